From an optimization exercise on the open Yosys and OpenROAD flow, aimed at small area, a short achievable clock period and few clock cycles; shortcuts taken in it are not production practice. Where RTL was checked, it was by simulation tests only, not by an equivalence proof against the original. The runs stand in the order in which they began. Some may have run side by side, so a run need not build on the results above it, and the first need not be the original design. The series may have gaps, and a smaller design here may also do less where the tests do not look. The RTL of runs 2 to 4, 6, 9, 10, 12, 14, 20, 21, 23, 24, 30, 33 to 37, 39, 42, 54 and 55 was laid out without a check of its function. Power figures rest on the tool's default switching activity, not on a simulated workload.

==> design/flow/design.v <==
module SQRT(
	RST,
	CLK,
	IN_VALID,
	IN,
	OUT_VALID,
	OUT
);
input CLK;
input RST;
input [15:0] IN;
input IN_VALID;
output [11:0] OUT;
output OUT_VALID;
reg ovalid ;
reg [11:0] ans ;
reg [25:0] result ;
reg [25:0] indata ;  
reg [25:0] lhd ;
reg [25:0] mid ; 
reg [25:0] rhd ;  
reg [2:0] state ; 
reg [3:0] cnt ; 
assign OUT_VALID = ovalid  ;  
assign OUT = ans ;  
always@( posedge CLK or posedge RST )
begin
    if( RST == 1 )
    begin
        ovalid <= 0 ;
    end
    else 
    begin
    case(state)
    3'd0:
    begin
        ovalid <= 0 ;
    end
    3'd2:
    begin
        ovalid <= 1 ; 
    end
    endcase
    end
end
always@( posedge CLK or posedge RST )
begin
    if( RST == 1 )
    begin
        ans <= 0 ;
    end
    else 
    begin
    case(state)
    3'd2:
    begin
        ans <= result[12:1] + result[0] ; 
    end
    endcase
    end
end
always@( posedge CLK or posedge RST )
begin
    if( RST == 1 )
    begin
        state <= 0 ;  
    end
    else 
    begin
    case(state)
    3'd0:
    begin
        if( IN_VALID == 1 )
	    begin
		    state <= 1 ;  
	    end
        else
        begin
            state <= 0 ; 
        end
    end
    3'd1:
    begin
        if( cnt == 0 )
        begin
            state <= 2 ;
        end
        else
        begin
            state <= 1 ;
        end
    end
    3'd2:
    begin
        state <= 0 ;
    end
    endcase
    end
end
always@( posedge CLK )
begin
    if( state == 0 )
    begin
        if( IN_VALID == 1 )
        begin
            indata <= IN << 10 ; 
        end
    end
end
always@( posedge CLK )
begin
    if( state == 1 )
    begin
        if( cnt == 0 )
        begin
            if( lhd >= mid )
            begin 
                result <= rhd | 1 ;
            end
            else
            begin
                result <= rhd ; 
            end
        end
    end
end
always@( posedge CLK or posedge RST )
begin
    if( RST == 1 )
    begin
        cnt <= 12 ;
    end
    else 
    begin
    case(state)
    3'd0:
    begin
        cnt <= 12 ; 
    end
    3'd1:
    begin
        cnt <= cnt - 1 ; 
    end
    endcase
    end
end
always@( posedge CLK or posedge RST )
begin
    if( RST == 1 )
    begin
        lhd <= 0 ;
    end
    else 
    begin
    case(state)
    3'd0:
    begin
        if( IN_VALID == 1 )
	    begin
		    lhd <= IN << 10 ; 
	    end
    end
    3'd1:
    begin
	if( lhd >= mid )
        begin 
            lhd <= lhd - mid ;
        end
    end
    endcase
    end
end
always@( posedge CLK or posedge RST )
begin
	if( RST == 1 )
	begin	 
        mid <= 16777216 ;  
	end
	else
	begin
	case(state)
	3'd0:		
	begin
	    if( IN_VALID == 1 )
	    begin
            mid <= 16777216 ; 
	    end
	end
    3'd1:
    begin
        if( cnt != 0 )
        begin
            if( lhd >= mid )
            begin 
                mid <= ( ( rhd | ( 1 << cnt ) ) << cnt ) | ( 1 << ( cnt + cnt - 2 ) ); 
            end
            else
            begin
                mid <= ( rhd  << cnt ) | ( 1 << ( cnt + cnt - 2 ) ) ; 
            end
        end
    end
	endcase
	end
end
always@( posedge CLK or posedge RST )
begin
	if( RST == 1 )
	begin	
        rhd <= 0 ; 
	end
	else
	begin
	case(state)
	3'd0:		
	begin
	    if( IN_VALID == 1 )
	    begin
            rhd <= 0 ; 
	    end
	end
    3'd1:
    begin
        if( cnt != 0 )
        begin
           if( lhd >= mid )
            begin 
                rhd <= rhd | ( 1 << cnt ) ;
            end
        end
    end
	endcase
	end
end
endmodule
==> design/flow/run.sh <==
#!/bin/bash
# synth_recipe.tcl (not shown) runs the flow's synth.tcl, then flattens the netlist and writes it again
# the make line also repeats each setting of config.mk as NAME=value (left out here)
make -C /OpenROAD-flow-scripts/flow DESIGN_CONFIG=/design/flow/config.mk WORK_HOME=/design/flow/orfs CLKGATE_MAP_FILE= SYNTH_SCRIPT=/design/flow/synth_recipe.tcl finish
==> design/flow/config.mk <==
export PLATFORM = sky130hd
export DESIGN_NAME = SQRT
export DESIGN_NICKNAME = SQRT
export VERILOG_FILES = /design/flow/design.v
export SDC_FILE = /design/flow/constraint.sdc
export NUM_CORES = 4
export LEC_CHECK = 0
export CAP_MARGIN = 20
export CORE_MARGIN = 2
export CORE_UTILIZATION = 40
export SLEW_MARGIN = 20
==> design/flow/constraint.sdc <==
create_clock -name core_clock -period 5.0 [get_ports {CLK}]
set_input_delay 1.0000 -clock core_clock [delete_from_list [all_inputs] [get_ports {CLK}]]
set_output_delay 1.0000 -clock core_clock [all_outputs]
set_load 0.01 [all_outputs]
==> results.json, run 1 <==
{
  "first_pass_iters": 7,
  "skew_ns": 0.0110,
  "grt_pass1_vias": 5769,
  "core_mm2": 0.0167,
  "whs_ns": 0.481,
  "clockBufferDepth": 2,
  "startpoint": "lhd[0]$_DFFE_PP0P_",
  "numCtsBuffers": 9,
  "outcome": "finished clean",
  "final_core_util_pct": 45.8,
  "timing.rr.start": "lhd[0]$_DFFE_PP0P_",
  "vias": 6050,
  "filler_cell_count": 1685,
  "viasPerCell": 5.98,
  "synth-seq-cells": 100,
  "syn-cell-area_mm2": 0.00686,
  "syn-num-nets": 846,
  "grt_max_degree": 40,
  "cts_tree": "done",
  "drt_iter0_drc": 498,
  "syn-instance-count": 789,
  "drive_above_1_share_pct": 7.83,
  "path_max_fanout": 12,
  "cp.required_ns": 5.22,
  "ys.flop_type": "dfrtp_1",
  "synth_edf_count": 13,
  "drt_wl_total_mm": 19.9,
  "num_antenna_cells": 0,
  "setup_violations": 0,
  "timing_worst_setup_path_type": "register to register",
  "avgSynthCellArea_um2": 8.70,
  "antenna_found_initial": 0,
  "min_from": "ovalid$_DFFE_PP0P_",
  "insertion_delay_ns": 0.37,
  "min_period_ns": 3.89,
  "die_x_um": 135,
  "ant_nets": 0,
  "yosysSeqAreaShare_pct": 37.5,
  "drv_slew": 0,
  "cap_viol_max_count": 0,
  "post_cts_resize_count": 0,
  "post_cts_buffers": 0,
  "holdBufCountCts": 0,
  "clockRootBuffer": "clkbuf_16",
  "ioPinCount": 32,
  "gp_congestion": 1.02,
  "wl_per_cell_um": 19.7,
  "port-buffer-count": 31,
  "post-route-period-util_pct": 77.8,
  "relSlewSlack_pct": 39.8,
  "tns_ns": 0,
  "synth_async_sr_flop_share_pct": 87.0,
  "track_usage_pct": 22.5,
  "end_kind": "register",
  "rows": 47,
  "area_delta_synth_final_pct": 11.4,
  "drc_errors": 0,
  "rrSetupSlack_ns": 1.11,
  "layout_common_cells": "dfrtp_1 (84), nand2_1 (68), nor2_1 (66)",
  "yosysUniqueCellTypes": 66,
  "cts_sinks": 100,
  "hold_path.class": "register to register",
  "clk_pin_slew_ns": 0.08,
  "startpoint_type": "register",
  "worst_ep_arrival_time_ns": 4.11,
  "nNetsFinal": 844,
  "rsz0062_at_grt": "no",
  "dp_cells": 996,
  "dp_hpwl_mm": 14.4,
  "overflow": 0,
  "stdcell_count": 1012,
  "timing.final.hold_violations": 0,
  "die_area_mm2": 0.0182,
  "die_h_um": 135,
  "yosys_warnings": 1,
  "fmax_ghz": 0.257,
  "h-tree-depth": 3,
  "final_common_cell": "dfrtp_1",
  "worst_pin_slew_ns": 0.904,
  "initial_utilization_pct": 41.1,
  "grt_pass1_wl_mm": 31.9
}
==> worst paths after layout <==
kind | end | cells after the start
max | mid[12]$_DFFE_PP0P_ | 13
min | ovalid$_DFFE_PP0P_ | 1
max reg2reg | mid[12]$_DFFE_PP0P_ | 13
min reg2reg | ovalid$_DFFE_PP0P_ | 1
max in group asynchronous | rhd[2]$_DFFE_PP0P_ | 3
min in group asynchronous | state[0]$_DFFE_PP0P_ | 2
==> metrics by stage <==
stage / setup slack [ns] / area [um^2]
2_1_floorplan: 1.75 / 6860
3_3_place_gp: 1.26 / 7320
3_5_place_dp: 1.18 / 7340
4_1_cts: 1.17 / 7650
5_1_grt: 0.889 / 7650
6_report: 1.11 / 7650
==> per-layer routing <==
metal  GRT usage [%]  part of all wire (%)
met3            4.17                   5.7
met2            34.5                    46
met5               0                     0
met1            32.5                    47
met4            6.37                   1.6
==> cells in the mapped netlist (5+ instances only) <==
library cell	n	area (um^2)
o221ai_1	5	43.8
o31ai_1	7	52.6
ha_1	37	463
mux2_2	13	146
nor2_1	67	251
a21o_1	10	75.1
nand3_1	32	160
and3_1	7	43.8
dfrtp_1	84	2100
inv_1	45	169
nand2_1	68	255
mux2i_1	20	200
a211oi_1	6	45.0
nor3_1	10	50.1
a32oi_1	5	43.8
o31a_1	5	43.8
edfxtp_1	13	390
xor2_1	16	140
o21ai_0	58	290
and2_1	7	43.8
a31oi_1	24	150
a21oi_1	59	295
o211ai_1	16	120
clkbuf_1	47	176
xnor2_1	14	123
nand2b_1	5	31.3
nand4_1	10	62.6
buf_1	7	26.3
nor4_1	5	31.3
a22o_1	5	43.8
a22oi_1	18	135
==> state kept, by name, indices dropped and copies added, names as in the netlist <==
register,flops
ans,12
ovalid,1
mid,26
lhd,26
rhd,16
cnt,4
result,13
state,2
==> cell type report <==
cell class	count	area, um^2	share of cell area (%)
Timing Repair Buffer	45	428	5.60
Clock buffer	9	225	2.95
Sequential cell	100	2570	33.6
Tap cell	220	275	3.60
Multi-Input combinational cell	584	3890	50.9
Clock inverter	7	80.1	1.05
Inverter	47	178	2.32
==> critical path: stages, from the launching register on <==
cell,delay [ns]
dfrtp_1,0.37
inv_1,0.07
ha_1,0.17
inv_1,0.06
fa_1,0.40
a21o_1,0.20
a221oi_2,0.40
nor4_1,0.10
o31a_1,0.47
or2_2,0.45
o21ai_0,0.41
mux2i_1,0.17
o21ai_0,0.31
o221ai_1,0.17
==> logic make-up (layout without fill, tap and decap cells) <==
kind of cell,Yosys count,after routing,share of synthesized area (%)
AND/OR/NAND/NOR,222,222,14.6
AO/OA/AOI/OAI,257,257,24.8
flip-flops,100,100,37.5
multiplexers,37,37,6.36
adder cells (fa/ha/maj),38,38,7.04
XOR/XNOR,30,30,3.83
buffers and inverters,105,108,5.91
Testbench counts, summed over its fixed seeds: cycles 60,008.
Power of run 1 is not shown: the default activity estimate is doubtful for this run.
==> run 2, diff against run 1 <==
==> design/flow/design.v (replaced) <==
module SQRT(
	RST,
	CLK,
	IN_VALID,
	IN,
	OUT_VALID,
	OUT
);
input CLK;
input RST;
input [15:0] IN;
input IN_VALID;
output [11:0] OUT;
output OUT_VALID;
reg [3:0] cnt;       
reg ovalid;
reg [13:0] r;        
reg [11:0] q;        
reg [7:0] x;         
assign OUT_VALID = ovalid;
assign OUT = q;
wire busy  = |cnt;
wire start = IN_VALID & ~busy;
wire last  = (cnt == 4'd9);
function [8:0] sqrt8;
	input [7:0] v;
	reg [3:0] qq;
	reg [4:0] rr;
	reg [6:0] w;
	integer i;
	begin
		qq = 4'd0;
		rr = 5'd0;
		for (i = 3; i >= 0; i = i - 1) begin
			w = {rr, v[2*i+1], v[2*i]};
			if (w >= {1'b0, qq, 2'b01}) begin
				rr = w - {1'b0, qq, 2'b01};
				qq = {qq[2:0], 1'b1};
			end else begin
				rr = w[4:0];
				qq = {qq[2:0], 1'b0};
			end
		end
		sqrt8 = {qq, rr};
	end
endfunction
wire [8:0] first = sqrt8(IN[15:8]);
wire        pos = ~r[13];
wire [15:0] a   = {r, x[7:6]};
wire [15:0] op  = {{2{pos}}, q ^ {12{pos}}, 2'b11};
wire [15:0] sum = a + op;
wire        bit_ = ~sum[15];
always @(posedge CLK or posedge RST) begin
	if (RST) begin
		cnt <= 4'd0;
		ovalid <= 1'b0;
	end else begin
		cnt <= start ? 4'd1 : (last ? 4'd0 : cnt + {3'd0, busy});
		ovalid <= last;
	end
end
always @(posedge CLK) begin
	if (start) begin
		r <= {9'd0, first[4:0]};
		q <= {8'd0, first[8:5]};
		x <= IN[7:0];
	end else begin
		r <= sum[13:0];
		q <= last ? q + {11'd0, bit_} : {q[10:0], bit_};
		x <= {x[5:0], 2'b00};
	end
end
endmodule
==> results.json, run 2 <==
{
  "syn-instance-count": 343,
  "dr_wl_met2_mm": 2.74,
  "port-buffer-count": 31,
  "nWellTaps": 96,
  "yosysUniqueCellTypes": 63,
  "skew_ns": 0.00314,
  "setup_violations": 0,
  "antenna_found_initial": 0,
  "clock_area_share_pct": 2.95,
  "nNetsFinal": 431,
  "fmax_ghz": 0.217,
  "irDropWorstVdd_mv": 0.294,
  "grtUsageMet1_pct": 22.1,
  "die_h_um": 87.7,
  "numCtsBuffers": 5,
  "min_period_ns": 4.61,
  "multi_input_area_share_pct": 55.0,
  "hold_path.class": "register to register",
  "inv_count": 22,
  "timing_worst_setup_path_type": "primary input to register",
  "synth.area.top_cells": "dfxtp_1 (24%), ha_1 (13%), xnor2_1 (8.8%), nand2_1 (6.0%), a21oi_1 (5.4%)",
  "post_cts_resize_count": 0,
  "largest_register_ffs": 14,
  "area_delta_synth_final_pct": 20.9,
  "wl_per_cell_um": 12.2,
  "synth-seq-cells": 39,
  "multi_input_area_mm2": 0.00187,
  "clkbuf_count": 8,
  "drive_above_1_share_pct": 11.2,
  "path_max_fanout": 6,
  "first_pass_iters": 4,
  "ant_nets": 0,
  "gp_congestion": 0.868,
  "clockRootBuffer": "clkbuf_8",
  "overflow": 0,
  "top_layer_used": "met4",
  "reg_top3": "r x14, q x12, x x8",
  "drt_wl_total_mm": 5.86,
  "rsz0062_at_grt": "no",
  "whs_ns": 0.426,
  "track_usage_pct": 16.3,
  "worst_ep_arrival_time_ns": 4.85,
  "largestClassByArea": "multi-input gates",
  "grt_pass1_vias": 2208,
  "seq_area_share_pct": 23.8,
  "regMostFlops": "r",
  "die_x_um": 87.7,
  "filler_cell_count": 674,
  "drv_slew": 0,
  "ioPinCount": 32,
  "gr-max-usage-layer": "met2",
  "wl_met3_um": 168,
  "met1_length_mm": 2.90,
  "synth_edf_count": 0,
  "final_common_cell": "nand2_1",
  "die_area_mm2": 0.00769,
  "synth_top_area_share_pct": 24.3,
  "grt_pass1_wl_mm": 10.0,
  "cts_sinks": 39,
  "synthTopCellsByCount": "nand2_1 (45), dfxtp_1 (34), a21oi_1 (30), nor2_1 (30)",
  "clockBufferDepth": 2,
  "dp_hpwl_mm": 4.60,
  "startpoint_type": "primary input",
  "drt_iter0_drc": 75,
  "syn-cell-area_mm2": 0.00280,
  "outcome": "finished clean",
  "post-route-period-util_pct": 92.2,
  "holdBufCountCts": 0,
  "timing.final.hold_violations": 0,
  "relSlewSlack_pct": 50.7,
  "powerDensity_mw_per_mm2": 729,
  "dp_cells": 473,
  "yosysSeqAreaShare_pct": 28.7,
  "cp.required_ns": 5.24,
  "h-tree-depth": 2,
  "syn-num-nets": 390,
  "core_mm2": 0.00679,
  "synth_async_sr_flop_share_pct": 12.8,
  "leakagePower_nw": 1.42,
  "bufAreaShareNonClock_pct": 12.3,
  "synth_top_cell_by_area": "dfxtp_1",
  "grtUsageMet2_pct": 26.5,
  "seq_area_um2": 806,
  "drc_errors": 0,
  "yosysMostFrequentCell": "nand2_1",
  "nMultiInputCombCells": 271,
  "clk_pin_slew_ns": 0.07,
  "stdcell_count": 481,
  "ys.flop_type": "dfxtp_1",
  "initial_utilization_pct": 41.3,
  "tns_ns": 0,
  "avgSynthCellArea_um2": 8.17,
  "met3_usage_pct": 3.39,
  "viasPerCell": 4.99,
  "vias": 2399,
  "seq_cell_count": 39,
  "signal_buffers": 45,
  "rows": 30,
  "cts_tree": "done",
  "end_kind": "register",
  "cap_viol_max_count": 0,
  "num_antenna_cells": 0,
  "post_cts_buffers": 0,
  "worst_pin_slew_ns": 0.740,
  "yosys_warnings": 1,
  "layout_common_cells": "nand2_1 (45), dfxtp_1 (34), clkdlybuf4s50_1 (31)",
  "insertion_delay_ns": 0.29,
  "grt_max_degree": 21
}
-- run 2: cell count changes after synthesis, moves of 25 or more --
cell / change
clkbuf_1: -38
dfxtp_1: +34
nor2_1: -37
inv_1: -25
a21oi_1: -29
dfrtp_1: -79
o21ai_0: -44
-- run 2: where the power goes --
part | leakage, nW | internal [mW] | switching [mW]
combinational | 1.02 | 0.807 | 0.823
clock | 0.0515 | 0.126 | 0.111
sequential | 0.346 | 0.479 | 0.126
total | 1.42 | 1.41 | 1.06
-- run 2: final timing paths --
check / depth (start not counted) / endpoint / slack [ns] / startpoint
hold reg to reg: 2 / x[4]$_DFF_P_ / 0.43 / x[2]$_DFF_P_
min in group asynchronous: 2 / cnt[2]$_DFF_PP0_ / 0.91 / RST
setup reg to reg: 18 / q[10]$_SDFF_PP0_ / 1.15 / r[13]$_SDFF_PP0_
max in group asynchronous: 2 / ovalid$_DFF_PP0_ / 3.92 / RST
hold / removal: 2 / x[4]$_DFF_P_ / 0.43 / x[2]$_DFF_P_
setup / recovery: 20 / r[1]$_DFF_P_ / 0.39 / IN[12]
-- run 2: critical path, cell delays in order --
cell and delay, ns:
clkdlybuf4s50_1 0.50, ha_1 0.30, nor4_4 0.19, nor2_2 0.07, inv_2 0.07, o21ai_0 0.11, ha_1 0.32, nand2_1 0.05
or4_4 0.41, o211a_4 0.16, nand3_2 0.10, nor2_1 0.05, a21oi_1 0.16, ha_1 0.32, a31oi_1 0.19, a22oi_2 0.12
nor3_4 0.27, buf_4 0.17, mux2i_1 0.17, o21a_1 0.11
-- run 2: metrics by stage --
| stage | power, mW | util [%] | setup slack, ns | instance area [um^2] |
|---|---|---|---|---|
| detailed placement | 2.25 | 48.4 | 0.0557 | 3290 |
| floorplan | 1.87 | - | 0.703 | 2800 |
| global placement | 2.23 | 48.4 | 0.158 | 3290 |
| global route | 2.77 | 49.9 | 0.0501 | 3390 |
| CTS | 2.50 | 49.9 | 0.360 | 3390 |
| finish | 2.47 | 49.9 | 0.388 | 3390 |
-- run 2: logic make-up after synthesis --
logic type      count (synthesis)  share of synthesized area [%]
buf+inv                        33                           4.69
compound gates                 77                           18.4
fa+ha+maj                      28                           12.5
flops                          39                           28.7
mux                             4                           1.43
simple gates                  128                           23.3
xor+xnor                       34                           10.9
==> run 3, diff against run 2 <==
--- a/design/flow/config.mk
+++ b/design/flow/config.mk
@@ -8,4 +8,5 @@
 export CAP_MARGIN = 20
 export CORE_MARGIN = 2
 export CORE_UTILIZATION = 40
+export SETUP_SLACK_MARGIN = 2.5
 export SLEW_MARGIN = 20
==> results.json, run 3 <==
{
  "whs_ns": 0.427,
  "grtUsageMet1_pct": 23.1,
  "hold_path.class": "register to register",
  "drc_errors": 0,
  "dp_hpwl_mm": 4.75,
  "rsz0062_at_grt": "yes",
  "nNetsFinal": 457,
  "synthTopCellsByCount": "nand2_1 (45), dfxtp_1 (34), a21oi_1 (30), nor2_1 (30)",
  "clockBufferDepth": 2,
  "clk_pin_slew_ns": 0.07,
  "synth.area.top_cells": "dfxtp_1 (24%), ha_1 (13%), xnor2_1 (8.8%), nand2_1 (6.0%), a21oi_1 (5.4%)",
  "cts_sinks": 39,
  "timing.rr.start": "r[13]$_SDFF_PP0_",
  "syn-instance-count": 343,
  "synth_top_cell_by_area": "dfxtp_1",
  "timing_worst_setup_path_type": "primary input to register",
  "ioPinCount": 32,
  "core_mm2": 0.00679,
  "grt_pass1_vias": 2466,
  "setup_violations": 0,
  "outcome": "finished clean",
  "skew_ns": 0.00645,
  "viasPerCell": 5.06,
  "syn-num-nets": 390,
  "ys.flop_type": "dfxtp_1",
  "whs_path_depth": 2,
  "layout_common_cells": "nand2_1 (43), buf_4 (36), dfxtp_1 (30)",
  "rows": 30,
  "die_h_um": 87.7,
  "fin_ws_ns": 0.984,
  "vias": 2563,
  "regMostFlops": "r",
  "die_area_mm2": 0.00769,
  "drv_slew": 0,
  "yosysMostFrequentCell": "nand2_1",
  "post-route-period-util_pct": 80.3,
  "final_area_mm2": 0.00389,
  "cp.required_ns": 5.16,
  "ant_nets": 0,
  "startpoint_type": "primary input",
  "drt_wl_total_mm": 6.66,
  "relSlewSlack_pct": 53.9,
  "path_max_fanout": 6,
  "synth_async_sr_flop_share_pct": 12.8,
  "avgSynthCellArea_um2": 8.17,
  "place_area_mm2": 0.00340,
  "timing.final.hold_violations": 0,
  "drive_above_1_share_pct": 27.5,
  "final_common_cell": "nand2_1",
  "synth-seq-cells": 39,
  "numCtsBuffers": 5,
  "synth_top_area_share_pct": 24.3,
  "antenna_found_initial": 0,
  "num_antenna_cells": 0,
  "met3_usage_pct": 3.39,
  "grtUsageMet2_pct": 29.9,
  "startpoint": "IN[13]",
  "min_from": "x[0]$_SDFF_PN0_",
  "fmax_ghz": 0.249,
  "worst_pin_slew_ns": 0.685,
  "gp_congestion": 0.838,
  "insertion_delay_ns": 0.30,
  "clockRootBuffer": "clkbuf_8",
  "filler_cell_count": 612,
  "min_period_ns": 4.02,
  "worst_ep_arrival_time_ns": 4.17,
  "reg2reg_depth": 16,
  "yosys_warnings": 1,
  "end_kind": "register",
  "port-buffer-count": 31,
  "gr-max-usage-layer": "met2",
  "largest_register_ffs": 14,
  "yosysUniqueCellTypes": 63,
  "grt_pass1_wl_mm": 10.9,
  "drt_iter0_drc": 80,
  "cap_viol_max_count": 0,
  "area_delta_synth_final_pct": 38.8,
  "first_pass_iters": 4,
  "reg_top3": "r x14, q x12, x x8",
  "track_usage_pct": 17.8,
  "die_x_um": 87.7,
  "wl_per_cell_um": 13.1,
  "cts_tree": "done",
  "tns_ns": 0,
  "syn-cell-area_mm2": 0.00280,
  "h-tree-depth": 2,
  "synth_edf_count": 0,
  "initial_utilization_pct": 41.3,
  "place_ws_ns": 0.0552,
  "grt_max_degree": 18,
  "overflow": 0,
  "yosysSeqAreaShare_pct": 28.7
}
## run 3: stage by stage
step	std cells	util, %
3_3_place_gp	472	50.1
6_report	507	57.2
3_5_place_dp	472	50.1
2_1_floorplan	343	-
5_1_grt	507	57.2
4_1_cts	497	54.5
## run 3: repair_timing
item	in CTS	in global routing
pin swaps	14	16
buffers inserted	17	10
gates cloned	0	0
setup endpoints to repair	19	20
hold buffers	0	0
gates resized for setup	37	23
## run 3: logic make-up after synthesis
logic type	after synthesis	synth area share, %
compound gates	77	18.4
xor+xnor	34	10.9
fa+ha+maj	28	12.5
buf+inv	33	4.69
flops	39	28.7
mux	4	1.43
simple gates	128	23.3
## run 3: critical path, stage by stage
cell	delay [ns]
buf_12	0.11
buf_6	0.12
nor4_4	0.29
nor2_2	0.07
inv_2	0.10
o21ai_4	0.07
ha_4	0.27
nand2_1	0.05
or4_4	0.41
o211a_4	0.16
nand3_4	0.12
inv_6	0.04
ha_4	0.28
buf_4	0.12
nand2_1	0.05
nor2_1	0.08
nand4_1	0.09
o311a_1	0.18
nor2_1	0.17
o21ai_1	0.09
a21oi_1	0.20
o41ai_2	0.08
## run 3: layout make-up
| type | instances | area [um^2] | share of cell area, % |
|---|---|---|---|
| tap | 96 | 120 | 3.09 |
| clock buffer | 5 | 68.8 | 1.77 |
| clock inverter | 3 | 15.0 | 0.386 |
| multi-input combinational | 271 | 2130 | 54.9 |
| inverter | 22 | 100 | 2.57 |
| timing repair buffer | 71 | 638 | 16.4 |
| sequential | 39 | 813 | 20.9 |
## run 3: worst paths after layout
path                                    endpoint  slack [ns]
worst min register to register      x[2]$_DFF_P_        0.43
worst max-delay path                r[4]$_DFF_P_        0.98
worst max register to register  q[10]$_SDFF_PP0_        2.00
worst min-delay path                x[2]$_DFF_P_        0.43
max in group asynchronous       ovalid$_DFF_PP0_        3.92
min in group asynchronous       cnt[0]$_DFF_PP0_        0.90
## run 3: layer usage
metal  vias to the layer above  share of wire, %
met2                        35                50
met3                        11               2.5
met5                         -                 0
met1                      1186                46
met4                         0               1.5
li1                       1331                 -
Power of run 3 is not shown: the default activity estimate is doubtful for this run.
==> run 4, diff against run 3 <==
--- a/design/flow/config.mk
+++ b/design/flow/config.mk
@@ -8,5 +8,5 @@
 export CAP_MARGIN = 20
 export CORE_MARGIN = 2
 export CORE_UTILIZATION = 40
-export SETUP_SLACK_MARGIN = 2.5
+export SETUP_SLACK_MARGIN = 3.2
 export SLEW_MARGIN = 20
==> results.json, run 4 <==
{
  "initial_utilization_pct": 41.3,
  "hold_path.class": "register to register",
  "final_core_util_pct": 69.3,
  "cts_sinks": 39,
  "synthTopCellsByCount": "nand2_1 (45), dfxtp_1 (34), a21oi_1 (30), nor2_1 (30)",
  "synth_async_sr_flop_share_pct": 12.8,
  "viasPerCell": 5.19,
  "insertion_delay_ns": 0.29,
  "drt_iter0_drc": 84,
  "wl_per_cell_um": 14.3,
  "grt_max_degree": 18,
  "final_common_cell": "buf_4",
  "timing.rr.start": "r[13]$_SDFF_PP0_",
  "path_max_fanout": 6,
  "grt_pass1_wl_mm": 12.5,
  "area_delta_synth_final_pct": 68.0,
  "end_kind": "register",
  "grt_pass1_vias": 2679,
  "first_pass_iters": 4,
  "reg2reg_depth": 16,
  "regMostFlops": "r",
  "dp_cells": 472,
  "h-tree-depth": 2,
  "ant_nets": 0,
  "relSlewSlack_pct": 62.4,
  "timing.final.hold_violations": 0,
  "syn-cell-area_mm2": 0.00280,
  "dp_hpwl_mm": 4.67,
  "drive_above_1_share_pct": 46.3,
  "ys.flop_type": "dfxtp_1",
  "numCtsBuffers": 5,
  "die_area_mm2": 0.00769,
  "synth_top_cell_by_area": "dfxtp_1",
  "gp_congestion": 0.827,
  "syn-instance-count": 343,
  "startpoint_type": "primary input",
  "min_period_ns": 4.04,
  "drc_errors": 0,
  "clockBufferDepth": 2,
  "tns_ns": 0,
  "track_usage_pct": 20.5,
  "ioPinCount": 32,
  "die_x_um": 87.7,
  "reg2reg_to": "q[10]$_SDFF_PP0_",
  "yosysSeqAreaShare_pct": 28.7,
  "clockRootBuffer": "clkbuf_8",
  "layout_common_cells": "buf_4 (58), nand2_1 (43), buf_6 (43)",
  "cp.required_ns": 5.17,
  "worst_ep_arrival_time_ns": 4.21,
  "synth_edf_count": 0,
  "post-route-period-util_pct": 80.8,
  "drv_slew": 0,
  "rsz0062_at_grt": "yes",
  "rrSetupSlack_ns": 1.95,
  "antenna_found_initial": 0,
  "synth.area.top_cells": "dfxtp_1 (24%), ha_1 (13%), xnor2_1 (8.8%), nand2_1 (6.0%), a21oi_1 (5.4%)",
  "worst_pin_slew_ns": 0.557,
  "rows": 30,
  "drt_wl_total_mm": 7.97,
  "yosys_warnings": 1,
  "syn-num-nets": 390,
  "clk_pin_slew_ns": 0.08,
  "endpoint": "r[4]$_DFF_P_",
  "cap_viol_max_count": 0,
  "avgSynthCellArea_um2": 8.17,
  "synth-seq-cells": 39,
  "cts_tree": "done",
  "reg_top3": "r x14, q x12, x x8",
  "yosysMostFrequentCell": "nand2_1",
  "overflow": 0,
  "setup_violations": 0,
  "largest_register_ffs": 14,
  "stdcell_count": 558,
  "num_antenna_cells": 0,
  "core_mm2": 0.00679,
  "startpoint": "IN[13]",
  "yosysUniqueCellTypes": 63,
  "nNetsFinal": 508,
  "die_h_um": 87.7,
  "skew_ns": 0.00628,
  "synth_top_area_share_pct": 24.3,
  "fmax_ghz": 0.247,
  "vias": 2896,
  "outcome": "finished clean",
  "timing_worst_setup_path_type": "primary input to register",
  "port-buffer-count": 31
}
==> run 4: timing repair <==
action	in CTS	in global routing
gates cloned	0	0
hold buffers	0	0
pin swaps	44	41
resized for setup	172	41
setup buffers	59	19
endpoints found under the setup margin	49	49
hold endpoints to repair	0	0
==> run 4: layout make-up <==
cell class	instances	area, um^2
multi-input cells	271	2360
fillers	492	2090
repair buffers	122	1160
flip-flops and latches	39	852
well taps	96	120
inverters	22	104
clock buffers	6	82.6
clock inverters	2	35.0
==> run 4: worst min path at each step <==
stage / end / slack [ns] / cells past startpoint / from
global route: x[6]$_DFF_P_ / 0.45 / 2 / x[4]$_DFF_P_
CTS: x[2]$_DFF_P_ / 0.43 / 2 / x[0]$_SDFF_PN0_
global placement: x[2]$_DFF_P_ / 0.40 / 2 / x[0]$_SDFF_PN0_
floorplan: x[2]$_DFF_P_ / 0.40 / 2 / x[0]$_SDFF_PN0_
finish: x[2]$_DFF_P_ / 0.43 / 2 / x[0]$_SDFF_PN0_
detailed placement: x[6]$_DFF_P_ / 0.41 / 2 / x[4]$_DFF_P_
==> run 4: per-stage QoR <==
| step | hold slack, ns | setup WS, ns | cell area, um^2 |
|---|---|---|---|
| detailed placement | 0.413 | 0.0110 | 3410 |
| finish | 0.427 | 0.959 | 4710 |
| global placement | 0.404 | 0.120 | 3410 |
| floorplan | 0.399 | 0.818 | 2960 |
| CTS | 0.434 | 1.02 | 4330 |
| global route | 0.448 | 0.849 | 4710 |
==> run 4: routing by layer <==
metal	routed length, um	GRT usage, %
met1	3370	26.6
met2	4060	35.8
met3	304	3.58
met4	236	4.20
met5	0	0
==> run 4: kinds of logic (layout without fill, tap and decap cells) <==
group	after synthesis	after routing	synth area share, %
fa+ha+maj	28	28	12.5
simple gates	128	128	23.3
compound gates	77	77	18.4
buf+inv	33	152	4.69
flops	39	39	28.7
xor+xnor	34	34	10.9
mux	4	4	1.43
==> run 4: critical path, cell delays in order <==
cell      delay, ns
buf_12         0.09
inv_12         0.03
ha_4           0.16
nor4_4         0.27
nor2_2         0.07
inv_2          0.09
o21ai_4        0.08
ha_4           0.27
nand2_1        0.04
or4_4          0.41
o211a_4        0.17
nand3_4        0.14
a21oi_4        0.08
ha_4           0.31
buf_6          0.11
nand2b_4       0.04
o311a_1        0.35
nor2_1         0.14
o21ai_1        0.08
a21oi_1        0.17
o41ai_2        0.09
Power of run 4 is not shown: the default activity estimate is doubtful for this run.
==> run 5, diff against run 4 <==
==> design/flow/design.v (replaced) <==
module SQRT(
	RST,
	CLK,
	IN_VALID,
	IN,
	OUT_VALID,
	OUT
);
input CLK;
input RST;
input [15:0] IN;
input IN_VALID;
output [11:0] OUT;
output OUT_VALID;
reg [3:0] cnt;       
reg ovalid;
reg [13:0] r;        
reg [11:0] q;        
reg [11:0] x;         
assign OUT_VALID = ovalid;
assign OUT = q;
wire busy  = |cnt;
wire start = IN_VALID & ~busy;
wire last  = (cnt == 4'd11);
function [4:0] sqrt_first;
	input [3:0] v;
	reg [1:0] qq;
	reg [2:0] rr;
	reg [4:0] w;
	integer i;
	begin
		qq = 2'd0;
		rr = 3'd0;
		for (i = 1; i >= 0; i = i - 1) begin
			w = {rr, v[2*i+1], v[2*i]};
			if (w >= {1'b0, qq, 2'b01}) begin
				rr = w - {1'b0, qq, 2'b01};
				qq = {qq, 1'b1};
			end else begin
				rr = w[2:0];
				qq = {qq, 1'b0};
			end
		end
		sqrt_first = {qq, rr};
	end
endfunction
wire [4:0] first = sqrt_first(IN[15:12]);
wire        pos = ~r[13];
wire [15:0] a   = {r, x[11:10]};
wire [15:0] op  = {{2{pos}}, q ^ {12{pos}}, 2'b11};
wire [15:0] sum = a + op;
wire        nb  = ~sum[15];
wire [11:0] qinc = q + 12'd1;
always @(posedge CLK or posedge RST) begin
	if (RST) begin
		cnt <= 4'd0;
		ovalid <= 1'b0;
	end else begin
		cnt <= start ? 4'd1 : (last ? 4'd0 : cnt + {3'd0, busy});
		ovalid <= last;
	end
end
always @(posedge CLK) begin
	if (start) begin
		r <= {11'd0, first[2:0]};
		q <= {10'd0, first[4:3]};
		x <= IN[11:0];
	end else begin
		r <= sum[13:0];
		q <= last ? (nb ? qinc : q) : {q[10:0], nb};
		x <= {x[9:0], 2'b00};
	end
end
endmodule
--- a/design/flow/config.mk
+++ b/design/flow/config.mk
@@ -8,5 +8,4 @@
 export CAP_MARGIN = 20
 export CORE_MARGIN = 2
 export CORE_UTILIZATION = 40
-export SETUP_SLACK_MARGIN = 3.2
 export SLEW_MARGIN = 20
==> results.json, run 5 <==
{
  "outcome": "finished clean",
  "ant_nets": 0,
  "startpoint_type": "register",
  "post_cts_resize_count": 0,
  "regMostFlops": "r",
  "dp_hpwl_mm": 4.04,
  "timing.rr.start": "r[13]$_SDFF_PP0_",
  "avgSynthCellArea_um2": 8.35,
  "post-route-period-util_pct": 58.7,
  "dr_wl_met2_mm": 2.46,
  "top_layer_used": "met4",
  "skew_ns": 0.00677,
  "antenna_found_initial": 0,
  "hold_path.class": "register to register",
  "reg_top3": "r x14, q x12, x x12",
  "synth_async_sr_flop_share_pct": 11.6,
  "track_usage_pct": 16.6,
  "yosysUniqueCellTypes": 46,
  "clk_pin_slew_ns": 0.09,
  "drive_above_1_share_pct": 5.47,
  "met1_length_mm": 2.71,
  "final_common_cell": "nand2_1",
  "final_core_util_pct": 50.1,
  "setup_violations": 0,
  "cp.required_ns": 5.18,
  "first_pass_iters": 4,
  "nNetsFinal": 368,
  "timing_worst_setup_path_type": "register to register",
  "area_delta_synth_final_pct": 19.9,
  "syn-cell-area_mm2": 0.00249,
  "cap_viol_max_count": 0,
  "yosysSeqAreaShare_pct": 36.4,
  "largest_register_ffs": 14,
  "grt_pass1_vias": 2017,
  "holdBufCountCts": 0,
  "h-tree-depth": 2,
  "fmax_ghz": 0.341,
  "synth_top_cell_by_area": "dfxtp_1",
  "path_max_fanout": 13,
  "die_x_um": 82.9,
  "clockBufferDepth": 2,
  "syn-num-nets": 338,
  "post_cts_buffers": 0,
  "die_area_mm2": 0.00686,
  "ys.flop_type": "dfxtp_1",
  "drc_errors": 0,
  "port-buffer-count": 31,
  "startpoint": "r[13]$_SDFF_PP0_",
  "ioPinCount": 32,
  "relSlewSlack_pct": 35.8,
  "grt_pass1_wl_mm": 9.44,
  "drv_slew": 0,
  "clockRootBuffer": "clkbuf_8",
  "rows": 28,
  "tns_ns": 0,
  "gp_congestion": 0.876,
  "min_period_ns": 2.94,
  "cts_sinks": 43,
  "timing.final.hold_violations": 0,
  "wl_per_cell_um": 13.5,
  "drt_wl_total_mm": 5.46,
  "insertion_delay_ns": 0.30,
  "synth.area.top_cells": "dfxtp_1 (29%), ha_1 (11%), xnor2_1 (9.5%), nand2_1 (8.3%), dfrtp_1 (5.0%)",
  "synthTopCellsByCount": "nand2_1 (55), dfxtp_1 (36), xnor2_1 (27)",
  "grt_max_degree": 32,
  "yosysMostFrequentCell": "nand2_1",
  "overflow": 0,
  "core_mm2": 0.00596,
  "vias": 2105,
  "yosys_warnings": 1,
  "viasPerCell": 5.21,
  "layout_common_cells": "nand2_1 (55), dfxtp_1 (36), clkdlybuf4s50_1 (31)",
  "min_from": "x[6]$_DFF_P_",
  "synth-seq-cells": 43,
  "synth_edf_count": 2,
  "numCtsBuffers": 5,
  "rsz0062_at_grt": "no",
  "worst_ep_arrival_time_ns": 3.12,
  "drt_iter0_drc": 86,
  "num_antenna_cells": 0,
  "cts_tree": "done",
  "die_h_um": 82.9,
  "wl_met3_um": 199,
  "syn-instance-count": 298,
  "worst_pin_slew_ns": 0.959,
  "initial_utilization_pct": 41.8,
  "end_kind": "register",
  "synth_top_area_share_pct": 29.0
}
[run 5: layer usage]
metal  vias up  global-route usage (%)
met5         -                       0
li1       1079                       -
met4         0                    6.11
met1       971                    22.2
met3         8                    3.38
met2        47                    26.5
[run 5: final timing paths]
kind                                endpoint  slack [ns]  depth (start not counted)
setup / recovery           q[5]$_SDFFE_PP0P_        2.06                          8
min in group asynchronous   cnt[0]$_DFF_PP0_        0.89                          2
setup reg to reg           q[5]$_SDFFE_PP0P_        2.06                          8
hold reg to reg                 x[8]$_DFF_P_        0.43                          2
hold / removal                  x[8]$_DFF_P_        0.43                          2
max in group asynchronous   cnt[1]$_DFF_PP0_        3.94                          2
[run 5: final cells by class]
cell class	count	area (um^2)
Inverter	17	63.8
Tap cell	75	93.8
Clock inverter	3	43.8
Timing Repair Buffer	32	318
Clock buffer	5	68.8
Multi-Input combinational cell	229	1490
Sequential cell	43	906
Fill cell	611	2970
[run 5: cell families after synthesis]
logic type	count (synthesis)	share of synthesized area, %
buffers and inverters	26	3.97
AO/OA/AOI/OAI	66	17.9
adder cells (fa/ha/maj)	21	10.6
XOR/XNOR	32	11.3
flip-flops	43	36.4
multiplexers	1	0.453
AND/OR/NAND/NOR	109	19.5
[run 5: critical path, stage by stage, from the launching register on]
cell and delay [ns]:
dfxtp_1 0.73, xnor2_1 0.19, ha_1 0.28, a21oi_1 0.20, o21a_1 0.17, a2bb2oi_1 0.77, a211oi_1 0.20, xnor2_1 0.20
o21ai_1 0.07
[run 5: per-stage QoR]
stage / cell area (um^2) / setup WS [ns] / std cells / hold slack [ns]
floorplan: 2490 / 2.21 / 298 / 0.399
global placement: 2870 / 2.11 / 396 / 0.403
detailed placement: 2870 / 2.10 / 396 / 0.406
CTS: 2980 / 2.07 / 404 / 0.428
global route: 2980 / 1.81 / 404 / 0.446
finish: 2980 / 2.06 / 404 / 0.427
Testbench counts for the RTL of run 5, summed over its fixed seeds: cycles 48,008.
Power of run 5 is not shown: the default activity estimate is doubtful for this run.
==> run 6, diff against run 5 <==
==> design/flow/design.v (replaced) <==
module SQRT(
	RST,
	CLK,
	IN_VALID,
	IN,
	OUT_VALID,
	OUT
);
input CLK;
input RST;
input [15:0] IN;
input IN_VALID;
output [11:0] OUT;
output OUT_VALID;
reg [3:0] cnt;       
reg ovalid;
reg [13:0] r;        
reg [11:0] q;        
reg [9:0] x;         
assign OUT_VALID = ovalid;
assign OUT = q;
wire busy  = |cnt;
wire start = IN_VALID & ~busy;
wire last  = (cnt == 4'd10);
function [6:0] sqrt_first;
	input [5:0] v;
	reg [2:0] qq;
	reg [3:0] rr;
	reg [5:0] w;
	integer i;
	begin
		qq = 3'd0;
		rr = 4'd0;
		for (i = 2; i >= 0; i = i - 1) begin
			w = {rr, v[2*i+1], v[2*i]};
			if (w >= {1'b0, qq, 2'b01}) begin
				rr = w - {1'b0, qq, 2'b01};
				qq = {qq, 1'b1};
			end else begin
				rr = w[3:0];
				qq = {qq, 1'b0};
			end
		end
		sqrt_first = {qq, rr};
	end
endfunction
wire [6:0] first = sqrt_first(IN[15:10]);
wire        pos = ~r[13];
wire [15:0] a   = {r, x[9:8]};
wire [15:0] op  = {{2{pos}}, q ^ {12{pos}}, 2'b11};
wire [15:0] sum = a + op;
wire        nb  = ~sum[15];
wire [11:0] qinc = q + 12'd1;
always @(posedge CLK or posedge RST) begin
	if (RST) begin
		cnt <= 4'd0;
		ovalid <= 1'b0;
	end else begin
		cnt <= start ? 4'd1 : (last ? 4'd0 : cnt + {3'd0, busy});
		ovalid <= last;
	end
end
always @(posedge CLK) begin
	if (start) begin
		r <= {10'd0, first[3:0]};
		q <= {9'd0, first[6:4]};
		x <= IN[9:0];
	end else begin
		r <= sum[13:0];
		q <= last ? (nb ? qinc : q) : {q[10:0], nb};
		x <= {x[7:0], 2'b00};
	end
end
endmodule
==> results.json, run 6 <==
{
  "final_common_cell": "nand2_1",
  "grt_pass1_vias": 2092,
  "layout_common_cells": "nand2_1 (41), nor2_1 (33), dfxtp_1 (33)",
  "num_antenna_cells": 0,
  "synthTopCellsByCount": "nand2_1 (41), dfxtp_1 (33), nor2_1 (33)",
  "holdBufCountCts": 0,
  "grt_pass1_wl_mm": 9.68,
  "h-tree-depth": 2,
  "clockBufferDepth": 2,
  "end_kind": "register",
  "rrSetupSlack_ns": 1.91,
  "ioPinCount": 32,
  "drc_errors": 0,
  "syn-instance-count": 297,
  "track_usage_pct": 16.7,
  "syn-cell-area_mm2": 0.00253,
  "outcome": "finished clean",
  "met3_usage_pct": 3.07,
  "ys.flop_type": "dfxtp_1",
  "yosysMostFrequentCell": "nand2_1",
  "cap_viol_max_count": 0,
  "antenna_found_initial": 0,
  "relSlewSlack_pct": 48.4,
  "first_pass_iters": 4,
  "wl_per_cell_um": 13.6,
  "rows": 28,
  "viasPerCell": 5.47,
  "synth_edf_count": 3,
  "initial_utilization_pct": 42.0,
  "cts_sinks": 41,
  "skew_ns": 0.00754,
  "min_period_ns": 3.51,
  "place_area_mm2": 0.00289,
  "stdcell_count": 399,
  "whs_ns": 0.429,
  "hold_path.class": "register to register",
  "path_max_fanout": 6,
  "worst_ep_arrival_time_ns": 3.69,
  "cp.required_ns": 5.18,
  "clk_pin_slew_ns": 0.10,
  "clockRootBuffer": "clkbuf_8",
  "drt_iter0_drc": 81,
  "regMostFlops": "r",
  "port-buffer-count": 31,
  "final_area_mm2": 0.00298,
  "drv_slew": 0,
  "ant_nets": 0,
  "startpoint_type": "primary input",
  "synth-seq-cells": 41,
  "post-route-period-util_pct": 70.2,
  "yosysSeqAreaShare_pct": 34.6,
  "synth.area.top_cells": "dfxtp_1 (26%), ha_1 (11%), xnor2_1 (8.7%), nand2_1 (6.1%), dfrtp_1 (4.9%)",
  "dp_hpwl_mm": 4.00,
  "numCtsBuffers": 5,
  "timing_worst_setup_path_type": "primary input to register",
  "reg_top3": "r x14, q x12, x x10",
  "gp_congestion": 0.803,
  "synth_async_sr_flop_share_pct": 12.2,
  "grtUsageMet2_pct": 26.4,
  "synth_top_cell_by_area": "dfxtp_1",
  "vias": 2181,
  "core_mm2": 0.00603,
  "die_area_mm2": 0.00698,
  "area_delta_synth_final_pct": 17.8,
  "grtUsageMet1_pct": 22.8,
  "dp_cells": 391,
  "gr-max-usage-layer": "met2",
  "yosysUniqueCellTypes": 57,
  "largest_register_ffs": 14,
  "drive_above_1_share_pct": 5.25,
  "rsz0062_at_grt": "no",
  "post_cts_buffers": 0,
  "nNetsFinal": 364,
  "fmax_ghz": 0.285,
  "drt_wl_total_mm": 5.44,
  "avgSynthCellArea_um2": 8.52,
  "cts_tree": "done",
  "tns_ns": 0,
  "timing.final.hold_violations": 0,
  "syn-num-nets": 338,
  "worst_pin_slew_ns": 0.765,
  "overflow": 0,
  "grt_max_degree": 29,
  "post_cts_resize_count": 0,
  "synth_top_area_share_pct": 26.1,
  "die_h_um": 83.5,
  "die_x_um": 83.5,
  "setup_violations": 0,
  "insertion_delay_ns": 0.30,
  "yosys_warnings": 1
}
run 6: changes by cell type after synthesis, moves of 3 or more:
cell      before  now
a32o_1         0    3
o21ai_0       14   11
mux2i_1        0    3
a211oi_1       5    1
o21ai_1        5    1
nor2_1        22   33
o211ai_1       6    0
nand2_1       55   41
nor3_1         5    2
and3_1         2    7
dfxtp_1       36   33
nand3_1       10    4
run 6: area by class of cell:
class | instances | area, um^2
fill | 600 | 3050
inverter | 14 | 52.6
tap | 75 | 93.8
clock buffer | 5 | 68.8
sequential | 41 | 876
multi-input combinational | 229 | 1550
clock inverter | 3 | 26.3
timing repair buffer | 32 | 318
run 6: per-layer routing:
layer	vias up	part of all wire (%)
met5	-	0
met4	0	1.8
met3	10	3.3
met2	37	46
met1	1034	48
li1	1100	-
run 6: worst max-delay path: stages:
cell,delay [ns]
clkdlybuf4s50_1,0.49
inv_1,0.12
ha_1,0.18
inv_1,0.05
o31a_1,0.33
a21oi_1,0.21
ha_1,0.29
a311oi_2,0.51
mux2i_1,0.28
xnor2_1,0.14
a21oi_1,0.08
run 6: cells by family (layout without fill, tap and decap cells):
group	after synthesis	in the layout	synth area share, %
fa+ha+maj	22	22	10.9
xor+xnor	30	30	10.4
buf+inv	27	54	4.30
simple gates	109	109	20.5
compound gates	65	65	18.1
flops	41	41	34.6
mux	3	3	1.19
run 6: final timing paths:
| check | depth (start not counted) | from | endpoint |
|---|---|---|---|
| worst min-delay path | 2 | x[2]$_DFF_P_ | x[4]$_DFF_P_ |
| min in group asynchronous | 2 | RST | cnt[0]$_DFF_PP0_ |
| worst max-delay path | 11 | IN[12] | r[2]$_DFF_P_ |
| max in group asynchronous | 2 | RST | ovalid$_DFF_PP0_ |
| worst min register to register | 2 | x[2]$_DFF_P_ | x[4]$_DFF_P_ |
| worst max register to register | 9 | r[13]$_SDFF_PP0_ | q[1]$_DFFE_PP_ |
run 6: per-stage QoR:
step	worst slack (ns)	util, %
final	1.49	49.5
after global routing	1.21	49.5
after CTS	1.47	49.5
after detailed placement	1.16	47.9
after global placement	1.22	47.9
after floorplan	1.94	-
Power of run 6 is not shown: the default activity estimate is doubtful for this run.
==> run 7, diff against run 6 <==
==> design/flow/design.v (replaced) <==
module SQRT(
	RST,
	CLK,
	IN_VALID,
	IN,
	OUT_VALID,
	OUT
);
input CLK;
input RST;
input [15:0] IN;
input IN_VALID;
output [11:0] OUT;
output OUT_VALID;
reg [3:0] cnt;       
reg ovalid;
reg [13:0] r;        
reg [11:0] q;        
reg [11:0] x;         
assign OUT_VALID = ovalid;
assign OUT = q;
wire busy  = |cnt;
wire start = IN_VALID & ~busy;
wire last  = (cnt == 4'd11);
function [4:0] sqrt_first;
	input [3:0] v;
	reg [1:0] qq;
	reg [2:0] rr;
	reg [4:0] w;
	integer i;
	begin
		qq = 2'd0;
		rr = 3'd0;
		for (i = 1; i >= 0; i = i - 1) begin
			w = {rr, v[2*i+1], v[2*i]};
			if (w >= {1'b0, qq, 2'b01}) begin
				rr = w - {1'b0, qq, 2'b01};
				qq = {qq, 1'b1};
			end else begin
				rr = w[2:0];
				qq = {qq, 1'b0};
			end
		end
		sqrt_first = {qq, rr};
	end
endfunction
wire [4:0] first = sqrt_first(IN[15:12]);
wire        pos = ~r[13];
wire [15:0] a   = {r, x[11:10]};
wire [15:0] op  = {{2{pos}}, q ^ {12{pos}}, 2'b11};
wire [15:0] sum = a + op;
wire        nb  = ~sum[15];
wire [11:0] qinc = q + 12'd1;
always @(posedge CLK or posedge RST) begin
	if (RST) begin
		cnt <= 4'd0;
		ovalid <= 1'b0;
	end else begin
		cnt <= start ? 4'd1 : (last ? 4'd0 : cnt + {3'd0, busy});
		ovalid <= last;
	end
end
always @(posedge CLK) begin
	if (start) begin
		r <= {11'd0, first[2:0]};
		q <= {10'd0, first[4:3]};
		x <= IN[11:0];
	end else begin
		r <= sum[13:0];
		q <= last ? (nb ? qinc : q) : {q[10:0], nb};
		x <= {x[9:0], 2'b00};
	end
end
endmodule
--- a/design/flow/config.mk
+++ b/design/flow/config.mk
@@ -8,4 +8,5 @@
 export CAP_MARGIN = 20
 export CORE_MARGIN = 2
 export CORE_UTILIZATION = 40
+export SETUP_SLACK_MARGIN = 2.3
 export SLEW_MARGIN = 20
==> results.json, run 7 <==
{
  "outcome": "finished clean",
  "vias": 2075,
  "initial_utilization_pct": 41.8,
  "timing_worst_setup_path_type": "register to register",
  "viasPerCell": 5.09,
  "clockRootBuffer": "clkbuf_8",
  "ant_nets": 0,
  "overflow": 0,
  "wl_per_cell_um": 12.4,
  "skew_ns": 0.00808,
  "grt_pass1_wl_mm": 8.66,
  "synth_top_area_share_pct": 29.0,
  "yosysMostFrequentCell": "nand2_1",
  "die_area_mm2": 0.00686,
  "path_max_fanout": 9,
  "nNetsFinal": 372,
  "numCtsBuffers": 5,
  "synth_async_sr_flop_share_pct": 11.6,
  "yosysSeqAreaShare_pct": 36.4,
  "clockBufferDepth": 2,
  "drc_errors": 0,
  "startpoint_type": "register",
  "clk_pin_slew_ns": 0.09,
  "cp.required_ns": 5.04,
  "drv_slew": 0,
  "syn-num-nets": 338,
  "gp_congestion": 0.811,
  "layout_common_cells": "nand2_1 (55), dfxtp_1 (35), clkdlybuf4s50_1 (31)",
  "rsz0062_at_grt": "yes",
  "die_x_um": 82.9,
  "holdBufCountCts": 0,
  "dp_hpwl_mm": 3.79,
  "ys.flop_type": "dfxtp_1",
  "relSlewSlack_pct": 48.4,
  "drt_iter0_drc": 117,
  "grt_pass1_vias": 1851,
  "drt_wl_total_mm": 5.08,
  "syn-cell-area_mm2": 0.00249,
  "hold_path.class": "register to register",
  "syn-instance-count": 298,
  "synth-seq-cells": 43,
  "avgSynthCellArea_um2": 8.35,
  "final_common_cell": "nand2_1",
  "grt_max_degree": 19,
  "rows": 28,
  "worst_ep_arrival_time_ns": 2.59,
  "end_kind": "register",
  "die_h_um": 82.9,
  "synth_edf_count": 2,
  "antenna_found_initial": 0,
  "cts_sinks": 43,
  "synth.area.top_cells": "dfxtp_1 (29%), ha_1 (11%), xnor2_1 (9.5%), nand2_1 (8.3%), dfrtp_1 (5.0%)",
  "timing.final.hold_violations": 0,
  "port-buffer-count": 31,
  "post-route-period-util_pct": 50.9,
  "ioPinCount": 32,
  "area_delta_synth_final_pct": 22.5,
  "worst_pin_slew_ns": 0.773,
  "cts_tree": "done",
  "core_mm2": 0.00596,
  "min_period_ns": 2.55,
  "yosysUniqueCellTypes": 46,
  "synth_top_cell_by_area": "dfxtp_1",
  "track_usage_pct": 15.3,
  "regMostFlops": "r",
  "cap_viol_max_count": 0,
  "h-tree-depth": 2,
  "insertion_delay_ns": 0.30,
  "yosys_warnings": 1,
  "setup_violations": 0,
  "drive_above_1_share_pct": 7.21,
  "fmax_ghz": 0.393,
  "tns_ns": 0,
  "largest_register_ffs": 14,
  "num_antenna_cells": 0,
  "first_pass_iters": 4,
  "reg_top3": "r x14, q x12, x x12",
  "synthTopCellsByCount": "nand2_1 (55), dfxtp_1 (36), xnor2_1 (27)"
}
## run 7: final timing paths
path,from,endpoint,slack (ns),cells after the start
hold / removal,x[6]$_DFF_P_,x[8]$_DFF_P_,0.43,2
max in group asynchronous,RST,cnt[2]$_DFF_PP0_,3.94,2
setup reg to reg,q[3]$_SDFFE_PP0P_,q[0]$_DFFE_PP_,2.45,7
hold reg to reg,x[6]$_DFF_P_,x[8]$_DFF_P_,0.43,2
setup / recovery,q[3]$_SDFFE_PP0P_,q[0]$_DFFE_PP_,2.45,7
min in group asynchronous,RST,cnt[0]$_DFF_PP0_,0.89,2
## run 7: logic make-up after synthesis
group                    synth area share (%)
buffers and inverters                    3.97
flip-flops                               36.4
multiplexers                            0.453
adder cells (fa/ha/maj)                  10.6
XOR/XNOR                                 11.3
AO/OA/AOI/OAI                            17.9
AND/OR/NAND/NOR                          19.5
## run 7: routing by layer
layer / global-route usage, % / part of all wire (%) / up-vias
met2: 25.2 / 47 / 53
met5: 0 / 0 / -
met3: 4.77 / 4.6 / 5
met4: 2.68 / 0.73 / 0
met1: 20.0 / 47 / 921
li1: - / - / 1096
## run 7: worst max-delay path: stages, from the launching register on
cell      delay (ns)
dfxtp_1         0.50
xnor2_1         0.13
ha_1            0.37
a211o_1         0.33
nor3b_2         0.17
nor3_1          0.34
o31a_1          0.29
o221ai_1        0.15
## run 7: through the flow
step | cells | setup slack, ns | hold slack [ns] | util, % | cell area, um^2
2_1_floorplan | 298 | 2.43 | 0.399 | - | 2490
3_3_place_gp | 396 | 2.00 | 0.403 | 48.3 | 2880
3_5_place_dp | 396 | 1.91 | 0.406 | 48.3 | 2880
4_1_cts | 404 | 2.39 | 0.430 | 50.6 | 3010
5_1_grt | 408 | 2.30 | 0.445 | 51.2 | 3050
6_report | 408 | 2.45 | 0.427 | 51.2 | 3050
## run 7: timing repair
action	4_1_cts	5_1_grt
setup endpoints to repair	14	7
buffers inserted	0	4
gates resized for setup	2	1
## run 7: layout make-up
type,count,area (um^2)
Multi-Input combinational cell,229,1500
Sequential cell,43,910
Clock buffer,6,93.8
Tap cell,75,93.8
Clock inverter,2,37.5
Inverter,17,63.8
Fill cell,586,2910
Timing Repair Buffer,36,348
Testbench counts for the RTL of run 7, summed over its fixed seeds: cycles 48,008.
Power of run 7 is not shown: the default activity estimate is doubtful for this run.
==> run 8, diff against run 7 <==
--- a/design/flow/config.mk
+++ b/design/flow/config.mk
@@ -8,5 +8,5 @@
 export CAP_MARGIN = 20
 export CORE_MARGIN = 2
 export CORE_UTILIZATION = 40
-export SETUP_SLACK_MARGIN = 2.3
+export SETUP_SLACK_MARGIN = 2.7
 export SLEW_MARGIN = 20
==> results.json, run 8 <==
{
  "port-buffer-count": 31,
  "post-route-period-util_pct": 48.5,
  "drt_iter0_drc": 93,
  "timing.final.hold_violations": 0,
  "num_antenna_cells": 0,
  "layout_common_cells": "nand2_1 (54), xnor2_1 (27), clkdlybuf4s50_1 (27)",
  "grt_pass1_wl_mm": 9.18,
  "synth_edf_count": 2,
  "crit_path_cell_trace": "xnor2_1, ha_1, nand3_2, a211oi_4, nor3_2, o31a_1, or4_1, nand3_1",
  "cts_sinks": 43,
  "timing.rr.start": "r[13]$_SDFF_PP0_",
  "nNetsFinal": 387,
  "viasPerCell": 5.01,
  "die_area_mm2": 0.00686,
  "reg_top3": "r x14, q x12, x x12",
  "initial_utilization_pct": 41.8,
  "yosysMostFrequentCell": "nand2_1",
  "drc_errors": 0,
  "hold_path.class": "register to register",
  "reg2reg_depth": 8,
  "syn-num-nets": 338,
  "drv_slew": 0,
  "synth-seq-cells": 43,
  "min_period_ns": 2.43,
  "ant_nets": 0,
  "area_delta_synth_final_pct": 29.6,
  "numCtsBuffers": 5,
  "skew_ns": 0.00724,
  "dp_hpwl_mm": 3.79,
  "clockBufferDepth": 2,
  "fmax_ghz": 0.412,
  "hold_path_end": "x[6]$_DFF_P_",
  "track_usage_pct": 16.1,
  "timing_worst_setup_path_type": "register to register",
  "h-tree-depth": 2,
  "vias": 2121,
  "clockRootBuffer": "clkbuf_8",
  "largest_register_ffs": 14,
  "worst_ep_arrival_time_ns": 2.67,
  "insertion_delay_ns": 0.30,
  "drt_wl_total_mm": 5.55,
  "critical_path.max_stage_delay_ns": 0.42,
  "cap_viol_max_count": 0,
  "startpoint_type": "register",
  "rsz0062_at_grt": "yes",
  "end_kind": "register",
  "ioPinCount": 32,
  "worst_pin_slew_ns": 0.492,
  "rrSetupSlack_ns": 2.57,
  "rows": 28,
  "path_max_fanout": 11,
  "synthTopCellsByCount": "nand2_1 (55), dfxtp_1 (36), xnor2_1 (27)",
  "synth_async_sr_flop_share_pct": 11.6,
  "endpoint": "q[2]$_SDFFE_PP0P_",
  "syn-cell-area_mm2": 0.00249,
  "drive_above_1_share_pct": 16.1,
  "min_from": "x[4]$_DFF_P_",
  "tns_ns": 0,
  "final_common_cell": "nand2_1",
  "gp_congestion": 0.784,
  "grt_max_degree": 32,
  "regMostFlops": "r",
  "core_mm2": 0.00596,
  "cts_tree": "done",
  "whs_path_depth": 2,
  "overflow": 0,
  "avgSynthCellArea_um2": 8.35,
  "startpoint": "r[13]$_SDFF_PP0_",
  "yosysSeqAreaShare_pct": 36.4,
  "syn-instance-count": 298,
  "synth_top_cell_by_area": "dfxtp_1",
  "die_x_um": 82.9,
  "wl_per_cell_um": 13.1,
  "setup_violations": 0,
  "synth.area.top_cells": "dfxtp_1 (29%), ha_1 (11%), xnor2_1 (9.5%), nand2_1 (8.3%), dfrtp_1 (5.0%)",
  "yosys_warnings": 1,
  "first_pass_iters": 4,
  "reg2reg_to": "q[2]$_SDFFE_PP0P_",
  "relSlewSlack_pct": 67.1,
  "ys.flop_type": "dfxtp_1",
  "clk_pin_slew_ns": 0.09,
  "cp.required_ns": 5.24,
  "grt_pass1_vias": 2063,
  "outcome": "finished clean",
  "synth_top_area_share_pct": 29.0,
  "antenna_found_initial": 0,
  "die_h_um": 82.9,
  "cp_slowest_cell": "or4_1",
  "yosysUniqueCellTypes": 46
}
==> run 8: area by class of cell <==
| class | count | area (um^2) |
|---|---|---|
| clock buffers | 6 | 93.8 |
| multi-input cells | 229 | 1570 |
| clock inverters | 2 | 17.5 |
| fillers | 581 | 2730 |
| flip-flops and latches | 43 | 923 |
| well taps | 75 | 93.8 |
| inverters | 17 | 63.8 |
| repair buffers | 51 | 464 |
==> run 8: metal layers <==
layer / GRT usage (%) / vias up / share of wire (%)
li1: - / 1116 / -
met1: 20.0 / 954 / 46
met2: 28.7 / 43 / 50
met3: 2.98 / 8 / 3.8
met4: 4.02 / 0 / 1.0
met5: 0 / - / 0
==> run 8: per-stage QoR <==
stage | util, % | hold slack, ns | cells | instance area, um^2 | worst slack (ns)
global route | 54.1 | 0.443 | 423 | 3220 | 2.47
floorplan | - | 0.399 | 298 | 2520 | 2.64
detailed placement | 48.4 | 0.410 | 396 | 2890 | 2.21
CTS | 53.1 | 0.431 | 420 | 3160 | 2.61
finish | 54.1 | 0.428 | 423 | 3220 | 2.57
global placement | 48.4 | 0.405 | 396 | 2890 | 2.25
==> run 8: logic make-up (layout without fill, tap and decap cells) <==
kind of cell / after synthesis / in the layout / share of synthesized area (%)
buffers and inverters: 26 / 76 / 3.97
adders and majority gates: 21 / 21 / 10.6
muxes: 1 / 1 / 0.453
and+or+nand+nor: 109 / 109 / 19.5
DFF: 43 / 43 / 36.4
AOI/OAI and AO/OA: 66 / 66 / 17.9
xor gates and xnor gates: 32 / 32 / 11.3
==> run 8: worst max-delay path, delay by kind of cell, from the launching register on <==
family | cells | cell delay (ns)
AND/OR/NAND/NOR | 4 | 0.76
AO/OA/AOI/OAI | 2 | 0.68
flip-flops | 1 | 0.41
XOR/XNOR | 1 | 0.16
adder cells (fa/ha/maj) | 1 | 0.35
==> run 8: repair_timing <==
action,4_1_cts,5_1_grt
hold buffers,0,0
endpoints found under the hold margin,0,0
gates cloned,0,1
resized for setup,19,9
setup endpoints to repair,34,23
pin swaps,10,3
setup buffers,16,2
Power of run 8 is not shown: the default activity estimate is doubtful for this run.
==> run 9, diff against run 8 <==
==> design/flow/design.v (replaced) <==
module SQRT(
	RST,
	CLK,
	IN_VALID,
	IN,
	OUT_VALID,
	OUT
);
input CLK;
input RST;
input [15:0] IN;
input IN_VALID;
output [11:0] OUT;
output OUT_VALID;
reg [3:0] cnt;       
reg ovalid;
reg [13:0] r;        
reg [11:0] q;        
reg [9:0] x;         
assign OUT_VALID = ovalid;
assign OUT = q;
wire busy  = |cnt;
wire start = IN_VALID & ~busy;
wire last  = (cnt == 4'd10);
function [6:0] sqrt_first;
	input [5:0] v;
	reg [2:0] qq;
	reg [3:0] rr;
	reg [5:0] w;
	integer i;
	begin
		qq = 3'd0;
		rr = 4'd0;
		for (i = 2; i >= 0; i = i - 1) begin
			w = {rr, v[2*i+1], v[2*i]};
			if (w >= {1'b0, qq, 2'b01}) begin
				rr = w - {1'b0, qq, 2'b01};
				qq = {qq, 1'b1};
			end else begin
				rr = w[3:0];
				qq = {qq, 1'b0};
			end
		end
		sqrt_first = {qq, rr};
	end
endfunction
wire [6:0] first = sqrt_first(IN[15:10]);
wire        pos = ~r[13];
wire [15:0] a   = {r, x[9:8]};
wire [15:0] op  = {{2{pos}}, q ^ {12{pos}}, 2'b11};
wire [15:0] sum = a + op;
wire        nb  = ~sum[15];
wire [11:0] qinc = q + 12'd1;
always @(posedge CLK or posedge RST) begin
	if (RST) begin
		cnt <= 4'd0;
		ovalid <= 1'b0;
	end else begin
		cnt <= start ? 4'd1 : (last ? 4'd0 : cnt + {3'd0, busy});
		ovalid <= last;
	end
end
always @(posedge CLK) begin
	if (start) begin
		r <= {10'd0, first[3:0]};
		q <= {9'd0, first[6:4]};
		x <= IN[9:0];
	end else begin
		r <= sum[13:0];
		q <= last ? (nb ? qinc : q) : {q[10:0], nb};
		x <= {x[7:0], 2'b00};
	end
end
endmodule
--- a/design/flow/config.mk
+++ b/design/flow/config.mk
@@ -8,5 +8,5 @@
 export CAP_MARGIN = 20
 export CORE_MARGIN = 2
 export CORE_UTILIZATION = 40
-export SETUP_SLACK_MARGIN = 2.7
+export SETUP_SLACK_MARGIN = 2.4
 export SLEW_MARGIN = 20
==> results.json, run 9 <==
{
  "die_h_um": 83.5,
  "grt_max_degree": 22,
  "antenna_found_initial": 0,
  "avgSynthCellArea_um2": 8.52,
  "syn-instance-count": 297,
  "critical_path.max_stage_delay_ns": 0.31,
  "yosys_warnings": 1,
  "vias": 2257,
  "die_x_um": 83.5,
  "numCtsBuffers": 5,
  "synth_edf_count": 3,
  "timing.rr.start": "r[13]$_SDFF_PP0_",
  "core_mm2": 0.00603,
  "clockBufferDepth": 2,
  "first_pass_iters": 5,
  "nNetsFinal": 391,
  "yosysMostFrequentCell": "nand2_1",
  "drt_iter0_drc": 106,
  "timing.final.hold_violations": 0,
  "setup_violations": 0,
  "cts_sinks": 41,
  "die_area_mm2": 0.00698,
  "filler_cell_count": 546,
  "tns_ns": 0,
  "timing_worst_setup_path_type": "primary input to register",
  "clockRootBuffer": "clkbuf_8",
  "min_from": "x[1]$_SDFF_PN0_",
  "layout_common_cells": "nand2_1 (41), nor2_1 (31), dfxtp_1 (29)",
  "gp_congestion": 0.793,
  "whs_path_depth": 2,
  "overflow": 0,
  "startpoint_type": "primary input",
  "synth_top_cell_by_area": "dfxtp_1",
  "whs_ns": 0.426,
  "rsz0062_at_grt": "yes",
  "drc_errors": 0,
  "grt_pass1_wl_mm": 9.88,
  "synth_top_area_share_pct": 26.1,
  "synth-seq-cells": 41,
  "synth.area.top_cells": "dfxtp_1 (26%), ha_1 (11%), xnor2_1 (8.7%), nand2_1 (6.1%), dfrtp_1 (4.9%)",
  "path_max_fanout": 3,
  "cp.required_ns": 5.06,
  "port-buffer-count": 31,
  "drive_above_1_share_pct": 24.2,
  "relSlewSlack_pct": 59.5,
  "area_delta_synth_final_pct": 36.9,
  "synthTopCellsByCount": "nand2_1 (41), dfxtp_1 (33), nor2_1 (33)",
  "grt_pass1_vias": 2112,
  "drt_wl_total_mm": 5.94,
  "cts_tree": "done",
  "crit_path_cell_trace": "buf_8, inv_8, ha_4, inv_2, o31a_1, a21oi_2, ha_4, a311oi_4, buf_6, a22oi_2, o31a_1",
  "ioPinCount": 32,
  "yosysSeqAreaShare_pct": 34.6,
  "min_period_ns": 2.65,
  "startpoint": "IN[13]",
  "largest_register_ffs": 14,
  "holdBufCountCts": 0,
  "cap_viol_max_count": 0,
  "drv_slew": 0,
  "insertion_delay_ns": 0.29,
  "yosysUniqueCellTypes": 57,
  "final_core_util_pct": 57.5,
  "post-route-period-util_pct": 53.1,
  "syn-cell-area_mm2": 0.00253,
  "regMostFlops": "r",
  "dp_hpwl_mm": 4.04,
  "track_usage_pct": 17.0,
  "wl_per_cell_um": 14.0,
  "cp_slowest_cell": "o31a_1",
  "final_common_cell": "nand2_1",
  "h-tree-depth": 2,
  "end_kind": "register",
  "outcome": "finished clean",
  "seq_area_um2": 886,
  "worst_pin_slew_ns": 0.602,
  "ant_nets": 0,
  "reg2reg_depth": 10,
  "hold_path.class": "register to register",
  "ys.flop_type": "dfxtp_1",
  "skew_ns": 0.00543,
  "initial_utilization_pct": 42.0,
  "syn-num-nets": 338,
  "num_antenna_cells": 0,
  "fmax_ghz": 0.377,
  "viasPerCell": 5.30,
  "synth_async_sr_flop_share_pct": 12.2,
  "clk_pin_slew_ns": 0.09,
  "multi_input_area_mm2": 0.00177,
  "reg_top3": "r x14, q x12, x x10",
  "worst_ep_arrival_time_ns": 2.71,
  "rows": 28
}
run 9: cell count changes after synthesis, sizes merged, moves of 5 or more:
cell and delta:
nand2 -14, nor2 +11, o21ai -8, and3 +6
nand3 -6, o211ai -6, a211oi -5
run 9: cell type report:
class	instances	area share [%]
Clock inverter	3	0.723
Multi-Input combinational cell	229	51.1
Sequential cell	41	25.6
Timing Repair Buffer	59	15.8
Tap cell	75	2.71
Clock buffer	5	1.99
Inverter	14	2.10
run 9: worst max-delay path: cells and delay by family:
family,cells,cell delay [ns]
buffers and inverters,4,0.36
adder cells (fa/ha/maj),2,0.36
AO/OA/AOI/OAI,5,0.99
run 9: metal layers:
layer  vias to the layer above  share of wire [%]  global-route usage [%]
met3                         4                2.5                    2.77
met2                        21                 48                    26.6
li1                       1150                  -                       -
met4                         0               0.72                    4.40
met1                      1082                 49                    24.5
met5                         -                  0                       0
run 9: stage by stage:
step | setup WS, ns | instances | instance area (um^2)
finish | 2.35 | 426 | 3460
global route | 2.24 | 426 | 3460
CTS | 2.24 | 418 | 3260
detailed placement | 1.21 | 391 | 2970
global placement | 1.27 | 391 | 2970
floorplan | 2.17 | 297 | 2630
run 9: logic make-up (layout without fill, tap and decap cells):
logic type      Yosys count  in the layout  share of synthesized area (%)
simple gates            109            109                           20.5
buf+inv                  27             81                           4.30
xor+xnor                 30             30                           10.4
fa+ha+maj                22             22                           10.9
flops                    41             41                           34.6
mux                       3              3                           1.19
compound gates           65             65                           18.1
run 9: final timing paths:
path | slack [ns] | endpoint
min | 0.43 | x[3]$_DFF_P_
max | 2.35 | q[0]$_DFFE_PP_
min in group asynchronous | 0.89 | ovalid$_DFF_PP0_
max reg2reg | 2.45 | q[1]$_DFFE_PP_
min reg2reg | 0.43 | x[3]$_DFF_P_
max in group asynchronous | 3.93 | cnt[3]$_DFF_PP0_
run 9: what timing repair did:
item                       4_1_cts  5_1_grt
pin swaps                        9       14
setup buffers                   19        8
setup endpoints to repair       20       16
cloned                           0        0
resized for setup               30       32
Power of run 9 is not shown: the default activity estimate is doubtful for this run.
==> run 10, diff against run 9 <==
==> design/flow/design.v (replaced) <==
module SQRT(
	RST,
	CLK,
	IN_VALID,
	IN,
	OUT_VALID,
	OUT
);
input CLK;
input RST;
input [15:0] IN;
input IN_VALID;
output [11:0] OUT;
output OUT_VALID;
reg [3:0] cnt;       
reg ovalid;
reg [13:0] r;        
reg [11:0] q;        
reg [7:0] x;         
assign OUT_VALID = ovalid;
assign OUT = q;
wire busy  = |cnt;
wire start = IN_VALID & ~busy;
wire last  = (cnt == 4'd9);
function [8:0] sqrt_first;
	input [7:0] v;
	reg [3:0] qq;
	reg [4:0] rr;
	reg [6:0] w;
	integer i;
	begin
		qq = 4'd0;
		rr = 5'd0;
		for (i = 3; i >= 0; i = i - 1) begin
			w = {rr, v[2*i+1], v[2*i]};
			if (w >= {1'b0, qq, 2'b01}) begin
				rr = w - {1'b0, qq, 2'b01};
				qq = {qq, 1'b1};
			end else begin
				rr = w[4:0];
				qq = {qq, 1'b0};
			end
		end
		sqrt_first = {qq, rr};
	end
endfunction
wire [8:0] first = sqrt_first(IN[15:8]);
wire        pos = ~r[13];
wire [15:0] a   = {r, x[7:6]};
wire [15:0] op  = {{2{pos}}, q ^ {12{pos}}, 2'b11};
wire [15:0] sum = a + op;
wire        nb  = ~sum[15];
wire [11:0] qinc = q + 12'd1;
always @(posedge CLK or posedge RST) begin
	if (RST) begin
		cnt <= 4'd0;
		ovalid <= 1'b0;
	end else begin
		cnt <= start ? 4'd1 : (last ? 4'd0 : cnt + {3'd0, busy});
		ovalid <= last;
	end
end
always @(posedge CLK) begin
	if (start) begin
		r <= {9'd0, first[4:0]};
		q <= {8'd0, first[8:5]};
		x <= IN[7:0];
	end else begin
		r <= sum[13:0];
		q <= last ? (nb ? qinc : q) : {q[10:0], nb};
		x <= {x[5:0], 2'b00};
	end
end
endmodule
==> results.json, run 10 <==
{
  "outcome": "finished clean",
  "worst_ep_arrival_time_ns": 4.01,
  "synth-seq-cells": 39,
  "cts_sinks": 39,
  "place_ws_ns": 0.0467,
  "area_delta_synth_final_pct": 40.3,
  "syn-num-nets": 387,
  "overflow": 0,
  "largest_register_ffs": 14,
  "ys.flop_type": "dfxtp_1",
  "final_common_cell": "nand2_1",
  "crit_path_cell_trace": "buf_12, inv_12, ha_4, or3_4, nand2_4, ha_4, or3_4, a21oi_4, nor3_4, a21oi_2, xnor2_2, ha_1, a21oi_2, o21a_1, o211a_4, mux2_4, mux2i_4",
  "filler_cell_count": 613,
  "rows": 30,
  "cp.required_ns": 5.22,
  "tns_ns": 0,
  "yosysMostFrequentCell": "nand2_1",
  "reg_top3": "r x14, q x12, x x8",
  "met3_usage_pct": 3.20,
  "drc_errors": 0,
  "timing_worst_setup_path_type": "primary input to register",
  "drv_slew": 0,
  "ioPinCount": 32,
  "port-buffer-count": 31,
  "core_mm2": 0.00679,
  "clk_pin_slew_ns": 0.07,
  "gr-max-usage-layer": "met2",
  "yosys_warnings": 1,
  "grtUsageMet1_pct": 26.2,
  "synth_top_area_share_pct": 21.3,
  "reg2reg_depth": 12,
  "skew_ns": 0.0121,
  "initial_utilization_pct": 41.5,
  "die_area_mm2": 0.00774,
  "synth_async_sr_flop_share_pct": 12.8,
  "first_pass_iters": 4,
  "die_x_um": 88.0,
  "critical_path.max_stage_delay_ns": 0.34,
  "worst_pin_slew_ns": 0.615,
  "cp_slowest_cell": "or3_4",
  "regMostFlops": "r",
  "holdBufCountCts": 0,
  "fin_ws_ns": 1.21,
  "timing.final.hold_violations": 0,
  "synth.area.top_cells": "dfxtp_1 (21%), ha_1 (13%), xnor2_1 (8.4%), nand2_1 (5.6%), dfrtp_1 (4.4%)",
  "yosysSeqAreaShare_pct": 30.0,
  "h-tree-depth": 2,
  "grt_max_degree": 20,
  "nNetsFinal": 451,
  "antenna_found_initial": 0,
  "dr_wl_met2_mm": 3.51,
  "top_layer_used": "met4",
  "grt_pass1_wl_mm": 11.4,
  "numCtsBuffers": 5,
  "syn-instance-count": 339,
  "num_antenna_cells": 0,
  "dp_hpwl_mm": 4.88,
  "drt_wl_total_mm": 7.34,
  "whs_path_depth": 2,
  "clockBufferDepth": 2,
  "viasPerCell": 5.24,
  "synth_edf_count": 4,
  "yosysUniqueCellTypes": 59,
  "cap_viol_max_count": 0,
  "gp_congestion": 0.838,
  "grt_pass1_vias": 2480,
  "synthTopCellsByCount": "nand2_1 (42), dfxtp_1 (30), ha_1 (29)",
  "synth_top_cell_by_area": "dfxtp_1",
  "vias": 2622,
  "cts_tree": "done",
  "path_max_fanout": 4,
  "end_kind": "register",
  "relSlewSlack_pct": 59.0,
  "hold_path.class": "register to register",
  "track_usage_pct": 18.8,
  "ant_nets": 0,
  "drt_iter0_drc": 138,
  "startpoint_type": "primary input",
  "avgSynthCellArea_um2": 8.33,
  "drive_above_1_share_pct": 23.8,
  "fmax_ghz": 0.264,
  "post-route-period-util_pct": 75.9,
  "clockRootBuffer": "clkbuf_8",
  "grtUsageMet2_pct": 30.0,
  "wl_met3_um": 314,
  "wl_per_cell_um": 14.7,
  "die_h_um": 88.0,
  "met1_length_mm": 3.46,
  "layout_common_cells": "nand2_1 (40), buf_4 (29), clkdlybuf4s50_1 (27), dfxtp_1 (27), inv_1 (25)",
  "setup_violations": 0,
  "syn-cell-area_mm2": 0.00282,
  "min_period_ns": 3.79,
  "rsz0062_at_grt": "yes",
  "insertion_delay_ns": 0.30
}
## run 10: changes by cell type after synthesis, moves of 4 or more
cell / before / now
nand3_1: 4 / 10
inv_1: 14 / 26
a31oi_1: 2 / 6
a21oi_1: 17 / 24
nor3_1: 2 / 12
nor2_1: 33 / 19
o21a_1: 2 / 7
ha_1: 22 / 29
## run 10: metrics by stage
| stage | area (um^2) | hold WS [ns] | cells | utilization, % |
|---|---|---|---|---|
| global placement | 3330 | 0.405 | 462 | 49.1 |
| CTS | 3720 | 0.427 | 487 | 54.7 |
| global route | 3960 | 0.442 | 500 | 58.3 |
| floorplan | 2910 | 0.399 | 339 | - |
| detailed placement | 3330 | 0.408 | 462 | 49.1 |
| finish | 3960 | 0.425 | 500 | 58.3 |
## run 10: cells by family (layout without fill, tap and decap cells)
| family | count (synthesis) | in the layout | synth area share [%] |
|---|---|---|---|
| buffers and inverters | 37 | 101 | 5.19 |
| AOI/OAI and AO/OA | 83 | 84 | 20.3 |
| xor gates and xnor gates | 29 | 29 | 9.00 |
| and+or+nand+nor | 117 | 117 | 20.3 |
| DFF | 39 | 39 | 30.0 |
| muxes | 5 | 5 | 2.39 |
| adders and majority gates | 29 | 29 | 12.9 |
## run 10: what timing repair did
action	4_1_cts	5_1_grt
pin swaps	18	27
setup endpoints to repair	23	21
resized for setup	43	26
gates cloned	1	0
buffers inserted	16	13
## run 10: path summary, 6_finish.rpt
kind,from,slack [ns],endpoint
hold / removal,x[0]$_SDFF_PN0_,0.43,x[2]$_DFF_P_
hold reg to reg,x[0]$_SDFF_PN0_,0.43,x[2]$_DFF_P_
min in group asynchronous,RST,0.89,ovalid$_DFF_PP0_
max in group asynchronous,RST,3.92,cnt[1]$_DFF_PP0_
setup / recovery,IN[13],1.21,r[1]$_DFF_P_
setup reg to reg,r[13]$_SDFF_PP0_,2.38,q[4]$_SDFFE_PP0P_
## run 10: critical path: cells and delay by family
family	cells	cell delay [ns]
and+or+nand+nor	4	0.87
AOI/OAI and AO/OA	5	0.83
adders and majority gates	3	0.67
muxes	2	0.43
buffers and inverters	2	0.12
xor gates and xnor gates	1	0.09
## run 10: final cells by class
cell class	instances	area, um^2	area share, %
tap	96	120	3.03
clock buffer	7	97.6	2.46
sequential	39	852	21.5
clock inverter	1	30.0	0.758
inverter	26	110	2.78
timing repair buffer	67	616	15.5
multi-input combinational	264	2130	53.9
Power of run 10 is not shown: the default activity estimate is doubtful for this run.
==> run 11, diff against run 10 <==
==> design/flow/design.v (replaced) <==
module SQRT(
	RST,
	CLK,
	IN_VALID,
	IN,
	OUT_VALID,
	OUT
);
input CLK;
input RST;
input [15:0] IN;
input IN_VALID;
output [11:0] OUT;
output OUT_VALID;
reg [3:0] cnt;       
reg ovalid;
reg [13:0] r;        
reg [11:0] q;        
reg [11:0] x;         
assign OUT_VALID = ovalid;
assign OUT = q;
wire busy  = |cnt;
wire start = IN_VALID & ~busy;
wire last  = (cnt == 4'd11);
function [4:0] sqrt_first;
	input [3:0] v;
	reg [1:0] qq;
	reg [2:0] rr;
	reg [4:0] w;
	integer i;
	begin
		qq = 2'd0;
		rr = 3'd0;
		for (i = 1; i >= 0; i = i - 1) begin
			w = {rr, v[2*i+1], v[2*i]};
			if (w >= {1'b0, qq, 2'b01}) begin
				rr = w - {1'b0, qq, 2'b01};
				qq = {qq, 1'b1};
			end else begin
				rr = w[2:0];
				qq = {qq, 1'b0};
			end
		end
		sqrt_first = {qq, rr};
	end
endfunction
wire [4:0] first = sqrt_first(IN[15:12]);
wire        pos = ~r[13];
wire [15:0] a   = {r, x[11:10]};
wire [15:0] op  = {{2{pos}}, q ^ {12{pos}}, 2'b11};
wire [15:0] sum = a + op;
wire        nb  = ~sum[15];
wire [11:0] qinc = q + 12'd1;
always @(posedge CLK or posedge RST) begin
	if (RST) begin
		cnt <= 4'd0;
		ovalid <= 1'b0;
	end else begin
		cnt <= start ? 4'd1 : (last ? 4'd0 : cnt + {3'd0, busy});
		ovalid <= last;
	end
end
always @(posedge CLK) begin
	if (start) begin
		r <= {11'd0, first[2:0]};
		q <= {10'd0, first[4:3]};
		x <= IN[11:0];
	end else begin
		r <= sum[13:0];
		q <= last ? (nb ? qinc : q) : {q[10:0], nb};
		x <= {x[9:0], 2'b00};
	end
end
endmodule
==> design/flow/flow/run.sh (new file) <==
#!/bin/bash
set -o pipefail
export BUFFER_PORTS_ARGS="-buffer_cell sky130_fd_sc_hd__buf_1"
bash standard.sh > standard.log 2>&1
==> design/flow/standard.sh (new file) <==
#!/bin/bash
# synth_recipe.tcl (not shown) runs the flow's synth.tcl, then flattens the netlist and writes it again
# the make line also repeats each setting of config.mk as NAME=value (left out here)
make -C /OpenROAD-flow-scripts/flow DESIGN_CONFIG=/design/flow/config.mk WORK_HOME=/design/flow/orfs CLKGATE_MAP_FILE= SYNTH_SCRIPT=/design/flow/synth_recipe.tcl "${@:-finish}"
--- a/design/flow/config.mk
+++ b/design/flow/config.mk
@@ -8,5 +8,5 @@
 export CAP_MARGIN = 20
 export CORE_MARGIN = 2
 export CORE_UTILIZATION = 40
-export SETUP_SLACK_MARGIN = 2.4
+export SETUP_SLACK_MARGIN = 2.3
 export SLEW_MARGIN = 20
removed: design/flow/run.sh
==> results.json, run 11 <==
{
  "syn-instance-count": 298,
  "synth_top_area_share_pct": 29.0,
  "critical_path.max_stage_delay_ns": 0.48,
  "rrSetupSlack_ns": 2.52,
  "crit_buf_inv": 0,
  "h-tree-depth": 2,
  "viasPerCell": 5.02,
  "final_common_cell": "nand2_1",
  "insertion_delay_ns": 0.30,
  "min_period_ns": 2.48,
  "cts_tree": "done",
  "wl_met3_um": 200,
  "path_max_fanout": 7,
  "gr-max-usage-layer": "met2",
  "cp.required_ns": 5.24,
  "drive_above_1_share_pct": 6.95,
  "met3_usage_pct": 2.98,
  "clk_pin_slew_ns": 0.09,
  "ioPinCount": 32,
  "cts_sinks": 43,
  "met1_length_mm": 2.56,
  "core_mm2": 0.00596,
  "overflow": 0,
  "numCtsBuffers": 5,
  "relSlewSlack_pct": 47.2,
  "setup_violations": 0,
  "timing_worst_setup_path_type": "register to register",
  "drt_wl_total_mm": 5.13,
  "clockRootBuffer": "clkbuf_8",
  "wl_per_cell_um": 12.6,
  "die_h_um": 82.9,
  "tns_ns": 0,
  "vias": 2037,
  "antenna_found_initial": 0,
  "drc_errors": 0,
  "synth_edf_count": 2,
  "die_x_um": 82.9,
  "synthTopCellsByCount": "nand2_1 (55), dfxtp_1 (36), xnor2_1 (27)",
  "synth-seq-cells": 43,
  "yosysSeqAreaShare_pct": 36.4,
  "ant_nets": 0,
  "rows": 28,
  "syn-num-nets": 338,
  "die_area_mm2": 0.00686,
  "startpoint_type": "register",
  "reg_top3": "r x14, q x12, x x12",
  "gp_congestion": 0.836,
  "outcome": "finished clean",
  "regMostFlops": "r",
  "layout_common_cells": "nand2_1 (55), dfxtp_1 (34), buf_1 (31)",
  "post-route-period-util_pct": 49.6,
  "filler_cell_count": 616,
  "worst_ep_arrival_time_ns": 2.72,
  "top_layer_used": "met4",
  "grtUsageMet2_pct": 25.2,
  "avgSynthCellArea_um2": 8.35,
  "dp_hpwl_mm": 3.73,
  "skew_ns": 0.00683,
  "fmax_ghz": 0.403,
  "hold_path.class": "register to register",
  "syn-cell-area_mm2": 0.00249,
  "area_delta_synth_final_pct": 12.3,
  "dr_wl_met2_mm": 2.33,
  "drt_iter0_drc": 132,
  "cap_viol_max_count": 0,
  "synth.area.top_cells": "dfxtp_1 (29%), ha_1 (11%), xnor2_1 (9.5%), nand2_1 (8.3%), dfrtp_1 (5.0%)",
  "first_pass_iters": 4,
  "synth_top_cell_by_area": "dfxtp_1",
  "rsz0062_at_grt": "no",
  "grt_max_degree": 32,
  "yosys_warnings": 1,
  "end_kind": "register",
  "clockBufferDepth": 2,
  "port-buffer-count": 31,
  "timing.final.hold_violations": 0,
  "grt_pass1_wl_mm": 8.96,
  "drv_slew": 0,
  "track_usage_pct": 15.6,
  "nNetsFinal": 370,
  "largest_register_ffs": 14,
  "crit_family": "simple AND/OR/NAND/NOR gates",
  "ys.flop_type": "dfxtp_1",
  "cp_slowest_cell": "dfxtp_1",
  "grtUsageMet1_pct": 21.7,
  "crit_path_cell_trace": "xnor2_1, ha_1, nand4_2, a211oi_2, nor3_1, o31a_1, or4_1, nand3_1",
  "grt_pass1_vias": 1973,
  "synth_async_sr_flop_share_pct": 11.6,
  "yosysUniqueCellTypes": 46,
  "worst_pin_slew_ns": 0.789,
  "num_antenna_cells": 0,
  "yosysMostFrequentCell": "nand2_1",
  "initial_utilization_pct": 41.8
}
==> run 11: repair_timing <==
action,CTS,global route
resized for setup,1,2
hold buffers,0,0
endpoints found under the setup margin,12,9
setup buffers,0,2
==> run 11: through the flow <==
step | hold WS (ns) | cell area, um^2 | instances | setup slack [ns] | utilization, %
floorplan | 0.399 | 2490 | 298 | 2.43 | -
global placement | 0.404 | 2680 | 396 | 2.27 | 45.0
detailed placement | 0.405 | 2680 | 396 | 2.19 | 45.0
CTS | 0.425 | 2770 | 404 | 2.41 | 46.6
global route | 0.446 | 2790 | 406 | 2.32 | 46.9
finish | 0.423 | 2790 | 406 | 2.52 | 46.9
==> run 11: final timing paths <==
path,to,from,cells past startpoint
max in group asynchronous,cnt[3]$_DFF_PP0_,RST,2
max reg2reg,q[2]$_SDFFE_PP0P_,q[4]$_SDFFE_PP0P_,8
max,q[2]$_SDFFE_PP0P_,q[4]$_SDFFE_PP0P_,8
min reg2reg,x[2]$_DFF_P_,x[0]$_SDFF_PN0_,2
min,x[2]$_DFF_P_,x[0]$_SDFF_PN0_,2
min in group asynchronous,ovalid$_DFF_PP0_,RST,2
==> run 11: area by class of cell <==
class | instances | area, um^2 | share of cell area, %
Sequential cell | 43 | 911 | 32.6
Multi-Input combinational cell | 229 | 1490 | 53.5
Clock buffer | 5 | 68.8 | 2.46
Clock inverter | 3 | 22.5 | 0.806
Tap cell | 75 | 93.8 | 3.36
Inverter | 17 | 63.8 | 2.28
Timing Repair Buffer | 34 | 139 | 4.97
==> run 11: cells by family (layout without fill, tap and decap cells) <==
| logic type | after synthesis | after routing | share of synthesized area (%) |
|---|---|---|---|
| AO/OA/AOI/OAI | 66 | 66 | 17.9 |
| XOR/XNOR | 32 | 32 | 11.3 |
| adder cells (fa/ha/maj) | 21 | 21 | 10.6 |
| buffers and inverters | 26 | 59 | 3.97 |
| flip-flops | 43 | 43 | 36.4 |
| multiplexers | 1 | 1 | 0.453 |
| AND/OR/NAND/NOR | 109 | 109 | 19.5 |
==> run 11: worst reg2reg max path, delay by kind of cell (launching register included) <==
family	cells	cell delay, ns
and+or+nand+nor	4	0.79
AOI/OAI and AO/OA	2	0.61
adders and majority gates	1	0.39
DFF	1	0.48
xor gates and xnor gates	1	0.15
Testbench counts for the RTL of run 11, summed over its fixed seeds: cycles 48,008.
Power of run 11 is not shown: the default activity estimate is doubtful for this run.
==> run 12, diff against run 11 <==
==> design/flow/design.v (replaced) <==
module SQRT(
	RST,
	CLK,
	IN_VALID,
	IN,
	OUT_VALID,
	OUT
);
input CLK;
input RST;
input [15:0] IN;
input IN_VALID;
output [11:0] OUT;
output OUT_VALID;
reg [3:0] cnt;       
reg ovalid;
reg [13:0] r;        
reg [11:0] q;        
reg [9:0] x;         
assign OUT_VALID = ovalid;
assign OUT = q;
wire busy  = |cnt;
wire start = IN_VALID & ~busy;
wire last  = (cnt == 4'd10);
function [6:0] sqrt_first;
	input [5:0] v;
	reg [2:0] qq;
	reg [3:0] rr;
	reg [5:0] w;
	integer i;
	begin
		qq = 3'd0;
		rr = 4'd0;
		for (i = 2; i >= 0; i = i - 1) begin
			w = {rr, v[2*i+1], v[2*i]};
			if (w >= {1'b0, qq, 2'b01}) begin
				rr = w - {1'b0, qq, 2'b01};
				qq = {qq, 1'b1};
			end else begin
				rr = w[3:0];
				qq = {qq, 1'b0};
			end
		end
		sqrt_first = {qq, rr};
	end
endfunction
wire [6:0] first = sqrt_first(IN[15:10]);
wire        pos = ~r[13];
wire [15:0] a   = {r, x[9:8]};
wire [15:0] op  = {{2{pos}}, q ^ {12{pos}}, 2'b11};
wire [15:0] sum = a + op;
wire        nb  = ~sum[15];
wire [11:0] qinc = q + 12'd1;
always @(posedge CLK or posedge RST) begin
	if (RST) begin
		cnt <= 4'd0;
		ovalid <= 1'b0;
	end else begin
		cnt <= start ? 4'd1 : (last ? 4'd0 : cnt + {3'd0, busy});
		ovalid <= last;
	end
end
always @(posedge CLK) begin
	if (start) begin
		r <= {10'd0, first[3:0]};
		q <= {9'd0, first[6:4]};
		x <= IN[9:0];
	end else begin
		r <= sum[13:0];
		q <= last ? (nb ? qinc : q) : {q[10:0], nb};
		x <= {x[7:0], 2'b00};
	end
end
endmodule
==> results.json, run 12 <==
{
  "track_usage_pct": 16.8,
  "clockBufferDepth": 2,
  "die_x_um": 83.5,
  "synth_top_family_by_area": "simple AND/OR/NAND/NOR gates",
  "clk_pin_slew_ns": 0.09,
  "port-buffer-count": 31,
  "ioPinCount": 32,
  "dp_cells": 391,
  "rows": 28,
  "stdcell_count": 422,
  "synth.area.top_cells": "dfxtp_1 (26%), ha_1 (11%), xnor2_1 (8.7%), nand2_1 (6.1%), dfrtp_1 (4.9%)",
  "ant_nets": 0,
  "synth-adder-area-share_pct": 10.9,
  "worst_pin_slew_ns": 0.552,
  "num_antenna_cells": 0,
  "final_common_cell": "nand2_1",
  "drt_iter0_drc": 100,
  "largest_register_ffs": 14,
  "cp.required_ns": 5.18,
  "viasPerCell": 5.31,
  "synthTopCellsByCount": "nand2_1 (41), dfxtp_1 (33), nor2_1 (33)",
  "timing_worst_setup_path_type": "primary input to register",
  "reg_top3": "r x14, q x12, x x10",
  "layout_common_cells": "nand2_1 (41), nor2_1 (32), dfxtp_1 (30)",
  "reg2reg_depth": 9,
  "vias": 2240,
  "cts_sinks": 41,
  "syn-num-nets": 338,
  "startpoint": "IN[13]",
  "post-route-period-util_pct": 55.2,
  "synth_compound_area_share_pct": 18.1,
  "timing.rr.start": "q[0]$_DFFE_PP_",
  "avgSynthCellArea_um2": 8.52,
  "synth_async_sr_flop_share_pct": 12.2,
  "synth_top_area_share_pct": 26.1,
  "cap_viol_max_count": 0,
  "synthMuxAreaShare_pct": 1.19,
  "drv_slew": 0,
  "rrSetupSlack_ns": 2.38,
  "min_period_ns": 2.76,
  "rsz0062_at_grt": "yes",
  "drc_errors": 0,
  "drt_wl_total_mm": 5.62,
  "overflow": 0,
  "syn-instance-count": 297,
  "die_h_um": 83.5,
  "grt_max_degree": 29,
  "grt_pass1_wl_mm": 9.65,
  "path_max_fanout": 4,
  "numCtsBuffers": 5,
  "cts_tree": "done",
  "synth_simple_gate_area_share_pct": 20.5,
  "tns_ns": 0,
  "relSlewSlack_pct": 62.9,
  "first_pass_iters": 4,
  "ys.flop_type": "dfxtp_1",
  "whs_ns": 0.428,
  "fmax_ghz": 0.363,
  "yosysUniqueCellTypes": 57,
  "reg2reg_to": "q[2]$_DFFE_PP_",
  "initial_utilization_pct": 42.0,
  "place_area_mm2": 0.00276,
  "end_kind": "register",
  "syn-cell-area_mm2": 0.00253,
  "yosysMostFrequentCell": "nand2_1",
  "area_delta_synth_final_pct": 23.8,
  "grt_pass1_vias": 2124,
  "insertion_delay_ns": 0.30,
  "synth_top_cell_by_area": "dfxtp_1",
  "startpoint_type": "primary input",
  "min_from": "x[3]$_DFF_P_",
  "timing.final.hold_violations": 0,
  "yosys_warnings": 1,
  "h-tree-depth": 2,
  "worst_ep_arrival_time_ns": 2.94,
  "endpoint": "r[2]$_DFF_P_",
  "nNetsFinal": 387,
  "skew_ns": 0.00324,
  "synth-seq-cells": 41,
  "core_mm2": 0.00603,
  "antenna_found_initial": 0,
  "synth_edf_count": 3,
  "drive_above_1_share_pct": 17.3,
  "wl_per_cell_um": 13.3,
  "outcome": "finished clean",
  "clockRootBuffer": "clkbuf_8",
  "regMostFlops": "r",
  "dp_hpwl_mm": 3.92,
  "filler_cell_count": 578,
  "yosysSeqAreaShare_pct": 34.6,
  "setup_violations": 0,
  "die_area_mm2": 0.00698,
  "gp_congestion": 0.825,
  "hold_path.class": "register to register",
  "synth_xor_xnor_area_share_pct": 10.4,
  "final_area_mm2": 0.00313
}
## run 12: changes by cell type in the layout (fill, tap and decap cells not counted), moves of 5 or more
cell / delta
buf_4: +20
inv_1: -5
nand2_1: -14
nand3_1: -6
nor2_1: +10
o211ai_1: -6
o21ai_1: -5
## run 12: metrics by stage
stage               setup WS [ns]  utilization (%)
floorplan                    2.17                -
global placement             1.62             45.9
detailed placement           1.55             45.9
CTS                          2.19             50.0
global route                 2.18             52.0
finish                       2.24             52.0
## run 12: logic make-up (layout without fill, tap and decap cells)
kind of cell / count (synthesis) / in the layout
multiplexers: 3 / 3
adder cells (fa/ha/maj): 22 / 22
flip-flops: 41 / 41
AO/OA/AOI/OAI: 65 / 65
AND/OR/NAND/NOR: 109 / 109
buffers and inverters: 27 / 77
XOR/XNOR: 30 / 30
## run 12: per-layer routing
layer | up-vias | global-route usage [%] | wire (um)
li1 | 1144 | - | -
met1 | 1045 | 21.8 | 2740
met2 | 44 | 28.1 | 2590
met3 | 7 | 3.46 | 225
met4 | 0 | 4.99 | 63
met5 | - | 0 | 0
## run 12: repair_timing
item | CTS | global route
gates resized for setup | 14 | 9
setup endpoints to repair | 19 | 14
cloned | 0 | 0
hold buffers | 0 | 0
pin swaps | 9 | 8
buffers inserted | 12 | 11
## run 12: critical path, stage by stage
cell and delay, ns:
buf_8 0.11, inv_8 0.05, ha_4 0.13, inv_2 0.03, o31a_1 0.33, a21oi_2 0.21
ha_4 0.23, a311oi_4 0.26, buf_4 0.18, mux2i_1 0.21, xnor2_1 0.14, a21oi_1 0.07
## run 12: worst min-delay path by stage
stage,to,slack (ns),cells past startpoint
2_1_floorplan,x[2]$_DFF_P_,0.40,2
3_3_place_gp,x[4]$_DFF_P_,0.40,2
3_5_place_dp,x[5]$_DFF_P_,0.41,2
4_1_cts,x[3]$_DFF_P_,0.43,2
5_1_grt,x[4]$_DFF_P_,0.45,2
6_report,x[5]$_DFF_P_,0.43,2
## run 12: final cells by class
class	count	area, um^2	area share (%)
repair buffers	55	328	10.5
well taps	75	93.8	3.00
inverters	14	72.6	2.32
multi-input cells	229	1640	52.4
clock buffers	5	68.8	2.20
flip-flops and latches	41	882	28.2
clock inverters	3	46.3	1.48
Power of run 12 is not shown: the default activity estimate is doubtful for this run.
==> run 13, diff against run 12 <==
==> design/flow/design.v (replaced) <==
module SQRT(
	RST,
	CLK,
	IN_VALID,
	IN,
	OUT_VALID,
	OUT
);
input CLK;
input RST;
input [15:0] IN;
input IN_VALID;
output [11:0] OUT;
output OUT_VALID;
reg [3:0] cnt;       
reg ovalid;
reg [13:0] r;        
reg [11:0] q;        
reg [11:0] x;         
assign OUT_VALID = ovalid;
assign OUT = q;
wire busy  = |cnt;
wire start = IN_VALID & ~busy;
wire last  = (cnt == 4'd11);
function [4:0] sqrt_first;
	input [3:0] v;
	reg [1:0] qq;
	reg [2:0] rr;
	reg [4:0] w;
	integer i;
	begin
		qq = 2'd0;
		rr = 3'd0;
		for (i = 1; i >= 0; i = i - 1) begin
			w = {rr, v[2*i+1], v[2*i]};
			if (w >= {1'b0, qq, 2'b01}) begin
				rr = w - {1'b0, qq, 2'b01};
				qq = {qq, 1'b1};
			end else begin
				rr = w[2:0];
				qq = {qq, 1'b0};
			end
		end
		sqrt_first = {qq, rr};
	end
endfunction
wire [4:0] first = sqrt_first(IN[15:12]);
wire        pos = ~r[13];
wire [15:0] a   = {r, x[11:10]};
wire [15:0] op  = {{2{pos}}, q ^ {12{pos}}, 2'b11};
wire [15:0] sum = a + op;
wire        nb  = ~sum[15];
wire [11:0] qinc = q + 12'd1;
always @(posedge CLK or posedge RST) begin
	if (RST) begin
		cnt <= 4'd0;
		ovalid <= 1'b0;
	end else begin
		cnt <= start ? 4'd1 : (last ? 4'd0 : cnt + {3'd0, busy});
		ovalid <= last;
	end
end
always @(posedge CLK) begin
	if (start) begin
		r <= {11'd0, first[2:0]};
		q <= {10'd0, first[4:3]};
		x <= IN[11:0];
	end else begin
		r <= sum[13:0];
		q <= last ? (nb ? qinc : q) : {q[10:0], nb};
		x <= {x[9:0], 2'b00};
	end
end
endmodule
--- a/design/flow/config.mk
+++ b/design/flow/config.mk
@@ -7,6 +7,6 @@
 export LEC_CHECK = 0
 export CAP_MARGIN = 20
 export CORE_MARGIN = 2
-export CORE_UTILIZATION = 40
-export SETUP_SLACK_MARGIN = 2.3
+export CORE_UTILIZATION = 60
+export SETUP_SLACK_MARGIN = 2.5
 export SLEW_MARGIN = 20
==> results.json, run 13 <==
{
  "outcome": "finished clean",
  "rsz0062_at_grt": "yes",
  "path_max_fanout": 8,
  "port-buffer-count": 31,
  "antenna_found_initial": 0,
  "cts_sinks": 43,
  "grt_max_degree": 19,
  "timing.final.hold_violations": 0,
  "worst_ep_arrival_time_ns": 2.77,
  "rrSetupSlack_ns": 2.48,
  "relSlewSlack_pct": 48.1,
  "drive_above_1_share_pct": 12.8,
  "synthTopCellsByCount": "nand2_1 (55), dfxtp_1 (36), xnor2_1 (27)",
  "viasPerCell": 5.56,
  "nNetsFinal": 383,
  "num_antenna_cells": 0,
  "final_area_mm2": 0.00297,
  "die_x_um": 68.4,
  "initial_utilization_pct": 62.2,
  "regMostFlops": "r",
  "core_mm2": 0.00400,
  "clockBufferDepth": 2,
  "overflow": 0,
  "die_area_mm2": 0.00468,
  "holdBufCountCts": 0,
  "synth_top_cell_by_area": "dfxtp_1",
  "yosys_warnings": 1,
  "grt_pass1_vias": 1861,
  "vias": 2189,
  "drt_wl_total_mm": 5.48,
  "largest_register_ffs": 14,
  "cap_viol_max_count": 0,
  "final_core_util_pct": 74.1,
  "hold_path_end": "x[3]$_DFF_P_",
  "layout_common_cells": "nand2_1 (55), dfxtp_1 (33), buf_1 (31)",
  "post_cts_resize_count": 3,
  "fmax_ghz": 0.396,
  "syn-num-nets": 338,
  "numCtsBuffers": 5,
  "reg2reg_depth": 9,
  "track_usage_pct": 23.7,
  "timing.rr.start": "r[13]$_SDFF_PP0_",
  "yosysSeqAreaShare_pct": 36.4,
  "place_area_mm2": 0.00266,
  "area_delta_synth_final_pct": 19.2,
  "syn-instance-count": 298,
  "synth.area.top_cells": "dfxtp_1 (29%), ha_1 (11%), xnor2_1 (9.5%), nand2_1 (8.3%), dfrtp_1 (5.0%)",
  "timing_worst_setup_path_type": "register to register",
  "ant_nets": 0,
  "die_h_um": 68.4,
  "drt_iter0_drc": 73,
  "min_period_ns": 2.52,
  "tns_ns": 0,
  "clk_pin_slew_ns": 0.09,
  "ioPinCount": 32,
  "setup_violations": 0,
  "synth_async_sr_flop_share_pct": 11.6,
  "filler_cell_count": 312,
  "insertion_delay_ns": 0.30,
  "reg2reg_to": "q[2]$_SDFFE_PP0P_",
  "dp_cells": 371,
  "first_pass_iters": 4,
  "skew_ns": 0.00407,
  "synth_edf_count": 2,
  "stdcell_count": 394,
  "min_from": "x[1]$_SDFF_PN0_",
  "startpoint_type": "register",
  "syn-cell-area_mm2": 0.00249,
  "dp_hpwl_mm": 3.73,
  "final_common_cell": "nand2_1",
  "ys.flop_type": "dfxtp_1",
  "drc_errors": 0,
  "whs_path_depth": 2,
  "drv_slew": 0,
  "h-tree-depth": 2,
  "yosysUniqueCellTypes": 46,
  "synth_top_area_share_pct": 29.0,
  "post-route-period-util_pct": 50.4,
  "wl_per_cell_um": 13.9,
  "synth-seq-cells": 43,
  "worst_pin_slew_ns": 0.776,
  "hold_path.class": "register to register",
  "end_kind": "register",
  "rows": 23,
  "clockRootBuffer": "clkbuf_8",
  "reg_top3": "r x14, q x12, x x12",
  "avgSynthCellArea_um2": 8.35,
  "gp_congestion": 0.835,
  "cts_tree": "done",
  "yosysMostFrequentCell": "nand2_1",
  "cp.required_ns": 5.25,
  "post_cts_buffers": 2,
  "grt_pass1_wl_mm": 8.19
}
-- run 13: cell count changes after synthesis, moves of 4 or more --
cell / before / now
a211oi_1: 1 / 5
and3_1: 7 / 2
nand2_1: 41 / 55
nand3_1: 4 / 10
nor2_1: 33 / 22
o211ai_1: 0 / 6
o21ai_1: 1 / 5
-- run 13: how the worst max path moves through the flow --
stage                              to  slack [ns]  depth (start not counted)              from
CTS                    q[1]$_DFFE_PP_        2.53                          7          IN_VALID
global placement       q[1]$_DFFE_PP_        2.19                          7          IN_VALID
detailed placement     q[1]$_DFFE_PP_        2.21                          7          IN_VALID
global route        q[2]$_SDFFE_PP0P_        2.40                          9  r[13]$_SDFF_PP0_
finish              q[2]$_SDFFE_PP0P_        2.48                          9  r[13]$_SDFF_PP0_
floorplan           q[2]$_SDFFE_PP0P_        2.53                         10  r[13]$_SDFF_PP0_
-- run 13: per-layer routing --
metal / wire (um) / vias to the layer above / GRT usage [%]
li1: - / 1111 / -
met1: 2430 / 1021 / 29.1
met2: 2750 / 44 / 41.5
met3: 191 / 13 / 4.93
met4: 111 / 0 / 6.75
met5: 0 / - / 0
-- run 13: cells by family after synthesis --
group | after synthesis | share of synthesized area (%)
and+or+nand+nor | 109 | 19.5
adders and majority gates | 21 | 10.6
xor gates and xnor gates | 32 | 11.3
muxes | 1 | 0.453
buffers and inverters | 26 | 3.97
DFF | 43 | 36.4
AOI/OAI and AO/OA | 66 | 17.9
-- run 13: final cells by class --
cell class,count,area (um^2),area share [%]
Tap cell,50,62.6,2.11
Clock buffer,5,68.8,2.32
Inverter,17,63.8,2.15
Multi-Input combinational cell,230,1600,54.1
Timing Repair Buffer,46,229,7.72
Sequential cell,43,915,30.8
Clock inverter,3,23.8,0.802
-- run 13: critical path, stage by stage, from the launching register on --
cell and delay [ns]:
dfxtp_4 0.39, buf_4 0.18, xnor2_1 0.14, ha_2 0.41, nand2_1 0.11, o21ai_2 0.28, nor3_2 0.09, o31a_1 0.36
or4_1 0.41, nand3_1 0.09
-- run 13: per-stage QoR --
stage                     worst slack (ns)  hold WS (ns)
after floorplan                       2.53         0.399
after global placement                2.19         0.401
after detailed placement              2.21         0.410
after CTS                             2.53         0.430
after global routing                  2.40         0.446
final                                 2.48         0.428
Testbench counts for the RTL of run 13, summed over its fixed seeds: cycles 48,008.
Power of run 13 is not shown: default switching activity piles up to over one toggle a cycle in this logic, so the estimate is an artifact.
==> run 14, diff against run 13 <==
--- a/design/flow/design.v
+++ b/design/flow/design.v
@@ -46,10 +46,10 @@
 endfunction
 wire [4:0] first = sqrt_first(IN[15:12]);
 wire        pos = ~r[13];
-wire [15:0] a   = {r, x[11:10]};
-wire [15:0] op  = {{2{pos}}, q ^ {12{pos}}, 2'b11};
-wire [15:0] sum = a + op;
-wire        nb  = ~sum[15];
+wire [14:0] a   = {r[12:0], x[11:10]};
+wire [14:0] op  = {pos, q ^ {12{pos}}, 2'b11};
+wire [14:0] sum = a + op;
+wire        nb  = ~sum[14];
 wire [11:0] qinc = q + 12'd1;
 always @(posedge CLK or posedge RST) begin
 	if (RST) begin
--- a/design/flow/config.mk
+++ b/design/flow/config.mk
@@ -7,6 +7,6 @@
 export LEC_CHECK = 0
 export CAP_MARGIN = 20
 export CORE_MARGIN = 2
-export CORE_UTILIZATION = 60
-export SETUP_SLACK_MARGIN = 2.5
+export CORE_UTILIZATION = 40
+export SETUP_SLACK_MARGIN = 2.3
 export SLEW_MARGIN = 20
==> results.json, run 14 <==
{
  "outcome": "finished clean",
  "timing.final.hold_violations": 0,
  "clockRootBuffer": "clkbuf_8",
  "clockBufferDepth": 2,
  "dr_wl_met2_mm": 3.09,
  "place_ws_ns": 1.73,
  "critical_path.max_stage_delay_ns": 0.47,
  "die_x_um": 83.6,
  "grt_pass1_wl_mm": 10.0,
  "tns_ns": 0,
  "end_kind": "register",
  "whs_ns": 0.427,
  "viasPerCell": 5.38,
  "rows": 29,
  "cap_viol_max_count": 0,
  "regMostFlops": "r",
  "drv_slew": 0,
  "ys.flop_type": "dfxtp_1",
  "min_period_ns": 2.77,
  "fin_ws_ns": 2.23,
  "syn-num-nets": 344,
  "skew_ns": 0.00525,
  "syn-cell-area_mm2": 0.00253,
  "port-buffer-count": 31,
  "startpoint_type": "register",
  "overflow": 0,
  "initial_utilization_pct": 40.6,
  "crit_path_cell_trace": "buf_8, xnor2_2, ha_1, nand3_2, nor2_1, a221o_1, or3_4, a21o_4, or4_1, nand3_1",
  "final_area_mm2": 0.00310,
  "nNetsFinal": 385,
  "cp.required_ns": 5.24,
  "insertion_delay_ns": 0.30,
  "core_mm2": 0.00624,
  "grt_max_degree": 30,
  "yosysSeqAreaShare_pct": 35.7,
  "worst_ep_arrival_time_ns": 3.01,
  "place_area_mm2": 0.00270,
  "synth_edf_count": 2,
  "synth_top_cell_by_area": "dfxtp_1",
  "drive_above_1_share_pct": 16.2,
  "top_layer_used": "met4",
  "setup_violations": 0,
  "synthTopCellsByCount": "nand2_1 (49), dfxtp_1 (36), nor2_1 (35)",
  "avgSynthCellArea_um2": 8.37,
  "met1_length_mm": 2.74,
  "first_pass_iters": 6,
  "cts_sinks": 43,
  "synth-seq-cells": 43,
  "track_usage_pct": 17.3,
  "largest_register_ffs": 14,
  "gp_congestion": 0.873,
  "dp_hpwl_mm": 3.93,
  "cts_tree": "done",
  "grt_pass1_vias": 2182,
  "yosysUniqueCellTypes": 53,
  "yosysMostFrequentCell": "nand2_1",
  "hold_path.class": "register to register",
  "relSlewSlack_pct": 40.0,
  "drt_iter0_drc": 66,
  "synth_top_area_share_pct": 28.4,
  "synth.area.top_cells": "dfxtp_1 (28%), ha_1 (11%), nand2_1 (7.3%), xnor2_1 (6.9%), nor2_1 (5.2%)",
  "ant_nets": 0,
  "post-route-period-util_pct": 55.4,
  "die_h_um": 83.6,
  "path_max_fanout": 8,
  "filler_cell_count": 626,
  "die_area_mm2": 0.00699,
  "reg_top3": "r x14, q x12, x x12",
  "ioPinCount": 32,
  "final_common_cell": "nand2_1",
  "drc_errors": 0,
  "yosys_warnings": 1,
  "numCtsBuffers": 5,
  "drt_wl_total_mm": 6.16,
  "synth_async_sr_flop_share_pct": 11.6,
  "cp_slowest_cell": "or4_1",
  "crit_family": "simple AND/OR/NAND/NOR gates",
  "fmax_ghz": 0.361,
  "clk_pin_slew_ns": 0.09,
  "h-tree-depth": 2,
  "wl_met3_um": 243,
  "num_antenna_cells": 0,
  "antenna_found_initial": 0,
  "rsz0062_at_grt": "yes",
  "vias": 2270,
  "timing_worst_setup_path_type": "register to register",
  "area_delta_synth_final_pct": 22.3,
  "wl_per_cell_um": 14.6,
  "layout_common_cells": "nand2_1 (49), nor2_1 (35), buf_1 (31)",
  "crit_buf_inv": 1,
  "syn-instance-count": 303,
  "worst_pin_slew_ns": 0.897
}
==> run 14: cell count changes after synthesis, moves of 4 or more <==
cell,change
o21ai_0,-8
xnor2_1,-7
nand3_1,+6
nand2_1,-6
nor2_1,+13
o21ai_1,-5
a211oi_1,-4
a21oi_1,-7
inv_1,-6
==> run 14: cells by family (layout without fill, tap and decap cells) <==
group                      Yosys count  in the layout  synth area share [%]
DFF                                 43             43                  35.7
and+or+nand+nor                    130            130                  23.5
adders and majority gates           22             22                  10.9
muxes                                1              1                 0.395
buffers and inverters               25             67                  4.29
xor gates and xnor gates            26             26                  8.98
AOI/OAI and AO/OA                   56             56                  16.2
==> run 14: repair_timing <==
| action | CTS | global route |
|---|---|---|
| hold buffers | 0 | 0 |
| endpoints found under the hold margin | 0 | 0 |
| pin swaps | 4 | 10 |
| setup endpoints to repair | 16 | 15 |
| gates resized for setup | 11 | 24 |
| setup buffers | 8 | 8 |
==> run 14: final timing paths <==
check                            startpoint                 end  slack [ns]  cells past startpoint
max                        r[13]$_SDFF_PP0_  q[11]$_SDFFE_PP0P_        2.23                     10
min                            x[5]$_DFF_P_        x[7]$_DFF_P_        0.43                      2
max reg2reg                r[13]$_SDFF_PP0_  q[11]$_SDFFE_PP0P_        2.23                     10
min reg2reg                    x[5]$_DFF_P_        x[7]$_DFF_P_        0.43                      2
max in group asynchronous               RST    cnt[2]$_DFF_PP0_        4.28                      2
min in group asynchronous               RST    cnt[1]$_DFF_PP0_        0.55                      2
==> run 14: layer usage <==
metal  vias to the layer above  global-route usage (%)
li1                       1142                       -
met1                      1073                    22.0
met2                        46                    30.0
met3                         9                    2.97
met4                         0                    5.13
met5                         -                       0
==> run 14: per-stage QoR <==
| stage | util (%) | cells |
|---|---|---|
| after global routing | 49.7 | 422 |
| after floorplan | - | 303 |
| final | 49.7 | 422 |
| after global placement | 43.2 | 398 |
| after CTS | 46.9 | 414 |
| after detailed placement | 43.2 | 398 |
==> run 14: final cells by class <==
cell class | count | area (um^2) | share of cell area [%]
inverters | 11 | 45.0 | 1.45
multi-input cells | 235 | 1650 | 53.3
flip-flops and latches | 43 | 918 | 29.6
well taps | 77 | 96.3 | 3.11
clock buffers | 5 | 68.8 | 2.22
repair buffers | 48 | 251 | 8.11
clock inverters | 3 | 67.6 | 2.18
Power of run 14 is left out for the same reason.
==> run 15, diff against run 14 <==
--- a/design/flow/design.v
+++ b/design/flow/design.v
@@ -46,10 +46,10 @@
 endfunction
 wire [4:0] first = sqrt_first(IN[15:12]);
 wire        pos = ~r[13];
-wire [14:0] a   = {r[12:0], x[11:10]};
-wire [14:0] op  = {pos, q ^ {12{pos}}, 2'b11};
-wire [14:0] sum = a + op;
-wire        nb  = ~sum[14];
+wire [15:0] a   = {r, x[11:10]};
+wire [15:0] op  = {{2{pos}}, q ^ {12{pos}}, 2'b11};
+wire [15:0] sum = a + op;
+wire        nb  = ~sum[15];
 wire [11:0] qinc = q + 12'd1;
 always @(posedge CLK or posedge RST) begin
 	if (RST) begin
--- a/design/flow/config.mk
+++ b/design/flow/config.mk
@@ -8,5 +8,5 @@
 export CAP_MARGIN = 20
 export CORE_MARGIN = 2
 export CORE_UTILIZATION = 40
-export SETUP_SLACK_MARGIN = 2.3
+export SETUP_SLACK_MARGIN = 2.0
 export SLEW_MARGIN = 20
==> results.json, run 15 <==
{
  "outcome": "finished clean",
  "synth_edf_count": 2,
  "wl_per_cell_um": 13.3,
  "synth_compound_area_share_pct": 17.9,
  "drv_slew": 0,
  "place_ws_ns": 2.09,
  "cp.required_ns": 5.23,
  "numCtsBuffers": 5,
  "skew_ns": 0.00539,
  "overflow": 0,
  "worst_ep_arrival_time_ns": 2.86,
  "grt_pass1_wl_mm": 9.43,
  "drc_errors": 0,
  "synth.area.top_cells": "dfxtp_1 (29%), ha_1 (11%), xnor2_1 (9.5%), nand2_1 (8.3%), dfrtp_1 (5.0%)",
  "cap_viol_max_count": 0,
  "ys.flop_type": "dfxtp_1",
  "fmax_ghz": 0.380,
  "gp_congestion": 0.816,
  "setup_violations": 0,
  "synth_simple_gate_area_share_pct": 19.5,
  "yosysUniqueCellTypes": 46,
  "drt_iter0_drc": 100,
  "avgSynthCellArea_um2": 8.35,
  "timing.final.hold_violations": 0,
  "layout_common_cells": "nand2_1 (55), dfxtp_1 (35), buf_1 (31)",
  "yosysSeqAreaShare_pct": 36.4,
  "rsz0062_at_grt": "no",
  "synth-adder-area-share_pct": 10.6,
  "post_cts_resize_count": 0,
  "reg_top3": "r x14, q x12, x x12",
  "holdBufCountCts": 0,
  "yosys_warnings": 1,
  "ioPinCount": 32,
  "dp_hpwl_mm": 3.91,
  "synth_async_sr_flop_share_pct": 11.6,
  "grt_max_degree": 32,
  "insertion_delay_ns": 0.30,
  "min_period_ns": 2.63,
  "cts_sinks": 43,
  "reg2reg_depth": 8,
  "place_area_mm2": 0.00268,
  "min_from": "x[5]$_DFF_P_",
  "fin_ws_ns": 2.37,
  "relSlewSlack_pct": 49.3,
  "rrSetupSlack_ns": 2.37,
  "core_mm2": 0.00596,
  "whs_ns": 0.430,
  "critical_path.max_stage_delay_ns": 0.52,
  "yosysMostFrequentCell": "nand2_1",
  "viasPerCell": 5.17,
  "drive_above_1_share_pct": 6.08,
  "rows": 28,
  "initial_utilization_pct": 41.8,
  "clockBufferDepth": 2,
  "final_common_cell": "nand2_1",
  "post-route-period-util_pct": 52.6,
  "area_delta_synth_final_pct": 12.5,
  "die_area_mm2": 0.00686,
  "end_kind": "register",
  "synthTopCellsByCount": "nand2_1 (55), dfxtp_1 (36), xnor2_1 (27)",
  "timing_worst_setup_path_type": "register to register",
  "whs_path_depth": 2,
  "num_antenna_cells": 0,
  "die_h_um": 82.9,
  "final_core_util_pct": 47.0,
  "synth_xor_xnor_area_share_pct": 11.3,
  "clk_pin_slew_ns": 0.09,
  "hold_path_end": "x[7]$_DFF_P_",
  "syn-cell-area_mm2": 0.00249,
  "synthMuxAreaShare_pct": 0.453,
  "track_usage_pct": 16.4,
  "worst_pin_slew_ns": 0.758,
  "synth_top_cell_by_area": "dfxtp_1",
  "synth-seq-cells": 43,
  "cts_tree": "done",
  "first_pass_iters": 4,
  "regMostFlops": "r",
  "crit_path_cell_trace": "xnor2_1, ha_1, o211ai_1, a211oi_2, nor3_1, o31a_1, o41ai_1, o2bb2ai_1",
  "hold_path.class": "register to register",
  "final_area_mm2": 0.00280,
  "startpoint_type": "register",
  "stdcell_count": 404,
  "path_max_fanout": 6,
  "tns_ns": 0,
  "reg2reg_to": "q[3]$_SDFFE_PP0P_",
  "largest_register_ffs": 14,
  "nNetsFinal": 368,
  "port-buffer-count": 31,
  "syn-num-nets": 338,
  "cp_slowest_cell": "edfxtp_1",
  "syn-instance-count": 298,
  "synth_top_family_by_area": "simple AND/OR/NAND/NOR gates",
  "clockRootBuffer": "clkbuf_8",
  "synth_top_area_share_pct": 29.0,
  "dp_cells": 396,
  "timing.rr.start": "q[1]$_DFFE_PP_",
  "grt_pass1_vias": 2061,
  "ant_nets": 0,
  "vias": 2089,
  "post_cts_buffers": 0,
  "h-tree-depth": 2,
  "die_x_um": 82.9,
  "drt_wl_total_mm": 5.38,
  "antenna_found_initial": 0
}
==> run 15: cell types whose count changed in the layout (fill, tap and decap cells not counted), sizes merged, moves of 4 or more <==
| cell | before | now |
|---|---|---|
| buf | 48 | 32 |
| o21ai | 6 | 20 |
| nor2 | 35 | 22 |
| inv | 10 | 17 |
| nand3 | 17 | 10 |
| xnor2 | 20 | 27 |
| a21oi | 9 | 15 |
| nand2 | 49 | 55 |
| a211oi | 1 | 6 |
| a21o | 6 | 2 |
==> run 15: worst max-delay path by stage <==
| stage | startpoint | endpoint | slack (ns) | cells past startpoint |
|---|---|---|---|---|
| floorplan | r[13]$_SDFF_PP0_ | q[11]$_SDFFE_PP0P_ | 2.21 | 10 |
| global placement | r[13]$_SDFF_PP0_ | q[9]$_SDFFE_PP0P_ | 2.16 | 8 |
| detailed placement | r[13]$_SDFF_PP0_ | q[10]$_SDFFE_PP0P_ | 2.09 | 8 |
| CTS | r[13]$_SDFF_PP0_ | q[10]$_SDFFE_PP0P_ | 2.08 | 8 |
| global route | q[0]$_DFFE_PP_ | q[3]$_SDFFE_PP0P_ | 2.17 | 8 |
| finish | q[1]$_DFFE_PP_ | q[3]$_SDFFE_PP0P_ | 2.37 | 8 |
==> run 15: logic make-up after synthesis <==
kind of cell | Yosys count
buffers and inverters | 26
adder cells (fa/ha/maj) | 21
flip-flops | 43
multiplexers | 1
AO/OA/AOI/OAI | 66
XOR/XNOR | 32
AND/OR/NAND/NOR | 109
==> run 15: per-layer routing <==
metal	part of all wire, %	wire, um	GRT usage (%)	up-vias
met5	0	0	0	-
met4	0.95	51	3.87	0
met3	3.3	178	3.08	5
met2	48	2570	28.7	31
met1	48	2580	21.0	971
li1	-	-	-	1082
==> run 15: critical path, delay by kind of cell, from the launching register on <==
kind,cells,cell delay (ns)
adder cells (fa/ha/maj),1,0.38
flip-flops,1,0.52
AO/OA/AOI/OAI,5,1.31
AND/OR/NAND/NOR,1,0.15
XOR/XNOR,1,0.19
==> run 15: final cells by class <==
cell class | count | area [um^2]
repair buffers | 32 | 124
inverters | 17 | 63.8
multi-input cells | 229 | 1490
clock inverters | 3 | 47.5
clock buffers | 5 | 68.8
flip-flops and latches | 43 | 907
well taps | 75 | 93.8
fillers | 612 | 3160
Testbench counts for the RTL of run 15, summed over its fixed seeds: cycles 48,008.
Power of run 15 is not shown: the default activity estimate is doubtful for this run.
==> run 16, diff against run 15 <==
--- a/design/flow/config.mk
+++ b/design/flow/config.mk
@@ -8,5 +8,5 @@
 export CAP_MARGIN = 20
 export CORE_MARGIN = 2
 export CORE_UTILIZATION = 40
-export SETUP_SLACK_MARGIN = 2.0
+export SETUP_SLACK_MARGIN = 2.45
 export SLEW_MARGIN = 20
==> results.json, run 16 <==
{
  "end_kind": "register",
  "clockBufferDepth": 2,
  "setup_violations": 0,
  "ant_nets": 0,
  "port-buffer-count": 31,
  "ioPinCount": 32,
  "synth.area.top_cells": "dfxtp_1 (29%), ha_1 (11%), xnor2_1 (9.5%), nand2_1 (8.3%), dfrtp_1 (5.0%)",
  "grt_max_degree": 31,
  "crit_buf_inv": 1,
  "syn-instance-count": 298,
  "wl_per_cell_um": 12.3,
  "whs_ns": 0.427,
  "rsz0062_at_grt": "yes",
  "core_mm2": 0.00596,
  "area_delta_synth_final_pct": 16.4,
  "drt_wl_total_mm": 5.08,
  "crit_family": "compound AO/OA/AOI/OAI gates",
  "synth_edf_count": 2,
  "insertion_delay_ns": 0.30,
  "outcome": "finished clean",
  "ys.flop_type": "dfxtp_1",
  "synth-seq-cells": 43,
  "hold_path.class": "register to register",
  "crit_path_cell_trace": "xnor2_1, ha_1, o211ai_1, a211oi_2, buf_4, nor3_4, o31a_1, or4_1, nand3_1",
  "yosysSeqAreaShare_pct": 36.4,
  "synthTopCellsByCount": "nand2_1 (55), dfxtp_1 (36), xnor2_1 (27)",
  "syn-num-nets": 338,
  "synth_top_area_share_pct": 29.0,
  "startpoint_type": "register",
  "final_common_cell": "nand2_1",
  "syn-cell-area_mm2": 0.00249,
  "largest_register_ffs": 14,
  "dp_cells": 396,
  "relSlewSlack_pct": 46.6,
  "clockRootBuffer": "clkbuf_8",
  "cap_viol_max_count": 0,
  "critical_path.max_stage_delay_ns": 0.50,
  "drc_errors": 0,
  "rows": 28,
  "cts_tree": "done",
  "die_x_um": 82.9,
  "drive_above_1_share_pct": 10.7,
  "final_area_mm2": 0.00290,
  "nNetsFinal": 376,
  "synth_top_cell_by_area": "dfxtp_1",
  "synth_async_sr_flop_share_pct": 11.6,
  "worst_pin_slew_ns": 0.798,
  "cp.required_ns": 5.24,
  "cp_slowest_cell": "edfxtp_1",
  "worst_ep_arrival_time_ns": 2.81,
  "overflow": 0,
  "cts_sinks": 43,
  "drv_slew": 0,
  "die_h_um": 82.9,
  "post-route-period-util_pct": 51.3,
  "min_period_ns": 2.57,
  "numCtsBuffers": 5,
  "yosysMostFrequentCell": "nand2_1",
  "avgSynthCellArea_um2": 8.35,
  "vias": 2112,
  "clk_pin_slew_ns": 0.09,
  "h-tree-depth": 2,
  "place_area_mm2": 0.00268,
  "num_antenna_cells": 0,
  "grt_pass1_wl_mm": 8.75,
  "track_usage_pct": 15.0,
  "fin_ws_ns": 2.43,
  "first_pass_iters": 4,
  "yosys_warnings": 1,
  "dp_hpwl_mm": 3.72,
  "viasPerCell": 5.13,
  "drt_iter0_drc": 120,
  "timing_worst_setup_path_type": "register to register",
  "gp_congestion": 0.796,
  "die_area_mm2": 0.00686,
  "yosysUniqueCellTypes": 46,
  "grt_pass1_vias": 1969,
  "regMostFlops": "r",
  "tns_ns": 0,
  "place_ws_ns": 2.19,
  "layout_common_cells": "nand2_1 (54), buf_1 (31), dfxtp_1 (30)",
  "initial_utilization_pct": 41.8,
  "stdcell_count": 412,
  "fmax_ghz": 0.390,
  "path_max_fanout": 5,
  "reg_top3": "r x14, q x12, x x12",
  "timing.final.hold_violations": 0,
  "final_core_util_pct": 48.6,
  "skew_ns": 0.0130,
  "antenna_found_initial": 0
}
## run 16: changes by cell type in the layout (fill, tap and decap cells not counted), sizes merged
cell      delta
clkbuf       +1
clkinv       -1
buf          +8
clkinvlp     +1
bufinv       -1
## run 16: worst register-to-register path: stages (launching register included)
cell and delay, ns:
edfxtp_1 0.50, xnor2_1 0.17, ha_1 0.32, o211ai_1 0.17, a211oi_2 0.26, buf_4 0.17
nor3_4 0.04, o31a_1 0.36, or4_1 0.42, nand3_1 0.09
## run 16: cell type report
class	instances	area, um^2
fill	601	3060
multi-input combinational	229	1530
sequential	43	916
timing repair buffer	40	184
clock buffer	6	93.8
tap	75	93.8
inverter	17	63.8
clock inverter	2	16.3
## run 16: path summary, 6_finish.rpt
kind,startpoint,depth (start not counted),to,slack (ns)
worst max-delay path,q[1]$_DFFE_PP_,9,q[2]$_SDFFE_PP0P_,2.43
worst min-delay path,x[6]$_DFF_P_,2,x[8]$_DFF_P_,0.43
worst max register to register,q[1]$_DFFE_PP_,9,q[2]$_SDFFE_PP0P_,2.43
worst min register to register,x[6]$_DFF_P_,2,x[8]$_DFF_P_,0.43
max in group asynchronous,RST,2,ovalid$_DFF_PP0_,4.26
min in group asynchronous,RST,2,cnt[3]$_DFF_PP0_,0.56
## run 16: what timing repair did
| item | 4_1_cts | 5_1_grt |
|---|---|---|
| hold buffers | 0 | 0 |
| endpoints found under the setup margin | 15 | 13 |
| resized for setup | 2 | 11 |
| pin swaps | 0 | 6 |
| setup buffers | 0 | 8 |
## run 16: cells by family (layout without fill, tap and decap cells)
kind of cell	count (synthesis)	after routing	share of synthesized area [%]
AO/OA/AOI/OAI	66	66	17.9
XOR/XNOR	32	32	11.3
adder cells (fa/ha/maj)	21	21	10.6
buffers and inverters	26	65	3.97
flip-flops	43	43	36.4
multiplexers	1	1	0.453
AND/OR/NAND/NOR	109	109	19.5
## run 16: metal layers
metal | global-route usage (%) | wire length (um) | vias to the layer above | share of wire, %
li1 | - | - | 1103 | -
met3 | 2.78 | 267 | 5 | 5.3
met5 | 0 | 0 | - | 0
met4 | 3.58 | 40 | 0 | 0.79
met2 | 25.0 | 2320 | 57 | 46
met1 | 20.2 | 2460 | 947 | 48
Power of run 16 is not shown: the default activity estimate is doubtful for this run.
==> run 17, diff against run 16 <==
--- a/design/flow/config.mk
+++ b/design/flow/config.mk
@@ -8,5 +8,5 @@
 export CAP_MARGIN = 20
 export CORE_MARGIN = 2
 export CORE_UTILIZATION = 40
-export SETUP_SLACK_MARGIN = 2.45
+export SETUP_SLACK_MARGIN = 2.6
 export SLEW_MARGIN = 20
==> results.json, run 17 <==
{
  "outcome": "finished clean",
  "regMostFlops": "r",
  "crit_buf_inv": 1,
  "drv_slew": 0,
  "syn-num-nets": 338,
  "holdBufCountCts": 0,
  "tns_ns": 0,
  "clockRootBuffer": "clkbuf_8",
  "drt_wl_total_mm": 5.23,
  "skew_ns": 0.0130,
  "met3_usage_pct": 3.08,
  "crit_path_cell_trace": "xnor2_1, ha_1, nand3_2, a211oi_4, buf_4, o21ai_4, a2111oi_4, xnor2_1, o22ai_1",
  "vias": 2089,
  "track_usage_pct": 15.1,
  "ant_nets": 0,
  "startpoint_type": "register",
  "initial_utilization_pct": 41.8,
  "synth_async_sr_flop_share_pct": 11.6,
  "relSlewSlack_pct": 45.7,
  "first_pass_iters": 4,
  "clockBufferDepth": 2,
  "synthTopCellsByCount": "nand2_1 (55), dfxtp_1 (36), xnor2_1 (27)",
  "drive_above_1_share_pct": 12.4,
  "reg_top3": "r x14, q x12, x x12",
  "timing_worst_setup_path_type": "register to register",
  "final_area_mm2": 0.00292,
  "antenna_found_initial": 0,
  "synth.area.top_cells": "dfxtp_1 (29%), ha_1 (11%), xnor2_1 (9.5%), nand2_1 (8.3%), dfrtp_1 (5.0%)",
  "worst_ep_arrival_time_ns": 2.61,
  "numCtsBuffers": 5,
  "viasPerCell": 5.06,
  "die_h_um": 82.9,
  "cap_viol_max_count": 0,
  "hold_path.class": "register to register",
  "ys.flop_type": "dfxtp_1",
  "yosysUniqueCellTypes": 46,
  "syn-instance-count": 298,
  "place_area_mm2": 0.00269,
  "critical_path.max_stage_delay_ns": 0.41,
  "dp_cells": 396,
  "timing.rr.start": "r[13]$_SDFF_PP0_",
  "layout_common_cells": "nand2_1 (55), buf_1 (31), dfxtp_1 (29)",
  "cp.required_ns": 5.18,
  "whs_ns": 0.429,
  "gr-max-usage-layer": "met2",
  "gp_congestion": 0.866,
  "die_area_mm2": 0.00686,
  "multi_input_area_mm2": 0.00155,
  "grtUsageMet2_pct": 24.0,
  "yosysMostFrequentCell": "nand2_1",
  "seq_area_um2": 917,
  "insertion_delay_ns": 0.30,
  "stdcell_count": 413,
  "crit_family": "compound AO/OA/AOI/OAI gates",
  "cts_sinks": 43,
  "cts_tree": "done",
  "grt_pass1_wl_mm": 8.71,
  "synth-seq-cells": 43,
  "clk_pin_slew_ns": 0.09,
  "synth_top_cell_by_area": "dfxtp_1",
  "rsz0062_at_grt": "yes",
  "path_max_fanout": 11,
  "rows": 28,
  "port-buffer-count": 31,
  "min_from": "x[4]$_DFF_P_",
  "yosys_warnings": 1,
  "core_mm2": 0.00596,
  "syn-cell-area_mm2": 0.00249,
  "drc_errors": 0,
  "avgSynthCellArea_um2": 8.35,
  "grt_pass1_vias": 1954,
  "num_antenna_cells": 0,
  "min_period_ns": 2.43,
  "end_kind": "register",
  "grt_max_degree": 32,
  "post-route-period-util_pct": 48.6,
  "worst_pin_slew_ns": 0.812,
  "final_common_cell": "nand2_1",
  "drt_iter0_drc": 108,
  "overflow": 0,
  "dp_hpwl_mm": 3.75,
  "grtUsageMet1_pct": 20.4,
  "wl_per_cell_um": 12.7,
  "fmax_ghz": 0.411,
  "ioPinCount": 32,
  "h-tree-depth": 2,
  "synth_edf_count": 2,
  "startpoint": "r[13]$_SDFF_PP0_",
  "nNetsFinal": 377,
  "timing.final.hold_violations": 0,
  "cp_slowest_cell": "dfxtp_4",
  "yosysSeqAreaShare_pct": 36.4,
  "synth_top_area_share_pct": 29.0,
  "die_x_um": 82.9,
  "setup_violations": 0,
  "filler_cell_count": 609,
  "area_delta_synth_final_pct": 17.6,
  "critPathMostFrequentCell": "xnor2_1",
  "largest_register_ffs": 14
}
## run 17: cell counts after synthesis
No cell type changed its count.
## run 17: metal layers
metal / vias up / part of all wire (%)
met2: 41 / 45
met3: 9 / 3.5
met5: - / 0
met1: 943 / 49
li1: 1096 / -
met4: 0 / 1.7
## run 17: kinds of logic (layout without fill, tap and decap cells)
group / after synthesis / after routing / synth area share [%]
and+or+nand+nor: 109 / 109 / 19.5
AOI/OAI and AO/OA: 66 / 66 / 17.9
DFF: 43 / 43 / 36.4
xor gates and xnor gates: 32 / 32 / 11.3
buffers and inverters: 26 / 66 / 3.97
adders and majority gates: 21 / 21 / 10.6
muxes: 1 / 1 / 0.453
## run 17: through the flow
stage	setup WS [ns]	utilization, %
5_1_grt	2.46	49.1
3_5_place_dp	2.21	45.1
2_1_floorplan	2.62	-
3_3_place_gp	2.28	45.1
6_report	2.57	49.1
4_1_cts	2.60	47.8
## run 17: timing repair
action | in CTS | in global routing
resized for setup | 9 | 8
cloned | 0 | 0
endpoints found under the setup margin | 16 | 14
pin swaps | 3 | 4
setup buffers | 4 | 5
## run 17: worst min-delay path, cell delays in order, from the launching register on
cell and delay [ns]:
dfxtp_1 0.31, nand2_1 0.04, nand2_1 0.04
## run 17: final timing paths
path                                      end  slack [ns]  depth (start not counted)
min reg2reg                      x[6]$_DFF_P_        0.43                          2
max in group asynchronous    cnt[3]$_DFF_PP0_        4.27                          2
min                              x[6]$_DFF_P_        0.43                          2
max                        q[11]$_SDFFE_PP0P_        2.57                          9
max reg2reg                q[11]$_SDFFE_PP0P_        2.57                          9
min in group asynchronous    cnt[0]$_DFF_PP0_        0.56                          2
## run 17: layout make-up
cell class	instances	share of cell area [%]
well taps	75	3.21
inverters	17	2.18
multi-input cells	229	52.9
clock buffers	6	3.21
flip-flops and latches	43	31.4
repair buffers	41	6.55
clock inverters	2	0.556
Power of run 17 is not shown: the default activity estimate is doubtful for this run.
==> run 18, diff against run 17 <==
--- a/design/flow/config.mk
+++ b/design/flow/config.mk
@@ -8,5 +8,8 @@
 export CAP_MARGIN = 20
 export CORE_MARGIN = 2
 export CORE_UTILIZATION = 40
-export SETUP_SLACK_MARGIN = 2.6
+export CTS_BUF_LIST = sky130_fd_sc_hd__clkbuf_16
+export CTS_CLUSTER_DIAMETER = 300
+export CTS_CLUSTER_SIZE = 60
+export SETUP_SLACK_MARGIN = 2.3
 export SLEW_MARGIN = 20
==> results.json, run 18 <==
{
  "ys.flop_type": "dfxtp_1",
  "rows": 28,
  "insertion_delay_ns": 0.29,
  "die_h_um": 82.9,
  "rsz0062_at_grt": "no",
  "die_area_mm2": 0.00686,
  "clk_pin_slew_ns": 0.07,
  "setup_violations": 0,
  "largest_register_ffs": 14,
  "filler_cell_count": 606,
  "grt_pass1_vias": 1976,
  "timing.final.hold_violations": 0,
  "worst_pin_slew_ns": 0.787,
  "startpoint_type": "register",
  "antenna_found_initial": 0,
  "post-route-period-util_pct": 49.5,
  "skew_ns": 0.00473,
  "numCtsBuffers": 5,
  "dp_hpwl_mm": 3.73,
  "tns_ns": 0,
  "holdBufCountCts": 0,
  "synth_top_cell_by_area": "dfxtp_1",
  "yosysMostFrequentCell": "nand2_1",
  "hold_path.class": "register to register",
  "ant_nets": 0,
  "clockRootBuffer": "clkbuf_16",
  "drt_iter0_drc": 117,
  "ioPinCount": 32,
  "port-buffer-count": 31,
  "initial_utilization_pct": 41.8,
  "syn-num-nets": 338,
  "fmax_ghz": 0.404,
  "viasPerCell": 4.99,
  "synth_edf_count": 2,
  "final_common_cell": "nand2_1",
  "outcome": "finished clean",
  "avgSynthCellArea_um2": 8.35,
  "area_delta_synth_final_pct": 14.5,
  "nNetsFinal": 370,
  "grt_max_degree": 32,
  "regMostFlops": "r",
  "synth.area.top_cells": "dfxtp_1 (29%), ha_1 (11%), xnor2_1 (9.5%), nand2_1 (8.3%), dfrtp_1 (5.0%)",
  "drive_above_1_share_pct": 6.95,
  "clockBufferDepth": 2,
  "relSlewSlack_pct": 47.4,
  "min_period_ns": 2.48,
  "layout_common_cells": "nand2_1 (55), dfxtp_1 (34), buf_1 (31)",
  "synth_top_area_share_pct": 29.0,
  "cts_tree": "done",
  "synth-seq-cells": 43,
  "yosys_warnings": 1,
  "core_mm2": 0.00596,
  "overflow": 0,
  "drv_slew": 0,
  "syn-instance-count": 298,
  "h-tree-depth": 2,
  "worst_ep_arrival_time_ns": 2.70,
  "vias": 2026,
  "fin_ws_ns": 2.52,
  "cp.required_ns": 5.23,
  "cap_viol_max_count": 0,
  "num_antenna_cells": 0,
  "first_pass_iters": 4,
  "yosysUniqueCellTypes": 46,
  "syn-cell-area_mm2": 0.00249,
  "end_kind": "register",
  "path_max_fanout": 7,
  "yosysSeqAreaShare_pct": 36.4,
  "synthTopCellsByCount": "nand2_1 (55), dfxtp_1 (36), xnor2_1 (27)",
  "cts_sinks": 43,
  "reg_top3": "r x14, q x12, x x12",
  "synth_async_sr_flop_share_pct": 11.6,
  "timing_worst_setup_path_type": "register to register",
  "drt_wl_total_mm": 5.18,
  "final_core_util_pct": 47.8,
  "wl_per_cell_um": 12.7,
  "track_usage_pct": 16.0,
  "die_x_um": 82.9,
  "drc_errors": 0,
  "grt_pass1_wl_mm": 9.05,
  "gp_congestion": 0.836,
  "place_ws_ns": 2.19
}
==> run 18: cell counts after synthesis <==
Identical to the previous run, type by type.
==> run 18: per-stage QoR <==
stage               area (um^2)  hold slack, ns  cells
finish                     2850           0.416    406
global route               2850           0.441    406
CTS                        2830           0.422    404
detailed placement         2680           0.405    396
global placement           2680           0.404    396
floorplan                  2490           0.399    298
==> run 18: cells by family after synthesis <==
kind of cell | count (synthesis) | share of synthesized area (%)
fa+ha+maj | 21 | 10.6
simple gates | 109 | 19.5
mux | 1 | 0.453
flops | 43 | 36.4
xor+xnor | 32 | 11.3
compound gates | 66 | 17.9
buf+inv | 26 | 3.97
==> run 18: critical path: stages (launching register included) <==
cell and delay (ns):
dfxtp_1 0.48, xnor2_1 0.15, ha_1 0.38, nand4_2 0.15, a211oi_2 0.29, nor3_1 0.13
o31a_1 0.32, or4_1 0.42, nand3_1 0.09
==> run 18: worst paths after layout <==
check	start	endpoint	slack, ns	cells after the start
setup reg to reg	q[4]$_SDFFE_PP0P_	q[2]$_SDFFE_PP0P_	2.52	8
hold reg to reg	x[0]$_SDFF_PN0_	x[2]$_DFF_P_	0.42	2
min in group asynchronous	RST	cnt[2]$_DFF_PP0_	0.57	2
max in group asynchronous	RST	cnt[3]$_DFF_PP0_	4.25	2
hold / removal	x[0]$_SDFF_PN0_	x[2]$_DFF_P_	0.42	2
setup / recovery	q[4]$_SDFFE_PP0P_	q[2]$_SDFFE_PP0P_	2.52	8
==> run 18: routing by layer <==
metal	vias up	part of all wire, %	GRT usage, %
met5	-	0	0
met4	0	1.5	5.37
met3	7	3.9	3.28
met2	37	45	25.3
met1	891	50	21.8
li1	1091	-	-
==> run 18: layout make-up <==
cell class	count	area [um^2]	share of cell area, %
multi-input cells	229	1490	52.4
flip-flops and latches	43	911	32.0
repair buffers	34	139	4.87
clock buffers	5	125	4.39
well taps	75	93.8	3.29
inverters	17	63.8	2.24
clock inverters	3	22.5	0.791
==> run 18: what timing repair did <==
item                       CTS  global route
hold endpoints to repair     0             0
setup buffers                0             2
gates resized for setup      1             2
setup endpoints to repair   12             9
Power of run 18 is not shown: the default activity estimate is doubtful for this run.
==> run 19, diff against run 18 <==
--- a/design/flow/config.mk
+++ b/design/flow/config.mk
@@ -8,8 +8,8 @@
 export CAP_MARGIN = 20
 export CORE_MARGIN = 2
 export CORE_UTILIZATION = 40
-export CTS_BUF_LIST = sky130_fd_sc_hd__clkbuf_16
-export CTS_CLUSTER_DIAMETER = 300
-export CTS_CLUSTER_SIZE = 60
+export CTS_BUF_LIST = sky130_fd_sc_hd__clkbuf_8
+export CTS_CLUSTER_DIAMETER = 200
+export CTS_CLUSTER_SIZE = 30
 export SETUP_SLACK_MARGIN = 2.3
 export SLEW_MARGIN = 20
==> results.json, run 19 <==
{
  "synthTopCellsByCount": "nand2_1 (55), dfxtp_1 (36), xnor2_1 (27)",
  "synth.area.top_cells": "dfxtp_1 (29%), ha_1 (11%), xnor2_1 (9.5%), nand2_1 (8.3%), dfrtp_1 (5.0%)",
  "outcome": "finished clean",
  "synth_edf_count": 2,
  "yosys_warnings": 1,
  "avgSynthCellArea_um2": 8.35,
  "rows": 28,
  "overflow": 0,
  "startpoint_type": "register",
  "viasPerCell": 5.02,
  "synth_top_cell_by_area": "dfxtp_1",
  "fmax_ghz": 0.403,
  "skew_ns": 0.00683,
  "area_delta_synth_final_pct": 12.3,
  "first_pass_iters": 4,
  "synth_top_area_share_pct": 29.0,
  "yosysUniqueCellTypes": 46,
  "hold_path.class": "register to register",
  "die_area_mm2": 0.00686,
  "core_mm2": 0.00596,
  "filler_cell_count": 616,
  "vias": 2037,
  "post-route-period-util_pct": 49.6,
  "grt_max_degree": 32,
  "clk_pin_slew_ns": 0.09,
  "synth_async_sr_flop_share_pct": 11.6,
  "ant_nets": 0,
  "dp_hpwl_mm": 3.73,
  "cap_viol_max_count": 0,
  "drc_errors": 0,
  "timing.rr.start": "q[4]$_SDFFE_PP0P_",
  "yosysMostFrequentCell": "nand2_1",
  "seq_area_um2": 911,
  "die_h_um": 82.9,
  "largest_register_ffs": 14,
  "grt_pass1_vias": 1973,
  "worst_ep_arrival_time_ns": 2.72,
  "crit_family": "simple AND/OR/NAND/NOR gates",
  "track_usage_pct": 15.6,
  "h-tree-depth": 2,
  "reg_top3": "r x14, q x12, x x12",
  "tns_ns": 0,
  "path_max_fanout": 7,
  "multi_input_area_mm2": 0.00149,
  "antenna_found_initial": 0,
  "rsz0062_at_grt": "no",
  "startpoint": "q[4]$_SDFFE_PP0P_",
  "num_antenna_cells": 0,
  "drt_wl_total_mm": 5.13,
  "crit_path_cell_trace": "xnor2_1, ha_1, nand4_2, a211oi_2, nor3_1, o31a_1, or4_1, nand3_1",
  "synth-seq-cells": 43,
  "ys.flop_type": "dfxtp_1",
  "ioPinCount": 32,
  "relSlewSlack_pct": 47.2,
  "initial_utilization_pct": 41.8,
  "drv_slew": 0,
  "min_period_ns": 2.48,
  "cp.required_ns": 5.24,
  "yosysSeqAreaShare_pct": 36.4,
  "numCtsBuffers": 5,
  "drive_above_1_share_pct": 6.95,
  "drt_iter0_drc": 132,
  "gp_congestion": 0.836,
  "clockRootBuffer": "clkbuf_8",
  "port-buffer-count": 31,
  "cts_sinks": 43,
  "crit_buf_inv": 0,
  "setup_violations": 0,
  "min_from": "x[0]$_SDFF_PN0_",
  "syn-cell-area_mm2": 0.00249,
  "grt_pass1_wl_mm": 8.96,
  "final_common_cell": "nand2_1",
  "worst_pin_slew_ns": 0.789,
  "die_x_um": 82.9,
  "cts_tree": "done",
  "clockBufferDepth": 2,
  "timing.final.hold_violations": 0,
  "regMostFlops": "r",
  "layout_common_cells": "nand2_1 (55), dfxtp_1 (34), buf_1 (31)",
  "cp_slowest_cell": "dfxtp_1",
  "syn-num-nets": 338,
  "wl_per_cell_um": 12.6,
  "nNetsFinal": 370,
  "timing_worst_setup_path_type": "register to register",
  "insertion_delay_ns": 0.30,
  "end_kind": "register",
  "syn-instance-count": 298,
  "holdBufCountCts": 0,
  "critical_path.max_stage_delay_ns": 0.48
}
run 19: cell type report:
cell class              instances  area share [%]
clock buffers                   5            2.46
clock inverters                 3           0.806
inverters                      17            2.28
multi-input cells             229            53.5
well taps                      75            3.36
flip-flops and latches         43            32.6
repair buffers                 34            4.97
run 19: logic make-up after synthesis:
logic type | share of synthesized area (%)
simple gates | 19.5
compound gates | 17.9
flops | 36.4
xor+xnor | 11.3
buf+inv | 3.97
fa+ha+maj | 10.6
mux | 0.453
run 19: through the flow:
| step | utilization (%) | std cells | setup slack (ns) | hold slack [ns] | instance area, um^2 |
|---|---|---|---|---|---|
| floorplan | - | 298 | 2.43 | 0.399 | 2490 |
| global placement | 45.0 | 396 | 2.27 | 0.404 | 2680 |
| detailed placement | 45.0 | 396 | 2.19 | 0.405 | 2680 |
| CTS | 46.6 | 404 | 2.41 | 0.425 | 2770 |
| global route | 46.9 | 406 | 2.32 | 0.446 | 2790 |
| finish | 46.9 | 406 | 2.52 | 0.423 | 2790 |
run 19: what timing repair did:
action / 4_1_cts / 5_1_grt
endpoints found under the setup margin: 12 / 9
resized for setup: 1 / 2
buffers inserted: 0 / 2
run 19: final timing paths:
check | to | slack [ns] | cells past startpoint
min in group asynchronous | ovalid$_DFF_PP0_ | 0.56 | 2
worst max-delay path | q[2]$_SDFFE_PP0P_ | 2.52 | 8
worst min-delay path | x[2]$_DFF_P_ | 0.42 | 2
max in group asynchronous | cnt[3]$_DFF_PP0_ | 4.27 | 2
worst min register to register | x[2]$_DFF_P_ | 0.42 | 2
worst max register to register | q[2]$_SDFFE_PP0P_ | 2.52 | 8
run 19: per-layer routing:
metal	part of all wire [%]	track usage, %	routed length [um]
met4	0.74	3.13	38
met1	50	21.7	2560
met5	0	0	0
met3	3.9	2.98	200
met2	45	25.2	2330
run 19: tightest hold or removal path: stages, from the launching register on:
cell     delay, ns
dfxtp_1       0.30
nand2_1       0.04
nand2_1       0.04
Power of run 19 is not shown: the default activity estimate is doubtful for this run.
==> run 20, diff against run 19 <==
--- a/design/flow/design.v
+++ b/design/flow/design.v
@@ -16,12 +16,14 @@
 reg ovalid;
 reg [13:0] r;        
 reg [11:0] q;        
-reg [11:0] x;         
+reg [11:0] x;        
+reg rb;              
 assign OUT_VALID = ovalid;
 assign OUT = q;
 wire busy  = |cnt;
 wire start = IN_VALID & ~busy;
-wire last  = (cnt == 4'd11);
+wire lastb = (cnt == 4'd11);    
+wire rnd   = (cnt == 4'd12);    
 function [4:0] sqrt_first;
 	input [3:0] v;
 	reg [1:0] qq;
@@ -45,30 +47,32 @@
 	end
 endfunction
 wire [4:0] first = sqrt_first(IN[15:12]);
+wire [1:0] q2 = first[4:3];
+wire [2:0] r2 = first[2:0];
 wire        pos = ~r[13];
 wire [15:0] a   = {r, x[11:10]};
 wire [15:0] op  = {{2{pos}}, q ^ {12{pos}}, 2'b11};
 wire [15:0] sum = a + op;
 wire        nb  = ~sum[15];
-wire [11:0] qinc = q + 12'd1;
 always @(posedge CLK or posedge RST) begin
 	if (RST) begin
 		cnt <= 4'd0;
 		ovalid <= 1'b0;
 	end else begin
-		cnt <= start ? 4'd1 : (last ? 4'd0 : cnt + {3'd0, busy});
-		ovalid <= last;
+		cnt <= start ? 4'd1 : (rnd ? 4'd0 : cnt + {3'd0, busy});
+		ovalid <= rnd;
 	end
 end
 always @(posedge CLK) begin
 	if (start) begin
-		r <= {11'd0, first[2:0]};
-		q <= {10'd0, first[4:3]};
+		r <= {11'd0, r2};
+		q <= {10'd0, q2};
 		x <= IN[11:0];
 	end else begin
 		r <= sum[13:0];
-		q <= last ? (nb ? qinc : q) : {q[10:0], nb};
+		q <= rnd ? q + {11'd0, rb} : (lastb ? q : {q[10:0], nb});
 		x <= {x[9:0], 2'b00};
 	end
+	rb <= nb;
 end
 endmodule
--- a/design/flow/config.mk
+++ b/design/flow/config.mk
@@ -8,8 +8,5 @@
 export CAP_MARGIN = 20
 export CORE_MARGIN = 2
 export CORE_UTILIZATION = 40
-export CTS_BUF_LIST = sky130_fd_sc_hd__clkbuf_8
-export CTS_CLUSTER_DIAMETER = 200
-export CTS_CLUSTER_SIZE = 30
 export SETUP_SLACK_MARGIN = 2.3
 export SLEW_MARGIN = 20
==> results.json, run 20 <==
{
  "first_pass_iters": 4,
  "overflow": 0,
  "timing.final.hold_violations": 0,
  "stdcell_count": 427,
  "fin_ws_ns": 2.65,
  "cts_sinks": 44,
  "end_kind": "register",
  "worst_ep_arrival_time_ns": 2.54,
  "drt_iter0_drc": 173,
  "die_area_mm2": 0.00718,
  "drive_above_1_share_pct": 4.29,
  "post_cts_buffers": 0,
  "cp.required_ns": 5.19,
  "min_period_ns": 2.35,
  "grt_max_degree": 32,
  "die_h_um": 84.8,
  "place_ws_ns": 2.37,
  "holdBufCountCts": 0,
  "port-buffer-count": 31,
  "clockBufferDepth": 2,
  "numCtsBuffers": 5,
  "clockRootBuffer": "clkbuf_8",
  "num_antenna_cells": 0,
  "wl_per_cell_um": 13.5,
  "synth_edf_count": 2,
  "yosysMostFrequentCell": "nand2_1",
  "syn-cell-area_mm2": 0.00261,
  "worst_pin_slew_ns": 0.811,
  "syn-num-nets": 365,
  "yosysUniqueCellTypes": 51,
  "die_x_um": 84.8,
  "reg_top3": "r x14, q x12, x x12",
  "hold_path.class": "register to register",
  "viasPerCell": 5.47,
  "dp_hpwl_mm": 4.21,
  "synth.area.top_cells": "dfxtp_1 (28%), ha_1 (10%), nand2_1 (8.5%), o21ai_0 (5.6%), dfrtp_1 (4.8%)",
  "synth_async_sr_flop_share_pct": 11.4,
  "grt_pass1_vias": 2157,
  "timing_worst_setup_path_type": "register to register",
  "layout_common_cells": "nand2_1 (59), dfxtp_1 (36), buf_1 (31)",
  "regMostFlops": "r",
  "ant_nets": 0,
  "tns_ns": 0,
  "final_common_cell": "nand2_1",
  "avgSynthCellArea_um2": 8.03,
  "dp_cells": 419,
  "rows": 29,
  "drc_errors": 0,
  "outcome": "finished clean",
  "synth_top_area_share_pct": 28.4,
  "core_mm2": 0.00631,
  "synth-seq-cells": 44,
  "area_delta_synth_final_pct": 10.6,
  "top_layer_used": "met4",
  "dr_wl_met2_mm": 2.66,
  "relSlewSlack_pct": 45.8,
  "antenna_found_initial": 0,
  "reg2reg_depth": 8,
  "vias": 2337,
  "grt_pass1_wl_mm": 9.92,
  "initial_utilization_pct": 41.3,
  "h-tree-depth": 2,
  "met1_length_mm": 2.85,
  "gp_congestion": 0.787,
  "synth_top_cell_by_area": "dfxtp_1",
  "track_usage_pct": 16.9,
  "fmax_ghz": 0.425,
  "nNetsFinal": 389,
  "drv_slew": 0,
  "post-route-period-util_pct": 47.0,
  "post_cts_resize_count": 0,
  "cap_viol_max_count": 0,
  "setup_violations": 0,
  "ys.flop_type": "dfxtp_1",
  "cts_tree": "done",
  "drt_wl_total_mm": 5.75,
  "yosys_warnings": 1,
  "rsz0062_at_grt": "no",
  "whs_path_depth": 2,
  "synthTopCellsByCount": "nand2_1 (59), dfxtp_1 (37), o21ai_0 (29)",
  "wl_met3_um": 209,
  "whs_ns": 0.429,
  "skew_ns": 0.00662,
  "path_max_fanout": 21,
  "clk_pin_slew_ns": 0.09,
  "syn-instance-count": 325,
  "largest_register_ffs": 14,
  "startpoint_type": "register",
  "insertion_delay_ns": 0.30,
  "yosysSeqAreaShare_pct": 35.5,
  "ioPinCount": 32
}
-- run 20: critical path: stages (launching register included) --
cell      delay [ns]
dfrtp_1         0.41
inv_1           0.07
ha_1            0.24
nand3_1         0.57
clkinv_1        0.43
o21ai_0         0.14
a22o_1          0.20
a22oi_1         0.14
nor2_1          0.05
-- run 20: per-layer routing --
metal  vias up  GRT usage (%)
met2        45           27.1
met4         0           4.47
met5         -              0
met1      1086           23.7
met3         2           2.85
li1       1204              -
-- run 20: final timing paths --
path / startpoint / end / slack [ns]
max: cnt[1]$_DFF_PP0_ / q[4]$_SDFFE_PP0P_ / 2.65
min: x[9]$_DFF_P_ / x[11]$_DFF_P_ / 0.43
max reg2reg: cnt[1]$_DFF_PP0_ / q[4]$_SDFFE_PP0P_ / 2.65
min reg2reg: x[9]$_DFF_P_ / x[11]$_DFF_P_ / 0.43
max in group asynchronous: RST / cnt[2]$_DFF_PP0_ / 4.26
min in group asynchronous: RST / ovalid$_DFF_PP0_ / 0.57
-- run 20: cell type report --
cell class | count | area (um^2)
multi-input cells | 251 | 1570
inverters | 15 | 56.3
flip-flops and latches | 44 | 927
repair buffers | 32 | 124
clock buffers | 6 | 72.6
fillers | 661 | 3430
clock inverters | 2 | 35.0
well taps | 77 | 96.3
-- run 20: cells by family after synthesis --
| logic type | Yosys count | synth area share (%) |
|---|---|---|
| adder cells (fa/ha/maj) | 21 | 10.1 |
| XOR/XNOR | 15 | 5.04 |
| multiplexers | 1 | 0.432 |
| buffers and inverters | 30 | 4.56 |
| AO/OA/AOI/OAI | 93 | 22.8 |
| AND/OR/NAND/NOR | 121 | 21.6 |
| flip-flops | 44 | 35.5 |
-- run 20: through the flow --
| stage | utilization (%) | instance area [um^2] |
|---|---|---|
| after floorplan | - | 2610 |
| after global placement | 44.0 | 2780 |
| after detailed placement | 44.0 | 2780 |
| after CTS | 45.7 | 2880 |
| after global routing | 45.7 | 2880 |
| final | 45.7 | 2880 |
Power of run 20 is not shown: the default activity estimate is doubtful for this run.
==> run 21, diff against run 20 <==
==> design/flow/design.v (replaced) <==
module SQRT(
	RST,
	CLK,
	IN_VALID,
	IN,
	OUT_VALID,
	OUT
);
input CLK;
input RST;
input [15:0] IN;
input IN_VALID;
output [11:0] OUT;
output OUT_VALID;
reg [3:0] cnt;       
reg ovalid;
reg [13:0] r;        
reg [11:0] q;        
reg [11:0] x;         
assign OUT_VALID = ovalid;
assign OUT = q;
wire busy  = |cnt;
wire start = IN_VALID & ~busy;
wire last  = (cnt == 4'd11);
function [4:0] sqrt_first;
	input [3:0] v;
	reg [1:0] qq;
	reg [2:0] rr;
	reg [4:0] w;
	integer i;
	begin
		qq = 2'd0;
		rr = 3'd0;
		for (i = 1; i >= 0; i = i - 1) begin
			w = {rr, v[2*i+1], v[2*i]};
			if (w >= {1'b0, qq, 2'b01}) begin
				rr = w - {1'b0, qq, 2'b01};
				qq = {qq, 1'b1};
			end else begin
				rr = w[2:0];
				qq = {qq, 1'b0};
			end
		end
		sqrt_first = {qq, rr};
	end
endfunction
wire [4:0] first = sqrt_first(IN[15:12]);
wire        pos = ~r[13];
wire [15:0] a   = {r, x[11:10]};
wire [15:0] op  = {{2{pos}}, q ^ {12{pos}}, 2'b11};
wire [15:0] sum = a + op;
wire        nb  = ~sum[15];
wire [11:0] qinc = q + 12'd1;
always @(posedge CLK or posedge RST) begin
	if (RST) begin
		cnt <= 4'd0;
		ovalid <= 1'b0;
	end else begin
		cnt <= start ? 4'd1 : (last ? 4'd0 : cnt + {3'd0, busy});
		ovalid <= last;
	end
end
always @(posedge CLK) begin
	if (~busy) begin
		r <= {11'd0, first[2:0]};
		q <= {10'd0, first[4:3]};
		x <= IN[11:0];
	end else begin
		r <= sum[13:0];
		q <= last ? (nb ? qinc : q) : {q[10:0], nb};
		x <= {x[9:0], 2'b00};
	end
end
endmodule
==> results.json, run 21 <==
{
  "ys.flop_type": "dfxtp_1",
  "die_area_mm2": 0.00691,
  "tns_ns": 0,
  "relSlewSlack_pct": 50.2,
  "cts_sinks": 43,
  "track_usage_pct": 15.3,
  "seq_area_um2": 913,
  "dp_hpwl_mm": 3.77,
  "yosysSeqAreaShare_pct": 36.2,
  "final_core_util_pct": 47.2,
  "clockRootBuffer": "clkbuf_8",
  "min_period_ns": 2.55,
  "drc_errors": 0,
  "clockBufferDepth": 2,
  "core_mm2": 0.00599,
  "synth-adder-area-share_pct": 9.99,
  "h-tree-depth": 2,
  "synth_top_area_share_pct": 28.8,
  "cp.required_ns": 5.17,
  "die_h_um": 83.1,
  "overflow": 0,
  "yosys_warnings": 1,
  "post-route-period-util_pct": 50.9,
  "synth_compound_area_share_pct": 21.1,
  "skew_ns": 0.00511,
  "clk_pin_slew_ns": 0.09,
  "layout_common_cells": "nand2_1 (50), dfxtp_1 (32), buf_1 (31)",
  "avgSynthCellArea_um2": 8.32,
  "gp_congestion": 0.856,
  "yosysMostFrequentCell": "nand2_1",
  "yosysUniqueCellTypes": 51,
  "synthMuxAreaShare_pct": 0,
  "syn-num-nets": 340,
  "syn-cell-area_mm2": 0.00250,
  "initial_utilization_pct": 41.8,
  "largest_register_ffs": 14,
  "synth_edf_count": 2,
  "regMostFlops": "r",
  "outcome": "finished clean",
  "setup_violations": 0,
  "nNetsFinal": 368,
  "rows": 28,
  "rsz0062_at_grt": "no",
  "startpoint_type": "register",
  "reg_top3": "r x14, q x12, x x12",
  "antenna_found_initial": 0,
  "final_common_cell": "nand2_1",
  "wl_per_cell_um": 13.0,
  "cts_tree": "done",
  "ant_nets": 0,
  "synth.area.top_cells": "dfxtp_1 (29%), ha_1 (10%), xnor2_1 (8.4%), nand2_1 (7.5%), dfrtp_1 (5.0%)",
  "synth_simple_gate_area_share_pct": 18.1,
  "synth_xor_xnor_area_share_pct": 10.1,
  "worst_pin_slew_ns": 0.746,
  "timing.final.hold_violations": 0,
  "area_delta_synth_final_pct": 12.8,
  "dp_cells": 396,
  "synthTopCellsByCount": "nand2_1 (50), dfxtp_1 (36), xnor2_1 (24)",
  "viasPerCell": 5.27,
  "fin_ws_ns": 2.45,
  "drt_iter0_drc": 100,
  "numCtsBuffers": 5,
  "filler_cell_count": 578,
  "synth-seq-cells": 43,
  "grt_pass1_wl_mm": 8.67,
  "synth_top_family_by_area": "compound AO/OA/AOI/OAI gates",
  "drive_above_1_share_pct": 6.97,
  "synth_async_sr_flop_share_pct": 11.6,
  "hold_path.class": "register to register",
  "grt_pass1_vias": 1945,
  "worst_ep_arrival_time_ns": 2.72,
  "synth_top_cell_by_area": "dfxtp_1",
  "timing_worst_setup_path_type": "register to register",
  "num_antenna_cells": 0,
  "insertion_delay_ns": 0.30,
  "path_max_fanout": 10,
  "rrSetupSlack_ns": 2.45,
  "port-buffer-count": 31,
  "place_ws_ns": 2.19,
  "holdBufCountCts": 0,
  "syn-instance-count": 301,
  "vias": 2135,
  "drv_slew": 0,
  "drt_wl_total_mm": 5.28,
  "ioPinCount": 32,
  "fmax_ghz": 0.393,
  "stdcell_count": 405,
  "cap_viol_max_count": 0,
  "grt_max_degree": 35,
  "multi_input_area_mm2": 0.00149,
  "die_x_um": 83.1,
  "end_kind": "register",
  "first_pass_iters": 4
}
## run 21: cell types whose count changed after synthesis, sizes merged, moves of 4 or more
cell / change
xor2: +4
o21ai: -17
o21a: -4
nand2: -9
xnor2: +10
inv: +4
nor3: -7
## run 21: critical path: stages, from the launching register on
cell and delay [ns]:
dfxtp_1 0.53, xnor2_1 0.15, ha_1 0.40, nand4_1 0.14, nor2_1 0.15, nand4_2 0.28, and2_4 0.29, o311ai_0 0.32
o21ai_0 0.15
## run 21: area by class of cell
type / instances / share of cell area (%)
clock buffer: 5 / 2.43
timing repair buffer: 33 / 5.09
multi-input combinational: 228 / 52.8
clock inverter: 3 / 1.68
tap: 75 / 3.32
inverter: 18 / 2.39
sequential: 43 / 32.3
## run 21: logic make-up after synthesis
kind of cell / count (synthesis)
DFF: 43
buffers and inverters: 30
xor gates and xnor gates: 29
AOI/OAI and AO/OA: 77
and+or+nand+nor: 102
adders and majority gates: 20
## run 21: what timing repair did
item | CTS | global route
setup buffers | 0 | 1
resized for setup | 1 | 5
hold endpoints to repair | 0 | 0
pin swaps | 0 | 1
endpoints found under the setup margin | 14 | 14
## run 21: path summary, 6_finish.rpt
kind,startpoint,end,cells after the start
max,q[8]$_SDFFE_PP0P_,q[5]$_SDFFE_PP0P_,8
min reg2reg,x[6]$_DFF_P_,x[8]$_DFF_P_,2
max in group asynchronous,RST,cnt[3]$_DFF_PP0_,2
min in group asynchronous,RST,ovalid$_DFF_PP0_,2
max reg2reg,q[8]$_SDFFE_PP0P_,q[5]$_SDFFE_PP0P_,8
min,x[6]$_DFF_P_,x[8]$_DFF_P_,2
## run 21: layer usage
layer	share of wire (%)	track usage (%)
met5	0	0
met4	1.2	5.37
met3	3.5	2.98
met2	48	25.7
met1	47	19.4
## run 21: metrics by stage
stage | cell area [um^2] | hold slack [ns]
3_5_place_dp | 2680 | 0.406
6_report | 2830 | 0.426
2_1_floorplan | 2510 | 0.399
3_3_place_gp | 2680 | 0.404
5_1_grt | 2830 | 0.439
4_1_cts | 2800 | 0.429
Power of run 21 is not shown: the default activity estimate is doubtful for this run.
==> run 22, diff against run 21 <==
--- a/design/flow/design.v
+++ b/design/flow/design.v
@@ -61,7 +61,7 @@
 	end
 end
 always @(posedge CLK) begin
-	if (~busy) begin
+	if (start) begin
 		r <= {11'd0, first[2:0]};
 		q <= {10'd0, first[4:3]};
 		x <= IN[11:0];
--- a/design/flow/config.mk
+++ b/design/flow/config.mk
@@ -7,6 +7,7 @@
 export LEC_CHECK = 0
 export CAP_MARGIN = 20
 export CORE_MARGIN = 2
-export CORE_UTILIZATION = 40
+export CORE_UTILIZATION = 55
+export PLACE_DENSITY = 0.75
 export SETUP_SLACK_MARGIN = 2.3
 export SLEW_MARGIN = 20
==> results.json, run 22 <==
{
  "outcome": "finished clean",
  "cap_viol_max_count": 0,
  "area_delta_synth_final_pct": 11.0,
  "die_area_mm2": 0.00508,
  "cts_sinks": 43,
  "layout_common_cells": "nand2_1 (55), dfxtp_1 (35), buf_1 (31)",
  "core_mm2": 0.00435,
  "drt_iter0_drc": 91,
  "yosysMostFrequentCell": "nand2_1",
  "critical_path.max_stage_delay_ns": 0.51,
  "synth_async_sr_flop_share_pct": 11.6,
  "avgSynthCellArea_um2": 8.35,
  "rows": 24,
  "reg_top3": "r x14, q x12, x x12",
  "setup_violations": 0,
  "gp_congestion": 0.842,
  "synthTopCellsByCount": "nand2_1 (55), dfxtp_1 (36), xnor2_1 (27)",
  "dp_hpwl_mm": 3.88,
  "regMostFlops": "r",
  "insertion_delay_ns": 0.29,
  "end_kind": "register",
  "first_pass_iters": 4,
  "die_h_um": 71.3,
  "synth_top_area_share_pct": 29.0,
  "hold_path.class": "register to register",
  "rrSetupSlack_ns": 2.46,
  "drive_above_1_share_pct": 6.06,
  "clockRootBuffer": "clkbuf_8",
  "cts_tree": "done",
  "drc_errors": 0,
  "syn-num-nets": 338,
  "whs_ns": 0.427,
  "initial_utilization_pct": 57.1,
  "grt_max_degree": 20,
  "track_usage_pct": 22.3,
  "post-route-period-util_pct": 50.7,
  "rsz0062_at_grt": "yes",
  "synth.area.top_cells": "dfxtp_1 (29%), ha_1 (11%), xnor2_1 (9.5%), nand2_1 (8.3%), dfrtp_1 (5.0%)",
  "holdBufCountCts": 0,
  "crit_path_cell_trace": "xnor2_1, ha_1, a211o_1, nor3b_2, o21ai_2, a211oi_1, o21ai_0, a21oi_1",
  "crit_buf_inv": 0,
  "timing.rr.start": "q[3]$_SDFFE_PP0P_",
  "crit_family": "compound AO/OA/AOI/OAI gates",
  "yosysSeqAreaShare_pct": 36.4,
  "drt_wl_total_mm": 5.20,
  "skew_ns": 0.00402,
  "ant_nets": 0,
  "yosys_warnings": 1,
  "cp.required_ns": 5.14,
  "startpoint": "q[3]$_SDFFE_PP0P_",
  "synth_edf_count": 2,
  "numCtsBuffers": 5,
  "ys.flop_type": "dfxtp_1",
  "final_common_cell": "nand2_1",
  "filler_cell_count": 372,
  "clk_pin_slew_ns": 0.08,
  "synth_top_cell_by_area": "dfxtp_1",
  "endpoint": "q[4]$_SDFFE_PP0P_",
  "syn-instance-count": 298,
  "port-buffer-count": 31,
  "viasPerCell": 5.59,
  "largest_register_ffs": 14,
  "place_area_mm2": 0.00266,
  "startpoint_type": "register",
  "num_antenna_cells": 0,
  "worst_ep_arrival_time_ns": 2.68,
  "tns_ns": 0,
  "final_area_mm2": 0.00276,
  "grt_pass1_wl_mm": 9.19,
  "yosysUniqueCellTypes": 46,
  "path_max_fanout": 10,
  "timing.final.hold_violations": 0,
  "cp.depth": 8,
  "worst_pin_slew_ns": 0.803,
  "synth-seq-cells": 43,
  "cp_slowest_cell": "dfxtp_1",
  "nNetsFinal": 369,
  "vias": 2137,
  "reg2reg_depth": 8,
  "clockBufferDepth": 2,
  "drv_slew": 0,
  "relSlewSlack_pct": 46.3,
  "overflow": 0,
  "h-tree-depth": 2,
  "wl_per_cell_um": 13.6,
  "syn-cell-area_mm2": 0.00249,
  "timing_worst_setup_path_type": "register to register",
  "fmax_ghz": 0.394,
  "die_x_um": 71.3,
  "min_period_ns": 2.54,
  "grt_pass1_vias": 2061,
  "ioPinCount": 32,
  "antenna_found_initial": 0,
  "reg2reg_to": "q[4]$_SDFFE_PP0P_"
}
==> run 22: cell count changes after synthesis, sizes merged, moves of 3 or more <==
cell | previous run | this run
o21ai | 17 | 20
nand3 | 6 | 10
clkbuf | 10 | 7
a31oi | 7 | 3
nand2 | 50 | 55
o211ai | 2 | 6
a21oi | 18 | 15
xnor2 | 24 | 27
==> run 22: kinds of logic (layout without fill, tap and decap cells) <==
group	after synthesis	after routing	share of synthesized area (%)
XOR/XNOR	32	32	11.3
multiplexers	1	1	0.453
buffers and inverters	26	58	3.97
adder cells (fa/ha/maj)	21	21	10.6
AO/OA/AOI/OAI	66	66	17.9
flip-flops	43	43	36.4
AND/OR/NAND/NOR	109	109	19.5
==> run 22: worst min-delay path by stage <==
stage          depth (start not counted)       endpoint            start  slack (ns)
6_report                               2   x[7]$_DFF_P_     x[5]$_DFF_P_        0.43
5_1_grt                                2   x[7]$_DFF_P_     x[5]$_DFF_P_        0.45
4_1_cts                                2   x[7]$_DFF_P_     x[5]$_DFF_P_        0.43
3_5_place_dp                           2   x[5]$_DFF_P_     x[3]$_DFF_P_        0.41
3_3_place_gp                           2   x[2]$_DFF_P_  x[0]$_SDFF_PN0_        0.40
2_1_floorplan                          2  x[10]$_DFF_P_     x[8]$_DFF_P_        0.40
==> run 22: through the flow <==
stage	worst slack, ns	instances	utilization [%]
floorplan	2.43	298	-
global placement	2.17	373	60.9
detailed placement	2.24	373	61.1
CTS	2.45	381	63.2
global route	2.27	382	63.4
finish	2.46	382	63.4
==> run 22: cell type report <==
cell class              instances  area [um^2]  area share, %
inverters                      17         63.8           2.31
repair buffers                 33          131           4.76
flip-flops and latches         43          910           32.9
well taps                      52         65.1           2.36
clock inverters                 1         5.00          0.181
clock buffers                   7         86.3           3.13
multi-input cells             229         1500           54.3
==> run 22: routing by layer <==
| layer | GRT usage [%] | share of wire, % | vias to the layer above |
|---|---|---|---|
| met4 | 4.82 | 0.62 | 0 |
| met3 | 4.22 | 4.4 | 4 |
| met1 | 28.4 | 45 | 1004 |
| met5 | 0 | 0 | - |
| li1 | - | - | 1085 |
| met2 | 39.3 | 50 | 44 |
==> run 22: timing repair <==
item,CTS,global route
gates cloned,0,0
endpoints found under the hold margin,0,0
buffers inserted,0,1
setup endpoints to repair,13,10
gates resized for setup,1,1
Testbench counts for the RTL of run 22, summed over its fixed seeds: cycles 48,008.
Power of run 22 is not shown: the default activity estimate is doubtful for this run.
==> run 23, diff against run 22 <==
==> design/flow/design.v (replaced) <==
module SQRT(
	RST,
	CLK,
	IN_VALID,
	IN,
	OUT_VALID,
	OUT
);
input CLK;
input RST;
input [15:0] IN;
input IN_VALID;
output [11:0] OUT;
output OUT_VALID;
reg [3:0] cnt;       
reg ovalid;
reg [13:0] r;        
reg [11:0] q;        
reg [9:0] x;         
assign OUT_VALID = ovalid;
assign OUT = q;
wire busy  = |cnt;
wire start = IN_VALID & ~busy;
wire last  = (cnt == 4'd10);
wire [5:0] v = IN[15:10];
wire [7:1] ge;                   
assign ge[1] = v >= 6'd1;
assign ge[2] = v >= 6'd4;
assign ge[3] = v >= 6'd9;
assign ge[4] = v >= 6'd16;
assign ge[5] = v >= 6'd25;
assign ge[6] = v >= 6'd36;
assign ge[7] = v >= 6'd49;
wire [2:0] q3 = {ge[4], ge[2] & ~ge[4] | ge[6], ge[1] & ~ge[2] | ge[3] & ~ge[4] | ge[5] & ~ge[6] | ge[7]};
wire [3:0] r3 = ge[7] ? v - 6'd49 : ge[6] ? v - 6'd36 : ge[5] ? v - 6'd25 : ge[4] ? v - 6'd16 :
                ge[3] ? v - 6'd9 : ge[2] ? v - 6'd4 : ge[1] ? v - 6'd1 : v[3:0];
wire [6:0] first = {q3, r3};
wire        pos = ~r[13];
wire [15:0] a   = {r, x[9:8]};
wire [15:0] op  = {{2{pos}}, q ^ {12{pos}}, 2'b11};
wire [15:0] sum = a + op;
wire        nb  = ~sum[15];
wire [11:0] qinc = q + 12'd1;
always @(posedge CLK or posedge RST) begin
	if (RST) begin
		cnt <= 4'd0;
		ovalid <= 1'b0;
	end else begin
		cnt <= start ? 4'd1 : (last ? 4'd0 : cnt + {3'd0, busy});
		ovalid <= last;
	end
end
always @(posedge CLK) begin
	if (start) begin
		r <= {10'd0, first[3:0]};
		q <= {9'd0, first[6:4]};
		x <= IN[9:0];
	end else begin
		r <= sum[13:0];
		q <= last ? (nb ? qinc : q) : {q[10:0], nb};
		x <= {x[7:0], 2'b00};
	end
end
endmodule
--- a/design/flow/config.mk
+++ b/design/flow/config.mk
@@ -7,7 +7,6 @@
 export LEC_CHECK = 0
 export CAP_MARGIN = 20
 export CORE_MARGIN = 2
-export CORE_UTILIZATION = 55
-export PLACE_DENSITY = 0.75
+export CORE_UTILIZATION = 40
 export SETUP_SLACK_MARGIN = 2.3
 export SLEW_MARGIN = 20
==> results.json, run 23 <==
{
  "startpoint_type": "primary input",
  "h-tree-depth": 2,
  "yosysMostFrequentCell": "nand2_1",
  "cts_sinks": 41,
  "fmax_ghz": 0.379,
  "met1_length_mm": 3.04,
  "grtUsageMet1_pct": 23.8,
  "largest_register_ffs": 14,
  "timing_worst_setup_path_type": "primary input to register",
  "rsz0062_at_grt": "yes",
  "synth_top_cell_by_area": "dfxtp_1",
  "setup_violations": 0,
  "grt_pass1_vias": 2257,
  "avgSynthCellArea_um2": 8.31,
  "clockRootBuffer": "clkbuf_8",
  "crit_buf_inv": 2,
  "syn-instance-count": 329,
  "synth_edf_count": 3,
  "vias": 2367,
  "relSlewSlack_pct": 58.6,
  "timing.rr.start": "r[13]$_SDFF_PP0_",
  "wl_per_cell_um": 14.1,
  "track_usage_pct": 18.0,
  "gp_congestion": 0.911,
  "insertion_delay_ns": 0.30,
  "cap_viol_max_count": 0,
  "worst_pin_slew_ns": 0.619,
  "final_area_mm2": 0.00308,
  "antenna_found_initial": 0,
  "drt_wl_total_mm": 6.34,
  "outcome": "finished clean",
  "crit_family": "compound AO/OA/AOI/OAI gates",
  "min_from": "x[2]$_DFF_P_",
  "die_x_um": 86.7,
  "top_layer_used": "met4",
  "synth_async_sr_flop_share_pct": 12.2,
  "critPathMostFrequentCell": "a31oi_1",
  "path_max_fanout": 7,
  "drc_errors": 0,
  "cts_tree": "done",
  "holdBufCountCts": 0,
  "hold_path.class": "register to register",
  "timing.final.hold_violations": 0,
  "crit_path_cell_trace": "clkbuf_4, clkinvlp_4, ha_1, a21bo_2, and3_1, mux2_2, nor2_1, a31oi_1, a31oi_1",
  "place_area_mm2": 0.00290,
  "skew_ns": 0.00912,
  "wl_met3_um": 311,
  "port-buffer-count": 31,
  "die_h_um": 86.7,
  "synthTopCellsByCount": "nand2_1 (46), dfxtp_1 (33), nor2_1 (30)",
  "gr-max-usage-layer": "met2",
  "ioPinCount": 32,
  "clockBufferDepth": 2,
  "num_antenna_cells": 0,
  "dr_wl_met2_mm": 2.90,
  "ant_nets": 0,
  "yosysSeqAreaShare_pct": 32.1,
  "grtUsageMet2_pct": 29.0,
  "grt_pass1_wl_mm": 10.7,
  "rows": 30,
  "post-route-period-util_pct": 52.8,
  "die_area_mm2": 0.00751,
  "reg_top3": "r x14, q x12, x x10",
  "nNetsFinal": 410,
  "viasPerCell": 5.28,
  "min_period_ns": 2.64,
  "place_ws_ns": 1.84,
  "cp_slowest_cell": "mux2_2",
  "synth-seq-cells": 41,
  "core_mm2": 0.00672,
  "synth_top_area_share_pct": 24.2,
  "startpoint": "IN[12]",
  "drv_slew": 0,
  "yosysUniqueCellTypes": 52,
  "critical_path.max_stage_delay_ns": 0.37,
  "dp_hpwl_mm": 4.60,
  "ys.flop_type": "dfxtp_1",
  "drive_above_1_share_pct": 11.7,
  "numCtsBuffers": 5,
  "syn-num-nets": 372,
  "clk_pin_slew_ns": 0.08,
  "worst_ep_arrival_time_ns": 2.87,
  "yosys_warnings": 1,
  "end_kind": "register",
  "layout_common_cells": "nand2_1 (46), dfxtp_1 (31), nor2_1 (30)",
  "cp.required_ns": 5.23,
  "initial_utilization_pct": 40.7,
  "final_common_cell": "nand2_1",
  "met3_usage_pct": 4.86,
  "synth.area.top_cells": "dfxtp_1 (24%), ha_1 (11%), xnor2_1 (8.0%), nand2_1 (6.3%), dfrtp_1 (4.6%)",
  "first_pass_iters": 4,
  "fin_ws_ns": 2.36,
  "area_delta_synth_final_pct": 12.6,
  "grt_max_degree": 29,
  "regMostFlops": "r",
  "overflow": 0,
  "syn-cell-area_mm2": 0.00273,
  "tns_ns": 0,
  "drt_iter0_drc": 127
}
==> run 23: cell types whose count changed in the layout (fill, tap and decap cells not counted), sizes merged, moves of 3 or more <==
| cell | delta |
|---|---|
| nand2 | -9 |
| a21oi | +8 |
| nor2 | +8 |
| and3 | +5 |
| o21ai | -5 |
| buf | +4 |
| inv | +4 |
| clkbuf | +3 |
| dfxtp | -3 |
| ha | +3 |
| nor3 | +3 |
| o211ai | -3 |
==> run 23: layout make-up <==
class | instances | area (um^2)
clock buffers | 6 | 72.6
clock inverters | 2 | 10.0
fillers | 705 | 3640
inverters | 21 | 82.6
multi-input cells | 257 | 1730
flip-flops and latches | 41 | 881
well taps | 80 | 100
repair buffers | 41 | 199
==> run 23: repair_timing <==
| item | 4_1_cts | 5_1_grt |
|---|---|---|
| pin swaps | 0 | 2 |
| gates resized for setup | 4 | 13 |
| endpoints found under the setup margin | 17 | 14 |
| cloned | 0 | 0 |
| buffers inserted | 1 | 7 |
==> run 23: through the flow <==
| step | cells | utilization [%] | hold slack, ns |
|---|---|---|---|
| 2_1_floorplan | 329 | - | 0.399 |
| 3_3_place_gp | 432 | 43.1 | 0.402 |
| 3_5_place_dp | 432 | 43.1 | 0.404 |
| 4_1_cts | 441 | 44.6 | 0.433 |
| 5_1_grt | 448 | 45.8 | 0.459 |
| 6_report | 448 | 45.8 | 0.428 |
==> run 23: logic make-up (layout without fill, tap and decap cells) <==
group | after synthesis | after routing | synth area share, %
and+or+nand+nor | 121 | 121 | 20.3
DFF | 41 | 41 | 32.1
adders and majority gates | 24 | 24 | 11.0
xor gates and xnor gates | 30 | 30 | 9.62
muxes | 4 | 4 | 1.56
AOI/OAI and AO/OA | 78 | 78 | 20.2
buffers and inverters | 31 | 70 | 5.27
==> run 23: path summary, 6_finish.rpt <==
check                           slack (ns)  cells past startpoint                to
max in group asynchronous             4.26                      2  ovalid$_DFF_PP0_
worst max register to register        2.47                      9    q[0]$_DFFE_PP_
worst min register to register        0.43                      2      x[4]$_DFF_P_
worst min-delay path                  0.43                      2      x[4]$_DFF_P_
worst max-delay path                  2.36                      9      r[2]$_DFF_P_
min in group asynchronous             0.56                      2  cnt[0]$_DFF_PP0_
Power of run 23 is not shown: the default activity estimate is doubtful for this run.
==> run 24, diff against run 23 <==
--- a/design/flow/config.mk
+++ b/design/flow/config.mk
@@ -8,5 +8,5 @@
 export CAP_MARGIN = 20
 export CORE_MARGIN = 2
 export CORE_UTILIZATION = 40
-export SETUP_SLACK_MARGIN = 2.3
+export SETUP_SLACK_MARGIN = 2.6
 export SLEW_MARGIN = 20
==> results.json, run 24 <==
{
  "cap_viol_max_count": 0,
  "h-tree-depth": 2,
  "synth.area.top_cells": "dfxtp_1 (24%), ha_1 (11%), xnor2_1 (8.0%), nand2_1 (6.3%), dfrtp_1 (4.6%)",
  "drt_iter0_drc": 111,
  "yosys_warnings": 1,
  "path_max_fanout": 3,
  "timing_worst_setup_path_type": "primary input to register",
  "first_pass_iters": 4,
  "grt_pass1_wl_mm": 10.6,
  "die_h_um": 86.7,
  "end_kind": "register",
  "track_usage_pct": 17.5,
  "largest_register_ffs": 14,
  "final_core_util_pct": 51.7,
  "worst_pin_slew_ns": 0.702,
  "avgSynthCellArea_um2": 8.31,
  "grtUsageMet1_pct": 22.5,
  "core_mm2": 0.00672,
  "rows": 30,
  "worst_ep_arrival_time_ns": 2.42,
  "skew_ns": 0.00402,
  "regMostFlops": "r",
  "syn-cell-area_mm2": 0.00273,
  "tns_ns": 0,
  "numCtsBuffers": 5,
  "cts_sinks": 41,
  "reg_top3": "r x14, q x12, x x10",
  "clockRootBuffer": "clkbuf_8",
  "overflow": 0,
  "num_antenna_cells": 0,
  "yosysMostFrequentCell": "nand2_1",
  "syn-instance-count": 329,
  "clk_pin_slew_ns": 0.08,
  "die_area_mm2": 0.00751,
  "place_ws_ns": 1.93,
  "synth_edf_count": 3,
  "cp.required_ns": 5.03,
  "synth_top_cell_by_area": "dfxtp_1",
  "nNetsFinal": 423,
  "relSlewSlack_pct": 52.8,
  "final_common_cell": "nand2_1",
  "fmax_ghz": 0.419,
  "outcome": "finished clean",
  "drv_slew": 0,
  "timing.rr.start": "r[13]$_SDFF_PP0_",
  "filler_cell_count": 607,
  "grt_max_degree": 29,
  "dp_hpwl_mm": 4.44,
  "drc_errors": 0,
  "synthTopCellsByCount": "nand2_1 (46), dfxtp_1 (33), nor2_1 (30)",
  "gp_congestion": 0.909,
  "timing.final.hold_violations": 0,
  "synth_top_area_share_pct": 24.2,
  "hold_path.class": "register to register",
  "holdBufCountCts": 0,
  "min_from": "x[5]$_DFF_P_",
  "drt_wl_total_mm": 6.51,
  "yosysSeqAreaShare_pct": 32.1,
  "vias": 2450,
  "setup_violations": 0,
  "reg2reg_to": "q[11]$_SDFFE_PP0P_",
  "min_period_ns": 2.39,
  "layout_common_cells": "nand2_1 (44), nor2_1 (29), dfxtp_1 (29)",
  "rrSetupSlack_ns": 2.65,
  "ioPinCount": 32,
  "initial_utilization_pct": 40.7,
  "hold_path_end": "x[7]$_DFF_P_",
  "syn-num-nets": 372,
  "synth-seq-cells": 41,
  "reg2reg_depth": 10,
  "whs_path_depth": 2,
  "startpoint_type": "primary input",
  "wl_per_cell_um": 14.1,
  "antenna_found_initial": 0,
  "die_x_um": 86.7,
  "ant_nets": 0,
  "yosysUniqueCellTypes": 52,
  "fin_ws_ns": 2.61,
  "port-buffer-count": 31,
  "grt_pass1_vias": 2333,
  "viasPerCell": 5.31,
  "drive_above_1_share_pct": 22.3,
  "synth_async_sr_flop_share_pct": 12.2,
  "gr-max-usage-layer": "met2",
  "grtUsageMet2_pct": 29.8,
  "insertion_delay_ns": 0.30,
  "clockBufferDepth": 2,
  "rsz0062_at_grt": "yes",
  "ys.flop_type": "dfxtp_1",
  "area_delta_synth_final_pct": 27.1,
  "cts_tree": "done",
  "post-route-period-util_pct": 47.8,
  "met3_usage_pct": 4.19
}
-- run 24: metal layers --
layer / part of all wire [%] / up-vias / wire [um]
li1: - / 1250 / -
met1: 45 / 1137 / 2930
met2: 49 / 56 / 3200
met3: 4.9 / 7 / 317
met4: 0.81 / 0 / 53
met5: 0 / - / 0
-- run 24: cell type report --
class                   count  area, um^2  share of cell area, %
multi-input cells         257        1950                   56.1
clock buffers               6        72.6                   2.09
repair buffers             54         339                   9.76
inverters                  21        92.6                   2.67
flip-flops and latches     41         886                   25.5
clock inverters             2        33.8                  0.973
well taps                  80         100                   2.88
-- run 24: cells by family (layout without fill, tap and decap cells) --
| logic type | Yosys count | after routing | synth area share, % |
|---|---|---|---|
| AO/OA/AOI/OAI | 78 | 78 | 20.2 |
| XOR/XNOR | 30 | 30 | 9.62 |
| adder cells (fa/ha/maj) | 24 | 24 | 11.0 |
| buffers and inverters | 31 | 83 | 5.27 |
| flip-flops | 41 | 41 | 32.1 |
| multiplexers | 4 | 4 | 1.56 |
| AND/OR/NAND/NOR | 121 | 121 | 20.3 |
-- run 24: worst max path at each step --
stage	slack, ns	start	to
2_1_floorplan	2.42	IN[12]	q[0]$_DFFE_PP_
4_1_cts	2.57	IN[11]	q[0]$_DFFE_PP_
3_5_place_dp	1.93	IN[12]	q[0]$_DFFE_PP_
3_3_place_gp	1.98	IN[12]	q[0]$_DFFE_PP_
5_1_grt	2.55	cnt[1]$_DFF_PP0_	q[2]$_DFFE_PP_
6_report	2.61	IN[11]	q[0]$_DFFE_PP_
-- run 24: repair_timing --
action / in CTS / in global routing
pin swaps: 9 / 26
gates resized for setup: 24 / 37
endpoints found under the setup margin: 24 / 20
endpoints found under the hold margin: 0 / 0
buffers inserted: 13 / 9
-- run 24: stage by stage --
step	hold WS, ns	instance area, um^2	std cells
after CTS	0.430	3220	452
after floorplan	0.399	2790	329
after detailed placement	0.411	2940	431
after global placement	0.405	2940	431
final	0.426	3470	461
after global routing	0.450	3470	461
-- run 24: critical path, cell delays in order --
cell and delay, ns:
buf_8 0.09, inv_8 0.04, ha_4 0.14, nand2b_4 0.15
a211oi_4 0.24, a21bo_2 0.27, a211oi_4 0.27, a22o_1 0.18
a21oi_1 0.04
Power of run 24 is not shown: the default activity estimate is doubtful for this run.
==> run 25, diff against run 24 <==
==> design/flow/design.v (replaced) <==
module SQRT(
	RST,
	CLK,
	IN_VALID,
	IN,
	OUT_VALID,
	OUT
);
input CLK;
input RST;
input [15:0] IN;
input IN_VALID;
output [11:0] OUT;
output OUT_VALID;
reg [3:0] cnt;       
reg ovalid;
reg [13:0] r;        
reg [11:0] q;        
reg [11:0] x;         
assign OUT_VALID = ovalid;
assign OUT = q;
wire busy  = |cnt;
wire start = IN_VALID & ~busy;
wire last  = (cnt == 4'd11);
function [4:0] sqrt_first;
	input [3:0] v;
	reg [1:0] qq;
	reg [2:0] rr;
	reg [4:0] w;
	integer i;
	begin
		qq = 2'd0;
		rr = 3'd0;
		for (i = 1; i >= 0; i = i - 1) begin
			w = {rr, v[2*i+1], v[2*i]};
			if (w >= {1'b0, qq, 2'b01}) begin
				rr = w - {1'b0, qq, 2'b01};
				qq = {qq, 1'b1};
			end else begin
				rr = w[2:0];
				qq = {qq, 1'b0};
			end
		end
		sqrt_first = {qq, rr};
	end
endfunction
wire [4:0] first = sqrt_first(IN[15:12]);
wire        pos = ~r[13];
wire [15:0] a   = {r, x[11:10]};
wire [15:0] op  = {{2{pos}}, q ^ {12{pos}}, 2'b11};
wire [15:0] sum = a + op;
wire        nb  = ~sum[15];
wire [11:0] qinc = q + 12'd1;
always @(posedge CLK or posedge RST) begin
	if (RST) begin
		cnt <= 4'd0;
		ovalid <= 1'b0;
	end else begin
		cnt <= start ? 4'd1 : (last ? 4'd0 : cnt + {3'd0, busy});
		ovalid <= last;
	end
end
always @(posedge CLK) begin
	if (start) begin
		r <= {11'd0, first[2:0]};
		q <= {10'd0, first[4:3]};
		x <= IN[11:0];
	end else begin
		r <= sum[13:0];
		q <= last ? (nb ? qinc : q) : {q[10:0], nb};
		x <= {x[9:0], 2'b00};
	end
end
endmodule
==> design/flow/flow/run.sh (replaced) <==
#!/bin/bash
set -euo pipefail
export BUFFER_PORTS_ARGS="-buffer_cell sky130_fd_sc_hd__buf_1"

bash standard.sh synth > standard_synth.log 2>&1

R=orfs/results/$FLOW_PLATFORM/SQRT/base
LIB=$FLOW_HOME/platforms/$FLOW_PLATFORM/lib/sky130_fd_sc_hd__tt_025C_1v80.lib
YOSYS=$(command -v yosys || echo $FLOW_HOME/../tools/install/yosys/bin/yosys)
cp $R/1_2_yosys.v standard_1_2_yosys.v

# sequential and tie cells stay as they are; everything else is re-mapped
SEQ=$(grep -o 'cell *( *"\?sky130_fd_sc_hd__[a-z0-9_]*' $LIB | grep -o 'sky130_fd_sc_hd__[a-z0-9_]*' \
      | grep -E '__(df|edf|sdf|sedf|dlx|dlr|dlclkp|sdlclkp|conb)' | tr '\n' ' ')
DU=$(grep -o 'sky130_fd_sc_hd__\(lpflow\|probe\)[a-z0-9_]*' $LIB | sort -u | sed 's/^/-dont_use /' | tr '\n' ' ')
cat > remap.ys <<EOT
read_liberty -ignore_miss_func $LIB
blackbox $SEQ
read_verilog standard_1_2_yosys.v
hierarchy -top $FLOW_TOP
flatten
opt_clean
stat
abc -liberty $LIB -script flow/remap.abc $DU
hilomap -singleton -hicell sky130_fd_sc_hd__conb_1 HI -locell sky130_fd_sc_hd__conb_1 LO
insbuf -buf sky130_fd_sc_hd__buf_4 A X
opt_clean -purge
stat -liberty $LIB
write_verilog -noattr -nohex -nodec remapped.v
EOT
$YOSYS -l remap.log remap.ys > /dev/null 2>&1
cp remapped.v $R/1_2_yosys.v

bash standard.sh > standard.log 2>&1
==> design/flow/flow/remap.abc (new file) <==
strash; dch; map -a; topo; stime -c
--- a/design/flow/config.mk
+++ b/design/flow/config.mk
@@ -8,5 +8,5 @@
 export CAP_MARGIN = 20
 export CORE_MARGIN = 2
 export CORE_UTILIZATION = 40
-export SETUP_SLACK_MARGIN = 2.6
+export SETUP_SLACK_MARGIN = 2.3
 export SLEW_MARGIN = 20
==> results.json, run 25 <==
{
  "syn-num-nets": 452,
  "rrSetupSlack_ns": 2.31,
  "cts_tree": "done",
  "viasPerCell": 4.63,
  "rows": 31,
  "timing.rr.start": "r[13]$_SDFF_PP0_",
  "hold_path.class": "register to register",
  "die_x_um": 91.5,
  "grt_pass1_vias": 1950,
  "clockBufferDepth": 2,
  "clk_pin_slew_ns": 0.08,
  "hold_path_end": "x[8]$_DFF_P_",
  "drv_slew": 0,
  "numCtsBuffers": 5,
  "cp.required_ns": 5.22,
  "path_max_fanout": 8,
  "min_from": "x[6]$_DFF_P_",
  "min_period_ns": 2.69,
  "area_delta_synth_final_pct": -9.85,
  "rsz0062_at_grt": "yes",
  "final_area_mm2": 0.00276,
  "timing.final.hold_violations": 0,
  "tns_ns": 0,
  "syn-instance-count": 433,
  "grt_max_degree": 25,
  "die_h_um": 91.5,
  "relSlewSlack_pct": 75.5,
  "nNetsFinal": 383,
  "die_area_mm2": 0.00837,
  "ant_nets": 0,
  "first_pass_iters": 4,
  "avgSynthCellArea_um2": 7.07,
  "num_antenna_cells": 0,
  "place_area_mm2": 0.00244,
  "whs_ns": 0.429,
  "vias": 2147,
  "drive_above_1_share_pct": 15.9,
  "ioPinCount": 32,
  "gp_congestion": 0.879,
  "worst_pin_slew_ns": 0.365,
  "skew_ns": 0.00746,
  "dp_hpwl_mm": 3.77,
  "worst_ep_arrival_time_ns": 2.92,
  "cts_sinks": 43,
  "grt_pass1_wl_mm": 8.84,
  "final_common_cell": "nand2_1",
  "reg2reg_depth": 21,
  "largest_register_ffs": 14,
  "antenna_found_initial": 0,
  "outcome": "finished clean",
  "drt_wl_total_mm": 5.41,
  "wl_per_cell_um": 11.7,
  "syn-cell-area_mm2": 0.00306,
  "reg_top3": "r x14, q x12, x x12",
  "drt_iter0_drc": 95,
  "reg2reg_to": "q[9]$_SDFFE_PP0P_",
  "drc_errors": 0,
  "port-buffer-count": 31,
  "layout_common_cells": "nand2_1 (57), nor2_1 (56), clkinv_1 (40)",
  "end_kind": "register",
  "post-route-period-util_pct": 53.9,
  "startpoint_type": "register",
  "h-tree-depth": 2,
  "clockRootBuffer": "clkbuf_8",
  "insertion_delay_ns": 0.30,
  "yosys_warnings": 1,
  "setup_violations": 0,
  "whs_path_depth": 2,
  "timing_worst_setup_path_type": "register to register",
  "fmax_ghz": 0.371,
  "core_mm2": 0.00733,
  "track_usage_pct": 13.2,
  "overflow": 0,
  "initial_utilization_pct": 41.8,
  "cap_viol_max_count": 0,
  "regMostFlops": "r"
}
run 25: cell type report:
cell class,count,area [um^2]
Multi-Input combinational cell,225,1220
Clock buffer,6,82.6
Tap cell,99,124
Inverter,48,184
Fill cell,763,4570
Clock inverter,2,35.0
Timing Repair Buffer,41,199
Sequential cell,43,912
run 25: worst max-delay path, stage by stage (launching register included):
cell and delay, ns:
dfxtp_4 0.44, buf_6 0.16, nand2_1 0.06, nand2_1 0.09
clkinv_1 0.06, nor2_1 0.13, clkinv_1 0.10, a21oi_1 0.14
o21ai_1 0.12, o21ai_4 0.12, nand2_2 0.09, nor2_2 0.11
nand2_1 0.06, nand2_2 0.13, inv_4 0.06, nor2_4 0.11
inv_2 0.06, nor2_4 0.13, nand2_2 0.07, nor2_2 0.14
o211ai_1 0.12, o21ai_1 0.10
run 25: what timing repair did:
item	4_1_cts	5_1_grt
resized for setup	11	37
endpoints found under the hold margin	0	0
hold buffers	0	0
endpoints found under the setup margin	12	12
buffers inserted	1	8
pin swaps	2	19
run 25: worst max path at each step:
stage                      from           endpoint  slack, ns  depth (start not counted)
6_report       r[13]$_SDFF_PP0_  q[9]$_SDFFE_PP0P_       2.31                         21
5_1_grt        r[13]$_SDFF_PP0_  q[9]$_SDFFE_PP0P_       2.06                         20
4_1_cts          q[0]$_DFFE_PP_  q[9]$_SDFFE_PP0P_       2.28                         22
3_5_place_dp   r[13]$_SDFF_PP0_  q[9]$_SDFFE_PP0P_       1.79                         22
3_3_place_gp   r[13]$_SDFF_PP0_  q[9]$_SDFFE_PP0P_       1.90                         22
2_1_floorplan    q[0]$_DFFE_PP_  q[9]$_SDFFE_PP0P_       2.34                         23
run 25: routing by layer:
| layer | wire length [um] | vias to the layer above | track usage, % |
|---|---|---|---|
| li1 | - | 1114 | - |
| met2 | 2560 | 41 | 22.1 |
| met5 | 0 | - | 0 |
| met3 | 238 | 11 | 3.32 |
| met4 | 91 | 0 | 4.42 |
| met1 | 2520 | 981 | 16.3 |
run 25: per-stage QoR:
stage                     cells  utilization, %  worst slack (ns)
final                       464            37.7              2.31
after global routing        464            37.7              2.06
after CTS                   456            35.4              2.28
after detailed placement    447            33.2              1.79
after global placement      447            33.2              1.90
after floorplan             433               -              2.34
Testbench counts for the RTL of run 25, summed over its fixed seeds: cycles 48,008.
Power of run 25 is not shown: the default activity estimate is doubtful for this run.
==> run 26, diff against run 25 <==
==> design/flow/flow/remap.abc (replaced) <==
strash; dch; map -D 1800; topo; stime -c; buffer -c; upsize -c; dnsize -c; stime -c
==> results.json, run 26 <==
{
  "outcome": "finished clean",
  "die_x_um": 93.8,
  "cp_slowest_cell": "dfxtp_4",
  "seq_area_um2": 911,
  "regMostFlops": "r",
  "clockBufferDepth": 2,
  "drt_iter0_drc": 84,
  "relSlewSlack_pct": 50.1,
  "wl_per_cell_um": 11.6,
  "crit_path_cell_trace": "buf_4, xnor2_2, nand2_2, inv_2, nor2_1, nand4_1, o22ai_4, nand2_2, nor2_2, a21boi_2, inv_2, nand2_4, nor2_8, nand3_2, a32o_1",
  "ant_nets": 0,
  "track_usage_pct": 13.1,
  "largest_register_ffs": 14,
  "vias": 2083,
  "hold_path_end": "x[5]$_DFF_P_",
  "rrSetupSlack_ns": 2.50,
  "drv_slew": 0,
  "grt_max_degree": 26,
  "core_mm2": 0.00777,
  "final_common_cell": "nand2_1",
  "die_h_um": 93.8,
  "layout_common_cells": "nand2_1 (66), nor2_1 (43), inv_1 (37)",
  "skew_ns": 0.00386,
  "end_kind": "register",
  "clk_pin_slew_ns": 0.09,
  "syn-num-nets": 448,
  "min_period_ns": 2.50,
  "cts_sinks": 43,
  "ioPinCount": 32,
  "rows": 32,
  "area_delta_synth_final_pct": -14.9,
  "drive_above_1_share_pct": 12.8,
  "numCtsBuffers": 5,
  "h-tree-depth": 2,
  "overflow": 0,
  "initial_utilization_pct": 41.5,
  "reg2reg_depth": 15,
  "grt_pass1_wl_mm": 9.06,
  "tns_ns": 0,
  "post-route-period-util_pct": 50.0,
  "filler_cell_count": 844,
  "dp_hpwl_mm": 3.98,
  "cp.required_ns": 5.20,
  "worst_pin_slew_ns": 0.747,
  "min_from": "x[3]$_DFF_P_",
  "cap_viol_max_count": 0,
  "die_area_mm2": 0.00880,
  "syn-instance-count": 429,
  "insertion_delay_ns": 0.30,
  "nNetsFinal": 369,
  "num_antenna_cells": 0,
  "fmax_ghz": 0.400,
  "worst_ep_arrival_time_ns": 2.70,
  "first_pass_iters": 4,
  "cts_tree": "done",
  "reg_top3": "r x14, q x12, x x12",
  "viasPerCell": 4.60,
  "drt_wl_total_mm": 5.26,
  "path_max_fanout": 12,
  "drc_errors": 0,
  "critical_path.max_stage_delay_ns": 0.43,
  "whs_path_depth": 2,
  "grt_pass1_vias": 1996,
  "gp_congestion": 0.829,
  "startpoint_type": "register",
  "timing.final.hold_violations": 0,
  "port-buffer-count": 31,
  "avgSynthCellArea_um2": 7.52,
  "holdBufCountCts": 0,
  "yosys_warnings": 1,
  "timing.rr.start": "r[13]$_SDFF_PP0_",
  "hold_path.class": "register to register",
  "antenna_found_initial": 0,
  "reg2reg_to": "q[8]$_SDFFE_PP0P_",
  "setup_violations": 0,
  "timing_worst_setup_path_type": "register to register",
  "clockRootBuffer": "clkbuf_8",
  "multi_input_area_mm2": 0.00128,
  "rsz0062_at_grt": "yes",
  "syn-cell-area_mm2": 0.00323
}
-- run 26: stage by stage --
step	utilization, %	hold WS, ns	area [um^2]	std cells	setup WS [ns]
floorplan	-	0.576	3230	429	2.63
CTS	34.7	0.439	2690	449	2.45
global route	35.4	0.450	2750	453	2.29
finish	35.4	0.435	2750	453	2.50
global placement	33.2	0.411	2580	441	1.97
detailed placement	33.2	0.415	2580	441	1.97
-- run 26: worst max-delay path, delay by kind of cell (launching register included) --
kind | cells | cell delay (ns)
flip-flops | 1 | 0.43
buffers and inverters | 3 | 0.32
AO/OA/AOI/OAI | 3 | 0.57
AND/OR/NAND/NOR | 8 | 0.93
XOR/XNOR | 1 | 0.14
-- run 26: worst max-delay path by stage --
stage | from | to | depth (start not counted)
5_1_grt | r[13]$_SDFF_PP0_ | q[8]$_SDFFE_PP0P_ | 15
3_5_place_dp | r[13]$_SDFF_PP0_ | q[0]$_DFFE_PP_ | 14
4_1_cts | r[13]$_SDFF_PP0_ | q[0]$_DFFE_PP_ | 14
2_1_floorplan | r[13]$_SDFF_PP0_ | q[8]$_SDFFE_PP0P_ | 18
3_3_place_gp | r[13]$_SDFF_PP0_ | q[0]$_DFFE_PP_ | 14
6_report | r[13]$_SDFF_PP0_ | q[8]$_SDFFE_PP0P_ | 15
-- run 26: metal layers --
metal | track usage, % | wire length [um] | up-vias
met4 | 5.56 | 90 | 0
met5 | 0 | 0 | -
li1 | - | - | 1093
met2 | 21.3 | 2480 | 34
met3 | 2.49 | 173 | 7
met1 | 17.1 | 2510 | 949
-- run 26: final cells by class --
type                    instances  share of cell area, %
clock buffers                   6                   3.42
flip-flops and latches         43                   33.2
inverters                      41                   5.60
clock inverters                 2                  0.501
multi-input cells             223                   46.6
well taps                     102                   4.64
repair buffers                 36                   6.06
-- run 26: timing repair --
action	4_1_cts	5_1_grt
resized for setup	2	3
setup buffers	0	4
endpoints found under the setup margin	13	7
Power of run 26 is not shown: the default activity estimate is doubtful for this run.
==> run 27, diff against run 26 <==
--- a/design/flow/flow/run.sh
+++ b/design/flow/flow/run.sh
@@ -19,12 +19,14 @@
 read_verilog standard_1_2_yosys.v
 hierarchy -top $FLOW_TOP
 flatten
+rename -hide w:*.*
 opt_clean
 stat
 abc -liberty $LIB -script flow/remap.abc $DU
+splitnets
+opt_clean -purge
 hilomap -singleton -hicell sky130_fd_sc_hd__conb_1 HI -locell sky130_fd_sc_hd__conb_1 LO
 insbuf -buf sky130_fd_sc_hd__buf_4 A X
-opt_clean -purge
 stat -liberty $LIB
 write_verilog -noattr -nohex -nodec remapped.v
 EOT
==> results.json, run 27 <==
{
  "outcome": "finished clean",
  "antenna_found_initial": 0,
  "h-tree-depth": 2,
  "crit_buf_inv": 3,
  "reg2reg_depth": 16,
  "initial_utilization_pct": 42.0,
  "end_kind": "register",
  "top_layer_used": "met4",
  "met1_length_mm": 2.52,
  "final_common_cell": "nand2_1",
  "reg_top3": "r x14, q x12, x x12",
  "cts_sinks": 43,
  "clockRootBuffer": "clkbuf_8",
  "reg2reg_to": "q[8]$_SDFFE_PP0P_",
  "avgSynthCellArea_um2": 7.53,
  "min_period_ns": 2.47,
  "place_ws_ns": 2.05,
  "dp_hpwl_mm": 3.74,
  "clk_pin_slew_ns": 0.08,
  "cp.depth": 16,
  "tns_ns": 0,
  "yosys_warnings": 1,
  "syn-num-nets": 332,
  "ioPinCount": 32,
  "critical_path.max_stage_delay_ns": 0.49,
  "largest_register_ffs": 14,
  "regMostFlops": "r",
  "grt_max_degree": 26,
  "grt_pass1_wl_mm": 8.55,
  "layout_common_cells": "nand2_1 (66), nor2_1 (43), inv_1 (37)",
  "seq_area_um2": 910,
  "insertion_delay_ns": 0.29,
  "gp_congestion": 0.862,
  "die_h_um": 80.7,
  "overflow": 0,
  "timing.final.hold_violations": 0,
  "timing_worst_setup_path_type": "register to register",
  "drt_iter0_drc": 76,
  "track_usage_pct": 16.8,
  "crit_family": "simple AND/OR/NAND/NOR gates",
  "drc_errors": 0,
  "worst_ep_arrival_time_ns": 2.66,
  "dr_wl_met2_mm": 2.20,
  "numCtsBuffers": 5,
  "port-buffer-count": 31,
  "worst_pin_slew_ns": 0.700,
  "cp_slowest_cell": "dfxtp_1",
  "dp_cells": 411,
  "wl_per_cell_um": 11.8,
  "skew_ns": 0.00670,
  "area_delta_synth_final_pct": 12.6,
  "num_antenna_cells": 0,
  "relSlewSlack_pct": 53.2,
  "core_mm2": 0.00561,
  "drive_above_1_share_pct": 11.2,
  "fin_ws_ns": 2.53,
  "startpoint": "q[2]$_SDFFE_PP0P_",
  "final_core_util_pct": 47.3,
  "die_area_mm2": 0.00652,
  "rsz0062_at_grt": "no",
  "hold_path.class": "register to register",
  "drt_wl_total_mm": 4.96,
  "cp.required_ns": 5.19,
  "setup_violations": 0,
  "wl_met3_um": 221,
  "clockBufferDepth": 2,
  "crit_path_cell_trace": "inv_1, nand2_1, nand2_1, inv_1, nor2_1, nor2_1, nand4_1, o22ai_4, nand2_2, nor2_2, a21boi_2, inv_2, nand2_4, nor2_8, nand3_2, a32o_1",
  "syn-cell-area_mm2": 0.00236,
  "path_max_fanout": 6,
  "drv_slew": 0,
  "ant_nets": 0,
  "cts_tree": "done",
  "timing.rr.start": "q[2]$_SDFFE_PP0P_",
  "endpoint": "q[8]$_SDFFE_PP0P_",
  "die_x_um": 80.7,
  "first_pass_iters": 5,
  "vias": 1997,
  "rows": 27,
  "grt_pass1_vias": 1902,
  "startpoint_type": "register",
  "filler_cell_count": 586,
  "cap_viol_max_count": 0,
  "stdcell_count": 421,
  "multi_input_area_mm2": 0.00127,
  "rrSetupSlack_ns": 2.53,
  "syn-instance-count": 313,
  "post-route-period-util_pct": 49.4,
  "viasPerCell": 4.74,
  "nNetsFinal": 367,
  "fmax_ghz": 0.405
}
==> run 27: area by class of cell <==
| class | count | area share (%) |
|---|---|---|
| clock inverter | 1 | 0.189 |
| clock buffer | 7 | 3.25 |
| tap | 72 | 3.39 |
| sequential | 43 | 34.3 |
| timing repair buffer | 34 | 5.23 |
| inverter | 41 | 5.80 |
| multi-input combinational | 223 | 47.9 |
==> run 27: what timing repair did <==
item,4_1_cts,5_1_grt
buffers inserted,0,2
gates resized for setup,1,1
endpoints found under the hold margin,0,0
hold buffers,0,0
setup endpoints to repair,12,11
pin swaps,0,0
==> run 27: worst register-to-register path: stages (launching register included) <==
cell and delay [ns]:
dfxtp_1 0.49, inv_1 0.15, nand2_1 0.08, nand2_1 0.06, inv_1 0.05, nor2_1 0.06
nor2_1 0.16, nand4_1 0.20, o22ai_4 0.22, nand2_2 0.09, nor2_2 0.10, a21boi_2 0.08
inv_2 0.12, nand2_4 0.08, nor2_8 0.10, nand3_2 0.07, a32o_1 0.26
==> run 27: worst min-delay path by stage <==
stage,slack [ns],cells after the start,end,start
2_1_floorplan,0.40,2,x[10]$_DFF_P_,x[8]$_DFF_P_
3_3_place_gp,0.41,2,x[4]$_DFF_P_,x[2]$_DFF_P_
3_5_place_dp,0.41,2,x[3]$_DFF_P_,x[1]$_SDFF_PN0_
4_1_cts,0.43,2,x[3]$_DFF_P_,x[1]$_SDFF_PN0_
5_1_grt,0.44,2,x[3]$_DFF_P_,x[1]$_SDFF_PN0_
6_report,0.43,2,x[2]$_DFF_P_,x[0]$_SDFF_PN0_
==> run 27: metrics by stage <==
step / hold slack (ns) / cell area (um^2)
6_report: 0.429 / 2650
5_1_grt: 0.442 / 2650
4_1_cts: 0.432 / 2640
3_5_place_dp: 0.411 / 2540
3_3_place_gp: 0.406 / 2540
2_1_floorplan: 0.403 / 2360
==> run 27: routing by layer <==
| layer | global-route usage (%) | vias to the layer above |
|---|---|---|
| met4 | 4.92 | 0 |
| li1 | - | 1086 |
| met3 | 2.89 | 2 |
| met1 | 22.9 | 869 |
| met5 | 0 | - |
| met2 | 27.3 | 40 |
Power of run 27 is not shown: the default activity estimate is doubtful for this run.
==> run 28, diff against run 27 <==
==> design/flow/flow/remap.abc (replaced) <==
strash; dch; map -a; topo; stime -c
==> results.json, run 28 <==
{
  "outcome": "finished clean",
  "die_area_mm2": 0.00608,
  "gp_congestion": 0.920,
  "vias": 2096,
  "grtUsageMet1_pct": 24.7,
  "area_delta_synth_final_pct": 22.3,
  "die_x_um": 78.0,
  "reg_top3": "r x14, q x12, x x12",
  "syn-cell-area_mm2": 0.00219,
  "syn-num-nets": 336,
  "end_kind": "register",
  "timing_worst_setup_path_type": "register to register",
  "drt_iter0_drc": 113,
  "place_ws_ns": 1.94,
  "grtUsageMet2_pct": 28.4,
  "die_h_um": 78.0,
  "timing.final.hold_violations": 0,
  "fmax_ghz": 0.392,
  "yosys_warnings": 1,
  "tns_ns": 0,
  "num_antenna_cells": 0,
  "startpoint_type": "register",
  "path_max_fanout": 8,
  "ant_nets": 0,
  "cts_tree": "done",
  "critical_path.max_stage_delay_ns": 0.41,
  "viasPerCell": 4.83,
  "layout_common_cells": "nand2_1 (58), nor2_1 (52), clkinv_1 (44)",
  "cp.required_ns": 5.23,
  "rows": 26,
  "clockRootBuffer": "clkbuf_8",
  "h-tree-depth": 2,
  "rrSetupSlack_ns": 2.45,
  "antenna_found_initial": 0,
  "avgSynthCellArea_um2": 6.91,
  "cts_sinks": 43,
  "nNetsFinal": 382,
  "clockBufferDepth": 2,
  "gr-max-usage-layer": "met2",
  "drt_wl_total_mm": 5.13,
  "skew_ns": 0.00647,
  "fin_ws_ns": 2.45,
  "cap_viol_max_count": 0,
  "worst_ep_arrival_time_ns": 2.78,
  "setup_violations": 0,
  "track_usage_pct": 17.8,
  "initial_utilization_pct": 42.1,
  "rsz0062_at_grt": "yes",
  "grt_max_degree": 24,
  "first_pass_iters": 4,
  "relSlewSlack_pct": 51.2,
  "hold_path.class": "register to register",
  "grt_pass1_vias": 1927,
  "overflow": 0,
  "regMostFlops": "r",
  "drc_errors": 0,
  "ioPinCount": 32,
  "filler_cell_count": 558,
  "insertion_delay_ns": 0.30,
  "largest_register_ffs": 14,
  "met3_usage_pct": 3.60,
  "numCtsBuffers": 5,
  "crit_path_cell_trace": "buf_8, buf_4, xnor2_1, and2_2, nor2_1, clkinv_1, nor2_2, nand2_1, nor2_1, nand2_1, nand2_2, inv_2, nor2_4, inv_2, nor2_4, nand2_2, nor2_2, o211ai_1, o21ai_1",
  "drv_slew": 0,
  "dp_hpwl_mm": 3.59,
  "final_common_cell": "nand2_1",
  "post-route-period-util_pct": 51.0,
  "worst_pin_slew_ns": 0.730,
  "min_period_ns": 2.55,
  "port-buffer-count": 31,
  "wl_per_cell_um": 11.8,
  "clk_pin_slew_ns": 0.09,
  "grt_pass1_wl_mm": 8.68,
  "drive_above_1_share_pct": 14.8,
  "core_mm2": 0.00520,
  "cp_slowest_cell": "dfxtp_4",
  "syn-instance-count": 317
}
run 28: cell type report:
cell class	instances	area [um^2]	area share, %
Tap cell	70	87.6	3.27
Clock inverter	3	47.5	1.77
Timing Repair Buffer	40	191	7.15
Sequential cell	43	912	34.0
Inverter	48	180	6.73
Multi-Input combinational cell	225	1190	44.5
Clock buffer	5	68.8	2.57
run 28: worst max-delay path, delay by kind of cell (launching register included):
kind	cells	cell delay, ns
DFF	1	0.41
xor gates and xnor gates	1	0.12
buffers and inverters	5	0.53
AOI/OAI and AO/OA	2	0.17
and+or+nand+nor	11	1.23
run 28: worst paths after layout:
kind / startpoint / end / cells past startpoint
min in group asynchronous: RST / ovalid$_DFF_PP0_ / 2
setup reg to reg: r[13]$_SDFF_PP0_ / q[9]$_SDFFE_PP0P_ / 19
setup / recovery: r[13]$_SDFF_PP0_ / q[9]$_SDFFE_PP0P_ / 19
hold / removal: x[0]$_SDFF_PN0_ / x[2]$_DFF_P_ / 2
hold reg to reg: x[0]$_SDFF_PN0_ / x[2]$_DFF_P_ / 2
max in group asynchronous: RST / cnt[0]$_DFF_PP0_ / 2
run 28: what timing repair did:
action | in CTS | in global routing
gates resized for setup | 6 | 35
setup buffers | 3 | 5
hold buffers | 0 | 0
pin swaps | 1 | 5
setup endpoints to repair | 12 | 12
gates cloned | 0 | 0
run 28: through the flow:
stage | hold WS, ns | util, % | cell area [um^2] | std cells
final | 0.430 | 51.5 | 2680 | 434
after floorplan | 0.403 | - | 2190 | 317
after CTS | 0.433 | 49.0 | 2550 | 429
after global routing | 0.447 | 51.5 | 2680 | 434
after detailed placement | 0.411 | 46.0 | 2400 | 418
after global placement | 0.406 | 46.0 | 2400 | 418
run 28: routing by layer:
layer / vias up / wire length [um]
met3: 4 / 174
li1: 1112 / -
met1: 947 / 2540
met4: 0 / 38
met2: 33 / 2370
met5: - / 0
Power of run 28 is not shown: the default activity estimate is doubtful for this run.
==> run 29, diff against run 28 <==
==> design/flow/flow/remap.abc (replaced) <==
strash; dch; map -D 1800; topo; stime -c; buffer -c; upsize -c; dnsize -c; stime -c
--- a/design/flow/config.mk
+++ b/design/flow/config.mk
@@ -8,5 +8,5 @@
 export CAP_MARGIN = 20
 export CORE_MARGIN = 2
 export CORE_UTILIZATION = 40
-export SETUP_SLACK_MARGIN = 2.3
+export SETUP_SLACK_MARGIN = 2.6
 export SLEW_MARGIN = 20
==> results.json, run 29 <==
{
  "place_ws_ns": 2.37,
  "post-route-period-util_pct": 48.8,
  "timing_worst_setup_path_type": "register to register",
  "cp_slowest_cell": "dfxtp_4",
  "yosys_warnings": 1,
  "whs_ns": 0.428,
  "fin_ws_ns": 2.56,
  "h-tree-depth": 2,
  "drt_iter0_drc": 118,
  "initial_utilization_pct": 42.0,
  "min_period_ns": 2.44,
  "startpoint_type": "register",
  "worst_ep_arrival_time_ns": 2.63,
  "vias": 2095,
  "numCtsBuffers": 5,
  "insertion_delay_ns": 0.29,
  "viasPerCell": 4.86,
  "path_max_fanout": 7,
  "regMostFlops": "r",
  "crit_family": "simple AND/OR/NAND/NOR gates",
  "cap_viol_max_count": 0,
  "ant_nets": 0,
  "num_antenna_cells": 0,
  "syn-instance-count": 313,
  "cts_tree": "done",
  "syn-cell-area_mm2": 0.00236,
  "syn-num-nets": 332,
  "relSlewSlack_pct": 66.9,
  "final_common_cell": "nand2_1",
  "final_core_util_pct": 50.3,
  "clk_pin_slew_ns": 0.09,
  "cp.required_ns": 5.19,
  "clockBufferDepth": 2,
  "cts_sinks": 43,
  "wl_per_cell_um": 11.9,
  "port-buffer-count": 31,
  "hold_path.class": "register to register",
  "drive_above_1_share_pct": 16.7,
  "die_area_mm2": 0.00652,
  "drv_slew": 0,
  "layout_common_cells": "nand2_1 (65), nor2_1 (41), inv_1 (37)",
  "overflow": 0,
  "ioPinCount": 32,
  "drt_wl_total_mm": 5.13,
  "outcome": "finished clean",
  "skew_ns": 0.00441,
  "clockRootBuffer": "clkbuf_8",
  "grt_pass1_wl_mm": 8.75,
  "avgSynthCellArea_um2": 7.53,
  "area_delta_synth_final_pct": 19.7,
  "reg_top3": "r x14, q x12, x x12",
  "critical_path.max_stage_delay_ns": 0.39,
  "rows": 27,
  "fmax_ghz": 0.410,
  "nNetsFinal": 377,
  "rsz0062_at_grt": "yes",
  "end_kind": "register",
  "setup_violations": 0,
  "tns_ns": 0,
  "die_x_um": 80.7,
  "grt_max_degree": 26,
  "first_pass_iters": 4,
  "grt_pass1_vias": 1966,
  "dp_hpwl_mm": 3.66,
  "largest_register_ffs": 14,
  "timing.final.hold_violations": 0,
  "track_usage_pct": 16.9,
  "core_mm2": 0.00561,
  "crit_buf_inv": 3,
  "antenna_found_initial": 0,
  "die_h_um": 80.7,
  "crit_path_cell_trace": "buf_8, buf_6, xnor2_4, xnor2_4, nor3_4, nand3_2, o21ai_1, nand3_1, a21boi_4, inv_2, nand2_4, nor2_8, nand3_2, a32o_1",
  "gp_congestion": 0.807,
  "worst_pin_slew_ns": 0.495,
  "drc_errors": 0
}
==> run 29: worst paths after layout <==
kind,depth (start not counted),endpoint,from,slack (ns)
setup / recovery,14,q[8]$_SDFFE_PP0P_,r[13]$_SDFF_PP0_,2.56
hold / removal,2,x[4]$_DFF_P_,x[2]$_DFF_P_,0.43
setup reg to reg,14,q[8]$_SDFFE_PP0P_,r[13]$_SDFF_PP0_,2.56
hold reg to reg,2,x[4]$_DFF_P_,x[2]$_DFF_P_,0.43
max in group asynchronous,2,cnt[0]$_DFF_PP0_,RST,4.29
min in group asynchronous,2,cnt[2]$_DFF_PP0_,RST,0.55
==> run 29: worst min-delay path, delay by kind of cell (launching register included) <==
| kind | cells | cell delay, ns |
|---|---|---|
| simple gates | 2 | 0.09 |
| flops | 1 | 0.31 |
==> run 29: area by class of cell <==
type | instances | area (um^2)
multi-input cells | 223 | 1340
clock buffers | 6 | 72.6
repair buffers | 44 | 238
fillers | 559 | 2790
inverters | 41 | 154
well taps | 72 | 90.1
flip-flops and latches | 43 | 912
clock inverters | 2 | 12.5
==> run 29: stage by stage <==
step                std cells  cell area [um^2]
floorplan                 313              2360
global placement          412              2550
detailed placement        412              2550
CTS                       424              2680
global route              431              2820
finish                    431              2820
==> run 29: routing by layer <==
| layer | global-route usage [%] | share of wire, % | vias up |
|---|---|---|---|
| li1 | - | - | 1101 |
| met1 | 23.4 | 48 | 932 |
| met2 | 25.9 | 44 | 52 |
| met3 | 3.78 | 5.8 | 10 |
| met4 | 6.44 | 2.1 | 0 |
| met5 | 0 | 0 | - |
==> run 29: timing repair <==
action | in CTS | in global routing
pin swaps | 0 | 9
hold buffers | 0 | 0
setup buffers | 4 | 7
gates resized for setup | 3 | 18
setup endpoints to repair | 11 | 11
gates cloned | 0 | 0
Power of run 29 is not shown: the default activity estimate is doubtful for this run.
==> run 30, diff against run 29 <==
==> design/flow/design.v (replaced) <==
module SQRT(
	RST,
	CLK,
	IN_VALID,
	IN,
	OUT_VALID,
	OUT
);
input CLK;
input RST;
input [15:0] IN;
input IN_VALID;
output [11:0] OUT;
output OUT_VALID;
reg [3:0] cnt;       
reg ovalid;
reg [13:0] r;        
reg [11:0] q;        
reg [9:0] x;         
assign OUT_VALID = ovalid;
assign OUT = q;
wire busy  = |cnt;
wire start = IN_VALID & ~busy;
wire last  = (cnt == 4'd10);
wire [5:0] v = IN[15:10];
wire [7:1] ge;                   
assign ge[1] = v >= 6'd1;
assign ge[2] = v >= 6'd4;
assign ge[3] = v >= 6'd9;
assign ge[4] = v >= 6'd16;
assign ge[5] = v >= 6'd25;
assign ge[6] = v >= 6'd36;
assign ge[7] = v >= 6'd49;
wire [2:0] q3 = {ge[4], ge[2] & ~ge[4] | ge[6], ge[1] & ~ge[2] | ge[3] & ~ge[4] | ge[5] & ~ge[6] | ge[7]};
wire [3:0] r3 = ge[7] ? v - 6'd49 : ge[6] ? v - 6'd36 : ge[5] ? v - 6'd25 : ge[4] ? v - 6'd16 :
                ge[3] ? v - 6'd9 : ge[2] ? v - 6'd4 : ge[1] ? v - 6'd1 : v[3:0];
wire [6:0] first = {q3, r3};
wire        pos = ~r[13];
wire [15:0] a   = {r, x[9:8]};
wire [15:0] op  = {{2{pos}}, q ^ {12{pos}}, 2'b11};
wire [15:0] sum = a + op;
wire        nb  = ~sum[15];
wire [11:0] qinc = q + 12'd1;
always @(posedge CLK or posedge RST) begin
	if (RST) begin
		cnt <= 4'd0;
		ovalid <= 1'b0;
	end else begin
		cnt <= start ? 4'd1 : (last ? 4'd0 : cnt + {3'd0, busy});
		ovalid <= last;
	end
end
always @(posedge CLK) begin
	if (start) begin
		r <= {10'd0, first[3:0]};
		q <= {9'd0, first[6:4]};
		x <= IN[9:0];
	end else begin
		r <= sum[13:0];
		q <= last ? (nb ? qinc : q) : {q[10:0], nb};
		x <= {x[7:0], 2'b00};
	end
end
endmodule
==> design/flow/flow/remap.abc (replaced) <==
strash; dch; map -D 1600; topo; stime -c; buffer -c; upsize -c; dnsize -c; stime -c
--- a/design/flow/config.mk
+++ b/design/flow/config.mk
@@ -8,5 +8,5 @@
 export CAP_MARGIN = 20
 export CORE_MARGIN = 2
 export CORE_UTILIZATION = 40
-export SETUP_SLACK_MARGIN = 2.6
+export SETUP_SLACK_MARGIN = 2.3
 export SLEW_MARGIN = 20
==> results.json, run 30 <==
{
  "drc_errors": 0,
  "crit_path_cell_trace": "buf_1, nand4_1, buf_4, clkinvlp_4, nor2_1, inv_1, o221a_2",
  "yosys_warnings": 1,
  "viasPerCell": 5.02,
  "place_area_mm2": 0.00265,
  "area_delta_synth_final_pct": 12.6,
  "grt_pass1_vias": 2005,
  "final_area_mm2": 0.00277,
  "crit_family": "buffers and inverters",
  "wl_met3_um": 245,
  "top_layer_used": "met4",
  "cts_sinks": 41,
  "first_pass_iters": 4,
  "syn-cell-area_mm2": 0.00246,
  "die_h_um": 82.4,
  "drt_iter0_drc": 149,
  "cap_viol_max_count": 0,
  "rsz0062_at_grt": "no",
  "port-buffer-count": 31,
  "ant_nets": 0,
  "syn-num-nets": 369,
  "vias": 2305,
  "end_kind": "register",
  "insertion_delay_ns": 0.30,
  "die_area_mm2": 0.00679,
  "timing_worst_setup_path_type": "primary input to register",
  "grt_pass1_wl_mm": 8.96,
  "rows": 28,
  "nNetsFinal": 402,
  "clockRootBuffer": "clkbuf_8",
  "die_x_um": 82.4,
  "core_mm2": 0.00592,
  "whs_ns": 0.433,
  "timing.final.hold_violations": 0,
  "h-tree-depth": 2,
  "clk_pin_slew_ns": 0.09,
  "fmax_ghz": 0.402,
  "skew_ns": 0.00780,
  "path_max_fanout": 27,
  "met1_length_mm": 2.70,
  "drt_wl_total_mm": 5.47,
  "setup_violations": 0,
  "cp.required_ns": 5.06,
  "largest_register_ffs": 14,
  "outcome": "finished clean",
  "crit_buf_inv": 4,
  "startpoint_type": "primary input",
  "ioPinCount": 32,
  "regMostFlops": "r",
  "syn-instance-count": 350,
  "cp_slowest_cell": "clkinvlp_4",
  "avgSynthCellArea_um2": 7.03,
  "num_antenna_cells": 0,
  "drv_slew": 0,
  "worst_ep_arrival_time_ns": 2.55,
  "filler_cell_count": 612,
  "drive_above_1_share_pct": 8.07,
  "post_cts_buffers": 0,
  "overflow": 0,
  "final_common_cell": "nand2_1",
  "numCtsBuffers": 5,
  "grt_max_degree": 28,
  "dp_hpwl_mm": 4.17,
  "stdcell_count": 459,
  "gp_congestion": 0.894,
  "clockBufferDepth": 2,
  "worst_pin_slew_ns": 0.455,
  "dp_cells": 451,
  "dr_wl_met2_mm": 2.44,
  "wl_per_cell_um": 11.9,
  "antenna_found_initial": 0,
  "initial_utilization_pct": 41.5,
  "tns_ns": 0,
  "post-route-period-util_pct": 49.7,
  "min_period_ns": 2.49,
  "cts_tree": "done",
  "hold_path.class": "register to register",
  "track_usage_pct": 17.5,
  "reg_top3": "r x14, q x12, x x10",
  "relSlewSlack_pct": 69.6,
  "critical_path.max_stage_delay_ns": 0.39,
  "layout_common_cells": "nand2_1 (72), nor2_1 (50), inv_1 (46)"
}
[run 30: cell type report]
type	count	area (um^2)	area share, %
sequential	41	880	31.8
inverter	48	184	6.64
tap	75	93.8	3.39
timing repair buffer	32	124	4.47
multi-input combinational	255	1380	49.7
clock inverter	2	38.8	1.40
clock buffer	6	72.6	2.62
[run 30: path summary, 6_finish.rpt]
kind                                         end      startpoint  cells after the start  slack, ns
worst max-delay path              q[2]$_DFFE_PP_        IN_VALID                      7       2.51
worst min-delay path                x[8]$_DFF_P_    x[6]$_DFF_P_                      2       0.43
worst max register to register    q[0]$_DFFE_PP_  q[0]$_DFFE_PP_                     12       2.53
worst min register to register      x[8]$_DFF_P_    x[6]$_DFF_P_                      2       0.43
max in group asynchronous       cnt[0]$_DFF_PP0_             RST                      2       4.28
min in group asynchronous       ovalid$_DFF_PP0_             RST                      2       0.55
[run 30: tightest hold or removal path, stage by stage (launching register included)]
cell and delay (ns):
dfxtp_1 0.31, nand2_1 0.05, nand2_1 0.05
[run 30: repair_timing]
| item | in CTS | in global routing |
|---|---|---|
| hold buffers | 0 | 0 |
| endpoints found under the setup margin | 13 | 6 |
| gates resized for setup | 1 | 3 |
[run 30: per-layer routing]
| layer | track usage (%) | up-vias |
|---|---|---|
| met1 | 24.3 | 1023 |
| met5 | 0 | - |
| met2 | 27.1 | 59 |
| li1 | - | 1215 |
| met3 | 3.26 | 8 |
| met4 | 6.00 | 0 |
[run 30: per-stage QoR]
step                      utilization [%]  setup WS, ns
after floorplan                         -          2.49
after global placement               44.7          2.02
after detailed placement             44.7          2.01
after CTS                            46.6          2.33
after global routing                 46.8          2.35
final                                46.8          2.51
Power of run 30 is not shown: the default activity estimate is doubtful for this run.
==> run 31, diff against run 30 <==
==> design/flow/design.v (replaced) <==
module SQRT(
	RST,
	CLK,
	IN_VALID,
	IN,
	OUT_VALID,
	OUT
);
input CLK;
input RST;
input [15:0] IN;
input IN_VALID;
output [11:0] OUT;
output OUT_VALID;
reg [3:0] cnt;       
reg ovalid;
reg [13:0] r;        
reg [11:0] q;        
reg [11:0] x;         
assign OUT_VALID = ovalid;
assign OUT = q;
wire busy  = |cnt;
wire start = IN_VALID & ~busy;
wire last  = (cnt == 4'd11);
function [4:0] sqrt_first;
	input [3:0] v;
	reg [1:0] qq;
	reg [2:0] rr;
	reg [4:0] w;
	integer i;
	begin
		qq = 2'd0;
		rr = 3'd0;
		for (i = 1; i >= 0; i = i - 1) begin
			w = {rr, v[2*i+1], v[2*i]};
			if (w >= {1'b0, qq, 2'b01}) begin
				rr = w - {1'b0, qq, 2'b01};
				qq = {qq, 1'b1};
			end else begin
				rr = w[2:0];
				qq = {qq, 1'b0};
			end
		end
		sqrt_first = {qq, rr};
	end
endfunction
wire [4:0] first = sqrt_first(IN[15:12]);
wire        pos = ~r[13];
wire [15:0] a   = {r, x[11:10]};
wire [15:0] op  = {{2{pos}}, q ^ {12{pos}}, 2'b11};
wire [15:0] sum = a + op;
wire        nb  = ~sum[15];
wire [11:0] qinc = q + 12'd1;
always @(posedge CLK or posedge RST) begin
	if (RST) begin
		cnt <= 4'd0;
		ovalid <= 1'b0;
	end else begin
		cnt <= start ? 4'd1 : (last ? 4'd0 : cnt + {3'd0, busy});
		ovalid <= last;
	end
end
always @(posedge CLK) begin
	if (start) begin
		r <= {11'd0, first[2:0]};
		q <= {10'd0, first[4:3]};
		x <= IN[11:0];
	end else begin
		r <= sum[13:0];
		q <= last ? (nb ? qinc : q) : {q[10:0], nb};
		x <= {x[9:0], 2'b00};
	end
end
endmodule
==> design/flow/flow/remap.abc (replaced) <==
strash; dch; map -D 1400; topo; stime -c; buffer -c; upsize -c; dnsize -c; stime -c
==> results.json, run 31 <==
{
  "worst_ep_arrival_time_ns": 2.55,
  "antenna_found_initial": 0,
  "h-tree-depth": 2,
  "gr-max-usage-layer": "met1",
  "nNetsFinal": 380,
  "timing_worst_setup_path_type": "register to register",
  "num_antenna_cells": 0,
  "relSlewSlack_pct": 65.2,
  "hold_path.class": "register to register",
  "place_ws_ns": 2.09,
  "fin_ws_ns": 2.64,
  "rows": 28,
  "min_period_ns": 2.36,
  "die_area_mm2": 0.00678,
  "post-route-period-util_pct": 47.2,
  "outcome": "finished clean",
  "tns_ns": 0,
  "cp.required_ns": 5.19,
  "port-buffer-count": 31,
  "crit_family": "simple AND/OR/NAND/NOR gates",
  "crit_path_cell_trace": "buf_4, xnor2_1, nand2_1, inv_1, nor2_4, nand2_2, o31ai_2, nand3_2, nand2_2, nand2_1, o21ai_0, o22ai_1",
  "gp_congestion": 0.863,
  "grtUsageMet1_pct": 24.3,
  "crit_buf_inv": 2,
  "clockBufferDepth": 2,
  "grt_max_degree": 29,
  "critical_path.max_stage_delay_ns": 0.33,
  "skew_ns": 0.00466,
  "core_mm2": 0.00592,
  "cts_tree": "done",
  "insertion_delay_ns": 0.30,
  "viasPerCell": 4.86,
  "wl_per_cell_um": 11.8,
  "stdcell_count": 437,
  "initial_utilization_pct": 41.5,
  "holdBufCountCts": 0,
  "regMostFlops": "r",
  "post_cts_buffers": 0,
  "ant_nets": 0,
  "largest_register_ffs": 14,
  "grt_pass1_vias": 1849,
  "die_h_um": 82.4,
  "syn-num-nets": 345,
  "worst_pin_slew_ns": 0.521,
  "cap_viol_max_count": 0,
  "vias": 2125,
  "rsz0062_at_grt": "no",
  "syn-cell-area_mm2": 0.00246,
  "grt_pass1_wl_mm": 8.58,
  "yosys_warnings": 1,
  "grtUsageMet2_pct": 24.1,
  "track_usage_pct": 16.6,
  "setup_violations": 0,
  "drive_above_1_share_pct": 13.5,
  "dp_cells": 429,
  "drt_iter0_drc": 85,
  "syn-instance-count": 326,
  "layout_common_cells": "nand2_1 (76), nor2_1 (43), dfxtp_1 (36)",
  "cts_sinks": 43,
  "met3_usage_pct": 4.13,
  "first_pass_iters": 4,
  "dp_hpwl_mm": 3.90,
  "reg_top3": "r x14, q x12, x x12",
  "die_x_um": 82.4,
  "area_delta_synth_final_pct": 11.8,
  "fmax_ghz": 0.424,
  "avgSynthCellArea_um2": 7.53,
  "overflow": 0,
  "end_kind": "register",
  "startpoint_type": "register",
  "clk_pin_slew_ns": 0.08,
  "reg2reg_depth": 12,
  "timing.final.hold_violations": 0,
  "drv_slew": 0,
  "drt_wl_total_mm": 5.15,
  "numCtsBuffers": 5,
  "whs_path_depth": 2,
  "final_common_cell": "nand2_1",
  "cp.depth": 12,
  "ioPinCount": 32,
  "cp_slowest_cell": "buf_4",
  "rrSetupSlack_ns": 2.64,
  "clockRootBuffer": "clkbuf_8",
  "path_max_fanout": 14,
  "drc_errors": 0
}
[run 31: path summary, 6_finish.rpt]
| path | start | to |
|---|---|---|
| worst max-delay path | r[13]$_SDFF_PP0_ | q[10]$_SDFFE_PP0P_ |
| worst min-delay path | x[5]$_DFF_P_ | x[7]$_DFF_P_ |
| worst max register to register | r[13]$_SDFF_PP0_ | q[10]$_SDFFE_PP0P_ |
| worst min register to register | x[5]$_DFF_P_ | x[7]$_DFF_P_ |
| max in group asynchronous | RST | cnt[0]$_DFF_PP0_ |
| min in group asynchronous | RST | ovalid$_DFF_PP0_ |
[run 31: what timing repair did]
item | in CTS | in global routing
endpoints found under the hold margin | 0 | 0
endpoints found under the setup margin | 0 | 1
gates resized for setup | 0 | 1
[run 31: per-stage QoR]
stage | hold WS (ns) | util, % | cell area [um^2]
after floorplan | 0.403 | - | 2460
after global placement | 0.407 | 44.9 | 2660
after detailed placement | 0.409 | 44.9 | 2660
after CTS | 0.431 | 46.3 | 2740
after global routing | 0.451 | 46.4 | 2750
final | 0.427 | 46.4 | 2750
[run 31: final cells by class]
| type | count | area [um^2] |
|---|---|---|
| Multi-Input combinational cell | 238 | 1370 |
| Clock buffer | 6 | 72.6 |
| Sequential cell | 43 | 906 |
| Inverter | 40 | 164 |
| Tap cell | 75 | 93.8 |
| Timing Repair Buffer | 33 | 131 |
| Clock inverter | 2 | 12.5 |
| Fill cell | 632 | 3180 |
[run 31: per-layer routing]
layer	wire length, um	vias to the layer above
met3	212	5
met5	0	-
met1	2610	953
met2	2260	27
met4	63	0
li1	-	1140
[run 31: worst register-to-register path: stages, from the launching register on]
cell,delay [ns]
dfxtp_1,0.31
buf_4,0.33
xnor2_1,0.16
nand2_1,0.15
inv_1,0.08
nor2_4,0.14
nand2_2,0.10
o31ai_2,0.25
nand3_2,0.15
nand2_2,0.18
nand2_1,0.13
o21ai_0,0.18
o22ai_1,0.08
Testbench counts for the RTL of run 31, summed over its fixed seeds: cycles 48,008.
Power of run 31 is not shown: the default activity estimate is doubtful for this run.
==> run 32, diff against run 31 <==
==> design/flow/flow/remap.abc (replaced) <==
strash; dch; map -D 1600; topo; stime -c; buffer -c; upsize -c; dnsize -c; stime -c
==> results.json, run 32 <==
{
  "outcome": "finished clean",
  "timing.final.hold_violations": 0,
  "path_max_fanout": 7,
  "reg_top3": "r x14, q x12, x x12",
  "min_period_ns": 2.38,
  "drt_wl_total_mm": 4.88,
  "grt_max_degree": 30,
  "grt_pass1_vias": 1841,
  "stdcell_count": 427,
  "end_kind": "register",
  "syn-instance-count": 321,
  "post_cts_buffers": 0,
  "multi_input_area_mm2": 0.00125,
  "yosys_warnings": 1,
  "seq_area_um2": 910,
  "core_mm2": 0.00557,
  "die_x_um": 80.4,
  "die_h_um": 80.4,
  "rsz0062_at_grt": "no",
  "overflow": 0,
  "filler_cell_count": 595,
  "cts_tree": "done",
  "regMostFlops": "r",
  "num_antenna_cells": 0,
  "setup_violations": 0,
  "vias": 2055,
  "avgSynthCellArea_um2": 7.27,
  "syn-num-nets": 340,
  "startpoint_type": "register",
  "syn-cell-area_mm2": 0.00233,
  "rows": 27,
  "post-route-period-util_pct": 47.6,
  "initial_utilization_pct": 41.9,
  "grt_pass1_wl_mm": 8.37,
  "largest_register_ffs": 14,
  "worst_ep_arrival_time_ns": 2.57,
  "skew_ns": 0.0108,
  "relSlewSlack_pct": 68.9,
  "dp_hpwl_mm": 3.74,
  "crit_path_cell_trace": "xnor2_2, and2_4, nor2_4, nand2_2, a21boi_4, nor2_2, o22ai_2, nand2_2, nor2_2, nand2_2, nand2_4, nand2_4, nor3_2, nand2_1, nand3_1, nand2_1",
  "nNetsFinal": 373,
  "holdBufCountCts": 0,
  "wl_per_cell_um": 11.4,
  "h-tree-depth": 2,
  "antenna_found_initial": 0,
  "drive_above_1_share_pct": 10.4,
  "worst_pin_slew_ns": 0.464,
  "final_common_cell": "nand2_1",
  "numCtsBuffers": 5,
  "ant_nets": 0,
  "drt_iter0_drc": 88,
  "drc_errors": 0,
  "insertion_delay_ns": 0.30,
  "clockBufferDepth": 2,
  "area_delta_synth_final_pct": 13.9,
  "critPathMostFrequentCell": "nand2_2",
  "clk_pin_slew_ns": 0.09,
  "layout_common_cells": "nand2_1 (69), nor2_1 (47), inv_1 (35), dfxtp_1 (35), buf_1 (31)",
  "clockRootBuffer": "clkbuf_8",
  "tns_ns": 0,
  "die_area_mm2": 0.00646,
  "cts_sinks": 43,
  "drv_slew": 0,
  "viasPerCell": 4.81,
  "critical_path.max_stage_delay_ns": 0.50,
  "cap_viol_max_count": 0,
  "cp_slowest_cell": "edfxtp_1",
  "ioPinCount": 32,
  "hold_path.class": "register to register",
  "track_usage_pct": 16.8,
  "gp_congestion": 0.831,
  "first_pass_iters": 4,
  "dp_cells": 419,
  "fmax_ghz": 0.420,
  "port-buffer-count": 31,
  "cp.required_ns": 5.19,
  "timing_worst_setup_path_type": "register to register"
}
==> run 32: routing by layer <==
| metal | track usage (%) | vias up | wire length, um |
|---|---|---|---|
| met5 | 0 | - | 0 |
| met4 | 5.08 | 0 | 60 |
| met3 | 4.27 | 6 | 220 |
| met2 | 24.8 | 28 | 2090 |
| met1 | 23.9 | 905 | 2510 |
| li1 | - | 1116 | - |
==> run 32: cell type report <==
class,count,area share [%]
Sequential cell,43,34.2
Timing Repair Buffer,32,4.66
Inverter,41,5.93
Tap cell,72,3.39
Multi-Input combinational cell,231,46.9
Clock buffer,6,3.53
Clock inverter,2,1.41
==> run 32: final timing paths <==
path / start / end / slack (ns) / cells past startpoint
worst max-delay path: q[0]$_DFFE_PP_ / q[8]$_SDFFE_PP0P_ / 2.62 / 16
worst min-delay path: x[8]$_DFF_P_ / x[10]$_DFF_P_ / 0.41 / 2
worst max register to register: q[0]$_DFFE_PP_ / q[8]$_SDFFE_PP0P_ / 2.62 / 16
worst min register to register: x[8]$_DFF_P_ / x[10]$_DFF_P_ / 0.41 / 2
max in group asynchronous: RST / cnt[2]$_DFF_PP0_ / 4.27 / 2
min in group asynchronous: RST / cnt[0]$_DFF_PP0_ / 0.55 / 2
==> run 32: repair_timing <==
item,4_1_cts,5_1_grt
gates cloned,0,0
endpoints found under the setup margin,8,6
resized for setup,1,2
==> run 32: worst max-delay path, delay by kind of cell (launching register included) <==
kind	cells	cell delay [ns]
simple gates	13	1.27
xor+xnor	1	0.19
flops	1	0.50
compound gates	2	0.31
==> run 32: stage by stage <==
stage	utilization (%)	worst slack (ns)	hold slack, ns	area, um^2
finish	47.7	2.62	0.415	2660
CTS	47.6	2.42	0.428	2650
detailed placement	45.2	2.09	0.407	2520
global route	47.7	2.36	0.458	2660
global placement	45.2	2.16	0.407	2520
floorplan	-	2.67	0.403	2330
Power of run 32 is not shown: the default activity estimate is doubtful for this run.
==> run 33, diff against run 32 <==
==> design/flow/design.v (replaced) <==
module SQRT(
	RST,
	CLK,
	IN_VALID,
	IN,
	OUT_VALID,
	OUT
);
input CLK;
input RST;
input [15:0] IN;
input IN_VALID;
output [11:0] OUT;
output OUT_VALID;
reg [3:0] cnt;       
reg ovalid;
reg [13:0] r;        
reg [11:0] q;        
reg [9:0] x;         
assign OUT_VALID = ovalid;
assign OUT = q;
wire busy  = |cnt;
wire start = IN_VALID & ~busy;
wire last  = (cnt == 4'd10);
function [6:0] sqrt_first;
	input [5:0] v;
	reg [2:0] qq;
	reg [3:0] rr;
	reg [5:0] w;
	integer i;
	begin
		qq = 3'd0;
		rr = 4'd0;
		for (i = 2; i >= 0; i = i - 1) begin
			w = {rr, v[2*i+1], v[2*i]};
			if (w >= {1'b0, qq, 2'b01}) begin
				rr = w - {1'b0, qq, 2'b01};
				qq = {qq, 1'b1};
			end else begin
				rr = w[3:0];
				qq = {qq, 1'b0};
			end
		end
		sqrt_first = {qq, rr};
	end
endfunction
wire [6:0] first = sqrt_first(IN[15:10]);
wire        pos = ~r[13];
wire [15:0] a   = {r, x[9:8]};
wire [15:0] op  = {{2{pos}}, q ^ {12{pos}}, 2'b11};
wire [15:0] sum = a + op;
wire        nb  = ~sum[15];
wire [11:0] qinc = q + 12'd1;
always @(posedge CLK or posedge RST) begin
	if (RST) begin
		cnt <= 4'd0;
		ovalid <= 1'b0;
	end else begin
		cnt <= start ? 4'd1 : (last ? 4'd0 : cnt + {3'd0, busy});
		ovalid <= last;
	end
end
always @(posedge CLK) begin
	if (start) begin
		r <= {10'd0, first[3:0]};
		q <= {9'd0, first[6:4]};
		x <= IN[9:0];
	end else begin
		r <= sum[13:0];
		q <= last ? (nb ? qinc : q) : {q[10:0], nb};
		x <= {x[7:0], 2'b00};
	end
end
endmodule
==> results.json, run 33 <==
{
  "holdBufCountCts": 0,
  "worst_ep_arrival_time_ns": 2.52,
  "grt_max_degree": 24,
  "whs_ns": 0.427,
  "skew_ns": 0.00525,
  "layout_common_cells": "nand2_1 (51), nor2_1 (44), inv_1 (35)",
  "initial_utilization_pct": 40.8,
  "nNetsFinal": 388,
  "area_delta_synth_final_pct": 14.2,
  "overflow": 0,
  "syn-cell-area_mm2": 0.00254,
  "syn-instance-count": 333,
  "clockBufferDepth": 2,
  "dr_wl_met2_mm": 2.61,
  "fmax_ghz": 0.401,
  "syn-num-nets": 352,
  "grt_pass1_wl_mm": 9.32,
  "path_max_fanout": 6,
  "dp_cells": 435,
  "drc_errors": 0,
  "filler_cell_count": 653,
  "end_kind": "register",
  "clockRootBuffer": "clkbuf_8",
  "wl_met3_um": 153,
  "top_layer_used": "met4",
  "core_mm2": 0.00624,
  "multi_input_area_mm2": 0.00145,
  "viasPerCell": 4.91,
  "stdcell_count": 447,
  "final_common_cell": "nand2_1",
  "avgSynthCellArea_um2": 7.64,
  "timing.final.hold_violations": 0,
  "min_period_ns": 2.50,
  "numCtsBuffers": 5,
  "drt_iter0_drc": 61,
  "ant_nets": 0,
  "rsz0062_at_grt": "no",
  "die_h_um": 83.8,
  "cp.required_ns": 5.03,
  "worst_pin_slew_ns": 0.379,
  "reg_top3": "r x14, q x12, x x10",
  "cts_tree": "done",
  "drive_above_1_share_pct": 17.0,
  "grt_pass1_vias": 2148,
  "vias": 2197,
  "relSlewSlack_pct": 74.6,
  "die_x_um": 83.8,
  "timing_worst_setup_path_type": "register to register",
  "insertion_delay_ns": 0.30,
  "num_antenna_cells": 0,
  "track_usage_pct": 16.3,
  "tns_ns": 0,
  "cap_viol_max_count": 0,
  "largest_register_ffs": 14,
  "cts_sinks": 41,
  "first_pass_iters": 4,
  "gp_congestion": 0.823,
  "final_core_util_pct": 46.6,
  "drv_slew": 0,
  "antenna_found_initial": 0,
  "ioPinCount": 32,
  "h-tree-depth": 2,
  "rows": 29,
  "hold_path.class": "register to register",
  "drt_wl_total_mm": 5.39,
  "seq_area_um2": 880,
  "dp_hpwl_mm": 4.07,
  "port-buffer-count": 31,
  "regMostFlops": "r",
  "wl_per_cell_um": 12.0,
  "outcome": "finished clean",
  "setup_violations": 0,
  "startpoint_type": "register",
  "post-route-period-util_pct": 49.9,
  "yosys_warnings": 1,
  "met1_length_mm": 2.53,
  "clk_pin_slew_ns": 0.08,
  "die_area_mm2": 0.00702
}
## run 33: what timing repair did
item / in CTS / in global routing
buffers inserted: 0 / 4
endpoints found under the hold margin: 0 / 0
endpoints found under the setup margin: 5 / 4
cloned: 0 / 0
gates resized for setup: 1 / 0
## run 33: layout make-up
type                            instances  share of cell area (%)
Clock buffer                            7                    3.70
Sequential cell                        41                    30.3
Timing Repair Buffer                   38                    6.68
Tap cell                               77                    3.32
Multi-Input combinational cell        238                    49.8
Inverter                               45                    5.99
Clock inverter                          1                   0.258
## run 33: metrics by stage
stage / setup slack (ns) / cell area [um^2]
4_1_cts: 2.47 / 2850
5_1_grt: 2.32 / 2910
6_report: 2.50 / 2910
3_3_place_gp: 2.27 / 2730
3_5_place_dp: 2.21 / 2730
2_1_floorplan: 2.60 / 2550
## run 33: worst paths after layout
path / from / end / slack, ns / depth (start not counted)
max in group asynchronous: RST / cnt[0]$_DFF_PP0_ / 4.28 / 2
min in group asynchronous: RST / cnt[3]$_DFF_PP0_ / 0.56 / 2
min reg2reg: x[0]$_SDFF_PN0_ / x[2]$_DFF_P_ / 0.43 / 2
max: q[0]$_DFFE_PP_ / q[2]$_DFFE_PP_ / 2.50 / 14
max reg2reg: q[0]$_DFFE_PP_ / q[2]$_DFFE_PP_ / 2.50 / 14
min: x[0]$_SDFF_PN0_ / x[2]$_DFF_P_ / 0.43 / 2
## run 33: critical path, stage by stage, from the launching register on
cell and delay, ns:
edfxtp_1 0.54, inv_4 0.12, nand2_4 0.05, a21o_1 0.20
nand2_2 0.09, nor2_4 0.04, a31oi_2 0.24, a21boi_2 0.10
nand2_2 0.09, o21ai_2 0.08, inv_2 0.08, a21oi_1 0.07
or2_1 0.23, nand2_1 0.12, nand3_1 0.17
## run 33: routing by layer
| metal | global-route usage, % | vias to the layer above |
|---|---|---|
| met5 | 0 | - |
| met4 | 6.01 | 0 |
| met3 | 2.97 | 9 |
| met2 | 28.1 | 32 |
| met1 | 20.2 | 990 |
| li1 | - | 1166 |
Power of run 33 is not shown: the default activity estimate is doubtful for this run.
==> run 34, diff against run 33 <==
==> design/flow/design.v (replaced) <==
module SQRT(
	RST,
	CLK,
	IN_VALID,
	IN,
	OUT_VALID,
	OUT
);
input CLK;
input RST;
input [15:0] IN;
input IN_VALID;
output [11:0] OUT;
output OUT_VALID;
reg [3:0] cnt;       
reg ovalid;
reg [13:0] r;        
reg [11:0] q;        
reg [7:0] x;         
assign OUT_VALID = ovalid;
assign OUT = q;
wire busy  = |cnt;
wire start = IN_VALID & ~busy;
wire last  = (cnt == 4'd9);
function [8:0] sqrt_first;
	input [7:0] v;
	reg [3:0] qq;
	reg [4:0] rr;
	reg [6:0] w;
	integer i;
	begin
		qq = 4'd0;
		rr = 5'd0;
		for (i = 3; i >= 0; i = i - 1) begin
			w = {rr, v[2*i+1], v[2*i]};
			if (w >= {1'b0, qq, 2'b01}) begin
				rr = w - {1'b0, qq, 2'b01};
				qq = {qq, 1'b1};
			end else begin
				rr = w[4:0];
				qq = {qq, 1'b0};
			end
		end
		sqrt_first = {qq, rr};
	end
endfunction
wire [8:0] first = sqrt_first(IN[15:8]);
wire        pos = ~r[13];
wire [15:0] a   = {r, x[7:6]};
wire [15:0] op  = {{2{pos}}, q ^ {12{pos}}, 2'b11};
wire [15:0] sum = a + op;
wire        nb  = ~sum[15];
wire [11:0] qinc = q + 12'd1;
always @(posedge CLK or posedge RST) begin
	if (RST) begin
		cnt <= 4'd0;
		ovalid <= 1'b0;
	end else begin
		cnt <= start ? 4'd1 : (last ? 4'd0 : cnt + {3'd0, busy});
		ovalid <= last;
	end
end
always @(posedge CLK) begin
	if (start) begin
		r <= {9'd0, first[4:0]};
		q <= {8'd0, first[8:5]};
		x <= IN[7:0];
	end else begin
		r <= sum[13:0];
		q <= last ? (nb ? qinc : q) : {q[10:0], nb};
		x <= {x[5:0], 2'b00};
	end
end
endmodule
==> results.json, run 34 <==
{
  "clk_pin_slew_ns": 0.09,
  "cp.required_ns": 5.23,
  "skew_ns": 0.0127,
  "worst_ep_arrival_time_ns": 2.99,
  "worst_pin_slew_ns": 0.855,
  "reg_top3": "r x14, q x12, x x8",
  "die_h_um": 88.3,
  "ioPinCount": 32,
  "syn-num-nets": 402,
  "syn-instance-count": 383,
  "path_max_fanout": 4,
  "rows": 30,
  "irDropWorstVdd_mv": 0.197,
  "cp_slowest_cell": "a31oi_4",
  "place_area_mm2": 0.00305,
  "outcome": "finished clean",
  "avgSynthCellArea_um2": 7.43,
  "numCtsBuffers": 5,
  "drc_errors": 0,
  "h-tree-depth": 2,
  "min_from": "x[1]$_SDFF_PN0_",
  "final_area_mm2": 0.00353,
  "reg2reg_depth": 13,
  "rsz0062_at_grt": "yes",
  "dp_hpwl_mm": 4.76,
  "hold_path.class": "register to register",
  "final_common_cell": "nand2_1",
  "whs_ns": 0.432,
  "largest_register_ffs": 14,
  "powerDensity_mw_per_mm2": 718,
  "filler_cell_count": 698,
  "crit_family": "simple AND/OR/NAND/NOR gates",
  "first_pass_iters": 5,
  "timing.rr.start": "q[0]$_DFFE_PP_",
  "timing.final.hold_violations": 0,
  "startpoint": "IN[12]",
  "overflow": 0,
  "final_core_util_pct": 51.7,
  "stdcell_count": 540,
  "place_ws_ns": 1.55,
  "cts_tree": "done",
  "drt_iter0_drc": 125,
  "core_mm2": 0.00683,
  "reg2reg_to": "q[0]$_DFFE_PP_",
  "syn-cell-area_mm2": 0.00285,
  "endpoint": "r[3]$_DFF_P_",
  "dp_cells": 504,
  "fin_ws_ns": 2.24,
  "area_delta_synth_final_pct": 24.1,
  "multi_input_area_mm2": 0.00179,
  "crit_buf_inv": 4,
  "clockRootBuffer": "clkbuf_8",
  "vias": 2633,
  "viasPerCell": 4.88,
  "cts_sinks": 39,
  "antenna_found_initial": 0,
  "cap_viol_max_count": 0,
  "drive_above_1_share_pct": 23.9,
  "port-buffer-count": 31,
  "seq_area_um2": 850,
  "rrSetupSlack_ns": 2.47,
  "fmax_ghz": 0.362,
  "die_x_um": 88.3,
  "crit_path_cell_trace": "buf_12, inv_16, nand2_8, nor2_8, nor2_4, o21ai_2, nand2_2, nor2_4, nor2_4, nand2_2, nand2_4, buf_6, o21ai_2, nand2_2, a31oi_4, buf_4, a41oi_1, a22oi_1",
  "grt_max_degree": 25,
  "nNetsFinal": 462,
  "die_area_mm2": 0.00780,
  "ant_nets": 0,
  "setup_violations": 0,
  "post-route-period-util_pct": 55.2,
  "insertion_delay_ns": 0.31,
  "leakagePower_nw": 1.55,
  "critical_path.max_stage_delay_ns": 0.24,
  "cp.depth": 18,
  "min_period_ns": 2.76,
  "grt_pass1_vias": 2333,
  "clockBufferDepth": 2,
  "grt_pass1_wl_mm": 10.4,
  "num_antenna_cells": 0,
  "power.total_mw": 2.53,
  "layout_common_cells": "nand2_1 (64), nor2_1 (55), inv_1 (45)",
  "gp_congestion": 0.810,
  "wl_per_cell_um": 12.6,
  "startpoint_type": "primary input",
  "drv_slew": 0,
  "regMostFlops": "r",
  "timing_worst_setup_path_type": "primary input to register",
  "track_usage_pct": 16.8,
  "initial_utilization_pct": 41.6,
  "relSlewSlack_pct": 42.8,
  "yosys_warnings": 1,
  "tns_ns": 0,
  "drt_wl_total_mm": 6.79,
  "end_kind": "register"
}
[run 34: how the worst min path moves through the flow]
stage | to | slack (ns) | cells after the start
after CTS | x[3]$_DFF_P_ | 0.43 | 2
after global routing | x[3]$_DFF_P_ | 0.45 | 2
after detailed placement | x[4]$_DFF_P_ | 0.41 | 2
after floorplan | x[2]$_DFF_P_ | 0.40 | 2
final | x[3]$_DFF_P_ | 0.43 | 2
after global placement | x[4]$_DFF_P_ | 0.40 | 2
[run 34: repair_timing]
| action | 4_1_cts | 5_1_grt |
|---|---|---|
| cloned | 0 | 1 |
| setup buffers | 3 | 24 |
| gates resized for setup | 12 | 27 |
| hold buffers | 0 | 0 |
| pin swaps | 2 | 22 |
| endpoints found under the setup margin | 21 | 23 |
[run 34: power breakdown]
part / switching (mW) / internal, mW / total (mW)
clock: 0.122 / 0.179 / 0.301
combinational: 0.962 / 0.649 / 1.61
sequential: 0.129 / 0.492 / 0.621
[run 34: metal layers]
metal,share of wire [%],vias up,GRT usage (%)
li1,-,1389,-
met1,45,1198,21.6
met2,50,40,28.8
met3,3.7,6,2.99
met4,1.1,0,5.10
met5,0,-,0
[run 34: worst min-delay path, stage by stage, from the launching register on]
cell,delay [ns]
dfxtp_1,0.32
nand2_1,0.04
nand2_1,0.05
[run 34: final cells by class]
| cell class | count | area share (%) |
|---|---|---|
| clock buffers | 6 | 2.66 |
| repair inverters | 1 | 0.142 |
| inverters | 54 | 7.41 |
| repair buffers | 59 | 10.7 |
| clock inverters | 2 | 1.06 |
| flip-flops and latches | 39 | 24.1 |
| multi-input cells | 283 | 50.6 |
| well taps | 96 | 3.40 |
==> run 35, diff against run 34 <==
==> design/flow/design.v (replaced) <==
module SQRT(
	RST,
	CLK,
	IN_VALID,
	IN,
	OUT_VALID,
	OUT
);
input CLK;
input RST;
input [15:0] IN;
input IN_VALID;
output [11:0] OUT;
output OUT_VALID;
reg [3:0] cnt;       
reg ovalid;
reg [13:0] r;        
reg [11:0] q;        
reg [9:0] x;         
assign OUT_VALID = ovalid;
assign OUT = q;
wire busy  = |cnt;
wire start = IN_VALID & ~busy;
wire last  = (cnt == 4'd10);
wire [5:0] v = IN[15:10];
wire [7:1] ge;                   
assign ge[1] = v >= 6'd1;
assign ge[2] = v >= 6'd4;
assign ge[3] = v >= 6'd9;
assign ge[4] = v >= 6'd16;
assign ge[5] = v >= 6'd25;
assign ge[6] = v >= 6'd36;
assign ge[7] = v >= 6'd49;
wire [2:0] q3 = {ge[4], ge[2] & ~ge[4] | ge[6], ge[1] & ~ge[2] | ge[3] & ~ge[4] | ge[5] & ~ge[6] | ge[7]};
wire [3:0] r3 = ge[7] ? v - 6'd49 : ge[6] ? v - 6'd36 : ge[5] ? v - 6'd25 : ge[4] ? v - 6'd16 :
                ge[3] ? v - 6'd9 : ge[2] ? v - 6'd4 : ge[1] ? v - 6'd1 : v[3:0];
wire [6:0] first = {q3, r3};
wire        pos = ~r[13];
wire [15:0] a   = {r, x[9:8]};
wire [15:0] op  = {{2{pos}}, q ^ {12{pos}}, 2'b11};
wire [15:0] sum = a + op;
wire        nb  = ~sum[15];
wire [11:0] qinc = q + 12'd1;
always @(posedge CLK or posedge RST) begin
	if (RST) begin
		cnt <= 4'd0;
		ovalid <= 1'b0;
	end else begin
		cnt <= start ? 4'd1 : (last ? 4'd0 : cnt + {3'd0, busy});
		ovalid <= last;
	end
end
always @(posedge CLK) begin
	if (start) begin
		r <= {10'd0, first[3:0]};
		q <= {9'd0, first[6:4]};
		x <= IN[9:0];
	end else begin
		r <= sum[13:0];
		q <= last ? (nb ? qinc : q) : {q[10:0], nb};
		x <= {x[7:0], 2'b00};
	end
end
endmodule
==> design/flow/flow/remap.abc (replaced) <==
strash; dch; map -D 1500; topo; stime -c; buffer -c; upsize -c; dnsize -c; stime -c
==> results.json, run 35 <==
{
  "area_delta_synth_final_pct": 12.5,
  "syn-instance-count": 338,
  "cts_tree": "done",
  "cap_viol_max_count": 0,
  "timing_worst_setup_path_type": "register to register",
  "grt_max_degree": 25,
  "vias": 2290,
  "initial_utilization_pct": 41.8,
  "die_x_um": 83.1,
  "track_usage_pct": 17.7,
  "viasPerCell": 5.12,
  "port-buffer-count": 31,
  "clk_pin_slew_ns": 0.09,
  "grt_pass1_vias": 2202,
  "path_max_fanout": 5,
  "ant_nets": 0,
  "die_area_mm2": 0.00691,
  "worst_pin_slew_ns": 0.472,
  "clockRootBuffer": "clkbuf_8",
  "dp_hpwl_mm": 4.24,
  "drt_wl_total_mm": 5.70,
  "timing.final.hold_violations": 0,
  "drive_above_1_share_pct": 9.41,
  "nNetsFinal": 390,
  "avgSynthCellArea_um2": 7.41,
  "cts_sinks": 41,
  "startpoint": "q[1]$_DFFE_PP_",
  "tns_ns": 0,
  "regMostFlops": "r",
  "largest_register_ffs": 14,
  "syn-num-nets": 357,
  "outcome": "finished clean",
  "cp.required_ns": 4.99,
  "wl_per_cell_um": 12.8,
  "min_period_ns": 2.44,
  "layout_common_cells": "nand2_1 (75), inv_1 (39), nor2_1 (37)",
  "overflow": 0,
  "die_h_um": 83.1,
  "gp_congestion": 0.901,
  "skew_ns": 0.00696,
  "hold_path.class": "register to register",
  "holdBufCountCts": 0,
  "timing.rr.start": "q[1]$_DFFE_PP_",
  "rsz0062_at_grt": "no",
  "relSlewSlack_pct": 68.5,
  "min_from": "x[7]$_DFF_P_",
  "insertion_delay_ns": 0.30,
  "drt_iter0_drc": 95,
  "grt_pass1_wl_mm": 10.1,
  "worst_ep_arrival_time_ns": 2.43,
  "end_kind": "register",
  "antenna_found_initial": 0,
  "final_common_cell": "nand2_1",
  "fmax_ghz": 0.410,
  "numCtsBuffers": 5,
  "ioPinCount": 32,
  "rows": 28,
  "startpoint_type": "register",
  "setup_violations": 0,
  "core_mm2": 0.00599,
  "clockBufferDepth": 2,
  "post-route-period-util_pct": 48.7,
  "drc_errors": 0,
  "yosys_warnings": 1,
  "syn-cell-area_mm2": 0.00250,
  "h-tree-depth": 2,
  "first_pass_iters": 4,
  "reg_top3": "r x14, q x12, x x10",
  "num_antenna_cells": 0,
  "drv_slew": 0
}
[run 35: repair_timing]
action,4_1_cts,5_1_grt
setup endpoints to repair,10,4
buffers inserted,0,0
gates resized for setup,1,2
[run 35: stage by stage]
step / std cells / setup WS (ns) / utilization [%] / hold slack (ns) / area, um^2
2_1_floorplan: 338 / 2.38 / - / 0.403 / 2500
3_3_place_gp: 439 / 2.21 / 45.0 / 0.407 / 2700
3_5_place_dp: 439 / 2.08 / 45.0 / 0.410 / 2700
4_1_cts: 447 / 2.41 / 46.9 / 0.432 / 2810
5_1_grt: 447 / 2.37 / 47.0 / 0.445 / 2820
6_report: 447 / 2.56 / 47.0 / 0.431 / 2820
[run 35: worst max-delay path, stage by stage (launching register included)]
cell and delay, ns:
edfxtp_1 0.55, xnor2_4 0.22, xnor2_1 0.15, a21o_2 0.23
a21boi_4 0.17, nor2_4 0.07, nand2_4 0.08, a21oi_1 0.07
nor2_2 0.13, nand2_2 0.09, o21ai_2 0.13, or2_0 0.24
[run 35: worst paths after layout]
| kind | to | slack [ns] | cells past startpoint |
|---|---|---|---|
| worst max register to register | q[2]$_DFFE_PP_ | 2.56 | 11 |
| max in group asynchronous | ovalid$_DFF_PP0_ | 4.26 | 2 |
| worst min register to register | x[9]$_DFF_P_ | 0.43 | 2 |
| worst max-delay path | q[2]$_DFFE_PP_ | 2.56 | 11 |
| min in group asynchronous | cnt[0]$_DFF_PP0_ | 0.56 | 2 |
| worst min-delay path | x[9]$_DFF_P_ | 0.43 | 2 |
[run 35: routing by layer]
layer | track usage (%) | part of all wire (%) | vias to the layer above
li1 | - | - | 1191
met1 | 23.8 | 48 | 1059
met4 | 3.58 | 0.74 | 0
met3 | 3.78 | 3.2 | 4
met2 | 29.3 | 48 | 36
met5 | 0 | 0 | -
[run 35: area by class of cell]
class	instances	area, um^2
fill	617	3170
clock inverter	3	45.0
tap	75	93.8
sequential	41	880
multi-input combinational	251	1450
timing repair buffer	33	131
inverter	39	146
clock buffer	5	68.8
Power of run 35 is not shown: the default activity estimate is doubtful for this run.
==> run 36, diff against run 35 <==
==> design/flow/flow/remap.abc (replaced) <==
strash; dch; map -D 1400; topo; stime -c; buffer -c; upsize -c; dnsize -c; stime -c
==> results.json, run 36 <==
{
  "outcome": "finished clean",
  "syn-num-nets": 378,
  "cap_viol_max_count": 0,
  "grt_pass1_vias": 2276,
  "area_delta_synth_final_pct": 10.8,
  "track_usage_pct": 17.6,
  "clk_pin_slew_ns": 0.09,
  "min_period_ns": 2.49,
  "post_cts_buffers": 0,
  "h-tree-depth": 2,
  "viasPerCell": 5.21,
  "timing.rr.start": "r[13]$_SDFF_PP0_",
  "stdcell_count": 468,
  "cts_tree": "done",
  "num_antenna_cells": 0,
  "skew_ns": 0.00631,
  "post-route-period-util_pct": 49.8,
  "dp_cells": 459,
  "drc_errors": 0,
  "path_max_fanout": 25,
  "min_from": "x[0]$_SDFF_PN0_",
  "relSlewSlack_pct": 65.4,
  "grt_pass1_wl_mm": 10.3,
  "fmax_ghz": 0.402,
  "reg2reg_depth": 10,
  "timing.final.hold_violations": 0,
  "final_common_cell": "nand2_1",
  "numCtsBuffers": 5,
  "clockBufferDepth": 2,
  "die_h_um": 84.8,
  "hold_path_end": "x[2]$_DFF_P_",
  "dp_hpwl_mm": 4.43,
  "cts_sinks": 41,
  "yosys_warnings": 1,
  "drv_slew": 0,
  "port-buffer-count": 31,
  "reg2reg_to": "q[6]$_SDFFE_PP0P_",
  "end_kind": "register",
  "clockRootBuffer": "clkbuf_8",
  "startpoint_type": "primary input",
  "cp.required_ns": 5.06,
  "avgSynthCellArea_um2": 7.27,
  "drive_above_1_share_pct": 11.5,
  "tns_ns": 0,
  "syn-cell-area_mm2": 0.00261,
  "worst_ep_arrival_time_ns": 2.55,
  "rows": 29,
  "regMostFlops": "r",
  "drt_wl_total_mm": 5.97,
  "setup_violations": 0,
  "hold_path.class": "register to register",
  "drt_iter0_drc": 134,
  "vias": 2436,
  "layout_common_cells": "nand2_1 (77), nor2_1 (47), inv_1 (44)",
  "grt_max_degree": 26,
  "timing_worst_setup_path_type": "primary input to register",
  "first_pass_iters": 4,
  "initial_utilization_pct": 41.3,
  "grtUsageMet1_pct": 23.6,
  "reg_top3": "r x14, q x12, x x10",
  "grtUsageMet2_pct": 29.0,
  "core_mm2": 0.00631,
  "wl_per_cell_um": 12.8,
  "met3_usage_pct": 2.95,
  "rrSetupSlack_ns": 2.68,
  "largest_register_ffs": 14,
  "die_area_mm2": 0.00719,
  "whs_path_depth": 2,
  "nNetsFinal": 409,
  "antenna_found_initial": 0,
  "die_x_um": 84.8,
  "rsz0062_at_grt": "no",
  "final_core_util_pct": 45.8,
  "worst_pin_slew_ns": 0.515,
  "insertion_delay_ns": 0.30,
  "syn-instance-count": 359,
  "ant_nets": 0,
  "filler_cell_count": 668,
  "gp_congestion": 0.902,
  "overflow": 0,
  "gr-max-usage-layer": "met2",
  "ioPinCount": 32
}
==> run 36: worst max-delay path, cell delays in order <==
cell        delay [ns]
buf_1             0.10
nand4_1           0.09
buf_4             0.30
clkinvlp_4        0.34
nor2_2            0.30
inv_1             0.17
o221a_2           0.25
==> run 36: final cells by class <==
cell class	instances	area (um^2)	share of cell area, %
Clock buffer	5	68.8	2.38
Clock inverter	3	28.8	0.995
Inverter	48	184	6.36
Multi-Input combinational cell	261	1510	52.1
Sequential cell	41	880	30.4
Tap cell	77	96.3	3.33
Timing Repair Buffer	32	124	4.28
Timing Repair inverter	1	5.00	0.173
==> run 36: what timing repair did <==
item | in CTS | in global routing
hold buffers | 0 | 0
setup endpoints to repair | 1 | 7
gates resized for setup | 1 | 2
gates cloned | 1 | 0
pin swaps | 0 | 0
==> run 36: through the flow <==
stage               worst slack [ns]  area, um^2  hold slack (ns)
finish                          2.51        2890            0.431
CTS                             2.41        2890            0.435
global placement                2.01        2780            0.406
floorplan                       2.33        2610            0.403
detailed placement              1.97        2780            0.411
global route                    2.36        2890            0.447
==> run 36: how the worst max path moves through the flow <==
stage	to	depth (start not counted)	from	slack, ns
after floorplan	q[0]$_DFFE_PP_	12	r[13]$_SDFF_PP0_	2.33
after CTS	q[2]$_DFFE_PP_	7	IN_VALID	2.41
after global placement	q[1]$_DFFE_PP_	7	r[13]$_SDFF_PP0_	2.01
after detailed placement	q[1]$_DFFE_PP_	8	IN_VALID	1.97
after global routing	q[1]$_DFFE_PP_	8	IN_VALID	2.36
final	q[2]$_DFFE_PP_	7	IN_VALID	2.51
==> run 36: per-layer routing <==
| layer | wire length [um] | vias up |
|---|---|---|
| li1 | - | 1251 |
| met1 | 2810 | 1111 |
| met2 | 2770 | 65 |
| met3 | 303 | 9 |
| met4 | 95 | 0 |
| met5 | 0 | - |
Power of run 36 is not shown: the default activity estimate is doubtful for this run.
==> run 37, diff against run 36 <==
==> design/flow/design.v (replaced) <==
module SQRT(
	RST,
	CLK,
	IN_VALID,
	IN,
	OUT_VALID,
	OUT
);
input CLK;
input RST;
input [15:0] IN;
input IN_VALID;
output [11:0] OUT;
output OUT_VALID;
reg [3:0] cnt;       
reg ovalid;
reg [13:0] r;        
reg [11:0] q;        
reg [11:0] x;        
reg rb;              
assign OUT_VALID = ovalid;
assign OUT = q;
wire busy  = |cnt;
wire start = IN_VALID & ~busy;
wire lastb = (cnt == 4'd11);    
wire rnd   = (cnt == 4'd12);    
function [4:0] sqrt_first;
	input [3:0] v;
	reg [1:0] qq;
	reg [2:0] rr;
	reg [4:0] w;
	integer i;
	begin
		qq = 2'd0;
		rr = 3'd0;
		for (i = 1; i >= 0; i = i - 1) begin
			w = {rr, v[2*i+1], v[2*i]};
			if (w >= {1'b0, qq, 2'b01}) begin
				rr = w - {1'b0, qq, 2'b01};
				qq = {qq, 1'b1};
			end else begin
				rr = w[2:0];
				qq = {qq, 1'b0};
			end
		end
		sqrt_first = {qq, rr};
	end
endfunction
wire [4:0] first = sqrt_first(IN[15:12]);
wire [1:0] q2 = first[4:3];
wire [2:0] r2 = first[2:0];
wire        pos = ~r[13];
wire [15:0] a   = {r, x[11:10]};
wire [15:0] op  = {{2{pos}}, q ^ {12{pos}}, 2'b11};
wire [15:0] sum = a + op;
wire        nb  = ~sum[15];
always @(posedge CLK or posedge RST) begin
	if (RST) begin
		cnt <= 4'd0;
		ovalid <= 1'b0;
	end else begin
		cnt <= start ? 4'd1 : (rnd ? 4'd0 : cnt + {3'd0, busy});
		ovalid <= rnd;
	end
end
always @(posedge CLK) begin
	if (start) begin
		r <= {11'd0, r2};
		q <= {10'd0, q2};
		x <= IN[11:0];
	end else begin
		r <= sum[13:0];
		q <= rnd ? q + {11'd0, rb} : (lastb ? q : {q[10:0], nb});
		x <= {x[9:0], 2'b00};
	end
	rb <= nb;
end
endmodule
==> design/flow/flow/remap.abc (replaced) <==
strash; dch; map -D 1600; topo; stime -c; buffer -c; upsize -c; dnsize -c; stime -c
==> results.json, run 37 <==
{
  "worst_pin_slew_ns": 0.473,
  "hold_path.class": "register to register",
  "num_antenna_cells": 0,
  "crit_path_cell_trace": "inv_12, nand2_4, nand2_4, xor2_2, or2_1, a21bo_1, nand2_2, nand3_2, and2_4, nand2_1, nand2_1, nor2_1, o311ai_0",
  "min_from": "x[4]$_DFF_P_",
  "relSlewSlack_pct": 68.5,
  "crit_buf_inv": 1,
  "port-buffer-count": 31,
  "cp.required_ns": 5.16,
  "viasPerCell": 4.75,
  "grt_max_degree": 30,
  "track_usage_pct": 17.3,
  "drc_errors": 0,
  "post-route-period-util_pct": 47.9,
  "dp_hpwl_mm": 3.87,
  "post_cts_buffers": 0,
  "clockRootBuffer": "clkbuf_8",
  "ant_nets": 0,
  "grtUsageMet2_pct": 29.6,
  "rrSetupSlack_ns": 2.61,
  "whs_ns": 0.434,
  "worst_ep_arrival_time_ns": 2.55,
  "die_area_mm2": 0.00673,
  "outcome": "finished clean",
  "path_max_fanout": 14,
  "initial_utilization_pct": 41.1,
  "layout_common_cells": "nand2_1 (63), nor2_1 (58), inv_1 (49)",
  "startpoint": "r[13]$_SDFF_PP0_",
  "post_cts_resize_count": 0,
  "drv_slew": 0,
  "clk_pin_slew_ns": 0.09,
  "cts_sinks": 44,
  "critical_path.max_stage_delay_ns": 0.64,
  "die_h_um": 82.0,
  "min_period_ns": 2.39,
  "wl_per_cell_um": 11.4,
  "regMostFlops": "r",
  "die_x_um": 82.0,
  "timing.rr.start": "r[13]$_SDFF_PP0_",
  "largest_register_ffs": 14,
  "vias": 2154,
  "grtUsageMet1_pct": 21.8,
  "holdBufCountCts": 0,
  "timing.final.hold_violations": 0,
  "skew_ns": 0.00644,
  "gp_congestion": 0.796,
  "syn-instance-count": 345,
  "final_common_cell": "nand2_1",
  "gr-max-usage-layer": "met2",
  "cap_viol_max_count": 0,
  "nNetsFinal": 396,
  "cp_slowest_cell": "dfxtp_2",
  "filler_cell_count": 600,
  "rsz0062_at_grt": "no",
  "timing_worst_setup_path_type": "register to register",
  "rows": 28,
  "end_kind": "register",
  "grt_pass1_wl_mm": 9.00,
  "grt_pass1_vias": 2016,
  "ioPinCount": 32,
  "met3_usage_pct": 4.18,
  "syn-num-nets": 364,
  "syn-cell-area_mm2": 0.00244,
  "yosys_warnings": 1,
  "area_delta_synth_final_pct": 11.8,
  "drt_wl_total_mm": 5.18,
  "avgSynthCellArea_um2": 7.06,
  "cts_tree": "done",
  "numCtsBuffers": 5,
  "tns_ns": 0,
  "fmax_ghz": 0.418,
  "drive_above_1_share_pct": 7.41,
  "h-tree-depth": 2,
  "first_pass_iters": 4,
  "reg_top3": "r x14, q x12, x x12",
  "startpoint_type": "register",
  "drt_iter0_drc": 81,
  "clockBufferDepth": 2,
  "setup_violations": 0,
  "insertion_delay_ns": 0.30,
  "overflow": 0,
  "antenna_found_initial": 0,
  "core_mm2": 0.00592,
  "crit_family": "simple AND/OR/NAND/NOR gates"
}
## run 37: area by class of cell
class / instances / area, um^2 / share of cell area (%)
Sequential cell: 44 / 927 / 34.0
Clock inverter: 2 / 16.3 / 0.597
Timing Repair Buffer: 34 / 139 / 5.10
Inverter: 53 / 216 / 7.95
Clock buffer: 6 / 93.8 / 3.45
Multi-Input combinational cell: 239 / 1240 / 45.4
Tap cell: 75 / 93.8 / 3.45
## run 37: path summary, 6_finish.rpt
check,to,cells after the start
min in group asynchronous,cnt[1]$_DFF_PP0_,2
max reg2reg,r[13]$_SDFF_PP0_,13
min,x[6]$_DFF_P_,2
min reg2reg,x[6]$_DFF_P_,2
max,r[13]$_SDFF_PP0_,13
max in group asynchronous,cnt[0]$_DFF_PP0_,2
## run 37: layer usage
metal | routed length [um] | part of all wire (%)
met1 | 2510 | 48
met2 | 2380 | 46
met3 | 253 | 4.9
met4 | 36 | 0.69
met5 | 0 | 0
## run 37: per-stage QoR
stage                     cell area (um^2)  utilization, %  worst slack [ns]  std cells
after detailed placement              2610            44.1              2.37        445
final                                 2720            46.0              2.61        453
after CTS                             2720            46.0              2.33        453
after floorplan                       2440               -              2.59        345
after global routing                  2720            46.0              2.38        453
after global placement                2610            44.1              2.41        445
## run 37: worst register-to-register path: stages, from the launching register on
cell and delay [ns]:
dfxtp_2 0.64, inv_12 0.04, nand2_4 0.08, nand2_4 0.05
xor2_2 0.14, or2_1 0.22, a21bo_1 0.21, nand2_2 0.08
nand3_2 0.06, and2_4 0.15, nand2_1 0.05, nand2_1 0.10
nor2_1 0.06, o311ai_0 0.38
Power of run 37 is not shown: the default activity estimate is doubtful for this run.
==> run 38, diff against run 37 <==
--- a/design/flow/design.v
+++ b/design/flow/design.v
@@ -16,14 +16,12 @@
 reg ovalid;
 reg [13:0] r;        
 reg [11:0] q;        
-reg [11:0] x;        
-reg rb;              
+reg [11:0] x;         
 assign OUT_VALID = ovalid;
 assign OUT = q;
 wire busy  = |cnt;
 wire start = IN_VALID & ~busy;
-wire lastb = (cnt == 4'd11);    
-wire rnd   = (cnt == 4'd12);    
+wire last  = (cnt == 4'd11);
 function [4:0] sqrt_first;
 	input [3:0] v;
 	reg [1:0] qq;
@@ -47,32 +45,30 @@
 	end
 endfunction
 wire [4:0] first = sqrt_first(IN[15:12]);
-wire [1:0] q2 = first[4:3];
-wire [2:0] r2 = first[2:0];
 wire        pos = ~r[13];
 wire [15:0] a   = {r, x[11:10]};
 wire [15:0] op  = {{2{pos}}, q ^ {12{pos}}, 2'b11};
 wire [15:0] sum = a + op;
 wire        nb  = ~sum[15];
+wire [11:0] qinc = q + 12'd1;
 always @(posedge CLK or posedge RST) begin
 	if (RST) begin
 		cnt <= 4'd0;
 		ovalid <= 1'b0;
 	end else begin
-		cnt <= start ? 4'd1 : (rnd ? 4'd0 : cnt + {3'd0, busy});
-		ovalid <= rnd;
+		cnt <= start ? 4'd1 : (last ? 4'd0 : cnt + {3'd0, busy});
+		ovalid <= last;
 	end
 end
 always @(posedge CLK) begin
 	if (start) begin
-		r <= {11'd0, r2};
-		q <= {10'd0, q2};
+		r <= {11'd0, first[2:0]};
+		q <= {10'd0, first[4:3]};
 		x <= IN[11:0];
 	end else begin
 		r <= sum[13:0];
-		q <= rnd ? q + {11'd0, rb} : (lastb ? q : {q[10:0], nb});
+		q <= last ? (nb ? qinc : q) : {q[10:0], nb};
 		x <= {x[9:0], 2'b00};
 	end
-	rb <= nb;
 end
 endmodule
--- a/design/flow/config.mk
+++ b/design/flow/config.mk
@@ -8,5 +8,5 @@
 export CAP_MARGIN = 20
 export CORE_MARGIN = 2
 export CORE_UTILIZATION = 40
-export SETUP_SLACK_MARGIN = 2.3
+export SETUP_SLACK_MARGIN = 2.45
 export SLEW_MARGIN = 20
==> results.json, run 38 <==
{
  "largest_register_ffs": 14,
  "cts_sinks": 43,
  "drive_above_1_share_pct": 12.5,
  "cts_tree": "done",
  "critical_path.max_stage_delay_ns": 0.42,
  "crit_path_cell_trace": "buf_4, xnor2_1, nor2_1, nor2_1, a311oi_2, a21boi_1, a21boi_1, o221ai_1",
  "area_delta_synth_final_pct": 16.1,
  "gp_congestion": 0.831,
  "layout_common_cells": "nand2_1 (69), nor2_1 (47), inv_1 (35)",
  "viasPerCell": 4.82,
  "worst_pin_slew_ns": 0.456,
  "startpoint_type": "register",
  "top_layer_used": "met4",
  "endpoint": "q[0]$_DFFE_PP_",
  "h-tree-depth": 2,
  "seq_area_um2": 911,
  "die_h_um": 80.4,
  "regMostFlops": "r",
  "core_mm2": 0.00557,
  "ant_nets": 0,
  "min_from": "x[8]$_DFF_P_",
  "ioPinCount": 32,
  "avgSynthCellArea_um2": 7.27,
  "post-route-period-util_pct": 47.7,
  "drv_slew": 0,
  "timing.rr.start": "r[13]$_SDFF_PP0_",
  "rsz0062_at_grt": "no",
  "clockRootBuffer": "clkbuf_8",
  "relSlewSlack_pct": 69.5,
  "cp_slowest_cell": "dfxtp_4",
  "die_x_um": 80.4,
  "track_usage_pct": 16.8,
  "reg2reg_to": "q[0]$_DFFE_PP_",
  "yosys_warnings": 1,
  "setup_violations": 0,
  "die_area_mm2": 0.00646,
  "port-buffer-count": 31,
  "reg_top3": "r x14, q x12, x x12",
  "stdcell_count": 433,
  "wl_per_cell_um": 11.5,
  "final_common_cell": "nand2_1",
  "reg2reg_depth": 8,
  "drc_errors": 0,
  "syn-instance-count": 321,
  "final_area_mm2": 0.00271,
  "dp_cells": 419,
  "cp.required_ns": 5.03,
  "numCtsBuffers": 5,
  "syn-num-nets": 340,
  "clockBufferDepth": 2,
  "antenna_found_initial": 0,
  "path_max_fanout": 12,
  "grt_pass1_wl_mm": 8.37,
  "rrSetupSlack_ns": 2.62,
  "grt_pass1_vias": 1841,
  "worst_ep_arrival_time_ns": 2.42,
  "holdBufCountCts": 0,
  "tns_ns": 0,
  "fmax_ghz": 0.419,
  "end_kind": "register",
  "clk_pin_slew_ns": 0.09,
  "initial_utilization_pct": 41.9,
  "outcome": "finished clean",
  "dp_hpwl_mm": 3.74,
  "final_core_util_pct": 48.6,
  "grt_max_degree": 30,
  "num_antenna_cells": 0,
  "drt_wl_total_mm": 4.99,
  "nNetsFinal": 379,
  "vias": 2088,
  "crit_buf_inv": 1,
  "timing.final.hold_violations": 0,
  "min_period_ns": 2.38,
  "skew_ns": 0.0101,
  "cap_viol_max_count": 0,
  "first_pass_iters": 5,
  "rows": 27,
  "met1_length_mm": 2.55,
  "cp.depth": 8,
  "syn-cell-area_mm2": 0.00233,
  "insertion_delay_ns": 0.30,
  "filler_cell_count": 589,
  "startpoint": "r[13]$_SDFF_PP0_",
  "place_area_mm2": 0.00252,
  "hold_path.class": "register to register",
  "drt_iter0_drc": 71,
  "dr_wl_met2_mm": 2.16,
  "wl_met3_um": 219,
  "overflow": 0,
  "crit_family": "compound AO/OA/AOI/OAI gates",
  "multi_input_area_mm2": 0.00125,
  "timing_worst_setup_path_type": "register to register"
}
==> run 38: worst min-delay path, stage by stage (launching register included) <==
cell and delay, ns:
dfxtp_1 0.31, nand2_1 0.04, nand2_1 0.05
==> run 38: how the worst min path moves through the flow <==
stage / to / slack [ns] / cells past startpoint
3_3_place_gp: x[4]$_DFF_P_ / 0.41 / 2
3_5_place_dp: x[10]$_DFF_P_ / 0.41 / 2
6_report: x[10]$_DFF_P_ / 0.42 / 2
5_1_grt: x[2]$_DFF_P_ / 0.46 / 2
2_1_floorplan: x[10]$_DFF_P_ / 0.40 / 2
4_1_cts: x[10]$_DFF_P_ / 0.43 / 2
==> run 38: layout make-up <==
| class | count | area share (%) |
|---|---|---|
| clock buffers | 6 | 3.46 |
| well taps | 72 | 3.32 |
| multi-input cells | 231 | 46.3 |
| clock inverters | 2 | 1.38 |
| inverters | 41 | 5.72 |
| repair buffers | 38 | 6.23 |
| flip-flops and latches | 43 | 33.6 |
==> run 38: layer usage <==
layer  GRT usage [%]  vias to the layer above
li1                -                     1128
met1            23.9                      914
met2            24.8                       40
met3            4.27                        6
met4            5.08                        0
met5               0                        -
==> run 38: what timing repair did <==
item	CTS	global route
resized for setup	2	3
endpoints found under the setup margin	13	11
hold endpoints to repair	0	0
buffers inserted	0	6
==> run 38: stage by stage <==
stage / setup WS (ns) / hold slack [ns]
after floorplan: 2.67 / 0.403
after global placement: 2.16 / 0.407
after detailed placement: 2.09 / 0.407
after CTS: 2.53 / 0.428
after global routing: 2.45 / 0.458
final: 2.62 / 0.415
Testbench counts for the RTL of run 38, summed over its fixed seeds: cycles 48,008.
Power of run 38 is not shown: the default activity estimate is doubtful for this run.
==> run 39, diff against run 38 <==
--- a/design/flow/design.v
+++ b/design/flow/design.v
@@ -46,10 +46,10 @@
 endfunction
 wire [4:0] first = sqrt_first(IN[15:12]);
 wire        pos = ~r[13];
-wire [15:0] a   = {r, x[11:10]};
-wire [15:0] op  = {{2{pos}}, q ^ {12{pos}}, 2'b11};
-wire [15:0] sum = a + op;
-wire        nb  = ~sum[15];
+wire [14:0] a   = {r[12:0], x[11:10]};
+wire [14:0] op  = {pos, q ^ {12{pos}}, 2'b11};
+wire [14:0] sum = a + op;
+wire        nb  = ~sum[14];
 wire [11:0] qinc = q + 12'd1;
 always @(posedge CLK or posedge RST) begin
 	if (RST) begin
--- a/design/flow/config.mk
+++ b/design/flow/config.mk
@@ -8,5 +8,5 @@
 export CAP_MARGIN = 20
 export CORE_MARGIN = 2
 export CORE_UTILIZATION = 40
-export SETUP_SLACK_MARGIN = 2.45
+export SETUP_SLACK_MARGIN = 2.3
 export SLEW_MARGIN = 20
==> results.json, run 39 <==
{
  "initial_utilization_pct": 41.8,
  "min_from": "x[4]$_DFF_P_",
  "area_delta_synth_final_pct": 13.4,
  "rows": 28,
  "startpoint_type": "register",
  "skew_ns": 0.00690,
  "reg_top3": "r x14, q x12, x x12",
  "cts_tree": "done",
  "clockRootBuffer": "clkbuf_8",
  "vias": 2112,
  "outcome": "finished clean",
  "clk_pin_slew_ns": 0.09,
  "path_max_fanout": 8,
  "worst_ep_arrival_time_ns": 2.66,
  "tns_ns": 0,
  "filler_cell_count": 591,
  "seq_area_um2": 910,
  "worst_pin_slew_ns": 0.951,
  "antenna_found_initial": 0,
  "crit_buf_inv": 2,
  "end_kind": "register",
  "dp_hpwl_mm": 3.88,
  "timing.final.hold_violations": 0,
  "setup_violations": 0,
  "crit_path_cell_trace": "buf_6, xnor2_1, nor2_2, o21ai_1, nor2_1, a22oi_4, nand3_2, nand3_2, a21o_4, nand2_4, nor3_4, buf_4, nand3_1, nand3_1, o211ai_1",
  "layout_common_cells": "nand2_1 (63), inv_1 (37), dfxtp_1 (35)",
  "relSlewSlack_pct": 36.4,
  "rsz0062_at_grt": "no",
  "syn-num-nets": 346,
  "drv_slew": 0,
  "first_pass_iters": 4,
  "core_mm2": 0.00599,
  "die_x_um": 83.1,
  "grt_max_degree": 30,
  "insertion_delay_ns": 0.30,
  "grt_pass1_wl_mm": 8.60,
  "numCtsBuffers": 5,
  "h-tree-depth": 2,
  "crit_family": "simple AND/OR/NAND/NOR gates",
  "rrSetupSlack_ns": 2.53,
  "gp_congestion": 0.816,
  "ant_nets": 0,
  "min_period_ns": 2.47,
  "drc_errors": 0,
  "die_area_mm2": 0.00691,
  "cap_viol_max_count": 0,
  "final_common_cell": "nand2_1",
  "track_usage_pct": 15.2,
  "nNetsFinal": 382,
  "drive_above_1_share_pct": 16.2,
  "drt_iter0_drc": 78,
  "num_antenna_cells": 0,
  "cts_sinks": 43,
  "viasPerCell": 4.81,
  "clockBufferDepth": 2,
  "drt_wl_total_mm": 5.07,
  "reg2reg_depth": 15,
  "timing.rr.start": "r[13]$_SDFF_PP0_",
  "reg2reg_to": "q[11]$_SDFFE_PP0P_",
  "overflow": 0,
  "multi_input_area_mm2": 0.00138,
  "critical_path.max_stage_delay_ns": 0.47,
  "die_h_um": 83.1,
  "port-buffer-count": 31,
  "grt_pass1_vias": 1946,
  "wl_per_cell_um": 11.6,
  "avgSynthCellArea_um2": 7.66,
  "timing_worst_setup_path_type": "register to register",
  "syn-cell-area_mm2": 0.00250,
  "regMostFlops": "r",
  "fmax_ghz": 0.406,
  "whs_path_depth": 2,
  "ioPinCount": 32,
  "hold_path.class": "register to register",
  "cp.required_ns": 5.19,
  "syn-instance-count": 327,
  "largest_register_ffs": 14,
  "hold_path_end": "x[6]$_DFF_P_",
  "yosys_warnings": 1,
  "post-route-period-util_pct": 49.3,
  "cp_slowest_cell": "dfxtp_4"
}
## run 39: worst register-to-register path: stages, from the launching register on
cell	delay (ns)
dfxtp_4	0.47
buf_6	0.21
xnor2_1	0.17
nor2_2	0.08
o21ai_1	0.18
nor2_1	0.09
a22oi_4	0.17
nand3_2	0.10
nand3_2	0.09
a21o_4	0.13
nand2_4	0.06
nor3_4	0.19
buf_4	0.18
nand3_1	0.07
nand3_1	0.08
o211ai_1	0.10
## run 39: timing repair
item	4_1_cts	5_1_grt
endpoints found under the hold margin	0	0
endpoints found under the setup margin	10	11
hold buffers	0	0
gates resized for setup	1	2
pin swaps	0	1
setup buffers	0	3
## run 39: layout make-up
cell class	instances	share of cell area, %
multi-input combinational	229	48.6
sequential	43	32.0
inverter	47	6.21
timing repair buffer	37	5.81
tap	75	3.30
clock buffer	5	2.42
clock inverter	3	1.67
## run 39: worst max path at each step
stage                startpoint            endpoint  slack (ns)  depth (start not counted)
2_1_floorplan  r[13]$_SDFF_PP0_   q[8]$_SDFFE_PP0P_        2.32                         13
3_3_place_gp   r[13]$_SDFF_PP0_   q[4]$_SDFFE_PP0P_        2.20                         13
3_5_place_dp   r[13]$_SDFF_PP0_  q[11]$_SDFFE_PP0P_        2.15                         13
4_1_cts        r[13]$_SDFF_PP0_  q[11]$_SDFFE_PP0P_        2.35                         13
5_1_grt        r[13]$_SDFF_PP0_  q[10]$_SDFFE_PP0P_        2.33                         14
6_report       r[13]$_SDFF_PP0_  q[11]$_SDFFE_PP0P_        2.53                         15
## run 39: metal layers
metal  vias up  GRT usage [%]  wire length, um
met4         0           5.81               78
met5         -              0                0
met3         8           3.88              225
met2        30           23.5             2250
met1       939           20.5             2520
li1       1135              -                -
## run 39: per-stage QoR
step | setup slack, ns | hold WS, ns | cells | utilization (%) | cell area, um^2
after floorplan | 2.32 | 0.403 | 327 | - | 2500
after global placement | 2.20 | 0.406 | 428 | 45.0 | 2700
after detailed placement | 2.15 | 0.410 | 428 | 45.0 | 2700
after CTS | 2.35 | 0.431 | 436 | 47.0 | 2810
after global routing | 2.33 | 0.442 | 439 | 47.4 | 2840
final | 2.53 | 0.430 | 439 | 47.4 | 2840
Power of run 39 is not shown: the default activity estimate is doubtful for this run.
==> run 40, diff against run 39 <==
--- a/design/flow/design.v
+++ b/design/flow/design.v
@@ -46,10 +46,10 @@
 endfunction
 wire [4:0] first = sqrt_first(IN[15:12]);
 wire        pos = ~r[13];
-wire [14:0] a   = {r[12:0], x[11:10]};
-wire [14:0] op  = {pos, q ^ {12{pos}}, 2'b11};
-wire [14:0] sum = a + op;
-wire        nb  = ~sum[14];
+wire [15:0] a   = {r, x[11:10]};
+wire [15:0] op  = {{2{pos}}, q ^ {12{pos}}, 2'b11};
+wire [15:0] sum = a + op;
+wire        nb  = ~sum[15];
 wire [11:0] qinc = q + 12'd1;
 always @(posedge CLK or posedge RST) begin
 	if (RST) begin
--- a/design/flow/config.mk
+++ b/design/flow/config.mk
@@ -7,6 +7,6 @@
 export LEC_CHECK = 0
 export CAP_MARGIN = 20
 export CORE_MARGIN = 2
-export CORE_UTILIZATION = 40
+export CORE_UTILIZATION = 50
 export SETUP_SLACK_MARGIN = 2.3
 export SLEW_MARGIN = 20
==> results.json, run 40 <==
{
  "ant_nets": 0,
  "fmax_ghz": 0.414,
  "worst_ep_arrival_time_ns": 2.45,
  "holdBufCountCts": 0,
  "layout_common_cells": "nand2_1 (69), nor2_1 (47), inv_1 (35), dfxtp_1 (35), buf_1 (31)",
  "syn-instance-count": 321,
  "num_antenna_cells": 0,
  "cts_tree": "done",
  "cts_sinks": 43,
  "area_delta_synth_final_pct": 12.7,
  "antenna_found_initial": 0,
  "crit_family": "compound AO/OA/AOI/OAI gates",
  "rsz0062_at_grt": "no",
  "grt_max_degree": 30,
  "viasPerCell": 5.07,
  "ioPinCount": 32,
  "largest_register_ffs": 14,
  "place_ws_ns": 2.29,
  "syn-num-nets": 340,
  "setup_violations": 0,
  "timing_worst_setup_path_type": "register to register",
  "crit_buf_inv": 0,
  "post_cts_resize_count": 1,
  "crit_path_cell_trace": "xnor2_1, nor2_1, nor2_1, a311oi_2, a21boi_1, a21boi_1, o221ai_1",
  "fin_ws_ns": 2.58,
  "end_kind": "register",
  "critical_path.max_stage_delay_ns": 0.61,
  "place_area_mm2": 0.00250,
  "clk_pin_slew_ns": 0.09,
  "post-route-period-util_pct": 48.3,
  "h-tree-depth": 2,
  "min_period_ns": 2.42,
  "numCtsBuffers": 5,
  "initial_utilization_pct": 52.9,
  "reg_top3": "r x14, q x12, x x12",
  "clockRootBuffer": "clkbuf_8",
  "rows": 24,
  "cap_viol_max_count": 0,
  "startpoint_type": "register",
  "final_common_cell": "nand2_1",
  "first_pass_iters": 4,
  "gp_congestion": 0.874,
  "relSlewSlack_pct": 70.4,
  "core_mm2": 0.00441,
  "vias": 2070,
  "outcome": "finished clean",
  "yosys_warnings": 1,
  "die_x_um": 72.3,
  "die_h_um": 72.3,
  "dp_hpwl_mm": 3.57,
  "drt_iter0_drc": 89,
  "drc_errors": 0,
  "timing.final.hold_violations": 0,
  "drive_above_1_share_pct": 10.4,
  "overflow": 0,
  "cp_slowest_cell": "dfxtp_2",
  "die_area_mm2": 0.00523,
  "path_max_fanout": 14,
  "tns_ns": 0,
  "clockBufferDepth": 2,
  "syn-cell-area_mm2": 0.00233,
  "drt_wl_total_mm": 4.73,
  "avgSynthCellArea_um2": 7.27,
  "drv_slew": 0,
  "post_cts_buffers": 0,
  "skew_ns": 0.00691,
  "port-buffer-count": 31,
  "cp.required_ns": 5.04,
  "final_area_mm2": 0.00263,
  "track_usage_pct": 20.0,
  "worst_pin_slew_ns": 0.442,
  "wl_per_cell_um": 11.6,
  "insertion_delay_ns": 0.29,
  "regMostFlops": "r",
  "whs_ns": 0.429,
  "grt_pass1_vias": 1890,
  "grt_pass1_wl_mm": 8.29,
  "hold_path.class": "register to register",
  "nNetsFinal": 374
}
[run 40: area by class of cell]
type	count	area, um^2
clock buffers	7	119
repair buffers	33	131
fillers	423	1780
multi-input cells	231	1250
flip-flops and latches	43	907
clock inverters	1	7.51
well taps	52	65.1
inverters	41	154
[run 40: worst paths after layout]
kind / from / to / slack, ns / cells past startpoint
min in group asynchronous: RST / ovalid$_DFF_PP0_ / 0.56 / 2
hold / removal: x[3]$_DFF_P_ / x[5]$_DFF_P_ / 0.43 / 2
max in group asynchronous: RST / cnt[2]$_DFF_PP0_ / 4.28 / 2
setup reg to reg: r[13]$_SDFF_PP0_ / q[0]$_DFFE_PP_ / 2.58 / 7
hold reg to reg: x[3]$_DFF_P_ / x[5]$_DFF_P_ / 0.43 / 2
setup / recovery: r[13]$_SDFF_PP0_ / q[0]$_DFFE_PP_ / 2.58 / 7
[run 40: through the flow]
step / cells / utilization [%]
2_1_floorplan: 321 / -
3_3_place_gp: 400 / 56.7
3_5_place_dp: 400 / 56.7
4_1_cts: 408 / 59.6
5_1_grt: 408 / 59.6
6_report: 408 / 59.6
[run 40: tightest hold or removal path, cell delays in order (launching register included)]
cell     delay, ns
dfxtp_1       0.31
nand2_1       0.04
nand2_1       0.05
[run 40: layer usage]
layer / vias to the layer above / GRT usage [%] / part of all wire (%)
li1: 1114 / - / -
met1: 915 / 26.7 / 50
met2: 36 / 32.2 / 45
met3: 5 / 4.17 / 3.6
met4: 0 / 6.92 / 1.2
met5: - / 0 / 0
Testbench counts for the RTL of run 40, summed over its fixed seeds: cycles 48,008.
Power of run 40 is not shown: the default activity estimate is doubtful for this run.
==> run 41, diff against run 40 <==
--- a/design/flow/config.mk
+++ b/design/flow/config.mk
@@ -7,6 +7,6 @@
 export LEC_CHECK = 0
 export CAP_MARGIN = 20
 export CORE_MARGIN = 2
-export CORE_UTILIZATION = 50
-export SETUP_SLACK_MARGIN = 2.3
+export CORE_UTILIZATION = 40
+export SETUP_SLACK_MARGIN = 2.0
 export SLEW_MARGIN = 20
==> results.json, run 41 <==
{
  "outcome": "finished clean",
  "clockRootBuffer": "clkbuf_8",
  "dp_cells": 419,
  "drt_iter0_drc": 83,
  "num_antenna_cells": 0,
  "overflow": 0,
  "timing.final.hold_violations": 0,
  "die_h_um": 80.4,
  "antenna_found_initial": 0,
  "numCtsBuffers": 5,
  "grt_max_degree": 30,
  "rows": 27,
  "clockBufferDepth": 2,
  "layout_common_cells": "nand2_1 (69), nor2_1 (47), inv_1 (35), dfxtp_1 (35), buf_1 (31)",
  "fmax_ghz": 0.393,
  "cap_viol_max_count": 0,
  "post-route-period-util_pct": 50.9,
  "path_max_fanout": 29,
  "worst_pin_slew_ns": 0.475,
  "vias": 2049,
  "h-tree-depth": 2,
  "setup_violations": 0,
  "first_pass_iters": 4,
  "largest_register_ffs": 14,
  "avgSynthCellArea_um2": 7.27,
  "holdBufCountCts": 0,
  "timing_worst_setup_path_type": "primary input to register",
  "rsz0062_at_grt": "no",
  "gp_congestion": 0.831,
  "syn-instance-count": 321,
  "core_mm2": 0.00557,
  "drive_above_1_share_pct": 10.1,
  "cts_tree": "done",
  "yosys_warnings": 1,
  "drt_wl_total_mm": 4.88,
  "whs_ns": 0.415,
  "stdcell_count": 427,
  "dp_hpwl_mm": 3.74,
  "syn-num-nets": 340,
  "wl_per_cell_um": 11.4,
  "track_usage_pct": 16.8,
  "final_core_util_pct": 47.6,
  "skew_ns": 0.00970,
  "end_kind": "register",
  "drv_slew": 0,
  "nNetsFinal": 373,
  "initial_utilization_pct": 41.9,
  "ant_nets": 0,
  "min_period_ns": 2.55,
  "relSlewSlack_pct": 68.1,
  "viasPerCell": 4.80,
  "area_delta_synth_final_pct": 13.7,
  "grt_pass1_vias": 1841,
  "die_x_um": 80.4,
  "clk_pin_slew_ns": 0.09,
  "tns_ns": 0,
  "cp.required_ns": 5.14,
  "hold_path.class": "register to register",
  "worst_ep_arrival_time_ns": 2.68,
  "startpoint_type": "primary input",
  "final_common_cell": "nand2_1",
  "drc_errors": 0,
  "grt_pass1_wl_mm": 8.37,
  "port-buffer-count": 31,
  "die_area_mm2": 0.00646,
  "regMostFlops": "r",
  "insertion_delay_ns": 0.30,
  "syn-cell-area_mm2": 0.00233,
  "ioPinCount": 32,
  "cts_sinks": 43,
  "reg_top3": "r x14, q x12, x x12"
}
## run 41: repair_timing
| action | in CTS | in global routing |
|---|---|---|
| hold endpoints to repair | 0 | 0 |
| setup buffers | 0 | 0 |
| endpoints found under the setup margin | 0 | 4 |
| resized for setup | 0 | 1 |
## run 41: area by class of cell
class                           count  area, um^2
Clock buffer                        6        93.8
Clock inverter                      2        37.5
Fill cell                         598        2920
Inverter                           41         154
Multi-Input combinational cell    231        1250
Sequential cell                    43         907
Tap cell                           72        90.1
Timing Repair Buffer               32         124
## run 41: worst paths after layout
check,from,to,slack [ns],cells after the start
setup / recovery,IN_VALID,q[0]$_DFFE_PP_,2.45,7
hold / removal,x[8]$_DFF_P_,x[10]$_DFF_P_,0.42,2
setup reg to reg,r[13]$_SDFF_PP0_,q[8]$_SDFFE_PP0P_,2.55,17
hold reg to reg,x[8]$_DFF_P_,x[10]$_DFF_P_,0.42,2
max in group asynchronous,RST,cnt[2]$_DFF_PP0_,4.27,2
min in group asynchronous,RST,cnt[0]$_DFF_PP0_,0.55,2
## run 41: metrics by stage
step | instance area, um^2 | setup WS [ns]
final | 2650 | 2.45
after global routing | 2650 | 2.22
after CTS | 2650 | 2.21
after detailed placement | 2520 | 2.09
after global placement | 2520 | 2.16
after floorplan | 2330 | 2.67
## run 41: critical path, stage by stage
cell and delay [ns]:
buf_1 0.07, nand2_1 0.05, buf_4 0.28, clkinv_1 0.47
nor2_1 0.44, inv_1 0.18, o221ai_1 0.19
## run 41: layer usage
layer | vias up | global-route usage [%] | routed length [um] | part of all wire, %
met1 | 893 | 23.9 | 2560 | 52
met2 | 32 | 24.8 | 2070 | 42
met4 | 0 | 5.08 | 60 | 1.2
li1 | 1118 | - | - | -
met3 | 6 | 4.27 | 195 | 4.0
met5 | - | 0 | 0 | 0
Power of run 41 is not shown: the default activity estimate is doubtful for this run.
==> run 42, diff against run 41 <==
==> design/flow/design.v (replaced) <==
module SQRT(
	RST,
	CLK,
	IN_VALID,
	IN,
	OUT_VALID,
	OUT
);
input CLK;
input RST;
input [15:0] IN;
input IN_VALID;
output [11:0] OUT;
output OUT_VALID;
reg [2:0] cnt;       
reg ovalid;
reg [11:0] r;        
reg [11:0] q;        
reg [5:0] x;         
assign OUT_VALID = ovalid;
assign OUT = q;
wire busy  = |cnt;
wire start = IN_VALID & ~busy;
wire last  = (cnt == 3'd4);
function [10:0] sqrt_first;
	input [9:0] v;
	reg [4:0] qq;
	reg [5:0] rr;
	reg [7:0] w;
	integer i;
	begin
		qq = 5'd0;
		rr = 6'd0;
		for (i = 4; i >= 0; i = i - 1) begin
			w = {rr, v[2*i+1], v[2*i]};
			if (w >= {1'b0, qq, 2'b01}) begin
				rr = w - {1'b0, qq, 2'b01};
				qq = {qq, 1'b1};
			end else begin
				rr = w[5:0];
				qq = {qq, 1'b0};
			end
		end
		sqrt_first = {qq, rr};
	end
endfunction
wire [10:0] first = sqrt_first(IN[15:6]);
wire [15:0] w  = {r, x[5:2]};
wire [16:0] s1 = {1'b0, w} - {2'b00, q[10:0], 3'b001};
wire [16:0] s2 = {1'b0, w} - {1'b0, q[10:0], 4'b0100};
wire [16:0] s3 = {1'b0, w} - ({1'b0, q[10:0], 4'b0000} + {2'b00, q[10:0], 3'b000} + 17'd9);
wire ge1 = ~s1[16];
wire ge2 = ~s2[16];
wire ge3 = ~s3[16];
wire [1:0] d = {ge2, ge3 | (ge1 & ~ge2)};
wire [11:0] rn = ge3 ? s3[11:0] : ge2 ? s2[11:0] : ge1 ? s1[11:0] : w[11:0];
wire [11:0] qa = {q[10:0], 1'b0};
wire [11:0] qb = {q[10:0], 1'b1};
wire [11:0] qc = {q[10:0] + 11'd1, 1'b0};
wire [11:0] qround = ge3 ? qc : ge1 ? qb : qa;
always @(posedge CLK or posedge RST) begin
	if (RST) begin
		cnt <= 3'd0;
		ovalid <= 1'b0;
	end else begin
		cnt <= start ? 3'd1 : (last ? 3'd0 : cnt + {2'd0, busy});
		ovalid <= last;
	end
end
always @(posedge CLK) begin
	if (start) begin
		r <= {6'd0, first[5:0]};
		q <= {7'd0, first[10:6]};
		x <= 6'd0 | ({IN[5:0]} << 0);
	end else begin
		r <= rn;
		q <= last ? qround : {q[9:0], d};
		x <= x << 4;
	end
end
endmodule
==> design/flow/flow/remap.abc (replaced) <==
strash; dch; map -D 1800; topo; stime -c; buffer -c; upsize -c; dnsize -c; stime -c
==> results.json, run 42 <==
{
  "outcome": "finished clean",
  "cts_tree": "done",
  "startpoint_type": "primary input",
  "die_x_um": 103,
  "nNetsFinal": 713,
  "dp_cells": 788,
  "initial_utilization_pct": 40.5,
  "cap_viol_max_count": 0,
  "setup_violations": 0,
  "syn-instance-count": 631,
  "layout_common_cells": "nand2_1 (120), nor2_1 (91), inv_1 (57)",
  "worst_pin_slew_ns": 0.672,
  "skew_ns": 0.00754,
  "drt_wl_total_mm": 11.6,
  "rsz0062_at_grt": "yes",
  "ant_nets": 0,
  "filler_cell_count": 998,
  "timing.final.hold_violations": 0,
  "rrSetupSlack_ns": 2.14,
  "numCtsBuffers": 5,
  "clockRootBuffer": "clkbuf_8",
  "port-buffer-count": 31,
  "wl_per_cell_um": 14.0,
  "drt_iter0_drc": 257,
  "ioPinCount": 32,
  "clockBufferDepth": 2,
  "fmax_ghz": 0.300,
  "drc_errors": 0,
  "avgSynthCellArea_um2": 6.18,
  "post-route-period-util_pct": 66.6,
  "syn-cell-area_mm2": 0.00390,
  "overflow": 0,
  "yosys_warnings": 1,
  "drv_slew": 0,
  "num_antenna_cells": 0,
  "hold_path.class": "register to register",
  "die_area_mm2": 0.0106,
  "holdBufCountCts": 0,
  "clk_pin_slew_ns": 0.07,
  "antenna_found_initial": 0,
  "drive_above_1_share_pct": 20.1,
  "grt_max_degree": 22,
  "timing_worst_setup_path_type": "primary input to register",
  "fin_ws_ns": 1.67,
  "die_h_um": 103,
  "cp.required_ns": 5.15,
  "min_period_ns": 3.33,
  "grt_pass1_vias": 4072,
  "h-tree-depth": 2,
  "grt_pass1_wl_mm": 18.4,
  "cts_sinks": 34,
  "dp_hpwl_mm": 8.57,
  "path_max_fanout": 6,
  "gp_congestion": 0.901,
  "area_delta_synth_final_pct": 25.8,
  "rows": 36,
  "end_kind": "register",
  "track_usage_pct": 21.6,
  "core_mm2": 0.00964,
  "worst_ep_arrival_time_ns": 3.49,
  "tns_ns": 0,
  "syn-num-nets": 650,
  "vias": 4468,
  "final_area_mm2": 0.00490,
  "viasPerCell": 5.40,
  "place_ws_ns": 0.836,
  "first_pass_iters": 5,
  "relSlewSlack_pct": 55.1,
  "stdcell_count": 828,
  "insertion_delay_ns": 0.28,
  "reg_top3": "q x12, r x12, x x6",
  "final_common_cell": "nand2_1",
  "place_area_mm2": 0.00421
}
-- run 42: path summary, 6_finish.rpt --
path | startpoint | end | cells after the start
setup / recovery | IN[15] | r[2]$_DFF_P_ | 18
hold / removal | x[0]$_SDFF_PN0_ | x[4]$_DFF_P_ | 2
setup reg to reg | q[10]$_SDFF_PP0_ | r[10]$_SDFF_PP0_ | 14
hold reg to reg | x[0]$_SDFF_PN0_ | x[4]$_DFF_P_ | 2
max in group asynchronous | RST | cnt[2]$_DFF_PP0_ | 2
min in group asynchronous | RST | ovalid$_DFF_PP0_ | 2
-- run 42: timing repair --
action / 4_1_cts / 5_1_grt
cloned: 1 / 0
pin swaps: 22 / 31
resized for setup: 51 / 35
setup buffers: 13 / 18
setup endpoints to repair: 23 / 22
-- run 42: critical path: stages --
cell and delay (ns):
buf_12 0.13, clkinv_16 0.05, nand3_4 0.08, nand2_2 0.08
o21ai_2 0.07, a31oi_4 0.31, o22ai_4 0.14, a21oi_4 0.22
o211ai_2 0.10, nand2_2 0.14, nand4_1 0.15, nand2_2 0.16
nand3_2 0.15, a21oi_4 0.23, o211ai_4 0.15, buf_4 0.16
nand3_2 0.04, o2111ai_1 0.11
-- run 42: per-layer routing --
metal / vias up / share of wire [%] / track usage, %
li1: 2291 / - / -
met1: 2041 / 45 / 26.9
met2: 115 / 50 / 39.3
met3: 21 / 3.3 / 2.58
met4: 0 / 2.0 / 5.87
met5: - / 0 / 0
-- run 42: per-stage QoR --
step                hold WS [ns]  util (%)
floorplan                  0.396         -
global placement           0.407      43.7
detailed placement         0.409      43.7
CTS                        0.425      47.8
global route               0.460      50.9
finish                     0.422      50.9
-- run 42: final cells by class --
type	count	area (um^2)	area share, %
clock inverters	1	5.00	0.102
well taps	133	166	3.39
clock buffers	7	86.3	1.76
flip-flops and latches	34	709	14.5
inverters	71	330	6.73
multi-input cells	519	3190	65.1
repair buffers	63	417	8.49
Power of run 42 is not shown: the default activity estimate is doubtful for this run.
==> run 43, diff against run 42 <==
--- a/design/flow/design.v
+++ b/design/flow/design.v
@@ -16,36 +16,36 @@
 reg ovalid;
 reg [11:0] r;        
 reg [11:0] q;        
-reg [5:0] x;         
+reg [9:0] x;         
 assign OUT_VALID = ovalid;
 assign OUT = q;
 wire busy  = |cnt;
 wire start = IN_VALID & ~busy;
-wire last  = (cnt == 3'd4);
-function [10:0] sqrt_first;
-	input [9:0] v;
-	reg [4:0] qq;
-	reg [5:0] rr;
-	reg [7:0] w;
+wire last  = (cnt == 3'd5);
+function [6:0] sqrt_first;
+	input [5:0] v;
+	reg [2:0] qq;
+	reg [3:0] rr;
+	reg [5:0] w;
 	integer i;
 	begin
-		qq = 5'd0;
-		rr = 6'd0;
-		for (i = 4; i >= 0; i = i - 1) begin
+		qq = 3'd0;
+		rr = 4'd0;
+		for (i = 2; i >= 0; i = i - 1) begin
 			w = {rr, v[2*i+1], v[2*i]};
 			if (w >= {1'b0, qq, 2'b01}) begin
 				rr = w - {1'b0, qq, 2'b01};
 				qq = {qq, 1'b1};
 			end else begin
-				rr = w[5:0];
+				rr = w[3:0];
 				qq = {qq, 1'b0};
 			end
 		end
 		sqrt_first = {qq, rr};
 	end
 endfunction
-wire [10:0] first = sqrt_first(IN[15:6]);
-wire [15:0] w  = {r, x[5:2]};
+wire [6:0] first = sqrt_first(IN[15:10]);
+wire [15:0] w  = {r, x[9:6]};
 wire [16:0] s1 = {1'b0, w} - {2'b00, q[10:0], 3'b001};
 wire [16:0] s2 = {1'b0, w} - {1'b0, q[10:0], 4'b0100};
 wire [16:0] s3 = {1'b0, w} - ({1'b0, q[10:0], 4'b0000} + {2'b00, q[10:0], 3'b000} + 17'd9);
@@ -69,9 +69,9 @@
 end
 always @(posedge CLK) begin
 	if (start) begin
-		r <= {6'd0, first[5:0]};
-		q <= {7'd0, first[10:6]};
-		x <= 6'd0 | ({IN[5:0]} << 0);
+		r <= {8'd0, first[3:0]};
+		q <= {9'd0, first[6:4]};
+		x <= 10'd0 | ({IN[9:0]} << 0);
 	end else begin
 		r <= rn;
 		q <= last ? qround : {q[9:0], d};
--- a/design/flow/config.mk
+++ b/design/flow/config.mk
@@ -8,5 +8,5 @@
 export CAP_MARGIN = 20
 export CORE_MARGIN = 2
 export CORE_UTILIZATION = 40
-export SETUP_SLACK_MARGIN = 2.0
+export SETUP_SLACK_MARGIN = 2.3
 export SLEW_MARGIN = 20
==> results.json, run 43 <==
{
  "path_max_fanout": 8,
  "cp.required_ns": 5.20,
  "layout_common_cells": "nand2_1 (107), nor2_1 (76), inv_1 (55)",
  "die_x_um": 96.9,
  "crit_path_cell_trace": "inv_6, nand2_1, nand2_1, o21a_1, nor2_2, a31oi_1, o31ai_2, a21oi_2, nor2_1, nor2_2, inv_2, a21oi_4, buf_12, inv_4, o21ai_2, nand2_1, a32oi_1",
  "drt_iter0_drc": 182,
  "final_area_mm2": 0.00424,
  "cts_tree": "done",
  "fmax_ghz": 0.382,
  "drive_above_1_share_pct": 24.9,
  "min_period_ns": 2.62,
  "worst_pin_slew_ns": 0.643,
  "worst_ep_arrival_time_ns": 2.82,
  "critical_path.max_stage_delay_ns": 0.40,
  "reg_top3": "q x12, r x12, x x10",
  "cp_slowest_cell": "dfxtp_4",
  "clockBufferDepth": 2,
  "syn-instance-count": 551,
  "grt_pass1_vias": 3559,
  "antenna_found_initial": 0,
  "area_delta_synth_final_pct": 22.7,
  "initial_utilization_pct": 41.6,
  "ioPinCount": 32,
  "wl_per_cell_um": 14.3,
  "timing_worst_setup_path_type": "register to register",
  "num_antenna_cells": 0,
  "grt_max_degree": 16,
  "first_pass_iters": 5,
  "grt_pass1_wl_mm": 16.1,
  "nNetsFinal": 632,
  "syn-cell-area_mm2": 0.00345,
  "rows": 33,
  "setup_violations": 0,
  "final_common_cell": "nand2_1",
  "die_h_um": 96.9,
  "numCtsBuffers": 5,
  "ant_nets": 0,
  "cap_viol_max_count": 0,
  "fin_ws_ns": 2.38,
  "rsz0062_at_grt": "yes",
  "post-route-period-util_pct": 52.3,
  "yosys_warnings": 1,
  "timing.final.hold_violations": 0,
  "critPathMostFrequentCell": "nand2_1",
  "core_mm2": 0.00830,
  "outcome": "finished clean",
  "clk_pin_slew_ns": 0.09,
  "final_core_util_pct": 51.0,
  "drc_errors": 0,
  "syn-num-nets": 570,
  "port-buffer-count": 31,
  "relSlewSlack_pct": 57.0,
  "avgSynthCellArea_um2": 6.27,
  "place_ws_ns": 1.85,
  "place_area_mm2": 0.00369,
  "drv_slew": 0,
  "clockRootBuffer": "clkbuf_8",
  "holdBufCountCts": 0,
  "dp_hpwl_mm": 7.38,
  "track_usage_pct": 20.4,
  "vias": 3923,
  "overflow": 0,
  "insertion_delay_ns": 0.30,
  "h-tree-depth": 2,
  "startpoint_type": "register",
  "end_kind": "register",
  "gp_congestion": 0.907,
  "die_area_mm2": 0.00939,
  "tns_ns": 0,
  "skew_ns": 0.0111,
  "cts_sinks": 38,
  "hold_path.class": "register to register",
  "viasPerCell": 5.46,
  "drt_wl_total_mm": 10.2
}
==> run 43: final timing paths <==
path	from	end	slack [ns]	depth (start not counted)
min	x[2]$_SDFF_PN0_	x[6]$_DFF_P_	0.42	2
min in group asynchronous	RST	cnt[0]$_DFF_PP0_	0.54	2
max reg2reg	q[0]$_DFF_P_	r[0]$_DFF_P_	2.38	17
min reg2reg	x[2]$_SDFF_PN0_	x[6]$_DFF_P_	0.42	2
max in group asynchronous	RST	cnt[1]$_DFF_PP0_	4.31	2
max	q[0]$_DFF_P_	r[0]$_DFF_P_	2.38	17
==> run 43: stage by stage <==
| stage | hold WS, ns | instances |
|---|---|---|
| after floorplan | 0.396 | 551 |
| after global placement | 0.404 | 684 |
| after detailed placement | 0.405 | 684 |
| after CTS | 0.427 | 700 |
| after global routing | 0.461 | 719 |
| final | 0.422 | 719 |
==> run 43: worst max-delay path: cells and delay by family, from the launching register on <==
kind                   cells  cell delay, ns
AO/OA/AOI/OAI              7            1.21
buffers and inverters      4            0.37
flip-flops                 1            0.40
AND/OR/NAND/NOR            6            0.53
==> run 43: area by class of cell <==
class,instances,area [um^2]
Multi-Input combinational cell,425,2480
Inverter,83,342
Clock inverter,2,10.0
Sequential cell,38,816
Clock buffer,6,72.6
Fill cell,862,4060
Tap cell,105,131
Timing Repair Buffer,60,387
==> run 43: metal layers <==
metal | vias to the layer above | GRT usage, % | wire length, um
li1 | 1951 | - | -
met1 | 1848 | 25.8 | 4570
met2 | 110 | 35.6 | 5080
met3 | 14 | 3.47 | 460
met4 | 0 | 5.85 | 138
met5 | - | 0 | 0
==> run 43: repair_timing <==
action | in CTS | in global routing
endpoints found under the setup margin | 24 | 24
resized for setup | 16 | 61
pin swaps | 3 | 23
buffers inserted | 8 | 19
Testbench counts for the RTL of run 43, summed over its fixed seeds: cycles 24,008.
Power of run 43 is not shown: default switching activity piles up to over one toggle a cycle in this logic, so the estimate is an artifact.
==> run 44, diff against run 43 <==
--- a/design/flow/config.mk
+++ b/design/flow/config.mk
@@ -8,5 +8,5 @@
 export CAP_MARGIN = 20
 export CORE_MARGIN = 2
 export CORE_UTILIZATION = 40
-export SETUP_SLACK_MARGIN = 2.3
+export SETUP_SLACK_MARGIN = 1.7
 export SLEW_MARGIN = 20
==> results.json, run 44 <==
{
  "skew_ns": 0.00327,
  "drt_iter0_drc": 173,
  "cts_sinks": 38,
  "outcome": "finished clean",
  "post_cts_buffers": 0,
  "die_h_um": 96.9,
  "ant_nets": 0,
  "final_area_mm2": 0.00378,
  "stdcell_count": 692,
  "cap_viol_max_count": 0,
  "syn-cell-area_mm2": 0.00345,
  "drv_slew": 0,
  "num_antenna_cells": 0,
  "vias": 3633,
  "die_x_um": 96.9,
  "port-buffer-count": 31,
  "nNetsFinal": 605,
  "crit_buf_inv": 4,
  "grt_max_degree": 16,
  "cts_tree": "done",
  "reg_top3": "q x12, r x12, x x10",
  "viasPerCell": 5.25,
  "antenna_found_initial": 0,
  "dp_hpwl_mm": 7.42,
  "syn-instance-count": 551,
  "insertion_delay_ns": 0.29,
  "drt_wl_total_mm": 9.47,
  "tns_ns": 0,
  "first_pass_iters": 5,
  "grt_pass1_wl_mm": 15.9,
  "overflow": 0,
  "initial_utilization_pct": 41.6,
  "area_delta_synth_final_pct": 9.60,
  "startpoint_type": "primary input",
  "layout_common_cells": "nand2_1 (108), nor2_1 (89), inv_1 (57)",
  "worst_ep_arrival_time_ns": 3.19,
  "crit_family": "compound AO/OA/AOI/OAI gates",
  "end_kind": "register",
  "drive_above_1_share_pct": 12.4,
  "seq_area_um2": 781,
  "grt_pass1_vias": 3406,
  "avgSynthCellArea_um2": 6.27,
  "crit_path_cell_trace": "buf_1, nor2_1, a21oi_1, inv_1, o21ai_2, xor2_1, o21ai_0, inv_1, nor2_1, inv_1, or2_2, o21ai_0, a21oi_1, a21oi_1",
  "worst_pin_slew_ns": 0.863,
  "track_usage_pct": 20.3,
  "rows": 33,
  "whs_ns": 0.424,
  "wl_per_cell_um": 13.7,
  "critical_path.max_stage_delay_ns": 0.30,
  "cp_slowest_cell": "or2_2",
  "syn-num-nets": 570,
  "drc_errors": 0,
  "timing.final.hold_violations": 0,
  "fmax_ghz": 0.337,
  "clockBufferDepth": 2,
  "filler_cell_count": 871,
  "rrSetupSlack_ns": 2.03,
  "yosys_warnings": 1,
  "relSlewSlack_pct": 42.1,
  "dp_cells": 684,
  "core_mm2": 0.00830,
  "final_common_cell": "nand2_1",
  "min_period_ns": 2.97,
  "post-route-period-util_pct": 59.4,
  "rsz0062_at_grt": "no",
  "setup_violations": 0,
  "gp_congestion": 0.890,
  "path_max_fanout": 7,
  "place_area_mm2": 0.00368,
  "hold_path.class": "register to register",
  "timing_worst_setup_path_type": "primary input to register",
  "clockRootBuffer": "clkbuf_8",
  "clk_pin_slew_ns": 0.07,
  "cp.required_ns": 5.22,
  "multi_input_area_mm2": 0.00231,
  "numCtsBuffers": 5,
  "ioPinCount": 32,
  "h-tree-depth": 2,
  "die_area_mm2": 0.00939
}
-- run 44: worst min-delay path: cells and delay by family (launching register included) --
| family | cells | cell delay [ns] |
|---|---|---|
| simple gates | 2 | 0.09 |
| flops | 1 | 0.31 |
-- run 44: final timing paths --
kind / start / cells past startpoint / endpoint
max: IN[12] / 14 / r[1]$_DFF_P_
min: x[2]$_SDFF_PN0_ / 2 / x[6]$_DFF_P_
max reg2reg: q[0]$_DFF_P_ / 15 / r[11]$_SDFF_PP0_
min reg2reg: x[2]$_SDFF_PN0_ / 2 / x[6]$_DFF_P_
max in group asynchronous: RST / 2 / cnt[1]$_DFF_PP0_
min in group asynchronous: RST / 2 / cnt[0]$_DFF_PP0_
-- run 44: area by class of cell --
| class | count | share of cell area, % |
|---|---|---|
| Clock buffer | 6 | 2.18 |
| Clock inverter | 2 | 0.331 |
| Inverter | 83 | 8.90 |
| Multi-Input combinational cell | 425 | 61.0 |
| Sequential cell | 38 | 20.6 |
| Tap cell | 105 | 3.47 |
| Timing Repair Buffer | 33 | 3.47 |
-- run 44: metal layers --
layer | vias to the layer above | share of wire [%] | track usage (%)
met5 | - | 0 | 0
met4 | 0 | 2.2 | 7.58
met3 | 20 | 4.4 | 2.89
met2 | 85 | 48 | 34.2
met1 | 1639 | 45 | 26.3
li1 | 1889 | - | -
-- run 44: what timing repair did --
action / CTS / global route
hold buffers: 0 / 0
gates resized for setup: 0 / 1
endpoints found under the setup margin: 0 / 1
-- run 44: per-stage QoR --
step | util (%) | worst slack, ns
floorplan | - | 2.27
global placement | 44.4 | 1.90
detailed placement | 44.4 | 1.65
CTS | 45.5 | 1.97
global route | 45.6 | 1.73
finish | 45.6 | 2.03
Power of run 44 is left out for the same reason.
==> run 45, diff against run 44 <==
==> design/flow/flow/remap.abc (replaced) <==
strash; dch; map -D 1500; topo; stime -c; buffer -c; upsize -c; dnsize -c; stime -c
--- a/design/flow/config.mk
+++ b/design/flow/config.mk
@@ -8,5 +8,5 @@
 export CAP_MARGIN = 20
 export CORE_MARGIN = 2
 export CORE_UTILIZATION = 40
-export SETUP_SLACK_MARGIN = 1.7
+export SETUP_SLACK_MARGIN = 2.0
 export SLEW_MARGIN = 20
==> results.json, run 45 <==
{
  "cap_viol_max_count": 0,
  "timing_worst_setup_path_type": "register to register",
  "cp.depth": 10,
  "cp_slowest_cell": "dfxtp_1",
  "crit_path_cell_trace": "inv_2, nand2_1, nand2_1, o21ai_0, o211ai_1, a31oi_1, a21boi_1, nor3_1, o211ai_1, o211ai_1",
  "clockBufferDepth": 2,
  "drc_errors": 0,
  "worst_ep_arrival_time_ns": 3.00,
  "nNetsFinal": 618,
  "final_area_mm2": 0.00396,
  "antenna_found_initial": 0,
  "fmax_ghz": 0.355,
  "initial_utilization_pct": 41.4,
  "tns_ns": 0,
  "rows": 34,
  "insertion_delay_ns": 0.30,
  "setup_violations": 0,
  "startpoint_type": "register",
  "outcome": "finished clean",
  "overflow": 0,
  "whs_ns": 0.421,
  "relSlewSlack_pct": 28.5,
  "ioPinCount": 32,
  "grt_max_degree": 20,
  "viasPerCell": 5.56,
  "syn-num-nets": 585,
  "endpoint": "r[9]$_SDFF_PP0_",
  "track_usage_pct": 21.0,
  "dp_cells": 700,
  "layout_common_cells": "nand2_1 (114), nor2_1 (80), inv_1 (49)",
  "place_area_mm2": 0.00382,
  "clockRootBuffer": "clkbuf_8",
  "post-route-period-util_pct": 56.3,
  "stdcell_count": 708,
  "timing.rr.start": "q[5]$_SDFF_PP0_",
  "crit_buf_inv": 1,
  "timing.final.hold_violations": 0,
  "path_max_fanout": 10,
  "min_period_ns": 2.82,
  "numCtsBuffers": 5,
  "grt_pass1_wl_mm": 16.9,
  "critPathMostFrequentCell": "o211ai_1",
  "rsz0062_at_grt": "yes",
  "final_common_cell": "nand2_1",
  "drt_wl_total_mm": 10.4,
  "hold_path.class": "register to register",
  "dp_hpwl_mm": 8.11,
  "drt_iter0_drc": 207,
  "core_mm2": 0.00872,
  "reg_top3": "q x12, r x12, x x10",
  "port-buffer-count": 31,
  "h-tree-depth": 2,
  "rrSetupSlack_ns": 2.18,
  "reg2reg_depth": 10,
  "crit_family": "compound AO/OA/AOI/OAI gates",
  "clk_pin_slew_ns": 0.08,
  "num_antenna_cells": 0,
  "vias": 3938,
  "syn-cell-area_mm2": 0.00361,
  "worst_pin_slew_ns": 1.06,
  "drv_slew": 0,
  "cts_sinks": 38,
  "avgSynthCellArea_um2": 6.38,
  "cts_tree": "done",
  "startpoint": "q[5]$_SDFF_PP0_",
  "grt_pass1_vias": 3634,
  "die_x_um": 99.0,
  "die_area_mm2": 0.00980,
  "yosys_warnings": 1,
  "critical_path.max_stage_delay_ns": 0.61,
  "gp_congestion": 0.876,
  "drive_above_1_share_pct": 13.5,
  "end_kind": "register",
  "area_delta_synth_final_pct": 9.81,
  "die_h_um": 99.0,
  "cp.required_ns": 5.18,
  "first_pass_iters": 5,
  "skew_ns": 0.00419,
  "reg2reg_to": "r[9]$_SDFF_PP0_",
  "syn-instance-count": 566,
  "ant_nets": 0,
  "wl_per_cell_um": 14.7
}
==> run 45: how the worst min path moves through the flow <==
stage	endpoint	from	slack [ns]	cells after the start
after floorplan	x[4]$_DFF_P_	x[0]$_SDFF_PN0_	0.40	2
final	x[4]$_DFF_P_	x[0]$_SDFF_PN0_	0.42	2
after detailed placement	x[4]$_DFF_P_	x[0]$_SDFF_PN0_	0.41	2
after global routing	x[7]$_DFF_P_	x[3]$_SDFF_PN0_	0.44	2
after CTS	x[4]$_DFF_P_	x[0]$_SDFF_PN0_	0.43	2
after global placement	x[4]$_DFF_P_	x[0]$_SDFF_PN0_	0.40	2
==> run 45: worst reg2reg max path: cells and delay by family, from the launching register on <==
| family | cells | cell delay, ns |
|---|---|---|
| compound gates | 6 | 1.53 |
| flops | 1 | 0.61 |
| simple gates | 3 | 0.36 |
| buf+inv | 1 | 0.18 |
==> run 45: what timing repair did <==
| action | in CTS | in global routing |
|---|---|---|
| hold buffers | 0 | 0 |
| resized for setup | 0 | 5 |
| endpoints found under the setup margin | 0 | 11 |
| buffers inserted | 0 | 0 |
==> run 45: routing by layer <==
layer / global-route usage (%) / wire, um / vias up
met2: 35.4 / 4860 / 143
met4: 7.59 / 276 / 0
li1: - / - / 1988
met3: 2.41 / 587 / 21
met1: 27.5 / 4680 / 1786
met5: 0 / 0 / -
==> run 45: cell type report <==
type	count	area [um^2]
inverter	71	290
clock buffer	7	108
tap	108	135
clock inverter	1	30.0
sequential	38	787
fill	925	4760
timing repair buffer	32	124
multi-input combinational	451	2490
==> run 45: stage by stage <==
stage / utilization, % / setup WS (ns)
CTS: 45.4 / 2.09
detailed placement: 43.8 / 2.03
floorplan: - / 2.56
global placement: 43.8 / 2.11
finish: 45.5 / 2.18
global route: 45.5 / 2.00
Power of run 45 is left out for the same reason.
==> run 46, diff against run 45 <==
==> design/flow/flow/remap.abc (replaced) <==
strash; dch; map -D 1800; topo; stime -c; buffer -c; upsize -c; dnsize -c; stime -c
--- a/design/flow/config.mk
+++ b/design/flow/config.mk
@@ -8,5 +8,5 @@
 export CAP_MARGIN = 20
 export CORE_MARGIN = 2
 export CORE_UTILIZATION = 40
-export SETUP_SLACK_MARGIN = 2.0
+export SETUP_SLACK_MARGIN = 2.15
 export SLEW_MARGIN = 20
==> results.json, run 46 <==
{
  "cts_sinks": 38,
  "overflow": 0,
  "multi_input_area_mm2": 0.00236,
  "post-route-period-util_pct": 55.7,
  "drv_slew": 0,
  "h-tree-depth": 2,
  "cap_viol_max_count": 0,
  "initial_utilization_pct": 41.6,
  "outcome": "finished clean",
  "rows": 33,
  "numCtsBuffers": 5,
  "tns_ns": 0,
  "avgSynthCellArea_um2": 6.27,
  "skew_ns": 0.00266,
  "port-buffer-count": 31,
  "setup_violations": 0,
  "grt_pass1_vias": 3406,
  "drt_iter0_drc": 155,
  "path_max_fanout": 7,
  "hold_path.class": "register to register",
  "startpoint_type": "primary input",
  "ioPinCount": 32,
  "viasPerCell": 5.30,
  "first_pass_iters": 5,
  "vias": 3722,
  "clockRootBuffer": "clkbuf_8",
  "drc_errors": 0,
  "final_common_cell": "nand2_1",
  "cp.required_ns": 5.22,
  "holdBufCountCts": 0,
  "area_delta_synth_final_pct": 14.2,
  "worst_ep_arrival_time_ns": 3.00,
  "cts_tree": "done",
  "die_area_mm2": 0.00939,
  "layout_common_cells": "nand2_1 (108), nor2_1 (85), inv_1 (56)",
  "wl_per_cell_um": 13.8,
  "top_layer_used": "met4",
  "fmax_ghz": 0.359,
  "yosys_warnings": 1,
  "dr_wl_met2_mm": 4.73,
  "gp_congestion": 0.890,
  "die_x_um": 96.9,
  "num_antenna_cells": 0,
  "nNetsFinal": 615,
  "clk_pin_slew_ns": 0.07,
  "timing_worst_setup_path_type": "primary input to register",
  "ant_nets": 0,
  "syn-instance-count": 551,
  "grt_max_degree": 16,
  "met1_length_mm": 4.23,
  "clockBufferDepth": 2,
  "worst_pin_slew_ns": 0.917,
  "insertion_delay_ns": 0.29,
  "reg_top3": "q x12, r x12, x x10",
  "drt_wl_total_mm": 9.71,
  "track_usage_pct": 20.4,
  "timing.final.hold_violations": 0,
  "rsz0062_at_grt": "yes",
  "die_h_um": 96.9,
  "syn-cell-area_mm2": 0.00345,
  "seq_area_um2": 808,
  "relSlewSlack_pct": 38.5,
  "grt_pass1_wl_mm": 16.0,
  "min_period_ns": 2.78,
  "antenna_found_initial": 0,
  "filler_cell_count": 859,
  "dp_hpwl_mm": 7.42,
  "end_kind": "register",
  "drive_above_1_share_pct": 17.8,
  "wl_met3_um": 538,
  "syn-num-nets": 570,
  "core_mm2": 0.00830
}
==> run 46: final cells by class <==
class	instances	area share [%]
clock buffer	6	2.10
sequential	38	20.5
timing repair buffer	43	5.27
clock inverter	2	0.317
multi-input combinational	425	59.9
tap	105	3.33
inverter	83	8.60
==> run 46: metrics by stage <==
step	hold WS (ns)	cell area, um^2	setup slack, ns	std cells	util, %
after floorplan	0.396	3450	2.27	551	-
after global placement	0.404	3680	1.90	684	44.4
after detailed placement	0.413	3680	1.65	684	44.4
after CTS	0.432	3810	2.12	695	45.9
after global routing	0.449	3940	2.01	702	47.5
final	0.424	3940	2.22	702	47.5
==> run 46: routing by layer <==
metal,track usage (%),vias up
met1,26.6,1677
met2,34.8,115
li1,-,1911
met5,0,-
met3,2.38,19
met4,7.26,0
==> run 46: critical path, stage by stage <==
cell      delay [ns]
clkbuf_2        0.14
nor2_1          0.09
a21oi_2         0.21
inv_2           0.08
o21ai_4         0.19
xor2_2          0.12
o21ai_1         0.23
inv_1           0.07
nor2_1          0.14
inv_1           0.10
or2_2           0.30
o21ai_0         0.15
a21oi_1         0.06
a21oi_1         0.11
==> run 46: path summary, 6_finish.rpt <==
path / start / to / slack, ns / depth (start not counted)
worst min register to register: x[2]$_SDFF_PN0_ / x[6]$_DFF_P_ / 0.42 / 2
min in group asynchronous: RST / cnt[0]$_DFF_PP0_ / 0.55 / 2
worst min-delay path: x[2]$_SDFF_PN0_ / x[6]$_DFF_P_ / 0.42 / 2
worst max-delay path: IN[12] / r[1]$_DFF_P_ / 2.22 / 14
max in group asynchronous: RST / cnt[1]$_DFF_PP0_ / 4.30 / 2
worst max register to register: q[3]$_SDFF_PP0_ / r[3]$_DFF_P_ / 2.35 / 16
==> run 46: timing repair <==
action	in CTS	in global routing
endpoints found under the setup margin	11	22
buffers inserted	3	7
resized for setup	7	28
pin swaps	1	5
Power of run 46 is left out for the same reason.
==> run 47, diff against run 46 <==
--- a/design/flow/config.mk
+++ b/design/flow/config.mk
@@ -8,5 +8,5 @@
 export CAP_MARGIN = 20
 export CORE_MARGIN = 2
 export CORE_UTILIZATION = 40
-export SETUP_SLACK_MARGIN = 2.15
+export SETUP_SLACK_MARGIN = 2.0
 export SLEW_MARGIN = 20
==> results.json, run 47 <==
{
  "outcome": "finished clean",
  "end_kind": "register",
  "h-tree-depth": 2,
  "initial_utilization_pct": 41.6,
  "core_mm2": 0.00830,
  "viasPerCell": 5.26,
  "path_max_fanout": 6,
  "clk_pin_slew_ns": 0.08,
  "relSlewSlack_pct": 40.7,
  "area_delta_synth_final_pct": 11.5,
  "first_pass_iters": 5,
  "vias": 3672,
  "insertion_delay_ns": 0.29,
  "gp_congestion": 0.890,
  "crit_family": "compound AO/OA/AOI/OAI gates",
  "layout_common_cells": "nand2_1 (108), nor2_1 (88), inv_1 (57)",
  "numCtsBuffers": 5,
  "nNetsFinal": 611,
  "overflow": 0,
  "dp_hpwl_mm": 7.42,
  "wl_per_cell_um": 13.7,
  "port-buffer-count": 31,
  "clockBufferDepth": 2,
  "grt_pass1_wl_mm": 15.9,
  "drt_iter0_drc": 190,
  "hold_path.class": "register to register",
  "drv_slew": 0,
  "cp.required_ns": 5.17,
  "syn-instance-count": 551,
  "startpoint_type": "register",
  "antenna_found_initial": 0,
  "avgSynthCellArea_um2": 6.27,
  "worst_ep_arrival_time_ns": 2.96,
  "post-route-period-util_pct": 55.9,
  "tns_ns": 0,
  "grt_max_degree": 16,
  "die_area_mm2": 0.00939,
  "syn-num-nets": 570,
  "critical_path.max_stage_delay_ns": 0.53,
  "cts_sinks": 38,
  "timing_worst_setup_path_type": "register to register",
  "ant_nets": 0,
  "cap_viol_max_count": 0,
  "cts_tree": "done",
  "grt_pass1_vias": 3413,
  "rows": 33,
  "num_antenna_cells": 0,
  "drc_errors": 0,
  "rsz0062_at_grt": "no",
  "fmax_ghz": 0.358,
  "holdBufCountCts": 0,
  "yosys_warnings": 1,
  "rrSetupSlack_ns": 2.20,
  "setup_violations": 0,
  "skew_ns": 0.00313,
  "min_period_ns": 2.80,
  "syn-cell-area_mm2": 0.00345,
  "cp_slowest_cell": "dfxtp_1",
  "worst_pin_slew_ns": 0.884,
  "die_h_um": 96.9,
  "die_x_um": 96.9,
  "track_usage_pct": 20.3,
  "drive_above_1_share_pct": 15.3,
  "final_common_cell": "nand2_1",
  "drt_wl_total_mm": 9.58,
  "crit_buf_inv": 2,
  "clockRootBuffer": "clkbuf_8",
  "crit_path_cell_trace": "nand2_1, nand2_1, o21a_1, nor2_1, a31oi_1, o31ai_1, a21oi_1, nor2_1, nor2_2, inv_2, a21oi_4, buf_4, o211ai_1, a221oi_1",
  "reg_top3": "q x12, r x12, x x10",
  "timing.final.hold_violations": 0,
  "ioPinCount": 32
}
## run 47: cell count changes in the layout (fill, tap and decap cells not counted), moves of 2 or more
cell	delta
xor2_2	-2
xor2_1	+2
dfxtp_1	+3
nor2_1	+3
dfxtp_4	-5
nor2_2	-2
dfxtp_2	+2
buf_4	-4
## run 47: cell type report
class	count	area [um^2]
flip-flops and latches	38	792
fillers	867	4450
clock buffers	6	82.6
multi-input cells	425	2310
clock inverters	2	12.5
repair buffers	39	178
well taps	105	131
inverters	83	337
## run 47: worst min-delay path: cells and delay by family, from the launching register on
family           cells  cell delay, ns
flip-flops           1            0.31
AND/OR/NAND/NOR      2            0.09
## run 47: timing repair
| item | in CTS | in global routing |
|---|---|---|
| endpoints found under the setup margin | 1 | 17 |
| pin swaps | 0 | 2 |
| buffers inserted | 0 | 6 |
| gates resized for setup | 1 | 13 |
## run 47: layer usage
metal  part of all wire, %  vias up  GRT usage (%)
met5                     0        -              0
li1                      -     1900              -
met4                   1.9        0           7.58
met2                    49       97           34.2
met1                    45     1660           26.3
met3                   4.2       15           2.89
## run 47: metrics by stage
| stage | instance area, um^2 | hold WS, ns | worst slack [ns] | instances | utilization (%) |
|---|---|---|---|---|---|
| after global routing | 3850 | 0.449 | 2.02 | 698 | 46.4 |
| after floorplan | 3450 | 0.396 | 2.27 | 551 | - |
| after CTS | 3780 | 0.432 | 2.03 | 692 | 45.6 |
| after global placement | 3680 | 0.404 | 1.90 | 684 | 44.4 |
| final | 3850 | 0.424 | 2.20 | 698 | 46.4 |
| after detailed placement | 3680 | 0.413 | 1.65 | 684 | 44.4 |
## run 47: path summary, 6_finish.rpt
path | start | to | cells after the start
worst max-delay path | r[0]$_DFF_P_ | r[8]$_SDFF_PP0_ | 14
worst min register to register | x[2]$_SDFF_PN0_ | x[6]$_DFF_P_ | 2
worst min-delay path | x[2]$_SDFF_PN0_ | x[6]$_DFF_P_ | 2
min in group asynchronous | RST | cnt[0]$_DFF_PP0_ | 2
max in group asynchronous | RST | cnt[1]$_DFF_PP0_ | 2
worst max register to register | r[0]$_DFF_P_ | r[8]$_SDFF_PP0_ | 14
Power of run 47 is left out for the same reason.
==> run 48, diff against run 47 <==
--- a/design/flow/config.mk
+++ b/design/flow/config.mk
@@ -7,6 +7,6 @@
 export LEC_CHECK = 0
 export CAP_MARGIN = 20
 export CORE_MARGIN = 2
-export CORE_UTILIZATION = 40
+export CORE_UTILIZATION = 50
 export SETUP_SLACK_MARGIN = 2.0
 export SLEW_MARGIN = 20
==> results.json, run 48 <==
{
  "min_period_ns": 2.79,
  "num_antenna_cells": 0,
  "tns_ns": 0,
  "holdBufCountCts": 0,
  "rows": 30,
  "layout_common_cells": "nand2_1 (108), nor2_1 (89), inv_1 (57)",
  "path_max_fanout": 9,
  "drv_slew": 0,
  "port-buffer-count": 31,
  "dp_hpwl_mm": 7.17,
  "whs_ns": 0.426,
  "drc_errors": 0,
  "cp.required_ns": 5.17,
  "grt_pass1_vias": 3326,
  "wl_met3_um": 425,
  "cap_viol_max_count": 0,
  "first_pass_iters": 4,
  "fin_ws_ns": 2.21,
  "crit_path_cell_trace": "nand2_1, nand2_1, o21a_1, nor2_1, a31oi_1, o31ai_1, a21oi_1, nor2_1, nor2_2, inv_2, a21oi_4, buf_4, o211ai_1, a221oi_1",
  "h-tree-depth": 2,
  "skew_ns": 0.00732,
  "relSlewSlack_pct": 61.0,
  "track_usage_pct": 25.7,
  "filler_cell_count": 698,
  "numCtsBuffers": 5,
  "worst_pin_slew_ns": 0.579,
  "outcome": "finished clean",
  "critical_path.max_stage_delay_ns": 0.53,
  "final_common_cell": "nand2_1",
  "crit_family": "compound AO/OA/AOI/OAI gates",
  "rsz0062_at_grt": "no",
  "clk_pin_slew_ns": 0.08,
  "place_ws_ns": 1.71,
  "initial_utilization_pct": 51.4,
  "clockRootBuffer": "clkbuf_8",
  "avgSynthCellArea_um2": 6.27,
  "vias": 3679,
  "wl_per_cell_um": 13.9,
  "overflow": 0,
  "cp.depth": 14,
  "drive_above_1_share_pct": 14.9,
  "seq_area_um2": 791,
  "ant_nets": 0,
  "startpoint_type": "register",
  "area_delta_synth_final_pct": 10.6,
  "cts_sinks": 38,
  "met1_length_mm": 4.14,
  "syn-instance-count": 551,
  "end_kind": "register",
  "post-route-period-util_pct": 55.8,
  "viasPerCell": 5.47,
  "insertion_delay_ns": 0.28,
  "yosys_warnings": 1,
  "grt_max_degree": 20,
  "antenna_found_initial": 0,
  "die_x_um": 87.1,
  "worst_ep_arrival_time_ns": 2.95,
  "timing.final.hold_violations": 0,
  "crit_buf_inv": 2,
  "clockBufferDepth": 2,
  "core_mm2": 0.00672,
  "cp_slowest_cell": "dfxtp_1",
  "cts_tree": "done",
  "gp_congestion": 0.900,
  "drt_wl_total_mm": 9.34,
  "die_area_mm2": 0.00758,
  "timing_worst_setup_path_type": "register to register",
  "syn-num-nets": 570,
  "setup_violations": 0,
  "drt_iter0_drc": 237,
  "ioPinCount": 32,
  "hold_path.class": "register to register",
  "syn-cell-area_mm2": 0.00345,
  "top_layer_used": "met4",
  "whs_path_depth": 2,
  "grt_pass1_wl_mm": 15.5,
  "multi_input_area_mm2": 0.00231,
  "reg2reg_depth": 14,
  "nNetsFinal": 610,
  "dr_wl_met2_mm": 4.64,
  "die_h_um": 87.1,
  "reg_top3": "q x12, r x12, x x10",
  "fmax_ghz": 0.359
}
[run 48: through the flow]
step,util [%],std cells,cell area [um^2]
detailed placement,54.4,659,3650
global placement,54.4,659,3650
CTS,55.8,667,3750
floorplan,-,551,3450
global route,56.8,672,3820
finish,56.8,672,3820
[run 48: worst paths after layout]
kind	start	endpoint	slack, ns
worst min register to register	x[4]$_DFF_P_	x[8]$_DFF_P_	0.43
worst min-delay path	x[4]$_DFF_P_	x[8]$_DFF_P_	0.43
min in group asynchronous	RST	ovalid$_DFF_PP0_	0.56
worst max register to register	r[0]$_DFF_P_	r[8]$_SDFF_PP0_	2.21
max in group asynchronous	RST	cnt[1]$_DFF_PP0_	4.29
worst max-delay path	r[0]$_DFF_P_	r[8]$_SDFF_PP0_	2.21
[run 48: tightest hold or removal path, cell delays in order, from the launching register on]
cell     delay [ns]
dfxtp_1        0.31
nand2_1        0.05
nand2_1        0.04
[run 48: timing repair]
item / CTS / global route
resized for setup: 1 / 11
buffers inserted: 0 / 5
pin swaps: 0 / 2
endpoints found under the setup margin: 1 / 17
[run 48: layout make-up]
cell class	count	share of cell area, %
clock buffers	6	2.16
clock inverters	2	0.328
inverters	83	8.82
multi-input cells	425	60.6
flip-flops and latches	38	20.7
well taps	80	2.62
repair buffers	38	4.79
[run 48: routing by layer]
layer	GRT usage, %	vias to the layer above
met3	3.13	12
li1	-	1911
met4	6.01	0
met5	0	-
met2	45.0	68
met1	33.5	1688
Power of run 48 is left out for the same reason.
==> run 49, diff against run 48 <==
--- a/design/flow/flow/run.sh
+++ b/design/flow/flow/run.sh
@@ -1,6 +1,7 @@
 #!/bin/bash
 set -euo pipefail
 export BUFFER_PORTS_ARGS="-buffer_cell sky130_fd_sc_hd__buf_1"
+export CTS_ARGS="-sink_clustering_enable -repair_clock_nets -sink_clustering_size 60 -sink_clustering_max_diameter 300 -buf_list sky130_fd_sc_hd__clkbuf_8"
 
 bash standard.sh synth > standard_synth.log 2>&1
 
--- a/design/flow/config.mk
+++ b/design/flow/config.mk
@@ -7,6 +7,6 @@
 export LEC_CHECK = 0
 export CAP_MARGIN = 20
 export CORE_MARGIN = 2
-export CORE_UTILIZATION = 50
+export CORE_UTILIZATION = 40
 export SETUP_SLACK_MARGIN = 2.0
 export SLEW_MARGIN = 20
==> results.json, run 49 <==
{
  "clockBufferDepth": 2,
  "clockRootBuffer": "clkbuf_8",
  "timing.final.hold_violations": 0,
  "grtUsageMet1_pct": 26.3,
  "timing.rr.start": "r[0]$_DFF_P_",
  "cap_viol_max_count": 0,
  "end_kind": "register",
  "rows": 33,
  "grtUsageMet2_pct": 34.2,
  "cp.required_ns": 5.17,
  "syn-num-nets": 570,
  "overflow": 0,
  "num_antenna_cells": 0,
  "drt_iter0_drc": 190,
  "outcome": "finished clean",
  "layout_common_cells": "nand2_1 (108), nor2_1 (88), inv_1 (57)",
  "die_h_um": 96.9,
  "initial_utilization_pct": 41.6,
  "area_delta_synth_final_pct": 11.5,
  "gr-max-usage-layer": "met2",
  "die_area_mm2": 0.00939,
  "rsz0062_at_grt": "no",
  "grt_max_degree": 16,
  "first_pass_iters": 5,
  "skew_ns": 0.00313,
  "numCtsBuffers": 5,
  "clk_pin_slew_ns": 0.08,
  "crit_path_cell_trace": "nand2_1, nand2_1, o21a_1, nor2_1, a31oi_1, o31ai_1, a21oi_1, nor2_1, nor2_2, inv_2, a21oi_4, buf_4, o211ai_1, a221oi_1",
  "hold_path.class": "register to register",
  "reg_top3": "q x12, r x12, x x10",
  "syn-cell-area_mm2": 0.00345,
  "worst_pin_slew_ns": 0.884,
  "h-tree-depth": 2,
  "post-route-period-util_pct": 55.9,
  "wl_per_cell_um": 13.7,
  "min_period_ns": 2.80,
  "fmax_ghz": 0.358,
  "viasPerCell": 5.26,
  "filler_cell_count": 867,
  "nNetsFinal": 611,
  "avgSynthCellArea_um2": 6.27,
  "drv_slew": 0,
  "met3_usage_pct": 2.89,
  "seq_area_um2": 792,
  "dp_hpwl_mm": 7.42,
  "startpoint": "r[0]$_DFF_P_",
  "ioPinCount": 32,
  "drive_above_1_share_pct": 15.3,
  "timing_worst_setup_path_type": "register to register",
  "min_from": "x[2]$_SDFF_PN0_",
  "drc_errors": 0,
  "drt_wl_total_mm": 9.58,
  "cp_slowest_cell": "dfxtp_1",
  "syn-instance-count": 551,
  "setup_violations": 0,
  "cts_tree": "done",
  "antenna_found_initial": 0,
  "vias": 3672,
  "final_common_cell": "nand2_1",
  "insertion_delay_ns": 0.29,
  "yosys_warnings": 1,
  "ant_nets": 0,
  "gp_congestion": 0.890,
  "die_x_um": 96.9,
  "worst_ep_arrival_time_ns": 2.96,
  "track_usage_pct": 20.3,
  "startpoint_type": "register",
  "port-buffer-count": 31,
  "critical_path.max_stage_delay_ns": 0.53,
  "grt_pass1_vias": 3413,
  "multi_input_area_mm2": 0.00231,
  "core_mm2": 0.00830,
  "cts_sinks": 38,
  "path_max_fanout": 6,
  "grt_pass1_wl_mm": 15.9,
  "tns_ns": 0,
  "relSlewSlack_pct": 40.7
}
-- run 49: what timing repair did --
item | CTS | global route
pin swaps | 0 | 2
setup endpoints to repair | 1 | 17
resized for setup | 1 | 13
hold buffers | 0 | 0
buffers inserted | 0 | 6
-- run 49: worst max-delay path: cells and delay by family, from the launching register on --
family / cells / cell delay [ns]
DFF: 1 / 0.53
buffers and inverters: 2 / 0.24
AOI/OAI and AO/OA: 7 / 1.36
and+or+nand+nor: 5 / 0.54
-- run 49: layer usage --
layer | share of wire [%] | wire length (um)
met2 | 49 | 4670
met4 | 1.9 | 184
met3 | 4.2 | 399
met5 | 0 | 0
met1 | 45 | 4320
-- run 49: final timing paths --
path                               endpoint  slack (ns)  cells past startpoint
setup / recovery            r[8]$_SDFF_PP0_        2.20                     14
hold / removal                 x[6]$_DFF_P_        0.42                      2
setup reg to reg            r[8]$_SDFF_PP0_        2.20                     14
hold reg to reg                x[6]$_DFF_P_        0.42                      2
max in group asynchronous  cnt[1]$_DFF_PP0_        4.30                      2
min in group asynchronous  cnt[0]$_DFF_PP0_        0.55                      2
-- run 49: area by class of cell --
cell class              count  area share [%]
multi-input cells         425            60.2
flip-flops and latches     38            20.6
inverters                  83            8.75
repair buffers             39            4.62
well taps                 105            3.41
clock buffers               6            2.15
clock inverters             2           0.325
-- run 49: per-stage QoR --
step	setup slack, ns	hold slack, ns	instances	utilization, %	cell area, um^2
6_report	2.20	0.424	698	46.4	3850
5_1_grt	2.02	0.449	698	46.4	3850
4_1_cts	2.03	0.432	692	45.6	3780
3_5_place_dp	1.65	0.413	684	44.4	3680
3_3_place_gp	1.90	0.404	684	44.4	3680
2_1_floorplan	2.27	0.396	551	-	3450
Power of run 49 is left out for the same reason.
==> run 50, diff against run 49 <==
--- a/design/flow/flow/run.sh
+++ b/design/flow/flow/run.sh
@@ -1,7 +1,6 @@
 #!/bin/bash
 set -euo pipefail
 export BUFFER_PORTS_ARGS="-buffer_cell sky130_fd_sc_hd__buf_1"
-export CTS_ARGS="-sink_clustering_enable -repair_clock_nets -sink_clustering_size 60 -sink_clustering_max_diameter 300 -buf_list sky130_fd_sc_hd__clkbuf_8"
 
 bash standard.sh synth > standard_synth.log 2>&1
 
==> design/flow/config.mk (replaced) <==
export PLATFORM = sky130hd
export DESIGN_NAME = SQRT
export DESIGN_NICKNAME = SQRT
export VERILOG_FILES = /design/flow/design.v
export SDC_FILE = /design/flow/constraint.sdc
export NUM_CORES = 4
export LEC_CHECK = 0
export CAP_MARGIN = 0
export CORE_MARGIN = 2
export CORE_UTILIZATION = 40
export SETUP_SLACK_MARGIN = 2.0
export SLEW_MARGIN = 0
==> results.json, run 50 <==
{
  "outcome": "finished clean",
  "die_x_um": 96.9,
  "crit_buf_inv": 2,
  "min_period_ns": 2.80,
  "final_core_util_pct": 46.4,
  "syn-cell-area_mm2": 0.00345,
  "relSlewSlack_pct": 40.7,
  "ant_nets": 0,
  "timing_worst_setup_path_type": "register to register",
  "drv_slew": 0,
  "initial_utilization_pct": 41.6,
  "core_mm2": 0.00830,
  "die_area_mm2": 0.00939,
  "rsz0062_at_grt": "no",
  "overflow": 0,
  "drt_iter0_drc": 190,
  "insertion_delay_ns": 0.29,
  "syn-num-nets": 570,
  "layout_common_cells": "nand2_1 (108), nor2_1 (88), inv_1 (57)",
  "hold_path.class": "register to register",
  "fmax_ghz": 0.358,
  "endpoint": "r[8]$_SDFF_PP0_",
  "track_usage_pct": 20.3,
  "path_max_fanout": 6,
  "die_h_um": 96.9,
  "post-route-period-util_pct": 55.9,
  "holdBufCountCts": 0,
  "worst_ep_arrival_time_ns": 2.96,
  "ioPinCount": 32,
  "syn-instance-count": 551,
  "drive_above_1_share_pct": 15.3,
  "reg_top3": "q x12, r x12, x x10",
  "numCtsBuffers": 5,
  "stdcell_count": 698,
  "reg2reg_to": "r[8]$_SDFF_PP0_",
  "viasPerCell": 5.26,
  "timing.rr.start": "r[0]$_DFF_P_",
  "setup_violations": 0,
  "cp.depth": 14,
  "vias": 3672,
  "skew_ns": 0.00313,
  "first_pass_iters": 5,
  "avgSynthCellArea_um2": 6.27,
  "grt_pass1_vias": 3413,
  "startpoint": "r[0]$_DFF_P_",
  "filler_cell_count": 867,
  "cts_sinks": 38,
  "crit_family": "compound AO/OA/AOI/OAI gates",
  "rrSetupSlack_ns": 2.20,
  "gp_congestion": 0.890,
  "cap_viol_max_count": 0,
  "startpoint_type": "register",
  "cp.required_ns": 5.17,
  "drt_wl_total_mm": 9.58,
  "reg2reg_depth": 14,
  "port-buffer-count": 31,
  "clk_pin_slew_ns": 0.08,
  "yosys_warnings": 1,
  "dp_cells": 684,
  "grt_pass1_wl_mm": 15.9,
  "cp_slowest_cell": "dfxtp_1",
  "drc_errors": 0,
  "grt_max_degree": 16,
  "tns_ns": 0,
  "wl_per_cell_um": 13.7,
  "clockRootBuffer": "clkbuf_8",
  "h-tree-depth": 2,
  "nNetsFinal": 611,
  "whs_ns": 0.424,
  "rows": 33,
  "area_delta_synth_final_pct": 11.5,
  "antenna_found_initial": 0,
  "timing.final.hold_violations": 0,
  "end_kind": "register",
  "critical_path.max_stage_delay_ns": 0.53,
  "cts_tree": "done",
  "worst_pin_slew_ns": 0.884,
  "num_antenna_cells": 0,
  "clockBufferDepth": 2,
  "crit_path_cell_trace": "nand2_1, nand2_1, o21a_1, nor2_1, a31oi_1, o31ai_1, a21oi_1, nor2_1, nor2_2, inv_2, a21oi_4, buf_4, o211ai_1, a221oi_1",
  "dp_hpwl_mm": 7.42,
  "final_common_cell": "nand2_1"
}
==> run 50: per-stage QoR <==
| step | cell area, um^2 | worst slack (ns) |
|---|---|---|
| 3_5_place_dp | 3680 | 1.65 |
| 6_report | 3850 | 2.20 |
| 2_1_floorplan | 3450 | 2.27 |
| 4_1_cts | 3780 | 2.03 |
| 3_3_place_gp | 3680 | 1.90 |
| 5_1_grt | 3850 | 2.02 |
==> run 50: worst reg2reg max path, stage by stage (launching register included) <==
cell,delay [ns]
dfxtp_1,0.53
nand2_1,0.12
nand2_1,0.10
o21a_1,0.16
nor2_1,0.07
a31oi_1,0.14
o31ai_1,0.12
a21oi_1,0.20
nor2_1,0.10
nor2_2,0.15
inv_2,0.07
a21oi_4,0.24
buf_4,0.17
o211ai_1,0.11
a221oi_1,0.39
==> run 50: worst min path at each step <==
stage,startpoint,slack [ns],cells after the start,end
after floorplan,x[0]$_SDFF_PN0_,0.40,2,x[4]$_DFF_P_
after global placement,x[3]$_SDFF_PN0_,0.40,2,x[7]$_DFF_P_
after detailed placement,x[2]$_SDFF_PN0_,0.41,2,x[6]$_DFF_P_
after CTS,x[2]$_SDFF_PN0_,0.43,2,x[6]$_DFF_P_
after global routing,x[3]$_SDFF_PN0_,0.45,2,x[7]$_DFF_P_
final,x[2]$_SDFF_PN0_,0.42,2,x[6]$_DFF_P_
==> run 50: cell type report <==
type,instances,area [um^2],area share (%)
clock buffer,6,82.6,2.15
clock inverter,2,12.5,0.325
inverter,83,337,8.75
multi-input combinational,425,2310,60.2
sequential,38,792,20.6
tap,105,131,3.41
timing repair buffer,39,178,4.62
==> run 50: repair_timing <==
item	CTS	global route
resized for setup	1	13
buffers inserted	0	6
endpoints found under the hold margin	0	0
endpoints found under the setup margin	1	17
pin swaps	0	2
==> run 50: routing by layer <==
| metal | vias to the layer above | part of all wire [%] | global-route usage (%) |
|---|---|---|---|
| met5 | - | 0 | 0 |
| met4 | 0 | 1.9 | 7.58 |
| met3 | 15 | 4.2 | 2.89 |
| met2 | 97 | 49 | 34.2 |
| met1 | 1660 | 45 | 26.3 |
| li1 | 1900 | - | - |
Power of run 50 is left out for the same reason.
==> run 51, diff against run 50 <==
==> design/flow/config.mk (replaced) <==
export PLATFORM = sky130hd
export DESIGN_NAME = SQRT
export DESIGN_NICKNAME = SQRT
export VERILOG_FILES = /design/flow/design.v
export SDC_FILE = /design/flow/constraint.sdc
export NUM_CORES = 4
export LEC_CHECK = 0
export CAP_MARGIN = 20
export CORE_MARGIN = 2
export CORE_UTILIZATION = 40
export GPL_TIMING_DRIVEN = 0
export SETUP_SLACK_MARGIN = 2.0
export SLEW_MARGIN = 20
==> results.json, run 51 <==
{
  "outcome": "finished clean",
  "rsz0062_at_grt": "yes",
  "filler_cell_count": 884,
  "rows": 33,
  "cap_viol_max_count": 0,
  "antenna_found_initial": 0,
  "clockRootBuffer": "clkbuf_8",
  "avgSynthCellArea_um2": 6.27,
  "worst_ep_arrival_time_ns": 2.99,
  "setup_violations": 0,
  "ioPinCount": 32,
  "insertion_delay_ns": 0.29,
  "die_x_um": 96.9,
  "syn-instance-count": 551,
  "startpoint_type": "register",
  "path_max_fanout": 10,
  "worst_pin_slew_ns": 0.854,
  "layout_common_cells": "nand2_1 (108), nor2_1 (87), inv_1 (57)",
  "post-route-period-util_pct": 56.5,
  "drt_iter0_drc": 180,
  "die_area_mm2": 0.00939,
  "first_pass_iters": 5,
  "final_common_cell": "nand2_1",
  "min_period_ns": 2.83,
  "h-tree-depth": 2,
  "clk_pin_slew_ns": 0.08,
  "hold_path.class": "register to register",
  "track_usage_pct": 20.6,
  "drt_wl_total_mm": 9.77,
  "cts_tree": "done",
  "drc_errors": 0,
  "die_h_um": 96.9,
  "relSlewSlack_pct": 42.8,
  "numCtsBuffers": 5,
  "end_kind": "register",
  "reg_top3": "q x12, r x12, x x10",
  "multi_input_area_mm2": 0.00234,
  "port-buffer-count": 31,
  "vias": 3702,
  "core_mm2": 0.00830,
  "timing_worst_setup_path_type": "register to register",
  "ant_nets": 0,
  "overflow": 0,
  "wl_per_cell_um": 14.0,
  "grt_max_degree": 13,
  "fmax_ghz": 0.354,
  "area_delta_synth_final_pct": 12.1,
  "nNetsFinal": 611,
  "syn-num-nets": 570,
  "tns_ns": 0,
  "gp_congestion": 0.901,
  "clockBufferDepth": 2,
  "syn-cell-area_mm2": 0.00345,
  "timing.final.hold_violations": 0,
  "dp_hpwl_mm": 7.56,
  "skew_ns": 0.00670,
  "grt_pass1_vias": 3494,
  "initial_utilization_pct": 41.6,
  "cts_sinks": 38,
  "drv_slew": 0,
  "viasPerCell": 5.30,
  "yosys_warnings": 1,
  "grt_pass1_wl_mm": 16.0,
  "cp.required_ns": 5.16,
  "num_antenna_cells": 0,
  "seq_area_um2": 795,
  "drive_above_1_share_pct": 15.3
}
[run 51: final timing paths]
check,startpoint,to,slack [ns],cells after the start
min,x[2]$_SDFF_PN0_,x[6]$_DFF_P_,0.42,2
max reg2reg,q[3]$_SDFF_PP0_,r[9]$_SDFF_PP0_,2.17,16
max in group asynchronous,RST,cnt[1]$_DFF_PP0_,4.30,2
min in group asynchronous,RST,ovalid$_DFF_PP0_,0.55,2
min reg2reg,x[2]$_SDFF_PN0_,x[6]$_DFF_P_,0.42,2
max,q[3]$_SDFF_PP0_,r[9]$_SDFF_PP0_,2.17,16
[run 51: layout make-up]
cell class | instances | area share, %
buffer | 5 | 0.776
clock buffer | 7 | 2.23
clock inverter | 1 | 0.129
inverter | 83 | 8.76
multi-input combinational | 425 | 60.5
sequential | 38 | 20.5
tap | 105 | 3.40
timing repair buffer | 34 | 3.62
[run 51: per-stage QoR]
step	cell area (um^2)	std cells	worst slack [ns]	util (%)	hold slack (ns)
floorplan	3450	551	2.27	-	0.396
global placement	3700	687	1.68	44.6	0.399
detailed placement	3700	687	1.60	44.6	0.408
CTS	3800	695	2.00	45.8	0.426
global route	3870	698	1.99	46.6	0.446
finish	3870	698	2.17	46.6	0.422
[run 51: worst max-delay path, stage by stage, from the launching register on]
cell and delay (ns):
dfxtp_2 0.48, inv_6 0.07, nor2_1 0.17, nor2_2 0.07, xor2_1 0.16, and2_1 0.17, nor2_1 0.07, a21oi_1 0.13
and2_4 0.20, nand2_4 0.06, a21oi_4 0.20, nor2_4 0.07, nor2_8 0.23, inv_4 0.12, nor2_8 0.21, nand4_1 0.14
o311ai_2 0.14
[run 51: per-layer routing]
layer | global-route usage (%) | wire (um) | part of all wire (%) | up-vias
li1 | - | - | - | 1915
met1 | 26.4 | 4590 | 47 | 1680
met2 | 35.5 | 4590 | 47 | 92
met3 | 2.31 | 359 | 3.7 | 15
met4 | 7.58 | 236 | 2.4 | 0
met5 | 0 | 0 | 0 | -
[run 51: what timing repair did]
| item | in CTS | in global routing |
|---|---|---|
| setup endpoints to repair | 2 | 18 |
| pin swaps | 0 | 1 |
| hold endpoints to repair | 0 | 0 |
| gates cloned | 0 | 0 |
| hold buffers | 0 | 0 |
| gates resized for setup | 3 | 19 |
| buffers inserted | 0 | 3 |
Power of run 51 is left out for the same reason.
==> run 52, diff against run 51 <==
==> design/flow/flow/remap.abc (replaced) <==
strash; dch; map -D 2000; topo; stime -c; buffer -c; upsize -c; dnsize -c; stime -c
--- a/design/flow/config.mk
+++ b/design/flow/config.mk
@@ -8,6 +8,5 @@
 export CAP_MARGIN = 20
 export CORE_MARGIN = 2
 export CORE_UTILIZATION = 40
-export GPL_TIMING_DRIVEN = 0
 export SETUP_SLACK_MARGIN = 2.0
 export SLEW_MARGIN = 20
==> results.json, run 52 <==
{
  "area_delta_synth_final_pct": 11.5,
  "crit_path_cell_trace": "inv_2, nor2_1, nor2_2, xor2_1, or2_2, nand2_1, a21oi_4, a21oi_4, nor2_4, nor2_2, nor2_1, inv_1, nor2_1, a221oi_1",
  "rrSetupSlack_ns": 2.16,
  "cts_tree": "done",
  "avgSynthCellArea_um2": 6.82,
  "yosys_warnings": 1,
  "timing.rr.start": "q[6]$_SDFF_PP0_",
  "critical_path.max_stage_delay_ns": 0.54,
  "clockRootBuffer": "clkbuf_8",
  "skew_ns": 0.00995,
  "startpoint_type": "register",
  "grt_pass1_wl_mm": 16.5,
  "reg2reg_to": "r[3]$_DFF_P_",
  "clockBufferDepth": 2,
  "cap_viol_max_count": 0,
  "cts_sinks": 38,
  "first_pass_iters": 5,
  "min_period_ns": 2.84,
  "drc_errors": 0,
  "crit_family": "simple AND/OR/NAND/NOR gates",
  "seq_area_um2": 803,
  "die_x_um": 99.9,
  "drive_above_1_share_pct": 21.7,
  "drt_iter0_drc": 179,
  "dp_hpwl_mm": 7.73,
  "cp.required_ns": 5.21,
  "reg2reg_depth": 14,
  "insertion_delay_ns": 0.30,
  "layout_common_cells": "nand2_1 (91), nor2_1 (88), inv_1 (49)",
  "nNetsFinal": 595,
  "rows": 34,
  "antenna_found_initial": 0,
  "rsz0062_at_grt": "yes",
  "tns_ns": 0,
  "grt_pass1_vias": 3404,
  "outcome": "finished clean",
  "end_kind": "register",
  "vias": 3659,
  "clk_pin_slew_ns": 0.08,
  "crit_buf_inv": 2,
  "cp_slowest_cell": "dfxtp_1",
  "hold_path.class": "register to register",
  "holdBufCountCts": 0,
  "multi_input_area_mm2": 0.00253,
  "reg_top3": "q x12, r x12, x x10",
  "syn-cell-area_mm2": 0.00368,
  "drv_slew": 0,
  "gp_congestion": 0.872,
  "drt_wl_total_mm": 9.83,
  "timing_worst_setup_path_type": "register to register",
  "min_from": "x[3]$_SDFF_PN0_",
  "viasPerCell": 5.34,
  "syn-instance-count": 539,
  "critPathMostFrequentCell": "nor2_1",
  "die_area_mm2": 0.00997,
  "relSlewSlack_pct": 43.5,
  "h-tree-depth": 2,
  "ant_nets": 0,
  "port-buffer-count": 31,
  "fmax_ghz": 0.352,
  "numCtsBuffers": 5,
  "wl_per_cell_um": 14.3,
  "overflow": 0,
  "worst_ep_arrival_time_ns": 3.05,
  "syn-num-nets": 558,
  "initial_utilization_pct": 41.7,
  "track_usage_pct": 20.6,
  "die_h_um": 99.9,
  "filler_cell_count": 914,
  "path_max_fanout": 9,
  "post-route-period-util_pct": 56.7,
  "whs_path_depth": 2,
  "hold_path_end": "x[7]$_DFF_P_",
  "setup_violations": 0,
  "worst_pin_slew_ns": 0.843,
  "grt_max_degree": 17,
  "num_antenna_cells": 0,
  "final_common_cell": "nand2_1",
  "timing.final.hold_violations": 0,
  "ioPinCount": 32,
  "core_mm2": 0.00881
}
==> run 52: per-layer routing <==
metal / part of all wire [%] / vias up / global-route usage, %
li1: - / 1881 / -
met1: 46 / 1689 / 26.3
met2: 49 / 76 / 36.2
met3: 3.6 / 13 / 2.72
met4: 1.7 / 0 / 6.32
met5: 0 / - / 0
==> run 52: per-stage QoR <==
step	utilization (%)	area, um^2	hold WS [ns]	setup slack [ns]	cells
floorplan	-	3680	0.396	2.18	539
global placement	44.4	3910	0.405	1.68	674
detailed placement	44.4	3910	0.413	1.63	674
CTS	45.7	4020	0.436	2.01	682
global route	46.5	4100	0.454	1.97	685
finish	46.5	4100	0.428	2.16	685
==> run 52: worst register-to-register path, cell delays in order, from the launching register on <==
cell      delay [ns]
dfxtp_1         0.54
inv_2           0.17
nor2_1          0.16
nor2_2          0.07
xor2_1          0.15
or2_2           0.29
nand2_1         0.13
a21oi_4         0.06
a21oi_4         0.23
nor2_4          0.06
nor2_2          0.25
nor2_1          0.11
inv_1           0.28
nor2_1          0.07
a221oi_1        0.20
==> run 52: repair_timing <==
item	4_1_cts	5_1_grt
gates resized for setup	8	19
pin swaps	0	4
setup buffers	0	3
endpoints found under the setup margin	21	21
==> run 52: area by class of cell <==
type                            count  share of cell area [%]
Clock buffer                        5                    1.68
Timing Repair Buffer               35                    3.60
Clock inverter                      3                   0.977
Inverter                           75                    9.19
Sequential cell                    38                    19.6
Tap cell                          108                    3.30
Multi-Input combinational cell    421                    61.7
==> run 52: how the worst max path moves through the flow <==
| stage | depth (start not counted) | slack (ns) | endpoint | start |
|---|---|---|---|---|
| final | 14 | 2.16 | r[3]$_DFF_P_ | q[6]$_SDFF_PP0_ |
| after global routing | 17 | 1.97 | r[2]$_DFF_P_ | q[0]$_DFF_P_ |
| after CTS | 16 | 2.01 | r[2]$_DFF_P_ | q[0]$_DFF_P_ |
| after detailed placement | 17 | 1.63 | q[7]$_SDFF_PP0_ | q[1]$_DFF_P_ |
| after global placement | 17 | 1.68 | q[7]$_SDFF_PP0_ | q[1]$_DFF_P_ |
| after floorplan | 14 | 2.18 | r[1]$_DFF_P_ | IN[14] |
Power of run 52 is left out for the same reason.
==> run 53, diff against run 52 <==
==> design/flow/flow/remap.abc (replaced) <==
strash; dch; map -D 1800; topo; stime -c; buffer -c; upsize -c; dnsize -c; stime -c
--- a/design/flow/config.mk
+++ b/design/flow/config.mk
@@ -8,5 +8,5 @@
 export CAP_MARGIN = 20
 export CORE_MARGIN = 2
 export CORE_UTILIZATION = 40
-export SETUP_SLACK_MARGIN = 2.0
+export SETUP_SLACK_MARGIN = 2.1
 export SLEW_MARGIN = 20
==> results.json, run 53 <==
{
  "outcome": "finished clean",
  "wl_met3_um": 422,
  "worst_ep_arrival_time_ns": 2.95,
  "min_period_ns": 2.73,
  "clockRootBuffer": "clkbuf_8",
  "timing.final.hold_violations": 0,
  "grt_max_degree": 16,
  "numCtsBuffers": 5,
  "avgSynthCellArea_um2": 6.27,
  "insertion_delay_ns": 0.29,
  "hold_path.class": "register to register",
  "endpoint": "r[1]$_DFF_P_",
  "cts_sinks": 38,
  "holdBufCountCts": 0,
  "initial_utilization_pct": 41.6,
  "die_x_um": 96.9,
  "drt_iter0_drc": 164,
  "die_area_mm2": 0.00939,
  "wl_per_cell_um": 13.8,
  "crit_family": "compound AO/OA/AOI/OAI gates",
  "clockBufferDepth": 2,
  "rows": 33,
  "grt_pass1_vias": 3413,
  "viasPerCell": 5.26,
  "drc_errors": 0,
  "vias": 3690,
  "syn-num-nets": 570,
  "ioPinCount": 32,
  "core_mm2": 0.00830,
  "relSlewSlack_pct": 41.4,
  "rsz0062_at_grt": "yes",
  "antenna_found_initial": 0,
  "skew_ns": 0.00307,
  "path_max_fanout": 7,
  "cp_slowest_cell": "or2_2",
  "drv_slew": 0,
  "drive_above_1_share_pct": 16.1,
  "startpoint": "IN[12]",
  "num_antenna_cells": 0,
  "syn-instance-count": 551,
  "track_usage_pct": 20.3,
  "reg_top3": "q x12, r x12, x x10",
  "setup_violations": 0,
  "reg2reg_to": "q[4]$_SDFF_PP0_",
  "timing_worst_setup_path_type": "primary input to register",
  "crit_path_cell_trace": "clkbuf_2, nor2_1, a21oi_2, inv_1, o21ai_2, xor2_1, o21ai_1, inv_1, nor2_1, inv_1, or2_2, o21ai_0, a21oi_1, a21oi_1",
  "tns_ns": 0,
  "cp.required_ns": 5.22,
  "dp_hpwl_mm": 7.42,
  "multi_input_area_mm2": 0.00232,
  "die_h_um": 96.9,
  "gp_congestion": 0.890,
  "cp.depth": 14,
  "critical_path.max_stage_delay_ns": 0.31,
  "ant_nets": 0,
  "startpoint_type": "primary input",
  "worst_pin_slew_ns": 0.874,
  "rrSetupSlack_ns": 2.29,
  "end_kind": "register",
  "yosys_warnings": 1,
  "filler_cell_count": 860,
  "clk_pin_slew_ns": 0.07,
  "layout_common_cells": "nand2_1 (108), nor2_1 (88), inv_1 (57)",
  "reg2reg_depth": 14,
  "first_pass_iters": 5,
  "final_common_cell": "nand2_1",
  "seq_area_um2": 798,
  "port-buffer-count": 31,
  "critPathMostFrequentCell": "inv_1",
  "grt_pass1_wl_mm": 15.9,
  "top_layer_used": "met4",
  "nNetsFinal": 614,
  "post-route-period-util_pct": 54.6,
  "crit_buf_inv": 4,
  "syn-cell-area_mm2": 0.00345,
  "fmax_ghz": 0.367,
  "timing.rr.start": "q[7]$_SDFF_PP0_",
  "met1_length_mm": 4.38,
  "area_delta_synth_final_pct": 12.6,
  "cap_viol_max_count": 0,
  "drt_wl_total_mm": 9.70,
  "dr_wl_met2_mm": 4.70,
  "cts_tree": "done",
  "h-tree-depth": 2,
  "overflow": 0
}
run 53: what timing repair did:
action                                  in CTS  in global routing
pin swaps                                    0                  3
cloned                                       0                  0
endpoints found under the setup margin       7                 22
buffers inserted                             0                  9
resized for setup                            4                 17
run 53: through the flow:
step	std cells	util [%]	area, um^2	hold slack (ns)	setup slack [ns]
after floorplan	551	-	3450	0.396	2.27
after global placement	684	44.4	3680	0.404	1.90
after detailed placement	684	44.4	3680	0.413	1.65
after CTS	692	45.6	3790	0.432	2.05
after global routing	701	46.8	3890	0.449	2.06
final	701	46.8	3890	0.424	2.27
run 53: tightest hold or removal path: cells and delay by family, from the launching register on:
family	cells	cell delay (ns)
DFF	1	0.31
and+or+nand+nor	2	0.09
run 53: routing by layer:
| layer | track usage, % | up-vias |
|---|---|---|
| met3 | 2.89 | 14 |
| li1 | - | 1910 |
| met2 | 34.2 | 100 |
| met5 | 0 | - |
| met1 | 26.3 | 1666 |
| met4 | 7.58 | 0 |
run 53: final cells by class:
cell class / count / share of cell area [%]
Multi-Input combinational cell: 425 / 59.8
Sequential cell: 38 / 20.5
Timing Repair Buffer: 42 / 5.15
Inverter: 83 / 8.72
Clock buffer: 6 / 2.12
Clock inverter: 2 / 0.322
Tap cell: 105 / 3.38
run 53: worst min-delay path by stage:
stage                               start            to  slack (ns)  cells past startpoint
after floorplan           x[0]$_SDFF_PN0_  x[4]$_DFF_P_        0.40                      2
after global placement    x[3]$_SDFF_PN0_  x[7]$_DFF_P_        0.40                      2
after detailed placement  x[2]$_SDFF_PN0_  x[6]$_DFF_P_        0.41                      2
after CTS                 x[2]$_SDFF_PN0_  x[6]$_DFF_P_        0.43                      2
after global routing      x[3]$_SDFF_PN0_  x[7]$_DFF_P_        0.45                      2
final                     x[2]$_SDFF_PN0_  x[6]$_DFF_P_        0.42                      2
Power of run 53 is left out for the same reason.
==> run 54, diff against run 53 <==
--- a/design/flow/design.v
+++ b/design/flow/design.v
@@ -68,7 +68,7 @@
 	end
 end
 always @(posedge CLK) begin
-	if (start) begin
+	if (~busy) begin
 		r <= {8'd0, first[3:0]};
 		q <= {9'd0, first[6:4]};
 		x <= 10'd0 | ({IN[9:0]} << 0);
==> results.json, run 54 <==
{
  "timing_worst_setup_path_type": "register to register",
  "die_area_mm2": 0.00951,
  "critical_path.max_stage_delay_ns": 0.39,
  "min_from": "x[5]$_DFF_P_",
  "final_common_cell": "nand2_1",
  "insertion_delay_ns": 0.30,
  "first_pass_iters": 5,
  "worst_pin_slew_ns": 0.790,
  "vias": 3720,
  "drc_errors": 0,
  "drv_slew": 0,
  "path_max_fanout": 7,
  "skew_ns": 0.0132,
  "outcome": "finished clean",
  "timing.final.hold_violations": 0,
  "relSlewSlack_pct": 47.2,
  "drt_wl_total_mm": 10.4,
  "die_h_um": 97.5,
  "dp_hpwl_mm": 7.78,
  "yosys_warnings": 1,
  "grt_pass1_wl_mm": 16.5,
  "cp_slowest_cell": "dfxtp_4",
  "layout_common_cells": "nand2_1 (112), nor2_1 (90), inv_1 (58)",
  "fin_ws_ns": 2.22,
  "rrSetupSlack_ns": 2.22,
  "tns_ns": 0,
  "drive_above_1_share_pct": 19.0,
  "clockRootBuffer": "clkbuf_8",
  "rows": 34,
  "setup_violations": 0,
  "cap_viol_max_count": 0,
  "whs_path_depth": 2,
  "post-route-period-util_pct": 55.6,
  "ioPinCount": 32,
  "clk_pin_slew_ns": 0.09,
  "gp_congestion": 0.920,
  "grt_pass1_vias": 3453,
  "cp.required_ns": 5.20,
  "antenna_found_initial": 0,
  "crit_path_cell_trace": "inv_4, nor2_4, nor2_4, xor2_2, nand2_1, nand2_1, nor2_2, o21ai_1, nor3_2, nand2_1, nor3_4, nor2_2, nor2_8, nand2_4, nor3_4, a21oi_1, o22ai_2",
  "holdBufCountCts": 0,
  "min_period_ns": 2.78,
  "core_mm2": 0.00859,
  "numCtsBuffers": 5,
  "drt_iter0_drc": 281,
  "area_delta_synth_final_pct": 19.0,
  "die_x_um": 97.5,
  "grt_max_degree": 23,
  "cts_tree": "done",
  "hold_path_end": "x[9]$_DFF_P_",
  "hold_path.class": "register to register",
  "viasPerCell": 5.28,
  "nNetsFinal": 614,
  "syn-num-nets": 566,
  "reg2reg_depth": 17,
  "place_ws_ns": 1.54,
  "reg_top3": "q x12, r x12, x x10",
  "track_usage_pct": 21.2,
  "port-buffer-count": 31,
  "cp.depth": 17,
  "crit_family": "simple AND/OR/NAND/NOR gates",
  "critPathMostFrequentCell": "nand2_1",
  "rsz0062_at_grt": "no",
  "fmax_ghz": 0.360,
  "worst_ep_arrival_time_ns": 2.98,
  "clockBufferDepth": 2,
  "avgSynthCellArea_um2": 6.40,
  "filler_cell_count": 873,
  "h-tree-depth": 2,
  "syn-instance-count": 547,
  "ant_nets": 0,
  "crit_buf_inv": 1,
  "initial_utilization_pct": 40.7,
  "end_kind": "register",
  "overflow": 0,
  "startpoint_type": "register",
  "wl_per_cell_um": 14.8,
  "reg2reg_to": "q[8]$_SDFF_PP0_",
  "timing.rr.start": "q[10]$_SDFF_PP0_",
  "cts_sinks": 38,
  "syn-cell-area_mm2": 0.00350,
  "num_antenna_cells": 0
}
[run 54: area by class of cell]
type	instances	area [um^2]	share of cell area, %
timing repair buffer	47	249	5.98
sequential	38	825	19.8
clock buffer	6	93.8	2.25
inverter	75	344	8.26
clock inverter	2	38.8	0.931
tap	108	135	3.25
multi-input combinational	428	2480	59.5
[run 54: worst max-delay path by stage]
| stage | from | endpoint |
|---|---|---|
| 4_1_cts | q[4]$_SDFF_PP0_ | r[1]$_DFF_P_ |
| 6_report | q[10]$_SDFF_PP0_ | q[8]$_SDFF_PP0_ |
| 2_1_floorplan | q[7]$_SDFF_PP0_ | q[7]$_SDFF_PP0_ |
| 5_1_grt | IN[12] | r[1]$_DFF_P_ |
| 3_5_place_dp | q[7]$_SDFF_PP0_ | r[9]$_SDFF_PP0_ |
| 3_3_place_gp | q[2]$_DFF_P_ | r[9]$_SDFF_PP0_ |
[run 54: timing repair]
| item | 4_1_cts | 5_1_grt |
|---|---|---|
| setup endpoints to repair | 23 | 23 |
| resized for setup | 13 | 39 |
| pin swaps | 2 | 11 |
| setup buffers | 5 | 11 |
[run 54: per-layer routing]
layer / share of wire [%] / wire length, um / vias up / GRT usage (%)
met5: 0 / 0 / - / 0
met4: 2.5 / 257 / 0 / 6.09
met3: 4.5 / 470 / 22 / 3.09
met2: 48 / 5040 / 102 / 35.5
met1: 45 / 4630 / 1691 / 28.3
li1: - / - / 1905 / -
[run 54: through the flow]
stage	hold slack, ns	util, %	area, um^2	std cells
global placement	0.408	43.3	3720	680
CTS	0.432	45.8	3930	693
detailed placement	0.410	43.3	3720	680
floorplan	0.403	-	3500	547
global route	0.455	48.5	4160	704
finish	0.432	48.5	4160	704
[run 54: tightest hold or removal path, stage by stage (launching register included)]
cell and delay (ns):
dfxtp_1 0.31, nand2_1 0.05, nand2_1 0.05
Power of run 54 is left out for the same reason.
==> run 55, diff against run 54 <==
--- a/design/flow/design.v
+++ b/design/flow/design.v
@@ -14,14 +14,15 @@
 output OUT_VALID;
 reg [2:0] cnt;       
 reg ovalid;
-reg [11:0] r;        
+reg [13:0] c;
 reg [11:0] q;        
-reg [9:0] x;         
 assign OUT_VALID = ovalid;
 assign OUT = q;
 wire busy  = |cnt;
 wire start = IN_VALID & ~busy;
 wire last  = (cnt == 3'd5);
+wire at3   = (cnt == 3'd1);    
+wire at5   = (cnt == 3'd2);    
 function [6:0] sqrt_first;
 	input [5:0] v;
 	reg [2:0] qq;
@@ -45,7 +46,9 @@
 	end
 endfunction
 wire [6:0] first = sqrt_first(IN[15:10]);
-wire [15:0] w  = {r, x[9:6]};
+wire [11:0] r  = {c[11:8] & {4{~(at3 | at5)}}, c[7:4] & {4{~at3}}, c[3:0]};
+wire [3:0]  b  = {c[13:12], c[11:10] & {2{~last}}};
+wire [15:0] w  = {r, b};
 wire [16:0] s1 = {1'b0, w} - {2'b00, q[10:0], 3'b001};
 wire [16:0] s2 = {1'b0, w} - {1'b0, q[10:0], 4'b0100};
 wire [16:0] s3 = {1'b0, w} - ({1'b0, q[10:0], 4'b0000} + {2'b00, q[10:0], 3'b000} + 17'd9);
@@ -68,14 +71,12 @@
 	end
 end
 always @(posedge CLK) begin
-	if (~busy) begin
-		r <= {8'd0, first[3:0]};
+	if (start) begin
+		c <= {IN[9:0], first[3:0]};
 		q <= {9'd0, first[6:4]};
-		x <= 10'd0 | ({IN[9:0]} << 0);
 	end else begin
-		r <= rn;
+		c <= {c[9:8] & {2{at3 | at5}}, at3 ? c[7:4] : rn[11:8], rn[7:0]};
 		q <= last ? qround : {q[9:0], d};
-		x <= x << 4;
 	end
 end
 endmodule
==> results.json, run 55 <==
{
  "clockRootBuffer": "clkbuf_8",
  "path_max_fanout": 7,
  "relSlewSlack_pct": 59.7,
  "outcome": "finished clean",
  "fmax_ghz": 0.345,
  "rrSetupSlack_ns": 2.10,
  "final_core_util_pct": 50.0,
  "rsz0062_at_grt": "yes",
  "grt_pass1_vias": 3935,
  "yosys_warnings": 1,
  "min_period_ns": 2.90,
  "grt_pass1_wl_mm": 19.3,
  "numCtsBuffers": 5,
  "timing.rr.start": "cnt[0]$_DFF_PP0_",
  "viasPerCell": 5.59,
  "ant_nets": 0,
  "drv_slew": 0,
  "largest_register_ffs": 14,
  "worst_pin_slew_ns": 0.603,
  "tns_ns": 0,
  "wl_per_cell_um": 15.8,
  "initial_utilization_pct": 41.3,
  "syn-instance-count": 601,
  "die_x_um": 99.1,
  "timing_worst_setup_path_type": "register to register",
  "die_h_um": 99.1,
  "track_usage_pct": 24.2,
  "post-route-period-util_pct": 58.0,
  "avgSynthCellArea_um2": 6.02,
  "cap_viol_max_count": 0,
  "dp_hpwl_mm": 8.94,
  "end_kind": "register",
  "setup_violations": 0,
  "insertion_delay_ns": 0.29,
  "endpoint": "c[6]$_DFF_P_",
  "stdcell_count": 767,
  "clockBufferDepth": 2,
  "area_delta_synth_final_pct": 20.9,
  "reg_top3": "c x14, q x12, cnt x3",
  "port-buffer-count": 31,
  "reg2reg_depth": 14,
  "dp_cells": 730,
  "clk_pin_slew_ns": 0.07,
  "ioPinCount": 32,
  "worst_ep_arrival_time_ns": 3.08,
  "core_mm2": 0.00876,
  "cts_sinks": 30,
  "die_area_mm2": 0.00983,
  "cp.required_ns": 5.18,
  "vias": 4289,
  "drt_iter0_drc": 344,
  "drive_above_1_share_pct": 19.6,
  "drc_errors": 0,
  "num_antenna_cells": 0,
  "antenna_found_initial": 0,
  "startpoint": "cnt[0]$_DFF_PP0_",
  "layout_common_cells": "nand2_1 (134), nor2_1 (85), inv_1 (58)",
  "whs_ns": 0.560,
  "first_pass_iters": 5,
  "skew_ns": 0.00739,
  "reg2reg_to": "c[6]$_DFF_P_",
  "nNetsFinal": 677,
  "final_common_cell": "nand2_1",
  "holdBufCountCts": 0,
  "drt_wl_total_mm": 12.1,
  "grt_max_degree": 20,
  "regMostFlops": "c",
  "cts_tree": "done",
  "h-tree-depth": 2,
  "hold_path.class": "primary input to async pin",
  "timing.final.hold_violations": 0,
  "gp_congestion": 0.991,
  "syn-num-nets": 620,
  "rows": 34,
  "syn-cell-area_mm2": 0.00362,
  "startpoint_type": "register",
  "overflow": 0
}
## run 55: changes by cell type in the layout (fill, tap and decap cells not counted), moves of 5 or more
| cell | delta |
|---|---|
| a21boi_0 | +5 |
| nand2_1 | +22 |
| nor2_1 | -5 |
| nand4_1 | +5 |
| inv_6 | -7 |
| a21oi_1 | +7 |
| nand3_1 | +13 |
| buf_4 | +12 |
| dfxtp_4 | -6 |
| o21ai_0 | +7 |
## run 55: worst min path at each step
stage,cells after the start,end,start
5_1_grt,2,ovalid$_DFF_PP0_,RST
4_1_cts,2,ovalid$_DFF_PP0_,RST
6_report,2,ovalid$_DFF_PP0_,RST
3_3_place_gp,2,c[1]$_DFF_P_,c[11]$_DFF_P_
2_1_floorplan,2,c[12]$_DFF_P_,c[8]$_DFF_P_
3_5_place_dp,2,c[1]$_DFF_P_,c[11]$_DFF_P_
## run 55: metrics by stage
step,setup slack [ns],instance area (um^2)
after floorplan,2.38,3620
after global placement,1.52,3810
after detailed placement,1.40,3810
after CTS,2.10,4070
after global routing,1.95,4380
final,2.10,4380
## run 55: final cells by class
cell class | count | area, um^2
clock buffer | 6 | 82.6
clock inverter | 2 | 12.5
fill | 918 | 4380
inverter | 71 | 288
multi-input combinational | 490 | 2870
sequential | 30 | 646
tap | 108 | 135
timing repair buffer | 60 | 342
## run 55: repair_timing
| item | in CTS | in global routing |
|---|---|---|
| gates cloned | 1 | 0 |
| resized for setup | 20 | 51 |
| pin swaps | 6 | 21 |
| endpoints found under the setup margin | 24 | 24 |
| buffers inserted | 11 | 17 |
## run 55: critical path, cell delays in order, from the launching register on
cell	delay (ns)
dfrtp_2	0.47
inv_8	0.09
nor2_8	0.06
o21ai_4	0.27
nand2_4	0.11
or2_4	0.24
a21boi_2	0.12
and2_1	0.16
nor2_1	0.06
a21oi_1	0.21
maj3_2	0.30
nand3_4	0.16
inv_2	0.17
nor2_2	0.09
a221oi_1	0.29
## run 55: routing by layer
layer | track usage [%] | share of wire [%]
met4 | 8.96 | 2.4
met3 | 3.16 | 6.4
met5 | 0 | 0
met2 | 40.7 | 48
met1 | 31.6 | 43
Power of run 55 is left out for the same reason.

port drivers added, routing unchanged:
Ports are ideal in the flow. The routed layouts listed here were re-timed in OpenROAD.
Step 1 sets driving cells, clkbuf_16 on the clock port and buf_2 on the other inputs (assumed; they add their load-dependent delay and slew).
Step 2 adds t to the input delays and takes it off the output delays; t is the mean of the earliest and latest rising clock arrival at the registers after step 1. Input paths then give back, and output paths get back, about the clock's delay inside the block.
Slacks: ideal ports / drivers / drivers and shift; pairs: ideal ports / drivers.
run	t (ns)	slack for setup (ns)	hold slack, ns	slew at the worst register clock pin (ns)	pins driven straight from the clock port
run 1	0.403	1.109 / 1.109 / 1.109	0.481 / 0.481 / 0.481	0.08 / 0.08	1
run 2	0.318	0.388 / 0.395 / 0.078	0.426 / 0.426 / 0.426	0.08 / 0.08	1
run 3	0.320	0.984 / 0.949 / 0.629	0.427 / 0.427 / 0.427	0.08 / 0.08	1
run 4	0.317	0.959 / 0.906 / 0.590	0.427 / 0.427 / 0.427	0.08 / 0.08	1
run 5	0.323	2.065 / 2.065 / 2.065	0.427 / 0.427 / 0.427	0.09 / 0.09	1
run 6	0.329	1.488 / 1.494 / 1.165	0.429 / 0.429 / 0.429	0.10 / 0.10	1
run 7	0.327	2.454 / 2.454 / 2.198	0.427 / 0.427 / 0.427	0.09 / 0.09	1
run 8	0.324	2.573 / 2.573 / 2.522	0.428 / 0.428 / 0.428	0.09 / 0.09	1
run 9	0.320	2.346 / 2.329 / 2.009	0.426 / 0.426 / 0.426	0.09 / 0.09	1
run 10	0.318	1.206 / 1.172 / 0.854	0.425 / 0.425 / 0.425	0.09 / 0.09	1
run 11	0.320	2.521 / 2.521 / 2.521	0.423 / 0.423 / 0.423	0.09 / 0.09	1
run 12	0.326	2.242 / 2.223 / 1.897	0.428 / 0.428 / 0.428	0.09 / 0.09	1
run 13	0.327	2.478 / 2.478 / 2.437	0.428 / 0.428 / 0.428	0.09 / 0.09	1
run 14	0.328	2.232 / 2.232 / 2.232	0.427 / 0.427 / 0.427	0.09 / 0.09	1
run 15	0.322	2.372 / 2.372 / 2.372	0.430 / 0.430 / 0.430	0.09 / 0.09	1
run 16	0.320	2.433 / 2.433 / 2.433	0.427 / 0.427 / 0.427	0.09 / 0.09	1
run 17	0.317	2.568 / 2.568 / 2.557	0.429 / 0.429 / 0.429	0.09 / 0.09	1
run 18	0.317	2.525 / 2.525 / 2.525	0.416 / 0.416 / 0.416	0.07 / 0.07	1
run 19	0.320	2.521 / 2.521 / 2.521	0.423 / 0.423 / 0.423	0.09 / 0.09	1
run 20	0.324	2.649 / 2.649 / 2.340	0.429 / 0.429 / 0.429	0.09 / 0.09	1
run 21	0.328	2.455 / 2.455 / 2.455	0.426 / 0.426 / 0.426	0.09 / 0.09	1
run 22	0.311	2.464 / 2.464 / 2.463	0.427 / 0.427 / 0.427	0.08 / 0.08	1
run 23	0.330	2.361 / 2.369 / 2.039	0.428 / 0.428 / 0.428	0.08 / 0.08	1
run 24	0.320	2.612 / 2.589 / 2.269	0.426 / 0.426 / 0.426	0.08 / 0.08	1
run 25	0.323	2.305 / 2.305 / 2.305	0.429 / 0.429 / 0.429	0.09 / 0.09	1
run 26	0.328	2.502 / 2.502 / 2.241	0.435 / 0.435 / 0.435	0.09 / 0.09	1
run 27	0.310	2.530 / 2.530 / 2.303	0.429 / 0.429 / 0.429	0.08 / 0.08	1
run 28	0.320	2.452 / 2.452 / 2.204	0.430 / 0.430 / 0.430	0.09 / 0.09	1
run 29	0.316	2.560 / 2.560 / 2.560	0.428 / 0.428 / 0.428	0.09 / 0.09	1
run 30	0.325	2.513 / 2.522 / 2.197	0.433 / 0.433 / 0.433	0.09 / 0.09	1
run 31	0.326	2.641 / 2.641 / 2.470	0.427 / 0.427 / 0.427	0.08 / 0.08	1
run 32	0.327	2.618 / 2.618 / 2.318	0.415 / 0.415 / 0.415	0.09 / 0.09	1
run 33	0.322	2.504 / 2.504 / 2.224	0.427 / 0.427 / 0.427	0.08 / 0.08	1
run 34	0.330	2.240 / 2.222 / 1.892	0.432 / 0.432 / 0.432	0.09 / 0.09	1
run 35	0.326	2.563 / 2.563 / 2.308	0.431 / 0.431 / 0.431	0.09 / 0.09	1
run 36	0.323	2.511 / 2.520 / 2.197	0.431 / 0.431 / 0.431	0.09 / 0.09	1
run 37	0.325	2.606 / 2.606 / 2.606	0.434 / 0.434 / 0.434	0.09 / 0.09	1
run 38	0.326	2.615 / 2.615 / 2.390	0.415 / 0.415 / 0.415	0.09 / 0.09	1
run 39	0.329	2.534 / 2.534 / 2.443	0.430 / 0.430 / 0.430	0.09 / 0.09	1
run 40	0.320	2.583 / 2.583 / 2.488	0.429 / 0.429 / 0.429	0.09 / 0.09	1
run 41	0.326	2.453 / 2.463 / 2.137	0.415 / 0.415 / 0.415	0.09 / 0.09	1
run 42	0.317	1.668 / 1.634 / 1.318	0.422 / 0.422 / 0.422	0.07 / 0.07	1
run 43	0.319	2.383 / 2.383 / 2.099	0.422 / 0.422 / 0.422	0.09 / 0.09	1
run 44	0.315	2.031 / 2.035 / 1.723	0.424 / 0.424 / 0.424	0.08 / 0.08	1
run 45	0.324	2.184 / 2.184 / 1.965	0.421 / 0.421 / 0.421	0.08 / 0.08	1
run 46	0.315	2.216 / 2.224 / 1.909	0.424 / 0.424 / 0.424	0.08 / 0.08	1
run 47	0.315	2.203 / 2.203 / 1.973	0.424 / 0.424 / 0.424	0.08 / 0.08	1
run 48	0.304	2.211 / 2.211 / 1.999	0.426 / 0.426 / 0.426	0.08 / 0.08	1
run 49	0.315	2.203 / 2.203 / 1.973	0.424 / 0.424 / 0.424	0.08 / 0.08	1
run 50	0.315	2.203 / 2.203 / 1.973	0.424 / 0.424 / 0.424	0.08 / 0.08	1
run 51	0.318	2.175 / 2.175 / 1.915	0.422 / 0.422 / 0.422	0.08 / 0.08	1
run 52	0.328	2.163 / 2.163 / 1.915	0.428 / 0.428 / 0.428	0.08 / 0.08	1
run 53	0.316	2.272 / 2.279 / 1.964	0.424 / 0.424 / 0.424	0.08 / 0.08	1
run 54	0.324	2.219 / 2.219 / 2.086	0.432 / 0.432 / 0.432	0.09 / 0.09	1
run 55	0.312	2.101 / 2.101 / 2.050	0.560 / 0.551 / 0.596	0.07 / 0.07	1
After both steps every run listed still meets setup and hold. For run 4, which loses most, drivers alone change the setup slack by -0.053 ns; drivers and shift together by -0.369 ns.
